What follows belongs to an exercise in optimizing a design on an open flow for small area and a short achievable clock period; a production flow would make more cautious choices. Where RTL was checked, it was by simulation tests only, not by an equivalence proof against the original. Order is by start time. A run may have started before the one above it ended, and the first run may already hold edits. Some runs may be left out. An edit can pass the tests and still lose a function that they never use. For runs 5 to 8, 10 to 12, 14 to 19, 22, 23, 27, 28 and 33, only the layout was checked, not whether the RTL still works. Power figures rest on the tool's default switching activity, not on a simulated workload.

## flow/config.mk

```make
export PLATFORM = sky130hd
export DESIGN_NAME = L1_cache
export DESIGN_NICKNAME = L1_cache
export VERILOG_FILES = /design/flow/design.v
export SDC_FILE = /design/flow/constraint.sdc
export NUM_CORES = 4
export LEC_CHECK = 0
export CAP_MARGIN = 20
export CORE_MARGIN = 2
export CORE_UTILIZATION = 40
export SLEW_MARGIN = 20
```

## flow/constraint.sdc

```tcl
create_clock -name core_clock -period 6.0 [get_ports {clock}]
set_input_delay 1.2000 -clock core_clock [delete_from_list [all_inputs] [get_ports {clock}]]
set_output_delay 1.2000 -clock core_clock [all_outputs]
set_load 0.01 [all_outputs]
```

## flow/design.v

```verilog
module L1_cache #(
    parameter CTID = 0) 
    (
    input logic clock,        
    input logic reset,      
    input logic [31:0] PCF,                  
    input logic [31:0] addr_rst,             
    input logic [1:0] tid_fetch,             
    input logic [31:0] br_target,            
    input logic [1:0] tid_br,                
    input logic [31:0] l2addr,               
    input logic [1:0] l2_tid,                
    input logic [127:0] l2_line,             
    input logic l2_valid_rsp,                
    output logic br_req,                     
    output logic req_spec,                   
    output logic req_refill,                 
    output logic [31:0] instr                
    );
    localparam integer WIDTH = 32;
    localparam integer block_size = 4;
    localparam logic [31:0] bubble = 32'b0;
    logic active;                     
    logic [31:0] i_addr, instr_required;     
    logic [127:0] cache_line;         
    logic cache_update_valid;
    logic   br_valid;
    logic [31:0] tag_bit;             
    logic [1:0] icount;           
    logic [127:0] l1_block_memory;    
    assign cache_update_valid   = l2_valid_rsp && (l2_tid == CTID);
    assign br_valid             = (tid_br == CTID);
    function automatic [1:0] offset_selector(input [3:0] sel);
        reg [1:0] instr_sl;
            case(sel)
                4'b0000: instr_sl = 0;
                4'b0100: instr_sl = 1;
                4'b1000: instr_sl = 2;
                4'b1100: instr_sl = 3;
					default: instr_sl = 0;
            endcase
        offset_selector = instr_sl;
    endfunction
    localparam read = 1'b1;
    localparam update = 1'b0;
    always_comb begin : cache_buffer
        l1_block_memory       = cache_update_valid ? l2_line : cache_line;
        i_addr                = active ? PCF : br_valid ? br_target : 32'b0;
        icount                = offset_selector(i_addr[3:0]);
        instr_required        = l1_block_memory[icount * WIDTH +: WIDTH];
        br_req     = 1'b0;
        instr      = 32'b0;
        req_spec   = 1'b0;
        req_refill = 1'b0;
        case(active)
            read: begin
                br_req = 1'b0;
                if (i_addr[31:4]==tag_bit[31:4]) begin
                    instr = instr_required;
                    req_spec = (icount == 3);
                    req_refill = 1'b0;
                end
                else begin
                    instr = bubble;
                    req_spec = 1'b0;
                    req_refill = 1'b1;        
                end
            end 
            default: begin
                instr = bubble;
                req_spec = 1'b0;
                req_refill = 1'b0;
                if (i_addr[31:4]==tag_bit[31:4]) begin
                    br_req = 1'b0;        
                end
                else begin
                    br_req = br_valid;    
                end
            end
        endcase
    end
    always_ff @(posedge clock ) begin 
	if (reset)  {tag_bit, cache_line} <= 160'h0;
        else if(cache_update_valid) {tag_bit, cache_line} <= {l2addr, l2_line};
        else                        {tag_bit, cache_line} <= {tag_bit, cache_line};
        if (tid_fetch == CTID) active <= read;
        else                   active <= update;
    end
endmodule
```

## flow/run.sh

```bash
#!/bin/bash
# synth_recipe.tcl (not shown) runs the flow's synth.tcl, then flattens the netlist and writes it again
# the make line also repeats each setting of config.mk as NAME=value (left out here)
make -C /OpenROAD-flow-scripts/flow DESIGN_CONFIG=/design/flow/config.mk WORK_HOME=/design/flow/orfs CLKGATE_MAP_FILE= SYNTH_SCRIPT=/design/flow/synth_recipe.tcl finish
```

==> metrics.csv, run 1 <==
metric,value,unit
status,no timing/DRC/antenna violations,
syn_area_per_cell,7.78,um^2
ys async rst share,0,%
Final Critical Period,5.61,ns
CTS tree,yes,
nets@finish,1568,
dpl ws,0.360,ns
Area Overhead vs Synth,41.7,%
Post-synth top cells,"333 x nand2_1, 182 x a21oi_1, 157 x dfxtp_1",
GRT Resource Usage Total,24.1,%
Fin Hold WS,0.454,ns
setup TNS,0,ns
Worst Max-Slew Pin Slew,0.691,ns
Peak Freq,178,MHz
sequential share of the synthesized area,37.0,%
crit share post-route,93.5,%
postcts setup bufs,0,
Worst-path clk slew,0.07,ns
first-pass GRT wire length,42900,um
final hold vios,0,
RSZ-0062 raised after global routing,false,
area share of the largest cell type after synthesis,37.0,%
switch share,27.0,%
Reg2Reg Depth,2,
Maximum Capacitance Violations,0,
die height,150,um
initial cell density of the core,40.5,%
DP Cell Count,1558,
vias in the first global route,8053,
Clk network pwr share,41.0,%
worst-path fanout max,31,
row count,53,
"Gates resized, CTS repair",0,
"Cell Area, Synth",8490,um^2
Final Skew,0,ns
combinational share of power,18.5,%
Longest Clk Path Bufs,2,
Final ANT Viol Nets,0,
hpwl dp,18400,um
core footprint,21000,um^2
DR vias,8502,
Worst Hold Class,reg2reg,
Buf/Inv on CP,4,
Leak,4.16,nW
Yosys warnings,1,
total power,2.70,mW
Main synth FF type,dfxtp_1,
CP Capture Type,primary output,
CTS H-tree depth,4,
first-pass detailed-route iteration total,4,
pin count of the biggest net entering global routing,67,
crit path DAT,4.41,ns
Port Buf Inserts,263,
CP max stage delay,0.56,ns
maximum vdd drop,0.205,mV
layout cells sized above 1,8.28,%
Yosys reg bits,157,
Final setup viols,0,
TritonCTS Sinks,157,
Die W,150,um
"Slowest-stage cell, CP",clkdlybuf4s50_1,
"Cell Chain, Critical Path",clkdlybuf4s50_1 -> buf_12 -> or4b_1 -> and3_1 -> nor4_1 -> and4_1 -> nand4_4 -> buf_4 -> a21oi_2 -> clkdlybuf4s50_1,
setup slack after layout,0.391,ns
number of synthesized flops with an enable pin,0,
"most used cell, CP",clkdlybuf4s50_1,
PD cells,225,nW/um^2
worst hold path depth,2,
CTS root buffer,clkbuf_16,
via density per instance,5.34,
Flop pwr share,40.5,%
post-route DRC violation count,0,
Routability Congestion,0.792,
Clock Latency Late Sink,0.42,ns
switching power,729,uW
CTS Hold Bufs,0,
overall routed net length,27200,um
CTS buffer count,17,
Synth area leader,dfxtp_1,
DR iter-0 viols,460,
drt wl/cell,17.1,um
Internal,1.97,mW
Mapped Cells,1092,
I/O pins,300,
Relative slew margins,53.3,%
final slew viol count,0,
post-route insts no fill,1592,
"Net Count, Synth",1357,
"Remaining Overflow, GRT",0,
Worst Path Required,4.80,ns
Synth cell types,39,
"count leader, synth",nand2_1,
Crit. path cell count,10,
initial antenna violation count,2,
Die ar.,22400,um^2
worst setup path class,in2out,
crit start category,input pin,
largest cells by area after synthesis,"dfxtp_1 37%, nand2_1 15%, a21oi_1 11%",
CP top delay family,simple AND/OR/NAND/NOR gates,
final cells by class:
class | count | area (um^2)
diodes | 1 | 2.50
clock buffers | 17 | 425
clock inverters | 15 | 175
fillers | 2026 | 8920
multi-input cells | 836 | 4930
flip-flops and latches | 157 | 3140
well taps | 275 | 344
repair buffers | 291 | 3020
worst min-delay path, cell delays in order, from the launching register on:
cell,delay (ns)
dfxtp_1,0.31
nand2_1,0.05
a21oi_1,0.05
metrics by stage:
stage                     utilization, %  area, um^2
final                               57.4       12000
after global routing                57.4       12000
after CTS                           57.3       12000
after detailed placement            54.4       11400
after global placement              54.4       11400
after floorplan                        -        8490
flip-flops by register name (all words and copies together), names as in the netlist:
| name | flops |
|---|---|
| active | 1 |
| cache_line | 128 |
| tag_bit | 28 |
path summary, 6_finish.rpt:
kind                  startpoint  slack, ns             end
setup / recovery       tid_br[1]       0.39       instr[15]
hold reg to reg   cache_line[68]       0.45  cache_line[68]
setup reg to reg  cache_line[95]       5.32  cache_line[95]
hold / removal    cache_line[68]       0.45  cache_line[68]
power by group through the flow:
stage                     logic, mW  clock network [mW]  registers (mW)
after CTS                     0.497                1.13            1.10
final                         0.499                1.11            1.10
after global placement        0.491                   0            1.12
after detailed placement      0.494                   0            1.12
after global routing          0.544                1.18            1.10
after floorplan               0.256                   0            1.11
cells in the final DEF (no fill, tap or decap), types with 2 or more instances in the layout:
cell type,count
nand2_1,332
clkdlybuf4s50_1,262
a21oi_1,181
dfxtp_1,156
mux2i_1,65
a2bb2oi_1,61
o211ai_1,61
a21oi_2,29
or4b_1,24
and3_1,24
clkbuf_16,17
buf_4,15
buf_12,14
nor2_1,8
nor4_2,7
nor4b_1,5
nor4_1,5
inv_6,5
o21ai_0,3
and2_1,3
inv_8,3
nor3_1,2
a31oi_1,2
and4_4,2
xnor2_1,2
or3_1,2
clkinvlp_4,2
bufinv_16,2
clkinv_4,2
layer usage:
metal	track usage, %	share of wire, %
met5	0	0
met4	5.90	1.4
met3	6.74	6.9
met2	38.8	45
met1	31.9	46
cell families (layout without fill, tap and decap cells):
kind of cell	count (synthesis)	after routing	synth area share, %
AND/OR/NAND/NOR	425	425	23.4
AO/OA/AOI/OAI	344	344	26.3
flip-flops	157	157	37.0
buffers and inverters	99	323	5.45
multiplexers	65	65	7.66
XOR/XNOR	2	2	0.206
other	0	1	0
==> run 2: changes to the inputs <==
==> flow/design.v (replaced) <==
module L1_cache #(
    parameter CTID = 0)
    (
    input logic clock,
    input logic reset,
    input logic [31:0] PCF,                  
    input logic [31:0] addr_rst,             
    input logic [1:0] tid_fetch,             
    input logic [31:0] br_target,            
    input logic [1:0] tid_br,                
    input logic [31:0] l2addr,               
    input logic [1:0] l2_tid,                
    input logic [127:0] l2_line,             
    input logic l2_valid_rsp,                
    output logic br_req,                     
    output logic req_spec,                   
    output logic req_refill,                 
    output logic [31:0] instr                
    );
    logic         active;       
    logic [27:0]  tag;          
    logic [127:0] data;         
    logic         zeroed;       
    logic         fill;
    logic [127:0] blk;
    logic [3:0]   wsel;         
    logic         mp, mb, hit, en;
    assign fill = l2_valid_rsp && (l2_tid == CTID);
    assign blk  = fill ? l2_line : data;
    assign wsel[3] = (PCF[3:0] == 4'hc);
    assign wsel[2] = (PCF[3:0] == 4'h8);
    assign wsel[1] = (PCF[3:0] == 4'h4);
    assign wsel[0] = ~(wsel[3] | wsel[2] | wsel[1]);
    assign mp  = (PCF[31:4] == tag);
    assign mb  = (br_target[31:4] == tag);
    assign hit = active && mp;
    assign en  = hit && (fill || !zeroed);
    always_comb begin
        instr = 32'b0;
        for (int k = 0; k < 4; k++)
            instr = instr | ({32{en && wsel[k]}} & blk[32*k +: 32]);
    end
    assign req_spec   = hit && wsel[3];
    assign req_refill = active && !mp;
    assign br_req     = !active && (tid_br == CTID) && !mb;
    always_ff @(posedge clock) begin
        active <= (tid_fetch == CTID);
        data   <= blk;
        if (reset) begin
            tag    <= 28'h0;
            zeroed <= 1'b1;
        end else if (fill) begin
            tag    <= l2addr[31:4];
            zeroed <= 1'b0;
        end
    end
endmodule
==> run 2 against run 1 <==
  * Die area decreased by 4.0%
  * Largest cell class unchanged
  * Cell count decreased by 8.5%
  * Non-clock buffer count decreased by 13
  * Still clean
  * Critical path type unchanged
==> metrics.csv, run 2 <==
metric,value,unit,change
layout cells sized above 1,6.66,%,-1.6 points
TritonCTS Sinks,158,,+0.64%
setup slack after layout,0.741,ns,+0.350 ns
sequential share of the synthesized area,38.9,%,+1.8 points
most frequent cells in the layout,"259 x clkdlybuf4s50_1, 248 x nand2_1, 157 x dfxtp_1",,
core footprint,20100,um^2,-4.1%
setup TNS,0,ns,unchanged
PD cells,247,nW/um^2,+10%
crit start category,input pin,,
CTS buffer count,17,,unchanged
Routability Congestion,0.813,,+2.6%
I/O pins,300,,unchanged
Die W,147,um,-2.0%
"Net Count, Synth",1205,,-11%
Final Cell Area,11600,um^2,-3.8%
Worst Path Required,4.80,ns,about the same
die height,147,um,-2.0%
"Slowest-stage cell, CP",clkdlybuf4s50_1,,
"Remaining Overflow, GRT",0,,unchanged
"most used cell, CP",clkdlybuf4s50_1,,
Fin Hold WS,0.436,ns,-0.0179 ns
Worst Max-Slew Pin Slew,0.728,ns,+0.0366 ns
first-pass detailed-route iteration total,4,,unchanged
placed cell area,10900,um^2,-4.1%
initial antenna violation count,1,,-1
via density per instance,4.74,,-11%
CP top delay family,buffers and inverters,,
area share of the largest cell type after synthesis,38.9,%,+1.8 points
Mapped Cells,940,,-14%
CTS H-tree depth,4,,unchanged
Yosys reg bits,158,,+0.64%
Reg2Reg Depth,2,,unchanged
status,no timing/DRC/antenna violations,,
initial cell density of the core,40.5,%,about the same
Port Buf Inserts,259,,-1.5%
pin count of the biggest net entering global routing,65,,-3.0%
Buf/Inv on CP,4,,unchanged
postcts setup bufs,0,,unchanged
combinational share of power,16.5,%,-2.0 points
Final Skew,0,ns,unchanged
GRT Resource Usage Total,21.3,%,-2.8 points
total power,2.86,mW,+5.9%
DP Cell Count,1424,,-8.6%
Main synth FF type,dfxtp_1,,
"Gates resized, CTS repair",0,,unchanged
DR vias,6910,,-19%
Final Critical Period,5.26,ns,-0.350 ns
CTS tree,yes,,
"Cell Area, Synth",8140,um^2,-4.1%
largest cells by area after synthesis,"dfxtp_1 39%, mux2i_1 16%, nand2_1 11%",,
crit share post-route,87.6,%,-5.8 points
Yosys warnings,1,,unchanged
hpwl dp,16200,um,-12%
Flop pwr share,44.3,%,+3.8 points
crit path DAT,4.06,ns,-0.35 ns
switching power,701,uW,-3.9%
worst hold path depth,2,,unchanged
Die ar.,21500,um^2,-4.0%
post-route insts no fill,1457,,-8.5%
RSZ-0062 raised after global routing,false,,
Leak,4.41,nW,+6.0%
"Cell Chain, Critical Path",clkdlybuf4s50_1 -> nor3b_4 -> buf_4 -> buf_12 -> mux2i_1 -> o22a_1 -> a211oi_1 -> clkdlybuf4s50_1,,
syn_area_per_cell,8.66,um^2,+11%
Maximum Capacitance Violations,0,,unchanged
final slew viol count,0,,unchanged
CP Capture Type,primary output,,
worst setup path class,in2out,,
number of synthesized flops with an enable pin,0,,unchanged
Worst Hold Class,reg2reg,,
ys async rst share,0,%,unchanged
Final Util,57.6,%,+0.15 points
Post-synth top cells,"249 x nand2_1, 158 x dfxtp_1, 128 x mux2i_1",,
Internal,2.16,mW,+9.5%
Area Overhead vs Synth,42.2,%,
CTS root buffer,clkbuf_16,,
worst-path fanout max,60,,+94%
Peak Freq,190,MHz,+6.7%
first-pass GRT wire length,36000,um,-16%
Relative slew margins,51.5,%,-1.8 points
Longest Clk Path Bufs,2,,unchanged
Clock Latency Late Sink,0.41,ns,about the same
DR iter-0 viols,317,,-31%
Final ANT Viol Nets,0,,unchanged
Synth area leader,dfxtp_1,,
"commonest non-fill, non-tap cell in the layout",clkdlybuf4s50_1,,
Synth cell types,28,,-28%
Crit. path cell count,8,,-2
CTS Hold Bufs,0,,unchanged
"count leader, synth",nand2_1,,
max reg flops,128,,unchanged
dpl ws,0.707,ns,+0.346 ns
overall routed net length,23100,um,-15%
final hold vios,0,,unchanged
switch share,24.5,%,-2.5 points
vias in the first global route,6822,,-15%
drt wl/cell,15.8,um,-7.5%
CP max stage delay,0.59,ns,+0.03 ns
Final setup viols,0,,unchanged
maximum vdd drop,0.181,mV,-12%
post-route DRC violation count,0,,unchanged
Worst-path clk slew,0.06,ns,about the same
nets@finish,1439,,-8.2%
row count,52,,-1.9%
Clk network pwr share,39.1,%,-1.9 points
run 2: cell types whose count changed after synthesis, sizes merged, moves of 63 or more:
| cell | previous run | this run |
|---|---|---|
| o22a | 0 | 64 |
| nor2b | 0 | 65 |
| mux2i | 65 | 128 |
| nand2 | 333 | 249 |
| inv | 0 | 65 |
| a21oi | 211 | 28 |
run 2: final cells by class:
type | instances | area (um^2)
Antenna cell | 1 | 2.50
Clock buffer | 21 | 460
Clock inverter | 10 | 139
Fill cell | 1862 | 8530
Inverter | 65 | 244
Multi-Input combinational cell | 654 | 4430
Sequential cell | 158 | 3160
Tap cell | 270 | 338
Timing Repair Buffer | 278 | 2790
run 2: power by group through the flow:
stage | combinational [mW] | sequential, mW | clock [mW]
floorplan | 0.270 | 1.28 | 0
global placement | 0.467 | 1.29 | 0
detailed placement | 0.476 | 1.29 | 0
CTS | 0.478 | 1.27 | 1.15
global route | 0.528 | 1.29 | 1.18
finish | 0.473 | 1.27 | 1.12
run 2: final timing paths:
kind	from	end	slack, ns
setup / recovery	l2_valid_rsp	instr[3]	0.74
hold / removal	data[37]	data[37]	0.44
setup reg to reg	zeroed	zeroed	5.31
hold reg to reg	data[37]	data[37]	0.44
run 2: routing by layer:
metal  global-route usage, %  share of wire [%]  wire, um  vias to the layer above
li1                        -                  -         -                     3594
met1                    26.3                 44     10100                     3086
met2                    34.9                 46     10700                      195
met3                    7.19                7.4      1710                       35
met4                    7.04                2.3       520                        0
met5                       0                  0         0                        -
run 2: cell families (layout without fill, tap and decap cells):
kind of cell | after synthesis | after routing | share of synthesized area (%)
and+or+nand+nor | 341 | 341 | 18.5
DFF | 158 | 158 | 38.9
AOI/OAI and AO/OA | 129 | 129 | 13.7
muxes | 128 | 128 | 15.7
buffers and inverters | 128 | 374 | 7.21
xor gates and xnor gates | 56 | 56 | 6.02
other | 0 | 1 | 0
run 2: worst min-delay path, cell delays in order (launching register included):
cell and delay, ns:
dfxtp_1 0.31, nand2_1 0.05, nand2_1 0.04
==> run 3: changes to the inputs <==
--- a/flow/config.mk
+++ b/flow/config.mk
@@ -10,2 +10,3 @@
 export CORE_UTILIZATION = 40
+export SETUP_SLACK_MARGIN = 1.5
 export SLEW_MARGIN = 20
==> run 3 against run 2 <==
  * Still clean on timing, DRC and antenna
  * Non-clock buffer count grew 23
  * Wire length grew 10%
  * First-iteration DRC count shrank 4.1%
  * Worst setup slack gained 0.84 ns
  * Flip-flop and latch count is the same
  * Hold slack is essentially flat
  * Clock skew is the same
  * Core utilization grew 2.5 points
  * Sequential share of layout area shrank 1.1 points
  * Total power grew 1.2%
  * Count of clock-buffer cells in the layout is the same
  * Largest cell class unchanged
==> metrics.csv, run 3 <==
metric,value,unit,change
status,no timing/DRC/antenna violations,,
R2R Path End,zeroed,,
CTS buffer count,17,,unchanged
initial cell density of the core,40.5,%,unchanged
simple-gate portion of the synthesized area,18.5,%,unchanged
drt wl/cell,17.2,um,+8.5%
ys async rst share,0,%,unchanged
DR vias,7133,,+3.2%
Worst setup startpoint,l2_tid[0],,
"commonest non-fill, non-tap cell in the layout",nand2_1,,
hold_sp,data[34],,
CP Capture Type,primary output,,
"Remaining Overflow, GRT",0,,unchanged
number of synthesized flops with an enable pin,0,,unchanged
compound-gate portion of the synthesized area,13.7,%,unchanged
first-pass detailed-route iteration total,4,,unchanged
Leak,4.76,nW,+8.0%
Post-synth top cells,"249 x nand2_1, 158 x dfxtp_1, 128 x mux2i_1",,
"Net Count, Synth",1205,,unchanged
vias in the first global route,7112,,+4.3%
syn_area_per_cell,8.66,um^2,unchanged
crit start category,input pin,,
overall routed net length,25400,um,+10%
sequential share of the synthesized area,38.9,%,unchanged
fill count,1811,,-2.7%
Worst Hold Class,reg2reg,,
I/O pins,300,,unchanged
Mapped Cells,940,,unchanged
Internal,2.18,mW,+0.78%
core footprint,20100,um^2,unchanged
Die W,147,um,unchanged
largest family of logic cells by synthesized area,simple AND/OR/NAND/NOR gates,,
worst-path fanout max,6,,-90%
Hold Path End,data[34],,
Reg2Reg Depth,2,,unchanged
DR iter-0 viols,304,,-4.1%
CTS tree,yes,,
final slew viol count,0,,unchanged
worst setup path class,in2out,,
Flop pwr share,43.9,%,-0.4 points
Adder-Cell Fraction of Synth Area,0,%,unchanged
die height,147,um,unchanged
CTS H-tree depth,4,,unchanged
Final setup viols,0,,unchanged
initial antenna violation count,2,,+1
setup TNS,0,ns,unchanged
crit path DAT,3.21,ns,-0.85 ns
Die ar.,21500,um^2,unchanged
FF-to-FF setup slack,5.16,ns,-0.15 ns
max reg flops,128,,unchanged
Clk network pwr share,38.7,%,-0.4 points
mux contribution to synthesized area,15.7,%,unchanged
largest cells by area after synthesis,"dfxtp_1 39%, mux2i_1 16%, nand2_1 11%",,
post-route DRC violation count,0,,unchanged
"count leader, synth",nand2_1,,
TritonCTS Sinks,158,,unchanged
first-pass GRT wire length,38600,um,+7.2%
hpwl dp,16200,um,unchanged
switch share,24.8,%,+0.30 points
Post-Synth XOR/XNOR Area,6.02,%,unchanged
Synth area leader,dfxtp_1,,
Final Skew,0,ns,unchanged
multi-input logic area,4520,um^2,+1.9%
Yosys warnings,1,,unchanged
via density per instance,4.82,,+1.6%
Peak Freq,227,MHz,+19%
most frequent cells in the layout,"248 x nand2_1, 223 x clkdlybuf4s50_1, 157 x dfxtp_1",,
Maximum Capacitance Violations,0,,unchanged
Area Overhead vs Synth,48.3,%,
GRT Resource Usage Total,23.1,%,+1.8 points
Worst-path clk slew,0.06,ns,about the same
layout cells sized above 1,10.4,%,+3.8 points
Final Critical Period,4.41,ns,-0.844 ns
Worst Path Required,4.80,ns,about the same
switching power,717,uW,+2.4%
Worst Max-Slew Pin Slew,0.774,ns,+0.0462 ns
Main synth FF type,dfxtp_1,,
CTS root buffer,clkbuf_16,,
Port Buf Inserts,259,,unchanged
combinational share of power,17.4,%,+0.9 points
final hold vios,0,,unchanged
Yosys reg bits,158,,unchanged
Reg-to-Reg Start,zeroed,,
worst hold path depth,2,,unchanged
area share of the largest cell type after synthesis,38.9,%,unchanged
total power,2.90,mW,+1.2%
Synth cell types,28,,unchanged
"Cell Area, Synth",8140,um^2,unchanged
nets@finish,1463,,+1.7%
maximum vdd drop,0.176,mV,-2.7%
Routability Congestion,0.813,,unchanged
RSZ-0062 raised after global routing,false,,
Longest Clk Path Bufs,2,,unchanged
Clock Latency Late Sink,0.42,ns,about the same
PD cells,240,nW/um^2,-3.0%
Relative slew margins,48.4,%,-3.1 points
row count,52,,unchanged
Final ANT Viol Nets,0,,unchanged
Reg area,3160,um^2,unchanged
pin count of the biggest net entering global routing,65,,unchanged
crit share post-route,73.6,%,-14 points
## run 3: cell counts after synthesis
No cell type changed its count.
## run 3: area by class of cell
type | instances | share of cell area (%)
clock inverters | 10 | 1.15
clock buffers | 21 | 3.81
repair buffers | 301 | 26.6
inverters | 65 | 2.02
flip-flops and latches | 158 | 26.2
multi-input cells | 655 | 37.4
well taps | 270 | 2.80
diodes | 1 | 0.0207
## run 3: kinds of logic after synthesis
family | count (synthesis)
buffers and inverters | 128
XOR/XNOR | 56
flip-flops | 158
multiplexers | 128
AO/OA/AOI/OAI | 129
AND/OR/NAND/NOR | 341
## run 3: timing repair
item                       4_1_cts  5_1_grt
setup buffers                    9        5
resized for setup              102       12
pin swaps                        5        3
hold buffers                     0        0
setup endpoints to repair       34       32
cloned                           8        3
## run 3: power by group through the flow
stage	Clock, mW	Sequential [mW]	Combinational, mW
floorplan	0	1.28	0.270
finish	1.12	1.27	0.504
detailed placement	0	1.29	0.476
CTS	1.15	1.27	0.505
global placement	0	1.29	0.467
global route	1.19	1.29	0.558
## run 3: per-layer routing
metal / track usage [%] / wire (um)
met4: 7.43 / 557
met3: 7.56 / 1840
met2: 38.6 / 12100
met5: 0 / 0
met1: 28.0 / 10900
## run 3: critical path, stage by stage
cell             delay, ns
dlygate4sd2_1         0.27
nor3b_4               0.21
buf_12                0.15
buf_12                0.14
o2111ai_4             0.25
buf_8                 0.24
o22a_1                0.23
a211oi_2              0.22
clkdlybuf4s15_1       0.31
## run 3: worst max-delay path by stage
stage | end | slack (ns) | depth (start not counted)
3_3_place_gp | instr[31] | 0.70 | 8
6_report | instr[30] | 1.59 | 9
2_1_floorplan | instr[2] | 2.37 | 6
5_1_grt | instr[29] | 1.50 | 10
3_5_place_dp | instr[3] | 0.71 | 8
4_1_cts | instr[31] | 1.46 | 9
## run 3: per-stage QoR
stage | util [%] | std cells | hold slack, ns | cell area [um^2] | setup slack (ns)
finish | 60.1 | 1481 | 0.436 | 12100 | 1.59
global route | 60.1 | 1481 | 0.451 | 12100 | 1.50
CTS | 59.4 | 1472 | 0.438 | 11900 | 1.46
detailed placement | 54.4 | 1424 | 0.428 | 10900 | 0.707
global placement | 54.4 | 1424 | 0.423 | 10900 | 0.699
floorplan | - | 940 | 0.415 | 8140 | 2.37
==> run 4: changes to the inputs <==
--- a/flow/config.mk
+++ b/flow/config.mk
@@ -10,3 +10,3 @@
 export CORE_UTILIZATION = 40
-export SETUP_SLACK_MARGIN = 1.5
+export SETUP_SLACK_MARGIN = 2.5
 export SLEW_MARGIN = 20
==> run 4 against run 3 <==
  * Largest cell class unchanged
  * Clock skew unchanged
  * Still clean
  * Cell count increased by 2.7%
  * Critical path depth increased by 3
==> metrics.csv, run 4 <==
metric,value,unit,change
status,no timing/DRC/antenna violations,,
total power,3.01,mW,+3.8%
initial cell density of the core,40.5,%,unchanged
initial antenna violation count,2,,unchanged
Worst Hold Class,reg2reg,,
PD cells,231,nW/um^2,-3.9%
Clock Latency Late Sink,0.42,ns,about the same
Reg2Reg Depth,2,,unchanged
most frequent cells in the layout,"248 x nand2_1, 161 x clkdlybuf4s50_1, 157 x dfxtp_1",,
ys async rst share,0,%,unchanged
Worst Path Required,4.80,ns,about the same
overall routed net length,28600,um,+12%
Worst-path clk slew,0.06,ns,about the same
Port Buf Inserts,259,,unchanged
Final Skew,0,ns,unchanged
Leak,5.31,nW,+12%
"count leader, synth",nand2_1,,
combinational share of power,18.8,%,+1.4 points
grt met1 use,35.0,%,+7.0 points
Final Util,64.9,%,+4.8 points
switching power,759,uW,+5.8%
I/O pins,300,,unchanged
Clk network pwr share,38.7,%,about the same
crit share post-route,68.3,%,-5.3 points
Routability Congestion,0.794,,-2.4%
CTS H-tree depth,4,,unchanged
CTS buffer count,17,,unchanged
row count,52,,unchanged
Synth cell types,28,,unchanged
maximum vdd drop,0.193,mV,+9.4%
worst-path fanout max,5,,-1
GRT met3 Usage,6.53,%,-1.0 points
Yosys warnings,1,,unchanged
hpwl dp,15800,um,-2.4%
"Remaining Overflow, GRT",0,,unchanged
nets@finish,1502,,+2.7%
area share of the largest cell type after synthesis,38.9,%,unchanged
Top Usage Layer GRT,met2,,
pin count of the biggest net entering global routing,93,,+43%
"Cell Area, Synth",8140,um^2,unchanged
Area Overhead vs Synth,60.2,%,
Relative slew margins,48.4,%,+0.048 points
final slew viol count,0,,unchanged
Reg-to-Reg Start,tag[27],,
Post-synth top cells,"249 x nand2_1, 158 x dfxtp_1, 128 x mux2i_1",,
CTS Hold Bufs,0,,unchanged
Synth area leader,dfxtp_1,,
switch share,25.2,%,+0.47 points
CP Capture Type,primary output,,
GRT Resource Usage Total,26.3,%,+3.3 points
Peak Freq,244,MHz,+7.8%
M2 GR Usage,43.9,%,+5.3 points
Final setup viols,0,,unchanged
max reg flops,128,,unchanged
first-pass detailed-route iteration total,5,,+1
die height,147,um,unchanged
Final Critical Period,4.10,ns,-0.319 ns
Final ANT Viol Nets,0,,unchanged
syn_area_per_cell,8.66,um^2,unchanged
Worst Max-Slew Pin Slew,0.773,ns,-0.000726 ns
"commonest non-fill, non-tap cell in the layout",nand2_1,,
drt wl/cell,18.8,um,+9.5%
worst setup path class,in2out,,
CTS tree,yes,,
core footprint,20100,um^2,unchanged
worst setup path endpoint,instr[26],,
Flop pwr share,42.6,%,-1.3 points
via density per instance,4.90,,+1.8%
sequential share of the synthesized area,38.9,%,unchanged
vias in the first global route,7324,,+3.0%
DR vias,7454,,+4.5%
CTS root buffer,clkbuf_16,,
layout cells sized above 1,21.6,%,+11 points
DR iter-0 viols,296,,-2.6%
Main synth FF type,dfxtp_1,,
Internal,2.25,mW,+3.1%
R2R Path End,tag[27],,
Die W,147,um,unchanged
Longest Clk Path Bufs,2,,unchanged
final hold vios,0,,unchanged
first-pass GRT wire length,43100,um,+12%
RSZ-0062 raised after global routing,true,,
number of synthesized flops with an enable pin,0,,unchanged
Fin Hold WS,0.436,ns,-0.0000510 ns
TritonCTS Sinks,158,,unchanged
crit start category,input pin,,
"Net Count, Synth",1205,,unchanged
Mapped Cells,940,,unchanged
Die ar.,21500,um^2,unchanged
crit path DAT,2.90,ns,-0.31 ns
setup TNS,0,ns,unchanged
post-route DRC violation count,0,,unchanged
Worst setup startpoint,l2_valid_rsp,,
Yosys reg bits,158,,unchanged
largest cells by area after synthesis,"dfxtp_1 39%, mux2i_1 16%, nand2_1 11%",,
Maximum Capacitance Violations,0,,unchanged
FF-to-FF setup slack,5.20,ns,+0.04 ns
==> run 4: cell counts after synthesis <==
No cell type changed its count.
==> run 4: worst min-delay path by stage <==
stage	start	endpoint	slack (ns)	cells past startpoint
6_report	data[54]	data[54]	0.44	2
5_1_grt	data[116]	data[116]	0.45	2
4_1_cts	data[97]	data[97]	0.44	2
3_5_place_dp	data[100]	data[100]	0.43	2
3_3_place_gp	data[121]	data[121]	0.42	2
2_1_floorplan	data[100]	data[100]	0.41	2
==> run 4: logic make-up after synthesis <==
kind of cell	Yosys count	synth area share (%)
buffers and inverters	128	7.21
muxes	128	15.7
AOI/OAI and AO/OA	129	13.7
DFF	158	38.9
xor gates and xnor gates	56	6.02
and+or+nand+nor	341	18.5
==> run 4: what timing repair did <==
action                                  CTS  global route
endpoints found under the setup margin   35            35
pin swaps                                76            33
endpoints found under the hold margin     0             0
cloned                                   28             1
resized for setup                       433            22
setup buffers                            34             4
==> run 4: layout make-up <==
cell class                      instances  area, um^2
Antenna cell                            1        2.50
Sequential cell                       158        3160
Multi-Input combinational cell        654        4800
Fill cell                            1707        7070
Clock inverter                         13         189
Timing Repair Buffer                  341        3860
Clock buffer                           19         433
Tap cell                              270         338
Inverter                               65         244
==> run 4: power by group through the flow <==
stage / sequential [mW] / clock (mW) / combinational (mW)
after floorplan: 1.28 / 0 / 0.273
after global placement: 1.29 / 0 / 0.466
after detailed placement: 1.29 / 0 / 0.474
after CTS: 1.28 / 1.18 / 0.551
after global routing: 1.30 / 1.23 / 0.618
final: 1.28 / 1.16 / 0.564
==> run 4: routing by layer <==
layer	wire length (um)	up-vias
met5	13	-
met4	202	2
met3	1860	16
met2	13700	216
met1	12800	3478
li1	-	3742
==> run 4: critical path, stage by stage <==
cell	delay [ns]
buf_8	0.09
nor3b_4	0.15
buf_6	0.13
buf_12	0.12
buf_16	0.13
buf_12	0.13
buf_16	0.14
buf_12	0.12
mux2i_1	0.12
o22a_1	0.20
a211oi_2	0.20
buf_2	0.17
==> run 4: through the flow <==
| step | setup WS, ns | area [um^2] | instances |
|---|---|---|---|
| 2_1_floorplan | 2.44 | 8220 | 940 |
| 3_3_place_gp | 0.619 | 11000 | 1420 |
| 3_5_place_dp | 0.607 | 11000 | 1420 |
| 4_1_cts | 1.89 | 12900 | 1514 |
| 5_1_grt | 1.86 | 13000 | 1520 |
| 6_report | 1.90 | 13000 | 1521 |
==> run 5: changes to the inputs <==
--- a/flow/design.v
+++ b/flow/design.v
@@ -23,3 +23,3 @@
     logic         zeroed;       
-    logic         fill;
+    logic         fill, fill_n;
     logic [127:0] blk;
@@ -28,3 +28,9 @@
     assign fill = l2_valid_rsp && (l2_tid == CTID);
-    assign blk  = fill ? l2_line : data;
+    assign fill_n = !fill;
+    genvar gi;
+    generate
+        for (gi = 0; gi < 128; gi++) begin : g_blk
+            L1_sel2 u_blk (.s(fill), .sn(fill_n), .a(l2_line[gi]), .b(data[gi]), .y(blk[gi]));
+        end
+    endgenerate
     assign wsel[3] = (PCF[3:0] == 4'hc);
@@ -37,7 +43,9 @@
     assign en  = hit && (fill || !zeroed);
-    always_comb begin
-        instr = 32'b0;
-        for (int k = 0; k < 4; k++)
-            instr = instr | ({32{en && wsel[k]}} & blk[32*k +: 32]);
-    end
+    logic [3:0] osel;
+    assign osel = {4{en}} & wsel;
+    generate
+        for (gi = 0; gi < 32; gi++) begin : g_out
+            L1_or4 u_out (.s(osel), .d({blk[96+gi], blk[64+gi], blk[32+gi], blk[gi]}), .y(instr[gi]));
+        end
+    endgenerate
     assign req_spec   = hit && wsel[3];
@@ -57 +65,7 @@
 endmodule
+module L1_sel2 (input logic s, input logic sn, input logic a, input logic b, output logic y);
+    assign y = (s & a) | (sn & b);
+endmodule
+module L1_or4 (input logic [3:0] s, input logic [3:0] d, output logic y);
+    assign y = |(s & d);
+endmodule
==> flow/flow/run.sh (new file) <==
#!/bin/bash
# Standard ORFS layout; the only change is that port buffers use the smallest buffer cell.
set -euo pipefail
export BUFFER_PORTS_ARGS="-buffer_cell sky130_fd_sc_hd__buf_1"
bash standard.sh > standard_flow.log 2>&1
==> flow/standard.sh (new file) <==
#!/bin/bash
# synth_recipe.tcl (not shown) runs the flow's synth.tcl, then flattens the netlist and writes it again
# the make line also repeats each setting of config.mk as NAME=value (left out here)
make -C /OpenROAD-flow-scripts/flow DESIGN_CONFIG=/design/flow/config.mk WORK_HOME=/design/flow/orfs CLKGATE_MAP_FILE= SYNTH_SCRIPT=/design/flow/synth_recipe.tcl "${@:-finish}"
--- a/flow/config.mk
+++ b/flow/config.mk
@@ -10,3 +10,4 @@
 export CORE_UTILIZATION = 40
-export SETUP_SLACK_MARGIN = 2.5
+export SETUP_SLACK_MARGIN = 2.0
 export SLEW_MARGIN = 20
+export SYNTH_HIERARCHICAL = 1
removed: flow/run.sh
==> run 5 against run 4 <==
  * Cell area down 33%
  * Global-route usage down 2.5 points
  * Sequential share of layout area up 12 points
  * Fmax down 5.9%
  * Non-clock buffer count down 49
  * Wire length down 27%
  * Synthesized cell count down 39%
==> metrics.csv, run 5 <==
metric,value,unit,change
setup TNS,0,ns,unchanged
Routability Congestion,0.892,,+12%
Area Overhead vs Synth,43.5,%,
fill count,1302,,-24%
row count,44,,-15%
hpwl dp,12500,um,-21%
number of synthesized flops with an enable pin,0,,unchanged
layout cells sized above 1,15.2,%,-6.4 points
Worst-path clk slew,0.06,ns,about the same
Longest Clk Path Bufs,2,,unchanged
final slew viol count,0,,unchanged
"Cell Area, Synth",6060,um^2,-26%
Post-synth top cells,"158 x dfxtp_1, 128 x a22o_1, 93 x nand2_1",,
pin count of the biggest net entering global routing,127,,+37%
area share of the largest cell type after synthesis,52.2,%,+13 points
die height,127,um,-13%
core footprint,14600,um^2,-27%
TritonCTS Sinks,158,,unchanged
crit start category,input pin,,
Worst Max-Slew Pin Slew,0.411,ns,-0.362 ns
final hold vios,0,,unchanged
post-route DRC violation count,0,,unchanged
Final Skew,0,ns,unchanged
Die ar.,16100,um^2,-25%
nets@finish,1139,,-24%
CTS buffer count,17,,unchanged
Worst Path Required,4.80,ns,about the same
CTS Hold Bufs,0,,unchanged
CTS root buffer,clkbuf_16,,
"commonest non-fill, non-tap cell in the layout",buf_1,,
worst-path fanout max,16,,+11
crit path DAT,3.15,ns,+0.25 ns
ys async rst share,0,%,unchanged
syn_area_per_cell,10.6,um^2,+22%
vias in the first global route,5853,,-20%
DR vias,5925,,-21%
Yosys warnings,7,,+6
largest cells by area after synthesis,"dfxtp_1 52%, a22o_1 19%, a22oi_1 7.9%",,
maximum vdd drop,0.173,mV,-10%
crit share post-route,72.6,%,+4.3 points
Synth cell types,27,,-3.6%
Final setup viols,0,,unchanged
Worst Hold Class,reg2reg,,
max reg flops,128,,unchanged
worst setup path class,in2out,,
Leak,3.62,nW,-32%
Mapped Cells,571,,-39%
CP Capture Type,primary output,,
"Remaining Overflow, GRT",0,,unchanged
Die W,127,um,-13%
CTS tree,yes,,
Synth area leader,dfxtp_1,,
initial antenna violation count,0,,-2
initial cell density of the core,41.4,%,+0.87 points
sequential share of the synthesized area,52.2,%,+13 points
Yosys reg bits,158,,unchanged
overall routed net length,21000,um,-27%
RSZ-0062 raised after global routing,true,,
Main synth FF type,dfxtp_1,,
Peak Freq,230,MHz,-5.9%
I/O pins,300,,unchanged
first-pass GRT wire length,30100,um,-30%
"Net Count, Synth",836,,-31%
most frequent cells in the layout,"225 x buf_1, 158 x dfxtp_1, 128 x a22o_1",,
first-pass detailed-route iteration total,5,,unchanged
GRT Resource Usage Total,23.9,%,-2.5 points
Relative slew margins,72.4,%,+24 points
"count leader, synth",dfxtp_1,,
Final ANT Viol Nets,0,,unchanged
Final Critical Period,4.35,ns,+0.259 ns
Maximum Capacitance Violations,0,,unchanged
setup slack after layout,1.65,ns,-0.259 ns
via density per instance,5.53,,+13%
CTS H-tree depth,4,,unchanged
Clock Latency Late Sink,0.42,ns,about the same
Port Buf Inserts,259,,unchanged
status,no timing/DRC/antenna violations,,
drt wl/cell,19.6,um,+4.1%
DR iter-0 viols,347,,+17%
PD cells,310,nW/um^2,+34%
Fin Hold WS,0.471,ns,+0.0348 ns
dpl ws,1.21,ns,+0.603 ns
[run 5: cell count changes after synthesis, sizes merged, moves of 32 or more]
cell,delta
o22a,-64
nor2b,-65
mux2i,-128
a22oi,+64
inv,-63
a22o,+128
nand2,-156
a211oi,-32
[run 5: repair_timing]
action | 4_1_cts | 5_1_grt
buffers inserted | 5 | 8
pin swaps | 2 | 42
setup endpoints to repair | 32 | 34
resized for setup | 21 | 107
cloned | 3 | 9
endpoints found under the hold margin | 0 | 0
[run 5: logic make-up (layout without fill, tap and decap cells)]
family	Yosys count	count (layout)	synth area share (%)
flops	158	158	52.2
simple gates	123	124	9.75
compound gates	223	223	29.1
buf+inv	11	326	0.847
xor+xnor	56	56	8.10
other cells	0	1	0
[run 5: final cells by class]
type	count	area, um^2	share of cell area [%]
sequential	158	3160	36.4
multi-input combinational	403	3070	35.3
timing repair buffer	292	1590	18.3
clock buffer	24	492	5.66
tap	184	230	2.65
clock inverter	8	128	1.47
inverter	2	20.0	0.230
antenna	1	2.50	0.0288
[run 5: worst paths after layout]
path | from | endpoint | slack, ns | cells after the start
setup / recovery | l2_tid[1] | instr[21] | 1.65 | 10
hold / removal | data[76] | data[76] | 0.47 | 1
setup reg to reg | tag[15] | tag[15] | 5.30 | 2
hold reg to reg | data[76] | data[76] | 0.47 | 1
[run 5: per-module statistics from Yosys, one instance, submodules excluded]
| module | flip-flops and latches | copies in the design |
|---|---|---|
| L1_cache | 158 | 1 |
| L1_or4 | 0 | 32 |
| L1_sel2 | 0 | 128 |
[run 5: metal layers]
layer | up-vias | part of all wire, % | track usage [%]
met2 | 230 | 48 | 39.6
met1 | 2854 | 42 | 28.7
met4 | 0 | 2.5 | 10.3
met3 | 33 | 7.2 | 7.50
met5 | - | 0 | 0
li1 | 2808 | - | -
[run 5: per-stage QoR]
step | utilization (%) | area [um^2] | cells | power [mW]
floorplan | - | 6110 | 571 | 1.46
detailed placement | 50.2 | 7350 | 1014 | 1.57
finish | 59.3 | 8690 | 1072 | 2.69
CTS | 55.7 | 8150 | 1054 | 2.70
global placement | 50.2 | 7350 | 1014 | 1.55
global route | 59.3 | 8690 | 1071 | 2.81
[run 5: power breakdown]
part           internal, mW  total [mW]  switching, mW  leakage (nW)
clock                 0.702        1.12          0.418         0.297
sequential             1.20        1.25         0.0523          1.32
combinational         0.162       0.322          0.160          2.01
[run 5: critical path, stage by stage]
cell	delay [ns]
buf_1	0.14
or3b_4	0.51
nand2_4	0.13
nand4b_1	0.17
nor4_4	0.30
buf_4	0.21
clkbuf_16	0.22
a22oi_2	0.07
nand2_1	0.07
buf_2	0.14
==> run 6: changes to the inputs <==
==> flow/run.sh (new file) <==
#!/bin/bash
# synth_recipe.tcl (not shown) runs the flow's synth.tcl, then flattens the netlist and writes it again
# the make line also repeats each setting of config.mk as NAME=value (left out here)
make -C /OpenROAD-flow-scripts/flow DESIGN_CONFIG=/design/flow/config.mk WORK_HOME=/design/flow/orfs CLKGATE_MAP_FILE= SYNTH_SCRIPT=/design/flow/synth_recipe.tcl finish
removed: flow/flow/run.sh
removed: flow/standard.sh
==> run 6 against run 5 <==
  * Combinational power increased by 36%
  * First-iteration DRC count increased by 22%
  * Area after synthesis unchanged
  * Count of clock-buffer cells in the layout decreased by 2
  * Register-to-register slack got worse by 0.20 ns
  * Cell area increased by 24%
  * Clock power about the same
  * Sequential share of layout area decreased by 7.0 points
  * Hold slack improved by 0.00063 ns
  * Clock skew unchanged
  * Global-route usage increased by 4.1 points
  * Cell count increased by 3.0%
==> metrics.csv, run 6 <==
metric,value,unit,change
status,no timing/DRC/antenna violations,,
Area Overhead vs Synth,77.5,%,
drt wl/cell,21.1,um,+7.5%
CTS buffer count,17,,unchanged
DR iter-0 viols,424,,+22%
final hold vios,0,,unchanged
die height,127,um,unchanged
multi-input logic area,3340,um^2,+8.8%
Final Skew,0,ns,unchanged
first-pass GRT wire length,34800,um,+16%
placed cell area,9030,um^2,+23%
first-pass detailed-route iteration total,5,,unchanged
"commonest non-fill, non-tap cell in the layout",clkdlybuf4s50_1,,
layout cells sized above 1,25.1,%,+9.9 points
syn_area_per_cell,10.6,um^2,unchanged
Peak Freq,225,MHz,-1.9%
I/O pins,300,,unchanged
Mapped Cells,571,,unchanged
total power,2.84,mW,+5.5%
crit path DAT,3.24,ns,+0.09 ns
RSZ-0062 raised after global routing,true,,
Yosys reg bits,158,,unchanged
worst setup path class,in2out,,
row count,44,,unchanged
Reg area,3160,um^2,unchanged
number of synthesized flops with an enable pin,0,,unchanged
GRT met3 Usage,8.63,%,+1.1 points
switch share,22.9,%,-0.46 points
maximum vdd drop,0.179,mV,+3.4%
most frequent cells in the layout,"189 x clkdlybuf4s50_1, 158 x dfxtp_1, 128 x a22o_1",,
PD cells,264,nW/um^2,-15%
Yosys warnings,7,,unchanged
Synth cell types,27,,unchanged
post-route DRC violation count,0,,unchanged
Worst-path clk slew,0.06,ns,about the same
max reg flops,128,,unchanged
Routability Congestion,0.862,,-3.4%
Main synth FF type,dfxtp_1,,
TritonCTS Sinks,158,,unchanged
Final Critical Period,4.44,ns,+0.0838 ns
Reg2Reg Depth,5,,+3
M2 GR Usage,48.4,%,+8.8 points
DR vias,6082,,+2.6%
Internal,2.19,mW,+6.1%
Final Cell Area,10800,um^2,+24%
overall routed net length,23200,um,+11%
"Net Count, Synth",836,,unchanged
sequential share of the synthesized area,52.2,%,unchanged
"count leader, synth",dfxtp_1,,
via density per instance,5.51,,-0.33%
Reg-to-Reg Start,zeroed,,
Port Buf Inserts,259,,unchanged
FF-to-FF setup slack,5.10,ns,-0.20 ns
"Cell Area, Synth",6060,um^2,unchanged
Maximum Capacitance Violations,0,,unchanged
ANT cells,0,,-1
CTS Hold Bufs,0,,unchanged
Clk network pwr share,40.5,%,-1.1 points
final slew viol count,0,,unchanged
hold_sp,data[16],,
Die ar.,16100,um^2,unchanged
Synth area leader,dfxtp_1,,
grt met1 use,33.5,%,+4.8 points
CP Capture Type,primary output,,
Hold Path End,data[16],,
Worst Path Required,4.80,ns,about the same
CTS tree,yes,,
Worst Max-Slew Pin Slew,0.573,ns,+0.161 ns
Top Usage Layer GRT,met2,,
ys async rst share,0,%,unchanged
dpl ws,0.605,ns,-0.606 ns
Final ANT Viol Nets,0,,unchanged
"Remaining Overflow, GRT",0,,unchanged
Longest Clk Path Bufs,2,,unchanged
crit share post-route,74.0,%,+1.4 points
Relative slew margins,61.8,%,-11 points
combinational share of power,15.4,%,+3.5 points
R2R Path End,zeroed,,
Leak,4.54,nW,+25%
pin count of the biggest net entering global routing,79,,-38%
vias in the first global route,6375,,+8.9%
fill count,1063,,-18%
crit start category,input pin,,
initial cell density of the core,41.4,%,unchanged
Flop pwr share,44.1,%,-2.4 points
worst hold path depth,1,,unchanged
hpwl dp,13800,um,+10%
worst-path fanout max,7,,-9
nets@finish,1173,,+3.0%
switching power,651,uW,+3.4%
setup TNS,0,ns,unchanged
Worst Hold Class,reg2reg,,
CTS root buffer,clkbuf_16,,
CTS H-tree depth,4,,unchanged
area share of the largest cell type after synthesis,52.2,%,unchanged
Die W,127,um,unchanged
initial antenna violation count,1,,+1
Clock Latency Late Sink,0.42,ns,about the same
largest cells by area after synthesis,"dfxtp_1 52%, a22o_1 19%, a22oi_1 7.9%",,
Post-synth top cells,"158 x dfxtp_1, 128 x a22o_1, 93 x nand2_1",,
GRT Resource Usage Total,28.0,%,+4.1 points
Final setup viols,0,,unchanged
core footprint,14600,um^2,unchanged
setup slack after layout,1.56,ns,-0.0838 ns
-- run 6: cell types whose count changed in the layout (fill, tap and decap cells not counted), moves of 13 or more --
| cell | delta |
|---|---|
| clkdlybuf4s50_1 | +189 |
| buf_12 | +13 |
| xor2_2 | +21 |
| buf_1 | -225 |
| xor2_1 | -22 |
| buf_2 | +15 |
| buf_6 | +16 |
-- run 6: through the flow --
stage	util, %	hold WS [ns]	cells
after CTS	72.1	0.472	1095
after global routing	73.4	0.488	1104
after global placement	61.7	0.452	1015
after detailed placement	61.7	0.452	1015
final	73.4	0.471	1104
after floorplan	-	0.440	571
-- run 6: worst max path at each step --
stage / startpoint / end / slack (ns) / cells past startpoint
final: PCF[9] / instr[29] / 1.56 / 12
after global routing: PCF[23] / instr[7] / 1.48 / 12
after floorplan: PCF[24] / instr[0] / 1.53 / 6
after CTS: PCF[6] / instr[29] / 1.60 / 12
after global placement: PCF[11] / instr[14] / 0.62 / 9
after detailed placement: PCF[11] / instr[24] / 0.60 / 9
-- run 6: cells by family (layout without fill, tap and decap cells) --
family	after synthesis	in the layout	synth area share, %
and+or+nand+nor	123	123	9.75
DFF	158	158	52.2
xor gates and xnor gates	56	56	8.10
AOI/OAI and AO/OA	223	223	29.1
buffers and inverters	11	360	0.847
-- run 6: per-layer routing --
| metal | vias to the layer above | part of all wire [%] |
|---|---|---|
| met3 | 38 | 8.2 |
| met5 | - | 0.056 |
| met4 | 2 | 2.2 |
| li1 | 2859 | - |
| met1 | 2903 | 40 |
| met2 | 280 | 49 |
-- run 6: modules after synthesis (local to each module, per instance) --
module,cells inside,times used
L1_sel2,1,128
L1_cache,347,1
L1_or4,3,32
-- run 6: cell type report --
type	instances	area share (%)
Inverter	2	0.140
Clock buffer	22	4.41
Clock inverter	9	1.47
Sequential cell	158	29.4
Timing Repair Buffer	327	31.4
Multi-Input combinational cell	402	31.0
Tap cell	184	2.14
-- run 6: critical path: stages --
cell     delay [ns]
buf_8          0.11
xor2_4         0.18
nor4_4         0.33
nand4_1        0.25
nor4b_4        0.36
buf_4          0.17
buf_6          0.11
buf_12         0.14
buf_12         0.11
a22oi_2        0.06
nand2_1        0.08
buf_2          0.13
-- run 6: power groups by stage --
stage	Combinational (mW)	Sequential, mW	Clock [mW]
2_1_floorplan	0.201	1.25	0
3_3_place_gp	0.382	1.27	0
3_5_place_dp	0.397	1.27	0
4_1_cts	0.425	1.25	1.17
5_1_grt	0.469	1.27	1.20
6_report	0.438	1.25	1.15
-- run 6: repair_timing --
item | CTS | global route
pin swaps | 41 | 40
buffers inserted | 40 | 9
endpoints found under the setup margin | 35 | 35
gates resized for setup | 322 | 45
cloned | 9 | 0
endpoints found under the hold margin | 0 | 0
==> run 7: changes to the inputs <==
==> flow/design.v (replaced) <==
module L1_cache #(
    parameter CTID = 0)
    (
    input logic clock,
    input logic reset,
    input logic [31:0] PCF,                  
    input logic [31:0] addr_rst,             
    input logic [1:0] tid_fetch,             
    input logic [31:0] br_target,            
    input logic [1:0] tid_br,                
    input logic [31:0] l2addr,               
    input logic [1:0] l2_tid,                
    input logic [127:0] l2_line,             
    input logic l2_valid_rsp,                
    output logic br_req,                     
    output logic req_spec,                   
    output logic req_refill,                 
    output logic [31:0] instr                
    );
    logic         active;       
    logic [27:0]  tag;          
    logic [127:0] data;         
    logic         zeroed;       
    genvar gi;
    logic [3:0]   fill_w, fill_wn;
    logic [127:0] blk;          
    generate
        for (gi = 0; gi < 4; gi++) begin : g_fill
            L1_fdec #(.CTID(CTID)) u_fdec (.valid(l2_valid_rsp), .tid(l2_tid), .f(fill_w[gi]), .fn(fill_wn[gi]));
        end
        for (gi = 0; gi < 128; gi++) begin : g_blk
            L1_sel2 u_blk (.s(fill_w[gi/32]), .sn(fill_wn[gi/32]), .a(l2_line[gi]), .b(data[gi]), .y(blk[gi]));
        end
    endgenerate
    logic fill, fill_n, tload, thold;
    L1_fdec #(.CTID(CTID)) u_fdec_t (.valid(l2_valid_rsp), .tid(l2_tid), .f(fill), .fn(fill_n));
    assign tload = fill & ~reset;
    assign thold = fill_n & ~reset;
    logic [27:0] tag_d;
    generate
        for (gi = 0; gi < 28; gi++) begin : g_tag
            L1_sel2 u_tag (.s(tload), .sn(thold), .a(l2addr[gi+4]), .b(tag[gi]), .y(tag_d[gi]));
        end
    endgenerate
    logic [6:0] ne_p, ne_b;
    generate
        for (gi = 0; gi < 7; gi++) begin : g_cmp
            L1_ne4 u_nep (.a(PCF[4*gi+7 -: 4]), .t(tag[4*gi+3 -: 4]), .ne(ne_p[gi]));
            L1_ne4 u_neb (.a(br_target[4*gi+7 -: 4]), .t(tag[4*gi+3 -: 4]), .ne(ne_b[gi]));
        end
    endgenerate
    logic miss_p, ok;
    assign miss_p = |ne_p;
    assign ok     = fill | ~zeroed;             
    logic hn;
    assign hn = ~(active & ok & ~miss_p);
    logic [3:0] wsel;
    assign wsel[3] = (PCF[3:0] == 4'hc);
    assign wsel[2] = (PCF[3:0] == 4'h8);
    assign wsel[1] = (PCF[3:0] == 4'h4);
    assign wsel[0] = ~(wsel[3] | wsel[2] | wsel[1]);
    generate
        for (gi = 0; gi < 32; gi++) begin : g_out
            L1_word u_out (.s(wsel), .d({blk[96+gi], blk[64+gi], blk[32+gi], blk[gi]}), .hn(hn), .y(instr[gi]));
        end
    endgenerate
    assign req_spec   = active & ~miss_p & wsel[3];
    assign req_refill = active & miss_p;
    assign br_req     = ~active & (tid_br == CTID) & (|ne_b);
    always_ff @(posedge clock) begin
        active <= (tid_fetch == CTID);
        data   <= blk;
        tag    <= tag_d;
        zeroed <= reset | (zeroed & fill_n);
    end
endmodule
module L1_fdec #(parameter CTID = 0) (input logic valid, input logic [1:0] tid, output logic f, output logic fn);
    assign f  = valid & (tid == CTID);
    assign fn = ~f;
endmodule
module L1_sel2 (input logic s, input logic sn, input logic a, input logic b, output logic y);
    assign y = (s & a) | (sn & b);
endmodule
module L1_ne4 (input logic [3:0] a, input logic [3:0] t, output logic ne);
    assign ne = |(a ^ t);
endmodule
module L1_word (input logic [3:0] s, input logic [3:0] d, input logic hn, output logic y);
    assign y = ~hn & (|(s & d));
endmodule
==> flow/flow/run.sh (new file) <==
#!/bin/bash
# Standard ORFS layout; the only change is that port buffers use the smallest buffer cell.
set -euo pipefail
export BUFFER_PORTS_ARGS="-buffer_cell sky130_fd_sc_hd__buf_1"
bash standard.sh > standard_flow.log 2>&1
==> flow/standard.sh (new file) <==
#!/bin/bash
# synth_recipe.tcl (not shown) runs the flow's synth.tcl, then flattens the netlist and writes it again
# the make line also repeats each setting of config.mk as NAME=value (left out here)
make -C /OpenROAD-flow-scripts/flow DESIGN_CONFIG=/design/flow/config.mk WORK_HOME=/design/flow/orfs CLKGATE_MAP_FILE= SYNTH_SCRIPT=/design/flow/synth_recipe.tcl "${@:-finish}"
--- a/flow/config.mk
+++ b/flow/config.mk
@@ -10,2 +10,3 @@
 export CORE_UTILIZATION = 40
+export CTS_BUF_LIST = sky130_fd_sc_hd__clkbuf_4 sky130_fd_sc_hd__clkbuf_8
 export SETUP_SLACK_MARGIN = 2.0
removed: flow/run.sh
==> run 7 against run 6 <==
  * Clock skew is the same
  * Wire length decreased by 9.5%
  * Synthesized cell count is 11% lower
  * Critical path type unchanged
  * Critical endpoint is now instr[12]
==> metrics.csv, run 7 <==
metric,value,unit,change
worst-path fanout max,20,,+13
Final setup viols,0,,unchanged
hpwl dp,13700,um,-0.53%
Synth cell types,22,,-19%
Post-Synth XOR/XNOR Area,8.22,%,+0.12 points
Yosys reg bits,158,,unchanged
DR vias,5817,,-4.4%
die height,126,um,-0.74%
Worst Hold Class,reg2reg,,
number of synthesized flops with an enable pin,0,,unchanged
DR iter-0 viols,357,,-16%
dpl ws,1.25,ns,+0.643 ns
Mapped Cells,508,,-11%
drt wl/cell,20.6,um,-2.1%
via density per instance,5.70,,+3.5%
Post-synth top cells,"158 x dfxtp_1, 156 x a22o_1, 64 x a22oi_1",,
core footprint,14500,um^2,-0.75%
mux contribution to synthesized area,0,%,unchanged
largest family of logic cells by synthesized area,compound AO/OA/AOI/OAI gates,,
I/O pins,300,,unchanged
post-route insts no fill,1020,,-7.6%
Longest Clk Path Bufs,2,,unchanged
first-pass detailed-route iteration total,5,,unchanged
crit path DAT,2.80,ns,-0.44 ns
total power,2.43,mW,-15%
layout cells sized above 1,18.5,%,-6.6 points
pin count of the biggest net entering global routing,34,,-57%
overall routed net length,21000,um,-9.5%
initial antenna violation count,1,,unchanged
Final ANT Viol Nets,0,,unchanged
GRT Resource Usage Total,25.8,%,-2.3 points
Reg2Reg Depth,1,,-4
Main synth FF type,dfxtp_1,,
worst setup path class,in2out,,
Worst Max-Slew Pin Slew,0.677,ns,+0.104 ns
Worst Path Required,4.80,ns,about the same
Synth area leader,dfxtp_1,,
"commonest non-fill, non-tap cell in the layout",buf_1,,
CTS Hold Bufs,0,,unchanged
largest cells by area after synthesis,"dfxtp_1 53%, a22o_1 23%, xnor2_1 8.2%",,
Port Buf Inserts,259,,unchanged
Maximum Capacitance Violations,0,,unchanged
Die ar.,15900,um^2,-1.5%
ANT cells,0,,unchanged
combinational share of power,15.9,%,+0.5 points
"count leader, synth",dfxtp_1,,
Final Cell Area,8260,um^2,-23%
max reg flops,128,,unchanged
CTS H-tree depth,4,,unchanged
status,no timing/DRC/antenna violations,,
area share of the largest cell type after synthesis,53.0,%,+0.80 points
Yosys warnings,7,,unchanged
setup TNS,0,ns,unchanged
switch share,25.8,%,+2.9 points
most frequent cells in the layout,"225 x buf_1, 158 x dfxtp_1, 156 x a22o_1",,
Die W,126,um,-0.74%
final hold vios,0,,unchanged
CTS buffer count,17,,unchanged
worst hold path depth,1,,unchanged
row count,44,,unchanged
placed cell area,7380,um^2,-18%
Final Skew,0,ns,unchanged
Area Overhead vs Synth,38.5,%,
Leak,3.19,nW,-30%
crit share post-route,66.6,%,-7.4 points
Clock Latency Late Sink,0.46,ns,+0.04 ns
TritonCTS Sinks,158,,unchanged
crit start category,input pin,,
first-pass GRT wire length,32100,um,-7.9%
CP Capture Type,primary output,,
Flop pwr share,51.4,%,+7.3 points
Worst-path clk slew,0.08,ns,+0.02 ns
"Remaining Overflow, GRT",0,,unchanged
final slew viol count,0,,unchanged
nets@finish,1088,,-7.2%
RSZ-0062 raised after global routing,true,,
post-route DRC violation count,0,,unchanged
sequential share of the synthesized area,53.0,%,+0.80 points
DP Cell Count,966,,-4.8%
Internal,1.80,mW,-18%
syn_area_per_cell,11.7,um^2,+11%
Routability Congestion,0.869,,+0.92%
CTS tree,yes,,
vias in the first global route,5952,,-6.6%
PD cells,294,nW/um^2,+11%
"Net Count, Synth",773,,-7.5%
"Cell Area, Synth",5970,um^2,-1.5%
Relative slew margins,54.8,%,-7.0 points
fill count,1341,,+26%
CTS root buffer,clkbuf_8,,
maximum vdd drop,0.136,mV,-24%
simple-gate portion of the synthesized area,4.45,%,-5.3 points
Clk network pwr share,32.7,%,-7.8 points
ys async rst share,0,%,unchanged
Final Critical Period,4.00,ns,-0.443 ns
initial cell density of the core,41.1,%,-0.32 points
setup slack after layout,2.00,ns,+0.443 ns
compound-gate portion of the synthesized area,34.3,%,+5.2 points
Peak Freq,250,MHz,+11%
Adder-Cell Fraction of Synth Area,0,%,unchanged
switching power,626,uW,-3.8%
-- run 7: kinds of logic after synthesis --
| group | Yosys count |
|---|---|
| AOI/OAI and AO/OA | 257 |
| DFF | 158 |
| xor gates and xnor gates | 56 |
| and+or+nand+nor | 36 |
| buffers and inverters | 1 |
-- run 7: worst max-delay path, stage by stage --
cell	delay (ns)
clkbuf_4	0.22
or3b_4	0.44
buf_6	0.19
a22o_1	0.23
a22oi_1	0.27
a21oi_2	0.09
buf_2	0.15
-- run 7: layer usage --
metal  GRT usage (%)  up-vias  routed length [um]
met1            33.8     2769                9300
met5               0        -                  12
met2            40.4      289                9420
met4            7.76        2                 450
li1                -     2716                   -
met3            8.67       41                1840
-- run 7: per-stage QoR --
step                      utilization, %  hold WS [ns]
final                               56.9         0.457
after global routing                56.9         0.485
after CTS                           55.3         0.466
after global placement              50.8         0.437
after detailed placement            50.8         0.446
after floorplan                        -         0.426
-- run 7: modules after synthesis (local to each module, per instance), excerpt --
| module | copies in the design | cells | cell area [um^2] |
|---|---|---|---|
| L1_sel2 | 156 | 1 | 8.76 |
| L1_cache | 1 | 176 | 3300 |
| L1_word | 32 | 3 | 20.0 |
| L1_ne4 | 14 | 5 | 41.3 |
-- run 7: cell type report --
cell class / count / area (um^2) / area share, %
sequential: 158 / 3160 / 38.3
multi-input combinational: 351 / 3120 / 37.7
timing repair buffer: 294 / 1350 / 16.4
clock buffer: 21 / 283 / 3.42
tap: 184 / 230 / 2.79
clock inverter: 11 / 115 / 1.39
inverter: 1 / 3.75 / 0.0454
-- run 7: final timing paths --
check	start	end	slack, ns
setup / recovery	l2_tid[1]	instr[12]	2.00
hold / removal	zeroed	zeroed	0.46
setup reg to reg	tag[9]	tag[9]	5.35
hold reg to reg	zeroed	zeroed	0.46
-- run 7: repair_timing --
| item | CTS | global route |
|---|---|---|
| pin swaps | 11 | 4 |
| cloned | 2 | 1 |
| setup endpoints to repair | 33 | 32 |
| gates resized for setup | 28 | 87 |
| endpoints found under the hold margin | 0 | 0 |
| buffers inserted | 19 | 0 |
-- run 7: power groups by stage --
stage | Combinational, mW | Sequential (mW) | Clock (mW)
floorplan | 0.233 | 1.26 | 0
global placement | 0.342 | 1.26 | 0
detailed placement | 0.356 | 1.27 | 0
CTS | 0.369 | 1.25 | 0.804
global route | 0.424 | 1.26 | 0.852
finish | 0.386 | 1.25 | 0.793
==> run 8: changes to the inputs <==
--- a/flow/config.mk
+++ b/flow/config.mk
@@ -10,3 +10,2 @@
 export CORE_UTILIZATION = 40
-export CTS_BUF_LIST = sky130_fd_sc_hd__clkbuf_4 sky130_fd_sc_hd__clkbuf_8
 export SETUP_SLACK_MARGIN = 2.0
==> run 8 against run 7 <==
  * Cell count unchanged
  * Die area unchanged
  * Non-clock buffer count unchanged
  * Cell area increased by 2.2%
  * Clock power increased by 34%
  * Core utilization increased by 1.3 points
  * Flip-flop and latch count unchanged
  * Sequential power about the same
  * Critical path type unchanged
  * Critical endpoint unchanged
==> metrics.csv, run 8 <==
metric,value,unit,change
status,no timing/DRC/antenna violations,,
TritonCTS Sinks,158,,unchanged
CP top delay family,buffers and inverters,,
CTS tree,yes,,
layout cells sized above 1,18.5,%,unchanged
die height,126,um,unchanged
crit path DAT,2.78,ns,-0.02 ns
CP max stage delay,0.31,ns,-0.13 ns
drt wl/cell,20.7,um,+0.31%
"most used cell, CP",buf_6,,
setup slack after layout,2.02,ns,+0.0152 ns
CTS H-tree depth,4,,unchanged
Yosys warnings,7,,unchanged
post-route insts no fill,1020,,unchanged
DR iter-0 viols,391,,+9.5%
Worst Path Required,4.80,ns,about the same
Final ANT Viol Nets,0,,unchanged
Peak Freq,251,MHz,+0.38%
final hold vios,0,,unchanged
Final setup viols,0,,unchanged
placed cell area,7380,um^2,unchanged
Final Cell Area,8450,um^2,+2.2%
overall routed net length,21100,um,+0.31%
largest cells by area after synthesis,"dfxtp_1 53%, a22o_1 23%, xnor2_1 8.2%",,
final slew viol count,0,,unchanged
Worst Max-Slew Pin Slew,0.682,ns,+0.00500 ns
pin count of the biggest net entering global routing,34,,unchanged
Mapped Cells,508,,unchanged
number of synthesized flops with an enable pin,0,,unchanged
via density per instance,5.71,,+0.17%
hpwl dp,13700,um,unchanged
Yosys reg bits,158,,unchanged
nets@finish,1088,,unchanged
Die W,126,um,unchanged
DP Cell Count,966,,unchanged
Worst-path clk slew,0.06,ns,-0.02 ns
total power,2.69,mW,+11%
first-pass detailed-route iteration total,4,,-1
initial antenna violation count,1,,unchanged
"Remaining Overflow, GRT",0,,unchanged
CTS root buffer,clkbuf_16,,
Relative slew margins,54.5,%,-0.33 points
GRT Resource Usage Total,25.9,%,+0.11 points
Main synth FF type,dfxtp_1,,
worst-path fanout max,8,,-60%
Maximum Capacitance Violations,0,,unchanged
PD cells,319,nW/um^2,+8.6%
fill count,1314,,-2.0%
DR vias,5827,,+0.17%
"Net Count, Synth",773,,unchanged
Post-synth top cells,"158 x dfxtp_1, 156 x a22o_1, 64 x a22oi_1",,
core footprint,14500,um^2,unchanged
"Slowest-stage cell, CP",nor4_4,,
Fin Hold WS,0.452,ns,-0.00526 ns
ANT cells,0,,unchanged
max reg flops,128,,unchanged
crit start category,input pin,,
I/O pins,300,,unchanged
maximum vdd drop,0.198,mV,+46%
dpl ws,1.25,ns,unchanged
Synth cell types,22,,unchanged
first-pass GRT wire length,32200,um,+0.39%
Leak,3.27,nW,+2.7%
CP Capture Type,primary output,,
setup TNS,0,ns,unchanged
Die ar.,15900,um^2,unchanged
row count,44,,unchanged
initial cell density of the core,41.1,%,unchanged
vias in the first global route,5981,,+0.49%
Worst Hold Class,reg2reg,,
"count leader, synth",dfxtp_1,,
RSZ-0062 raised after global routing,true,,
Final Skew,0,ns,unchanged
sequential share of the synthesized area,53.0,%,unchanged
"commonest non-fill, non-tap cell in the layout",buf_1,,
Area Overhead vs Synth,41.6,%,
area share of the largest cell type after synthesis,53.0,%,unchanged
Synth area leader,dfxtp_1,,
worst setup path class,in2out,,
syn_area_per_cell,11.7,um^2,unchanged
ys async rst share,0,%,unchanged
Buf/Inv on CP,5,,+2
Routability Congestion,0.869,,unchanged
Final Critical Period,3.98,ns,-0.0152 ns
Clock Latency Late Sink,0.42,ns,-0.04 ns
Final Util,58.1,%,+1.3 points
crit share post-route,66.3,%,-0.25 points
post-route DRC violation count,0,,unchanged
"Cell Chain, Critical Path",buf_6 -> xnor2_2 -> nand4_1 -> nor4_4 -> buf_6 -> buf_6 -> o2111ai_4 -> clkbuf_16 -> a21oi_2 -> buf_2,,
Longest Clk Path Bufs,2,,unchanged
CTS buffer count,17,,unchanged
most frequent cells in the layout,"224 x buf_1, 158 x dfxtp_1, 156 x a22o_1",,
Port Buf Inserts,259,,unchanged
"Cell Area, Synth",5970,um^2,unchanged
run 8: per-layer routing:
layer / wire (um) / GRT usage [%]
met1: 9440 / 34.0
met2: 9770 / 41.4
met3: 1580 / 7.48
met4: 286 / 7.89
met5: 10 / 0
run 8: repair_timing:
item / CTS / global route
hold buffers: 0 / 0
gates cloned: 2 / 1
resized for setup: 28 / 87
buffers inserted: 19 / 0
endpoints found under the setup margin: 33 / 32
pin swaps: 11 / 4
run 8: worst paths after layout:
| kind | cells after the start | startpoint | endpoint | slack, ns |
|---|---|---|---|---|
| max | 10 | PCF[12] | instr[12] | 2.02 |
| min | 1 | zeroed | zeroed | 0.45 |
| max reg2reg | 1 | tag[12] | tag[12] | 5.35 |
| min reg2reg | 1 | zeroed | zeroed | 0.45 |
run 8: cells by family after synthesis:
| group | after synthesis | synth area share (%) |
|---|---|---|
| compound gates | 257 | 34.3 |
| xor+xnor | 56 | 8.22 |
| buf+inv | 1 | 0.0628 |
| flops | 158 | 53.0 |
| simple gates | 36 | 4.45 |
run 8: cell type report:
class                      instances  area (um^2)  share of cell area [%]
sequential                       158         3160                    37.4
tap                              184          230                    2.73
clock inverter                    11          115                    1.36
multi-input combinational        351         3110                    36.8
clock buffer                      21          470                    5.57
inverter                           1         3.75                  0.0444
timing repair buffer             294         1350                    16.0
run 8: report_power, final:
group / total (mW) / switching [mW] / leakage [nW] / internal, mW
Clock: 1.06 / 0.418 / 0.281 / 0.641
Combinational: 0.387 / 0.189 / 1.67 / 0.198
Sequential: 1.25 / 0.0481 / 1.32 / 1.20
Total: 2.69 / 0.655 / 3.27 / 2.04
run 8: Yosys stat by module, one instance, submodules excluded, a selection:
module	copies in the design	cell area (um^2)	flops+latches
L1_ne4	14	41.3	0
L1_sel2	156	8.76	0
L1_cache	1	3300	158
L1_word	32	20.0	0
==> run 9: changes to the inputs <==
--- a/flow/design.v
+++ b/flow/design.v
@@ -24,2 +24,4 @@
     genvar gi;
+    logic         tid_ok;       
+    assign tid_ok = (l2_tid == CTID);
     logic [3:0]   fill_w, fill_wn;
@@ -28,3 +30,3 @@
         for (gi = 0; gi < 4; gi++) begin : g_fill
-            L1_fdec #(.CTID(CTID)) u_fdec (.valid(l2_valid_rsp), .tid(l2_tid), .f(fill_w[gi]), .fn(fill_wn[gi]));
+            L1_fdec u_fdec (.valid(l2_valid_rsp), .tid_ok(tid_ok), .f(fill_w[gi]), .fn(fill_wn[gi]));
         end
@@ -35,3 +37,3 @@
     logic fill, fill_n, tload, thold;
-    L1_fdec #(.CTID(CTID)) u_fdec_t (.valid(l2_valid_rsp), .tid(l2_tid), .f(fill), .fn(fill_n));
+    L1_fdec u_fdec_t (.valid(l2_valid_rsp), .tid_ok(tid_ok), .f(fill), .fn(fill_n));
     assign tload = fill & ~reset;
@@ -76,5 +78,5 @@
 endmodule
-module L1_fdec #(parameter CTID = 0) (input logic valid, input logic [1:0] tid, output logic f, output logic fn);
-    assign f  = valid & (tid == CTID);
-    assign fn = ~f;
+module L1_fdec (input logic valid, input logic tid_ok, output logic f, output logic fn);
+    assign f  = valid & tid_ok;
+    assign fn = ~(valid & tid_ok);
 endmodule
--- a/flow/config.mk
+++ b/flow/config.mk
@@ -10,3 +10,4 @@
 export CORE_UTILIZATION = 40
-export SETUP_SLACK_MARGIN = 2.0
+export CTS_BUF_LIST = sky130_fd_sc_hd__clkbuf_4 sky130_fd_sc_hd__clkbuf_8
+export SETUP_SLACK_MARGIN = 2.5
 export SLEW_MARGIN = 20
==> run 9 against run 8 <==
  * Still clean
  * Fmax down 1.2%
  * Clock power down 25%
  * Clock skew did not move
  * Critical path depth fell by 1
  * Sequential power about the same
  * Area after synthesis down 0.46%
  * Non-clock buffer count decreased by 25
  * Synthesized cell count rose by 0.20%
  * Sequential share of layout area grew 2.0 points
  * Critical endpoint is now instr[30]
==> metrics.csv, run 9 <==
metric,value,unit,change
Die ar.,15800,um^2,-0.44%
Clock Latency Late Sink,0.44,ns,+0.02 ns
Synth area leader,dfxtp_1,,
TritonCTS Sinks,158,,unchanged
Reg-to-Reg Start,tag[24],,
DR vias,5786,,-0.70%
"Cell Chain, Critical Path",buf_1 -> xnor2_1 -> nand4_1 -> nor4_4 -> buf_4 -> o2111ai_4 -> buf_16 -> a21oi_1 -> buf_2,,
GRT Resource Usage Total,27.1,%,+1.2 points
vias in the first global route,6012,,+0.52%
area share of the largest cell type after synthesis,53.3,%,+0.25 points
post-route DRC violation count,0,,unchanged
crit share post-route,67.2,%,+0.83 points
CP top delay family,buffers and inverters,,
dpl ws,1.56,ns,+0.309 ns
CTS Hold Bufs,0,,unchanged
Final Critical Period,4.03,ns,+0.0499 ns
Yosys warnings,7,,unchanged
placed cell area,7300,um^2,-1.2%
max reg flops,128,,unchanged
largest cells by area after synthesis,"dfxtp_1 53%, a22o_1 23%, xnor2_1 8.3%",,
worst-path fanout max,18,,+10
I/O pins,300,,unchanged
layout cells sized above 1,13.1,%,-5.5 points
syn_area_per_cell,11.7,um^2,-0.66%
crit path DAT,2.83,ns,+0.05 ns
sequential share of the synthesized area,53.3,%,+0.25 points
via density per instance,5.77,,+1.1%
Worst-path clk slew,0.08,ns,+0.02 ns
Final ANT Viol Nets,0,,unchanged
Worst setup startpoint,PCF[30],,
most frequent cells in the layout,"232 x buf_1, 158 x dfxtp_1, 156 x a22o_1",,
CP max stage delay,0.30,ns,about the same
pin count of the biggest net entering global routing,34,,unchanged
core footprint,14500,um^2,unchanged
Die W,126,um,-0.22%
Main synth FF type,dfxtp_1,,
"count leader, synth",dfxtp_1,,
initial antenna violation count,0,,-1
Final setup viols,0,,unchanged
RSZ-0062 raised after global routing,true,,
"Net Count, Synth",774,,+0.13%
initial cell density of the core,40.9,%,-0.19 points
overall routed net length,21600,um,+2.2%
Worst Path Required,4.80,ns,about the same
Maximum Capacitance Violations,0,,unchanged
worst setup path class,in2out,,
Relative slew margins,53.6,%,-0.83 points
status,no timing/DRC/antenna violations,,
maximum vdd drop,0.135,mV,-32%
PD cells,302,nW/um^2,-5.4%
final hold vios,0,,unchanged
Mapped Cells,509,,+0.20%
hpwl dp,13000,um,-4.9%
Synth cell types,22,,unchanged
drt wl/cell,21.5,um,+4.1%
CTS H-tree depth,4,,unchanged
"commonest non-fill, non-tap cell in the layout",buf_1,,
first-pass detailed-route iteration total,5,,+1
"Remaining Overflow, GRT",0,,unchanged
"Cell Area, Synth",5940,um^2,-0.46%
Longest Clk Path Bufs,2,,unchanged
nets@finish,1072,,-1.5%
CP Capture Type,primary output,,
CTS root buffer,clkbuf_8,,
Worst Hold Class,reg2reg,,
ANT cells,0,,unchanged
Port Buf Inserts,259,,unchanged
Final Cell Area,8010,um^2,-5.1%
CTS buffer count,17,,unchanged
CTS tree,yes,,
number of synthesized flops with an enable pin,0,,unchanged
"Slowest-stage cell, CP",nor4_4,,
Leak,3.07,nW,-6.2%
crit start category,input pin,,
setup TNS,0,ns,unchanged
Buf/Inv on CP,4,,-1
Area Overhead vs Synth,34.9,%,
setup slack after layout,1.97,ns,-0.0499 ns
row count,44,,unchanged
Post-synth top cells,"158 x dfxtp_1, 156 x a22o_1, 64 x a22oi_1",,
ys async rst share,0,%,unchanged
DR iter-0 viols,392,,+0.26%
Final Skew,0,ns,unchanged
Routability Congestion,0.827,,-4.8%
Worst Max-Slew Pin Slew,0.694,ns,+0.0124 ns
hold_sp,zeroed,,
final slew viol count,0,,unchanged
die height,126,um,-0.22%
Yosys reg bits,158,,unchanged
Peak Freq,248,MHz,-1.2%
first-pass GRT wire length,33100,um,+2.9%
-- run 9: cell count changes in the layout (fill, tap and decap cells not counted), sizes merged --
cell      before  now
and2           0   11
buf          291  257
clkbuf        24   36
clkinv         5    4
clkinvlp       4    0
nand2          0    7
nor2           2    5
nor3b          5    0
o2111ai        2    1
or3b           6    0
-- run 9: final timing paths --
check / endpoint / slack (ns) / depth (start not counted)
worst max-delay path: instr[30] / 1.97 / 9
worst min-delay path: zeroed / 0.47 / 1
worst max register to register: tag[24] / 5.33 / 1
worst min register to register: zeroed / 0.47 / 1
-- run 9: final cells by class --
type                       instances  area, um^2
fill                            1349        6520
sequential                       158        3160
multi-input combinational        360        3090
timing repair buffer             269        1130
clock buffer                      24         312
tap                              184         230
clock inverter                     6        83.8
inverter                           1        3.75
-- run 9: power breakdown --
part | total [mW] | internal [mW] | leakage [nW] | switching [mW]
combinational | 0.380 | 0.192 | 1.54 | 0.188
clock | 0.793 | 0.422 | 0.209 | 0.371
sequential | 1.25 | 1.20 | 1.32 | 0.0470
total | 2.42 | 1.81 | 3.07 | 0.606
-- run 9: modules after synthesis (local to each module, per instance) --
| module | cell area [um^2] | cells | times used | flip-flops and latches |
|---|---|---|---|---|
| L1_cache | 3300 | 177 | 1 | 158 |
| L1_ne4 | 41.3 | 5 | 14 | 0 |
| L1_word | 20.0 | 3 | 32 | 0 |
| L1_fdec | 10.0 | 2 | 5 | 0 |
| L1_sel2 | 8.76 | 1 | 156 | 0 |
-- run 9: routing by layer --
layer  track usage (%)  up-vias  share of wire [%]
li1                  -     2676                  -
met1              34.7     2761                 42
met2              44.0      321                 46
met3              8.37       28                9.6
met4              8.34        0                1.9
met5                 0        -                  0
-- run 9: through the flow --
step	hold slack, ns	total power [mW]	cells	util (%)
6_report	0.467	2.42	1002	55.1
5_1_grt	0.486	2.53	1002	55.1
4_1_cts	0.463	2.43	1001	54.6
3_5_place_dp	0.442	1.62	956	50.2
3_3_place_gp	0.436	1.60	955	50.0
2_1_floorplan	0.426	1.49	509	-
-- run 9: cells by family after synthesis --
kind of cell / Yosys count / synth area share, %
AOI/OAI and AO/OA: 257 / 34.4
xor gates and xnor gates: 56 / 8.26
buffers and inverters: 1 / 0.0631
DFF: 158 / 53.3
and+or+nand+nor: 37 / 4.00
-- run 9: repair_timing --
action                                  CTS  global route
setup buffers                             5             1
gates resized for setup                  38            17
hold endpoints to repair                  0             0
endpoints found under the setup margin   35            35
pin swaps                                 7             6
gates cloned                             10             0
==> run 10: changes to the inputs <==
--- a/flow/design.v
+++ b/flow/design.v
@@ -19,2 +19,4 @@
     );
+    localparam integer NF = 8;    
+    localparam integer NH = 4;    
     logic         active;       
@@ -24,12 +26,12 @@
     genvar gi;
-    logic         tid_ok;       
+    logic          tid_ok;      
     assign tid_ok = (l2_tid == CTID);
-    logic [3:0]   fill_w, fill_wn;
-    logic [127:0] blk;          
+    logic [NF-1:0] fill_c, fill_cn;
+    logic [127:0]  blk;         
     generate
-        for (gi = 0; gi < 4; gi++) begin : g_fill
-            L1_fdec u_fdec (.valid(l2_valid_rsp), .tid_ok(tid_ok), .f(fill_w[gi]), .fn(fill_wn[gi]));
+        for (gi = 0; gi < NF; gi++) begin : g_fill
+            L1_fdec u_fdec (.valid(l2_valid_rsp), .tid_ok(tid_ok), .f(fill_c[gi]), .fn(fill_cn[gi]));
         end
         for (gi = 0; gi < 128; gi++) begin : g_blk
-            L1_sel2 u_blk (.s(fill_w[gi/32]), .sn(fill_wn[gi/32]), .a(l2_line[gi]), .b(data[gi]), .y(blk[gi]));
+            L1_sel2 u_blk (.s(fill_c[gi/(128/NF)]), .sn(fill_cn[gi/(128/NF)]), .a(l2_line[gi]), .b(data[gi]), .y(blk[gi]));
         end
@@ -46,14 +48,18 @@
     endgenerate
-    logic [6:0] ne_p, ne_b;
+    logic [6:0] eq_p, eq_b;
     generate
         for (gi = 0; gi < 7; gi++) begin : g_cmp
-            L1_ne4 u_nep (.a(PCF[4*gi+7 -: 4]), .t(tag[4*gi+3 -: 4]), .ne(ne_p[gi]));
-            L1_ne4 u_neb (.a(br_target[4*gi+7 -: 4]), .t(tag[4*gi+3 -: 4]), .ne(ne_b[gi]));
+            L1_eq4 u_eqp (.a(PCF[4*gi+7 -: 4]), .t(tag[4*gi+3 -: 4]), .eq(eq_p[gi]));
+            L1_eq4 u_eqb (.a(br_target[4*gi+7 -: 4]), .t(tag[4*gi+3 -: 4]), .eq(eq_b[gi]));
         end
     endgenerate
-    logic miss_p, ok;
-    assign miss_p = |ne_p;
-    assign ok     = fill | ~zeroed;             
-    logic hn;
-    assign hn = ~(active & ok & ~miss_p);
+    logic ao;                                    
+    assign ao = active & (fill | ~zeroed);
+    logic [NH-1:0] hna, hnb;
+    generate
+        for (gi = 0; gi < NH; gi++) begin : g_hit
+            L1_nand4 u_hna (.a(eq_p[3:0]), .y(hna[gi]));
+            L1_nand4 u_hnb (.a({ao, eq_p[6:4]}), .y(hnb[gi]));
+        end
+    endgenerate
     logic [3:0] wsel;
@@ -65,8 +71,11 @@
         for (gi = 0; gi < 32; gi++) begin : g_out
-            L1_word u_out (.s(wsel), .d({blk[96+gi], blk[64+gi], blk[32+gi], blk[gi]}), .hn(hn), .y(instr[gi]));
+            L1_word u_out (.s(wsel), .d({blk[96+gi], blk[64+gi], blk[32+gi], blk[gi]}),
+                           .hna(hna[gi/(32/NH)]), .hnb(hnb[gi/(32/NH)]), .y(instr[gi]));
         end
     endgenerate
-    assign req_spec   = active & ~miss_p & wsel[3];
-    assign req_refill = active & miss_p;
-    assign br_req     = ~active & (tid_br == CTID) & (|ne_b);
+    logic hit_p;
+    assign hit_p      = &eq_p;
+    assign req_spec   = active & hit_p & wsel[3];
+    assign req_refill = active & ~hit_p;
+    assign br_req     = ~active & (tid_br == CTID) & ~(&eq_b);
     always_ff @(posedge clock) begin
@@ -85,7 +94,10 @@
 endmodule
-module L1_ne4 (input logic [3:0] a, input logic [3:0] t, output logic ne);
-    assign ne = |(a ^ t);
+module L1_eq4 (input logic [3:0] a, input logic [3:0] t, output logic eq);
+    assign eq = (a == t);
 endmodule
-module L1_word (input logic [3:0] s, input logic [3:0] d, input logic hn, output logic y);
-    assign y = ~hn & (|(s & d));
+module L1_nand4 (input logic [3:0] a, output logic y);
+    assign y = ~(&a);
 endmodule
+module L1_word (input logic [3:0] s, input logic [3:0] d, input logic hna, input logic hnb, output logic y);
+    assign y = ~(hna | hnb) & (|(s & d));
+endmodule
--- a/flow/config.mk
+++ b/flow/config.mk
@@ -11,3 +11,3 @@
 export CTS_BUF_LIST = sky130_fd_sc_hd__clkbuf_4 sky130_fd_sc_hd__clkbuf_8
-export SETUP_SLACK_MARGIN = 2.5
+export SETUP_SLACK_MARGIN = 3.0
 export SLEW_MARGIN = 20
==> run 10 against run 9 <==
  * Largest power group unchanged
  * Worst setup slack improved by 0.13 ns
  * Via count increased by 2.4%
  * Sequential share of layout area decreased by 3.1 points
  * Synthesized cell count increased by 3.7%
==> metrics.csv, run 10 <==
metric,value,unit,change
placed cell area,7690,um^2,+5.3%
number of synthesized flops with an enable pin,0,,unchanged
worst hold path depth,1,,unchanged
core footprint,15700,um^2,+8.1%
Worst Max-Slew Pin Slew,0.709,ns,+0.0151 ns
first-pass detailed-route iteration total,5,,unchanged
Mapped Cells,528,,+3.7%
Longest Clk Path Bufs,2,,unchanged
I/O pins,300,,unchanged
TritonCTS Sinks,158,,unchanged
hpwl dp,15000,um,+15%
status,no timing/DRC/antenna violations,,
Worst Hold Class,reg2reg,,
syn_area_per_cell,12.0,um^2,+3.1%
Reg-to-Reg Start,tag[22],,
die height,130,um,+3.3%
final slew viol count,0,,unchanged
Final Critical Period,3.90,ns,-0.131 ns
initial cell density of the core,40.4,%,-0.45 points
"most used cell, CP",buf_6,,
"Net Count, Synth",793,,+2.5%
setup TNS,0,ns,unchanged
Area Overhead vs Synth,37.0,%,
layout cells sized above 1,23.4,%,+10 points
Die ar.,16900,um^2,+6.7%
CP max stage delay,0.20,ns,-0.10 ns
DR iter-0 viols,300,,-23%
Clock Latency Late Sink,0.44,ns,about the same
Hold Path End,data[15],,
area share of the largest cell type after synthesis,49.8,%,-3.4 points
drt wl/cell,19.9,um,-7.5%
Final Cell Area,8700,um^2,+8.6%
Leak,3.51,nW,+14%
final hold vios,0,,unchanged
total power,2.48,mW,+2.4%
Routability Congestion,0.851,,+2.8%
Maximum Capacitance Violations,0,,unchanged
CTS Hold Bufs,0,,unchanged
row count,46,,+4.5%
Final setup viols,0,,unchanged
GRT Resource Usage Total,24.4,%,-2.6 points
CP top delay family,buffers and inverters,,
post-route DRC violation count,0,,unchanged
ANT cells,0,,unchanged
largest cells by area after synthesis,"dfxtp_1 50%, a22o_1 22%, xor2_1 7.7%",,
R2R Path End,tag[22],,
PD cells,285,nW/um^2,-5.7%
DP Cell Count,1007,,+5.3%
Yosys warnings,7,,unchanged
initial antenna violation count,0,,unchanged
"count leader, synth",dfxtp_1,,
CP Capture Type,primary output,,
worst setup path class,in2out,,
hold_sp,data[15],,
Worst Path Required,4.80,ns,about the same
pin count of the biggest net entering global routing,33,,-2.9%
crit path DAT,2.70,ns,-0.13 ns
via density per instance,5.55,,-3.9%
worst-path fanout max,10,,-8
fill count,1434,,+6.3%
ys async rst share,0,%,unchanged
post-route insts no fill,1068,,+6.6%
Port Buf Inserts,259,,unchanged
CTS root buffer,clkbuf_8,,
"commonest non-fill, non-tap cell in the layout",buf_1,,
Main synth FF type,dfxtp_1,,
Peak Freq,256,MHz,+3.4%
Final ANT Viol Nets,0,,unchanged
Fin Hold WS,0.478,ns,+0.0106 ns
crit start category,input pin,,
max reg flops,128,,unchanged
multi-input logic area,3490,um^2,+13%
CTS H-tree depth,4,,unchanged
Reg area,3160,um^2,unchanged
most frequent cells in the layout,"217 x buf_1, 158 x dfxtp_1, 156 x a22o_1",,
overall routed net length,21300,um,-1.4%
"Remaining Overflow, GRT",0,,unchanged
Die W,130,um,+3.3%
"Cell Area, Synth",6350,um^2,+6.9%
nets@finish,1104,,+3.0%
Reg2Reg Depth,1,,unchanged
"Cell Chain, Critical Path",buf_4 -> buf_6 -> and2_1 -> inv_1 -> a21oi_2 -> nand4_1 -> buf_6 -> a211oi_2 -> buf_2,,
Synth area leader,dfxtp_1,,
CTS tree,yes,,
Final Skew,0,ns,unchanged
vias in the first global route,5887,,-2.1%
FF-to-FF setup slack,5.32,ns,about the same
first-pass GRT wire length,31700,um,-4.4%
sequential share of the synthesized area,49.8,%,-3.4 points
Crit. path cell count,9,,unchanged
RSZ-0062 raised after global routing,true,,
maximum vdd drop,0.143,mV,+5.8%
"Slowest-stage cell, CP",a21oi_2,,
crit share post-route,65.0,%,-2.2 points
Worst-path clk slew,0.09,ns,about the same
Buf/Inv on CP,5,,+1
CTS buffer count,17,,unchanged
Synth cell types,20,,-9.1%
Relative slew margins,52.6,%,-1.0 points
Post-synth top cells,"158 x dfxtp_1, 156 x a22o_1, 64 x a22oi_1",,
DR vias,5926,,+2.4%
Yosys reg bits,158,,unchanged
==> run 10: cell types whose count changed in the layout (fill, tap and decap cells not counted), moves of 9 or more <==
cell	delta
buf_6	+9
xnor2_1	-55
clkbuf_2	-10
a22oi_1	-16
a211oi_2	+32
a22oi_2	+16
buf_2	+22
buf_1	-15
buf_4	+17
xor2_1	+53
a21oi_1	-24
==> run 10: layer usage <==
metal,global-route usage [%],wire length [um],part of all wire (%),vias to the layer above
met5,0,0,0,-
met4,8.22,528,2.5,0
met3,6.68,1410,6.7,36
met2,39.7,10100,48,252
met1,31.6,9220,43,2845
li1,-,-,-,2793
==> run 10: kinds of logic (layout without fill, tap and decap cells) <==
kind of cell              after synthesis  count (layout)  synth area share, %
DFF                                   158             158                 49.8
xor gates and xnor gates               56              56                 7.72
AOI/OAI and AO/OA                     257             257                 35.9
buffers and inverters                   3             327                0.177
and+or+nand+nor                        54              54                 6.38
==> run 10: per-stage QoR <==
stage,util (%),setup slack [ns]
after floorplan,-,2.13
after global placement,48.9,1.43
after detailed placement,48.9,1.39
after CTS,54.6,2.13
after global routing,55.4,2.04
final,55.4,2.10
==> run 10: power breakdown <==
group          switching, mW  internal (mW)  total [mW]
Clock                  0.436          0.391       0.827
Combinational          0.207          0.195       0.402
Sequential            0.0482           1.20        1.25
Total                  0.691           1.78        2.48
==> run 10: layout make-up <==
cell class	count	share of cell area [%]
clock buffers	18	2.78
clock inverters	14	1.96
inverters	3	0.173
multi-input cells	367	40.2
flip-flops and latches	158	36.4
well taps	216	3.11
repair buffers	291	15.4
repair inverters	1	0.0863
==> run 10: worst max path at each step <==
stage / end / from
6_report: instr[5] / l2_valid_rsp
5_1_grt: instr[16] / l2_valid_rsp
4_1_cts: instr[5] / l2_tid[0]
3_5_place_dp: instr[5] / l2_valid_rsp
3_3_place_gp: instr[4] / PCF[0]
2_1_floorplan: instr[0] / PCF[1]
==> run 10: repair_timing <==
item,in CTS,in global routing
buffers inserted,24,4
cloned,1,0
endpoints found under the setup margin,35,35
pin swaps,12,9
hold endpoints to repair,0,0
resized for setup,95,21
==> run 10: Yosys stat by module (local to each module, per instance) <==
module | times used | area, um^2 | flops+latches | cells inside
L1_cache | 1 | 3300 | 158 | 180
L1_nand4 | 8 | 6.26 | 0 | 1
L1_word | 32 | 27.5 | 0 | 3
L1_eq4 | 14 | 47.5 | 0 | 5
L1_fdec | 9 | 10.0 | 0 | 2
L1_sel2 | 156 | 8.76 | 0 | 1
==> run 11: changes to the inputs <==
--- a/flow/config.mk
+++ b/flow/config.mk
@@ -9,3 +9,3 @@
 export CORE_MARGIN = 2
-export CORE_UTILIZATION = 40
+export CORE_UTILIZATION = 60
 export CTS_BUF_LIST = sky130_fd_sc_hd__clkbuf_4 sky130_fd_sc_hd__clkbuf_8
==> run 11 against run 10 <==
  * Still clean on timing, DRC and antenna
  * Cell area up 5.6%
  * Die area down 32%
  * Synthesized cell count unchanged
  * Register-to-register slack worse by 0.21 ns
  * Wire length up 9.9%
  * Clock power up 7.6%
  * First-iteration DRC count rose to 3.0 times the previous value
  * Via count up 12%
  * Fmax down 1.2%
  * Sequential share of layout area down 1.9 points
  * Count of clock-buffer cells in the layout up 2
  * Highest routed layer unchanged
==> metrics.csv, run 11 <==
metric,value,unit,change
sequential share of the synthesized area,49.8,%,unchanged
layout cells sized above 1,29.7,%,+6.3 points
worst hold path depth,1,,unchanged
drt wl/cell,23.0,um,+15%
CP top delay family,buffers and inverters,,
Clock Latency Late Sink,0.45,ns,about the same
switch share,27.2,%,-0.70 points
worst-path fanout max,8,,-2
core footprint,10300,um^2,-35%
RSZ-0062 raised after global routing,true,,
CP Capture Type,primary output,,
Longest Clk Path Bufs,2,,unchanged
Final setup viols,0,,unchanged
first-pass GRT wire length,33400,um,+5.3%
PD cells,287,nW/um^2,+0.85%
Peak Freq,254,MHz,-1.2%
CTS buffer count,17,,unchanged
Yosys reg bits,158,,unchanged
row count,37,,-20%
ANT cells,0,,unchanged
pin count of the biggest net entering global routing,33,,unchanged
"commonest non-fill, non-tap cell in the layout",buf_1,,
Final Critical Period,3.94,ns,+0.0456 ns
final slew viol count,0,,unchanged
setup TNS,0,ns,unchanged
max reg flops,128,,unchanged
DR iter-0 viols,897,,+200%
"Slowest-stage cell, CP",a22oi_1,,
Synth cell types,20,,unchanged
Final Util,89.3,%,+34 points
"Net Count, Synth",793,,unchanged
Worst Max-Slew Pin Slew,0.680,ns,-0.0295 ns
hpwl dp,13700,um,-8.7%
"count leader, synth",dfxtp_1,,
fill count,459,,-68%
Main synth FF type,dfxtp_1,,
"Cell Area, Synth",6350,um^2,unchanged
crit share post-route,65.7,%,+0.76 points
CTS H-tree depth,4,,unchanged
combinational share of power,18.6,%,+2.4 points
Routability Congestion,0.863,,+1.4%
TritonCTS Sinks,158,,unchanged
Crit. path cell count,10,,+1
CTS Hold Bufs,0,,unchanged
switching power,718,uW,+3.8%
Maximum Capacitance Violations,0,,unchanged
FF-to-FF setup slack,5.11,ns,-0.21 ns
Area Overhead vs Synth,44.6,%,
Synth area leader,dfxtp_1,,
maximum vdd drop,0.208,mV,+46%
status,no timing/DRC/antenna violations,,
Die W,107,um,-18%
most frequent cells in the layout,"215 x buf_1, 158 x dfxtp_1, 156 x a22o_1",,
setup slack after layout,2.06,ns,-0.0456 ns
vias in the first global route,6455,,+9.6%
Buf/Inv on CP,5,,unchanged
Leak,3.73,nW,+6.3%
number of synthesized flops with an enable pin,0,,unchanged
"Cell Chain, Critical Path",buf_6 -> nor2_4 -> buf_12 -> buf_16 -> buf_8 -> nand2_8 -> a22o_1 -> a22oi_1 -> a211oi_2 -> buf_2,,
syn_area_per_cell,12.0,um^2,unchanged
ys async rst share,0,%,unchanged
Worst Path Required,4.80,ns,about the same
Relative slew margins,54.6,%,+2.0 points
first-pass detailed-route iteration total,6,,+1
crit path DAT,2.74,ns,+0.04 ns
Post-synth top cells,"158 x dfxtp_1, 156 x a22o_1, 64 x a22oi_1",,
area share of the largest cell type after synthesis,49.8,%,unchanged
crit start category,input pin,,
initial cell density of the core,61.8,%,+21 points
final hold vios,0,,unchanged
largest cells by area after synthesis,"dfxtp_1 50%, a22o_1 22%, xor2_1 7.7%",,
nets@finish,1134,,+2.7%
Final ANT Viol Nets,0,,unchanged
Reg2Reg Depth,3,,+2
Flop pwr share,47.6,%,-2.8 points
Internal,1.92,mW,+7.5%
"Remaining Overflow, GRT",0,,unchanged
Final Skew,0,ns,unchanged
I/O pins,300,,unchanged
overall routed net length,23400,um,+9.9%
CTS tree,yes,,
Port Buf Inserts,259,,unchanged
Yosys warnings,7,,unchanged
CP max stage delay,0.27,ns,+0.07 ns
Worst-path clk slew,0.08,ns,about the same
via density per instance,6.51,,+17%
Clk network pwr share,33.8,%,+0.4 points
worst setup path class,in2out,,
die height,107,um,-18%
dpl ws,1.40,ns,+0.00886 ns
DR vias,6630,,+12%
Die ar.,11400,um^2,-32%
Mapped Cells,528,,unchanged
CTS root buffer,clkbuf_8,,
Worst Hold Class,reg2reg,,
post-route DRC violation count,0,,unchanged
GRT Resource Usage Total,38.0,%,+14 points
initial antenna violation count,0,,unchanged
run 11: cell counts after synthesis:
No cell type changed its count.
run 11: cells by family after synthesis:
group           share of synthesized area (%)
xor+xnor                                 7.72
flops                                    49.8
simple gates                             6.38
buf+inv                                 0.177
compound gates                           35.9
run 11: layout make-up:
| type | count | area [um^2] | share of cell area (%) |
|---|---|---|---|
| Clock inverter | 12 | 184 | 2.00 |
| Multi-Input combinational cell | 374 | 3770 | 41.1 |
| Timing Repair inverter | 1 | 7.51 | 0.0818 |
| Timing Repair Buffer | 314 | 1600 | 17.4 |
| Tap cell | 136 | 170 | 1.85 |
| Inverter | 3 | 17.5 | 0.191 |
| Clock buffer | 20 | 269 | 2.93 |
| Sequential cell | 158 | 3160 | 34.4 |
run 11: power groups by stage:
stage,Combinational [mW],Clock [mW],Sequential (mW)
6_report,0.489,0.890,1.26
5_1_grt,0.517,0.933,1.27
4_1_cts,0.430,0.888,1.25
3_5_place_dp,0.354,0,1.27
3_3_place_gp,0.336,0,1.26
2_1_floorplan,0.238,0,1.26
run 11: routing by layer:
layer  wire (um)  track usage [%]  vias to the layer above
met2       11300             63.1                      502
met5           0                0                        -
met3        2340             9.79                      102
li1            -                -                     2869
met1        8590             45.9                     3157
met4        1100             18.3                        0
run 11: per-module statistics from Yosys (local to each module, per instance):
| module | cells | copies in the design | flops+latches | area, um^2 |
|---|---|---|---|---|
| L1_cache | 180 | 1 | 158 | 3300 |
| L1_fdec | 2 | 9 | 0 | 10.0 |
| L1_eq4 | 5 | 14 | 0 | 47.5 |
| L1_word | 3 | 32 | 0 | 27.5 |
| L1_sel2 | 1 | 156 | 0 | 8.76 |
| L1_nand4 | 1 | 8 | 0 | 6.26 |
run 11: worst register-to-register path, delay by kind of cell, from the launching register on:
kind | cells | cell delay, ns
DFF | 1 | 0.31
AOI/OAI and AO/OA | 1 | 0.21
buffers and inverters | 2 | 0.27
run 11: per-stage QoR:
| step | total power, mW | hold WS [ns] | cells | area, um^2 |
|---|---|---|---|---|
| floorplan | 1.49 | 0.426 | 528 | 6400 |
| global placement | 1.60 | 0.436 | 926 | 7570 |
| detailed placement | 1.62 | 0.441 | 926 | 7570 |
| CTS | 2.56 | 0.477 | 998 | 8870 |
| global route | 2.72 | 0.488 | 1018 | 9180 |
| finish | 2.64 | 0.479 | 1018 | 9180 |
run 11: final timing paths:
kind / startpoint / end
hold / removal: data[53] / data[53]
hold reg to reg: data[53] / data[53]
setup / recovery: l2_tid[1] / instr[2]
setup reg to reg: data[56] / data[56]
run 11: timing repair:
action / 4_1_cts / 5_1_grt
gates cloned: 9 / 1
resized for setup: 142 / 38
setup buffers: 31 / 19
endpoints found under the setup margin: 35 / 35
pin swaps: 43 / 60
==> run 12: changes to the inputs <==
--- a/flow/design.v
+++ b/flow/design.v
@@ -24,3 +24,3 @@
     logic [127:0] data;         
-    logic         zeroed;       
+    logic         rst_q;        
     genvar gi;
@@ -32,3 +32,3 @@
         for (gi = 0; gi < NF; gi++) begin : g_fill
-            L1_fdec u_fdec (.valid(l2_valid_rsp), .tid_ok(tid_ok), .f(fill_c[gi]), .fn(fill_cn[gi]));
+            L1_fdec u_fdec (.valid(l2_valid_rsp), .tid_ok(tid_ok), .clr(rst_q), .f(fill_c[gi]), .fn(fill_cn[gi]));
         end
@@ -39,3 +39,3 @@
     logic fill, fill_n, tload, thold;
-    L1_fdec u_fdec_t (.valid(l2_valid_rsp), .tid_ok(tid_ok), .f(fill), .fn(fill_n));
+    L1_fdec u_fdec_t (.valid(l2_valid_rsp), .tid_ok(tid_ok), .clr(1'b0), .f(fill), .fn(fill_n));
     assign tload = fill & ~reset;
@@ -55,4 +55,2 @@
     endgenerate
-    logic ao;                                    
-    assign ao = active & (fill | ~zeroed);
     logic [NH-1:0] hna, hnb;
@@ -61,3 +59,3 @@
             L1_nand4 u_hna (.a(eq_p[3:0]), .y(hna[gi]));
-            L1_nand4 u_hnb (.a({ao, eq_p[6:4]}), .y(hnb[gi]));
+            L1_nand4 u_hnb (.a({active, eq_p[6:4]}), .y(hnb[gi]));
         end
@@ -84,8 +82,8 @@
         tag    <= tag_d;
-        zeroed <= reset | (zeroed & fill_n);
+        rst_q  <= reset;
     end
 endmodule
-module L1_fdec (input logic valid, input logic tid_ok, output logic f, output logic fn);
+module L1_fdec (input logic valid, input logic tid_ok, input logic clr, output logic f, output logic fn);
     assign f  = valid & tid_ok;
-    assign fn = ~(valid & tid_ok);
+    assign fn = ~((valid & tid_ok) | clr);
 endmodule
--- a/flow/config.mk
+++ b/flow/config.mk
@@ -9,3 +9,3 @@
 export CORE_MARGIN = 2
-export CORE_UTILIZATION = 60
+export CORE_UTILIZATION = 40
 export CTS_BUF_LIST = sky130_fd_sc_hd__clkbuf_4 sky130_fd_sc_hd__clkbuf_8
==> run 12 against run 11 <==
  * Still clean on timing, DRC and antenna
  * Sequential share of layout area increased by 0.23 points
  * Clock power increased by 4.6%
  * Fmax increased by 2.8%
  * Worst setup slack improved by 0.11 ns
  * Largest cell class unchanged
==> metrics.csv, run 12 <==
metric,value,unit,change
"Cell Area, Synth",6350,um^2,about the same
Peak Freq,261,MHz,+2.8%
Relative slew margins,53.5,%,-1.1 points
DR vias,6011,,-9.3%
max reg flops,128,,unchanged
die height,130,um,+22%
"Net Count, Synth",791,,-0.25%
post-route DRC violation count,0,,unchanged
worst setup path class,in2out,,
CTS tree,yes,,
CP Capture Type,primary output,,
CTS Hold Bufs,0,,unchanged
Worst Hold Class,reg2reg,,
routed length on met2,10600,um,-6.8%
Reg-to-Reg Start,rst_q,,
sequential share of the synthesized area,49.8,%,about the same
largest cells by area after synthesis,"dfxtp_1 50%, a22o_1 22%, xor2_1 7.7%",,
hold_sp,data[34],,
Post-synth top cells,"158 x dfxtp_1, 156 x a22o_1, 64 x a22oi_1",,
GRT Resource Usage Total,25.8,%,-12 points
Area Overhead vs Synth,43.6,%,
nets@finish,1118,,-1.4%
Yosys reg bits,158,,unchanged
PD cells,256,nW/um^2,-11%
Die W,130,um,+22%
Worst-path clk slew,0.07,ns,about the same
Final ANT Viol Nets,0,,unchanged
TritonCTS Sinks,158,,unchanged
Final setup viols,0,,unchanged
Die ar.,16900,um^2,+48%
status,no timing/DRC/antenna violations,,
total power,2.33,mW,-11%
row count,46,,+24%
syn_area_per_cell,12.1,um^2,+0.40%
I/O pins,300,,unchanged
CTS H-tree depth,4,,unchanged
Worst Max-Slew Pin Slew,0.696,ns,+0.0167 ns
drt wl/cell,20.4,um,-11%
Longest Clk Path Bufs,2,,unchanged
met3 routed WL,1520,um,-35%
layout cells sized above 1,27.3,%,-2.5 points
first-pass detailed-route iteration total,4,,-2
initial cell density of the core,40.4,%,-21 points
hpwl dp,15300,um,+12%
area share of the largest cell type after synthesis,49.8,%,about the same
Port Buf Inserts,259,,unchanged
vias in the first global route,6152,,-4.7%
Maximum Capacitance Violations,0,,unchanged
Yosys warnings,7,,unchanged
via density per instance,5.56,,-15%
number of synthesized flops with an enable pin,0,,unchanged
Leak,3.39,nW,-9.0%
Reg2Reg Depth,4,,+1
Final Cell Area,9120,um^2,-0.67%
"commonest non-fill, non-tap cell in the layout",buf_1,,
setup TNS,0,ns,unchanged
Synth area leader,dfxtp_1,,
Final Skew,0.0122,ns,+0.0122 ns
FF-to-FF setup slack,4.67,ns,-0.44 ns
CTS buffer count,17,,unchanged
worst hold path depth,1,,unchanged
Main synth FF type,dfxtp_1,,
Routability Congestion,0.834,,-3.3%
ys async rst share,0,%,unchanged
Hold Path End,data[34],,
DR iter-0 viols,394,,-56%
Final Critical Period,3.84,ns,-0.107 ns
pin count of the biggest net entering global routing,33,,unchanged
"count leader, synth",dfxtp_1,,
maximum vdd drop,0.126,mV,-39%
Met1 Wirelength,9340,um,+8.8%
worst-path fanout max,8,,unchanged
RSZ-0062 raised after global routing,true,,
crit share post-route,64.0,%,-1.8 points
Final Util,58.1,%,-31 points
crit start category,input pin,,
ANT cells,0,,unchanged
Mapped Cells,526,,-0.38%
Worst Path Required,4.80,ns,about the same
final hold vios,0,,unchanged
crit path DAT,2.64,ns,-0.10 ns
placed cell area,7740,um^2,+2.3%
overall routed net length,22100,um,-5.5%
final slew viol count,0,,unchanged
Synth cell types,19,,-5.0%
Fin Hold WS,0.476,ns,-0.00288 ns
"Remaining Overflow, GRT",0,,unchanged
CTS root buffer,clkbuf_8,,
Clock Latency Late Sink,0.44,ns,about the same
R2R Path End,data[58],,
first-pass GRT wire length,33200,um,-0.43%
core footprint,15700,um^2,+53%
initial antenna violation count,0,,unchanged
max layer used,met4,,
most frequent cells in the layout,"217 x buf_1, 158 x dfxtp_1, 156 x a22o_1",,
==> run 12: critical path, cell delays in order <==
cell and delay (ns):
clkbuf_2 0.10, xor2_2 0.16, nor4_4 0.30, buf_4 0.18, nand4_1 0.10, buf_6 0.18
a211oi_2 0.24, buf_2 0.18
==> run 12: per-module statistics from Yosys (local to each module, per instance) <==
| module | area [um^2] | cells inside | flops+latches |
|---|---|---|---|
| L1_eq4 | 47.5 | 5 | 0 |
| L1_nand4 | 6.26 | 1 | 0 |
| L1_word | 27.5 | 3 | 0 |
| L1_cache | 3290 | 178 | 158 |
| L1_fdec | 11.3 | 2 | 0 |
| L1_sel2 | 8.76 | 1 | 0 |
==> run 12: metrics by stage <==
stage	std cells	setup slack [ns]
after floorplan	526	2.13
after global placement	1013	1.41
after detailed placement	1013	1.37
after CTS	1080	2.14
after global routing	1082	2.10
final	1082	2.16
==> run 12: area by class of cell <==
class	count	area, um^2
fill	1419	6590
sequential	158	3160
clock buffer	18	241
inverter	2	11.3
multi-input combinational	368	3640
tap	216	270
timing repair buffer	306	1560
clock inverter	14	228
==> run 12: worst max-delay path by stage <==
stage	startpoint	end	slack (ns)	depth (start not counted)
floorplan	PCF[1]	instr[0]	2.13	3
global placement	l2_tid[1]	instr[7]	1.41	7
detailed placement	l2_tid[1]	instr[7]	1.37	7
CTS	l2_tid[0]	instr[26]	2.14	10
global route	PCF[25]	instr[26]	2.10	8
finish	PCF[24]	instr[26]	2.16	8
==> run 12: what timing repair did <==
item                       4_1_cts  5_1_grt
buffers inserted                30        2
setup endpoints to repair       35       35
pin swaps                       52       26
gates cloned                     5        0
gates resized for setup        146       16
==> run 12: metal layers <==
metal	global-route usage (%)	up-vias
li1	-	2824
met1	33.6	2887
met3	5.45	42
met5	0	-
met4	9.99	0
met2	42.1	258
==> run 12: report_power, final <==
group / internal (mW) / switching [mW] / total, mW
Clock: 0.510 / 0.421 / 0.931
Combinational: 0.130 / 0.153 / 0.283
Sequential: 1.10 / 0.0197 / 1.12
==> run 12: cells by family (layout without fill, tap and decap cells) <==
logic type | after synthesis | after routing | share of synthesized area (%)
AOI/OAI and AO/OA | 264 | 264 | 36.4
xor gates and xnor gates | 56 | 56 | 7.72
buffers and inverters | 2 | 340 | 0.118
DFF | 158 | 158 | 49.8
other | 1 | 1 | 0.0590
and+or+nand+nor | 45 | 47 | 5.89
==> run 13: changes to the inputs <==
==> flow/design.v: back to that of run 9 <==
==> run 13 against run 12 <==
  * Still clean on timing, DRC and antenna
  * Combinational power grew 33%
  * Cell count is 8.0% lower
  * Area after synthesis fell by 6.5%
  * Worst setup slack got worse by 0.17 ns
  * Hold slack worse by 0.010 ns
  * Wire length fell by 5.3%
  * Clock power is 19% lower
  * Non-clock buffer count down 38
  * Critical endpoint is now instr[30]
==> metrics.csv, run 13 <==
metric,value,unit,change
most frequent cells in the layout,"231 x buf_1, 158 x dfxtp_1, 156 x a22o_1",,
Crit. path cell count,8,,unchanged
status,no timing/DRC/antenna violations,,
crit path DAT,2.81,ns,+0.17 ns
Relative slew margins,53.6,%,+0.094 points
setup TNS,0,ns,unchanged
DR vias,5728,,-4.7%
largest cells by area after synthesis,"dfxtp_1 53%, a22o_1 23%, xnor2_1 8.3%",,
sequential share of the synthesized area,53.3,%,+3.5 points
Reg-to-Reg Start,tag[10],,
first-pass GRT wire length,32200,um,-3.2%
worst setup path class,in2out,,
Peak Freq,249,MHz,-4.3%
R2R Path End,tag[10],,
"Slowest-stage cell, CP",nor4_4,,
hpwl dp,13200,um,-14%
number of synthesized flops with an enable pin,0,,unchanged
Port Buf Inserts,259,,unchanged
CTS H-tree depth,4,,unchanged
"Cell Chain, Critical Path",buf_1 -> xnor2_2 -> nand4_1 -> nor4_4 -> o2111ai_4 -> buf_16 -> a21oi_1 -> buf_2,,
core footprint,14500,um^2,-7.5%
CP max stage delay,0.38,ns,+0.08 ns
die height,126,um,-3.2%
initial cell density of the core,40.9,%,+0.45 points
max reg flops,128,,unchanged
multi-input logic area,3050,um^2,-16%
ANT cells,0,,unchanged
"Remaining Overflow, GRT",0,,unchanged
syn_area_per_cell,11.7,um^2,-3.4%
DR iter-0 viols,342,,-13%
Synth cell types,22,,+3
Yosys reg bits,158,,unchanged
PD cells,299,nW/um^2,+17%
"commonest non-fill, non-tap cell in the layout",buf_1,,
"count leader, synth",dfxtp_1,,
CTS tree,yes,,
max layer used,met4,,
Worst Max-Slew Pin Slew,0.695,ns,-0.00140 ns
Final Cell Area,7940,um^2,-13%
worst setup path endpoint,instr[30],,
vias in the first global route,5793,,-5.8%
Final setup viols,0,,unchanged
area share of the largest cell type after synthesis,53.3,%,+3.5 points
Longest Clk Path Bufs,2,,unchanged
CTS buffer count,17,,unchanged
final slew viol count,0,,unchanged
Routability Congestion,0.844,,+1.2%
Reg area,3160,um^2,unchanged
Reg2Reg Depth,1,,-3
first-pass detailed-route iteration total,5,,+1
hold_sp,zeroed,,
Maximum Capacitance Violations,0,,unchanged
initial antenna violation count,0,,unchanged
FF-to-FF setup slack,5.34,ns,+0.67 ns
Worst setup startpoint,PCF[12],,
Leak,3.04,nW,-10%
crit start category,input pin,,
Main synth FF type,dfxtp_1,,
fill count,1368,,-3.6%
"Net Count, Synth",774,,-2.1%
maximum vdd drop,0.160,mV,+27%
CTS Hold Bufs,0,,unchanged
layout cells sized above 1,12.6,%,-15 points
Die ar.,15800,um^2,-6.3%
GRT Resource Usage Total,26.1,%,+0.31 points
Die W,126,um,-3.2%
via density per instance,5.76,,+3.6%
Clock Latency Late Sink,0.44,ns,about the same
CP Capture Type,primary output,,
Worst Path Required,4.80,ns,about the same
Synth area leader,dfxtp_1,,
Final Util,54.6,%,-3.4 points
Area Overhead vs Synth,33.6,%,
row count,44,,-4.3%
Met1 Wirelength,8950,um,-4.2%
RSZ-0062 raised after global routing,true,,
Post-synth top cells,"158 x dfxtp_1, 156 x a22o_1, 64 x a22oi_1",,
Mapped Cells,509,,-3.2%
crit share post-route,66.9,%,+2.9 points
pin count of the biggest net entering global routing,34,,+3.0%
drt wl/cell,21.0,um,+3.0%
post-route DRC violation count,0,,unchanged
Buf/Inv on CP,3,,-1
Worst-path clk slew,0.08,ns,about the same
worst-path fanout max,21,,+13
Yosys warnings,7,,unchanged
I/O pins,300,,unchanged
Final ANT Viol Nets,0,,unchanged
final hold vios,0,,unchanged
Final Critical Period,4.01,ns,+0.174 ns
"Cell Area, Synth",5940,um^2,-6.5%
DP Cell Count,956,,-5.6%
met3 routed WL,1740,um,+14%
CP top delay family,buffers and inverters,,
TritonCTS Sinks,158,,unchanged
CTS root buffer,clkbuf_8,,
setup slack after layout,1.99,ns,-0.174 ns
dpl ws,1.59,ns,+0.219 ns
post-route insts no fill,995,,-8.0%
nets@finish,1066,,-4.7%
Worst Hold Class,reg2reg,,
routed length on met2,9970,um,-5.7%
Final Skew,0,ns,-0.0122 ns
overall routed net length,20900,um,-5.3%
ys async rst share,0,%,unchanged
placed cell area,7340,um^2,-5.3%
run 13: cell count changes after synthesis, sizes merged, moves of 5 or more:
cell / delta
a21oi: +23
nand2: +5
xnor2: +56
a211oi: -32
xor2: -56
nor4: -13
run 13: stage by stage:
step                      power [mW]  hold slack, ns
after floorplan                 1.49           0.426
after global placement          1.60           0.435
after detailed placement        1.62           0.450
after CTS                       2.39           0.470
after global routing            2.49           0.486
final                           2.37           0.466
run 13: logic make-up after synthesis:
logic type                count (synthesis)  synth area share, %
AOI/OAI and AO/OA                       257                 34.4
xor gates and xnor gates                 56                 8.26
buffers and inverters                     1               0.0631
DFF                                     158                 53.3
and+or+nand+nor                          37                 4.00
run 13: worst min path at each step:
stage | depth (start not counted) | end | slack [ns]
after floorplan | 1 | zeroed | 0.43
after global placement | 1 | zeroed | 0.44
after detailed placement | 1 | zeroed | 0.45
after CTS | 1 | zeroed | 0.47
after global routing | 1 | zeroed | 0.49
final | 1 | zeroed | 0.47
run 13: power by group:
| group | switching (mW) | leakage [nW] | internal [mW] |
|---|---|---|---|
| clock network | 0.362 | 0.192 | 0.390 |
| registers | 0.0460 | 1.32 | 1.20 |
| logic | 0.185 | 1.53 | 0.191 |
run 13: layout make-up:
| cell class | count | area share [%] |
|---|---|---|
| clock buffer | 22 | 3.50 |
| inverter | 1 | 0.0473 |
| multi-input combinational | 355 | 38.4 |
| sequential | 158 | 39.8 |
| timing repair buffer | 268 | 14.2 |
| tap | 184 | 2.90 |
| clock inverter | 7 | 1.15 |
run 13: modules after synthesis, one instance, submodules excluded:
module	flip-flops and latches	area, um^2
L1_word	0	20.0
L1_cache	158	3300
L1_sel2	0	8.76
L1_fdec	0	10.0
L1_ne4	0	41.3
run 13: layer usage:
metal | GRT usage, % | up-vias
li1 | - | 2658
met1 | 33.9 | 2754
met2 | 43.1 | 298
met3 | 7.90 | 18
met4 | 5.75 | 0
met5 | 0 | -
run 13: what timing repair did:
action	in CTS	in global routing
resized for setup	33	14
cloned	5	0
setup endpoints to repair	35	35
setup buffers	5	0
pin swaps	8	3
==> run 14: changes to the inputs <==
==> flow/design.v: back to that of run 12 <==
--- a/flow/config.mk
+++ b/flow/config.mk
@@ -14 +14,2 @@
 export SYNTH_HIERARCHICAL = 1
+export TNS_END_PERCENT = 5
==> run 14 against run 13 <==
  * Still clean on timing, DRC and antenna
  * Register-to-register slack got worse by 0.76 ns
  * Combinational power is 25% lower
  * Die area is 6.7% higher
  * Non-clock buffer count grew 32
  * Sequential power decreased by 9.7%
  * Core utilization rose by 2.3 points
  * Flip-flop and latch count unchanged
  * Area after synthesis grew 6.9%
  * Cell area rose by 13%
  * Critical path type unchanged
  * Largest power group unchanged
  * Highest routed layer unchanged
==> metrics.csv, run 14 <==
metric,value,unit,change
status,no timing/DRC/antenna violations,,
crit path DAT,2.69,ns,-0.12 ns
RSZ-0062 raised after global routing,true,,
Longest Clk Path Bufs,2,,unchanged
Die ar.,16900,um^2,+6.7%
Final setup viols,0,,unchanged
final hold vios,0,,unchanged
Final ANT Viol Nets,0,,unchanged
CTS buffer count,17,,unchanged
"Cell Area, Synth",6350,um^2,+6.9%
DR iter-0 viols,489,,+43%
Worst Hold Class,reg2reg,,
R2R Path End,data[69],,
area share of the largest cell type after synthesis,49.8,%,-3.5 points
vias in the first global route,6001,,+3.6%
mux contribution to synthesized area,0,%,unchanged
CTS H-tree depth,4,,unchanged
overall routed net length,22400,um,+7.0%
GRT Resource Usage Total,25.5,%,-0.64 points
Hold Path End,data[8],,
final slew viol count,0,,unchanged
Reg-to-Reg Start,rst_q,,
Die W,130,um,+3.3%
Synth cell types,19,,-14%
Routability Congestion,0.840,,-0.46%
simple-gate portion of the synthesized area,5.89,%,+1.9 points
Final Util,56.9,%,+2.3 points
Yosys warnings,7,,unchanged
core footprint,15700,um^2,+8.1%
"commonest non-fill, non-tap cell in the layout",buf_1,,
"Net Count, Synth",791,,+2.2%
nets@finish,1120,,+5.1%
crit start category,input pin,,
Final Skew,0.0106,ns,+0.0106 ns
Post-Synth XOR/XNOR Area,7.72,%,-0.54 points
Reg2Reg Depth,4,,+3
I/O pins,300,,unchanged
Worst Path Required,4.80,ns,about the same
Maximum Capacitance Violations,0,,unchanged
Mapped Cells,526,,+3.3%
Final Critical Period,3.89,ns,-0.121 ns
worst-path fanout max,8,,-62%
Area Overhead vs Synth,40.8,%,
Relative slew margins,52.9,%,-0.66 points
"Remaining Overflow, GRT",0,,unchanged
via density per instance,5.61,,-2.5%
Clock Latency Late Sink,0.45,ns,about the same
ys async rst share,0,%,unchanged
drt wl/cell,20.7,um,-1.8%
ANT cells,0,,unchanged
CTS root buffer,clkbuf_8,,
initial antenna violation count,0,,unchanged
worst setup path class,in2out,,
max reg flops,128,,unchanged
Adder-Cell Fraction of Synth Area,0,%,unchanged
setup TNS,0,ns,unchanged
first-pass GRT wire length,32600,um,+1.4%
Synth area leader,dfxtp_1,,
Leak,3.22,nW,+5.9%
TritonCTS Sinks,158,,unchanged
worst hold path depth,1,,unchanged
die height,130,um,+3.3%
"count leader, synth",dfxtp_1,,
layout cells sized above 1,23.8,%,+11 points
FF-to-FF setup slack,4.58,ns,-0.76 ns
Main synth FF type,dfxtp_1,,
maximum vdd drop,0.115,mV,-28%
pin count of the biggest net entering global routing,29,,-15%
largest family of logic cells by synthesized area,compound AO/OA/AOI/OAI gates,,
initial cell density of the core,40.4,%,-0.45 points
compound-gate portion of the synthesized area,36.4,%,+2.0 points
first-pass detailed-route iteration total,5,,unchanged
hold_sp,data[8],,
hpwl dp,15000,um,+13%
Post-synth top cells,"158 x dfxtp_1, 156 x a22o_1, 64 x a22oi_1",,
Worst Max-Slew Pin Slew,0.705,ns,+0.00985 ns
PD cells,243,nW/um^2,-19%
number of synthesized flops with an enable pin,0,,unchanged
crit share post-route,64.9,%,-2.0 points
Port Buf Inserts,259,,unchanged
DR vias,6086,,+6.3%
Peak Freq,257,MHz,+3.1%
sequential share of the synthesized area,49.8,%,-3.5 points
most frequent cells in the layout,"236 x buf_1, 158 x dfxtp_1, 156 x a22o_1",,
CP Capture Type,primary output,,
largest cells by area after synthesis,"dfxtp_1 50%, a22o_1 22%, xor2_1 7.7%",,
Yosys reg bits,158,,unchanged
Worst-path clk slew,0.09,ns,about the same
post-route DRC violation count,0,,unchanged
syn_area_per_cell,12.1,um^2,+3.5%
CTS tree,yes,,
row count,46,,+4.5%
## run 14: cell types whose count changed in the layout (fill, tap and decap cells not counted), sizes merged, moves of 3 or more
| cell | change |
|---|---|
| xor2 | +56 |
| xnor2 | -56 |
| a21oi | -23 |
| a211oi | +32 |
| nand2 | -5 |
| buf | +33 |
| nand4 | -4 |
| clkinvlp | +3 |
| and2 | +6 |
| nor4 | +13 |
## run 14: layout make-up
cell class / instances / area (um^2)
fillers: 1439 / 6770
multi-input cells: 375 / 3660
flip-flops and latches: 158 / 3160
repair buffers: 300 / 1440
clock buffers: 21 / 283
well taps: 216 / 270
clock inverters: 11 / 108
inverters: 2 / 11.3
repair inverters: 1 / 7.51
## run 14: per-module statistics from Yosys, one instance, submodules excluded
module | copies in the design | area (um^2)
L1_word | 32 | 27.5
L1_cache | 1 | 3290
L1_sel2 | 156 | 8.76
L1_fdec | 9 | 11.3
L1_eq4 | 14 | 47.5
L1_nand4 | 8 | 6.26
## run 14: what timing repair did
action,4_1_cts,5_1_grt
endpoints found under the setup margin,35,35
gates resized for setup,84,47
gates cloned,12,4
pin swaps,12,12
hold buffers,0,0
buffers inserted,18,3
## run 14: power breakdown
group          internal, mW  switching, mW
clock                 0.369          0.403
sequential             1.10         0.0206
combinational         0.128          0.154
total                  1.60          0.578
## run 14: worst max path at each step
stage	slack, ns	startpoint	end	cells past startpoint
after floorplan	2.13	PCF[1]	instr[0]	3
after global placement	1.43	PCF[0]	instr[0]	6
after detailed placement	1.36	PCF[2]	instr[17]	6
after CTS	2.15	l2_tid[0]	instr[8]	9
after global routing	2.09	l2_tid[1]	instr[5]	9
final	2.11	l2_tid[1]	instr[5]	9
## run 14: through the flow
step	area [um^2]	hold slack (ns)	setup slack, ns	cells	total power [mW]
3_3_place_gp	7730	0.452	1.43	1014	1.36
2_1_floorplan	6390	0.440	2.13	526	1.26
6_report	8940	0.474	2.11	1084	2.17
3_5_place_dp	7750	0.452	1.36	1015	1.37
5_1_grt	8940	0.487	2.09	1084	2.26
4_1_cts	8720	0.478	2.15	1077	2.17
## run 14: kinds of logic after synthesis
family,count (synthesis)
xor+xnor,56
other cells,1
simple gates,45
compound gates,264
flops,158
buf+inv,2
## run 14: metal layers
layer / GRT usage, % / vias up / routed length (um)
met5: 0 / - / 0
met4: 8.48 / 0 / 506
met3: 6.68 / 37 / 1520
met2: 41.0 / 275 / 10700
met1: 33.4 / 2925 / 9690
li1: - / 2849 / -
## run 14: worst max-delay path, cell delays in order
cell and delay, ns:
buf_12 0.11, nor2_4 0.18, buf_12 0.17, a21oi_4 0.08, buf_6 0.17, a22o_1 0.21, a22oi_2 0.29, a211oi_4 0.11
buf_2 0.16
==> run 15: changes to the inputs <==
--- a/flow/config.mk
+++ b/flow/config.mk
@@ -11,5 +11,4 @@
 export CTS_BUF_LIST = sky130_fd_sc_hd__clkbuf_4 sky130_fd_sc_hd__clkbuf_8
-export SETUP_SLACK_MARGIN = 3.0
+export SETUP_SLACK_MARGIN = 2.3
 export SLEW_MARGIN = 20
 export SYNTH_HIERARCHICAL = 1
-export TNS_END_PERCENT = 5
==> run 15 against run 14 <==
  * Hold slack improved by 0.0044 ns
  * Die area did not move
  * Sequential power barely moved
  * Cell count rose by 0.83%
  * Worst setup slack got worse by 0.0011 ns
  * Combinational power rose by 4%
  * Global-route usage rose by 0.25 points
  * Total power rose by 2.0%
==> metrics.csv, run 15 <==
metric,value,unit,change
status,no timing/DRC/antenna violations,,
vias in the first global route,6115,,+1.9%
crit path DAT,2.69,ns,about the same
CTS tree,yes,,
final slew viol count,0,,unchanged
"Remaining Overflow, GRT",0,,unchanged
"count leader, synth",dfxtp_1,,
Final Cell Area,9160,um^2,+2.4%
Leak,3.40,nW,+5.7%
max reg flops,128,,unchanged
Final ANT Viol Nets,0,,unchanged
Worst Path Required,4.80,ns,about the same
RSZ-0062 raised after global routing,true,,
CTS root buffer,clkbuf_8,,
"Cell Area, Synth",6350,um^2,unchanged
I/O pins,300,,unchanged
CTS H-tree depth,4,,unchanged
layout cells sized above 1,27.6,%,+3.7 points
Relative slew margins,52.1,%,-0.85 points
area share of the largest cell type after synthesis,49.8,%,unchanged
Die ar.,16900,um^2,unchanged
setup slack after layout,2.11,ns,-0.00110 ns
Die W,130,um,unchanged
pin count of the biggest net entering global routing,33,,+14%
TritonCTS Sinks,158,,unchanged
GRT Resource Usage Total,25.7,%,+0.25 points
post-route DRC violation count,0,,unchanged
Final Skew,0.00796,ns,-0.00266 ns
Maximum Capacitance Violations,0,,unchanged
Mapped Cells,526,,unchanged
via density per instance,5.54,,-1.4%
first-pass GRT wire length,32900,um,+1.0%
initial antenna violation count,0,,unchanged
Post-synth top cells,"158 x dfxtp_1, 156 x a22o_1, 64 x a22oi_1",,
initial cell density of the core,40.4,%,unchanged
crit share post-route,64.9,%,about the same
PD cells,242,nW/um^2,-0.33%
Clock Latency Late Sink,0.45,ns,about the same
worst setup path class,in2out,,
drt wl/cell,20.4,um,-1.5%
total power,2.22,mW,+2.0%
Yosys warnings,7,,unchanged
Synth cell types,19,,unchanged
Final setup viols,0,,unchanged
row count,46,,unchanged
DR iter-0 viols,376,,-23%
core footprint,15700,um^2,unchanged
Worst Max-Slew Pin Slew,0.717,ns,+0.0127 ns
ys async rst share,0,%,unchanged
placed cell area,7750,um^2,about the same
Final Critical Period,3.89,ns,+0.00110 ns
syn_area_per_cell,12.1,um^2,unchanged
ANT cells,0,,unchanged
"commonest non-fill, non-tap cell in the layout",buf_1,,
overall routed net length,22200,um,-0.64%
Main synth FF type,dfxtp_1,,
die height,130,um,unchanged
Yosys reg bits,158,,unchanged
sequential share of the synthesized area,49.8,%,unchanged
Worst-path clk slew,0.09,ns,about the same
first-pass detailed-route iteration total,5,,unchanged
Port Buf Inserts,259,,unchanged
CTS buffer count,17,,unchanged
dpl ws,1.33,ns,-0.0282 ns
nets@finish,1129,,+0.80%
worst-path fanout max,8,,unchanged
Synth area leader,dfxtp_1,,
setup TNS,0,ns,unchanged
maximum vdd drop,0.128,mV,+11%
CP Capture Type,primary output,,
Final Util,58.3,%,+1.3 points
crit start category,input pin,,
largest cells by area after synthesis,"dfxtp_1 50%, a22o_1 22%, xor2_1 7.7%",,
CTS Hold Bufs,0,,unchanged
final hold vios,0,,unchanged
most frequent cells in the layout,"219 x buf_1, 158 x dfxtp_1, 154 x a22o_1",,
Area Overhead vs Synth,44.2,%,
Longest Clk Path Bufs,2,,unchanged
number of synthesized flops with an enable pin,0,,unchanged
Peak Freq,257,MHz,about the same
Routability Congestion,0.817,,-2.8%
"Net Count, Synth",791,,unchanged
Worst Hold Class,reg2reg,,
DR vias,6050,,-0.59%
hpwl dp,15100,um,+0.91%
## run 15: cell counts after synthesis
Identical to the previous run, type by type.
## run 15: worst max-delay path, stage by stage
cell and delay, ns:
buf_6 0.09, nor2_4 0.15, buf_12 0.14, buf_6 0.10, a21oi_2 0.05, buf_6 0.17
buf_12 0.13, a22o_4 0.22, a22oi_2 0.20, a211oi_2 0.09, buf_2 0.15
## run 15: worst paths after layout
| check | from | to | slack (ns) | depth (start not counted) |
|---|---|---|---|---|
| max | l2_tid[1] | instr[1] | 2.11 | 11 |
| min | data[86] | data[86] | 0.48 | 1 |
| max reg2reg | rst_q | data[32] | 4.53 | 5 |
| min reg2reg | data[86] | data[86] | 0.48 | 1 |
## run 15: report_power, final
part | leakage (nW) | switching [mW] | internal [mW]
registers | 1.29 | 0.0206 | 1.10
logic | 1.92 | 0.155 | 0.139
clock network | 0.197 | 0.422 | 0.383
## run 15: cell type report
class | count | area, um^2
flip-flops and latches | 158 | 3160
repair buffers | 314 | 1650
inverters | 2 | 11.3
fillers | 1383 | 6560
repair inverters | 1 | 7.51
clock buffers | 18 | 241
multi-input cells | 370 | 3660
well taps | 216 | 270
clock inverters | 14 | 156
## run 15: cells by family (layout without fill, tap and decap cells)
| logic type | count (synthesis) | after routing | share of synthesized area [%] |
|---|---|---|---|
| other | 1 | 1 | 0.0590 |
| flip-flops | 158 | 158 | 49.8 |
| XOR/XNOR | 56 | 56 | 7.72 |
| AND/OR/NAND/NOR | 45 | 49 | 5.89 |
| AO/OA/AOI/OAI | 264 | 264 | 36.4 |
| buffers and inverters | 2 | 349 | 0.118 |
## run 15: stage by stage
stage / hold slack, ns / cells
floorplan: 0.440 / 526
global route: 0.489 / 1093
CTS: 0.477 / 1091
global placement: 0.451 / 1013
finish: 0.479 / 1093
detailed placement: 0.452 / 1014
## run 15: layer usage
layer  global-route usage, %  share of wire (%)  vias to the layer above
met5                       0                  0                        -
met4                    9.87                2.7                        0
met3                    5.49                6.8                       37
met2                    41.4                 48                      268
met1                    34.0                 42                     2892
li1                        -                  -                     2853
## run 15: modules after synthesis (local to each module, per instance)
module,cells inside,cell area [um^2],copies in the design
L1_fdec,2,11.3,9
L1_nand4,1,6.26,8
L1_sel2,1,8.76,156
L1_word,3,27.5,32
L1_cache,178,3290,1
L1_eq4,5,47.5,14
## run 15: what timing repair did
action,4_1_cts,5_1_grt
endpoints found under the setup margin,34,34
pin swaps,33,31
resized for setup,123,43
setup buffers,35,2
gates cloned,10,0
==> run 16: changes to the inputs <==
--- a/flow/config.mk
+++ b/flow/config.mk
@@ -11,3 +11,2 @@
 export CTS_BUF_LIST = sky130_fd_sc_hd__clkbuf_4 sky130_fd_sc_hd__clkbuf_8
-export SETUP_SLACK_MARGIN = 2.3
 export SLEW_MARGIN = 20
==> run 16 against run 15 <==
  * Area after synthesis stayed put
  * Sequential share of layout area is 4.6 points higher
  * Clock power is 8.7% lower
  * Largest power group unchanged
  * Critical endpoint is now instr[10]
  * Sequential power hardly changed
  * Flip-flop and latch count stayed put
  * Synthesized cell count stayed put
  * Total power is 6.1% lower
  * Core utilization is 6.8 points lower
  * Still clean
  * Largest cell class unchanged
  * Combinational power is 22% lower
  * Cell area is 12% lower
==> metrics.csv, run 16 <==
metric,value,unit,change
switching power,548,uW,-8.2%
Final Skew,0.00891,ns,+0.000949 ns
Main synth FF type,dfxtp_1,,
CTS Hold Bufs,0,,unchanged
final slew viol count,0,,unchanged
Reg2Reg Depth,3,,-2
DR vias,5768,,-4.7%
ANT cells,0,,unchanged
via density per instance,5.52,,-0.28%
crit share post-route,76.4,%,+12 points
syn_area_per_cell,12.1,um^2,unchanged
switch share,26.3,%,-0.61 points
Final Util,51.4,%,-6.8 points
core footprint,15700,um^2,unchanged
hold_sp,data[124],,
worst hold path depth,1,,unchanged
worst setup path class,in2out,,
Yosys reg bits,158,,unchanged
Clock Latency Late Sink,0.45,ns,about the same
row count,46,,unchanged
postcts setup bufs,0,,-100%
"Cell Area, Synth",6350,um^2,unchanged
Final Critical Period,4.59,ns,+0.693 ns
Die ar.,16900,um^2,unchanged
PD cells,258,nW/um^2,+6.3%
FF-to-FF setup slack,4.81,ns,+0.28 ns
Maximum Capacitance Violations,0,,unchanged
"Gates resized, CTS repair",0,,-100%
Yosys warnings,7,,unchanged
"count leader, synth",dfxtp_1,,
Clk network pwr share,35.3,%,-1.0 points
TritonCTS Sinks,158,,unchanged
Reg area,3160,um^2,unchanged
CP Capture Type,primary output,,
Relative slew margins,30.4,%,-22 points
Worst-path clk slew,0.08,ns,about the same
Longest Clk Path Bufs,2,,unchanged
Fin Hold WS,0.476,ns,-0.00270 ns
"commonest non-fill, non-tap cell in the layout",buf_1,,
CTS root buffer,clkbuf_8,,
Worst Hold Class,reg2reg,,
Area Overhead vs Synth,27.3,%,
Hold Path End,data[124],,
"Net Count, Synth",791,,unchanged
max reg flops,128,,unchanged
crit path DAT,3.39,ns,+0.70 ns
DR iter-0 viols,381,,+1.3%
Reg-to-Reg Start,rst_q,,
Synth area leader,dfxtp_1,,
Die W,130,um,unchanged
pin count of the biggest net entering global routing,33,,unchanged
I/O pins,300,,unchanged
initial cell density of the core,40.4,%,unchanged
first-pass detailed-route iteration total,5,,unchanged
Routability Congestion,0.848,,+3.8%
drt wl/cell,19.6,um,-3.9%
total power,2.08,mW,-6.1%
Internal,1.53,mW,-5.3%
placed cell area,7700,um^2,-0.53%
crit start category,input pin,,
combinational share of power,11.0,%,-2.2 points
fill count,1491,,+7.8%
Final ANT Viol Nets,0,,unchanged
Post-synth top cells,"158 x dfxtp_1, 156 x a22o_1, 64 x a22oi_1",,
layout cells sized above 1,11.6,%,-16 points
Leak,2.87,nW,-16%
Flop pwr share,53.7,%,+3.2 points
maximum vdd drop,0.115,mV,-10%
Final setup viols,0,,unchanged
ys async rst share,0,%,unchanged
CTS H-tree depth,4,,unchanged
status,no timing/DRC/antenna violations,,
setup TNS,0,ns,unchanged
"Remaining Overflow, GRT",0,,unchanged
multi-input logic area,3210,um^2,-12%
overall routed net length,20400,um,-8.1%
initial antenna violation count,0,,unchanged
Synth cell types,19,,unchanged
nets@finish,1081,,-4.3%
GRT Resource Usage Total,23.5,%,-2.3 points
first-pass GRT wire length,30300,um,-8.0%
Peak Freq,218,MHz,-15%
RSZ-0062 raised after global routing,false,,
hpwl dp,14800,um,-2.3%
die height,130,um,unchanged
largest cells by area after synthesis,"dfxtp_1 50%, a22o_1 22%, xor2_1 7.7%",,
post-route DRC violation count,0,,unchanged
final hold vios,0,,unchanged
vias in the first global route,5748,,-6.0%
sequential share of the synthesized area,49.8,%,unchanged
Worst Path Required,4.80,ns,about the same
R2R Path End,data[37],,
worst-path fanout max,32,,+24
CTS buffer count,17,,unchanged
CTS tree,yes,,
area share of the largest cell type after synthesis,49.8,%,unchanged
Mapped Cells,526,,unchanged
most frequent cells in the layout,"259 x buf_1, 158 x dfxtp_1, 156 x a22o_1",,
Worst Max-Slew Pin Slew,1.04,ns,+0.326 ns
number of synthesized flops with an enable pin,0,,unchanged
Final Cell Area,8080,um^2,-12%
Port Buf Inserts,259,,unchanged
[run 16: changes by cell type in the layout (fill, tap and decap cells not counted), moves of 7 or more]
cell | previous run | this run
buf_4 | 29 | 12
and2_4 | 12 | 0
buf_6 | 26 | 0
a22oi_2 | 37 | 0
a22oi_1 | 27 | 64
buf_2 | 30 | 0
nor4_2 | 8 | 15
buf_1 | 219 | 259
and2_1 | 1 | 9
nor4_4 | 7 | 0
[run 16: cell families after synthesis]
family,synth area share (%)
buf+inv,0.118
flops,49.8
other cells,0.0590
xor+xnor,7.72
compound gates,36.4
simple gates,5.89
[run 16: power groups by stage]
stage | Sequential [mW] | Combinational (mW) | Clock, mW
2_1_floorplan | 1.14 | 0.122 | 0
3_3_place_gp | 1.14 | 0.221 | 0
3_5_place_dp | 1.14 | 0.226 | 0
4_1_cts | 1.12 | 0.228 | 0.751
5_1_grt | 1.12 | 0.251 | 0.784
6_report | 1.12 | 0.229 | 0.735
[run 16: final cells by class]
type,instances,share of cell area [%]
multi-input cells,366,39.7
clock inverters,10,0.975
repair buffers,271,13.1
well taps,216,3.34
flip-flops and latches,158,39.1
inverters,2,0.0929
clock buffers,22,3.59
[run 16: how the worst max path moves through the flow]
stage	startpoint	endpoint	cells after the start
global placement	PCF[8]	instr[29]	6
detailed placement	PCF[8]	instr[29]	6
global route	PCF[8]	instr[29]	6
CTS	PCF[8]	instr[29]	6
floorplan	PCF[2]	instr[0]	3
finish	PCF[0]	instr[10]	6
[run 16: metrics by stage]
stage / worst slack [ns] / cells
2_1_floorplan: 0.281 / 526
3_3_place_gp: 1.44 / 1013
3_5_place_dp: 1.39 / 1013
4_1_cts: 1.39 / 1045
5_1_grt: 1.21 / 1045
6_report: 1.42 / 1045
[run 16: critical path: stages]
cell and delay, ns:
buf_1 0.13, nand4bb_1 0.38, inv_1 0.86, a22oi_1 0.33, a211oi_2 0.28, buf_1 0.21
[run 16: per-layer routing]
layer	routed length [um]	track usage (%)	part of all wire, %	vias up
li1	-	-	-	2753
met1	8960	30.9	44	2748
met2	9600	37.4	47	239
met3	1380	5.74	6.7	28
met4	497	8.73	2.4	0
met5	0	0	0	-
[run 16: per-module statistics from Yosys (local to each module, per instance)]
module    cell area, um^2  cells  flops+latches  copies in the design
L1_nand4             6.26      1              0                     8
L1_eq4               47.5      5              0                    14
L1_cache             3290    178            158                     1
L1_sel2              8.76      1              0                   156
L1_word              27.5      3              0                    32
L1_fdec              11.3      2              0                     9
==> run 17: changes to the inputs <==
==> flow/design.v (replaced) <==
module L1_cache #(
    parameter CTID = 0)
    (
    input logic clock,
    input logic reset,
    input logic [31:0] PCF,                  
    input logic [31:0] addr_rst,             
    input logic [1:0] tid_fetch,             
    input logic [31:0] br_target,            
    input logic [1:0] tid_br,                
    input logic [31:0] l2addr,               
    input logic [1:0] l2_tid,                
    input logic [127:0] l2_line,             
    input logic l2_valid_rsp,                
    output logic br_req,                     
    output logic req_spec,                   
    output logic req_refill,                 
    output logic [31:0] instr                
    );
    logic         active;       
    logic [27:0]  tag;          
    logic [127:0] data;         
    logic         rst_q;        
    genvar gi;
    logic         tid_ok;       
    assign tid_ok = (l2_tid == CTID);
    logic [3:0]   fill_w, fill_wn;
    logic [127:0] blk;          
    generate
        for (gi = 0; gi < 4; gi++) begin : g_fill
            L1_fdec u_fdec (.valid(l2_valid_rsp), .tid_ok(tid_ok), .clr(rst_q), .f(fill_w[gi]), .fn(fill_wn[gi]));
        end
        for (gi = 0; gi < 128; gi++) begin : g_blk
            L1_sel2 u_blk (.s(fill_w[gi/32]), .sn(fill_wn[gi/32]), .a(l2_line[gi]), .b(data[gi]), .y(blk[gi]));
        end
    endgenerate
    logic fill, tload, thold;
    L1_fdec u_fdec_t (.valid(l2_valid_rsp), .tid_ok(tid_ok), .clr(reset), .f(fill), .fn(thold));
    assign tload = fill & ~reset;
    logic [27:0] tag_d;
    generate
        for (gi = 0; gi < 28; gi++) begin : g_tag
            L1_sel2 u_tag (.s(tload), .sn(thold), .a(l2addr[gi+4]), .b(tag[gi]), .y(tag_d[gi]));
        end
    endgenerate
    logic [6:0] ne_p, ne_b;
    generate
        for (gi = 0; gi < 7; gi++) begin : g_cmp
            L1_ne4 u_nep (.a(PCF[4*gi+7 -: 4]), .t(tag[4*gi+3 -: 4]), .ne(ne_p[gi]));
            L1_ne4 u_neb (.a(br_target[4*gi+7 -: 4]), .t(tag[4*gi+3 -: 4]), .ne(ne_b[gi]));
        end
    endgenerate
    logic miss_p;
    assign miss_p = |ne_p;
    logic hn;
    assign hn = ~(active & ~miss_p);
    logic [3:0] wsel;
    assign wsel[3] = (PCF[3:0] == 4'hc);
    assign wsel[2] = (PCF[3:0] == 4'h8);
    assign wsel[1] = (PCF[3:0] == 4'h4);
    assign wsel[0] = ~(wsel[3] | wsel[2] | wsel[1]);
    generate
        for (gi = 0; gi < 32; gi++) begin : g_out
            L1_word u_out (.s(wsel), .d({blk[96+gi], blk[64+gi], blk[32+gi], blk[gi]}), .hn(hn), .y(instr[gi]));
        end
    endgenerate
    assign req_spec   = active & ~miss_p & wsel[3];
    assign req_refill = active & miss_p;
    assign br_req     = ~active & (tid_br == CTID) & (|ne_b);
    always_ff @(posedge clock) begin
        active <= (tid_fetch == CTID);
        data   <= blk;
        tag    <= tag_d;
        rst_q  <= reset;
    end
endmodule
module L1_fdec (input logic valid, input logic tid_ok, input logic clr, output logic f, output logic fn);
    assign f  = valid & tid_ok;
    assign fn = ~((valid & tid_ok) | clr);
endmodule
module L1_sel2 (input logic s, input logic sn, input logic a, input logic b, output logic y);
    assign y = (s & a) | (sn & b);
endmodule
module L1_ne4 (input logic [3:0] a, input logic [3:0] t, output logic ne);
    assign ne = |(a ^ t);
endmodule
module L1_word (input logic [3:0] s, input logic [3:0] d, input logic hn, output logic y);
    assign y = ~hn & (|(s & d));
endmodule
--- a/flow/config.mk
+++ b/flow/config.mk
@@ -11,2 +11,3 @@
 export CTS_BUF_LIST = sky130_fd_sc_hd__clkbuf_4 sky130_fd_sc_hd__clkbuf_8
+export SETUP_SLACK_MARGIN = 3.0
 export SLEW_MARGIN = 20
==> run 17 against run 16 <==
  * Still clean
  * Fmax grew 17%
  * Worst setup slack better by 0.66 ns
  * Non-clock buffer count is 29 higher
  * Synthesized cell count shrank 3.8%
  * Register-to-register slack got worse by 0.31 ns
  * Flip-flop and latch count stayed put
  * Cell count shrank 1.2%
  * Global-route usage grew 4.0 points
  * First-iteration DRC count increased by 18%
  * Critical endpoint is now instr[4]
==> metrics.csv, run 17 <==
metric,value,unit,change
status,no timing/DRC/antenna violations,,
maximum vdd drop,0.140,mV,+22%
nets@finish,1099,,+1.7%
DR vias,5904,,+2.4%
CTS tree,yes,,
number of synthesized flops with an enable pin,0,,unchanged
Final Util,58.9,%,+7.4 points
Worst Path Required,4.80,ns,about the same
initial antenna violation count,0,,unchanged
worst hold path depth,1,,unchanged
Main synth FF type,dfxtp_1,,
Final Critical Period,3.92,ns,-0.661 ns
pin count of the biggest net entering global routing,34,,+3.0%
first-pass detailed-route iteration total,5,,unchanged
Worst-path clk slew,0.08,ns,about the same
Yosys warnings,7,,unchanged
Hold Path End,data[57],,
die height,126,um,-3.3%
Maximum Capacitance Violations,0,,unchanged
Synth area leader,dfxtp_1,,
Final Skew,0.0137,ns,+0.00478 ns
max reg flops,128,,unchanged
Longest Clk Path Bufs,2,,unchanged
CTS Hold Bufs,0,,unchanged
"count leader, synth",dfxtp_1,,
crit start category,input pin,,
Clock Latency Late Sink,0.45,ns,about the same
final slew viol count,0,,unchanged
PD cells,262,nW/um^2,+1.9%
Reg-to-Reg Start,rst_q,,
RSZ-0062 raised after global routing,true,,
CTS root buffer,clkbuf_8,,
Leak,3.07,nW,+7.0%
"Cell Area, Synth",5920,um^2,-6.7%
row count,44,,-4.3%
Clk network pwr share,37.3,%,+2.0 points
TritonCTS Sinks,158,,unchanged
M2 GR Usage,43.4,%,+6.0 points
Internal,1.66,mW,+8.5%
Final ANT Viol Nets,0,,unchanged
FF-to-FF setup slack,4.50,ns,-0.31 ns
I/O pins,300,,unchanged
first-pass GRT wire length,33500,um,+10%
Worst Max-Slew Pin Slew,0.826,ns,-0.218 ns
Synth cell types,19,,unchanged
largest cells by area after synthesis,"dfxtp_1 53%, a22o_1 23%, xnor2_1 8.3%",,
hpwl dp,12900,um,-13%
via density per instance,5.72,,+3.6%
combinational share of power,12.5,%,+1.5 points
GRT Resource Usage Total,27.4,%,+4.0 points
"Net Count, Synth",771,,-2.5%
worst-path fanout max,11,,-66%
drt wl/cell,21.4,um,+9.3%
CTS H-tree depth,4,,unchanged
R2R Path End,data[66],,
initial cell density of the core,40.9,%,+0.50 points
core footprint,14500,um^2,-7.9%
vias in the first global route,6195,,+7.8%
"commonest non-fill, non-tap cell in the layout",buf_1,,
Flop pwr share,50.3,%,-3.4 points
Peak Freq,255,MHz,+17%
setup TNS,0,ns,unchanged
Final setup viols,0,,unchanged
Die ar.,15800,um^2,-6.5%
Reg2Reg Depth,3,,unchanged
post-route DRC violation count,0,,unchanged
grt met1 use,35.1,%,+4.1 points
Port Buf Inserts,259,,unchanged
Mapped Cells,506,,-3.8%
"Slowest-stage cell, CP",nor4_4,,
DR iter-0 viols,448,,+18%
switching power,573,uW,+4.5%
Area Overhead vs Synth,43.9,%,
Top Usage Layer GRT,met2,,
switch share,25.6,%,-0.71 points
CTS buffer count,17,,unchanged
GRT met3 Usage,7.52,%,+1.8 points
CP max stage delay,0.29,ns,-0.57 ns
Post-synth top cells,"158 x dfxtp_1, 156 x a22o_1, 64 x a22oi_1",,
total power,2.24,mW,+7.4%
Fin Hold WS,0.476,ns,-0.000212 ns
layout cells sized above 1,20.8,%,+9.2 points
most frequent cells in the layout,"223 x buf_1, 158 x dfxtp_1, 156 x a22o_1",,
syn_area_per_cell,11.7,um^2,-3.0%
Worst Hold Class,reg2reg,,
Yosys reg bits,158,,unchanged
area share of the largest cell type after synthesis,53.4,%,+3.6 points
ys async rst share,0,%,unchanged
Routability Congestion,0.854,,+0.77%
Relative slew margins,44.9,%,+15 points
sequential share of the synthesized area,53.4,%,+3.6 points
"Remaining Overflow, GRT",0,,unchanged
CP Capture Type,primary output,,
crit path DAT,2.72,ns,-0.67 ns
worst setup path class,in2out,,
crit share post-route,65.4,%,-11 points
Die W,126,um,-3.3%
overall routed net length,22100,um,+7.9%
hold_sp,data[57],,
final hold vios,0,,unchanged
"Cell Chain, Critical Path",buf_1 -> xnor2_2 -> nand4_1 -> nor4_4 -> buf_4 -> buf_6 -> nand3_4 -> buf_12 -> a21oi_4 -> buf_2,,
## run 17: changes by cell type after synthesis, moves of 2 or more
cell	previous run	this run
xor2_1	56	0
a21oi_1	9	37
o21a_1	2	0
nor4_2	15	0
a211oi_2	32	0
and2_1	9	5
xnor2_1	0	56
inv_1	2	0
nand4_1	10	14
## run 17: per-layer routing
layer / vias to the layer above / wire length (um)
met4: 0 / 733
met5: - / 0
li1: 2736 / -
met2: 267 / 10400
met1: 2848 / 9390
met3: 53 / 1560
## run 17: per-stage QoR
step / setup slack, ns / area (um^2) / cells
6_report: 2.08 / 8520 / 1032
5_1_grt: 2.02 / 8520 / 1031
4_1_cts: 2.08 / 8420 / 1024
3_5_place_dp: 1.51 / 7440 / 953
3_3_place_gp: 1.54 / 7440 / 953
2_1_floorplan: 2.25 / 6200 / 506
## run 17: timing repair
action	4_1_cts	5_1_grt
endpoints found under the setup margin	35	35
pin swaps	18	5
buffers inserted	30	7
gates cloned	9	0
gates resized for setup	54	10
## run 17: cell type report
class	instances	area [um^2]
repair buffers	300	1500
clock buffers	19	255
fillers	1311	5960
clock inverters	13	161
multi-input cells	357	3210
diodes	1	2.50
well taps	184	230
flip-flops and latches	158	3160
## run 17: power groups by stage
stage               Sequential, mW  Combinational, mW  Clock (mW)
finish                        1.12              0.279       0.834
global route                  1.13              0.300       0.899
CTS                           1.12              0.273       0.849
detailed placement            1.15              0.234           0
global placement              1.15              0.226           0
floorplan                     1.14              0.132           0
## run 17: how the worst max path moves through the flow
stage / startpoint / slack (ns) / endpoint / depth (start not counted)
2_1_floorplan: PCF[0] / 2.25 / instr[0] / 3
3_3_place_gp: PCF[3] / 1.54 / instr[4] / 6
3_5_place_dp: PCF[3] / 1.51 / instr[4] / 6
4_1_cts: PCF[12] / 2.08 / instr[26] / 10
5_1_grt: PCF[26] / 2.02 / instr[26] / 10
6_report: PCF[31] / 2.08 / instr[4] / 10
## run 17: logic make-up (layout without fill, tap and decap cells)
kind of cell	Yosys count	after routing	share of synthesized area [%]
buffers and inverters	0	332	0
other	0	1	0
AND/OR/NAND/NOR	32	37	3.67
XOR/XNOR	56	56	8.28
AO/OA/AOI/OAI	260	264	34.7
flip-flops	158	158	53.4
## run 17: per-module statistics from Yosys, one instance, submodules excluded
module	flops+latches	times used	cells inside	cell area (um^2)
L1_cache	158	1	174	3280
L1_ne4	0	14	5	41.3
L1_word	0	32	3	20.0
L1_fdec	0	5	2	11.3
L1_sel2	0	156	1	8.76
## run 17: worst max-delay path, delay by kind of cell
family / cells / cell delay (ns)
AOI/OAI and AO/OA: 1 / 0.14
buffers and inverters: 5 / 0.73
xor gates and xnor gates: 1 / 0.12
and+or+nand+nor: 3 / 0.53
==> run 18: changes to the inputs <==
--- a/flow/config.mk
+++ b/flow/config.mk
@@ -11,3 +11,3 @@
 export CTS_BUF_LIST = sky130_fd_sc_hd__clkbuf_4 sky130_fd_sc_hd__clkbuf_8
-export SETUP_SLACK_MARGIN = 3.0
+export SETUP_SLACK_MARGIN = 2.5
 export SLEW_MARGIN = 20
==> run 18 against run 17 <==
  * Total power fell by 0.10%
  * Fmax up 0.69%
  * Combinational power increased by 4%
  * Cell count about the same
  * Critical path type unchanged
  * Synthesized cell count did not move
  * Via count is 1.7% higher
  * Sequential share of layout area shrank 0.18 points
  * Highest routed layer unchanged
  * Largest cell class unchanged
  * Flip-flop and latch count stayed put
  * Register-to-register slack got worse by 0.05 ns
==> metrics.csv, run 18 <==
metric,value,unit,change
"commonest non-fill, non-tap cell in the layout",buf_1,,
worst-path fanout max,13,,+2
die height,126,um,unchanged
Post-synth top cells,"158 x dfxtp_1, 156 x a22o_1, 64 x a22oi_1",,
Post-Synth XOR/XNOR Area,8.28,%,unchanged
"Cell Area, Synth",5920,um^2,unchanged
PD cells,261,nW/um^2,-0.58%
Peak Freq,257,MHz,+0.69%
Area Overhead vs Synth,44.6,%,
Synth cell types,19,,unchanged
Worst Hold Class,reg2reg,,
compound-gate portion of the synthesized area,34.7,%,unchanged
simple-gate portion of the synthesized area,3.67,%,unchanged
Buf/Inv on CP,5,,unchanged
Clock Latency Late Sink,0.44,ns,about the same
DP Cell Count,952,,-0.10%
Flop pwr share,50.3,%,about the same
area share of the largest cell type after synthesis,53.4,%,unchanged
"count leader, synth",dfxtp_1,,
pin count of the biggest net entering global routing,34,,unchanged
Die W,126,um,unchanged
CP max stage delay,0.24,ns,-0.05 ns
layout cells sized above 1,22.0,%,+1.2 points
CTS buffer count,17,,unchanged
RSZ-0062 raised after global routing,true,,
final hold vios,0,,unchanged
crit path DAT,2.70,ns,-0.02 ns
Port Buf Inserts,259,,unchanged
Routability Congestion,0.810,,-5.1%
Synth area leader,dfxtp_1,,
largest family of logic cells by synthesized area,compound AO/OA/AOI/OAI gates,,
GRT Resource Usage Total,28.3,%,+0.90 points
Final Critical Period,3.90,ns,-0.0269 ns
switch share,25.2,%,-0.42 points
Die ar.,15800,um^2,unchanged
combinational share of power,13.0,%,+0.5 points
maximum vdd drop,0.215,mV,+54%
final slew viol count,0,,unchanged
CTS H-tree depth,4,,unchanged
Relative slew margins,44.0,%,-0.84 points
CP top delay family,buffers and inverters,,
first-pass detailed-route iteration total,5,,unchanged
Worst Path Required,4.80,ns,about the same
first-pass GRT wire length,34200,um,+2.2%
initial cell density of the core,40.9,%,unchanged
ys async rst share,0,%,unchanged
DR iter-0 viols,374,,-17%
row count,44,,unchanged
crit start category,input pin,,
"Cell Chain, Critical Path",buf_1 -> nor2_4 -> buf_4 -> buf_4 -> a21oi_4 -> buf_12 -> a22o_1 -> a22oi_1 -> a21oi_4 -> buf_2,,
Worst Max-Slew Pin Slew,0.838,ns,+0.0126 ns
Worst-path clk slew,0.08,ns,about the same
core footprint,14500,um^2,unchanged
"Net Count, Synth",771,,unchanged
setup TNS,0,ns,unchanged
number of synthesized flops with an enable pin,0,,unchanged
initial antenna violation count,0,,unchanged
CTS root buffer,clkbuf_8,,
via density per instance,5.81,,+1.6%
Yosys reg bits,158,,unchanged
Clk network pwr share,36.7,%,-0.6 points
Adder-Cell Fraction of Synth Area,0,%,unchanged
Internal,1.67,mW,+0.46%
sequential share of the synthesized area,53.4,%,unchanged
Main synth FF type,dfxtp_1,,
vias in the first global route,6072,,-2.0%
Longest Clk Path Bufs,2,,unchanged
CP Capture Type,primary output,,
post-route DRC violation count,0,,unchanged
I/O pins,300,,unchanged
Yosys warnings,7,,unchanged
overall routed net length,23200,um,+5.0%
TritonCTS Sinks,158,,unchanged
worst setup path class,in2out,,
crit share post-route,65.0,%,-0.45 points
nets@finish,1099,,unchanged
drt wl/cell,22.4,um,+4.9%
switching power,563,uW,-1.7%
"Slowest-stage cell, CP",a22oi_1,,
Final ANT Viol Nets,0,,unchanged
syn_area_per_cell,11.7,um^2,unchanged
Maximum Capacitance Violations,0,,unchanged
"Remaining Overflow, GRT",0,,unchanged
DR vias,6002,,+1.7%
max reg flops,128,,unchanged
mux contribution to synthesized area,0,%,unchanged
Final Skew,0.00846,ns,-0.00523 ns
most frequent cells in the layout,"222 x buf_1, 158 x dfxtp_1, 156 x a22o_1",,
CTS tree,yes,,
Leak,3.03,nW,-1.6%
Mapped Cells,506,,unchanged
status,no timing/DRC/antenna violations,,
hpwl dp,12700,um,-1.1%
post-route insts no fill,1033,,+0.097%
largest cells by area after synthesis,"dfxtp_1 53%, a22o_1 23%, xnor2_1 8.3%",,
Final setup viols,0,,unchanged
[run 18: path summary, 6_finish.rpt]
kind,startpoint,end,slack (ns),cells past startpoint
min,data[67],data[67],0.48,1
max reg2reg,rst_q,data[82],4.45,3
min reg2reg,data[67],data[67],0.48,1
max,l2_tid[1],instr[20],2.10,10
[run 18: Yosys stat by module (local to each module, per instance)]
| module | times used | area [um^2] | flip-flops and latches |
|---|---|---|---|
| L1_sel2 | 156 | 8.76 | 0 |
| L1_ne4 | 14 | 41.3 | 0 |
| L1_word | 32 | 20.0 | 0 |
| L1_cache | 1 | 3280 | 158 |
| L1_fdec | 5 | 11.3 | 0 |
[run 18: area by class of cell]
cell class / count / area (um^2)
Timing Repair Buffer: 293 / 1450
Multi-Input combinational cell: 364 / 3310
Clock buffer: 21 / 270
Tap cell: 184 / 230
Fill cell: 1295 / 5910
Sequential cell: 158 / 3160
Clock inverter: 11 / 141
Antenna cell: 2 / 5.00
[run 18: cell families (layout without fill, tap and decap cells)]
logic type             after synthesis  in the layout
AO/OA/AOI/OAI                      260            265
flip-flops                         158            158
XOR/XNOR                            56             56
AND/OR/NAND/NOR                     32             43
other                                0              2
buffers and inverters                0            325
[run 18: metal layers]
metal	GRT usage (%)	share of wire, %	up-vias
li1	-	-	2755
met1	36.5	42	2926
met2	45.7	47	282
met3	7.99	8.5	39
met4	10.1	2.2	0
met5	0	0	-
[run 18: repair_timing]
item	4_1_cts	5_1_grt
gates resized for setup	73	25
hold endpoints to repair	0	0
cloned	16	1
buffers inserted	28	2
endpoints found under the setup margin	34	35
hold buffers	0	0
pin swaps	23	6
[run 18: power by group through the flow]
stage,combinational (mW),sequential (mW),clock (mW)
after global placement,0.224,1.15,0
final,0.290,1.12,0.820
after CTS,0.283,1.12,0.831
after detailed placement,0.231,1.15,0
after global routing,0.312,1.13,0.876
after floorplan,0.130,1.14,0
[run 18: metrics by stage]
stage	worst slack [ns]	utilization (%)	power [mW]	hold WS, ns	area, um^2
after floorplan	2.25	-	1.27	0.440	6150
after global placement	1.56	51.0	1.37	0.452	7390
after detailed placement	1.55	51.0	1.38	0.452	7390
after CTS	2.16	58.5	2.24	0.476	8470
after global routing	1.99	59.1	2.32	0.482	8560
final	2.10	59.2	2.23	0.477	8560
==> run 19: changes to the inputs <==
==> flow/design.v (replaced) <==
module L1_cache #(
    parameter CTID = 0)
    (
    input logic clock,
    input logic reset,
    input logic [31:0] PCF,                  
    input logic [31:0] addr_rst,             
    input logic [1:0] tid_fetch,             
    input logic [31:0] br_target,            
    input logic [1:0] tid_br,                
    input logic [31:0] l2addr,               
    input logic [1:0] l2_tid,                
    input logic [127:0] l2_line,             
    input logic l2_valid_rsp,                
    output logic br_req,                     
    output logic req_spec,                   
    output logic req_refill,                 
    output logic [31:0] instr                
    );
    localparam integer NF = 8;    
    localparam integer NH = 4;    
    logic         active;       
    logic [27:0]  tag;          
    logic [127:0] data;         
    logic         rst_q;        
    genvar gi;
    logic          tid_ok;      
    assign tid_ok = (l2_tid == CTID);
    logic [NF-1:0] fill_c, fill_cn;
    logic [127:0]  blk;         
    generate
        for (gi = 0; gi < NF; gi++) begin : g_fill
            L1_fdec u_fdec (.valid(l2_valid_rsp), .tid_ok(tid_ok), .clr(rst_q), .f(fill_c[gi]), .fn(fill_cn[gi]));
        end
        for (gi = 0; gi < 128; gi++) begin : g_blk
            L1_sel2 u_blk (.s(fill_c[gi/(128/NF)]), .sn(fill_cn[gi/(128/NF)]), .a(l2_line[gi]), .b(data[gi]), .y(blk[gi]));
        end
    endgenerate
    logic fill, fill_n, tload, thold;
    L1_fdec u_fdec_t (.valid(l2_valid_rsp), .tid_ok(tid_ok), .clr(1'b0), .f(fill), .fn(fill_n));
    assign tload = fill & ~reset;
    assign thold = fill_n & ~reset;
    logic [27:0] tag_d;
    generate
        for (gi = 0; gi < 28; gi++) begin : g_tag
            L1_sel2 u_tag (.s(tload), .sn(thold), .a(l2addr[gi+4]), .b(tag[gi]), .y(tag_d[gi]));
        end
    endgenerate
    logic [13:0] ne2_p;
    logic [6:0]  eq_p, eq_b;
    generate
        for (gi = 0; gi < 14; gi++) begin : g_cmpp
            L1_ne2 u_ne2 (.a(PCF[2*gi+5 -: 2]), .t(tag[2*gi+1 -: 2]), .ne(ne2_p[gi]));
        end
        for (gi = 0; gi < 7; gi++) begin : g_cmp
            L1_nor2 u_eqp (.a(ne2_p[2*gi]), .b(ne2_p[2*gi+1]), .y(eq_p[gi]));
            L1_eq4 u_eqb (.a(br_target[4*gi+7 -: 4]), .t(tag[4*gi+3 -: 4]), .eq(eq_b[gi]));
        end
    endgenerate
    logic [NH-1:0] hna, hnb;
    generate
        for (gi = 0; gi < NH; gi++) begin : g_hit
            L1_nand4 u_hna (.a(eq_p[3:0]), .y(hna[gi]));
            L1_nand4 u_hnb (.a({active, eq_p[6:4]}), .y(hnb[gi]));
        end
    endgenerate
    logic [3:0] wsel;
    logic [NH-1:0][3:0] wsel_c;
    assign wsel[3] = (PCF[3:0] == 4'hc);
    generate
        for (gi = 0; gi < NH; gi++) begin : g_wdec
            L1_wdec u_wdec (.a(PCF[3:0]), .s(wsel_c[gi]));
        end
        for (gi = 0; gi < 32; gi++) begin : g_out
            L1_word u_out (.s(wsel_c[gi/(32/NH)]), .d({blk[96+gi], blk[64+gi], blk[32+gi], blk[gi]}),
                           .hna(hna[gi/(32/NH)]), .hnb(hnb[gi/(32/NH)]), .y(instr[gi]));
        end
    endgenerate
    logic hit_p;
    assign hit_p      = &eq_p;
    assign req_spec   = active & hit_p & wsel[3];
    assign req_refill = active & ~hit_p;
    assign br_req     = ~active & (tid_br == CTID) & ~(&eq_b);
    always_ff @(posedge clock) begin
        active <= (tid_fetch == CTID);
        data   <= blk;
        tag    <= tag_d;
        rst_q  <= reset;
    end
endmodule
module L1_fdec (input logic valid, input logic tid_ok, input logic clr, output logic f, output logic fn);
    assign f  = valid & tid_ok;
    assign fn = ~((valid & tid_ok) | clr);
endmodule
module L1_sel2 (input logic s, input logic sn, input logic a, input logic b, output logic y);
    assign y = (s & a) | (sn & b);
endmodule
module L1_ne2 (input logic [1:0] a, input logic [1:0] t, output logic ne);
    assign ne = |(a ^ t);
endmodule
module L1_nor2 (input logic a, input logic b, output logic y);
    assign y = ~(a | b);
endmodule
module L1_wdec (input logic [3:0] a, output logic [3:0] s);
    assign s[3] = (a == 4'hc);
    assign s[2] = (a == 4'h8);
    assign s[1] = (a == 4'h4);
    assign s[0] = ~(s[3] | s[2] | s[1]);
endmodule
module L1_eq4 (input logic [3:0] a, input logic [3:0] t, output logic eq);
    assign eq = (a == t);
endmodule
module L1_nand4 (input logic [3:0] a, output logic y);
    assign y = ~(&a);
endmodule
module L1_word (input logic [3:0] s, input logic [3:0] d, input logic hna, input logic hnb, output logic y);
    assign y = ~(hna | hnb) & (|(s & d));
endmodule
--- a/flow/config.mk
+++ b/flow/config.mk
@@ -11,3 +11,3 @@
 export CTS_BUF_LIST = sky130_fd_sc_hd__clkbuf_4 sky130_fd_sc_hd__clkbuf_8
-export SETUP_SLACK_MARGIN = 2.5
+export SETUP_SLACK_MARGIN = 3.0
 export SLEW_MARGIN = 20
==> run 19 against run 18 <==
  * Cell area is 11% higher
  * Sequential power about the same
  * Clock skew is 0.0010 ns higher
  * Wire length fell by 2.8%
  * Critical path type unchanged
  * Fmax fell by 0.56%
  * Still clean
  * Non-clock buffer count up 5
==> metrics.csv, run 19 <==
metric,value,unit,change
DR vias,6178,,+2.9%
via density per instance,5.58,,-4.0%
CTS buffer count,17,,unchanged
I/O pins,300,,unchanged
CP Capture Type,primary output,,
Die ar.,17100,um^2,+8.4%
"Remaining Overflow, GRT",0,,unchanged
Worst-path clk slew,0.08,ns,about the same
ys async rst share,0,%,unchanged
crit path DAT,2.72,ns,+0.02 ns
pin count of the biggest net entering global routing,29,,-15%
fill count,1409,,+8.8%
setup TNS,0,ns,unchanged
core footprint,15800,um^2,+9.3%
hpwl dp,15800,um,+24%
CTS tree,yes,,
Clock Latency Late Sink,0.45,ns,about the same
final hold vios,0,,unchanged
Worst Max-Slew Pin Slew,0.872,ns,+0.0341 ns
"most used cell, CP",buf_6,,
Worst Path Required,4.80,ns,about the same
Yosys reg bits,158,,unchanged
"count leader, synth",dfxtp_1,,
initial cell density of the core,40.7,%,-0.23 points
TritonCTS Sinks,158,,unchanged
status,no timing/DRC/antenna violations,,
largest cells by area after synthesis,"dfxtp_1 49%, a22o_1 21%, a22oi_1 7.5%",,
Routability Congestion,0.878,,+8.4%
maximum vdd drop,0.140,mV,-35%
Final Cell Area,9520,um^2,+11%
area share of the largest cell type after synthesis,49.1,%,-4.3 points
Mapped Cells,555,,+9.7%
Yosys warnings,7,,unchanged
Port Buf Inserts,259,,unchanged
layout cells sized above 1,31.2,%,+9.2 points
crit share post-route,65.3,%,+0.37 points
Peak Freq,255,MHz,-0.56%
Die W,131,um,+4.1%
"Cell Area, Synth",6440,um^2,+8.7%
row count,46,,+4.5%
CTS H-tree depth,4,,unchanged
most frequent cells in the layout,"218 x buf_1, 158 x dfxtp_1, 148 x a22o_1",,
RSZ-0062 raised after global routing,true,,
Worst Hold Class,reg2reg,,
number of synthesized flops with an enable pin,0,,unchanged
overall routed net length,22500,um,-2.8%
Final Skew,0.00949,ns,+0.00103 ns
Maximum Capacitance Violations,0,,unchanged
total power,2.22,mW,-0.75%
first-pass GRT wire length,31800,um,-7.2%
Longest Clk Path Bufs,2,,unchanged
PD cells,233,nW/um^2,-11%
Post-synth top cells,"158 x dfxtp_1, 156 x a22o_1, 64 x a22oi_1",,
CP max stage delay,0.26,ns,+0.02 ns
Area Overhead vs Synth,47.9,%,
dpl ws,1.49,ns,-0.0567 ns
worst-path fanout max,8,,-5
setup slack after layout,2.08,ns,-0.0221 ns
"Slowest-stage cell, CP",a211oi_2,,
Relative slew margins,41.8,%,-2.3 points
sequential share of the synthesized area,49.1,%,-4.3 points
nets@finish,1144,,+4.1%
Final setup viols,0,,unchanged
"Cell Chain, Critical Path",buf_6 -> nor2_4 -> buf_6 -> buf_12 -> buf_6 -> a21oi_4 -> clkbuf_16 -> a22o_1 -> a22oi_2 -> a211oi_2 -> buf_2,,
CTS root buffer,clkbuf_8,,
drt wl/cell,20.3,um,-9.4%
post-route DRC violation count,0,,unchanged
Leak,3.42,nW,+13%
initial antenna violation count,0,,unchanged
Final Critical Period,3.92,ns,+0.0221 ns
first-pass detailed-route iteration total,6,,+1
"commonest non-fill, non-tap cell in the layout",buf_1,,
"Net Count, Synth",820,,+6.4%
syn_area_per_cell,11.6,um^2,-0.90%
Final Util,60.2,%,+1.0 points
die height,131,um,+4.1%
GRT Resource Usage Total,24.4,%,-3.9 points
Buf/Inv on CP,6,,+1
placed cell area,7960,um^2,+7.7%
worst setup path class,in2out,,
DR iter-0 viols,284,,-24%
max reg flops,128,,unchanged
Main synth FF type,dfxtp_1,,
final slew viol count,0,,unchanged
Synth cell types,21,,+2
Final ANT Viol Nets,0,,unchanged
vias in the first global route,5795,,-4.6%
crit start category,input pin,,
Synth area leader,dfxtp_1,,
CP top delay family,buffers and inverters,,
==> run 19: cell types whose count changed after synthesis, sizes merged, moves of 6 or more <==
cell    previous run  this run
nor2               3        13
xor2               0        28
nor4b              2         8
nand2              0        15
xnor2             56        28
nor4               2         8
a21oi             37         9
a211oi             0        32
==> run 19: Yosys stat by module (local to each module, per instance) <==
module    cells inside  cell area, um^2  times used
L1_cache           173             3250           1
L1_eq4               5             47.5           7
L1_fdec              2             11.3           9
L1_nand4             1             6.26           8
L1_ne2               3             21.3          14
L1_nor2              1             3.75           7
L1_sel2              1             8.76         156
L1_wdec              5             32.5           4
L1_word              3             27.5          32
==> run 19: worst paths after layout <==
check                  from        to  slack [ns]  depth (start not counted)
hold reg to reg    data[13]  data[13]        0.48                          1
setup reg to reg      rst_q  data[63]        4.37                          4
hold / removal     data[13]  data[13]        0.48                          1
setup / recovery  l2_tid[0]  instr[5]        2.08                         11
==> run 19: routing by layer <==
metal	track usage, %	wire (um)	share of wire [%]
met5	0	0	0
met4	7.70	391	1.7
met3	5.86	1450	6.4
met2	39.9	11000	49
met1	32.1	9670	43
==> run 19: cells by family (layout without fill, tap and decap cells) <==
| family | count (synthesis) | in the layout | share of synthesized area, % |
|---|---|---|---|
| other | 1 | 2 | 0.0582 |
| AND/OR/NAND/NOR | 73 | 80 | 7.07 |
| XOR/XNOR | 56 | 56 | 7.62 |
| buffers and inverters | 0 | 329 | 0 |
| flip-flops | 158 | 158 | 49.1 |
| AO/OA/AOI/OAI | 267 | 267 | 36.1 |
==> run 19: cell type report <==
cell class | count | area, um^2 | area share (%)
sequential | 158 | 3160 | 33.2
clock inverter | 13 | 133 | 1.39
multi-input combinational | 404 | 4160 | 43.7
tap | 216 | 270 | 2.84
antenna | 1 | 2.50 | 0.0263
clock buffer | 18 | 248 | 2.60
timing repair buffer | 298 | 1540 | 16.2
==> run 19: stage by stage <==
step | std cells | hold WS, ns
final | 1108 | 0.476
after global routing | 1107 | 0.487
after CTS | 1093 | 0.478
after global placement | 1030 | 0.451
after detailed placement | 1030 | 0.453
after floorplan | 555 | 0.440
==> run 19: what timing repair did <==
action	4_1_cts	5_1_grt
gates cloned	0	11
gates resized for setup	94	88
pin swaps	19	24
endpoints found under the setup margin	35	35
setup buffers	32	3
hold buffers	0	0
==> run 19: where the power goes <==
part	leakage, nW	internal, mW	switching, mW	total, mW
Clock	0.181	0.347	0.423	0.769
Sequential	1.29	1.10	0.0231	1.12
Combinational	1.95	0.157	0.170	0.327
Total	3.42	1.60	0.615	2.22
==> run 20: changes to the inputs <==
==> flow/design.v: back to that of run 9 <==
==> flow/flow/run.sh (replaced) <==
#!/bin/bash
# Standard ORFS layout with two changes: port buffers use the smallest buffer
# cell, and timing repair only resizes and swaps pins (no buffering or cloning).
set -euo pipefail
export BUFFER_PORTS_ARGS="-buffer_cell sky130_fd_sc_hd__buf_1"
export SETUP_MOVE_SEQUENCE="sizeup,swap"
bash standard.sh > standard_flow.log 2>&1
==> run 20 against run 19 <==
  * Sequential power is 11% higher
  * Clock power decreased by 2%
  * Hold slack lost 0.0090 ns
  * Critical path depth down 3
  * Area after synthesis down 7.8%
  * Wire length fell by 11%
  * Global-route usage grew 0.50 points
  * Total power rose by 6.6%
  * Cell area decreased by 17%
  * Critical path type unchanged
==> metrics.csv, run 20 <==
metric,value,unit,change
status,no timing/DRC/antenna violations,,
ys async rst share,0,%,unchanged
drt wl/cell,20.3,um,-0.30%
Longest Clk Path Bufs,2,,unchanged
Worst Path Required,4.80,ns,about the same
pin count of the biggest net entering global routing,34,,+17%
routed length on met2,9510,um,-14%
worst hold path depth,1,,unchanged
worst-path fanout max,21,,+13
"Slowest-stage cell, CP",nor4_4,,
Maximum Capacitance Violations,0,,unchanged
R2R Path End,tag[9],,
crit share post-route,70.2,%,+4.9 points
CP Capture Type,primary output,,
"commonest non-fill, non-tap cell in the layout",buf_1,,
worst setup path class,in2out,,
final hold vios,0,,unchanged
CP max stage delay,0.36,ns,+0.10 ns
Area Overhead vs Synth,33.1,%,
Reg2Reg Depth,1,,-3
first-pass detailed-route iteration total,5,,-1
met3 routed WL,1570,um,+8.2%
hold_sp,zeroed,,
CTS Hold Bufs,0,,unchanged
Reg-to-Reg Start,tag[9],,
layout cells sized above 1,14.4,%,-17 points
Mapped Cells,509,,-8.3%
Final Skew,0,ns,-0.00949 ns
ANT cells,0,,-1
CTS root buffer,clkbuf_8,,
Met1 Wirelength,8700,um,-10%
DR vias,5631,,-8.9%
Final ANT Viol Nets,0,,unchanged
row count,44,,-4.3%
Clock Latency Late Sink,0.44,ns,about the same
initial antenna violation count,0,,unchanged
Peak Freq,237,MHz,-6.9%
Worst-path clk slew,0.08,ns,about the same
setup TNS,0,ns,unchanged
CTS tree,yes,,
max layer used,met4,,
Yosys reg bits,158,,unchanged
total power,2.36,mW,+6.6%
max reg flops,128,,unchanged
core footprint,14500,um^2,-8.2%
area share of the largest cell type after synthesis,53.3,%,+4.1 points
syn_area_per_cell,11.7,um^2,+0.56%
CTS buffer count,17,,unchanged
via density per instance,5.72,,+2.5%
most frequent cells in the layout,"220 x buf_1, 158 x dfxtp_1, 156 x a22o_1",,
DR iter-0 viols,369,,+30%
post-route DRC violation count,0,,unchanged
"Cell Area, Synth",5940,um^2,-7.8%
Routability Congestion,0.844,,-3.9%
post-route insts no fill,985,,-11%
Main synth FF type,dfxtp_1,,
Leak,3.06,nW,-10%
first-pass GRT wire length,31100,um,-2.2%
Port Buf Inserts,259,,unchanged
vias in the first global route,5754,,-0.71%
initial cell density of the core,40.9,%,+0.18 points
crit start category,input pin,,
overall routed net length,20000,um,-11%
Yosys warnings,7,,unchanged
Worst Max-Slew Pin Slew,0.686,ns,-0.187 ns
"Remaining Overflow, GRT",0,,unchanged
hpwl dp,13200,um,-17%
PD cells,299,nW/um^2,+28%
maximum vdd drop,0.159,mV,+14%
crit path DAT,3.01,ns,+0.29 ns
"count leader, synth",dfxtp_1,,
Final setup viols,0,,unchanged
nets@finish,1056,,-7.7%
postcts setup bufs,0,,-100%
FF-to-FF setup slack,5.35,ns,+0.98 ns
DP Cell Count,956,,-7.2%
"Cell Chain, Critical Path",buf_1 -> xnor2_1 -> nand4_1 -> nor4_4 -> o2111ai_4 -> clkbuf_16 -> a21oi_1 -> buf_2,,
Worst Hold Class,reg2reg,,
Synth cell types,22,,+4.8%
die height,126,um,-3.8%
final slew viol count,0,,unchanged
RSZ-0062 raised after global routing,true,,
Post-synth top cells,"158 x dfxtp_1, 156 x a22o_1, 64 x a22oi_1",,
TritonCTS Sinks,158,,unchanged
Synth area leader,dfxtp_1,,
number of synthesized flops with an enable pin,0,,unchanged
CTS H-tree depth,4,,unchanged
I/O pins,300,,unchanged
GRT Resource Usage Total,24.9,%,+0.50 points
Final Critical Period,4.21,ns,+0.292 ns
"Net Count, Synth",774,,-5.6%
Relative slew margins,54.2,%,+12 points
Hold Path End,zeroed,,
largest cells by area after synthesis,"dfxtp_1 53%, a22o_1 23%, xnor2_1 8.3%",,
sequential share of the synthesized area,53.3,%,+4.1 points
Die ar.,15800,um^2,-7.5%
Die W,126,um,-3.8%
run 20: cell types whose count changed after synthesis, sizes merged, moves of 3 or more:
cell	delta
a211oi	-32
a21oi	+23
and2	-4
and3	-4
nand2	-10
nand4	+4
nor2	-10
nor4	-6
nor4b	-6
o21ai	-3
xnor2	+28
xor2	-28
run 20: modules after synthesis, one instance, submodules excluded:
module | cells inside | times used | flops+latches | area, um^2
L1_ne4 | 5 | 14 | 0 | 41.3
L1_word | 3 | 32 | 0 | 20.0
L1_fdec | 2 | 5 | 0 | 10.0
L1_sel2 | 1 | 156 | 0 | 8.76
L1_cache | 177 | 1 | 158 | 3300
run 20: metal layers:
layer | GRT usage [%] | vias up
li1 | - | 2628
met1 | 32.1 | 2736
met2 | 41.3 | 256
met3 | 7.99 | 11
met4 | 5.24 | 0
met5 | 0 | -
run 20: where the power goes:
group | total [mW] | switching, mW | internal, mW
Combinational | 0.369 | 0.181 | 0.188
Sequential | 1.24 | 0.0455 | 1.20
Clock | 0.750 | 0.360 | 0.390
Total | 2.36 | 0.587 | 1.78
run 20: worst max-delay path by stage:
| stage | start | end |
|---|---|---|
| 2_1_floorplan | PCF[2] | instr[16] |
| 3_3_place_gp | PCF[8] | instr[29] |
| 3_5_place_dp | l2_tid[1] | instr[25] |
| 4_1_cts | PCF[23] | instr[28] |
| 5_1_grt | PCF[29] | instr[8] |
| 6_report | PCF[26] | instr[28] |
run 20: through the flow:
| stage | setup WS [ns] | hold WS (ns) | utilization [%] | area, um^2 |
|---|---|---|---|---|
| 2_1_floorplan | 2.21 | 0.426 | - | 6080 |
| 3_3_place_gp | 1.42 | 0.435 | 50.3 | 7310 |
| 3_5_place_dp | 1.59 | 0.450 | 50.5 | 7340 |
| 4_1_cts | 1.80 | 0.470 | 54.1 | 7860 |
| 5_1_grt | 1.66 | 0.485 | 54.4 | 7910 |
| 6_report | 1.79 | 0.467 | 54.4 | 7910 |
run 20: area by class of cell:
class	instances	area (um^2)
timing repair buffer	263	1100
inverter	1	3.75
clock inverter	7	91.3
tap	184	230
multi-input combinational	350	3040
clock buffer	22	278
fill	1372	6630
sequential	158	3160
run 20: repair_timing:
item,in CTS,in global routing
resized for setup,61,12
pin swaps,19,14
hold endpoints to repair,0,0
endpoints found under the setup margin,35,35
run 20: cell families (layout without fill, tap and decap cells):
kind of cell	after synthesis	count (layout)	synth area share [%]
AOI/OAI and AO/OA	257	257	34.4
DFF	158	158	53.3
buffers and inverters	1	293	0.0631
xor gates and xnor gates	56	56	8.26
and+or+nand+nor	37	37	4.00
run 20: critical path, delay by kind of cell:
family / cells / cell delay, ns
buf+inv: 3 / 0.57
compound gates: 2 / 0.49
simple gates: 2 / 0.58
xor+xnor: 1 / 0.15
==> run 21: changes to the inputs <==
==> flow/flow/run.sh (replaced) <==
#!/bin/bash
# Standard ORFS layout with two changes: port buffers use the smallest buffer
# cell, and power recovery downsizes cells off the critical paths after repair.
set -euo pipefail
export BUFFER_PORTS_ARGS="-buffer_cell sky130_fd_sc_hd__buf_1"
export RECOVER_POWER=100
bash standard.sh > standard_flow.log 2>&1
==> run 21 against run 20 <==
  * Now fails the layout checks on max-capacitance violations, max-slew violations
  * Hold slack got worse by 0.0027 ns
  * Register-to-register slack about the same
  * Total power increased by 0.16%
  * Area after synthesis unchanged
  * Fmax decreased by 14%
==> metrics.csv, run 21 <==
metric,value,unit,change
Buf/Inv on CP,4,,+1
Clk network pwr share,31.9,%,+0.2 points
CTS Hold Bufs,0,,unchanged
row count,44,,unchanged
nets@finish,1066,,+0.95%
syn_area_per_cell,11.7,um^2,unchanged
Clock Latency Late Sink,0.44,ns,about the same
Die W,126,um,unchanged
Die ar.,15800,um^2,unchanged
Final setup viols,0,,unchanged
crit start category,input pin,,
core footprint,14500,um^2,unchanged
Yosys warnings,7,,unchanged
"most used cell, CP",clkbuf_1,,
pin count of the biggest net entering global routing,34,,unchanged
Routability Congestion,0.844,,unchanged
CTS H-tree depth,4,,unchanged
switch share,24.9,%,+0.089 points
Longest Clk Path Bufs,2,,unchanged
drt wl/cell,21.1,um,+4.2%
"Slowest-stage cell, CP",and2_0,,
post-route DRC violation count,0,,unchanged
DP Cell Count,956,,unchanged
initial cell density of the core,40.9,%,unchanged
"count leader, synth",dfxtp_1,,
Internal,1.78,mW,about the same
ys async rst share,0,%,unchanged
CTS buffer count,17,,unchanged
TritonCTS Sinks,158,,unchanged
Worst-path clk slew,0.08,ns,about the same
Synth cell types,22,,unchanged
Final Util,53.7,%,-0.72 points
total power,2.37,mW,+0.16%
DR vias,5686,,+0.98%
Leak,2.89,nW,-5.5%
"Cell Area, Synth",5940,um^2,unchanged
sequential share of the synthesized area,53.3,%,unchanged
setup slack after layout,1.09,ns,-0.698 ns
CP max stage delay,1.06,ns,+0.70 ns
vias in the first global route,5793,,+0.68%
"Remaining Overflow, GRT",0,,unchanged
dpl ws,1.59,ns,unchanged
DR iter-0 viols,353,,-4.3%
Port Buf Inserts,259,,unchanged
CTS root buffer,clkbuf_8,,
Relative slew margins,-37.3,%,-92 points
area share of the largest cell type after synthesis,53.3,%,unchanged
I/O pins,300,,unchanged
combinational share of power,15.6,%,about the same
Post-synth top cells,"158 x dfxtp_1, 156 x a22o_1, 64 x a22oi_1",,
Worst Hold Class,reg2reg,,
Yosys reg bits,158,,unchanged
die height,126,um,unchanged
overall routed net length,21000,um,+5.2%
PD cells,303,nW/um^2,+1.5%
Maximum Capacitance Violations,1,,+1
CP Capture Type,primary output,,
Area Overhead vs Synth,31.3,%,
Final ANT Viol Nets,0,,unchanged
post-route insts no fill,995,,+1.0%
Final Cell Area,7800,um^2,-1.3%
Main synth FF type,dfxtp_1,,
initial antenna violation count,0,,unchanged
number of synthesized flops with an enable pin,0,,unchanged
Final Critical Period,4.91,ns,+0.698 ns
crit path DAT,3.71,ns,+0.70 ns
worst setup path class,in2out,,
layout cells sized above 1,8.01,%,-6.3 points
RSZ-0062 raised after global routing,true,,
ANT cells,0,,unchanged
via density per instance,5.71,,about the same
Worst Path Required,4.80,ns,about the same
"commonest non-fill, non-tap cell in the layout",buf_1,,
Final Skew,0,ns,unchanged
Mapped Cells,509,,unchanged
Worst Max-Slew Pin Slew,2.06,ns,+1.37 ns
final hold vios,0,,unchanged
GRT Resource Usage Total,26.1,%,+1.2 points
"Net Count, Synth",774,,unchanged
"Cell Chain, Critical Path",clkbuf_1 -> nor2_1 -> buf_12 -> clkbuf_1 -> and2_0 -> a22o_1 -> a22oi_1 -> a21oi_1 -> clkbuf_1,,
CTS tree,yes,,
setup TNS,0,ns,unchanged
maximum vdd drop,0.160,mV,+0.79%
first-pass detailed-route iteration total,5,,unchanged
placed cell area,7340,um^2,unchanged
status,failed layout checks,,
Synth area leader,dfxtp_1,,
most frequent cells in the layout,"231 x buf_1, 158 x dfxtp_1, 156 x a22o_1",,
CP top delay family,simple AND/OR/NAND/NOR gates,,
crit share post-route,81.8,%,+12 points
max reg flops,128,,unchanged
Flop pwr share,52.6,%,about the same
first-pass GRT wire length,32200,um,+3.6%
Peak Freq,204,MHz,-14%
largest cells by area after synthesis,"dfxtp_1 53%, a22o_1 23%, xnor2_1 8.3%",,
hpwl dp,13200,um,unchanged
switching power,590,uW,+0.51%
worst-path fanout max,16,,-24%
layout check faults,"max-capacitance violations, max-slew violations",,
Fin Hold WS,0.464,ns,-0.00268 ns
final slew viol count,29,,+29
-- run 21: cell counts after synthesis --
Identical to the previous run, type by type.
-- run 21: final timing paths --
kind	from	endpoint	slack, ns	cells past startpoint
worst max-delay path	l2_tid[0]	instr[19]	1.09	9
worst min-delay path	zeroed	zeroed	0.46	1
worst max register to register	tag[10]	tag[10]	5.34	1
worst min register to register	zeroed	zeroed	0.46	1
-- run 21: power groups by stage --
stage / clock (mW) / combinational (mW) / sequential, mW
5_1_grt: 0.822 / 0.404 / 1.26
4_1_cts: 0.770 / 0.373 / 1.24
2_1_floorplan: 0 / 0.237 / 1.26
6_report: 0.754 / 0.368 / 1.24
3_3_place_gp: 0 / 0.341 / 1.26
3_5_place_dp: 0 / 0.353 / 1.27
-- run 21: logic make-up after synthesis --
family	synth area share, %
and+or+nand+nor	4.00
AOI/OAI and AO/OA	34.4
buffers and inverters	0.0631
DFF	53.3
xor gates and xnor gates	8.26
-- run 21: repair_timing --
item,in CTS,in global routing
gates resized for setup,33,14
cloned,5,0
buffers inserted,5,0
endpoints found under the setup margin,35,35
pin swaps,8,3
-- run 21: Yosys stat by module, one instance, submodules excluded --
| module | copies in the design | area (um^2) | flip-flops and latches |
|---|---|---|---|
| L1_sel2 | 156 | 8.76 | 0 |
| L1_cache | 1 | 3300 | 158 |
| L1_ne4 | 14 | 41.3 | 0 |
| L1_word | 32 | 20.0 | 0 |
| L1_fdec | 5 | 10.0 | 0 |
-- run 21: final cells by class --
| type | instances | area (um^2) |
|---|---|---|
| Timing Repair Buffer | 268 | 1090 |
| Clock buffer | 22 | 278 |
| Multi-Input combinational cell | 355 | 2940 |
| Sequential cell | 158 | 3160 |
| Tap cell | 184 | 230 |
| Fill cell | 1391 | 6730 |
| Inverter | 1 | 3.75 |
| Clock inverter | 7 | 91.3 |
-- run 21: metal layers --
layer | up-vias | track usage (%) | wire length (um)
met1 | 2723 | 33.9 | 8990
met5 | - | 0 | 0
met4 | 0 | 5.75 | 257
met3 | 17 | 7.90 | 1780
li1 | 2657 | - | -
met2 | 289 | 43.1 | 9970
==> run 22: changes to the inputs <==
==> flow/design.v: back to that of run 19 <==
==> flow/flow/run.sh (replaced) <==
#!/bin/bash
# Standard ORFS layout; the only change is that port buffers use the smallest buffer cell.
set -euo pipefail
export BUFFER_PORTS_ARGS="-buffer_cell sky130_fd_sc_hd__buf_1"
bash standard.sh > standard_flow.log 2>&1
--- a/flow/config.mk
+++ b/flow/config.mk
@@ -11,3 +11,3 @@
 export CTS_BUF_LIST = sky130_fd_sc_hd__clkbuf_4 sky130_fd_sc_hd__clkbuf_8
-export SETUP_SLACK_MARGIN = 3.0
+export SETUP_SLACK_MARGIN = 0
 export SLEW_MARGIN = 20
==> run 22 against run 21 <==
  * Clock power increased by 18%
  * Synthesized cell count up 9.0%
  * Total power is 5.1% lower
  * Cell area grew 5.9%
  * Fmax is 8.4% higher
  * Wire length decreased by 4.4%
  * Via count up 3.9%
  * Cell count up 8.0%
  * Largest cell class is now multi-input gates
  * Non-clock buffer count is 6 higher
  * Area after synthesis up 8.4%
  * Now clean on timing, DRC and antenna
  * Core utilization shrank 1.5 points
  * Worst setup slack improved by 0.38 ns
==> metrics.csv, run 22 <==
metric,value,unit,change
Final Util,52.2,%,-1.5 points
Worst Hold Class,reg2reg,,
CTS buffer count,17,,unchanged
Reg area,3160,um^2,unchanged
Synth cell types,21,,-4.5%
CTS Hold Bufs,0,,unchanged
crit share post-route,75.5,%,-6.3 points
most frequent cells in the layout,"259 x buf_1, 158 x dfxtp_1, 156 x a22o_1",,
drt wl/cell,18.7,um,-12%
Maximum Capacitance Violations,0,,-1
Worst-path clk slew,0.08,ns,about the same
hpwl dp,15500,um,+18%
hold_sp,data[120],,
Longest Clk Path Bufs,2,,unchanged
number of synthesized flops with an enable pin,0,,unchanged
worst setup path class,in2out,,
Final Skew,0.00769,ns,+0.00769 ns
"Net Count, Synth",820,,+5.9%
"Slowest-stage cell, CP",and2_1,,
Final ANT Viol Nets,0,,unchanged
setup TNS,0,ns,unchanged
initial antenna violation count,0,,unchanged
worst-path fanout max,18,,+2
CP Capture Type,primary output,,
Final Critical Period,4.53,ns,-0.379 ns
"most used cell, CP",buf_1,,
Relative slew margins,30.0,%,+67 points
crit start category,input pin,,
max reg flops,128,,unchanged
DR vias,5908,,+3.9%
DP Cell Count,1045,,+9.3%
"Cell Chain, Critical Path",buf_1 -> and2_1 -> a22o_1 -> a22oi_1 -> a211oi_2 -> buf_1,,
Reg-to-Reg Start,rst_q,,
Final setup viols,0,,unchanged
post-route DRC violation count,0,,unchanged
ANT cells,0,,unchanged
multi-input logic area,3300,um^2,+12%
Routability Congestion,0.847,,+0.40%
crit path DAT,3.33,ns,-0.38 ns
sequential share of the synthesized area,49.1,%,-4.1 points
fill count,1500,,+7.8%
"commonest non-fill, non-tap cell in the layout",buf_1,,
dpl ws,1.38,ns,-0.203 ns
PD cells,272,nW/um^2,-10%
first-pass detailed-route iteration total,5,,unchanged
area share of the largest cell type after synthesis,49.1,%,-4.1 points
via density per instance,5.50,,-3.8%
die height,131,um,+4.0%
maximum vdd drop,0.123,mV,-23%
Post-synth top cells,"158 x dfxtp_1, 156 x a22o_1, 64 x a22oi_1",,
row count,46,,+4.5%
Area Overhead vs Synth,28.3,%,
Worst setup startpoint,l2_valid_rsp,,
Synth area leader,dfxtp_1,,
CTS tree,yes,,
Clock Latency Late Sink,0.44,ns,about the same
postcts setup bufs,0,,-5
vias in the first global route,5681,,-1.9%
largest cells by area after synthesis,"dfxtp_1 49%, a22o_1 21%, a22oi_1 7.5%",,
RSZ-0062 raised after global routing,false,,
Yosys warnings,7,,unchanged
GRT Resource Usage Total,22.8,%,-3.3 points
pin count of the biggest net entering global routing,29,,-15%
syn_area_per_cell,11.6,um^2,-0.56%
initial cell density of the core,40.7,%,-0.18 points
"count leader, synth",dfxtp_1,,
CP max stage delay,0.65,ns,-0.41 ns
DR iter-0 viols,405,,+15%
final hold vios,0,,unchanged
"Gates resized, CTS repair",0,,-100%
first-pass GRT wire length,29700,um,-7.7%
worst hold path depth,1,,unchanged
Port Buf Inserts,259,,unchanged
Die ar.,17100,um^2,+8.2%
"Remaining Overflow, GRT",0,,unchanged
core footprint,15800,um^2,+8.9%
CTS H-tree depth,4,,unchanged
Main synth FF type,dfxtp_1,,
Reg2Reg Depth,2,,+1
status,no timing/DRC/antenna violations,,
TritonCTS Sinks,158,,unchanged
total power,2.25,mW,-5.1%
CP top delay family,buffers and inverters,,
Buf/Inv on CP,2,,-2
final slew viol count,0,,-100%
"Cell Area, Synth",6440,um^2,+8.4%
setup slack after layout,1.47,ns,+0.379 ns
overall routed net length,20100,um,-4.4%
Yosys reg bits,158,,unchanged
Crit. path cell count,6,,-3
Worst Path Required,4.80,ns,about the same
Mapped Cells,555,,+9.0%
CTS root buffer,clkbuf_8,,
I/O pins,300,,unchanged
Die W,131,um,+4.0%
nets@finish,1113,,+4.4%
Worst Max-Slew Pin Slew,1.04,ns,-1.02 ns
Peak Freq,221,MHz,+8.4%
Leak,2.85,nW,-1.4%
layout cells sized above 1,10.4,%,+2.3 points
post-route insts no fill,1075,,+8.0%
ys async rst share,0,%,unchanged
-- run 22: logic make-up after synthesis --
group | count (synthesis) | share of synthesized area, %
AO/OA/AOI/OAI | 267 | 36.1
flip-flops | 158 | 49.1
XOR/XNOR | 56 | 7.62
AND/OR/NAND/NOR | 73 | 7.07
other | 1 | 0.0582
-- run 22: cell type report --
class | instances | area share [%]
Clock buffer | 19 | 3.09
Clock inverter | 11 | 2.32
Multi-Input combinational cell | 397 | 39.9
Sequential cell | 158 | 38.3
Tap cell | 216 | 3.27
Timing Repair Buffer | 274 | 13.1
-- run 22: power breakdown --
group          switching, mW  internal (mW)  total (mW)
clock network          0.384          0.506       0.890
registers             0.0199           1.10        1.12
logic                  0.131          0.107       0.237
total                  0.534           1.71        2.25
-- run 22: modules after synthesis (local to each module, per instance) --
module	cells inside	area, um^2	times used
L1_nand4	1	6.26	8
L1_word	3	27.5	32
L1_cache	173	3250	1
L1_wdec	5	32.5	4
L1_sel2	1	8.76	156
L1_nor2	1	3.75	7
L1_eq4	5	47.5	7
L1_fdec	2	11.3	9
L1_ne2	3	21.3	14
-- run 22: routing by layer --
layer / vias to the layer above / GRT usage [%] / share of wire [%]
li1: 2849 / - / -
met2: 253 / 34.5 / 45
met3: 30 / 6.56 / 7.7
met4: 0 / 8.70 / 2.6
met5: - / 0 / 0
met1: 2776 / 30.9 / 45
-- run 22: final timing paths --
check	to	slack (ns)
setup reg to reg	data[65]	4.64
hold reg to reg	data[120]	0.47
hold / removal	data[120]	0.47
setup / recovery	instr[23]	1.47
-- run 22: metrics by stage --
stage          area (um^2)  hold WS [ns]
2_1_floorplan         6440         0.440
3_3_place_gp          7800         0.452
5_1_grt               8260         0.487
6_report              8260         0.472
3_5_place_dp          7800         0.453
4_1_cts               8250         0.477
==> run 23: changes to the inputs <==
--- a/flow/config.mk
+++ b/flow/config.mk
@@ -11,3 +11,3 @@
 export CTS_BUF_LIST = sky130_fd_sc_hd__clkbuf_4 sky130_fd_sc_hd__clkbuf_8
-export SETUP_SLACK_MARGIN = 0
+export SETUP_SLACK_MARGIN = 1.5
 export SLEW_MARGIN = 20
==> run 23 against run 22 <==
  * Still clean on timing, DRC and antenna
  * Clock skew grew 0.0026 ns
  * Total power grew 0.19%
  * Synthesized cell count is the same
  * Critical path type unchanged
==> metrics.csv, run 23 <==
metric,value,unit,change
DR vias,5925,,+0.29%
die height,131,um,unchanged
most frequent cells in the layout,"258 x buf_1, 158 x dfxtp_1, 156 x a22o_1",,
FF-to-FF setup slack,4.71,ns,+0.07 ns
crit share post-route,72.4,%,-3.1 points
Final Critical Period,4.35,ns,-0.185 ns
I/O pins,300,,unchanged
row count,46,,unchanged
initial cell density of the core,40.7,%,unchanged
post-route insts no fill,1075,,unchanged
Yosys reg bits,158,,unchanged
Peak Freq,230,MHz,+4.3%
Worst Max-Slew Pin Slew,1.07,ns,+0.0288 ns
"count leader, synth",dfxtp_1,,
area share of the largest cell type after synthesis,49.1,%,unchanged
Worst Hold Class,reg2reg,,
CTS tree,yes,,
fill count,1502,,+0.13%
CP Capture Type,primary output,,
DR iter-0 viols,405,,unchanged
crit path DAT,3.15,ns,-0.18 ns
CTS Hold Bufs,0,,unchanged
largest cells by area after synthesis,"dfxtp_1 49%, a22o_1 21%, a22oi_1 7.5%",,
number of synthesized flops with an enable pin,0,,unchanged
Hold Path End,data[120],,
Final Cell Area,8280,um^2,+0.24%
overall routed net length,20100,um,+0.37%
hpwl dp,15500,um,unchanged
Maximum Capacitance Violations,0,,unchanged
final slew viol count,0,,unchanged
Die ar.,17100,um^2,unchanged
first-pass GRT wire length,29700,um,unchanged
syn_area_per_cell,11.6,um^2,unchanged
GRT Resource Usage Total,22.8,%,unchanged
"commonest non-fill, non-tap cell in the layout",buf_1,,
ys async rst share,0,%,unchanged
Reg-to-Reg Start,rst_q,,
first-pass detailed-route iteration total,5,,unchanged
pin count of the biggest net entering global routing,29,,unchanged
"Net Count, Synth",820,,unchanged
RSZ-0062 raised after global routing,false,,
Mapped Cells,555,,unchanged
setup slack after layout,1.65,ns,+0.185 ns
nets@finish,1113,,unchanged
final hold vios,0,,unchanged
setup TNS,0,ns,unchanged
Port Buf Inserts,259,,unchanged
maximum vdd drop,0.125,mV,+1.5%
post-route DRC violation count,0,,unchanged
drt wl/cell,18.7,um,+0.37%
Worst Path Required,4.80,ns,about the same
postcts setup bufs,0,,unchanged
"Cell Area, Synth",6440,um^2,unchanged
CTS H-tree depth,4,,unchanged
Final ANT Viol Nets,0,,unchanged
worst hold path depth,1,,unchanged
vias in the first global route,5682,,+0.018%
Clock Latency Late Sink,0.44,ns,about the same
status,no timing/DRC/antenna violations,,
core footprint,15800,um^2,unchanged
"Remaining Overflow, GRT",0,,unchanged
dpl ws,1.38,ns,unchanged
layout cells sized above 1,10.8,%,+0.47 points
hold_sp,data[120],,
Reg2Reg Depth,3,,+1
total power,2.25,mW,+0.19%
Worst-path clk slew,0.08,ns,about the same
PD cells,272,nW/um^2,about the same
Relative slew margins,28.0,%,-1.9 points
worst-path fanout max,17,,-1
Main synth FF type,dfxtp_1,,
Final Util,52.3,%,+0.13 points
Fin Hold WS,0.473,ns,+0.000613 ns
initial antenna violation count,0,,unchanged
CTS root buffer,clkbuf_8,,
sequential share of the synthesized area,49.1,%,unchanged
Leak,2.86,nW,+0.29%
ANT cells,0,,unchanged
Post-synth top cells,"158 x dfxtp_1, 156 x a22o_1, 64 x a22oi_1",,
Yosys warnings,7,,unchanged
R2R Path End,data[11],,
Synth cell types,21,,unchanged
Routability Congestion,0.847,,unchanged
Longest Clk Path Bufs,2,,unchanged
CTS buffer count,17,,unchanged
via density per instance,5.51,,+0.29%
Die W,131,um,unchanged
DP Cell Count,1045,,unchanged
Final Skew,0.0103,ns,+0.00257 ns
TritonCTS Sinks,158,,unchanged
max reg flops,128,,unchanged
placed cell area,7800,um^2,unchanged
Area Overhead vs Synth,28.6,%,
Final setup viols,0,,unchanged
Synth area leader,dfxtp_1,,
crit start category,input pin,,
worst setup path class,in2out,,
run 23: cell counts after synthesis:
No cell type changed its count.
run 23: cells by family after synthesis:
kind of cell | after synthesis | share of synthesized area (%)
AOI/OAI and AO/OA | 267 | 36.1
DFF | 158 | 49.1
xor gates and xnor gates | 56 | 7.62
other | 1 | 0.0582
and+or+nand+nor | 73 | 7.07
run 23: final cells by class:
cell class                 count  area (um^2)  area share, %
clock buffer                  19          255           3.08
tap                          216          270           3.26
sequential                   158         3160           38.2
timing repair buffer         274         1090           13.1
clock inverter                11          191           2.31
multi-input combinational    397         3320           40.1
run 23: power by group:
group	leakage [nW]	switching [mW]	total [mW]	internal, mW
clock network	0.229	0.386	0.892	0.506
registers	1.29	0.0201	1.12	1.10
logic	1.34	0.132	0.239	0.107
run 23: routing by layer:
metal / vias up / GRT usage [%] / share of wire, %
met3: 29 / 6.56 / 7.5
li1: 2850 / - / -
met4: 0 / 8.70 / 2.5
met2: 244 / 34.5 / 45
met1: 2802 / 30.9 / 45
met5: - / 0 / 0
run 23: worst max-delay path, cell delays in order:
cell and delay, ns:
buf_1 0.28, o21ai_0 0.90, a22oi_1 0.28, a211oi_2 0.30, buf_1 0.18
run 23: per-module statistics from Yosys (local to each module, per instance):
module | cells inside | times used
L1_cache | 173 | 1
L1_eq4 | 5 | 7
L1_fdec | 2 | 9
L1_nand4 | 1 | 8
L1_ne2 | 3 | 14
L1_nor2 | 1 | 7
L1_sel2 | 1 | 156
L1_wdec | 5 | 4
L1_word | 3 | 32
run 23: worst max-delay path by stage:
stage,slack [ns],start,to
finish,1.65,PCF[3],instr[4]
global route,1.51,PCF[14],instr[4]
CTS,1.51,l2_valid_rsp,instr[30]
detailed placement,1.38,l2_valid_rsp,instr[12]
global placement,1.49,l2_valid_rsp,instr[1]
floorplan,2.03,l2_tid[1],instr[0]
run 23: what timing repair did:
action / CTS / global route
hold endpoints to repair: 0 / 0
pin swaps: 0 / 0
gates resized for setup: 2 / 7
gates cloned: 0 / 0
endpoints found under the setup margin: 32 / 32
==> run 24: changes to the inputs <==
==> flow/design.v: back to that of run 9 <==
--- a/flow/config.mk
+++ b/flow/config.mk
@@ -11,3 +11,3 @@
 export CTS_BUF_LIST = sky130_fd_sc_hd__clkbuf_4 sky130_fd_sc_hd__clkbuf_8
-export SETUP_SLACK_MARGIN = 1.5
+export SETUP_SLACK_MARGIN = 4.0
 export SLEW_MARGIN = 20
==> run 24 against run 23 <==
  * Area after synthesis fell by 7.8%
  * Sequential share of layout area rose by 0.54 points
  * Count of clock-buffer cells in the layout increased by 2
  * Cell area shrank 1.4%
  * Hold slack worse by 0.0076 ns
  * Combinational power increased by 63%
  * Register-to-register slack improved by 0.63 ns
  * Wire length increased by 9.2%
  * Clock skew is 0.010 ns lower
  * Critical endpoint unchanged
  * Largest power group unchanged
==> metrics.csv, run 24 <==
metric,value,unit,change
status,no timing/DRC/antenna violations,,
ys async rst share,0,%,unchanged
Fin Hold WS,0.465,ns,-0.00758 ns
final slew viol count,0,,unchanged
PD cells,305,nW/um^2,+12%
dpl ws,1.55,ns,+0.165 ns
Clock Latency Late Sink,0.44,ns,about the same
crit share post-route,66.3,%,-6.2 points
number of synthesized flops with an enable pin,0,,unchanged
CTS root buffer,clkbuf_8,,
Worst Path Required,4.80,ns,about the same
overall routed net length,22000,um,+9.2%
Final Skew,0,ns,-0.0103 ns
CP max stage delay,0.39,ns,-0.51 ns
RSZ-0062 raised after global routing,true,,
"Slowest-stage cell, CP",nor4_4,,
Post-synth top cells,"158 x dfxtp_1, 156 x a22o_1, 64 x a22oi_1",,
final hold vios,0,,unchanged
max reg flops,128,,unchanged
Synth cell types,22,,+4.8%
ANT cells,0,,unchanged
Yosys warnings,7,,unchanged
initial cell density of the core,40.9,%,+0.18 points
first-pass detailed-route iteration total,5,,unchanged
Worst-path clk slew,0.08,ns,about the same
"commonest non-fill, non-tap cell in the layout",buf_1,,
CTS tree,yes,,
Main synth FF type,dfxtp_1,,
Leak,3.11,nW,+8.8%
Worst Hold Class,reg2reg,,
fill count,1312,,-13%
multi-input logic area,3110,um^2,-6.2%
Relative slew margins,64.0,%,+36 points
Die W,126,um,-3.8%
area share of the largest cell type after synthesis,53.3,%,+4.1 points
Die ar.,15800,um^2,-7.5%
syn_area_per_cell,11.7,um^2,+0.56%
Final ANT Viol Nets,0,,unchanged
drt wl/cell,21.8,um,+16%
"Net Count, Synth",774,,-5.6%
"Remaining Overflow, GRT",0,,unchanged
nets@finish,1076,,-3.3%
worst setup path class,in2out,,
"count leader, synth",dfxtp_1,,
Worst setup startpoint,PCF[26],,
CP Capture Type,primary output,,
post-route DRC violation count,0,,unchanged
Port Buf Inserts,259,,unchanged
Maximum Capacitance Violations,0,,unchanged
most frequent cells in the layout,"236 x buf_1, 158 x dfxtp_1, 156 x a22o_1",,
via density per instance,5.88,,+6.7%
I/O pins,300,,unchanged
hold_sp,zeroed,,
first-pass GRT wire length,33400,um,+12%
GRT Resource Usage Total,27.1,%,+4.3 points
die height,126,um,-3.8%
"Cell Chain, Critical Path",buf_1 -> xnor2_1 -> nand4_1 -> nor4_4 -> o2111ai_4 -> buf_12 -> a21oi_1 -> clkbuf_2,,
Worst Max-Slew Pin Slew,0.540,ns,-0.528 ns
Peak Freq,252,MHz,+9.3%
layout cells sized above 1,13.7,%,+2.9 points
Area Overhead vs Synth,37.5,%,
crit start category,input pin,,
vias in the first global route,6105,,+7.4%
sequential share of the synthesized area,53.3,%,+4.1 points
DR vias,5926,,+0.017%
Yosys reg bits,158,,unchanged
TritonCTS Sinks,158,,unchanged
worst-path fanout max,32,,+15
setup slack after layout,2.02,ns,+0.370 ns
setup TNS,0,ns,unchanged
crit path DAT,2.78,ns,-0.37 ns
core footprint,14500,um^2,-8.2%
Reg-to-Reg Start,tag[21],,
CTS H-tree depth,4,,unchanged
Longest Clk Path Bufs,2,,unchanged
row count,44,,-4.3%
CTS Hold Bufs,0,,unchanged
CTS buffer count,17,,unchanged
Reg area,3160,um^2,unchanged
Mapped Cells,509,,-8.3%
DR iter-0 viols,543,,+34%
Final Critical Period,3.98,ns,-0.370 ns
largest cells by area after synthesis,"dfxtp_1 53%, a22o_1 23%, xnor2_1 8.3%",,
maximum vdd drop,0.143,mV,+15%
hpwl dp,13500,um,-13%
pin count of the biggest net entering global routing,33,,+14%
Final setup viols,0,,unchanged
Synth area leader,dfxtp_1,,
Routability Congestion,0.832,,-1.9%
"Cell Area, Synth",5940,um^2,-7.8%
initial antenna violation count,0,,unchanged
-- run 24: cell count changes after synthesis, moves of 6 or more --
cell      delta
a211oi_2    -32
xnor2_1     +28
xor2_1      -28
a21oi_1     +23
nand2_1     -10
nor2_1      -10
nor4_2       -8
nor4b_1      -6
-- run 24: what timing repair did --
action	4_1_cts	5_1_grt
pin swaps	10	4
cloned	8	1
gates resized for setup	34	18
setup buffers	7	4
setup endpoints to repair	191	52
-- run 24: critical path, delay by kind of cell --
| family | cells | cell delay (ns) |
|---|---|---|
| XOR/XNOR | 1 | 0.12 |
| AND/OR/NAND/NOR | 2 | 0.58 |
| AO/OA/AOI/OAI | 2 | 0.37 |
| buffers and inverters | 3 | 0.48 |
-- run 24: logic make-up after synthesis --
kind of cell    Yosys count  share of synthesized area, %
flops                   158                          53.3
compound gates          257                          34.4
buf+inv                   1                        0.0631
xor+xnor                 56                          8.26
simple gates             37                          4.00
-- run 24: worst paths after layout --
check / cells past startpoint / end / slack (ns)
worst max register to register: 1 / tag[21] / 5.34
worst min-delay path: 1 / zeroed / 0.47
worst max-delay path: 8 / instr[4] / 2.02
worst min register to register: 1 / zeroed / 0.47
-- run 24: layout make-up --
class	instances	share of cell area, %
Timing Repair Buffer	275	15.0
Sequential cell	158	38.7
Multi-Input combinational cell	358	38.1
Tap cell	184	2.82
Clock buffer	21	3.39
Inverter	1	0.0460
Clock inverter	11	1.91
-- run 24: through the flow --
stage                     cell area, um^2  utilization (%)  instances  total power, mW
after detailed placement             7350             50.6        956             1.63
after global placement               7350             50.6        956             1.61
after floorplan                      6120                -        509             1.49
final                                8170             56.2       1008             2.49
after CTS                            8040             55.3       1003             2.49
after global routing                 8170             56.2       1008             2.59
-- run 24: metal layers --
| metal | vias to the layer above | track usage [%] | share of wire, % |
|---|---|---|---|
| li1 | 2685 | - | - |
| met1 | 2911 | 35.1 | 43 |
| met2 | 301 | 44.1 | 47 |
| met3 | 29 | 7.60 | 8.4 |
| met4 | 0 | 8.47 | 1.6 |
| met5 | - | 0 | 0 |
-- run 24: report_power, final --
group | switching, mW | internal (mW)
registers | 0.0474 | 1.20
logic | 0.192 | 0.198
clock network | 0.408 | 0.448
-- run 24: Yosys stat by module (local to each module, per instance) --
| module | copies in the design | flops+latches | cell area, um^2 | cells |
|---|---|---|---|---|
| L1_fdec | 5 | 0 | 10.0 | 2 |
| L1_ne4 | 14 | 0 | 41.3 | 5 |
| L1_sel2 | 156 | 0 | 8.76 | 1 |
| L1_cache | 1 | 158 | 3300 | 177 |
| L1_word | 32 | 0 | 20.0 | 3 |
==> run 25: changes to the inputs <==
--- a/flow/config.mk
+++ b/flow/config.mk
@@ -9,5 +9,5 @@
 export CORE_MARGIN = 2
-export CORE_UTILIZATION = 40
+export CORE_UTILIZATION = 30
 export CTS_BUF_LIST = sky130_fd_sc_hd__clkbuf_4 sky130_fd_sc_hd__clkbuf_8
-export SETUP_SLACK_MARGIN = 4.0
+export SETUP_SLACK_MARGIN = 3.0
 export SLEW_MARGIN = 20
==> run 25 against run 24 <==
  * Flip-flop and latch count unchanged
  * Clock skew unchanged
  * Register-to-register slack got worse by 0.03 ns
  * Critical endpoint is now instr[11]
  * Fmax decreased by 1.8%
  * Non-clock buffer count increased by 1
  * Hold slack improved by 0.0081 ns
  * Still clean on timing, DRC and antenna
  * Sequential power about the same
  * Clock power decreased by 6.2%
==> metrics.csv, run 25 <==
metric,value,unit,change
PD cells,290,nW/um^2,-5.1%
CTS tree,yes,,
syn_area_per_cell,11.7,um^2,unchanged
mux contribution to synthesized area,0,%,unchanged
via density per instance,5.18,,-12%
Synth area leader,dfxtp_1,,
most frequent cells in the layout,"215 x buf_1, 158 x dfxtp_1, 156 x a22o_1",,
status,no timing/DRC/antenna violations,,
layout cells sized above 1,19.0,%,+5.3 points
Worst Max-Slew Pin Slew,0.693,ns,+0.152 ns
CTS Hold Bufs,0,,unchanged
Worst Path Required,4.80,ns,about the same
final hold vios,0,,unchanged
first-pass GRT wire length,31900,um,-4.4%
Reg-to-Reg Start,tag[10],,
"Net Count, Synth",774,,unchanged
Adder-Cell Fraction of Synth Area,0,%,unchanged
initial antenna violation count,0,,unchanged
worst setup path class,in2out,,
crit path DAT,2.85,ns,+0.07 ns
drt wl/cell,20.6,um,-5.6%
CTS root buffer,clkbuf_8,,
Die W,145,um,+15%
CTS H-tree depth,4,,unchanged
Worst Hold Class,reg2reg,,
overall routed net length,22400,um,+1.8%
Maximum Capacitance Violations,0,,unchanged
compound-gate portion of the synthesized area,34.4,%,unchanged
"commonest non-fill, non-tap cell in the layout",buf_1,,
Final Critical Period,4.05,ns,+0.0724 ns
Worst setup startpoint,PCF[14],,
Yosys reg bits,158,,unchanged
final slew viol count,0,,unchanged
Final setup viols,0,,unchanged
ANT cells,0,,unchanged
RSZ-0062 raised after global routing,true,,
largest cells by area after synthesis,"dfxtp_1 53%, a22o_1 23%, xnor2_1 8.3%",,
largest family of logic cells by synthesized area,compound AO/OA/AOI/OAI gates,,
Final Skew,0,ns,unchanged
row count,51,,+16%
hpwl dp,13300,um,-1.0%
multi-input logic area,3200,um^2,+2.9%
hold_sp,data[14],,
initial cell density of the core,30.5,%,-10 points
Reg area,3160,um^2,unchanged
Mapped Cells,509,,unchanged
number of synthesized flops with an enable pin,0,,unchanged
Final ANT Viol Nets,0,,unchanged
Port Buf Inserts,259,,unchanged
"Remaining Overflow, GRT",0,,unchanged
nets@finish,1074,,-0.19%
max reg flops,128,,unchanged
core footprint,19500,um^2,+34%
Die ar.,20900,um^2,+32%
maximum vdd drop,0.150,mV,+4.9%
Relative slew margins,53.7,%,-10 points
Synth cell types,22,,unchanged
area share of the largest cell type after synthesis,53.3,%,unchanged
"count leader, synth",dfxtp_1,,
DR iter-0 viols,230,,-58%
Routability Congestion,0.806,,-3.1%
Fin Hold WS,0.473,ns,+0.00812 ns
first-pass detailed-route iteration total,5,,unchanged
"Cell Area, Synth",5940,um^2,unchanged
ys async rst share,0,%,unchanged
post-route DRC violation count,0,,unchanged
Yosys warnings,7,,unchanged
fill count,1928,,+47%
crit share post-route,67.5,%,+1.2 points
pin count of the biggest net entering global routing,33,,unchanged
DR vias,5626,,-5.1%
Worst-path clk slew,0.10,ns,+0.02 ns
GRT Resource Usage Total,20.5,%,-6.6 points
Peak Freq,247,MHz,-1.8%
die height,145,um,+15%
Post-synth top cells,"158 x dfxtp_1, 156 x a22o_1, 64 x a22oi_1",,
Area Overhead vs Synth,41.6,%,
I/O pins,300,,unchanged
CP Capture Type,primary output,,
Longest Clk Path Bufs,2,,unchanged
vias in the first global route,5646,,-7.5%
Post-Synth XOR/XNOR Area,8.26,%,unchanged
setup TNS,0,ns,unchanged
Main synth FF type,dfxtp_1,,
TritonCTS Sinks,158,,unchanged
Leak,3.20,nW,+2.9%
sequential share of the synthesized area,53.3,%,unchanged
Clock Latency Late Sink,0.44,ns,about the same
CTS buffer count,17,,unchanged
worst-path fanout max,5,,-84%
crit start category,input pin,,
simple-gate portion of the synthesized area,4.00,%,unchanged
[run 25: area by class of cell]
cell class / count / share of cell area, %
multi-input combinational: 355 / 38.1
sequential: 158 / 37.6
timing repair buffer: 276 / 15.6
clock inverter: 14 / 1.79
tap: 265 / 3.94
clock buffer: 18 / 2.95
inverter: 1 / 0.0446
[run 25: metrics by stage]
stage               std cells  cell area (um^2)  setup slack [ns]  utilization, %  power (mW)
finish                   1087              8410              1.95            43.2        2.44
global route             1087              8410              1.90            43.2        2.56
CTS                      1082              8060              1.94            41.4        2.45
detailed placement       1037              7430              1.37            38.2        1.62
global placement         1037              7420              1.38            38.1        1.61
floorplan                 509              6080              2.21               -        1.49
[run 25: routing by layer]
metal,vias to the layer above,routed length [um],GRT usage (%)
li1,2683,-,-
met1,2639,9620,25.9
met2,287,10300,34.0
met3,17,2270,6.38
met4,0,243,5.42
met5,-,0,0
[run 25: kinds of logic after synthesis]
group	Yosys count
AOI/OAI and AO/OA	257
DFF	158
xor gates and xnor gates	56
and+or+nand+nor	37
buffers and inverters	1
[run 25: path summary, 6_finish.rpt]
| path | slack [ns] | cells past startpoint | endpoint |
|---|---|---|---|
| worst min-delay path | 0.47 | 1 | data[14] |
| worst max register to register | 5.31 | 1 | tag[10] |
| worst min register to register | 0.47 | 1 | data[14] |
| worst max-delay path | 1.95 | 9 | instr[11] |
[run 25: what timing repair did]
action | 4_1_cts | 5_1_grt
gates resized for setup | 32 | 110
cloned | 5 | 3
setup buffers | 8 | 2
setup endpoints to repair | 35 | 35
pin swaps | 11 | 8
[run 25: report_power, final]
group / internal (mW) / switching, mW
Clock: 0.355 / 0.448
Sequential: 1.20 / 0.0457
Combinational: 0.194 / 0.195
[run 25: critical path, stage by stage]
cell and delay, ns:
buf_6 0.10, xnor2_2 0.13, nand4_1 0.18, nor4_4 0.42, o2111ai_4 0.19, buf_12 0.19, clkbuf_16 0.16, a21oi_2 0.11
buf_2 0.15
[run 25: modules after synthesis (local to each module, per instance)]
module	times used	cells inside	area, um^2	flops+latches
L1_cache	1	177	3300	158
L1_fdec	5	2	10.0	0
L1_ne4	14	5	41.3	0
L1_sel2	156	1	8.76	0
L1_word	32	3	20.0	0
==> run 26: changes to the inputs <==
--- a/flow/design.v
+++ b/flow/design.v
@@ -56,4 +56,16 @@
     assign ok     = fill | ~zeroed;             
-    logic hn;
-    assign hn = ~(active & ok & ~miss_p);
+    localparam integer NH = 4;
+    logic       ao_n;
+    logic [3:0] pe;
+    logic [NH-1:0] hn;
+    assign ao_n = ~(active & ok);
+    L1_nor2 u_pe0 (.a(ne_p[0]), .b(ne_p[1]), .y(pe[0]));
+    L1_nor2 u_pe1 (.a(ne_p[2]), .b(ne_p[3]), .y(pe[1]));
+    L1_nor2 u_pe2 (.a(ne_p[4]), .b(ne_p[5]), .y(pe[2]));
+    L1_nor2 u_pe3 (.a(ne_p[6]), .b(ao_n),    .y(pe[3]));
+    generate
+        for (gi = 0; gi < NH; gi++) begin : g_hit
+            L1_nand4 u_hn (.a(pe), .y(hn[gi]));
+        end
+    endgenerate
     logic [3:0] wsel;
@@ -65,3 +77,3 @@
         for (gi = 0; gi < 32; gi++) begin : g_out
-            L1_word u_out (.s(wsel), .d({blk[96+gi], blk[64+gi], blk[32+gi], blk[gi]}), .hn(hn), .y(instr[gi]));
+            L1_word u_out (.s(wsel), .d({blk[96+gi], blk[64+gi], blk[32+gi], blk[gi]}), .hn(hn[gi/(32/NH)]), .y(instr[gi]));
         end
@@ -91 +103,7 @@
 endmodule
+module L1_nor2 (input logic a, input logic b, output logic y);
+    assign y = ~(a | b);
+endmodule
+module L1_nand4 (input logic [3:0] a, output logic y);
+    assign y = ~(&a);
+endmodule
--- a/flow/config.mk
+++ b/flow/config.mk
@@ -9,3 +9,3 @@
 export CORE_MARGIN = 2
-export CORE_UTILIZATION = 30
+export CORE_UTILIZATION = 40
 export CTS_BUF_LIST = sky130_fd_sc_hd__clkbuf_4 sky130_fd_sc_hd__clkbuf_8
==> run 26 against run 25 <==
  * Still clean on timing, DRC and antenna
  * Core utilization rose by 16 points
  * Critical path depth did not move
  * Sequential power barely moved
  * Cell count fell by 5.6%
  * Critical path type unchanged
  * Largest power group unchanged
==> metrics.csv, run 26 <==
metric,value,unit,change
Area Overhead vs Synth,43.9,%,
die height,126,um,-13%
Adder-Cell Fraction of Synth Area,0,%,unchanged
Main synth FF type,dfxtp_1,,
FF-to-FF setup slack,5.24,ns,-0.07 ns
max reg flops,128,,unchanged
Synth area leader,dfxtp_1,,
CTS H-tree depth,4,,unchanged
Relative slew margins,52.0,%,-1.7 points
compound-gate portion of the synthesized area,34.2,%,-0.17 points
Reg2Reg Depth,2,,+1
RSZ-0062 raised after global routing,true,,
I/O pins,300,,unchanged
worst hold path depth,1,,unchanged
area share of the largest cell type after synthesis,53.1,%,-0.20 points
core footprint,14500,um^2,-25%
Worst-path clk slew,0.08,ns,-0.02 ns
Post-Synth XOR/XNOR Area,8.23,%,-0.031 points
final slew viol count,0,,unchanged
Routability Congestion,0.863,,+7.1%
status,no timing/DRC/antenna violations,,
first-pass GRT wire length,34300,um,+7.6%
worst setup path class,in2out,,
Die W,126,um,-13%
first-pass detailed-route iteration total,5,,unchanged
total power,2.48,mW,+1.7%
drt wl/cell,22.5,um,+9.3%
"count leader, synth",dfxtp_1,,
DR iter-0 viols,438,,+90%
overall routed net length,23100,um,+3.1%
Longest Clk Path Bufs,2,,unchanged
pin count of the biggest net entering global routing,33,,unchanged
Final ANT Viol Nets,0,,unchanged
Yosys reg bits,158,,unchanged
DR vias,5933,,+5.5%
hpwl dp,13200,um,-1.3%
simple-gate portion of the synthesized area,4.41,%,+0.40 points
CP Capture Type,primary output,,
CTS root buffer,clkbuf_8,,
CTS buffer count,17,,unchanged
Clock Latency Late Sink,0.45,ns,about the same
Hold Path End,zeroed,,
"Cell Area, Synth",5960,um^2,+0.38%
Worst Path Required,4.80,ns,about the same
dpl ws,1.61,ns,+0.241 ns
"Net Count, Synth",782,,+1.0%
"Remaining Overflow, GRT",0,,unchanged
Fin Hold WS,0.462,ns,-0.0110 ns
initial cell density of the core,41.0,%,+11 points
final hold vios,0,,unchanged
Post-synth top cells,"158 x dfxtp_1, 156 x a22o_1, 64 x a22oi_1",,
most frequent cells in the layout,"213 x buf_1, 158 x dfxtp_1, 156 x a22o_1",,
largest cells by area after synthesis,"dfxtp_1 53%, a22o_1 23%, xnor2_1 8.2%",,
worst-path fanout max,8,,+3
R2R Path End,data[22],,
maximum vdd drop,0.218,mV,+45%
Leak,3.24,nW,+1.0%
nets@finish,1093,,+1.8%
Synth cell types,20,,-9.1%
vias in the first global route,6148,,+8.9%
Final Critical Period,3.81,ns,-0.242 ns
PD cells,289,nW/um^2,-0.32%
Port Buf Inserts,259,,unchanged
initial antenna violation count,0,,unchanged
row count,44,,-14%
setup TNS,0,ns,unchanged
crit start category,input pin,,
Reg-to-Reg Start,data[22],,
CTS Hold Bufs,0,,unchanged
Die ar.,15900,um^2,-24%
setup slack after layout,2.19,ns,+0.242 ns
"commonest non-fill, non-tap cell in the layout",buf_1,,
TritonCTS Sinks,158,,unchanged
via density per instance,5.78,,+12%
crit path DAT,2.61,ns,-0.24 ns
ys async rst share,0,%,unchanged
GRT Resource Usage Total,28.3,%,+7.8 points
sequential share of the synthesized area,53.1,%,-0.20 points
CTS tree,yes,,
mux contribution to synthesized area,0,%,unchanged
Worst Hold Class,reg2reg,,
largest family of logic cells by synthesized area,compound AO/OA/AOI/OAI gates,,
Maximum Capacitance Violations,0,,unchanged
layout cells sized above 1,23.8,%,+4.8 points
Final setup viols,0,,unchanged
Mapped Cells,517,,+1.6%
syn_area_per_cell,11.5,um^2,-1.2%
post-route DRC violation count,0,,unchanged
hold_sp,zeroed,,
crit share post-route,63.4,%,-4.0 points
Peak Freq,263,MHz,+6.4%
Yosys warnings,7,,unchanged
Final Skew,0,ns,unchanged
Worst Max-Slew Pin Slew,0.719,ns,+0.0261 ns
number of synthesized flops with an enable pin,0,,unchanged
==> run 26: changes by cell type after synthesis <==
cell	before	now
nand4_1	14	18
nor2_1	3	7
a2111oi_0	1	0
a2111oi_1	0	1
and4bb_1	0	1
and4bb_2	1	0
nor4_1	1	2
nor4_4	1	0
o2111ai_1	1	0
o21ai_0	1	2
==> run 26: worst max path at each step <==
stage	cells after the start	startpoint	end
after global placement	7	l2_valid_rsp	instr[26]
after detailed placement	7	l2_valid_rsp	instr[26]
final	9	l2_tid[0]	instr[9]
after global routing	10	l2_tid[0]	instr[15]
after floorplan	3	PCF[2]	instr[0]
after CTS	9	l2_tid[0]	instr[6]
==> run 26: cells by family (layout without fill, tap and decap cells) <==
group                  Yosys count  in the layout
buffers and inverters            1            311
other                            0              1
XOR/XNOR                        56             56
flip-flops                     158            158
AND/OR/NAND/NOR                 45             59
AO/OA/AOI/OAI                  257            257
==> run 26: per-module statistics from Yosys, one instance, submodules excluded <==
module	cell area (um^2)	cells inside	copies in the design
L1_nand4	6.26	1	4
L1_nor2	3.75	1	4
L1_ne4	41.3	5	14
L1_cache	3290	177	1
L1_fdec	10.0	2	5
L1_word	20.0	3	32
L1_sel2	8.76	1	156
==> run 26: stage by stage <==
stage	cells	cell area [um^2]	utilization, %
global placement	963	7410	51.0
finish	1026	8580	59.0
global route	1025	8580	59.0
floorplan	517	6180	-
detailed placement	963	7410	51.0
CTS	1023	8450	58.2
==> run 26: routing by layer <==
metal  track usage [%]  part of all wire (%)  up-vias
met1              34.3                    41     2882
met3              9.05                   7.6       49
met2              47.8                    49      252
met4              9.11                   2.8        0
met5                 0                     0        -
li1                  -                     -     2750
==> run 26: layout make-up <==
class	instances	area [um^2]
Tap cell	184	230
Timing Repair Buffer	278	1320
Sequential cell	158	3160
Clock inverter	4	50.0
Antenna cell	1	2.50
Multi-Input combinational cell	372	3460
Fill cell	1307	5950
Inverter	1	3.75
Clock buffer	28	354
==> run 26: what timing repair did <==
| action | CTS | global route |
|---|---|---|
| gates resized for setup | 99 | 31 |
| setup buffers | 14 | 2 |
| pin swaps | 30 | 10 |
| cloned | 14 | 0 |
| setup endpoints to repair | 35 | 35 |
==> run 26: worst max-delay path, stage by stage <==
cell	delay [ns]
buf_6	0.10
nor2_4	0.16
buf_12	0.17
buf_12	0.16
nand2_8	0.10
a22o_1	0.25
a22oi_2	0.22
a21oi_4	0.08
buf_2	0.15
==> run 26: where the power goes <==
part / switching (mW) / total, mW / internal, mW
combinational: 0.217 / 0.438 / 0.220
sequential: 0.0481 / 1.25 / 1.20
clock: 0.375 / 0.793 / 0.418
total: 0.640 / 2.48 / 1.84
==> run 27: changes to the inputs <==
--- a/flow/design.v
+++ b/flow/design.v
@@ -24,12 +24,19 @@
     genvar gi;
-    logic         tid_ok;       
-    assign tid_ok = (l2_tid == CTID);
-    logic [3:0]   fill_w, fill_wn;
-    logic [127:0] blk;          
+    localparam integer NF = 8;
+    logic [1:0]    tid_ok;      
+    logic [NF-1:0] fill_w, fill_wn;
+    logic [127:0]  blk;         
     generate
-        for (gi = 0; gi < 4; gi++) begin : g_fill
-            L1_fdec u_fdec (.valid(l2_valid_rsp), .tid_ok(tid_ok), .f(fill_w[gi]), .fn(fill_wn[gi]));
+        for (gi = 0; gi < 2; gi++) begin : g_tid
+            if (CTID == 0) begin : g_t0
+                L1_nor2 u_tidok (.a(l2_tid[0]), .b(l2_tid[1]), .y(tid_ok[gi]));
+            end else begin : g_tn
+                assign tid_ok[gi] = (l2_tid == CTID);
+            end
+        end
+        for (gi = 0; gi < NF; gi++) begin : g_fill
+            L1_fdec u_fdec (.valid(l2_valid_rsp), .tid_ok(tid_ok[gi/(NF/2)]), .f(fill_w[gi]), .fn(fill_wn[gi]));
         end
         for (gi = 0; gi < 128; gi++) begin : g_blk
-            L1_sel2 u_blk (.s(fill_w[gi/32]), .sn(fill_wn[gi/32]), .a(l2_line[gi]), .b(data[gi]), .y(blk[gi]));
+            L1_sel2 u_blk (.s(fill_w[gi/(128/NF)]), .sn(fill_wn[gi/(128/NF)]), .a(l2_line[gi]), .b(data[gi]), .y(blk[gi]));
         end
@@ -37,3 +44,3 @@
     logic fill, fill_n, tload, thold;
-    L1_fdec u_fdec_t (.valid(l2_valid_rsp), .tid_ok(tid_ok), .f(fill), .fn(fill_n));
+    L1_fdec u_fdec_t (.valid(l2_valid_rsp), .tid_ok(tid_ok[1]), .f(fill), .fn(fill_n));
     assign tload = fill & ~reset;
--- a/flow/config.mk
+++ b/flow/config.mk
@@ -11,3 +11,3 @@
 export CTS_BUF_LIST = sky130_fd_sc_hd__clkbuf_4 sky130_fd_sc_hd__clkbuf_8
-export SETUP_SLACK_MARGIN = 3.0
+export SETUP_SLACK_MARGIN = 2.0
 export SLEW_MARGIN = 20
==> run 27 against run 26 <==
  * Fmax shrank 3.5%
  * Count of clock-buffer cells in the layout down 10
  * Combinational power down 16%
  * Hold slack better by 0.0082 ns
  * Critical path depth unchanged
  * Worst setup slack worse by 0.14 ns
  * Global-route usage fell by 3.7 points
  * Clock skew did not move
  * Largest cell class is now sequential cells
==> metrics.csv, run 27 <==
metric,value,unit,change
final hold vios,0,,unchanged
initial antenna violation count,0,,unchanged
die height,127,um,+0.36%
Mapped Cells,526,,+1.7%
max reg flops,128,,unchanged
Relative slew margins,53.3,%,+1.3 points
Routability Congestion,0.870,,+0.79%
Worst Max-Slew Pin Slew,0.700,ns,-0.0193 ns
Die ar.,16000,um^2,+0.72%
final slew viol count,0,,unchanged
CTS root buffer,clkbuf_8,,
Yosys warnings,7,,unchanged
fill count,1373,,+5.0%
Final setup viols,0,,unchanged
maximum vdd drop,0.161,mV,-26%
sequential share of the synthesized area,52.7,%,-0.39 points
Post-synth top cells,"158 x dfxtp_1, 156 x a22o_1, 64 x a22oi_1",,
area share of the largest cell type after synthesis,52.7,%,-0.39 points
hpwl dp,14400,um,+9.3%
Final Util,54.1,%,-5.0 points
Worst-path clk slew,0.08,ns,about the same
Synth area leader,dfxtp_1,,
core footprint,14600,um^2,+0.38%
CTS buffer count,17,,unchanged
largest family of logic cells by synthesized area,compound AO/OA/AOI/OAI gates,,
post-route DRC violation count,0,,unchanged
simple-gate portion of the synthesized area,5.10,%,+0.70 points
Peak Freq,254,MHz,-3.5%
CP Capture Type,primary output,,
Area Overhead vs Synth,31.4,%,
"count leader, synth",dfxtp_1,,
largest cells by area after synthesis,"dfxtp_1 53%, a22o_1 23%, xnor2_1 8.2%",,
CTS H-tree depth,4,,unchanged
Clock Latency Late Sink,0.45,ns,about the same
"Cell Area, Synth",6010,um^2,+0.73%
Final ANT Viol Nets,0,,unchanged
most frequent cells in the layout,"245 x buf_1, 158 x dfxtp_1, 156 x a22o_1",,
DR iter-0 viols,473,,+8.0%
Leak,2.99,nW,-7.8%
Worst Path Required,4.80,ns,about the same
setup TNS,0,ns,unchanged
ANT cells,0,,-1
Post-Synth XOR/XNOR Area,8.17,%,-0.060 points
TritonCTS Sinks,158,,unchanged
Port Buf Inserts,259,,unchanged
worst-path fanout max,8,,unchanged
Synth cell types,20,,unchanged
pin count of the biggest net entering global routing,33,,unchanged
RSZ-0062 raised after global routing,true,,
Worst Hold Class,reg2reg,,
I/O pins,300,,unchanged
DR vias,5798,,-2.3%
Fin Hold WS,0.471,ns,+0.00824 ns
"Net Count, Synth",791,,+1.2%
Main synth FF type,dfxtp_1,,
Yosys reg bits,158,,unchanged
first-pass detailed-route iteration total,5,,unchanged
"commonest non-fill, non-tap cell in the layout",buf_1,,
Adder-Cell Fraction of Synth Area,0,%,unchanged
GRT Resource Usage Total,24.7,%,-3.7 points
Maximum Capacitance Violations,0,,unchanged
Reg2Reg Depth,1,,-1
Final Skew,0,ns,unchanged
crit start category,input pin,,
vias in the first global route,5801,,-5.6%
compound-gate portion of the synthesized area,34.0,%,-0.25 points
initial cell density of the core,41.2,%,+0.15 points
Final Critical Period,3.94,ns,+0.138 ns
status,no timing/DRC/antenna violations,,
row count,44,,unchanged
first-pass GRT wire length,30900,um,-10%
layout cells sized above 1,10.7,%,-13 points
"Remaining Overflow, GRT",0,,unchanged
overall routed net length,20300,um,-12%
worst hold path depth,1,,unchanged
crit share post-route,65.7,%,+2.3 points
ys async rst share,0,%,unchanged
mux contribution to synthesized area,0,%,unchanged
number of synthesized flops with an enable pin,0,,unchanged
crit path DAT,2.74,ns,+0.13 ns
via density per instance,5.70,,-1.5%
worst setup path class,in2out,,
CTS tree,yes,,
Longest Clk Path Bufs,2,,unchanged
syn_area_per_cell,11.4,um^2,-0.99%
nets@finish,1086,,-0.64%
PD cells,302,nW/um^2,+4.5%
Die W,127,um,+0.36%
CTS Hold Bufs,0,,unchanged
drt wl/cell,19.9,um,-11%
## run 27: changes by cell type in the layout (fill, tap and decap cells not counted), sizes merged, moves of 2 or more
cell / delta
nor2: +2
clkbuf: -7
buf: -6
inv: +4
clkinv: +6
and2: -5
## run 27: logic make-up (layout without fill, tap and decap cells)
family	after synthesis	in the layout
xor gates and xnor gates	56	56
buffers and inverters	1	308
DFF	158	158
AOI/OAI and AO/OA	257	257
and+or+nand+nor	54	55
## run 27: routing by layer
layer / part of all wire [%] / routed length [um] / track usage (%)
met5: 0 / 0 / 0
met3: 8.4 / 1710 / 7.21
met4: 2.1 / 418 / 7.37
met1: 44 / 8910 / 33.1
met2: 46 / 9250 / 38.6
## run 27: final timing paths
path	from	slack, ns	endpoint
worst max-delay path	l2_tid[0]	2.06	instr[8]
worst max register to register	tag[0]	5.35	tag[0]
worst min-delay path	zeroed	0.47	zeroed
worst min register to register	zeroed	0.47	zeroed
## run 27: metrics by stage
step	instance area, um^2	total power [mW]	instances	setup slack (ns)
after floorplan	6040	1.49	526	2.01
after global placement	7280	1.60	973	1.50
after detailed placement	7300	1.62	974	1.47
after CTS	7780	2.38	1014	2.00
after global routing	7890	2.49	1018	1.99
final	7890	2.38	1018	2.06
## run 27: per-module statistics from Yosys (local to each module, per instance)
| module | times used | flip-flops and latches |
|---|---|---|
| L1_fdec | 9 | 0 |
| L1_sel2 | 156 | 0 |
| L1_ne4 | 14 | 0 |
| L1_word | 32 | 0 |
| L1_nor2 | 6 | 0 |
| L1_cache | 1 | 158 |
| L1_nand4 | 4 | 0 |
## run 27: where the power goes
group	internal, mW	switching, mW
clock network	0.347	0.422
logic	0.190	0.176
registers	1.20	0.0470
total	1.73	0.645
## run 27: cell type report
cell class	instances	area (um^2)	area share [%]
Sequential cell	158	3160	40.1
Multi-Input combinational cell	368	2990	37.8
Timing Repair Buffer	275	1120	14.2
Inverter	1	3.75	0.0476
Clock buffer	18	248	3.14
Tap cell	184	230	2.92
Clock inverter	14	135	1.71
## run 27: timing repair
item,4_1_cts,5_1_grt
pin swaps,1,3
endpoints found under the setup margin,33,32
cloned,0,1
buffers inserted,8,3
gates resized for setup,22,34
## run 27: worst max-delay path, stage by stage
cell	delay (ns)
buf_2	0.17
nor2_4	0.20
and2_1	0.17
o21ai_0	0.08
nor2_1	0.24
nand4_1	0.14
buf_4	0.20
a21oi_1	0.17
buf_1	0.17
==> run 28: changes to the inputs <==
--- a/flow/config.mk
+++ b/flow/config.mk
@@ -11,3 +11,3 @@
 export CTS_BUF_LIST = sky130_fd_sc_hd__clkbuf_4 sky130_fd_sc_hd__clkbuf_8
-export SETUP_SLACK_MARGIN = 2.0
+export SETUP_SLACK_MARGIN = 2.5
 export SLEW_MARGIN = 20
==> run 28 against run 27 <==
  * Die area stayed put
  * Still clean on timing, DRC and antenna
  * Critical path type unchanged
  * Clock skew is the same
  * Critical path depth stayed put
  * First-iteration DRC count shrank 40%
  * Fmax rose by 6.0%
  * Critical endpoint is now instr[3]
  * Core utilization increased by 6.5 points
  * Worst setup slack improved by 0.22 ns
  * Hold slack better by 0.0080 ns
  * Largest cell class is now multi-input gates
==> metrics.csv, run 28 <==
metric,value,unit,change
Post-synth top cells,"158 x dfxtp_1, 156 x a22o_1, 64 x a22oi_1",,
via density per instance,5.67,,-0.51%
max reg flops,128,,unchanged
Synth area leader,dfxtp_1,,
Worst Hold Class,reg2reg,,
most frequent cells in the layout,"216 x buf_1, 158 x dfxtp_1, 156 x a22o_1",,
number of synthesized flops with an enable pin,0,,unchanged
Post-Synth XOR/XNOR Area,8.17,%,unchanged
worst hold path depth,1,,unchanged
area share of the largest cell type after synthesis,52.7,%,unchanged
Worst Max-Slew Pin Slew,0.697,ns,-0.00308 ns
hpwl dp,14200,um,-1.2%
Final ANT Viol Nets,0,,unchanged
PD cells,286,nW/um^2,-5.1%
Die W,127,um,unchanged
DR vias,5961,,+2.8%
Clock Latency Late Sink,0.45,ns,about the same
Mapped Cells,526,,unchanged
CTS Hold Bufs,0,,unchanged
Yosys warnings,7,,unchanged
first-pass detailed-route iteration total,4,,-1
crit path DAT,2.52,ns,-0.22 ns
post-route DRC violation count,0,,unchanged
Reg-to-Reg Start,data[11],,
nets@finish,1121,,+3.2%
Worst-path clk slew,0.07,ns,about the same
CTS root buffer,clkbuf_8,,
syn_area_per_cell,11.4,um^2,unchanged
Yosys reg bits,158,,unchanged
Worst setup startpoint,l2_tid[0],,
CTS tree,yes,,
Port Buf Inserts,259,,unchanged
fill count,1263,,-8.0%
"Net Count, Synth",791,,unchanged
Area Overhead vs Synth,47.1,%,
simple-gate portion of the synthesized area,5.10,%,unchanged
TritonCTS Sinks,158,,unchanged
Routability Congestion,0.889,,+2.2%
Worst Path Required,4.80,ns,about the same
hold_sp,data[73],,
Hold Path End,data[73],,
Final setup viols,0,,unchanged
status,no timing/DRC/antenna violations,,
initial cell density of the core,41.2,%,unchanged
largest cells by area after synthesis,"dfxtp_1 53%, a22o_1 23%, xnor2_1 8.2%",,
core footprint,14600,um^2,unchanged
Adder-Cell Fraction of Synth Area,0,%,unchanged
setup TNS,0,ns,unchanged
compound-gate portion of the synthesized area,34.0,%,unchanged
Main synth FF type,dfxtp_1,,
CTS buffer count,17,,unchanged
die height,127,um,unchanged
Final Critical Period,3.72,ns,-0.225 ns
"Remaining Overflow, GRT",0,,unchanged
I/O pins,300,,unchanged
ys async rst share,0,%,unchanged
maximum vdd drop,0.212,mV,+32%
DP Cell Count,973,,-0.10%
final slew viol count,0,,unchanged
"Cell Area, Synth",6010,um^2,unchanged
CP Capture Type,primary output,,
post-route insts no fill,1052,,+3.3%
row count,44,,unchanged
"count leader, synth",dfxtp_1,,
Peak Freq,269,MHz,+6.0%
worst-path fanout max,8,,unchanged
worst setup path class,in2out,,
Longest Clk Path Bufs,2,,unchanged
mux contribution to synthesized area,0,%,unchanged
first-pass GRT wire length,33200,um,+7.5%
Relative slew margins,53.5,%,+0.21 points
initial antenna violation count,0,,unchanged
crit start category,input pin,,
Synth cell types,20,,unchanged
R2R Path End,data[11],,
"commonest non-fill, non-tap cell in the layout",buf_1,,
pin count of the biggest net entering global routing,29,,-12%
Reg2Reg Depth,4,,+3
crit share post-route,62.0,%,-3.7 points
sequential share of the synthesized area,52.7,%,unchanged
FF-to-FF setup slack,5.04,ns,-0.31 ns
overall routed net length,21900,um,+7.7%
ANT cells,0,,unchanged
layout cells sized above 1,27.1,%,+16 points
Die ar.,16000,um^2,unchanged
final hold vios,0,,unchanged
CTS H-tree depth,4,,unchanged
Maximum Capacitance Violations,0,,unchanged
largest family of logic cells by synthesized area,compound AO/OA/AOI/OAI gates,,
Final Skew,0,ns,unchanged
drt wl/cell,20.8,um,+4.3%
RSZ-0062 raised after global routing,true,,
vias in the first global route,6171,,+6.4%
GRT Resource Usage Total,26.6,%,+1.9 points
DR iter-0 viols,283,,-40%
Leak,3.38,nW,+13%
run 28: cell types whose count changed in the layout (fill, tap and decap cells not counted), moves of 7 or more:
cell / before / now
buf_1: 245 / 216
a21oi_2: 0 / 30
buf_2: 4 / 31
and2_4: 6 / 13
a21oi_1: 32 / 0
a22oi_2: 2 / 42
a22oi_1: 62 / 22
buf_4: 14 / 37
run 28: kinds of logic after synthesis:
kind of cell,after synthesis
buf+inv,1
compound gates,257
flops,158
xor+xnor,56
simple gates,54
run 28: per-layer routing:
metal | GRT usage (%) | share of wire [%] | vias to the layer above
met3 | 8.73 | 8.4 | 35
met5 | 0 | 0 | -
met2 | 44.4 | 48 | 220
met4 | 9.37 | 2.2 | 0
li1 | - | - | 2803
met1 | 32.1 | 41 | 2903
run 28: critical path: stages:
cell and delay [ns]:
buf_8 0.10, nor2_4 0.05, buf_12 0.12, buf_16 0.13, and2_4 0.17, a22o_1 0.24
a22oi_2 0.28, a21oi_2 0.09, buf_2 0.15
run 28: per-stage QoR:
stage / total power [mW] / hold WS, ns / setup WS (ns) / utilization [%] / area, um^2
floorplan: 1.50 / 0.426 / 2.25 / - / 6160
global placement: 1.62 / 0.435 / 1.52 / 50.7 / 7400
detailed placement: 1.63 / 0.452 / 1.45 / 50.8 / 7410
CTS: 2.51 / 0.476 / 2.28 / 59.0 / 8610
global route: 2.63 / 0.499 / 2.23 / 60.5 / 8830
finish: 2.53 / 0.479 / 2.28 / 60.5 / 8830
run 28: how the worst max path moves through the flow:
stage	to	slack, ns	cells after the start
after floorplan	instr[0]	2.25	3
after global placement	instr[16]	1.52	6
after detailed placement	instr[24]	1.45	7
after CTS	instr[3]	2.28	9
after global routing	instr[0]	2.23	7
final	instr[3]	2.28	9
run 28: power by group:
part	switching (mW)	total [mW]	internal, mW	leakage [nW]
Sequential	0.0489	1.25	1.20	1.32
Clock	0.380	0.809	0.429	0.210
Combinational	0.227	0.472	0.245	1.85
Total	0.656	2.53	1.87	3.38
run 28: what timing repair did:
| action | in CTS | in global routing |
|---|---|---|
| pin swaps | 75 | 44 |
| setup endpoints to repair | 33 | 35 |
| cloned | 8 | 2 |
| resized for setup | 154 | 24 |
| buffers inserted | 25 | 13 |
run 28: area by class of cell:
type	count	area [um^2]	area share [%]
clock buffer	25	319	3.61
clock inverter	6	82.6	0.935
inverter	1	3.75	0.0425
multi-input combinational	375	3520	39.9
sequential	158	3160	35.8
tap	184	230	2.61
timing repair buffer	303	1510	17.1
run 28: Yosys stat by module, one instance, submodules excluded:
module,copies in the design,cells inside,flops+latches
L1_sel2,156,1,0
L1_word,32,3,0
L1_ne4,14,5,0
L1_fdec,9,2,0
L1_nand4,4,1,0
L1_nor2,6,1,0
L1_cache,1,176,158
==> run 29: changes to the inputs <==
--- a/flow/design.v
+++ b/flow/design.v
@@ -24,19 +24,12 @@
     genvar gi;
-    localparam integer NF = 8;
-    logic [1:0]    tid_ok;      
-    logic [NF-1:0] fill_w, fill_wn;
-    logic [127:0]  blk;         
+    logic         tid_ok;       
+    assign tid_ok = (l2_tid == CTID);
+    logic [3:0]   fill_w, fill_wn;
+    logic [127:0] blk;          
     generate
-        for (gi = 0; gi < 2; gi++) begin : g_tid
-            if (CTID == 0) begin : g_t0
-                L1_nor2 u_tidok (.a(l2_tid[0]), .b(l2_tid[1]), .y(tid_ok[gi]));
-            end else begin : g_tn
-                assign tid_ok[gi] = (l2_tid == CTID);
-            end
-        end
-        for (gi = 0; gi < NF; gi++) begin : g_fill
-            L1_fdec u_fdec (.valid(l2_valid_rsp), .tid_ok(tid_ok[gi/(NF/2)]), .f(fill_w[gi]), .fn(fill_wn[gi]));
+        for (gi = 0; gi < 4; gi++) begin : g_fill
+            L1_fdec u_fdec (.valid(l2_valid_rsp), .tid_ok(tid_ok), .f(fill_w[gi]), .fn(fill_wn[gi]));
         end
         for (gi = 0; gi < 128; gi++) begin : g_blk
-            L1_sel2 u_blk (.s(fill_w[gi/(128/NF)]), .sn(fill_wn[gi/(128/NF)]), .a(l2_line[gi]), .b(data[gi]), .y(blk[gi]));
+            L1_sel2 u_blk (.s(fill_w[gi/32]), .sn(fill_wn[gi/32]), .a(l2_line[gi]), .b(data[gi]), .y(blk[gi]));
         end
@@ -44,3 +37,3 @@
     logic fill, fill_n, tload, thold;
-    L1_fdec u_fdec_t (.valid(l2_valid_rsp), .tid_ok(tid_ok[1]), .f(fill), .fn(fill_n));
+    L1_fdec u_fdec_t (.valid(l2_valid_rsp), .tid_ok(tid_ok), .f(fill), .fn(fill_n));
     assign tload = fill & ~reset;
--- a/flow/config.mk
+++ b/flow/config.mk
@@ -11,3 +11,3 @@
 export CTS_BUF_LIST = sky130_fd_sc_hd__clkbuf_4 sky130_fd_sc_hd__clkbuf_8
-export SETUP_SLACK_MARGIN = 2.5
+export SETUP_SLACK_MARGIN = 2.0
 export SLEW_MARGIN = 20
==> run 29 against run 28 <==
  * Cell count shrank 3.1%
  * First-iteration DRC count increased by 42%
  * Count of clock-buffer cells in the layout is 5 lower
  * Global-route usage fell by 0.74 points
  * Fmax down 5.0%
  * Total power down 4.4%
  * Still clean on timing, DRC and antenna
  * Area after synthesis decreased by 0.73%
  * Cell area shrank 10%
  * Synthesized cell count down 1.7%
  * Die area down 0.71%
  * Register-to-register slack improved by 0.31 ns
==> metrics.csv, run 29 <==
metric,value,unit,change
Mapped Cells,517,,-1.7%
vias in the first global route,6046,,-2.0%
Synth area leader,dfxtp_1,,
CTS buffer count,17,,unchanged
CP Capture Type,primary output,,
status,no timing/DRC/antenna violations,,
setup TNS,0,ns,unchanged
Final Skew,0,ns,unchanged
"commonest non-fill, non-tap cell in the layout",buf_1,,
CTS Hold Bufs,0,,unchanged
sequential share of the synthesized area,53.1,%,+0.39 points
Relative slew margins,53.4,%,about the same
post-route DRC violation count,0,,unchanged
ANT cells,0,,unchanged
number of synthesized flops with an enable pin,0,,unchanged
overall routed net length,21500,um,-1.5%
Fin Hold WS,0.470,ns,-0.00903 ns
placed cell area,7290,um^2,-1.5%
PD cells,305,nW/um^2,+6.4%
Final setup viols,0,,unchanged
Routability Congestion,0.824,,-7.3%
"Cell Chain, Critical Path",buf_1 -> nor2_4 -> buf_12 -> nand2_4 -> buf_4 -> a22o_1 -> a22oi_1 -> a21oi_1 -> buf_1,,
Post-synth top cells,"158 x dfxtp_1, 156 x a22o_1, 64 x a22oi_1",,
final slew viol count,0,,unchanged
Final Critical Period,3.92,ns,+0.198 ns
I/O pins,300,,unchanged
row count,44,,unchanged
DR iter-0 viols,402,,+42%
"count leader, synth",dfxtp_1,,
Die W,126,um,-0.36%
hpwl dp,14200,um,-0.17%
worst-path fanout max,18,,+10
CTS tree,yes,,
first-pass detailed-route iteration total,5,,+1
Maximum Capacitance Violations,0,,unchanged
Final Cell Area,7930,um^2,-10%
Worst Path Required,4.80,ns,about the same
Clock Latency Late Sink,0.44,ns,about the same
Worst-path clk slew,0.08,ns,about the same
Final ANT Viol Nets,0,,unchanged
"most used cell, CP",buf_1,,
"Cell Area, Synth",5960,um^2,-0.73%
layout cells sized above 1,9.46,%,-18 points
Port Buf Inserts,259,,unchanged
RSZ-0062 raised after global routing,false,,
worst setup path class,in2out,,
combinational share of power,15.4,%,-3.3 points
Clk network pwr share,33.1,%,+1.1 points
ys async rst share,0,%,unchanged
initial cell density of the core,41.0,%,-0.15 points
Area Overhead vs Synth,33.1,%,
maximum vdd drop,0.143,mV,-33%
drt wl/cell,21.1,um,+1.7%
first-pass GRT wire length,32100,um,-3.4%
TritonCTS Sinks,158,,unchanged
CP max stage delay,0.32,ns,+0.04 ns
total power,2.42,mW,-4.4%
crit start category,input pin,,
initial antenna violation count,0,,unchanged
syn_area_per_cell,11.5,um^2,+1.0%
Yosys reg bits,158,,unchanged
core footprint,14500,um^2,-0.38%
Leak,2.97,nW,-12%
CTS H-tree depth,4,,unchanged
crit share post-route,65.3,%,+3.3 points
pin count of the biggest net entering global routing,33,,+14%
"Slowest-stage cell, CP",buf_4,,
switching power,627,uW,-4.4%
CTS root buffer,clkbuf_8,,
Peak Freq,255,MHz,-5.0%
most frequent cells in the layout,"254 x buf_1, 158 x dfxtp_1, 156 x a22o_1",,
crit path DAT,2.72,ns,+0.20 ns
CP top delay family,buffers and inverters,,
DR vias,5878,,-1.4%
nets@finish,1087,,-3.0%
Synth cell types,20,,unchanged
"Remaining Overflow, GRT",0,,unchanged
fill count,1367,,+8.2%
Yosys warnings,7,,unchanged
Internal,1.79,mW,-4.4%
final hold vios,0,,unchanged
largest cells by area after synthesis,"dfxtp_1 53%, a22o_1 23%, xnor2_1 8.2%",,
Longest Clk Path Bufs,2,,unchanged
area share of the largest cell type after synthesis,53.1,%,+0.39 points
switch share,25.9,%,about the same
"Net Count, Synth",782,,-1.1%
via density per instance,5.77,,+1.8%
max reg flops,128,,unchanged
Worst Hold Class,reg2reg,,
GRT Resource Usage Total,25.8,%,-0.74 points
Flop pwr share,51.5,%,+2.2 points
Buf/Inv on CP,4,,unchanged
die height,126,um,-0.36%
Die ar.,15900,um^2,-0.71%
Worst Max-Slew Pin Slew,0.696,ns,-0.000893 ns
Main synth FF type,dfxtp_1,,
==> run 29: repair_timing <==
action | 4_1_cts | 5_1_grt
setup buffers | 8 | 4
setup endpoints to repair | 33 | 29
cloned | 2 | 2
gates resized for setup | 19 | 15
pin swaps | 8 | 3
==> run 29: cell type report <==
type / count / area [um^2] / share of cell area, %
clock buffer: 20 / 269 / 3.39
clock inverter: 12 / 138 / 1.73
inverter: 1 / 3.75 / 0.0473
multi-input combinational: 362 / 2940 / 37.1
sequential: 158 / 3160 / 39.9
tap: 184 / 230 / 2.90
timing repair buffer: 282 / 1190 / 15.0
==> run 29: kinds of logic (layout without fill, tap and decap cells) <==
logic type / count (synthesis) / count (layout) / share of synthesized area, %
AND/OR/NAND/NOR: 45 / 48 / 4.41
XOR/XNOR: 56 / 56 / 8.23
AO/OA/AOI/OAI: 257 / 258 / 34.2
flip-flops: 158 / 158 / 53.1
buffers and inverters: 1 / 315 / 0.0629
==> run 29: path summary, 6_finish.rpt <==
check | from | to | slack, ns | cells after the start
max | l2_tid[1] | instr[7] | 2.08 | 9
min | zeroed | zeroed | 0.47 | 1
max reg2reg | tag[16] | tag[16] | 5.35 | 1
min reg2reg | zeroed | zeroed | 0.47 | 1
==> run 29: through the flow <==
step           util [%]  std cells  setup WS [ns]
5_1_grt            54.6       1019           2.00
3_3_place_gp       50.2        971           1.29
3_5_place_dp       50.2        971           1.29
2_1_floorplan         -        517           2.00
4_1_cts            53.8       1013           2.02
6_report           54.6       1019           2.08
==> run 29: per-module statistics from Yosys (local to each module, per instance) <==
module    flops+latches  times used  cells inside  cell area [um^2]
L1_cache            158           1           177              3290
L1_nor2               0           4             1              3.75
L1_nand4              0           4             1              6.26
L1_sel2               0         156             1              8.76
L1_ne4                0          14             5              41.3
L1_fdec               0           5             2              10.0
L1_word               0          32             3              20.0
==> run 29: metal layers <==
metal | vias to the layer above | global-route usage [%] | wire length [um]
met5 | - | 0 | 0
met4 | 0 | 6.66 | 286
met3 | 21 | 8.20 | 2000
met2 | 304 | 42.9 | 10200
met1 | 2833 | 32.7 | 9080
li1 | 2720 | - | -
==> run 29: power by group through the flow <==
stage / Combinational, mW / Clock (mW) / Sequential [mW]
global placement: 0.339 / 0 / 1.26
detailed placement: 0.351 / 0 / 1.27
global route: 0.405 / 0.864 / 1.26
finish: 0.373 / 0.800 / 1.24
floorplan: 0.231 / 0 / 1.26
CTS: 0.363 / 0.819 / 1.24
==> run 30: changes to the inputs <==
--- a/flow/config.mk
+++ b/flow/config.mk
@@ -11,3 +11,3 @@
 export CTS_BUF_LIST = sky130_fd_sc_hd__clkbuf_4 sky130_fd_sc_hd__clkbuf_8
-export SETUP_SLACK_MARGIN = 2.0
+export SETUP_SLACK_MARGIN = 2.2
 export SLEW_MARGIN = 20
==> run 30 against run 29 <==
  * Sequential power about the same
  * Combinational power increased by 12%
  * Clock skew unchanged
  * Die area unchanged
  * Cell count increased by 2.1%
  * Total power increased by 8.5%
  * Cell area increased by 7.7%
  * Register-to-register slack got worse by 0.09 ns
  * Non-clock buffer count increased by 13
  * Highest routed layer unchanged
==> metrics.csv, run 30 <==
metric,value,unit,change
status,no timing/DRC/antenna violations,,
placed cell area,7260,um^2,-0.46%
"count leader, synth",dfxtp_1,,
hpwl dp,13700,um,-3.5%
max reg flops,128,,unchanged
hold_sp,data[21],,
TritonCTS Sinks,158,,unchanged
Main synth FF type,dfxtp_1,,
Worst-path clk slew,0.09,ns,about the same
Synth area leader,dfxtp_1,,
"Remaining Overflow, GRT",0,,unchanged
syn_area_per_cell,11.5,um^2,unchanged
most frequent cells in the layout,"227 x buf_1, 158 x dfxtp_1, 155 x a22o_1",,
"commonest non-fill, non-tap cell in the layout",buf_1,,
Worst setup startpoint,l2_tid[1],,
Yosys warnings,7,,unchanged
ys async rst share,0,%,unchanged
worst-path fanout max,16,,-2
Final Cell Area,8550,um^2,+7.7%
RSZ-0062 raised after global routing,true,,
area share of the largest cell type after synthesis,53.1,%,unchanged
ANT cells,0,,unchanged
"Net Count, Synth",782,,unchanged
die height,126,um,unchanged
setup TNS,0,ns,unchanged
Die W,126,um,unchanged
"Cell Area, Synth",5960,um^2,unchanged
nets@finish,1108,,+1.9%
CTS tree,yes,,
GRT Resource Usage Total,27.7,%,+1.9 points
row count,44,,unchanged
Routability Congestion,0.849,,+3.1%
Worst Path Required,4.80,ns,about the same
maximum vdd drop,0.186,mV,+31%
Port Buf Inserts,259,,unchanged
Clock Latency Late Sink,0.45,ns,about the same
Longest Clk Path Bufs,2,,unchanged
Top Usage Layer GRT,met2,,
Leak,3.30,nW,+11%
CTS root buffer,clkbuf_8,,
DR vias,5974,,+1.6%
I/O pins,300,,unchanged
grt met1 use,35.6,%,+2.8 points
largest cells by area after synthesis,"dfxtp_1 53%, a22o_1 23%, xnor2_1 8.2%",,
sequential share of the synthesized area,53.1,%,unchanged
crit share post-route,63.3,%,-2.0 points
Final Skew,0,ns,unchanged
M2 GR Usage,45.2,%,+2.3 points
vias in the first global route,6164,,+2.0%
Yosys reg bits,158,,unchanged
initial cell density of the core,41.0,%,unchanged
crit start category,input pin,,
layout cells sized above 1,17.9,%,+8.4 points
first-pass GRT wire length,33900,um,+5.6%
Final Critical Period,3.80,ns,-0.118 ns
worst setup path class,in2out,,
post-route DRC violation count,0,,unchanged
Final ANT Viol Nets,0,,unchanged
Reg-to-Reg Start,data[80],,
via density per instance,5.74,,-0.42%
Peak Freq,263,MHz,+3.1%
Final setup viols,0,,unchanged
Area Overhead vs Synth,43.4,%,
Worst Hold Class,reg2reg,,
Worst Max-Slew Pin Slew,0.706,ns,+0.0103 ns
crit path DAT,2.60,ns,-0.12 ns
pin count of the biggest net entering global routing,33,,unchanged
PD cells,307,nW/um^2,+0.72%
first-pass detailed-route iteration total,6,,+1
GRT met3 Usage,7.73,%,-0.47 points
Mapped Cells,517,,unchanged
Post-synth top cells,"158 x dfxtp_1, 156 x a22o_1, 64 x a22oi_1",,
Maximum Capacitance Violations,0,,unchanged
number of synthesized flops with an enable pin,0,,unchanged
overall routed net length,22800,um,+6.0%
Fin Hold WS,0.474,ns,+0.00463 ns
final hold vios,0,,unchanged
CP Capture Type,primary output,,
Relative slew margins,52.8,%,-0.61 points
core footprint,14500,um^2,unchanged
final slew viol count,0,,unchanged
CTS H-tree depth,4,,unchanged
Die ar.,15900,um^2,unchanged
drt wl/cell,21.9,um,+3.9%
Synth cell types,20,,unchanged
DR iter-0 viols,389,,-3.2%
CTS buffer count,17,,unchanged
initial antenna violation count,0,,unchanged
## run 30: cell types whose count changed in the layout (fill, tap and decap cells not counted), moves of 6 or more
cell | previous run | this run
buf_1 | 254 | 227
buf_2 | 3 | 22
a21oi_1 | 31 | 21
a21oi_2 | 1 | 11
buf_12 | 1 | 11
a22oi_1 | 64 | 58
a22oi_2 | 0 | 6
## run 30: where the power goes
group | leakage [nW] | switching, mW | internal [mW] | total, mW
Clock | 0.241 | 0.410 | 0.550 | 0.960
Sequential | 1.32 | 0.0466 | 1.20 | 1.24
Combinational | 1.74 | 0.200 | 0.219 | 0.418
Total | 3.30 | 0.656 | 1.97 | 2.62
## run 30: metal layers
layer | up-vias | wire (um) | share of wire (%)
met5 | - | 0 | 0
met4 | 0 | 620 | 2.7
met3 | 37 | 1870 | 8.2
met2 | 301 | 10700 | 47
met1 | 2872 | 9680 | 42
li1 | 2764 | - | -
## run 30: worst paths after layout
check,endpoint,slack (ns),cells past startpoint
setup reg to reg,data[80],5.26,2
hold / removal,data[21],0.47,1
hold reg to reg,data[21],0.47,1
setup / recovery,instr[10],2.20,8
## run 30: what timing repair did
item | 4_1_cts | 5_1_grt
setup buffers | 25 | 7
hold buffers | 0 | 0
pin swaps | 15 | 32
resized for setup | 40 | 88
gates cloned | 8 | 4
setup endpoints to repair | 33 | 32
## run 30: Yosys stat by module (local to each module, per instance)
module / flops+latches / cells inside
L1_cache: 158 / 177
L1_ne4: 0 / 5
L1_word: 0 / 3
L1_fdec: 0 / 2
L1_sel2: 0 / 1
L1_nand4: 0 / 1
L1_nor2: 0 / 1
## run 30: stage by stage
stage | utilization [%] | setup slack, ns | cells | power, mW
after floorplan | - | 2.20 | 517 | 1.49
after global placement | 49.9 | 1.54 | 964 | 1.60
after detailed placement | 50.0 | 1.45 | 964 | 1.62
after CTS | 56.7 | 2.15 | 1029 | 2.61
after global routing | 58.8 | 2.12 | 1040 | 2.74
final | 58.8 | 2.20 | 1040 | 2.62
## run 30: cell families after synthesis
group | share of synthesized area, %
AOI/OAI and AO/OA | 34.2
DFF | 53.1
xor gates and xnor gates | 8.23
and+or+nand+nor | 4.41
buffers and inverters | 0.0629
## run 30: final cells by class
cell class	count	area (um^2)
clock inverters	14	239
clock buffers	18	248
inverters	1	3.75
multi-input cells	370	3150
well taps	184	230
fillers	1294	5990
repair buffers	295	1510
flip-flops and latches	158	3160
## run 30: worst max-delay path, stage by stage
cell and delay (ns):
buf_12 0.11, nor2_4 0.17, buf_12 0.17, nand2_4 0.20, a22o_1 0.29, a22oi_1 0.23
a21oi_2 0.08, buf_2 0.14
==> run 31: changes to the inputs <==
--- a/flow/config.mk
+++ b/flow/config.mk
@@ -11,3 +11,3 @@
 export CTS_BUF_LIST = sky130_fd_sc_hd__clkbuf_4 sky130_fd_sc_hd__clkbuf_8
-export SETUP_SLACK_MARGIN = 2.2
+export SETUP_SLACK_MARGIN = 1.5
 export SLEW_MARGIN = 20
==> run 31 against run 30 <==
  * Still clean
  * Global-route usage down 2.5 points
  * Die area unchanged
  * Area after synthesis unchanged
  * Critical path depth unchanged
  * First-iteration DRC count down 13%
  * Clock skew unchanged
  * Register-to-register slack better by 0.10 ns
  * Combinational power down 14%
  * Fmax down 13%
  * Count of clock-buffer cells in the layout up 2
  * Non-clock buffer count down 20
  * Synthesized cell count unchanged
  * Critical endpoint is now instr[26]
  * Largest power group unchanged
==> metrics.csv, run 31 <==
metric,value,unit,change
RSZ-0062 raised after global routing,false,,
sequential share of the synthesized area,53.1,%,unchanged
Mapped Cells,517,,unchanged
CP max stage delay,0.54,ns,+0.25 ns
TritonCTS Sinks,158,,unchanged
post-route DRC violation count,0,,unchanged
Main synth FF type,dfxtp_1,,
final hold vios,0,,unchanged
placed cell area,7310,um^2,+0.65%
row count,44,,unchanged
Clock Latency Late Sink,0.44,ns,about the same
Final setup viols,0,,unchanged
die height,126,um,unchanged
Synth cell types,20,,unchanged
largest cells by area after synthesis,"dfxtp_1 53%, a22o_1 23%, xnor2_1 8.2%",,
CTS buffer count,17,,unchanged
GRT Resource Usage Total,25.2,%,-2.5 points
Relative slew margins,27.7,%,-25 points
status,no timing/DRC/antenna violations,,
Synth area leader,dfxtp_1,,
CTS Hold Bufs,0,,unchanged
ANT cells,0,,unchanged
worst-path fanout max,10,,-6
initial cell density of the core,41.0,%,unchanged
fill count,1370,,+5.9%
first-pass detailed-route iteration total,7,,+1
nets@finish,1076,,-2.9%
Maximum Capacitance Violations,0,,unchanged
dpl ws,1.28,ns,-0.178 ns
number of synthesized flops with an enable pin,0,,unchanged
Routability Congestion,0.849,,about the same
most frequent cells in the layout,"259 x buf_1, 158 x dfxtp_1, 156 x a22o_1",,
Peak Freq,229,MHz,-13%
DR iter-0 viols,338,,-13%
Worst Hold Class,reg2reg,,
Final Critical Period,4.36,ns,+0.564 ns
syn_area_per_cell,11.5,um^2,unchanged
core footprint,14500,um^2,unchanged
setup TNS,0,ns,unchanged
Final Cell Area,7780,um^2,-9.0%
"Cell Area, Synth",5960,um^2,unchanged
worst setup path class,in2out,,
Longest Clk Path Bufs,2,,unchanged
"Cell Chain, Critical Path",buf_1 -> nor2_2 -> and2_1 -> o21ai_0 -> nor2_1 -> nand4_1 -> a21oi_1 -> buf_1,,
CP top delay family,simple AND/OR/NAND/NOR gates,,
CTS root buffer,clkbuf_8,,
setup slack after layout,1.64,ns,-0.564 ns
Area Overhead vs Synth,30.5,%,
"Slowest-stage cell, CP",nand4_1,,
hpwl dp,14000,um,+2.1%
Worst-path clk slew,0.08,ns,about the same
first-pass GRT wire length,31300,um,-7.6%
Yosys warnings,7,,unchanged
Post-synth top cells,"158 x dfxtp_1, 156 x a22o_1, 64 x a22oi_1",,
maximum vdd drop,0.144,mV,-23%
initial antenna violation count,0,,unchanged
ys async rst share,0,%,unchanged
crit start category,input pin,,
CTS tree,yes,,
Leak,2.89,nW,-12%
Die W,126,um,unchanged
CP Capture Type,primary output,,
Yosys reg bits,158,,unchanged
Port Buf Inserts,259,,unchanged
PD cells,316,nW/um^2,+2.9%
DR vias,5733,,-4.0%
via density per instance,5.69,,-0.99%
"most used cell, CP",buf_1,,
CTS H-tree depth,4,,unchanged
Die ar.,15900,um^2,unchanged
"commonest non-fill, non-tap cell in the layout",buf_1,,
drt wl/cell,20.1,um,-8.5%
Final ANT Viol Nets,0,,unchanged
"Remaining Overflow, GRT",0,,unchanged
crit share post-route,72.7,%,+9.4 points
I/O pins,300,,unchanged
Worst Path Required,4.80,ns,about the same
Final Skew,0,ns,unchanged
area share of the largest cell type after synthesis,53.1,%,unchanged
vias in the first global route,5982,,-3.0%
Buf/Inv on CP,2,,-1
pin count of the biggest net entering global routing,33,,unchanged
"Net Count, Synth",782,,unchanged
Worst Max-Slew Pin Slew,1.08,ns,+0.374 ns
final slew viol count,0,,unchanged
crit path DAT,3.16,ns,+0.56 ns
max reg flops,128,,unchanged
"count leader, synth",dfxtp_1,,
overall routed net length,20200,um,-11%
layout cells sized above 1,6.92,%,-11 points
## run 31: cell counts after synthesis
Identical to the previous run, type by type.
## run 31: layout make-up
type | instances | area [um^2] | share of cell area, %
repair buffers | 275 | 1090 | 14.0
inverters | 1 | 3.75 | 0.0483
clock inverters | 12 | 158 | 2.03
flip-flops and latches | 158 | 3160 | 40.7
clock buffers | 20 | 275 | 3.54
multi-input cells | 358 | 2860 | 36.7
well taps | 184 | 230 | 2.96
## run 31: modules after synthesis, one instance, submodules excluded
module    flip-flops and latches  cells inside  area (um^2)
L1_cache                     158           177         3290
L1_word                        0             3         20.0
L1_fdec                        0             2         10.0
L1_nand4                       0             1         6.26
L1_nor2                        0             1         3.75
L1_sel2                        0             1         8.76
L1_ne4                         0             5         41.3
## run 31: cell families (layout without fill, tap and decap cells)
| family | Yosys count | in the layout | synth area share (%) |
|---|---|---|---|
| simple gates | 45 | 45 | 4.41 |
| flops | 158 | 158 | 53.1 |
| buf+inv | 1 | 308 | 0.0629 |
| compound gates | 257 | 257 | 34.2 |
| xor+xnor | 56 | 56 | 8.23 |
## run 31: routing by layer
layer  GRT usage (%)  up-vias  share of wire (%)
met3            7.39       27                7.6
met5               0        -                  0
met2            42.5      263                 48
met4            8.08        0                1.9
li1                -     2689                  -
met1            30.9     2754                 42
## run 31: repair_timing
action | in CTS | in global routing
buffers inserted | 0 | 3
hold endpoints to repair | 0 | 0
pin swaps | 0 | 0
gates resized for setup | 2 | 2
endpoints found under the setup margin | 32 | 32
## run 31: per-stage QoR
stage,utilization (%),power (mW),std cells,hold WS [ns]
floorplan,-,1.49,517,0.426
global placement,50.3,1.60,973,0.437
detailed placement,50.3,1.62,973,0.452
CTS,53.3,2.47,1005,0.473
global route,53.5,2.56,1008,0.489
finish,53.5,2.46,1008,0.463
## run 31: path summary, 6_finish.rpt
path,start,endpoint,slack [ns],cells after the start
worst min-delay path,zeroed,zeroed,0.46,1
worst min register to register,zeroed,zeroed,0.46,1
worst max-delay path,l2_tid[1],instr[26],1.64,8
worst max register to register,tag[16],tag[16],5.36,1
## run 31: power breakdown
| part | total [mW] | internal [mW] | switching [mW] |
|---|---|---|---|
| clock | 0.853 | 0.447 | 0.406 |
| sequential | 1.24 | 1.20 | 0.0455 |
| combinational | 0.359 | 0.185 | 0.174 |
==> run 32: changes to the inputs <==
--- a/flow/config.mk
+++ b/flow/config.mk
@@ -11,3 +11,4 @@
 export CTS_BUF_LIST = sky130_fd_sc_hd__clkbuf_4 sky130_fd_sc_hd__clkbuf_8
-export SETUP_SLACK_MARGIN = 1.5
+export GPL_TIMING_DRIVEN = 0
+export SETUP_SLACK_MARGIN = 2.0
 export SLEW_MARGIN = 20
==> run 32 against run 31 <==
  * Still clean on timing, DRC and antenna
  * Wire length increased by 9.5%
  * Hold slack improved by 0.011 ns
  * Critical path depth decreased by 1
  * First-iteration DRC count rose by 17%
  * Flip-flop and latch count unchanged
  * Clock skew unchanged
==> metrics.csv, run 32 <==
metric,value,unit,change
Final Critical Period,3.92,ns,-0.438 ns
DR iter-0 viols,394,,+17%
Die ar.,15900,um^2,unchanged
crit path DAT,2.72,ns,-0.44 ns
Clock Latency Late Sink,0.44,ns,about the same
"Net Count, Synth",782,,unchanged
hpwl dp,14500,um,+3.4%
Worst Path Required,4.80,ns,about the same
switch share,25.4,%,-0.075 points
syn_area_per_cell,11.5,um^2,unchanged
FF-to-FF setup slack,5.26,ns,-0.10 ns
initial cell density of the core,41.0,%,unchanged
"Slowest-stage cell, CP",nor4b_4,,
Yosys warnings,7,,unchanged
combinational share of power,16.4,%,+1.8 points
Buf/Inv on CP,4,,+2
via density per instance,5.79,,+1.9%
Flop pwr share,51.5,%,+0.9 points
number of synthesized flops with an enable pin,0,,unchanged
post-route DRC violation count,0,,unchanged
pin count of the biggest net entering global routing,33,,unchanged
Die W,126,um,unchanged
Final setup viols,0,,unchanged
crit share post-route,65.4,%,-7.3 points
layout cells sized above 1,13.1,%,+6.1 points
"commonest non-fill, non-tap cell in the layout",buf_1,,
"Remaining Overflow, GRT",0,,unchanged
Mapped Cells,517,,unchanged
Peak Freq,255,MHz,+11%
die height,126,um,unchanged
Main synth FF type,dfxtp_1,,
nets@finish,1095,,+1.8%
row count,44,,unchanged
largest cells by area after synthesis,"dfxtp_1 53%, a22o_1 23%, xnor2_1 8.2%",,
Final Cell Area,8190,um^2,+5.2%
vias in the first global route,6150,,+2.8%
core footprint,14500,um^2,unchanged
Longest Clk Path Bufs,2,,unchanged
fill count,1354,,-1.2%
Worst-path clk slew,0.07,ns,about the same
CTS tree,yes,,
CTS root buffer,clkbuf_8,,
Final Skew,0,ns,unchanged
worst-path fanout max,11,,+1
final slew viol count,0,,unchanged
first-pass detailed-route iteration total,5,,-2
GRT Resource Usage Total,26.9,%,+1.8 points
Leak,3.12,nW,+8.0%
Internal,1.81,mW,-1.4%
Worst Hold Class,reg2reg,,
CTS buffer count,17,,unchanged
CP max stage delay,0.33,ns,-0.21 ns
crit start category,input pin,,
Maximum Capacitance Violations,0,,unchanged
Synth area leader,dfxtp_1,,
Port Buf Inserts,259,,unchanged
worst setup path class,in2out,,
ANT cells,0,,unchanged
Synth cell types,20,,unchanged
RSZ-0062 raised after global routing,false,,
DR vias,5945,,+3.7%
area share of the largest cell type after synthesis,53.1,%,unchanged
status,no timing/DRC/antenna violations,,
Area Overhead vs Synth,37.3,%,
setup TNS,0,ns,unchanged
final hold vios,0,,unchanged
Post-synth top cells,"158 x dfxtp_1, 156 x a22o_1, 64 x a22oi_1",,
overall routed net length,22200,um,+9.5%
"count leader, synth",dfxtp_1,,
I/O pins,300,,unchanged
"Cell Area, Synth",5960,um^2,unchanged
drt wl/cell,21.6,um,+7.6%
initial antenna violation count,0,,unchanged
most frequent cells in the layout,"240 x buf_1, 158 x dfxtp_1, 156 x a22o_1",,
Clk network pwr share,32.0,%,-2.7 points
ys async rst share,0,%,unchanged
CTS H-tree depth,4,,unchanged
Relative slew margins,48.5,%,+21 points
"Cell Chain, Critical Path",buf_1 -> nor4b_4 -> buf_6 -> buf_4 -> a22oi_1 -> a21oi_1 -> buf_1,,
maximum vdd drop,0.125,mV,-13%
max reg flops,128,,unchanged
switching power,614,uW,-1.7%
Routability Congestion,0.826,,-2.7%
sequential share of the synthesized area,53.1,%,unchanged
first-pass GRT wire length,33100,um,+5.8%
Worst Max-Slew Pin Slew,0.769,ns,-0.310 ns
CP Capture Type,primary output,,
TritonCTS Sinks,158,,unchanged
CP top delay family,buffers and inverters,,
Yosys reg bits,158,,unchanged
CTS Hold Bufs,0,,unchanged
PD cells,296,nW/um^2,-6.4%
"most used cell, CP",buf_1,,
Final ANT Viol Nets,0,,unchanged
placed cell area,7380,um^2,+0.92%
[run 32: cell types whose count changed in the layout (fill, tap and decap cells not counted), sizes merged]
cell	before	now
clkbuf	20	35
buf	275	280
and2	5	9
bufinv	3	1
clkinv	4	2
inv	3	1
clkinvlp	3	2
nor2	7	8
[run 32: per-stage QoR]
stage	util (%)	cells	setup WS, ns	total power [mW]	hold WS (ns)
final	56.3	1026	2.08	2.42	0.473
after global routing	56.3	1026	1.98	2.53	0.485
after CTS	54.5	1014	1.98	2.41	0.471
after detailed placement	50.7	969	1.31	1.63	0.452
after global placement	49.5	960	0.448	1.60	0.434
after floorplan	-	517	2.00	1.49	0.426
[run 32: final timing paths]
path             start        end  depth (start not counted)
min          data[127]  data[127]                          1
min reg2reg  data[127]  data[127]                          1
max reg2reg    data[8]    data[8]                          2
max             PCF[3]  instr[18]                          7
[run 32: repair_timing]
action,in CTS,in global routing
endpoints found under the hold margin,0,0
endpoints found under the setup margin,32,32
gates cloned,4,4
gates resized for setup,12,53
buffers inserted,10,8
pin swaps,9,24
[run 32: layout make-up]
type,instances,area (um^2),share of cell area (%)
tap,184,230,2.81
timing repair buffer,289,1410,17.2
clock inverter,5,55.1,0.672
clock buffer,26,333,4.07
sequential,158,3160,38.6
inverter,1,3.75,0.0459
multi-input combinational,363,2990,36.6
[run 32: power by group through the flow]
stage	combinational (mW)	clock, mW	sequential (mW)
3_5_place_dp	0.356	0	1.27
6_report	0.398	0.775	1.25
4_1_cts	0.371	0.788	1.25
2_1_floorplan	0.231	0	1.26
3_3_place_gp	0.333	0	1.26
5_1_grt	0.433	0.832	1.26
[run 32: logic make-up after synthesis]
group / after synthesis / share of synthesized area (%)
DFF: 158 / 53.1
and+or+nand+nor: 45 / 4.41
xor gates and xnor gates: 56 / 8.23
buffers and inverters: 1 / 0.0629
AOI/OAI and AO/OA: 257 / 34.2
[run 32: worst register-to-register path, cell delays in order (launching register included)]
cell	delay (ns)
dfxtp_1	0.31
a22o_1	0.20
buf_4	0.14
[run 32: per-layer routing]
layer  routed length, um  up-vias  global-route usage, %
li1                    -     2735                      -
met3                1950       34                   7.90
met5                   0        -                      0
met1                9520     2864                   34.6
met4                 444        0                   8.34
met2               10200      312                   44.0
[run 32: Yosys stat by module, one instance, submodules excluded]
module | flip-flops and latches | copies in the design
L1_nand4 | 0 | 4
L1_ne4 | 0 | 14
L1_nor2 | 0 | 4
L1_sel2 | 0 | 156
L1_cache | 158 | 1
L1_word | 0 | 32
L1_fdec | 0 | 5
==> run 33: changes to the inputs <==
--- a/flow/design.v
+++ b/flow/design.v
@@ -24,12 +24,19 @@
     genvar gi;
-    logic         tid_ok;       
-    assign tid_ok = (l2_tid == CTID);
-    logic [3:0]   fill_w, fill_wn;
-    logic [127:0] blk;          
+    localparam integer NF = 8;
+    logic [1:0]    tid_ok;      
+    logic [NF-1:0] fill_w, fill_wn;
+    logic [127:0]  blk;         
     generate
-        for (gi = 0; gi < 4; gi++) begin : g_fill
-            L1_fdec u_fdec (.valid(l2_valid_rsp), .tid_ok(tid_ok), .f(fill_w[gi]), .fn(fill_wn[gi]));
+        for (gi = 0; gi < 2; gi++) begin : g_tid
+            if (CTID == 0) begin : g_t0
+                L1_nor2 u_tidok (.a(l2_tid[0]), .b(l2_tid[1]), .y(tid_ok[gi]));
+            end else begin : g_tn
+                assign tid_ok[gi] = (l2_tid == CTID);
+            end
+        end
+        for (gi = 0; gi < NF; gi++) begin : g_fill
+            L1_fdec u_fdec (.valid(l2_valid_rsp), .tid_ok(tid_ok[gi/(NF/2)]), .f(fill_w[gi]), .fn(fill_wn[gi]));
         end
         for (gi = 0; gi < 128; gi++) begin : g_blk
-            L1_sel2 u_blk (.s(fill_w[gi/32]), .sn(fill_wn[gi/32]), .a(l2_line[gi]), .b(data[gi]), .y(blk[gi]));
+            L1_sel2 u_blk (.s(fill_w[gi/(128/NF)]), .sn(fill_wn[gi/(128/NF)]), .a(l2_line[gi]), .b(data[gi]), .y(blk[gi]));
         end
@@ -37,3 +44,3 @@
     logic fill, fill_n, tload, thold;
-    L1_fdec u_fdec_t (.valid(l2_valid_rsp), .tid_ok(tid_ok), .f(fill), .fn(fill_n));
+    L1_fdec u_fdec_t (.valid(l2_valid_rsp), .tid_ok(tid_ok[1]), .f(fill), .fn(fill_n));
     assign tload = fill & ~reset;
@@ -56,3 +63,3 @@
     assign ok     = fill | ~zeroed;             
-    localparam integer NH = 4;
+    localparam integer NH = 8;
     logic       ao_n;
@@ -70,10 +77,12 @@
     endgenerate
+    localparam integer NW = 4;
     logic [3:0] wsel;
-    assign wsel[3] = (PCF[3:0] == 4'hc);
-    assign wsel[2] = (PCF[3:0] == 4'h8);
-    assign wsel[1] = (PCF[3:0] == 4'h4);
-    assign wsel[0] = ~(wsel[3] | wsel[2] | wsel[1]);
+    logic [NW-1:0][3:0] wsel_c;
+    L1_wdec u_wdec_s (.a(PCF[3:0]), .s(wsel));
     generate
+        for (gi = 0; gi < NW; gi++) begin : g_wdec
+            L1_wdec u_wdec (.a(PCF[3:0]), .s(wsel_c[gi]));
+        end
         for (gi = 0; gi < 32; gi++) begin : g_out
-            L1_word u_out (.s(wsel), .d({blk[96+gi], blk[64+gi], blk[32+gi], blk[gi]}), .hn(hn[gi/(32/NH)]), .y(instr[gi]));
+            L1_word u_out (.s(wsel_c[gi/(32/NW)]), .d({blk[96+gi], blk[64+gi], blk[32+gi], blk[gi]}), .hn(hn[gi/(32/NH)]), .y(instr[gi]));
         end
@@ -109 +118,7 @@
 endmodule
+module L1_wdec (input logic [3:0] a, output logic [3:0] s);
+    assign s[3] = (a == 4'hc);
+    assign s[2] = (a == 4'h8);
+    assign s[1] = (a == 4'h4);
+    assign s[0] = ~(s[3] | s[2] | s[1]);
+endmodule
--- a/flow/config.mk
+++ b/flow/config.mk
@@ -11,3 +11,2 @@
 export CTS_BUF_LIST = sky130_fd_sc_hd__clkbuf_4 sky130_fd_sc_hd__clkbuf_8
-export GPL_TIMING_DRIVEN = 0
 export SETUP_SLACK_MARGIN = 2.0
==> run 33 against run 32 <==
  * Die area rose by 2.9%
  * Critical endpoint is now instr[31]
  * Still clean
  * Sequential power hardly changed
  * Area after synthesis grew 3.0%
  * Sequential share of layout area rose by 0.31 points
  * Count of clock-buffer cells in the layout shrank 6
  * Largest power group unchanged
  * Critical path depth increased by 1
  * Register-to-register slack gained 0.07 ns
  * Flip-flop and latch count is the same
  * Cell count up 1.7%
==> metrics.csv, run 33 <==
metric,value,unit,change
status,no timing/DRC/antenna violations,,
routed length on met2,9250,um,-9.7%
Reg area,3160,um^2,unchanged
first-pass detailed-route iteration total,5,,unchanged
"Cell Chain, Critical Path",buf_4 -> nor2_4 -> buf_4 -> nand2_4 -> a22o_1 -> a22oi_1 -> a21oi_1 -> buf_1,,
initial cell density of the core,40.7,%,-0.34 points
Fin Hold WS,0.462,ns,-0.0117 ns
row count,45,,+2.3%
most frequent cells in the layout,"249 x buf_1, 158 x dfxtp_1, 156 x a22o_1",,
crit start category,input pin,,
DP Cell Count,1002,,+3.4%
R2R Path End,tag[8],,
Clock Latency Late Sink,0.44,ns,about the same
syn_area_per_cell,11.2,um^2,-2.7%
Reg2Reg Depth,1,,-1
Yosys warnings,7,,unchanged
initial antenna violation count,0,,unchanged
setup TNS,0,ns,unchanged
GRT Resource Usage Total,23.7,%,-3.3 points
"Remaining Overflow, GRT",0,,unchanged
Internal,1.92,mW,+6.1%
worst-path fanout max,16,,+5
nets@finish,1107,,+1.1%
TritonCTS Sinks,158,,unchanged
hold_sp,zeroed,,
max reg flops,128,,unchanged
Leak,3.04,nW,-2.5%
Hold Path End,zeroed,,
I/O pins,300,,unchanged
hpwl dp,15200,um,+5.4%
worst setup path class,in2out,,
switch share,25.1,%,-0.25 points
CTS H-tree depth,4,,unchanged
CTS tree,yes,,
Die W,128,um,+1.4%
Final ANT Viol Nets,0,,unchanged
Worst-path clk slew,0.09,ns,+0.02 ns
Worst Max-Slew Pin Slew,0.674,ns,-0.0950 ns
combinational share of power,15.1,%,-1.3 points
"Net Count, Synth",812,,+3.8%
Worst Hold Class,reg2reg,,
switching power,644,uW,+4.7%
Relative slew margins,54.9,%,+6.5 points
Final Skew,0,ns,unchanged
CP Capture Type,primary output,,
final slew viol count,0,,unchanged
fill count,1444,,+6.6%
Buf/Inv on CP,3,,-1
Final setup viols,0,,unchanged
Flop pwr share,48.7,%,-2.8 points
pin count of the biggest net entering global routing,29,,-12%
Clk network pwr share,36.3,%,+4.3 points
final hold vios,0,,unchanged
multi-input logic area,3120,um^2,+4.3%
"most used cell, CP",buf_4,,
via density per instance,5.68,,-1.9%
CTS root buffer,clkbuf_8,,
CP top delay family,compound AO/OA/AOI/OAI gates,,
Die ar.,16400,um^2,+2.9%
first-pass GRT wire length,30100,um,-9.3%
ANT cells,0,,unchanged
vias in the first global route,5746,,-6.6%
crit path DAT,2.74,ns,+0.02 ns
crit share post-route,65.7,%,+0.29 points
CP max stage delay,0.34,ns,about the same
post-route insts no fill,1043,,+1.7%
PD cells,315,nW/um^2,+6.6%
Port Buf Inserts,259,,unchanged
drt wl/cell,19.3,um,-11%
"commonest non-fill, non-tap cell in the layout",buf_1,,
FF-to-FF setup slack,5.33,ns,+0.07 ns
Met1 Wirelength,8940,um,-6.1%
"Cell Area, Synth",6140,um^2,+3.0%
CTS buffer count,17,,unchanged
Final Critical Period,3.94,ns,+0.0176 ns
max layer used,met4,,
layout cells sized above 1,10.6,%,-2.4 points
Area Overhead vs Synth,32.3,%,
Mapped Cells,547,,+5.8%
core footprint,15100,um^2,+3.8%
Peak Freq,254,MHz,-0.45%
overall routed net length,20100,um,-9.1%
DR vias,5927,,-0.30%
"Slowest-stage cell, CP",a22oi_1,,
Longest Clk Path Bufs,2,,unchanged
worst hold path depth,1,,unchanged
Reg-to-Reg Start,tag[8],,
maximum vdd drop,0.128,mV,+2.8%
Worst Path Required,4.80,ns,about the same
Maximum Capacitance Violations,0,,unchanged
post-route DRC violation count,0,,unchanged
Routability Congestion,0.910,,+10%
met3 routed WL,1410,um,-28%
RSZ-0062 raised after global routing,false,,
die height,128,um,+1.4%
DR iter-0 viols,388,,-1.5%
Crit. path cell count,8,,+1
## run 33: layout make-up
type | instances | area share (%)
Multi-Input combinational cell | 389 | 38.4
Tap cell | 188 | 2.90
Clock inverter | 12 | 2.57
Timing Repair Buffer | 275 | 13.8
Sequential cell | 158 | 38.9
Inverter | 1 | 0.0462
Clock buffer | 20 | 3.31
## run 33: timing repair
action	CTS	global route
hold buffers	0	0
resized for setup	28	44
cloned	0	1
setup buffers	1	7
pin swaps	1	3
endpoints found under the setup margin	32	32
## run 33: power groups by stage
stage	Clock (mW)	Combinational [mW]	Sequential (mW)
6_report	0.929	0.386	1.25
5_1_grt	0.988	0.421	1.26
4_1_cts	0.950	0.371	1.25
3_5_place_dp	0	0.363	1.27
3_3_place_gp	0	0.352	1.26
2_1_floorplan	0	0.234	1.26
## run 33: worst max-delay path by stage
stage               from         to
2_1_floorplan  l2_tid[1]   instr[0]
5_1_grt        l2_tid[1]  instr[21]
4_1_cts        l2_tid[1]  instr[29]
3_3_place_gp   l2_tid[1]  instr[29]
6_report       l2_tid[1]  instr[31]
3_5_place_dp   l2_tid[1]  instr[29]
## run 33: metal layers
layer | up-vias | global-route usage, %
met4 | 0 | 9.76
met2 | 243 | 37.5
met3 | 32 | 5.13
li1 | 2822 | -
met1 | 2830 | 31.4
met5 | - | 0
## run 33: per-stage QoR
step	cell area, um^2	power [mW]	util [%]	worst slack, ns
floorplan	6140	1.49	-	2.30
global placement	7410	1.62	49.1	1.43
detailed placement	7410	1.63	49.1	1.42
CTS	7950	2.57	52.7	1.98
global route	8120	2.67	53.8	2.01
finish	8120	2.56	53.8	2.06
==> run 34: changes to the inputs <==
==> flow/design.v: back to that of run 26 <==
--- a/flow/config.mk
+++ b/flow/config.mk
@@ -7,3 +7,3 @@
 export LEC_CHECK = 0
-export CAP_MARGIN = 20
+export CAP_MARGIN = 10
 export CORE_MARGIN = 2
@@ -12,3 +12,3 @@
 export SETUP_SLACK_MARGIN = 2.0
-export SLEW_MARGIN = 20
+export SLEW_MARGIN = 10
 export SYNTH_HIERARCHICAL = 1
==> run 34 against run 33 <==
  * Critical path depth up 1
  * Non-clock buffer count increased by 6
  * Flip-flop and latch count did not move
  * Core utilization increased by 0.59 points
  * Fmax hardly changed
  * Highest routed layer unchanged
==> metrics.csv, run 34 <==
metric,value,unit,change
via density per instance,5.77,,+1.5%
Main synth FF type,dfxtp_1,,
most frequent cells in the layout,"249 x buf_1, 158 x dfxtp_1, 156 x a22o_1",,
nets@finish,1086,,-1.9%
CTS Hold Bufs,0,,unchanged
Maximum Capacitance Violations,0,,unchanged
PD cells,305,nW/um^2,-3.2%
Worst Max-Slew Pin Slew,1.17,ns,+0.496 ns
CP max stage delay,0.23,ns,-0.11 ns
Final Skew,0,ns,unchanged
"most used cell, CP",buf_1,,
Clk network pwr share,33.1,%,-3.2 points
ANT cells,0,,unchanged
Yosys warnings,7,,unchanged
Die ar.,15900,um^2,-2.8%
hpwl dp,14200,um,-6.8%
final hold vios,0,,unchanged
area share of the largest cell type after synthesis,53.1,%,
initial cell density of the core,41.0,%,+0.34 points
Synth cell types,20,,
overall routed net length,21500,um,+6.5%
Worst Hold Class,reg2reg,,
"Cell Chain, Critical Path",buf_1 -> nor2_4 -> and2_1 -> o21ai_0 -> nor2_1 -> nand4_1 -> buf_6 -> a21oi_1 -> buf_1,,
switching power,626,uW,-2.8%
CTS H-tree depth,4,,unchanged
Clock Latency Late Sink,0.44,ns,about the same
"count leader, synth",dfxtp_1,,
initial antenna violation count,0,,unchanged
Mapped Cells,517,,-5.5%
fill count,1371,,-5.1%
status,no timing/DRC/antenna violations,,
CTS buffer count,17,,unchanged
Fin Hold WS,0.470,ns,+0.00854 ns
syn_area_per_cell,11.5,um^2,+2.8%
Final setup viols,0,,unchanged
Post-synth top cells,"158 x dfxtp_1, 156 x a22o_1, 64 x a22oi_1",,
largest cells by area after synthesis,"dfxtp_1 53%, a22o_1 23%, xnor2_1 8.2%",,
setup TNS,0,ns,unchanged
total power,2.41,mW,-5.7%
worst-path fanout max,8,,-8
CTS root buffer,clkbuf_8,,
number of synthesized flops with an enable pin,0,,
"Net Count, Synth",782,,-3.7%
Die W,126,um,-1.4%
crit share post-route,65.7,%,about the same
final slew viol count,0,,unchanged
Synth area leader,dfxtp_1,,
Adder-Cell Fraction of Synth Area,0,%,
DR iter-0 viols,449,,+16%
"Remaining Overflow, GRT",0,,unchanged
"Slowest-stage cell, CP",nor2_4,,
RSZ-0062 raised after global routing,true,,
Post-Synth XOR/XNOR Area,8.23,%,
Flop pwr share,51.6,%,+2.9 points
Routability Congestion,0.824,,-9.4%
simple-gate portion of the synthesized area,4.41,%,
"commonest non-fill, non-tap cell in the layout",buf_1,,
Final ANT Viol Nets,0,,unchanged
Internal,1.79,mW,-6.7%
max reg flops,128,,unchanged
"Cell Area, Synth",5960,um^2,-2.9%
Area Overhead vs Synth,32.6,%,
Yosys reg bits,158,,
pin count of the biggest net entering global routing,33,,+14%
I/O pins,300,,unchanged
row count,44,,-2.2%
crit path DAT,2.74,ns,about the same
die height,126,um,-1.4%
CTS tree,yes,,
largest family of logic cells by synthesized area,compound AO/OA/AOI/OAI gates,,
combinational share of power,15.4,%,+0.3 points
first-pass detailed-route iteration total,5,,unchanged
compound-gate portion of the synthesized area,34.2,%,
TritonCTS Sinks,158,,unchanged
core footprint,14500,um^2,-3.7%
DR vias,5870,,-0.96%
Peak Freq,254,MHz,about the same
Relative slew margins,21.6,%,-33 points
drt wl/cell,21.1,um,+9.2%
maximum vdd drop,0.143,mV,+11%
ys async rst share,0,%,
Worst Path Required,4.80,ns,about the same
mux contribution to synthesized area,0,%,
crit start category,input pin,,
Port Buf Inserts,259,,unchanged
GRT Resource Usage Total,25.8,%,+2.2 points
vias in the first global route,6046,,+5.2%
Worst-path clk slew,0.08,ns,about the same
sequential share of the synthesized area,53.1,%,
Final Critical Period,3.94,ns,-0.000700 ns
first-pass GRT wire length,32100,um,+6.8%
Longest Clk Path Bufs,2,,unchanged
post-route DRC violation count,0,,unchanged
worst setup path class,in2out,,
Leak,2.97,nW,-2.4%
switch share,25.9,%,+0.79 points
layout cells sized above 1,10.1,%,-0.57 points
CP Capture Type,primary output,,
==> run 34: path summary, 6_finish.rpt <==
path              startpoint        to  slack [ns]  depth (start not counted)
hold reg to reg       zeroed    zeroed        0.47                          1
setup reg to reg     tag[16]   tag[16]        5.35                          1
setup / recovery   l2_tid[0]  instr[8]        2.06                          9
hold / removal        zeroed    zeroed        0.47                          1
==> run 34: kinds of logic after synthesis <==
| group | count (synthesis) |
|---|---|
| AOI/OAI and AO/OA | 257 |
| DFF | 158 |
| xor gates and xnor gates | 56 |
| and+or+nand+nor | 45 |
| buffers and inverters | 1 |
==> run 34: Yosys stat by module, one instance, submodules excluded <==
| module | flops+latches | copies in the design |
|---|---|---|
| L1_cache | 158 | 1 |
| L1_fdec | 0 | 5 |
| L1_nand4 | 0 | 4 |
| L1_ne4 | 0 | 14 |
| L1_nor2 | 0 | 4 |
| L1_sel2 | 0 | 156 |
| L1_word | 0 | 32 |
==> run 34: layout make-up <==
type                       instances  area, um^2  area share [%]
timing repair buffer             281        1170            14.8
inverter                           1        3.75          0.0475
clock buffer                      20         269            3.40
sequential                       158        3160            40.0
multi-input combinational        362        2930            37.1
tap                              184         230            2.91
clock inverter                    12         138            1.74
==> run 34: worst max-delay path, delay by kind of cell <==
family / cells / cell delay, ns
buffers and inverters: 3 / 0.51
AND/OR/NAND/NOR: 4 / 0.77
AO/OA/AOI/OAI: 2 / 0.26
==> run 34: power groups by stage <==
| stage | Sequential [mW] | Clock [mW] | Combinational (mW) |
|---|---|---|---|
| 2_1_floorplan | 1.26 | 0 | 0.231 |
| 3_3_place_gp | 1.26 | 0 | 0.339 |
| 3_5_place_dp | 1.27 | 0 | 0.351 |
| 4_1_cts | 1.24 | 0.819 | 0.363 |
| 5_1_grt | 1.26 | 0.863 | 0.402 |
| 6_report | 1.24 | 0.798 | 0.371 |
==> run 34: what timing repair did <==
item	in CTS	in global routing
cloned	2	2
setup endpoints to repair	33	29
pin swaps	8	3
gates resized for setup	19	17
setup buffers	8	3
==> run 34: metal layers <==
layer	vias to the layer above	wire [um]	GRT usage (%)	share of wire (%)
li1	2718	-	-	-
met1	2827	9220	32.7	43
met2	304	9980	42.9	47
met3	21	1960	8.20	9.1
met4	0	299	6.66	1.4
met5	-	0	0	0
==> run 34: stage by stage <==
step           instance area [um^2]  util, %  cells  setup slack [ns]
2_1_floorplan                  5990        -    517              2.00
3_3_place_gp                   7290     50.2    971              1.29
3_5_place_dp                   7290     50.2    971              1.29
4_1_cts                        7830     53.8   1013              2.02
5_1_grt                        7910     54.4   1018              1.93
6_report                       7910     54.4   1018              2.06
==> run 35: changes to the inputs <==
--- a/flow/design.v
+++ b/flow/design.v
@@ -24,12 +24,19 @@
     genvar gi;
-    logic         tid_ok;       
-    assign tid_ok = (l2_tid == CTID);
-    logic [3:0]   fill_w, fill_wn;
-    logic [127:0] blk;          
+    localparam integer NF = 8;
+    logic [1:0]    tid_ok;      
+    logic [NF-1:0] fill_w, fill_wn;
+    logic [127:0]  blk;         
     generate
-        for (gi = 0; gi < 4; gi++) begin : g_fill
-            L1_fdec u_fdec (.valid(l2_valid_rsp), .tid_ok(tid_ok), .f(fill_w[gi]), .fn(fill_wn[gi]));
+        for (gi = 0; gi < 2; gi++) begin : g_tid
+            if (CTID == 0) begin : g_t0
+                L1_nor2 u_tidok (.a(l2_tid[0]), .b(l2_tid[1]), .y(tid_ok[gi]));
+            end else begin : g_tn
+                assign tid_ok[gi] = (l2_tid == CTID);
+            end
+        end
+        for (gi = 0; gi < NF; gi++) begin : g_fill
+            L1_fdec u_fdec (.valid(l2_valid_rsp), .tid_ok(tid_ok[gi/(NF/2)]), .f(fill_w[gi]), .fn(fill_wn[gi]));
         end
         for (gi = 0; gi < 128; gi++) begin : g_blk
-            L1_sel2 u_blk (.s(fill_w[gi/32]), .sn(fill_wn[gi/32]), .a(l2_line[gi]), .b(data[gi]), .y(blk[gi]));
+            L1_sel2 u_blk (.s(fill_w[gi/(128/NF)]), .sn(fill_wn[gi/(128/NF)]), .a(l2_line[gi]), .b(data[gi]), .y(blk[gi]));
         end
@@ -37,3 +44,3 @@
     logic fill, fill_n, tload, thold;
-    L1_fdec u_fdec_t (.valid(l2_valid_rsp), .tid_ok(tid_ok), .f(fill), .fn(fill_n));
+    L1_fdec u_fdec_t (.valid(l2_valid_rsp), .tid_ok(tid_ok[1]), .f(fill), .fn(fill_n));
     assign tload = fill & ~reset;
@@ -70,13 +77,15 @@
     endgenerate
-    logic [3:0] wsel;
-    assign wsel[3] = (PCF[3:0] == 4'hc);
-    assign wsel[2] = (PCF[3:0] == 4'h8);
-    assign wsel[1] = (PCF[3:0] == 4'h4);
-    assign wsel[0] = ~(wsel[3] | wsel[2] | wsel[1]);
+    localparam integer NW = 2;
+    logic [NW:0] nm;
+    logic [NW:0][3:0] wsel_c;
     generate
+        for (gi = 0; gi <= NW; gi++) begin : g_wdec
+            L1_nor2 u_nm (.a(PCF[1]), .b(PCF[0]), .y(nm[gi]));
+            L1_wdec u_wdec (.a(PCF[3:2]), .nm(nm[gi]), .s(wsel_c[gi]));
+        end
         for (gi = 0; gi < 32; gi++) begin : g_out
-            L1_word u_out (.s(wsel), .d({blk[96+gi], blk[64+gi], blk[32+gi], blk[gi]}), .hn(hn[gi/(32/NH)]), .y(instr[gi]));
+            L1_word u_out (.s(wsel_c[gi/(32/NW)]), .d({blk[96+gi], blk[64+gi], blk[32+gi], blk[gi]}), .hn(hn[gi/(32/NH)]), .y(instr[gi]));
         end
     endgenerate
-    assign req_spec   = active & ~miss_p & wsel[3];
+    assign req_spec   = active & ~miss_p & wsel_c[NW][3];
     assign req_refill = active & miss_p;
@@ -109 +118,7 @@
 endmodule
+module L1_wdec (input logic [1:0] a, input logic nm, output logic [3:0] s);
+    assign s[3] = nm &  a[1] &  a[0];
+    assign s[2] = nm &  a[1] & ~a[0];
+    assign s[1] = nm & ~a[1] &  a[0];
+    assign s[0] = ~(nm & (a[1] | a[0]));
+endmodule
--- a/flow/config.mk
+++ b/flow/config.mk
@@ -7,3 +7,3 @@
 export LEC_CHECK = 0
-export CAP_MARGIN = 10
+export CAP_MARGIN = 20
 export CORE_MARGIN = 2
@@ -11,4 +11,4 @@
 export CTS_BUF_LIST = sky130_fd_sc_hd__clkbuf_4 sky130_fd_sc_hd__clkbuf_8
-export SETUP_SLACK_MARGIN = 2.0
-export SLEW_MARGIN = 10
+export SETUP_SLACK_MARGIN = 2.3
+export SLEW_MARGIN = 20
 export SYNTH_HIERARCHICAL = 1
==> run 35 against run 34 <==
  * Critical path depth unchanged
  * First-iteration DRC count increased by 11%
  * Synthesized cell count increased by 3.1%
  * Non-clock buffer count decreased by 7
  * Clock skew unchanged
  * Largest power group unchanged
  * Sequential power about the same
  * Fmax increased by 5.1%
  * Hold slack got worse by 0.0010 ns
==> metrics.csv, run 35 <==
metric,value,unit,change
status,no timing/DRC/antenna violations,,
Relative slew margins,52.2,%,+31 points
worst-path fanout max,16,,+8
setup slack after layout,2.25,ns,+0.192 ns
initial cell density of the core,41.3,%,+0.31 points
Worst Hold Class,reg2reg,,
Port Buf Inserts,259,,unchanged
hpwl dp,14300,um,+0.43%
fill count,1358,,-0.95%
initial antenna violation count,0,,unchanged
max reg flops,128,,unchanged
Maximum Capacitance Violations,0,,unchanged
crit share post-route,62.5,%,-3.2 points
Worst-path clk slew,0.08,ns,about the same
core footprint,14600,um^2,+0.76%
GRT Resource Usage Total,24.9,%,-0.97 points
I/O pins,300,,unchanged
crit path DAT,2.55,ns,-0.19 ns
Reg2Reg Depth,2,,+1
Final setup viols,0,,unchanged
final hold vios,0,,unchanged
PD cells,296,nW/um^2,-3.1%
"commonest non-fill, non-tap cell in the layout",buf_1,,
nets@finish,1092,,+0.55%
worst setup path class,in2out,,
worst hold path depth,1,,unchanged
CTS tree,yes,,
DR vias,5781,,-1.5%
Routability Congestion,0.851,,+3.3%
pin count of the biggest net entering global routing,29,,-12%
first-pass GRT wire length,31300,um,-2.4%
crit start category,input pin,,
row count,44,,unchanged
Final Skew,0,ns,unchanged
Mapped Cells,533,,+3.1%
"Remaining Overflow, GRT",0,,unchanged
CP Capture Type,primary output,,
post-route DRC violation count,0,,unchanged
Worst Path Required,4.80,ns,about the same
Peak Freq,267,MHz,+5.1%
hold_sp,zeroed,,
most frequent cells in the layout,"224 x buf_1, 158 x dfxtp_1, 156 x a22o_1",,
CTS H-tree depth,4,,unchanged
Yosys warnings,7,,unchanged
vias in the first global route,5939,,-1.8%
CTS root buffer,clkbuf_8,,
TritonCTS Sinks,158,,unchanged
final slew viol count,0,,unchanged
Final Critical Period,3.75,ns,-0.192 ns
die height,127,um,+0.73%
"Net Count, Synth",798,,+2.0%
via density per instance,5.65,,-2.0%
CTS Hold Bufs,0,,unchanged
ANT cells,0,,unchanged
Worst Max-Slew Pin Slew,0.716,ns,-0.454 ns
maximum vdd drop,0.147,mV,+3.2%
Final ANT Viol Nets,0,,unchanged
Reg-to-Reg Start,data[81],,
drt wl/cell,20.1,um,-4.8%
overall routed net length,20500,um,-4.3%
"Cell Area, Synth",6050,um^2,+1.5%
dpl ws,1.47,ns,+0.180 ns
RSZ-0062 raised after global routing,true,,
Die ar.,16100,um^2,+1.5%
syn_area_per_cell,11.4,um^2,-1.5%
Die W,127,um,+0.73%
Longest Clk Path Bufs,2,,unchanged
Final Util,56.5,%,+2.1 points
Leak,3.15,nW,+6.1%
Worst setup startpoint,l2_tid[1],,
first-pass detailed-route iteration total,4,,-1
Area Overhead vs Synth,36.6,%,
DR iter-0 viols,500,,+11%
Clock Latency Late Sink,0.45,ns,about the same
layout cells sized above 1,19.5,%,+9.5 points
setup TNS,0,ns,unchanged
CTS buffer count,17,,unchanged
==> run 35: metal layers <==
metal  wire, um  GRT usage (%)  part of all wire, %
met1       9020           32.1                   44
met5          0              0                    0
met3       1420           6.87                  6.9
met4        384           8.02                  1.9
met2       9700           40.6                   47
==> run 35: metrics by stage <==
step | hold WS, ns | instance area, um^2 | power, mW | std cells
finish | 0.469 | 8270 | 2.45 | 1023
global route | 0.487 | 8270 | 2.56 | 1023
CTS | 0.477 | 8130 | 2.45 | 1020
detailed placement | 0.452 | 7270 | 1.62 | 977
global placement | 0.436 | 7270 | 1.60 | 977
floorplan | 0.426 | 6050 | 1.49 | 533
==> run 35: final timing paths <==
check | to | slack (ns)
setup / recovery | instr[17] | 2.25
setup reg to reg | data[81] | 5.24
hold reg to reg | zeroed | 0.47
hold / removal | zeroed | 0.47
==> run 35: power by group <==
part	leakage (nW)	internal (mW)	total (mW)	switching [mW]
clock	0.191	0.392	0.799	0.407
combinational	1.64	0.201	0.401	0.199
sequential	1.32	1.20	1.25	0.0471
==> run 35: area by class of cell <==
type,instances,area [um^2],area share [%]
multi-input combinational,375,3260,39.4
timing repair buffer,274,1210,14.7
clock inverter,12,135,1.63
sequential,158,3160,38.3
tap,184,230,2.78
clock buffer,19,262,3.16
inverter,1,3.75,0.0454
==> run 35: worst max-delay path, cell delays in order <==
cell,delay (ns)
buf_12,0.11
nor2_4,0.12
buf_12,0.12
buf_4,0.13
nand2_8,0.09
a22o_1,0.23
a22oi_2,0.29
a21oi_2,0.09
buf_2,0.15
==> run 35: timing repair <==
action,4_1_cts,5_1_grt
setup endpoints to repair,32,32
resized for setup,124,26
gates cloned,1,0
setup buffers,11,3
pin swaps,11,5
==> run 36: changes to the inputs <==
--- a/flow/config.mk
+++ b/flow/config.mk
@@ -11,3 +11,3 @@
 export CTS_BUF_LIST = sky130_fd_sc_hd__clkbuf_4 sky130_fd_sc_hd__clkbuf_8
-export SETUP_SLACK_MARGIN = 2.3
+export SETUP_SLACK_MARGIN = 2.0
 export SLEW_MARGIN = 20
==> run 36 against run 35 <==
  * First-iteration DRC count is 3.4% lower
  * Combinational power is 7.7% lower
  * Clock skew stayed put
  * Critical path type unchanged
  * Area after synthesis stayed put
  * Still clean on timing, DRC and antenna
  * Critical endpoint is now instr[16]
  * Highest routed layer unchanged
  * Wire length is 3.1% lower
  * Sequential share of layout area is 1.9 points higher
==> metrics.csv, run 36 <==
metric,value,unit,change
status,no timing/DRC/antenna violations,,
Port Buf Inserts,259,,unchanged
most frequent cells in the layout,"253 x buf_1, 158 x dfxtp_1, 156 x a22o_1",,
Area Overhead vs Synth,30.3,%,
Final setup viols,0,,unchanged
Hold Path End,zeroed,,
Yosys warnings,7,,unchanged
post-route DRC violation count,0,,unchanged
GRT Resource Usage Total,24.0,%,-0.86 points
"Net Count, Synth",798,,unchanged
combinational share of power,15.3,%,-1.1 points
Clk network pwr share,33.0,%,+0.3 points
layout cells sized above 1,9.47,%,-10 points
Longest Clk Path Bufs,2,,unchanged
"Cell Area, Synth",6050,um^2,unchanged
Internal,1.76,mW,-1.6%
Die ar.,16100,um^2,unchanged
setup slack after layout,2.07,ns,-0.177 ns
Maximum Capacitance Violations,0,,unchanged
overall routed net length,19900,um,-3.1%
first-pass detailed-route iteration total,5,,+1
Reg2Reg Depth,1,,-1
worst-path fanout max,16,,unchanged
Peak Freq,255,MHz,-4.5%
setup TNS,0,ns,unchanged
crit path DAT,2.73,ns,+0.18 ns
Worst Path Required,4.80,ns,about the same
total power,2.41,mW,-1.4%
Relative slew margins,55.1,%,+2.9 points
initial cell density of the core,41.3,%,unchanged
drt wl/cell,19.5,um,-2.7%
DR iter-0 viols,483,,-3.4%
vias in the first global route,5637,,-5.1%
Flop pwr share,51.7,%,+0.8 points
Worst Hold Class,reg2reg,,
"commonest non-fill, non-tap cell in the layout",buf_1,,
Clock Latency Late Sink,0.45,ns,about the same
maximum vdd drop,0.160,mV,+8.8%
final slew viol count,0,,unchanged
Worst Max-Slew Pin Slew,0.672,ns,-0.0435 ns
CP Capture Type,primary output,,
Leak,2.97,nW,-5.7%
die height,127,um,unchanged
TritonCTS Sinks,158,,unchanged
switching power,648,uW,-0.90%
row count,44,,unchanged
Routability Congestion,0.851,,about the same
Final ANT Viol Nets,0,,unchanged
CTS buffer count,17,,unchanged
CTS root buffer,clkbuf_8,,
ANT cells,0,,unchanged
nets@finish,1086,,-0.55%
dpl ws,1.50,ns,+0.0312 ns
"Remaining Overflow, GRT",0,,unchanged
R2R Path End,tag[7],,
I/O pins,300,,unchanged
initial antenna violation count,0,,unchanged
max reg flops,128,,unchanged
via density per instance,5.61,,-0.73%
hpwl dp,14300,um,+0.14%
pin count of the biggest net entering global routing,29,,unchanged
core footprint,14600,um^2,unchanged
syn_area_per_cell,11.4,um^2,unchanged
DP Cell Count,978,,+0.10%
crit share post-route,65.4,%,+2.9 points
Worst-path clk slew,0.08,ns,about the same
PD cells,306,nW/um^2,+3.4%
FF-to-FF setup slack,5.34,ns,+0.10 ns
DR vias,5711,,-1.2%
CTS H-tree depth,4,,unchanged
final hold vios,0,,unchanged
CTS tree,yes,,
switch share,26.9,%,+0.14 points
post-route insts no fill,1018,,-0.49%
worst hold path depth,1,,unchanged
RSZ-0062 raised after global routing,false,,
Final Skew,0,ns,unchanged
Mapped Cells,533,,unchanged
first-pass GRT wire length,30100,um,-4.0%
Final Critical Period,3.93,ns,+0.177 ns
worst setup path class,in2out,,
Die W,127,um,unchanged
hold_sp,zeroed,,
CTS Hold Bufs,0,,unchanged
crit start category,input pin,,
Reg-to-Reg Start,tag[7],,
run 36: layout make-up:
class,count,area (um^2)
Clock buffer,17,234
Clock inverter,15,164
Fill cell,1378,6760
Inverter,1,3.75
Multi-Input combinational cell,375,3020
Sequential cell,158,3160
Tap cell,184,230
Timing Repair Buffer,268,1070
run 36: how the worst max path moves through the flow:
stage | cells after the start | to | from | slack (ns)
global placement | 7 | instr[9] | l2_tid[1] | 1.54
detailed placement | 7 | instr[9] | l2_tid[1] | 1.50
global route | 7 | instr[12] | l2_tid[1] | 2.01
CTS | 7 | instr[19] | l2_tid[1] | 2.00
finish | 8 | instr[16] | l2_tid[0] | 2.07
floorplan | 3 | instr[0] | PCF[3] | 2.23
run 36: power groups by stage:
stage / sequential, mW / clock [mW] / combinational, mW
after detailed placement: 1.27 / 0 / 0.350
after CTS: 1.25 / 0.813 / 0.357
after global routing: 1.26 / 0.861 / 0.406
final: 1.25 / 0.795 / 0.370
after global placement: 1.26 / 0 / 0.338
after floorplan: 1.26 / 0 / 0.233
run 36: metal layers:
layer	GRT usage, %	share of wire (%)	routed length, um
met1	32.0	44	8840
met2	37.6	46	9080
met3	6.83	7.9	1570
met4	8.34	2.0	397
met5	0	0	0
run 36: metrics by stage:
step,utilization [%],hold WS [ns],instance area (um^2)
after detailed placement,49.7,0.446,7270
after CTS,53.0,0.466,7760
after global routing,53.9,0.486,7890
after floorplan,-,0.426,6050
final,53.9,0.469,7890
after global placement,49.7,0.436,7270
run 36: worst max-delay path, cell delays in order:
cell	delay [ns]
clkbuf_2	0.20
nor2_4	0.07
buf_12	0.14
and2_4	0.20
a22o_1	0.26
a22oi_1	0.33
a21oi_1	0.16
buf_1	0.16
run 36: what timing repair did:
item / 4_1_cts / 5_1_grt
buffers inserted: 4 / 3
pin swaps: 4 / 4
cloned: 0 / 1
endpoints found under the setup margin: 32 / 32
resized for setup: 25 / 25
==> run 37: changes to the inputs <==
--- a/flow/config.mk
+++ b/flow/config.mk
@@ -11,3 +11,3 @@
 export CTS_BUF_LIST = sky130_fd_sc_hd__clkbuf_4 sky130_fd_sc_hd__clkbuf_8
-export SETUP_SLACK_MARGIN = 2.0
+export SETUP_SLACK_MARGIN = 2.1
 export SLEW_MARGIN = 20
==> run 37 against run 36 <==
  * Still clean on timing, DRC and antenna
  * Core utilization up 0.094 points
  * Synthesized cell count unchanged
  * Sequential share of layout area down 0.070 points
  * Critical path depth unchanged
  * Total power about the same
  * Cell count about the same
  * Count of clock-buffer cells in the layout unchanged
  * Combinational power about the same
  * Clock skew unchanged
  * Cell area up 0.17%
  * Area after synthesis unchanged
  * Global-route usage up 0.24 points
  * Critical path type unchanged
  * Highest routed layer unchanged
==> metrics.csv, run 37 <==
metric,value,unit,change
initial cell density of the core,41.3,%,unchanged
"Cell Area, Synth",6050,um^2,unchanged
first-pass detailed-route iteration total,5,,unchanged
max reg flops,128,,unchanged
Worst Hold Class,reg2reg,,
Relative slew margins,55.0,%,-0.093 points
hpwl dp,14300,um,unchanged
Mapped Cells,533,,unchanged
Final Critical Period,3.82,ns,-0.107 ns
Clock Latency Late Sink,0.46,ns,about the same
fill count,1368,,-0.73%
crit share post-route,63.7,%,-1.8 points
CTS tree,yes,,
first-pass GRT wire length,30400,um,+0.89%
overall routed net length,19800,um,-0.58%
layout cells sized above 1,10.3,%,+0.85 points
CP Capture Type,primary output,,
Final Skew,0,ns,unchanged
setup slack after layout,2.18,ns,+0.107 ns
row count,44,,unchanged
CP max stage delay,0.30,ns,-0.03 ns
"Cell Chain, Critical Path",buf_2 -> nor2_4 -> buf_12 -> and2_4 -> a22o_1 -> a22oi_1 -> a21oi_2 -> clkbuf_2,,
Area Overhead vs Synth,30.5,%,
CTS buffer count,17,,unchanged
PD cells,305,nW/um^2,-0.16%
worst setup path class,in2out,,
Routability Congestion,0.851,,unchanged
Fin Hold WS,0.469,ns,+0.000149 ns
setup TNS,0,ns,unchanged
vias in the first global route,5675,,+0.67%
Worst Path Required,4.80,ns,about the same
ANT cells,0,,unchanged
Yosys warnings,7,,unchanged
total power,2.41,mW,about the same
GRT met3 Usage,6.83,%,unchanged
Die ar.,16100,um^2,unchanged
Maximum Capacitance Violations,0,,unchanged
die height,127,um,unchanged
Longest Clk Path Bufs,2,,unchanged
core footprint,14600,um^2,unchanged
initial antenna violation count,0,,unchanged
crit start category,input pin,,
Leak,2.98,nW,+0.51%
dpl ws,1.50,ns,unchanged
final hold vios,0,,unchanged
CTS H-tree depth,4,,unchanged
most frequent cells in the layout,"248 x buf_1, 158 x dfxtp_1, 156 x a22o_1",,
status,no timing/DRC/antenna violations,,
M2 GR Usage,37.8,%,+0.16 points
"Net Count, Synth",798,,unchanged
DR iter-0 viols,466,,-3.5%
I/O pins,300,,unchanged
GRT Resource Usage Total,24.3,%,+0.24 points
nets@finish,1085,,-0.092%
DR vias,5729,,+0.32%
post-route DRC violation count,0,,unchanged
pin count of the biggest net entering global routing,29,,unchanged
TritonCTS Sinks,158,,unchanged
maximum vdd drop,0.161,mV,+0.44%
post-route insts no fill,1017,,-0.098%
FF-to-FF setup slack,5.34,ns,about the same
via density per instance,5.63,,+0.41%
DP Cell Count,978,,unchanged
Final setup viols,0,,unchanged
worst-path fanout max,16,,unchanged
drt wl/cell,19.4,um,-0.48%
Port Buf Inserts,259,,unchanged
"Slowest-stage cell, CP",a22oi_1,,
final slew viol count,0,,unchanged
"commonest non-fill, non-tap cell in the layout",buf_1,,
Peak Freq,262,MHz,+2.8%
Die W,127,um,unchanged
Worst Max-Slew Pin Slew,0.674,ns,+0.00140 ns
syn_area_per_cell,11.4,um^2,unchanged
CTS root buffer,clkbuf_8,,
RSZ-0062 raised after global routing,true,,
"Remaining Overflow, GRT",0,,unchanged
crit path DAT,2.62,ns,-0.11 ns
CTS Hold Bufs,0,,unchanged
Worst-path clk slew,0.08,ns,about the same
Top Usage Layer GRT,met2,,
grt met1 use,32.6,%,+0.58 points
Final ANT Viol Nets,0,,unchanged
-- run 37: critical path, delay by kind of cell --
family,cells,cell delay [ns]
compound gates,3,0.66
buf+inv,3,0.47
simple gates,2,0.27
-- run 37: per-layer routing --
metal	vias to the layer above	routed length, um
li1	2736	-
met1	2676	8760
met2	284	9060
met3	33	1510
met4	0	439
met5	-	0
-- run 37: timing repair --
action                                  CTS  global route
pin swaps                                 7             2
buffers inserted                          5             1
endpoints found under the setup margin   32            32
gates cloned                              1             0
gates resized for setup                  42            17
-- run 37: final timing paths --
path	depth (start not counted)	startpoint	endpoint
setup / recovery	8	l2_tid[1]	instr[2]
hold / removal	1	zeroed	zeroed
hold reg to reg	1	zeroed	zeroed
setup reg to reg	1	tag[7]	tag[7]
-- run 37: area by class of cell --
type	instances	area [um^2]	area share, %
repair buffers	267	1080	13.6
clock buffers	17	234	2.96
flip-flops and latches	158	3160	40.0
multi-input cells	375	3030	38.3
inverters	1	3.75	0.0475
clock inverters	15	164	2.07
well taps	184	230	2.91
-- run 37: report_power, final --
part | internal, mW | switching, mW | total [mW]
combinational | 0.190 | 0.180 | 0.370
sequential | 1.20 | 0.0470 | 1.25
clock | 0.375 | 0.421 | 0.795
total | 1.76 | 0.648 | 2.41
-- run 37: through the flow --
stage / util (%) / instance area (um^2)
after floorplan: - / 6050
after global placement: 49.7 / 7270
after detailed placement: 49.7 / 7270
after CTS: 53.4 / 7820
after global routing: 53.9 / 7900
final: 53.9 / 7900
==> run 38: changes to the inputs <==
--- a/flow/design.v
+++ b/flow/design.v
@@ -25,3 +25,3 @@
     localparam integer NF = 8;
-    logic [1:0]    tid_ok;      
+    logic [NF:0]   tid_ok;      
     logic [NF-1:0] fill_w, fill_wn;
@@ -29,3 +29,3 @@
     generate
-        for (gi = 0; gi < 2; gi++) begin : g_tid
+        for (gi = 0; gi <= NF; gi++) begin : g_tid
             if (CTID == 0) begin : g_t0
@@ -37,3 +37,3 @@
         for (gi = 0; gi < NF; gi++) begin : g_fill
-            L1_fdec u_fdec (.valid(l2_valid_rsp), .tid_ok(tid_ok[gi/(NF/2)]), .f(fill_w[gi]), .fn(fill_wn[gi]));
+            L1_fdec u_fdec (.valid(l2_valid_rsp), .tid_ok(tid_ok[gi]), .f(fill_w[gi]), .fn(fill_wn[gi]));
         end
@@ -44,3 +44,3 @@
     logic fill, fill_n, tload, thold;
-    L1_fdec u_fdec_t (.valid(l2_valid_rsp), .tid_ok(tid_ok[1]), .f(fill), .fn(fill_n));
+    L1_fdec u_fdec_t (.valid(l2_valid_rsp), .tid_ok(tid_ok[NF]), .f(fill), .fn(fill_n));
     assign tload = fill & ~reset;
--- a/flow/config.mk
+++ b/flow/config.mk
@@ -11,3 +11,3 @@
 export CTS_BUF_LIST = sky130_fd_sc_hd__clkbuf_4 sky130_fd_sc_hd__clkbuf_8
-export SETUP_SLACK_MARGIN = 2.1
+export SETUP_SLACK_MARGIN = 2.2
 export SLEW_MARGIN = 20
==> run 38 against run 37 <==
  * Register-to-register slack lost 0.02 ns
  * Fmax grew 1.6%
  * Still clean on timing, DRC and antenna
  * Largest power group unchanged
  * Sequential power is essentially flat
==> metrics.csv, run 38 <==
metric,value,unit,change
max reg flops,128,,unchanged
PD cells,302,nW/um^2,-1.2%
first-pass GRT wire length,30000,um,-1.2%
die height,127,um,+0.21%
CTS root buffer,clkbuf_8,,
Longest Clk Path Bufs,2,,unchanged
crit start category,input pin,,
worst-path fanout max,16,,unchanged
Clock Latency Late Sink,0.45,ns,about the same
Worst-path clk slew,0.09,ns,about the same
worst hold path depth,1,,unchanged
Routability Congestion,0.885,,+4.0%
I/O pins,300,,unchanged
Reg area,3160,um^2,unchanged
Leak,3.12,nW,+4.5%
Worst Hold Class,reg2reg,,
via density per instance,5.67,,+0.73%
crit path DAT,2.56,ns,-0.06 ns
M2 GR Usage,38.8,%,+0.99 points
Die W,127,um,+0.21%
worst setup path class,in2out,,
Relative slew margins,52.6,%,-2.4 points
"Net Count, Synth",805,,+0.88%
initial cell density of the core,40.4,%,-0.89 points
Final Util,53.6,%,-0.31 points
Maximum Capacitance Violations,0,,unchanged
drt wl/cell,20.0,um,+3.1%
GRT Resource Usage Total,23.8,%,-0.50 points
core footprint,15000,um^2,+2.7%
Peak Freq,266,MHz,+1.6%
Final ANT Viol Nets,0,,unchanged
first-pass detailed-route iteration total,4,,-1
"commonest non-fill, non-tap cell in the layout",buf_1,,
fill count,1417,,+3.6%
final slew viol count,0,,unchanged
pin count of the biggest net entering global routing,29,,unchanged
most frequent cells in the layout,"228 x buf_1, 158 x dfxtp_1, 156 x a22o_1",,
ANT cells,0,,unchanged
Yosys warnings,7,,unchanged
CP Capture Type,primary output,,
Final Critical Period,3.76,ns,-0.0589 ns
grt met1 use,30.0,%,-2.6 points
TritonCTS Sinks,158,,unchanged
Port Buf Inserts,259,,unchanged
initial antenna violation count,0,,unchanged
"Remaining Overflow, GRT",0,,unchanged
status,no timing/DRC/antenna violations,,
setup TNS,0,ns,unchanged
multi-input logic area,3160,um^2,+4.3%
Reg2Reg Depth,1,,unchanged
crit share post-route,62.7,%,-0.98 points
vias in the first global route,5721,,+0.81%
final hold vios,0,,unchanged
layout cells sized above 1,14.7,%,+4.4 points
GRT met3 Usage,5.53,%,-1.3 points
Worst Max-Slew Pin Slew,0.709,ns,+0.0356 ns
Die ar.,16200,um^2,+0.42%
row count,45,,+2.3%
hpwl dp,14300,um,about the same
Fin Hold WS,0.471,ns,+0.00234 ns
Final setup viols,0,,unchanged
CTS H-tree depth,4,,unchanged
DR iter-0 viols,351,,-25%
syn_area_per_cell,11.3,um^2,-0.87%
"Cell Area, Synth",6080,um^2,+0.43%
DR vias,5850,,+2.1%
overall routed net length,20700,um,+4.6%
RSZ-0062 raised after global routing,false,,
Final Skew,0,ns,unchanged
maximum vdd drop,0.116,mV,-28%
nets@finish,1095,,+0.92%
post-route DRC violation count,0,,unchanged
CTS buffer count,17,,unchanged
Area Overhead vs Synth,32.6,%,
Top Usage Layer GRT,met2,,
Mapped Cells,540,,+1.3%
Worst Path Required,4.80,ns,about the same
total power,2.43,mW,+0.86%
CTS tree,yes,,
run 38: final cells by class:
cell class	instances	area share (%)
Clock buffer	20	3.34
Clock inverter	12	1.68
Sequential cell	158	39.2
Timing Repair Buffer	266	13.6
Inverter	1	0.0466
Tap cell	188	2.92
Multi-Input combinational cell	386	39.2
run 38: repair_timing:
action / in CTS / in global routing
endpoints found under the setup margin: 32 / 32
setup buffers: 5 / 0
hold buffers: 0 / 0
gates resized for setup: 39 / 78
gates cloned: 0 / 5
pin swaps: 3 / 5
run 38: metal layers:
metal | routed length (um) | vias up
li1 | - | 2766
met1 | 9100 | 2800
met2 | 9710 | 242
met3 | 1200 | 42
met4 | 665 | 0
met5 | 0 | -
run 38: final timing paths:
check / from / endpoint / slack [ns]
setup / recovery: l2_tid[1] / instr[28] / 2.24
hold / removal: zeroed / zeroed / 0.47
setup reg to reg: tag[16] / tag[16] / 5.32
hold reg to reg: zeroed / zeroed / 0.47
run 38: report_power, final:
part	internal, mW	switching, mW	total (mW)
sequential	1.20	0.0479	1.25
combinational	0.192	0.189	0.381
clock	0.400	0.404	0.805
run 38: through the flow:
step                instances  instance area, um^2  setup WS [ns]
floorplan                 540                 6080           2.23
global placement          989                 7310           1.61
detailed placement        989                 7310           1.55
CTS                      1026                 7820           2.19
global route             1031                 8060           2.19
finish                   1031                 8060           2.24
run 38: worst max-delay path: stages:
cell,delay (ns)
buf_6,0.14
nor2_1,0.22
and2_4,0.33
a22o_1,0.21
a22oi_1,0.12
a21oi_4,0.19
buf_2,0.15
==> run 39: changes to the inputs <==
--- a/flow/config.mk
+++ b/flow/config.mk
@@ -11,3 +11,3 @@
 export CTS_BUF_LIST = sky130_fd_sc_hd__clkbuf_4 sky130_fd_sc_hd__clkbuf_8
-export SETUP_SLACK_MARGIN = 2.2
+export SETUP_SLACK_MARGIN = 2.3
 export SLEW_MARGIN = 20
==> run 39 against run 38 <==
  * Synthesized cell count unchanged
  * Worst setup slack better by 0.088 ns
  * First-iteration DRC count down 8.3%
  * Sequential share of layout area down 1.9 points
  * Fmax up 2.4%
  * Combinational power up 7.3%
  * Core utilization up 2.8 points
  * Die area unchanged
  * Flip-flop and latch count unchanged
  * Clock skew unchanged
  * Critical path type unchanged
  * Largest cell class is now multi-input gates
  * Highest routed layer unchanged
==> metrics.csv, run 39 <==
metric,value,unit,change
Yosys warnings,7,,unchanged
first-pass detailed-route iteration total,5,,+1
GRT Resource Usage Total,25.1,%,+1.3 points
"Net Count, Synth",805,,unchanged
post-route DRC violation count,0,,unchanged
I/O pins,300,,unchanged
crit share post-route,61.2,%,-1.5 points
core footprint,15000,um^2,unchanged
overall routed net length,21000,um,+1.5%
placed cell area,7310,um^2,about the same
Die W,127,um,unchanged
Mapped Cells,540,,unchanged
syn_area_per_cell,11.3,um^2,unchanged
via density per instance,5.67,,about the same
CTS tree,yes,,
final hold vios,0,,unchanged
Final Cell Area,8480,um^2,+5.2%
maximum vdd drop,0.134,mV,+16%
pin count of the biggest net entering global routing,29,,unchanged
max reg flops,128,,unchanged
drt wl/cell,20.2,um,+0.84%
CP max stage delay,0.30,ns,-0.03 ns
Reg2Reg Depth,1,,unchanged
CP top delay family,simple AND/OR/NAND/NOR gates,,
"Cell Area, Synth",6080,um^2,unchanged
TritonCTS Sinks,158,,unchanged
first-pass GRT wire length,31400,um,+4.6%
DR iter-0 viols,322,,-8.3%
CP Capture Type,primary output,,
"commonest non-fill, non-tap cell in the layout",buf_1,,
FF-to-FF setup slack,5.31,ns,about the same
vias in the first global route,5927,,+3.6%
Port Buf Inserts,259,,unchanged
Worst-path clk slew,0.08,ns,about the same
Die ar.,16200,um^2,unchanged
worst setup path class,in2out,,
nets@finish,1103,,+0.73%
worst-path fanout max,8,,-8
initial antenna violation count,0,,unchanged
Maximum Capacitance Violations,0,,unchanged
status,no timing/DRC/antenna violations,,
CTS H-tree depth,4,,unchanged
RSZ-0062 raised after global routing,true,,
CTS root buffer,clkbuf_8,,
final slew viol count,0,,unchanged
crit start category,input pin,,
Buf/Inv on CP,2,,unchanged
ANT cells,0,,unchanged
Reg-to-Reg Start,tag[17],,
Area Overhead vs Synth,39.6,%,
row count,45,,unchanged
"Cell Chain, Critical Path",buf_16 -> nor2_4 -> and2_2 -> a22o_1 -> a22oi_2 -> a21oi_2 -> buf_2,,
R2R Path End,tag[17],,
hold_sp,zeroed,,
Leak,3.25,nW,+4.3%
hpwl dp,14400,um,+1.0%
PD cells,295,nW/um^2,-2.1%
"Slowest-stage cell, CP",and2_2,,
Final Critical Period,3.67,ns,-0.0881 ns
DR vias,5886,,+0.62%
Final Util,56.4,%,+2.8 points
fill count,1404,,-0.92%
Worst Path Required,4.80,ns,about the same
Peak Freq,272,MHz,+2.4%
"Remaining Overflow, GRT",0,,unchanged
Crit. path cell count,7,,unchanged
die height,127,um,unchanged
crit path DAT,2.47,ns,-0.09 ns
Routability Congestion,0.920,,+4.0%
Hold Path End,zeroed,,
Clock Latency Late Sink,0.44,ns,about the same
Worst Max-Slew Pin Slew,0.708,ns,-0.000790 ns
setup TNS,0,ns,unchanged
CTS buffer count,17,,unchanged
Relative slew margins,52.7,%,+0.053 points
worst hold path depth,1,,unchanged
total power,2.50,mW,+3.0%
Final setup viols,0,,unchanged
most frequent cells in the layout,"219 x buf_1, 158 x dfxtp_1, 156 x a22o_1",,
Worst Hold Class,reg2reg,,
layout cells sized above 1,21.1,%,+6.3 points
initial cell density of the core,40.4,%,unchanged
Final Skew,0,ns,unchanged
Longest Clk Path Bufs,2,,unchanged
Final ANT Viol Nets,0,,unchanged
-- run 39: cell types whose count changed in the layout (fill, tap and decap cells not counted), moves of 8 or more --
cell / before / now
buf_2: 12 / 33
a21oi_1: 23 / 3
a21oi_2: 8 / 28
clkbuf_2: 16 / 2
a22oi_1: 60 / 51
a22oi_2: 4 / 13
buf_1: 228 / 219
nor2_4: 4 / 12
-- run 39: cell type report --
type	count	area, um^2	area share, %
sequential	158	3160	37.3
multi-input combinational	389	3420	40.3
clock inverter	9	133	1.56
timing repair buffer	271	1230	14.6
inverter	1	3.75	0.0442
clock buffer	22	297	3.50
tap	188	235	2.77
-- run 39: what timing repair did --
| item | 4_1_cts | 5_1_grt |
|---|---|---|
| gates resized for setup | 117 | 66 |
| pin swaps | 7 | 14 |
| hold buffers | 0 | 0 |
| endpoints found under the setup margin | 32 | 33 |
| setup buffers | 9 | 1 |
| hold endpoints to repair | 0 | 0 |
| gates cloned | 7 | 2 |
-- run 39: per-stage QoR --
stage | hold slack, ns | worst slack, ns | std cells
2_1_floorplan | 0.426 | 2.58 | 540
3_3_place_gp | 0.434 | 1.64 | 988
3_5_place_dp | 0.449 | 1.55 | 988
4_1_cts | 0.468 | 2.31 | 1035
5_1_grt | 0.486 | 2.24 | 1038
6_report | 0.467 | 2.33 | 1038
-- run 39: worst max-delay path by stage --
| stage | from | to | slack (ns) |
|---|---|---|---|
| 2_1_floorplan | PCF[3] | instr[0] | 2.58 |
| 6_report | l2_tid[0] | instr[9] | 2.33 |
| 5_1_grt | PCF[12] | instr[22] | 2.24 |
| 3_5_place_dp | l2_valid_rsp | instr[23] | 1.55 |
| 4_1_cts | PCF[29] | instr[10] | 2.31 |
| 3_3_place_gp | l2_valid_rsp | instr[4] | 1.64 |
-- run 39: where the power goes --
group / total, mW / internal (mW) / leakage [nW] / switching [mW]
clock network: 0.849 / 0.459 / 0.215 / 0.390
registers: 1.25 / 1.20 / 1.32 / 0.0474
logic: 0.409 / 0.205 / 1.72 / 0.204
total: 2.50 / 1.86 / 3.25 / 0.642
-- run 39: layer usage --
layer,track usage (%),up-vias,part of all wire (%)
met5,0,-,0
met4,11.1,0,3.1
met3,6.07,44,6.9
met2,39.6,282,46
met1,32.6,2775,44
li1,-,2785,-
==> run 40: changes to the inputs <==
--- a/flow/config.mk
+++ b/flow/config.mk
@@ -11,3 +11,3 @@
 export CTS_BUF_LIST = sky130_fd_sc_hd__clkbuf_4 sky130_fd_sc_hd__clkbuf_8
-export SETUP_SLACK_MARGIN = 2.3
+export SETUP_SLACK_MARGIN = 2.1
 export SLEW_MARGIN = 20
==> run 40 against run 39 <==
  * First-iteration DRC count rose by 16%
  * Sequential power barely moved
  * Largest power group unchanged
  * Largest cell class is now sequential cells
  * Still clean on timing, DRC and antenna
  * Critical endpoint is now instr[15]
  * Total power fell by 3.6%
==> metrics.csv, run 40 <==
metric,value,unit,change
ANT cells,0,,unchanged
Worst Max-Slew Pin Slew,0.704,ns,-0.00414 ns
first-pass detailed-route iteration total,5,,unchanged
"Slowest-stage cell, CP",and2_2,,
crit start category,input pin,,
CTS root buffer,clkbuf_8,,
max reg flops,128,,unchanged
worst setup path class,in2out,,
PD cells,306,nW/um^2,+3.6%
via density per instance,5.63,,-0.74%
"Net Count, Synth",805,,unchanged
"Cell Area, Synth",6080,um^2,unchanged
Yosys warnings,7,,unchanged
Longest Clk Path Bufs,2,,unchanged
crit path DAT,2.60,ns,+0.13 ns
syn_area_per_cell,11.3,um^2,unchanged
maximum vdd drop,0.124,mV,-8.1%
overall routed net length,20100,um,-4.0%
I/O pins,300,,unchanged
most frequent cells in the layout,"242 x buf_1, 158 x dfxtp_1, 156 x a22o_1",,
Final setup viols,0,,unchanged
Worst Path Required,4.80,ns,about the same
CP Capture Type,primary output,,
setup TNS,0,ns,unchanged
TritonCTS Sinks,158,,unchanged
"commonest non-fill, non-tap cell in the layout",buf_1,,
DR iter-0 viols,373,,+16%
CTS buffer count,17,,unchanged
Final Util,52.6,%,-3.9 points
Hold Path End,zeroed,,
Fin Hold WS,0.471,ns,+0.00469 ns
Port Buf Inserts,259,,unchanged
row count,45,,unchanged
CP max stage delay,0.30,ns,about the same
layout cells sized above 1,11.1,%,-10 points
CTS tree,yes,,
final hold vios,0,,unchanged
Reg2Reg Depth,1,,unchanged
RSZ-0062 raised after global routing,true,,
CTS H-tree depth,4,,unchanged
Worst Hold Class,reg2reg,,
fill count,1424,,+1.4%
worst hold path depth,1,,unchanged
drt wl/cell,19.6,um,-3.2%
Leak,3.01,nW,-7.4%
Peak Freq,263,MHz,-3.3%
"Remaining Overflow, GRT",0,,unchanged
Die W,127,um,unchanged
CP top delay family,compound AO/OA/AOI/OAI gates,,
GRT Resource Usage Total,23.8,%,-1.3 points
FF-to-FF setup slack,5.33,ns,+0.02 ns
first-pass GRT wire length,30000,um,-4.4%
hold_sp,zeroed,,
status,no timing/DRC/antenna violations,,
Area Overhead vs Synth,30.0,%,
initial antenna violation count,0,,unchanged
Final ANT Viol Nets,0,,unchanged
Die ar.,16200,um^2,unchanged
Final Critical Period,3.80,ns,+0.124 ns
Routability Congestion,0.885,,-3.8%
final slew viol count,0,,unchanged
"Cell Chain, Critical Path",buf_2 -> nor2_1 -> and2_2 -> a22o_1 -> a22oi_1 -> a21oi_1 -> buf_1,,
DR vias,5792,,-1.6%
Relative slew margins,53.0,%,+0.28 points
nets@finish,1093,,-0.91%
Reg-to-Reg Start,tag[16],,
crit share post-route,63.3,%,+2.1 points
CTS Hold Bufs,0,,unchanged
vias in the first global route,5724,,-3.4%
Maximum Capacitance Violations,0,,unchanged
Clock Latency Late Sink,0.45,ns,about the same
Mapped Cells,540,,unchanged
worst-path fanout max,16,,+8
Buf/Inv on CP,2,,unchanged
pin count of the biggest net entering global routing,29,,unchanged
R2R Path End,tag[16],,
Final Skew,0,ns,unchanged
post-route DRC violation count,0,,unchanged
hpwl dp,14300,um,-1.0%
Worst-path clk slew,0.09,ns,about the same
initial cell density of the core,40.4,%,unchanged
core footprint,15000,um^2,unchanged
die height,127,um,unchanged
run 40: what timing repair did:
action                                  in CTS  in global routing
setup buffers                                4                  2
endpoints found under the setup margin      32                 32
cloned                                       0                  2
resized for setup                           24                 37
pin swaps                                    0                  3
run 40: final cells by class:
cell class	count	area, um^2	share of cell area, %
flip-flops and latches	158	3160	40.0
multi-input cells	383	3030	38.4
repair buffers	267	1060	13.5
clock buffers	20	269	3.40
well taps	188	235	2.98
clock inverters	12	135	1.71
inverters	1	3.75	0.0475
run 40: how the worst max path moves through the flow:
stage	from	end	slack (ns)	cells after the start
floorplan	PCF[3]	instr[0]	2.23	3
global placement	l2_valid_rsp	instr[7]	1.61	6
detailed placement	l2_valid_rsp	instr[28]	1.55	6
CTS	l2_valid_rsp	instr[28]	2.07	6
global route	l2_tid[1]	instr[21]	2.10	7
finish	l2_tid[1]	instr[15]	2.20	7
run 40: layer usage:
metal	vias to the layer above	share of wire, %	GRT usage, %
li1	2752	-	-
met1	2761	43	30.1
met2	237	47	38.7
met3	42	6.0	5.53
met4	0	3.3	10.9
met5	-	0	0
run 40: per-stage QoR:
stage,instance area [um^2],setup slack (ns),instances,power (mW)
after global placement,7310,1.61,989,1.60
after detailed placement,7310,1.55,989,1.62
final,7900,2.20,1029,2.42
after global routing,7900,2.10,1029,2.53
after floorplan,6080,2.23,540,1.49
after CTS,7780,2.07,1025,2.42
run 40: where the power goes:
part	switching, mW	internal [mW]
Combinational	0.180	0.188
Sequential	0.0479	1.20
Clock	0.401	0.400
==> run 41: changes to the inputs <==
--- a/flow/config.mk
+++ b/flow/config.mk
@@ -11,3 +11,3 @@
 export CTS_BUF_LIST = sky130_fd_sc_hd__clkbuf_4 sky130_fd_sc_hd__clkbuf_8
-export SETUP_SLACK_MARGIN = 2.1
+export SETUP_SLACK_MARGIN = 2.15
 export SLEW_MARGIN = 20
==> run 41 against run 40 <==
  * Still clean on timing, DRC and antenna
  * Cell count is 0.29% higher
  * Sequential share of layout area is 0.45 points lower
  * Hold slack hardly changed
  * Fmax is 0.11% lower
  * Global-route usage stayed put
  * Largest cell class unchanged
  * Largest power group unchanged
  * Highest routed layer unchanged
==> metrics.csv, run 41 <==
metric,value,unit,change
CTS tree,yes,,
Worst-path clk slew,0.09,ns,about the same
nets@finish,1096,,+0.27%
dpl ws,1.55,ns,unchanged
Area Overhead vs Synth,31.5,%,
ANT cells,0,,unchanged
setup slack after layout,2.20,ns,-0.00435 ns
multi-input logic area,3110,um^2,+2.6%
Clk network pwr share,33.1,%,about the same
first-pass detailed-route iteration total,4,,-1
DR vias,5853,,+1.1%
CP Capture Type,primary output,,
hpwl dp,14300,um,unchanged
Worst Path Required,4.80,ns,about the same
CTS root buffer,clkbuf_8,,
setup TNS,0,ns,unchanged
Final ANT Viol Nets,0,,unchanged
final hold vios,0,,unchanged
switching power,635,uW,+0.94%
Peak Freq,263,MHz,-0.11%
first-pass GRT wire length,30000,um,unchanged
Mapped Cells,540,,unchanged
"Slowest-stage cell, CP",and2_2,,
Final Skew,0,ns,unchanged
"Remaining Overflow, GRT",0,,unchanged
Final Critical Period,3.80,ns,+0.00435 ns
Worst Max-Slew Pin Slew,0.705,ns,+0.000337 ns
core footprint,15000,um^2,unchanged
crit start category,input pin,,
Die ar.,16200,um^2,unchanged
GRT Resource Usage Total,23.8,%,unchanged
layout cells sized above 1,12.3,%,+1.3 points
Internal,1.79,mW,+0.14%
initial antenna violation count,0,,unchanged
vias in the first global route,5727,,+0.052%
Port Buf Inserts,259,,unchanged
crit share post-route,63.3,%,+0.072 points
CTS H-tree depth,4,,unchanged
Longest Clk Path Bufs,2,,unchanged
max reg flops,128,,unchanged
status,no timing/DRC/antenna violations,,
post-route DRC violation count,0,,unchanged
TritonCTS Sinks,158,,unchanged
initial cell density of the core,40.4,%,unchanged
Leak,3.06,nW,+1.5%
FF-to-FF setup slack,5.33,ns,about the same
crit path DAT,2.60,ns,about the same
row count,45,,unchanged
"Cell Area, Synth",6080,um^2,unchanged
overall routed net length,20600,um,+2.4%
"Cell Chain, Critical Path",buf_4 -> nor2_2 -> and2_2 -> a22o_1 -> a22oi_1 -> a21oi_1 -> buf_1,,
Relative slew margins,52.9,%,about the same
Die W,127,um,unchanged
RSZ-0062 raised after global routing,false,,
final slew viol count,0,,unchanged
"commonest non-fill, non-tap cell in the layout",buf_1,,
PD cells,303,nW/um^2,-0.78%
pin count of the biggest net entering global routing,29,,unchanged
Worst Hold Class,reg2reg,,
CP max stage delay,0.35,ns,+0.05 ns
combinational share of power,15.5,%,+0.3 points
via density per instance,5.67,,+0.76%
Final setup viols,0,,unchanged
"Net Count, Synth",805,,unchanged
I/O pins,300,,unchanged
Clock Latency Late Sink,0.45,ns,about the same
Yosys warnings,7,,unchanged
CTS buffer count,17,,unchanged
Routability Congestion,0.885,,unchanged
syn_area_per_cell,11.3,um^2,unchanged
DR iter-0 viols,345,,-7.5%
Flop pwr share,51.4,%,-0.2 points
Reg area,3160,um^2,unchanged
worst setup path class,in2out,,
die height,127,um,unchanged
drt wl/cell,20.0,um,+2.1%
worst-path fanout max,9,,-7
switch share,26.2,%,+0.15 points
most frequent cells in the layout,"242 x buf_1, 158 x dfxtp_1, 156 x a22o_1",,
maximum vdd drop,0.120,mV,-3.3%
Maximum Capacitance Violations,0,,unchanged
fill count,1421,,-0.21%
[run 41: repair_timing]
item                                    CTS  global route
pin swaps                                 0             5
gates resized for setup                  30            53
buffers inserted                          4             2
cloned                                    0             5
endpoints found under the setup margin   32            32
hold buffers                              0             0
[run 41: cell type report]
type                            instances  share of cell area [%]
Clock inverter                         12                    1.69
Sequential cell                       158                    39.6
Tap cell                              188                    2.94
Inverter                                1                  0.0470
Clock buffer                           20                    3.37
Timing Repair Buffer                  267                    13.5
Multi-Input combinational cell        386                    38.9
[run 41: path summary, 6_finish.rpt]
| path | startpoint | to | cells past startpoint |
|---|---|---|---|
| hold / removal | zeroed | zeroed | 1 |
| hold reg to reg | zeroed | zeroed | 1 |
| setup / recovery | l2_tid[1] | instr[22] | 7 |
| setup reg to reg | tag[16] | tag[16] | 1 |
[run 41: metal layers]
metal | share of wire [%] | global-route usage [%] | vias up
met2 | 47 | 38.7 | 246
met5 | 0 | 0 | -
li1 | - | - | 2764
met4 | 3.3 | 10.9 | 0
met1 | 44 | 30.1 | 2799
met3 | 5.7 | 5.53 | 44
[run 41: metrics by stage]
stage / cells / power [mW] / cell area [um^2] / utilization (%) / hold slack (ns)
floorplan: 540 / 1.49 / 6080 / - / 0.426
global placement: 989 / 1.60 / 7310 / 48.6 / 0.433
detailed placement: 989 / 1.62 / 7310 / 48.6 / 0.452
CTS: 1025 / 2.42 / 7790 / 51.8 / 0.476
global route: 1032 / 2.53 / 7990 / 53.2 / 0.488
finish: 1032 / 2.42 / 7990 / 53.2 / 0.471
[run 41: worst max-delay path, delay by kind of cell]
kind	cells	cell delay, ns
simple gates	2	0.60
compound gates	3	0.47
buf+inv	2	0.33
[run 41: power groups by stage]
stage          clock network [mW]  logic, mW  registers (mW)
2_1_floorplan                   0      0.233            1.26
3_3_place_gp                    0      0.339            1.26
3_5_place_dp                    0      0.353            1.27
4_1_cts                     0.817      0.359            1.25
5_1_grt                     0.862      0.411            1.26
6_report                    0.802      0.376            1.25
==> run 42: changes to the inputs <==
--- a/flow/config.mk
+++ b/flow/config.mk
@@ -9,5 +9,5 @@
 export CORE_MARGIN = 2
-export CORE_UTILIZATION = 40
+export CORE_UTILIZATION = 35
 export CTS_BUF_LIST = sky130_fd_sc_hd__clkbuf_4 sky130_fd_sc_hd__clkbuf_8
-export SETUP_SLACK_MARGIN = 2.15
+export SETUP_SLACK_MARGIN = 2.1
 export SLEW_MARGIN = 20
==> run 42 against run 41 <==
  * Flip-flop and latch count unchanged
  * Critical endpoint is now instr[26]
  * Highest routed layer unchanged
  * Cell count grew 3.2%
  * Cell area is 0.20% higher
  * Critical path type unchanged
==> metrics.csv, run 42 <==
metric,value,unit,change
status,no timing/DRC/antenna violations,,
layout cells sized above 1,10.6,%,-1.7 points
CP top delay family,simple AND/OR/NAND/NOR gates,,
final slew viol count,0,,unchanged
worst-path fanout max,16,,+7
Worst Hold Class,reg2reg,,
Reg area,3160,um^2,unchanged
Worst Path Required,4.80,ns,about the same
worst hold path depth,1,,unchanged
vias in the first global route,5614,,-2.0%
first-pass GRT wire length,29800,um,-0.67%
RSZ-0062 raised after global routing,true,,
"Cell Area, Synth",6080,um^2,unchanged
CP max stage delay,0.43,ns,+0.08 ns
crit start category,input pin,,
Reg2Reg Depth,1,,unchanged
Hold Path End,zeroed,,
Clk network pwr share,37.3,%,+4.2 points
die height,136,um,+6.7%
Maximum Capacitance Violations,0,,unchanged
Yosys warnings,7,,unchanged
initial cell density of the core,35.5,%,-4.9 points
fill count,1739,,+22%
final hold vios,0,,unchanged
overall routed net length,19900,um,-3.4%
"Remaining Overflow, GRT",0,,unchanged
core footprint,17100,um^2,+14%
combinational share of power,14.2,%,-1.3 points
ANT cells,0,,unchanged
row count,48,,+6.7%
crit share post-route,64.0,%,+0.61 points
Relative slew margins,71.6,%,+19 points
worst setup path class,in2out,,
I/O pins,300,,unchanged
Flop pwr share,48.5,%,-2.9 points
switch share,24.3,%,-1.9 points
Final ANT Viol Nets,0,,unchanged
initial antenna violation count,0,,unchanged
via density per instance,5.31,,-6.3%
nets@finish,1092,,-0.36%
dpl ws,1.51,ns,-0.0459 ns
"Net Count, Synth",805,,unchanged
"Cell Chain, Critical Path",buf_2 -> nor2_1 -> and2_2 -> a22o_1 -> a22oi_1 -> a21oi_1 -> clkbuf_2,,
post-route DRC violation count,0,,unchanged
max reg flops,128,,unchanged
"Slowest-stage cell, CP",and2_2,,
Area Overhead vs Synth,31.7,%,
CTS buffer count,17,,unchanged
CTS tree,yes,,
multi-input logic area,3000,um^2,-3.5%
PD cells,320,nW/um^2,+5.3%
Mapped Cells,540,,unchanged
drt wl/cell,18.7,um,-6.4%
TritonCTS Sinks,158,,unchanged
Leak,3.02,nW,-1.3%
switching power,622,uW,-2.0%
Reg-to-Reg Start,tag[0],,
Peak Freq,261,MHz,-0.95%
hold_sp,zeroed,,
hpwl dp,14100,um,-1.4%
setup TNS,0,ns,unchanged
"commonest non-fill, non-tap cell in the layout",buf_1,,
Die ar.,18400,um^2,+14%
GRT Resource Usage Total,21.2,%,-2.6 points
Port Buf Inserts,259,,unchanged
crit path DAT,2.64,ns,+0.04 ns
DR vias,5657,,-3.3%
CP Capture Type,primary output,,
maximum vdd drop,0.137,mV,+14%
FF-to-FF setup slack,5.36,ns,+0.03 ns
Longest Clk Path Bufs,2,,unchanged
first-pass detailed-route iteration total,4,,unchanged
Worst Max-Slew Pin Slew,0.424,ns,-0.280 ns
Clock Latency Late Sink,0.44,ns,about the same
Final Critical Period,3.84,ns,+0.0365 ns
Final Skew,0,ns,unchanged
Buf/Inv on CP,2,,unchanged
R2R Path End,tag[0],,
Final setup viols,0,,unchanged
syn_area_per_cell,11.3,um^2,unchanged
pin count of the biggest net entering global routing,29,,unchanged
most frequent cells in the layout,"243 x buf_1, 158 x dfxtp_1, 156 x a22o_1",,
Worst-path clk slew,0.09,ns,about the same
CTS root buffer,clkbuf_8,,
Internal,1.94,mW,+8.2%
Routability Congestion,0.780,,-12%
Die W,136,um,+6.7%
DR iter-0 viols,345,,unchanged
setup slack after layout,2.16,ns,-0.0365 ns
CTS H-tree depth,4,,unchanged
## run 42: worst max path at each step
stage	startpoint	end	slack, ns	cells after the start
floorplan	PCF[3]	instr[0]	2.23	3
global placement	l2_valid_rsp	instr[8]	1.52	6
detailed placement	l2_valid_rsp	instr[8]	1.51	6
CTS	l2_valid_rsp	instr[8]	2.08	6
global route	l2_tid[1]	instr[1]	2.07	9
finish	l2_tid[1]	instr[26]	2.16	7
## run 42: power groups by stage
stage | clock network, mW | logic, mW | registers, mW
5_1_grt | 1.02 | 0.401 | 1.26
2_1_floorplan | 0 | 0.233 | 1.26
4_1_cts | 0.979 | 0.357 | 1.24
3_5_place_dp | 0 | 0.350 | 1.27
6_report | 0.955 | 0.363 | 1.24
3_3_place_gp | 0 | 0.346 | 1.26
## run 42: stage by stage
| step | power, mW | std cells | utilization, % | cell area, um^2 | hold slack, ns |
|---|---|---|---|---|---|
| floorplan | 1.49 | 540 | - | 6080 | 0.426 |
| global placement | 1.61 | 1028 | 43.0 | 7370 | 0.437 |
| detailed placement | 1.61 | 1028 | 43.0 | 7370 | 0.444 |
| CTS | 2.58 | 1064 | 46.3 | 7930 | 0.465 |
| global route | 2.68 | 1065 | 46.8 | 8010 | 0.476 |
| finish | 2.56 | 1065 | 46.8 | 8010 | 0.461 |
## run 42: per-layer routing
layer | global-route usage [%] | vias up | part of all wire, %
li1 | - | 2753 | -
met1 | 27.7 | 2661 | 46
met2 | 33.4 | 214 | 46
met3 | 6.02 | 29 | 6.7
met4 | 7.87 | 0 | 1.9
met5 | 0 | - | 0
## run 42: repair_timing
action                                  in CTS  in global routing
resized for setup                           25                 29
pin swaps                                    0                  1
endpoints found under the setup margin      32                 32
buffers inserted                             4                  1
hold buffers                                 0                  0
## run 42: cell type report
type | instances | share of cell area, %
sequential | 158 | 39.5
multi-input combinational | 381 | 37.5
timing repair buffer | 268 | 13.4
tap | 225 | 3.52
clock buffer | 19 | 3.11
clock inverter | 13 | 2.95
inverter | 1 | 0.0469
==> run 43: changes to the inputs <==
--- a/flow/config.mk
+++ b/flow/config.mk
@@ -9,3 +9,3 @@
 export CORE_MARGIN = 2
-export CORE_UTILIZATION = 35
+export CORE_UTILIZATION = 45
 export CTS_BUF_LIST = sky130_fd_sc_hd__clkbuf_4 sky130_fd_sc_hd__clkbuf_8
==> run 43 against run 42 <==
  * Still clean on timing, DRC and antenna
  * Fmax down 0.14%
  * Global-route usage up 5.1 points
  * Count of clock-buffer cells in the layout up 1
  * Cell area down 1.6%
  * Critical path depth up 1
  * Worst setup slack worse by 0.0053 ns
  * Sequential share of layout area up 0.64 points
  * Synthesized cell count unchanged
  * Die area down 22%
  * Wire length down 2.5%
  * Combinational power about the same
  * Via count up 1.3%
  * Critical path type unchanged
  * Highest routed layer unchanged
==> metrics.csv, run 43 <==
metric,value,unit,change
CTS tree,yes,,
Maximum Capacitance Violations,0,,unchanged
maximum vdd drop,0.120,mV,-12%
Worst-path clk slew,0.08,ns,about the same
Yosys warnings,7,,unchanged
R2R Path End,tag[6],,
"Slowest-stage cell, CP",buf_4,,
total power,2.47,mW,-3.7%
DP Cell Count,977,,-5.0%
post-route insts no fill,1013,,-4.9%
"Cell Area, Synth",6080,um^2,unchanged
Clock Latency Late Sink,0.44,ns,about the same
"Remaining Overflow, GRT",0,,unchanged
DR vias,5733,,+1.3%
TritonCTS Sinks,158,,unchanged
PD cells,313,nW/um^2,-2.1%
final hold vios,0,,unchanged
DR iter-0 viols,433,,+26%
Final ANT Viol Nets,0,,unchanged
CTS H-tree depth,4,,unchanged
FF-to-FF setup slack,5.35,ns,about the same
CTS buffer count,17,,unchanged
status,no timing/DRC/antenna violations,,
CP Capture Type,primary output,,
Peak Freq,260,MHz,-0.14%
Mapped Cells,540,,unchanged
Final Util,59.5,%,+13 points
drt wl/cell,19.2,um,+2.5%
CP top delay family,buffers and inverters,,
crit path DAT,2.64,ns,about the same
vias in the first global route,5700,,+1.5%
setup TNS,0,ns,unchanged
row count,42,,-13%
Final Critical Period,3.84,ns,+0.00535 ns
Die ar.,14500,um^2,-22%
CTS root buffer,clkbuf_8,,
pin count of the biggest net entering global routing,29,,unchanged
die height,120,um,-11%
Leak,3.00,nW,-0.52%
CP max stage delay,0.27,ns,-0.16 ns
Worst Path Required,4.80,ns,about the same
post-route DRC violation count,0,,unchanged
max reg flops,128,,unchanged
"commonest non-fill, non-tap cell in the layout",buf_1,,
I/O pins,300,,unchanged
via density per instance,5.66,,+6.5%
core footprint,13200,um^2,-23%
nets@finish,1090,,-0.18%
overall routed net length,19400,um,-2.5%
hold_sp,data[118],,
Hold Path End,data[118],,
Worst Hold Class,reg2reg,,
crit share post-route,64.0,%,+0.089 points
"Net Count, Synth",805,,unchanged
"Cell Chain, Critical Path",buf_4 -> and2_1 -> o21ai_0 -> nor2_1 -> nand4_1 -> buf_4 -> a21oi_1 -> buf_1,,
Final Skew,0,ns,unchanged
Fin Hold WS,0.473,ns,+0.0114 ns
worst hold path depth,1,,unchanged
initial cell density of the core,45.9,%,+10 points
ANT cells,0,,unchanged
crit start category,input pin,,
"most used cell, CP",buf_4,,
syn_area_per_cell,11.3,um^2,unchanged
final slew viol count,0,,unchanged
layout cells sized above 1,10.3,%,-0.32 points
first-pass detailed-route iteration total,5,,+1
CTS Hold Bufs,0,,unchanged
first-pass GRT wire length,29500,um,-1.0%
initial antenna violation count,0,,unchanged
Die W,120,um,-11%
Worst Max-Slew Pin Slew,0.683,ns,+0.259 ns
Longest Clk Path Bufs,2,,unchanged
worst-path fanout max,19,,+3
Buf/Inv on CP,3,,+1
Reg2Reg Depth,1,,unchanged
Reg-to-Reg Start,tag[6],,
Final setup viols,0,,unchanged
Port Buf Inserts,259,,unchanged
Area Overhead vs Synth,29.6,%,
RSZ-0062 raised after global routing,true,,
Routability Congestion,0.839,,+7.6%
worst setup path class,in2out,,
Relative slew margins,54.3,%,-17 points
GRT Resource Usage Total,26.3,%,+5.1 points
hpwl dp,14000,um,-0.73%
most frequent cells in the layout,"243 x buf_1, 158 x dfxtp_1, 156 x a22o_1",,
-- run 43: per-stage QoR --
stage / worst slack, ns / cell area, um^2
detailed placement: 1.61 / 7290
floorplan: 2.23 / 6080
global route: 2.07 / 7880
global placement: 1.67 / 7290
CTS: 2.08 / 7790
finish: 2.16 / 7880
-- run 43: how the worst max path moves through the flow --
stage / from / to / slack (ns) / depth (start not counted)
after floorplan: PCF[3] / instr[0] / 2.23 / 3
after global placement: l2_valid_rsp / instr[31] / 1.67 / 6
after detailed placement: l2_valid_rsp / instr[31] / 1.61 / 6
after CTS: l2_valid_rsp / instr[31] / 2.08 / 6
after global routing: l2_valid_rsp / instr[28] / 2.07 / 8
final: l2_valid_rsp / instr[9] / 2.16 / 8
-- run 43: routing by layer --
metal / vias to the layer above / share of wire (%) / GRT usage [%]
li1: 2750 / - / -
met1: 2696 / 42 / 34.1
met2: 264 / 47 / 42.6
met3: 23 / 8.6 / 7.31
met4: 0 / 1.6 / 8.65
met5: - / 0 / 0
-- run 43: report_power, final --
part | leakage [nW] | internal (mW) | switching [mW] | total, mW
clock | 0.218 | 0.476 | 0.382 | 0.858
sequential | 1.32 | 1.20 | 0.0455 | 1.24
combinational | 1.46 | 0.187 | 0.176 | 0.363
total | 3.00 | 1.86 | 0.603 | 2.47
-- run 43: repair_timing --
action	CTS	global route
resized for setup	23	33
pin swaps	0	3
cloned	0	1
setup buffers	4	0
endpoints found under the setup margin	32	32
-- run 43: final cells by class --
| class | instances | area, um^2 |
|---|---|---|
| clock buffer | 20 | 269 |
| multi-input combinational | 382 | 3020 |
| inverter | 1 | 3.75 |
| fill | 1227 | 5360 |
| clock inverter | 11 | 164 |
| sequential | 158 | 3160 |
| tap | 176 | 220 |
| timing repair buffer | 265 | 1040 |

[afterwards: timing with drivers on the ports]
Ports are ideal in the flow. The routed layouts listed here were re-timed in OpenROAD. Step 1, drivers: a clkbuf_16 drives clock and a buf_2 each remaining input, both assumed. Step 2 moves the port delays by t, midway between the first and last clock arrival at a register: inputs arrive t later, outputs are due t later. That takes back most of the time a late clock gives input paths. a / b / c = ideal / step 1 / step 2; a / b = the first two.
run | t, ns | setup WS [ns] | worst setup path at the end
run 1 | 0.471 | 0.391 / 0.357 / 0.357 | input to output
run 2 | 0.464 | 0.741 / 0.719 / 0.719 | input to output
run 3 | 0.464 | 1.585 / 1.541 / 1.541 | input to output
run 4 | 0.472 | 1.904 / 1.865 / 1.865 | input to output
run 5 | 0.459 | 1.646 / 1.627 / 1.627 | input to output
run 6 | 0.463 | 1.562 / 1.522 / 1.522 | input to output
run 7 | 0.496 | 2.004 / 1.979 / 1.979 | input to output
run 8 | 0.462 | 2.020 / 1.985 / 1.985 | input to output
run 9 | 0.475 | 1.970 / 1.948 / 1.948 | input to output
run 10 | 0.479 | 2.101 / 2.060 / 2.060 | input to output
run 11 | 0.484 | 2.055 / 2.021 / 2.021 | input to output
run 12 | 0.480 | 2.162 / 2.130 / 2.130 | input to output
run 13 | 0.474 | 1.988 / 1.966 / 1.966 | input to output
run 14 | 0.482 | 2.109 / 2.056 / 2.056 | input to output
run 15 | 0.487 | 2.108 / 2.076 / 2.076 | input to output
run 16 | 0.482 | 1.415 / 1.389 / 1.389 | input to output
run 17 | 0.482 | 2.076 / 2.037 / 2.037 | input to output
run 18 | 0.478 | 2.103 / 2.083 / 2.083 | input to output
run 19 | 0.486 | 2.081 / 2.036 / 2.036 | input to output
run 20 | 0.473 | 1.788 / 1.763 / 1.763 | input to output
run 21 | 0.473 | 1.090 / 1.070 / 1.070 | input to output
run 22 | 0.477 | 1.469 / 1.437 / 1.437 | input to output
run 23 | 0.479 | 1.654 / 1.620 / 1.620 | input to output
run 24 | 0.479 | 2.024 / 1.999 / 1.999 | input to output
run 25 | 0.482 | 1.952 / 1.912 / 1.912 | input to output
run 26 | 0.488 | 2.194 / 2.156 / 2.156 | input to output
run 27 | 0.488 | 2.055 / 2.027 / 2.027 | input to output
run 28 | 0.483 | 2.280 / 2.207 / 2.207 | input to output
run 29 | 0.473 | 2.083 / 2.058 / 2.058 | input to output
run 30 | 0.485 | 2.201 / 2.155 / 2.155 | input to output
run 31 | 0.484 | 1.637 / 1.617 / 1.617 | input to output
run 32 | 0.479 | 2.075 / 2.044 / 2.044 | input to output
run 33 | 0.475 | 2.058 / 2.032 / 2.032 | input to output
run 34 | 0.471 | 2.058 / 2.039 / 2.039 | input to output
run 35 | 0.487 | 2.250 / 2.195 / 2.195 | input to output
run 36 | 0.493 | 2.073 / 2.035 / 2.035 | input to output
run 37 | 0.493 | 2.181 / 2.143 / 2.143 | input to output
run 38 | 0.479 | 2.240 / 2.183 / 2.183 | input to output
run 39 | 0.481 | 2.328 / 2.218 / 2.218 | input to output
run 40 | 0.479 | 2.203 / 2.140 / 2.140 | input to output
run 41 | 0.481 | 2.199 / 2.148 / 2.148 | input to output
run 42 | 0.477 | 2.163 / 2.117 / 2.117 | input to output
run 43 | 0.472 | 2.157 / 2.114 / 2.114 | input to output
The setup slack of run 39, which loses most, moves by -0.110 ns with the drivers and by -0.110 ns with both steps.
